Background: an optimization exercise with open tools, aiming at small area and a short achievable clock period. Do not read the settings as production practice.
RTL that was checked went through simulation tests only; none was proved equivalent to the original.
The runs stand in the order in which they began. Some may have run side by side, so a run need not build on the results above it, and the first need not be the original design.
Not every run is shown, and edits may drop behaviour that the tests do not exercise.
The RTL of runs 4 to 8, 13 to 16 and 20 was laid out without a check of its function.
No activity file was given, so power comes from the tool's default toggle rates.

==> flow/design.v <==
`timescale 1ns/1ps
module ALU(X, B, R, y, valid_in, clk);
    input [15:0] X, B;
    input clk;
    input R;
	input valid_in;   
    output reg [38:0] y;
    wire [38:0] multiplier_out;
    wire [38:0] adder_out;
    multiplier multiplier (.A(X), .B(B), .Out(multiplier_out));
    addern adder (.X(multiplier_out), .Y(y), .S(adder_out), .valid_in(valid_in), .clk(clk));   
    always @(posedge clk) begin
        if (R) 
            y <= 39'b0;   
        else
            y <= adder_out;   
    end
endmodule
module multiplier(A,B,Out);
	input wire [15:0]A,B;
	output wire [38:0]Out;
	assign Out[31:0] = A * B;
	assign Out[38:32] = {7{Out[31]}};
endmodule
module addern(X, Y, S, valid_in, clk);
    parameter n = 38;  
    input wire [n:0] X, Y;
    input wire valid_in, clk;
    output wire [n:0] S;
	assign S = valid_in ? X + Y : Y;
endmodule
==> flow/run.sh <==
#!/bin/bash
# synth_recipe.tcl (not shown) runs the flow's synth.tcl, then flattens the netlist and writes it again
# the make line also repeats each setting of config.mk as NAME=value (left out here)
make -C /OpenROAD-flow-scripts/flow DESIGN_CONFIG=/design/flow/config.mk WORK_HOME=/design/flow/orfs CLKGATE_MAP_FILE= SYNTH_SCRIPT=/design/flow/synth_recipe.tcl finish
==> flow/config.mk <==
export PLATFORM = sky130hd
export DESIGN_NAME = ALU
export DESIGN_NICKNAME = ALU
export VERILOG_FILES = /design/flow/design.v
export SDC_FILE = /design/flow/constraint.sdc
export NUM_CORES = 4
export LEC_CHECK = 0
export CAP_MARGIN = 20
export CORE_MARGIN = 2
export CORE_UTILIZATION = 40
export SLEW_MARGIN = 20
==> flow/constraint.sdc <==
create_clock -name core_clock -period 10.0 [get_ports {clk}]
set_input_delay 2.0000 -clock core_clock [delete_from_list [all_inputs] [get_ports {clk}]]
set_output_delay 2.0000 -clock core_clock [all_outputs]
set_load 0.01 [all_outputs]
==> results of run 1 <==
routing by layer:
| layer | up-vias | global-route usage [%] | wire length, µm |
|---|---|---|---|
| met2 | 124 | 36.5 | 15600 |
| met1 | 5042 | 27.3 | 13800 |
| met5 | - | 0 | 0 |
| li1 | 4939 | - | - |
| met3 | 27 | 1.50 | 604 |
| met4 | 0 | 3.24 | 408 |
layout by cell type (no fill, tap or decap), types with 13 or more instances in the layout:
master and instances:
xnor2_1 35, a21oi_1 52, clkdlybuf4s50_1 50, ha_1 139
and2_1 117, inv_1 240, fa_1 188, buf_4 176
a21o_1 45, o21ai_0 28, dfxtp_1 39, mux2i_1 21
o21bai_1 13, nand2_1 181, nor2_1 67, xor2_1 21
what timing repair did:
action | 4_1_cts | 5_1_grt
endpoints found under the setup margin | 1 | 7
endpoints found under the hold margin | 0 | 0
pin swaps | 27 | 26
setup buffers | 4 | 1
hold buffers | 0 | 0
resized for setup | 37 | 50
stage by stage:
stage,area (µm²),instances,utilization (%)
after floorplan,12000,1414,-
after CTS,14600,2010,49.3
after global placement,14300,1998,48.3
final,14700,2011,49.7
after detailed placement,14300,1998,48.3
after global routing,14700,2011,49.7
worst max-delay path, delay by kind of cell:
family / cells / cell delay, ns
AO/OA/AOI/OAI: 13 / 2.55
AND/OR/NAND/NOR: 2 / 0.48
multiplexers: 2 / 0.66
buffers and inverters: 5 / 0.49
adder cells (fa/ha/maj): 8 / 3.54
XOR/XNOR: 1 / 0.13
Yosys cell counts, types with 29 or more instances:
cell	count	area share, %
dfxtp_1	39	6.5
clkbuf_1	47	1.5
nand2_1	185	5.8
ha_1	145	15
fa_1	195	33
xnor2_1	35	2.6
inv_1	242	7.6
a21oi_1	57	2.4
and2_1	119	6.2
o21ai_0	29	1.2
nor2_1	67	2.1
a21o_1	45	2.8
worst min-delay path by stage:
stage,start,to,depth (start not counted)
2_1_floorplan,y[34],y[34],2
3_3_place_gp,y[34],y[34],2
3_5_place_dp,y[36],y[36],2
5_1_grt,y[34],y[34],2
6_report,y[36],y[36],2
4_1_cts,y[36],y[36],2
area by class of cell:
cell class	count	area (µm²)	share of cell area, %
inverters	243	912	6.21
clock buffers	5	125	0.852
flip-flops and latches	39	781	5.31
well taps	390	488	3.32
multi-input cells	1076	10200	69.7
repair buffers	255	2080	14.2
clock inverters	3	67.6	0.460
cell families after synthesis:
group	after synthesis	synth area share [%]
adder cells (fa/ha/maj)	340	47.8
XOR/XNOR	56	4.10
flip-flops	39	6.53
buffers and inverters	299	9.52
AO/OA/AOI/OAI	226	12.8
multiplexers	23	1.95
AND/OR/NAND/NOR	431	17.3
==> impl_metrics.ini, run 1 <==
[outcome]
outcome = timing/DRC/antenna clean

[drt]
wire_per_inst_um = 15.1
vias = 10100
viasPerCell = 5.04
dr.pass1.iters = 5
drc = 0
drt_iter0_markers = 435
routed_wirelength_mm = 30.4
drtAntennaViolNets = 0

[sta]
fmax_mhz = 103
worst_hold_slack_ns = 0.499
rsz0062_at_grt = no
finalHoldViolations = 0
clock-skew-final_ns = 0.00627
slew_viol_final = 0
tightest_slew_ns = 1.03
post-route-min-period_ns = 9.69
relSlewSlack_pct = 31.2
fin_ws_ns = 0.314
setup_viol = 0
finalSetupTns_ns = 0
fin_crit_sh_pct = 96.9

[yosys]
synth_cells = 1414
yosys_warnings = 1
synthFlopType = dfxtp_1
avgSynthCellArea_um2 = 8.46
synth_seq_cells = 39
syn_area_um2 = 12000
synth.distinct_cells = 65
async_flop_share_pct = 0
synth-seq-area-share_pct = 6.53
synth_edf_count = 0

[worst_setup_path]
crit_top_cell = fa_1
cp_slowest_cell = fa_1
r2r_cells = 11
cp-start-kind = input port
cp-end-kind = flip-flop
crit_path_max_incr_delay_ns = 0.56
cp-endpoint = y[38]
r2r-start = y[0]
startpoint = B[3]
crit_required_ns = 10.18
cp.arrival_ns = 9.87
rr_endpoint = y[38]
reg2reg_slack_ns = 6.77
crit_type = input port to flip-flop
path_max_fanout = 5

[flow_run]
cap_viol_max_count = 0

[cells_and_area]
drive_above_1_share_pct = 15.5
largestRegisters = y: 39 flops
syn2layout_area_growth_pct = 22.9
fillerInstances = 2874
nets = 1995
top_register = y
largest_register_ff_count = 39
antenna_cells = 0

[clocking]
clk_latency_ns = 0.30
root_buffer = clkbuf_16
cts_buffers = 5
clk_pin_slew_worst_paths_ns = 0.06
cts_buffer_depth = 2
htree_levels = 2
cts_tree = yes
cts_sinks = 39

[global_route]
grt_usage_pct = 20.3
grt_max_degree = 43
grt_pass1_vias = 10700
overflow = 0
grt_pass1_wl_mm = 52.1
antenna_found_initial = 0

[floorplan]
start_util_pct = 40.4
io_pins = 74
die_h_um = 177
rows = 63
fp.dieW_um = 177
dieArea_um2 = 31300
coreArea_um2 = 29600

[placed_design]
gp_congestion = 0.914
pre_cts_ws_ns = -0.542
hpwl_mm = 26.4
numPortBuffers = 73

[hold_path]
hp-class = flip-flop to flip-flop
Power of run 1 is not shown: default switching activity piles up to over one toggle a cycle in this logic, so the estimate is an artifact.
==> run 2: changes to the inputs <==
==> flow/design.v (replaced) <==
`timescale 1ns/1ps
module ALU(X, B, R, y, valid_in, clk);
    input [15:0] X, B;
    input clk;
    input R;
    input valid_in;
    output reg [38:0] y;
    wire v = valid_in & ~R;
    wire [15:0] bg = B & {16{v}};
    wire [38:0] yg = y & {39{~R}};
    wire [255:0] pp;
    genvar gi, gj;
    generate
        for (gi = 0; gi < 16; gi = gi + 1) begin : g_row
            for (gj = 0; gj < 16; gj = gj + 1) begin : g_col
                assign pp[gi*16+gj] = X[gi] & bg[gj];
            end
        end
    endgenerate
  wire hs0, hc0;
  ha u_ha0 (.a(pp[13]), .b(pp[28]), .s(hs0), .co(hc0));
  wire fs0, fc0;
  fa u_fa0 (.a(pp[14]), .b(pp[29]), .c(pp[44]), .s(fs0), .co(fc0));
  wire hs1, hc1;
  ha u_ha1 (.a(pp[59]), .b(pp[74]), .s(hs1), .co(hc1));
  wire fs1, fc1;
  fa u_fa1 (.a(pp[15]), .b(pp[30]), .c(pp[45]), .s(fs1), .co(fc1));
  wire fs2, fc2;
  fa u_fa2 (.a(pp[60]), .b(pp[75]), .c(pp[90]), .s(fs2), .co(fc2));
  wire hs2, hc2;
  ha u_ha2 (.a(pp[105]), .b(pp[120]), .s(hs2), .co(hc2));
  wire fs3, fc3;
  fa u_fa3 (.a(pp[31]), .b(pp[46]), .c(pp[61]), .s(fs3), .co(fc3));
  wire fs4, fc4;
  fa u_fa4 (.a(pp[76]), .b(pp[91]), .c(pp[106]), .s(fs4), .co(fc4));
  wire hs3, hc3;
  ha u_ha3 (.a(pp[121]), .b(pp[136]), .s(hs3), .co(hc3));
  wire fs5, fc5;
  fa u_fa5 (.a(pp[47]), .b(pp[62]), .c(pp[77]), .s(fs5), .co(fc5));
  wire fs6, fc6;
  fa u_fa6 (.a(pp[92]), .b(pp[107]), .c(pp[122]), .s(fs6), .co(fc6));
  wire fs7, fc7;
  fa u_fa7 (.a(pp[63]), .b(pp[78]), .c(pp[93]), .s(fs7), .co(fc7));
  wire hs4, hc4;
  ha u_ha4 (.a(pp[9]), .b(pp[24]), .s(hs4), .co(hc4));
  wire fs8, fc8;
  fa u_fa8 (.a(pp[10]), .b(pp[25]), .c(pp[40]), .s(fs8), .co(fc8));
  wire hs5, hc5;
  ha u_ha5 (.a(pp[55]), .b(pp[70]), .s(hs5), .co(hc5));
  wire fs9, fc9;
  fa u_fa9 (.a(pp[11]), .b(pp[26]), .c(pp[41]), .s(fs9), .co(fc9));
  wire fs10, fc10;
  fa u_fa10 (.a(pp[56]), .b(pp[71]), .c(pp[86]), .s(fs10), .co(fc10));
  wire hs6, hc6;
  ha u_ha6 (.a(pp[101]), .b(pp[116]), .s(hs6), .co(hc6));
  wire fs11, fc11;
  fa u_fa11 (.a(pp[12]), .b(pp[27]), .c(pp[42]), .s(fs11), .co(fc11));
  wire fs12, fc12;
  fa u_fa12 (.a(pp[57]), .b(pp[72]), .c(pp[87]), .s(fs12), .co(fc12));
  wire fs13, fc13;
  fa u_fa13 (.a(pp[102]), .b(pp[117]), .c(pp[132]), .s(fs13), .co(fc13));
  wire hs7, hc7;
  ha u_ha7 (.a(pp[147]), .b(pp[162]), .s(hs7), .co(hc7));
  wire fs14, fc14;
  fa u_fa14 (.a(pp[43]), .b(pp[58]), .c(pp[73]), .s(fs14), .co(fc14));
  wire fs15, fc15;
  fa u_fa15 (.a(pp[88]), .b(pp[103]), .c(pp[118]), .s(fs15), .co(fc15));
  wire fs16, fc16;
  fa u_fa16 (.a(pp[133]), .b(pp[148]), .c(pp[163]), .s(fs16), .co(fc16));
  wire fs17, fc17;
  fa u_fa17 (.a(pp[178]), .b(pp[193]), .c(pp[208]), .s(fs17), .co(fc17));
  wire fs18, fc18;
  fa u_fa18 (.a(pp[89]), .b(pp[104]), .c(pp[119]), .s(fs18), .co(fc18));
  wire fs19, fc19;
  fa u_fa19 (.a(pp[134]), .b(pp[149]), .c(pp[164]), .s(fs19), .co(fc19));
  wire fs20, fc20;
  fa u_fa20 (.a(pp[179]), .b(pp[194]), .c(pp[209]), .s(fs20), .co(fc20));
  wire fs21, fc21;
  fa u_fa21 (.a(pp[224]), .b(hc0), .c(hs1), .s(fs21), .co(fc21));
  wire fs22, fc22;
  fa u_fa22 (.a(pp[135]), .b(pp[150]), .c(pp[165]), .s(fs22), .co(fc22));
  wire fs23, fc23;
  fa u_fa23 (.a(pp[180]), .b(pp[195]), .c(pp[210]), .s(fs23), .co(fc23));
  wire fs24, fc24;
  fa u_fa24 (.a(pp[225]), .b(pp[240]), .c(hc1), .s(fs24), .co(fc24));
  wire fs25, fc25;
  fa u_fa25 (.a(hs2), .b(fc0), .c(fs1), .s(fs25), .co(fc25));
  wire fs26, fc26;
  fa u_fa26 (.a(pp[151]), .b(pp[166]), .c(pp[181]), .s(fs26), .co(fc26));
  wire fs27, fc27;
  fa u_fa27 (.a(pp[196]), .b(pp[211]), .c(pp[226]), .s(fs27), .co(fc27));
  wire fs28, fc28;
  fa u_fa28 (.a(pp[241]), .b(hc2), .c(hs3), .s(fs28), .co(fc28));
  wire fs29, fc29;
  fa u_fa29 (.a(fc1), .b(fc2), .c(fs3), .s(fs29), .co(fc29));
  wire fs30, fc30;
  fa u_fa30 (.a(pp[137]), .b(pp[152]), .c(pp[167]), .s(fs30), .co(fc30));
  wire fs31, fc31;
  fa u_fa31 (.a(pp[182]), .b(pp[197]), .c(pp[212]), .s(fs31), .co(fc31));
  wire fs32, fc32;
  fa u_fa32 (.a(pp[227]), .b(pp[242]), .c(hc3), .s(fs32), .co(fc32));
  wire fs33, fc33;
  fa u_fa33 (.a(fc3), .b(fc4), .c(fs5), .s(fs33), .co(fc33));
  wire fs34, fc34;
  fa u_fa34 (.a(pp[108]), .b(pp[123]), .c(pp[138]), .s(fs34), .co(fc34));
  wire fs35, fc35;
  fa u_fa35 (.a(pp[153]), .b(pp[168]), .c(pp[183]), .s(fs35), .co(fc35));
  wire fs36, fc36;
  fa u_fa36 (.a(pp[198]), .b(pp[213]), .c(pp[228]), .s(fs36), .co(fc36));
  wire fs37, fc37;
  fa u_fa37 (.a(pp[243]), .b(fc5), .c(fc6), .s(fs37), .co(fc37));
  wire fs38, fc38;
  fa u_fa38 (.a(pp[79]), .b(pp[94]), .c(pp[109]), .s(fs38), .co(fc38));
  wire fs39, fc39;
  fa u_fa39 (.a(pp[124]), .b(pp[139]), .c(pp[154]), .s(fs39), .co(fc39));
  wire fs40, fc40;
  fa u_fa40 (.a(pp[169]), .b(pp[184]), .c(pp[199]), .s(fs40), .co(fc40));
  wire fs41, fc41;
  fa u_fa41 (.a(pp[214]), .b(pp[229]), .c(pp[244]), .s(fs41), .co(fc41));
  wire fs42, fc42;
  fa u_fa42 (.a(pp[95]), .b(pp[110]), .c(pp[125]), .s(fs42), .co(fc42));
  wire fs43, fc43;
  fa u_fa43 (.a(pp[140]), .b(pp[155]), .c(pp[170]), .s(fs43), .co(fc43));
  wire fs44, fc44;
  fa u_fa44 (.a(pp[185]), .b(pp[200]), .c(pp[215]), .s(fs44), .co(fc44));
  wire fs45, fc45;
  fa u_fa45 (.a(pp[111]), .b(pp[126]), .c(pp[141]), .s(fs45), .co(fc45));
  wire fs46, fc46;
  fa u_fa46 (.a(pp[156]), .b(pp[171]), .c(pp[186]), .s(fs46), .co(fc46));
  wire fs47, fc47;
  fa u_fa47 (.a(pp[127]), .b(pp[142]), .c(pp[157]), .s(fs47), .co(fc47));
  wire hs8, hc8;
  ha u_ha8 (.a(pp[6]), .b(pp[21]), .s(hs8), .co(hc8));
  wire fs48, fc48;
  fa u_fa48 (.a(pp[7]), .b(pp[22]), .c(pp[37]), .s(fs48), .co(fc48));
  wire hs9, hc9;
  ha u_ha9 (.a(pp[52]), .b(pp[67]), .s(hs9), .co(hc9));
  wire fs49, fc49;
  fa u_fa49 (.a(pp[8]), .b(pp[23]), .c(pp[38]), .s(fs49), .co(fc49));
  wire fs50, fc50;
  fa u_fa50 (.a(pp[53]), .b(pp[68]), .c(pp[83]), .s(fs50), .co(fc50));
  wire hs10, hc10;
  ha u_ha10 (.a(pp[98]), .b(pp[113]), .s(hs10), .co(hc10));
  wire fs51, fc51;
  fa u_fa51 (.a(pp[39]), .b(pp[54]), .c(pp[69]), .s(fs51), .co(fc51));
  wire fs52, fc52;
  fa u_fa52 (.a(pp[84]), .b(pp[99]), .c(pp[114]), .s(fs52), .co(fc52));
  wire fs53, fc53;
  fa u_fa53 (.a(pp[129]), .b(pp[144]), .c(hs4), .s(fs53), .co(fc53));
  wire fs54, fc54;
  fa u_fa54 (.a(pp[85]), .b(pp[100]), .c(pp[115]), .s(fs54), .co(fc54));
  wire fs55, fc55;
  fa u_fa55 (.a(pp[130]), .b(pp[145]), .c(pp[160]), .s(fs55), .co(fc55));
  wire fs56, fc56;
  fa u_fa56 (.a(hc4), .b(hs5), .c(fs8), .s(fs56), .co(fc56));
  wire fs57, fc57;
  fa u_fa57 (.a(pp[131]), .b(pp[146]), .c(pp[161]), .s(fs57), .co(fc57));
  wire fs58, fc58;
  fa u_fa58 (.a(pp[176]), .b(hc5), .c(hs6), .s(fs58), .co(fc58));
  wire fs59, fc59;
  fa u_fa59 (.a(fc8), .b(fs9), .c(fs10), .s(fs59), .co(fc59));
  wire fs60, fc60;
  fa u_fa60 (.a(pp[177]), .b(pp[192]), .c(hc6), .s(fs60), .co(fc60));
  wire fs61, fc61;
  fa u_fa61 (.a(hs7), .b(fc9), .c(fc10), .s(fs61), .co(fc61));
  wire fs62, fc62;
  fa u_fa62 (.a(fs11), .b(fs12), .c(fs13), .s(fs62), .co(fc62));
  wire fs63, fc63;
  fa u_fa63 (.a(hc7), .b(hs0), .c(fc11), .s(fs63), .co(fc63));
  wire fs64, fc64;
  fa u_fa64 (.a(fc12), .b(fc13), .c(fs14), .s(fs64), .co(fc64));
  wire fs65, fc65;
  fa u_fa65 (.a(fs15), .b(fs16), .c(fs17), .s(fs65), .co(fc65));
  wire fs66, fc66;
  fa u_fa66 (.a(fc14), .b(fc15), .c(fc16), .s(fs66), .co(fc66));
  wire fs67, fc67;
  fa u_fa67 (.a(fc17), .b(fs18), .c(fs19), .s(fs67), .co(fc67));
  wire fs68, fc68;
  fa u_fa68 (.a(fs20), .b(fs0), .c(fs21), .s(fs68), .co(fc68));
  wire fs69, fc69;
  fa u_fa69 (.a(fc18), .b(fc19), .c(fc20), .s(fs69), .co(fc69));
  wire fs70, fc70;
  fa u_fa70 (.a(fs22), .b(fs23), .c(fs2), .s(fs70), .co(fc70));
  wire fs71, fc71;
  fa u_fa71 (.a(fc21), .b(fs24), .c(fs25), .s(fs71), .co(fc71));
  wire fs72, fc72;
  fa u_fa72 (.a(fc22), .b(fc23), .c(fs26), .s(fs72), .co(fc72));
  wire fs73, fc73;
  fa u_fa73 (.a(fs27), .b(fs4), .c(fc24), .s(fs73), .co(fc73));
  wire fs74, fc74;
  fa u_fa74 (.a(fs28), .b(fc25), .c(fs29), .s(fs74), .co(fc74));
  wire fs75, fc75;
  fa u_fa75 (.a(fc26), .b(fc27), .c(fs30), .s(fs75), .co(fc75));
  wire fs76, fc76;
  fa u_fa76 (.a(fs31), .b(fs6), .c(fc28), .s(fs76), .co(fc76));
  wire fs77, fc77;
  fa u_fa77 (.a(fs32), .b(fc29), .c(fs33), .s(fs77), .co(fc77));
  wire fs78, fc78;
  fa u_fa78 (.a(fc30), .b(fc31), .c(fs34), .s(fs78), .co(fc78));
  wire fs79, fc79;
  fa u_fa79 (.a(fs35), .b(fs36), .c(fs7), .s(fs79), .co(fc79));
  wire fs80, fc80;
  fa u_fa80 (.a(fc32), .b(fc33), .c(fs37), .s(fs80), .co(fc80));
  wire fs81, fc81;
  fa u_fa81 (.a(fc34), .b(fc35), .c(fc36), .s(fs81), .co(fc81));
  wire fs82, fc82;
  fa u_fa82 (.a(fc7), .b(fs38), .c(fs39), .s(fs82), .co(fc82));
  wire fs83, fc83;
  fa u_fa83 (.a(fs40), .b(fs41), .c(fc37), .s(fs83), .co(fc83));
  wire fs84, fc84;
  fa u_fa84 (.a(pp[230]), .b(pp[245]), .c(fc38), .s(fs84), .co(fc84));
  wire fs85, fc85;
  fa u_fa85 (.a(fc39), .b(fc40), .c(fc41), .s(fs85), .co(fc85));
  wire fs86, fc86;
  fa u_fa86 (.a(fs42), .b(fs43), .c(fs44), .s(fs86), .co(fc86));
  wire fs87, fc87;
  fa u_fa87 (.a(pp[201]), .b(pp[216]), .c(pp[231]), .s(fs87), .co(fc87));
  wire fs88, fc88;
  fa u_fa88 (.a(pp[246]), .b(fc42), .c(fc43), .s(fs88), .co(fc88));
  wire fs89, fc89;
  fa u_fa89 (.a(fc44), .b(fs45), .c(fs46), .s(fs89), .co(fc89));
  wire fs90, fc90;
  fa u_fa90 (.a(pp[172]), .b(pp[187]), .c(pp[202]), .s(fs90), .co(fc90));
  wire fs91, fc91;
  fa u_fa91 (.a(pp[217]), .b(pp[232]), .c(pp[247]), .s(fs91), .co(fc91));
  wire fs92, fc92;
  fa u_fa92 (.a(fc45), .b(fc46), .c(fs47), .s(fs92), .co(fc92));
  wire fs93, fc93;
  fa u_fa93 (.a(pp[143]), .b(pp[158]), .c(pp[173]), .s(fs93), .co(fc93));
  wire fs94, fc94;
  fa u_fa94 (.a(pp[188]), .b(pp[203]), .c(pp[218]), .s(fs94), .co(fc94));
  wire fs95, fc95;
  fa u_fa95 (.a(pp[233]), .b(pp[248]), .c(fc47), .s(fs95), .co(fc95));
  wire fs96, fc96;
  fa u_fa96 (.a(pp[159]), .b(pp[174]), .c(pp[189]), .s(fs96), .co(fc96));
  wire fs97, fc97;
  fa u_fa97 (.a(pp[204]), .b(pp[219]), .c(pp[234]), .s(fs97), .co(fc97));
  wire fs98, fc98;
  fa u_fa98 (.a(pp[175]), .b(pp[190]), .c(pp[205]), .s(fs98), .co(fc98));
  wire hs11, hc11;
  ha u_ha11 (.a(pp[4]), .b(pp[19]), .s(hs11), .co(hc11));
  wire fs99, fc99;
  fa u_fa99 (.a(pp[5]), .b(pp[20]), .c(pp[35]), .s(fs99), .co(fc99));
  wire hs12, hc12;
  ha u_ha12 (.a(pp[50]), .b(pp[65]), .s(hs12), .co(hc12));
  wire fs100, fc100;
  fa u_fa100 (.a(pp[36]), .b(pp[51]), .c(pp[66]), .s(fs100), .co(fc100));
  wire fs101, fc101;
  fa u_fa101 (.a(pp[81]), .b(pp[96]), .c(hs8), .s(fs101), .co(fc101));
  wire fs102, fc102;
  fa u_fa102 (.a(pp[82]), .b(pp[97]), .c(pp[112]), .s(fs102), .co(fc102));
  wire fs103, fc103;
  fa u_fa103 (.a(hc8), .b(hs9), .c(fs48), .s(fs103), .co(fc103));
  wire fs104, fc104;
  fa u_fa104 (.a(pp[128]), .b(hc9), .c(hs10), .s(fs104), .co(fc104));
  wire fs105, fc105;
  fa u_fa105 (.a(fc48), .b(fs49), .c(fs50), .s(fs105), .co(fc105));
  wire fs106, fc106;
  fa u_fa106 (.a(hc10), .b(fc49), .c(fc50), .s(fs106), .co(fc106));
  wire fs107, fc107;
  fa u_fa107 (.a(fs51), .b(fs52), .c(fs53), .s(fs107), .co(fc107));
  wire fs108, fc108;
  fa u_fa108 (.a(fc51), .b(fc52), .c(fs54), .s(fs108), .co(fc108));
  wire fs109, fc109;
  fa u_fa109 (.a(fs55), .b(fc53), .c(fs56), .s(fs109), .co(fc109));
  wire fs110, fc110;
  fa u_fa110 (.a(fc54), .b(fc55), .c(fs57), .s(fs110), .co(fc110));
  wire fs111, fc111;
  fa u_fa111 (.a(fs58), .b(fc56), .c(fs59), .s(fs111), .co(fc111));
  wire fs112, fc112;
  fa u_fa112 (.a(fc57), .b(fc58), .c(fs60), .s(fs112), .co(fc112));
  wire fs113, fc113;
  fa u_fa113 (.a(fc59), .b(fs61), .c(fs62), .s(fs113), .co(fc113));
  wire fs114, fc114;
  fa u_fa114 (.a(fc60), .b(fc61), .c(fc62), .s(fs114), .co(fc114));
  wire fs115, fc115;
  fa u_fa115 (.a(fs63), .b(fs64), .c(fs65), .s(fs115), .co(fc115));
  wire fs116, fc116;
  fa u_fa116 (.a(fc63), .b(fc64), .c(fc65), .s(fs116), .co(fc116));
  wire fs117, fc117;
  fa u_fa117 (.a(fs66), .b(fs67), .c(fs68), .s(fs117), .co(fc117));
  wire fs118, fc118;
  fa u_fa118 (.a(fc66), .b(fc67), .c(fs69), .s(fs118), .co(fc118));
  wire fs119, fc119;
  fa u_fa119 (.a(fs70), .b(fc68), .c(fs71), .s(fs119), .co(fc119));
  wire fs120, fc120;
  fa u_fa120 (.a(fc69), .b(fc70), .c(fs72), .s(fs120), .co(fc120));
  wire fs121, fc121;
  fa u_fa121 (.a(fs73), .b(fc71), .c(fs74), .s(fs121), .co(fc121));
  wire fs122, fc122;
  fa u_fa122 (.a(fc72), .b(fc73), .c(fs75), .s(fs122), .co(fc122));
  wire fs123, fc123;
  fa u_fa123 (.a(fs76), .b(fc74), .c(fs77), .s(fs123), .co(fc123));
  wire fs124, fc124;
  fa u_fa124 (.a(fc75), .b(fs78), .c(fs79), .s(fs124), .co(fc124));
  wire fs125, fc125;
  fa u_fa125 (.a(fc76), .b(fc77), .c(fs80), .s(fs125), .co(fc125));
  wire fs126, fc126;
  fa u_fa126 (.a(fc78), .b(fc79), .c(fs81), .s(fs126), .co(fc126));
  wire fs127, fc127;
  fa u_fa127 (.a(fs82), .b(fc80), .c(fs83), .s(fs127), .co(fc127));
  wire fs128, fc128;
  fa u_fa128 (.a(fc81), .b(fc82), .c(fs84), .s(fs128), .co(fc128));
  wire fs129, fc129;
  fa u_fa129 (.a(fs85), .b(fs86), .c(fc83), .s(fs129), .co(fc129));
  wire fs130, fc130;
  fa u_fa130 (.a(fs87), .b(fc84), .c(fc85), .s(fs130), .co(fc130));
  wire fs131, fc131;
  fa u_fa131 (.a(fc86), .b(fs88), .c(fs89), .s(fs131), .co(fc131));
  wire fs132, fc132;
  fa u_fa132 (.a(fc87), .b(fs90), .c(fs91), .s(fs132), .co(fc132));
  wire fs133, fc133;
  fa u_fa133 (.a(fc88), .b(fc89), .c(fs92), .s(fs133), .co(fc133));
  wire fs134, fc134;
  fa u_fa134 (.a(fc90), .b(fc91), .c(fs93), .s(fs134), .co(fc134));
  wire fs135, fc135;
  fa u_fa135 (.a(fs94), .b(fc92), .c(fs95), .s(fs135), .co(fc135));
  wire fs136, fc136;
  fa u_fa136 (.a(pp[249]), .b(fc93), .c(fc94), .s(fs136), .co(fc136));
  wire fs137, fc137;
  fa u_fa137 (.a(fs96), .b(fs97), .c(fc95), .s(fs137), .co(fc137));
  wire fs138, fc138;
  fa u_fa138 (.a(pp[220]), .b(pp[235]), .c(pp[250]), .s(fs138), .co(fc138));
  wire fs139, fc139;
  fa u_fa139 (.a(fc96), .b(fc97), .c(fs98), .s(fs139), .co(fc139));
  wire fs140, fc140;
  fa u_fa140 (.a(pp[191]), .b(pp[206]), .c(pp[221]), .s(fs140), .co(fc140));
  wire fs141, fc141;
  fa u_fa141 (.a(pp[236]), .b(pp[251]), .c(fc98), .s(fs141), .co(fc141));
  wire fs142, fc142;
  fa u_fa142 (.a(pp[207]), .b(pp[222]), .c(pp[237]), .s(fs142), .co(fc142));
  wire hs13, hc13;
  ha u_ha13 (.a(pp[3]), .b(pp[18]), .s(hs13), .co(hc13));
  wire fs143, fc143;
  fa u_fa143 (.a(pp[34]), .b(pp[49]), .c(pp[64]), .s(fs143), .co(fc143));
  wire fs144, fc144;
  fa u_fa144 (.a(pp[80]), .b(hc11), .c(hs12), .s(fs144), .co(fc144));
  wire fs145, fc145;
  fa u_fa145 (.a(hc12), .b(fc99), .c(fs100), .s(fs145), .co(fc145));
  wire fs146, fc146;
  fa u_fa146 (.a(fc100), .b(fs102), .c(fc101), .s(fs146), .co(fc146));
  wire fs147, fc147;
  fa u_fa147 (.a(fc102), .b(fs104), .c(fc103), .s(fs147), .co(fc147));
  wire fs148, fc148;
  fa u_fa148 (.a(fc104), .b(fc105), .c(fs106), .s(fs148), .co(fc148));
  wire fs149, fc149;
  fa u_fa149 (.a(fc106), .b(fs108), .c(fc107), .s(fs149), .co(fc149));
  wire fs150, fc150;
  fa u_fa150 (.a(fc108), .b(fs110), .c(fc109), .s(fs150), .co(fc150));
  wire fs151, fc151;
  fa u_fa151 (.a(fc110), .b(fs112), .c(fc111), .s(fs151), .co(fc151));
  wire fs152, fc152;
  fa u_fa152 (.a(fc112), .b(fc113), .c(fs114), .s(fs152), .co(fc152));
  wire fs153, fc153;
  fa u_fa153 (.a(fc114), .b(fc115), .c(fs116), .s(fs153), .co(fc153));
  wire fs154, fc154;
  fa u_fa154 (.a(fc116), .b(fs118), .c(fc117), .s(fs154), .co(fc154));
  wire fs155, fc155;
  fa u_fa155 (.a(fc118), .b(fs120), .c(fc119), .s(fs155), .co(fc155));
  wire fs156, fc156;
  fa u_fa156 (.a(fc120), .b(fs122), .c(fc121), .s(fs156), .co(fc156));
  wire fs157, fc157;
  fa u_fa157 (.a(fc122), .b(fs124), .c(fc123), .s(fs157), .co(fc157));
  wire fs158, fc158;
  fa u_fa158 (.a(fc124), .b(fs126), .c(fc125), .s(fs158), .co(fc158));
  wire fs159, fc159;
  fa u_fa159 (.a(fc126), .b(fs128), .c(fc127), .s(fs159), .co(fc159));
  wire fs160, fc160;
  fa u_fa160 (.a(fc128), .b(fs130), .c(fs131), .s(fs160), .co(fc160));
  wire fs161, fc161;
  fa u_fa161 (.a(fs132), .b(fc130), .c(fc131), .s(fs161), .co(fc161));
  wire fs162, fc162;
  fa u_fa162 (.a(fc132), .b(fs134), .c(fc133), .s(fs162), .co(fc162));
  wire fs163, fc163;
  fa u_fa163 (.a(fc134), .b(fs136), .c(fc135), .s(fs163), .co(fc163));
  wire fs164, fc164;
  fa u_fa164 (.a(fs138), .b(fc136), .c(fs139), .s(fs164), .co(fc164));
  wire fs165, fc165;
  fa u_fa165 (.a(fc138), .b(fs140), .c(fc139), .s(fs165), .co(fc165));
  wire fs166, fc166;
  fa u_fa166 (.a(pp[252]), .b(fc140), .c(fs142), .s(fs166), .co(fc166));
  wire fs167, fc167;
  fa u_fa167 (.a(pp[223]), .b(pp[238]), .c(pp[253]), .s(fs167), .co(fc167));
  wire hs14, hc14;
  ha u_ha14 (.a(pp[2]), .b(pp[17]), .s(hs14), .co(hc14));
  wire fs168, fc168;
  fa u_fa168 (.a(pp[33]), .b(pp[48]), .c(hs13), .s(fs168), .co(fc168));
  wire fs169, fc169;
  fa u_fa169 (.a(hc13), .b(hs11), .c(fs143), .s(fs169), .co(fc169));
  wire fs170, fc170;
  fa u_fa170 (.a(fc143), .b(fs99), .c(fs144), .s(fs170), .co(fc170));
  wire fs171, fc171;
  fa u_fa171 (.a(fc144), .b(fs101), .c(fs145), .s(fs171), .co(fc171));
  wire fs172, fc172;
  fa u_fa172 (.a(fc145), .b(fs103), .c(fs146), .s(fs172), .co(fc172));
  wire fs173, fc173;
  fa u_fa173 (.a(fs105), .b(fc146), .c(fs147), .s(fs173), .co(fc173));
  wire fs174, fc174;
  fa u_fa174 (.a(fc147), .b(fs107), .c(fs148), .s(fs174), .co(fc174));
  wire fs175, fc175;
  fa u_fa175 (.a(fc148), .b(fs109), .c(fs149), .s(fs175), .co(fc175));
  wire fs176, fc176;
  fa u_fa176 (.a(fs111), .b(fc149), .c(fs150), .s(fs176), .co(fc176));
  wire fs177, fc177;
  fa u_fa177 (.a(fs113), .b(fc150), .c(fs151), .s(fs177), .co(fc177));
  wire fs178, fc178;
  fa u_fa178 (.a(fs115), .b(fc151), .c(fs152), .s(fs178), .co(fc178));
  wire fs179, fc179;
  fa u_fa179 (.a(fc152), .b(fs117), .c(fs153), .s(fs179), .co(fc179));
  wire fs180, fc180;
  fa u_fa180 (.a(fc153), .b(fs119), .c(fs154), .s(fs180), .co(fc180));
  wire fs181, fc181;
  fa u_fa181 (.a(fs121), .b(fc154), .c(fs155), .s(fs181), .co(fc181));
  wire fs182, fc182;
  fa u_fa182 (.a(fs123), .b(fc155), .c(fs156), .s(fs182), .co(fc182));
  wire fs183, fc183;
  fa u_fa183 (.a(fs125), .b(fc156), .c(fs157), .s(fs183), .co(fc183));
  wire fs184, fc184;
  fa u_fa184 (.a(fs127), .b(fc157), .c(fs158), .s(fs184), .co(fc184));
  wire fs185, fc185;
  fa u_fa185 (.a(fs129), .b(fc158), .c(fs159), .s(fs185), .co(fc185));
  wire fs186, fc186;
  fa u_fa186 (.a(fc129), .b(fs160), .c(fc159), .s(fs186), .co(fc186));
  wire fs187, fc187;
  fa u_fa187 (.a(fs133), .b(fc160), .c(fs161), .s(fs187), .co(fc187));
  wire fs188, fc188;
  fa u_fa188 (.a(fs135), .b(fc161), .c(fs162), .s(fs188), .co(fc188));
  wire fs189, fc189;
  fa u_fa189 (.a(fs137), .b(fc162), .c(fs163), .s(fs189), .co(fc189));
  wire fs190, fc190;
  fa u_fa190 (.a(fc137), .b(fs164), .c(fc163), .s(fs190), .co(fc190));
  wire fs191, fc191;
  fa u_fa191 (.a(fs141), .b(fc164), .c(fs165), .s(fs191), .co(fc191));
  wire fs192, fc192;
  fa u_fa192 (.a(fc141), .b(fs166), .c(fc165), .s(fs192), .co(fc192));
  wire fs193, fc193;
  fa u_fa193 (.a(fc142), .b(fs167), .c(fc166), .s(fs193), .co(fc193));
  wire fs194, fc194;
  fa u_fa194 (.a(pp[239]), .b(pp[254]), .c(fc167), .s(fs194), .co(fc194));
  wire [31:0] ps, pc;
  assign ps[0] = pp[0]; assign pc[0] = 1'b0;
  assign ps[1] = pp[1]; assign pc[1] = pp[16];
  assign ps[2] = pp[32]; assign pc[2] = hs14;
  assign ps[3] = hc14; assign pc[3] = fs168;
  assign ps[4] = fc168; assign pc[4] = fs169;
  assign ps[5] = fc169; assign pc[5] = fs170;
  assign ps[6] = fc170; assign pc[6] = fs171;
  assign ps[7] = fc171; assign pc[7] = fs172;
  assign ps[8] = fc172; assign pc[8] = fs173;
  assign ps[9] = fc173; assign pc[9] = fs174;
  assign ps[10] = fc174; assign pc[10] = fs175;
  assign ps[11] = fc175; assign pc[11] = fs176;
  assign ps[12] = fc176; assign pc[12] = fs177;
  assign ps[13] = fc177; assign pc[13] = fs178;
  assign ps[14] = fc178; assign pc[14] = fs179;
  assign ps[15] = fc179; assign pc[15] = fs180;
  assign ps[16] = fc180; assign pc[16] = fs181;
  assign ps[17] = fc181; assign pc[17] = fs182;
  assign ps[18] = fc182; assign pc[18] = fs183;
  assign ps[19] = fc183; assign pc[19] = fs184;
  assign ps[20] = fc184; assign pc[20] = fs185;
  assign ps[21] = fc185; assign pc[21] = fs186;
  assign ps[22] = fs187; assign pc[22] = fc186;
  assign ps[23] = fc187; assign pc[23] = fs188;
  assign ps[24] = fc188; assign pc[24] = fs189;
  assign ps[25] = fc189; assign pc[25] = fs190;
  assign ps[26] = fs191; assign pc[26] = fc190;
  assign ps[27] = fc191; assign pc[27] = fs192;
  assign ps[28] = fs193; assign pc[28] = fc192;
  assign ps[29] = fs194; assign pc[29] = fc193;
  assign ps[30] = pp[255]; assign pc[30] = fc194;
  assign ps[31] = 1'b0; assign pc[31] = 1'b0;
    wire [31:0] s3 = yg[31:0] ^ ps ^ pc;
    wire [32:0] c3 = {(yg[31:0] & ps) | (yg[31:0] & pc) | (ps & pc), 1'b0};
    wire [32:0] lo = {1'b0, s3} + c3;
    wire [31:0] pfull = ps + pc;
    wire p31 = pfull[31];
    wire [6:0] yh = yg[38:32];
    wire [6:0] yinc = yh + 7'd1;
    wire [6:0] ydec = yh - 7'd1;
    wire [6:0] hi = (lo[32] & ~p31) ? yinc : (~lo[32] & p31) ? ydec : yh;
    always @(posedge clk)
        y <= {hi, lo[31:0]};
endmodule
module fa(a, b, c, s, co);
    input a, b, c;
    output s, co;
    assign s = a ^ b ^ c;
    assign co = (a & b) | (c & (a ^ b));
endmodule
module ha(a, b, s, co);
    input a, b;
    output s, co;
    assign s = a ^ b;
    assign co = a & b;
endmodule
==> run 2 against run 1 <==
Effect of this change: global-route usage rose by 1.0 points; clock skew rose by 0.0047 ns; critical path depth decreased by 8; maximum frequency up 2.1%; wire length is 4.5% lower; hold slack improved by 0.047 ns; final area fell by 19%; flip-flop and latch count did not move; final cell count decreased by 20%; die area is 11% lower; setup slack gained 0.20 ns.
==> impl_metrics.ini, run 2 <==
[clocking]
cts_buffer_depth = 2
cts_setup_buffers = 0
cts_sinks = 39
htree_levels = 2
cts_buffers = 5
cts_tree = yes
clk_latency_ns = 0.29
hold_buffers = 0
clk_pin_slew_worst_paths_ns = 0.06
root_buffer = clkbuf_16
cts.repair.resized = 0

[floorplan]
rows = 59
fp.dieW_um = 167
io_pins = 74
coreArea_um2 = 26100
dieArea_um2 = 28000
die_h_um = 167
start_util_pct = 40.8

[cells_and_area]
fillerInstances = 2601
fin_area_um2 = 11900
layout_common_cells = inv_1, fa_1, nand2_1, and3_1, ha_1
syn2layout_area_growth_pct = 11.7
drive_above_1_share_pct = 2.68
largestRegisters = y: 39 flops
largest_register_ff_count = 39
seq_area_um2 = 781
antenna_cells = 0
top_register = y
nets = 1605
layout.cells.most_common = inv_1
multi_input_area_um2 = 8750

[placed_design]
numPortBuffers = 73
place_area_um2 = 11700
hpwl_mm = 23.5
gp_congestion = 0.875

[pwr]
peakVddDrop_v = 0.000108
p_leak_uw = 0.00614
p_total_uw = 1700
switching_share_pct = 47.4
clkPwrFrac_pct = 10.1
power_density_nw_per_um2 = 142
p_int_uw = 891
comb_power_share_pct = 74.6
seq_power_share_pct = 15.3
switchingPower_uw = 804

[yosys]
yosys-top-cells-count = inv_1, fa_1, nand2_1
synth_seq_cells = 39
synth_top_family_by_area = adder cells
synth-seq-area-share_pct = 7.33
yosys.area_share.simple_pct = 19.7
synth-compound-area-share_pct = 8.31
synth.largest_area_cell = fa_1
synth_cells = 1224
muxShareOfSynthArea_pct = 0
synthXorXnorAreaFrac_pct = 2.38
yosysMostFrequentCell = inv_1
synthFlopType = dfxtp_1
avgSynthCellArea_um2 = 8.71
synth_fa_ha_area_share_pct = 51.6
async_flop_share_pct = 0
synth_top_area_share_pct = 42.5
synthTopCellsByArea = fa_1, ha_1, inv_1, dfxtp_1, and3_1
synth.distinct_cells = 54
synth_edf_count = 0
yosys_warnings = 1
syn_area_um2 = 10700

[sta]
fin_crit_sh_pct = 94.9
relSlewSlack_pct = 42.8
finalSetupTns_ns = 0
finalHoldViolations = 0
slew_viol_final = 0
tightest_slew_ns = 0.856
post-route-min-period_ns = 9.49
clock-skew-final_ns = 0.0110
worst_hold_slack_ns = 0.546
setup_viol = 0
fmax_mhz = 105
rsz0062_at_grt = no

[hold_path]
min_from = y[37]
hp-class = flip-flop to flip-flop
min_to = y[37]
hold_depth = 1

[global_route]
grt_pass1_wl_mm = 46.7
grt_pass1_vias = 8912
grt_usage_pct = 21.4
overflow = 0
antenna_found_initial = 1
grt_max_degree = 102

[worst_setup_path]
r2r-start = y[1]
r2r_cells = 15
crit_type = input port to flip-flop
rr_endpoint = y[31]
cp.arrival_ns = 9.63
reg2reg_slack_ns = 6.05
cp-end-kind = flip-flop
crit_required_ns = 10.15
path_max_fanout = 101
cp-start-kind = input port

[outcome]
outcome = timing/DRC/antenna clean

[drt]
routed_wirelength_mm = 29.1
dr.pass1.iters = 16
drt_iter0_markers = 475
wire_per_inst_um = 18.1
viasPerCell = 5.30
drtAntennaViolNets = 0
drc = 0
vias = 8485

[flow_run]
cap_viol_max_count = 0
==> run 2: stage by stage <==
step,cells,utilization [%],setup slack [ns]
2_1_floorplan,1224,-,1.64
3_3_place_gp,1594,44.9,0.399
3_5_place_dp,1594,44.9,0.333
4_1_cts,1602,45.6,0.608
5_1_grt,1602,45.6,0.168
6_report,1602,45.6,0.514
==> run 2: kinds of logic after synthesis <==
family	after synthesis
xor gates and xnor gates	29
and+or+nand+nor	416
AOI/OAI and AO/OA	133
DFF	39
buffers and inverters	303
adders and majority gates	304
==> run 2: worst max path at each step <==
stage | cells past startpoint | from | endpoint
finish | 23 | valid_in | y[36]
global route | 23 | valid_in | y[36]
CTS | 23 | valid_in | y[36]
detailed placement | 23 | valid_in | y[36]
global placement | 26 | valid_in | y[26]
floorplan | 25 | valid_in | y[38]
==> run 2: final cells by class <==
cell class	instances	area share [%]
tap	335	3.52
clock inverter	1	0.0631
multi-input combinational	882	73.5
inverter	249	7.85
sequential	39	6.56
clock buffer	7	1.28
timing repair buffer	89	7.25
==> run 2: critical path, cell delays in order <==
cell and delay, ns:
clkdlybuf4s50_1 0.56, nor2b_4 0.57, buf_12 0.38, and2_1 0.49, nand2_1 0.15, fa_1 0.57
inv_1 0.05, fa_1 0.48, inv_1 0.05, fa_1 0.39, fa_1 0.53, inv_1 0.06
fa_1 0.42, fa_1 0.48, ha_1 0.39, a211oi_1 0.25, nor2_1 0.11, o41a_1 0.52
a41o_1 0.30, nor3_2 0.39, a32oi_1 0.17, a21boi_0 0.20, o21ai_0 0.10
==> run 2: power groups by stage <==
stage	clock [µW]	sequential [µW]	combinational [µW]
2_1_floorplan	0	283	853
3_3_place_gp	0	265	1250
3_5_place_dp	0	263	1260
4_1_cts	177	262	1270
5_1_grt	184	268	1420
6_report	171	260	1260
==> run 2: per-layer routing <==
layer	wire, µm	GRT usage [%]	part of all wire (%)	up-vias
li1	-	-	-	3902
met1	11800	27.6	41	4251
met2	14900	37.5	51	273
met3	1500	3.00	5.2	59
met4	811	6.47	2.8	0
met5	0	0	0	-
==> run 3: changes to the inputs <==
--- a/flow/config.mk
+++ b/flow/config.mk
@@ -8,4 +8,5 @@
 export CAP_MARGIN = 20
 export CORE_MARGIN = 2
 export CORE_UTILIZATION = 40
+export SETUP_SLACK_MARGIN = 3
 export SLEW_MARGIN = 20
==> run 3 against run 2 <==
Effect of this change: highest routed layer unchanged; flip-flop and latch count unchanged; clock power increased by 9%; clock-buffer cell count decreased by 2; global-route usage increased by 1.5 points; setup slack improved by 1.5 ns; critical path depth increased by 3; final cell count increased by 5.1%; critical path type unchanged; wire length increased by 9.4%; via count increased by 5.3%; die area unchanged; maximum frequency increased by 19%.
==> impl_metrics.ini, run 3 <==
[cells_and_area]
top_register = y
antenna_cells = 0
layout.cells.most_common = inv_1
largestRegisters = y: 39 flops
syn2layout_area_growth_pct = 26.3
layout_common_cells = inv_1, fa_1, nand2_1, and3_1, buf_4
fillerInstances = 2441
nets = 1687
seq_area_um2 = 781
multi_input_area_um2 = 9440
drive_above_1_share_pct = 19.9
largest_register_ff_count = 39

[clocking]
clk_latency_ns = 0.29
hold_buffers = 0
cts_tree = yes
cts_buffer_depth = 2
root_buffer = clkbuf_16
clk_pin_slew_worst_paths_ns = 0.06
cts_buffers = 5
cts_sinks = 39
htree_levels = 2

[yosys]
synth_seq_cells = 39
synth.distinct_cells = 54
yosys-top-cells-count = inv_1, fa_1, nand2_1
synthFlopType = dfxtp_1
synthTopCellsByArea = fa_1, ha_1, inv_1, dfxtp_1, and3_1
synth_cells = 1224
synth_top_area_share_pct = 42.5
synth.largest_area_cell = fa_1
avgSynthCellArea_um2 = 8.71
syn_area_um2 = 10700
async_flop_share_pct = 0
synth-seq-area-share_pct = 7.33
yosysMostFrequentCell = inv_1
yosys_warnings = 1
synth_edf_count = 0

[drt]
highest_layer = met4
drtAntennaViolNets = 0
viasPerCell = 5.31
drc = 0
routed_wirelength_mm = 31.8
dr_wl_met2_mm = 16.2
drt_iter0_markers = 508
dr_wl_met3_mm = 1.51
vias = 8931
met1_length_mm = 13.0
wire_per_inst_um = 18.9
dr.pass1.iters = 16

[sta]
fmax_mhz = 126
finalHoldViolations = 0
fin_crit_sh_pct = 79.7
worst_hold_slack_ns = 0.508
slew_viol_final = 0
post-route-min-period_ns = 7.97
relSlewSlack_pct = 45.8
clock-skew-final_ns = 0.00497
setup_viol = 0
finalSetupTns_ns = 0
rsz0062_at_grt = yes
tightest_slew_ns = 0.813

[global_route]
grt_max_degree = 45
grt_pass1_vias = 9225
grt_pass1_wl_mm = 49.7
grt_usage_pct = 22.9
overflow = 0
antenna_found_initial = 0

[floorplan]
die_h_um = 167
rows = 59
dieArea_um2 = 28000
coreArea_um2 = 26100
start_util_pct = 40.8
fp.dieW_um = 167
io_pins = 74

[worst_setup_path]
critPathBufInv = 6
path_max_fanout = 5
crit_type = input port to flip-flop
cp-end-kind = flip-flop
crit_top_cell = fa_2
cp_slowest_cell = fa_2
crit_path_max_incr_delay_ns = 0.61
crit_required_ns = 10.24
cpLargestDelayFamily = adder cells
cp-start-kind = input port
cp.arrival_ns = 8.20

[pwr]
peakVddDrop_v = 0.000169
p_leak_uw = 0.00671
power_density_nw_per_um2 = 173

[placed_design]
hpwl_mm = 23.5
gp_congestion = 0.881
numPortBuffers = 73

[flow_run]
cap_viol_max_count = 0

[hold_path]
hp-class = flip-flop to flip-flop

[outcome]
outcome = timing/DRC/antenna clean
## run 3: cell families (layout without fill, tap and decap cells)
| logic type | Yosys count | in the layout | synth area share (%) |
|---|---|---|---|
| xor+xnor | 29 | 29 | 2.38 |
| simple gates | 416 | 417 | 19.7 |
| flops | 39 | 39 | 7.33 |
| compound gates | 133 | 133 | 8.31 |
| buf+inv | 303 | 426 | 10.7 |
| fa+ha+maj | 304 | 304 | 51.6 |
## run 3: routing by layer
metal  global-route usage (%)  vias to the layer above
met5                        0                        -
met4                     8.32                        0
met3                     2.55                       60
met2                     39.4                      277
met1                     29.9                     4520
li1                         -                     4074
## run 3: worst paths after layout
kind	cells after the start	end	slack, ns	start
min reg2reg	1	y[37]	0.51	y[37]
min	1	y[37]	0.51	y[37]
max reg2reg	13	y[38]	6.34	y[2]
max	26	y[38]	2.03	valid_in
## run 3: power breakdown
group	total (µW)	switching, µW	leakage [µW]	internal (µW)
Clock	187	70.1	0.0000759	116
Sequential	260	33.9	0.000325	226
Combinational	1880	951	0.00631	927
Total	2320	1050	0.00671	1270
## run 3: final cells by class
cell class / instances / area share [%]
repair buffers: 170 / 12.8
well taps: 335 / 3.11
clock inverters: 2 / 0.279
flip-flops and latches: 39 / 5.80
inverters: 249 / 6.94
multi-input cells: 883 / 70.1
clock buffers: 5 / 0.929
## run 3: through the flow
step	instances	setup WS, ns	cell area, µm²	power [µW]	util [%]
5_1_grt	1683	1.91	13500	2510	51.5
3_5_place_dp	1589	0.458	11800	1600	45.3
6_report	1683	2.03	13500	2320	51.5
4_1_cts	1648	2.08	12800	2010	49.0
2_1_floorplan	1224	2.11	10900	1200	-
3_3_place_gp	1589	0.588	11800	1580	45.3
## run 3: timing repair
action / CTS / global route
gates cloned: 3 / 2
setup endpoints to repair: 31 / 26
resized for setup: 187 / 78
setup buffers: 49 / 33
pin swaps: 49 / 53
hold endpoints to repair: 0 / 0
--- run 4: outline of the changes from run 3 ---
flow/design.v: 496 -> 2104 lines; modules unchanged: 0
  ALU: edited, 483 -> 1991 lines, shown in part
  c_hipre: new, 12 lines
  c_f0: new, 5 lines
  c_f1: new, 5 lines
  c_f2: new, 5 lines
  c_f3: new, 5 lines
  c_f4: new, 5 lines
  c_f5: new, 5 lines
  c_f6: new, 5 lines
  c_f7: new, 5 lines
  c_f8: new, 5 lines
  c_f9: new, 5 lines
  c_f10: new, 5 lines
  c_f11: new, 5 lines
  c_f12: new, 5 lines
  c_f13: new, 5 lines
  c_f14: new, 5 lines
  c_f15: new, 5 lines
  c_f16: new, 5 lines
  c_f17: new, 5 lines
  c_f18: new, 5 lines
  c_f19: new, 5 lines
  removed: fa, ha
==> module ALU as of run 4, first 65 of 1991 lines <==
module ALU(X, B, R, y, valid_in, clk);
    input [15:0] X, B;
    input clk;
    input R;
    input valid_in;
    output reg [38:0] y;
  wire [6:0] yh = y[38:32] & {7{~R}};
  wire [6:0] hi;
  wire n1;
  c_f0 u_n1 (.i0(valid_in), .i1(R), .o0(n1));
  wire n2;
  c_f1 u_n2 (.i0(B[0]), .i1(n1), .o0(n2));
  wire n3;
  c_f1 u_n3 (.i0(B[1]), .i1(n1), .o0(n3));
  wire n4;
  c_f1 u_n4 (.i0(B[2]), .i1(n1), .o0(n4));
  wire n5;
  c_f1 u_n5 (.i0(B[3]), .i1(n1), .o0(n5));
  wire n6;
  c_f1 u_n6 (.i0(B[4]), .i1(n1), .o0(n6));
  wire n7;
  c_f1 u_n7 (.i0(B[5]), .i1(n1), .o0(n7));
  wire n8;
  c_f1 u_n8 (.i0(B[6]), .i1(n1), .o0(n8));
  wire n9;
  c_f1 u_n9 (.i0(B[7]), .i1(n1), .o0(n9));
  wire n10;
  c_f1 u_n10 (.i0(B[8]), .i1(n1), .o0(n10));
  wire n11;
  c_f1 u_n11 (.i0(B[9]), .i1(n1), .o0(n11));
  wire n12;
  c_f1 u_n12 (.i0(B[10]), .i1(n1), .o0(n12));
  wire n13;
  c_f1 u_n13 (.i0(B[11]), .i1(n1), .o0(n13));
  wire n14;
  c_f1 u_n14 (.i0(B[12]), .i1(n1), .o0(n14));
  wire n15;
  c_f1 u_n15 (.i0(B[13]), .i1(n1), .o0(n15));
  wire n16;
  c_f1 u_n16 (.i0(B[14]), .i1(n1), .o0(n16));
  wire n17;
  c_f1 u_n17 (.i0(B[15]), .i1(n1), .o0(n17));
  wire n18;
  c_f2 u_n18 (.i0(X[0]), .i1(n2), .o0(n18));
  wire n19;
  c_f2 u_n19 (.i0(X[0]), .i1(n3), .o0(n19));
  wire n20;
  c_f2 u_n20 (.i0(X[0]), .i1(n4), .o0(n20));
  wire n21;
  c_f2 u_n21 (.i0(X[0]), .i1(n5), .o0(n21));
  wire n22;
  c_f2 u_n22 (.i0(X[0]), .i1(n6), .o0(n22));
  wire n23;
  c_f2 u_n23 (.i0(X[0]), .i1(n7), .o0(n23));
  wire n24;
  c_f2 u_n24 (.i0(X[0]), .i1(n8), .o0(n24));
  wire n25;
  c_f2 u_n25 (.i0(X[0]), .i1(n9), .o0(n25));
  wire n26;
  c_f2 u_n26 (.i0(X[0]), .i1(n10), .o0(n26));
  wire n27;
  c_f2 u_n27 (.i0(X[0]), .i1(n11), .o0(n27));
  wire n28;
  c_f2 u_n28 (.i0(X[0]), .i1(n12), .o0(n28));
  wire n29;
==> module c_hipre as of run 4 <==
module c_hipre(yh, a1, b0, b1, h1, h0);
  input [6:0] yh;
  input a1, b0, b1;
  output [6:0] h1, h0;
  wire [6:0] yinc = yh + 7'd1;
  wire [6:0] ydec = yh - 7'd1;
  wire [1:0] b = b0 + b1;
  wire [1:0] a = {1'b0, a1};
  wire [1:0] ap = a + 2'd1;
  assign h1 = (ap > b) ? yinc : (ap < b) ? ydec : yh;
  assign h0 = (a > b) ? yinc : (a < b) ? ydec : yh;
endmodule
==> module c_f0 as of run 4 <==
module c_f0(i0, i1, o0);
  input i0, i1;
  output o0;
  assign o0 = i0 & ~i1;
endmodule
==> module c_f1 as of run 4 <==
module c_f1(i0, i1, o0);
  input i0, i1;
  output o0;
  assign o0 = i0 & i1;
endmodule
==> module c_f2 as of run 4 <==
module c_f2(i0, i1, o0);
  input i0, i1;
  output o0;
  assign o0 = ~(i0 & i1);
endmodule
==> module c_f3 as of run 4 <==
module c_f3(i0, i1, o0);
  input i0, i1;
  output o0;
  assign o0 = ~(i0 ^ i1);
endmodule
==> module c_f4 as of run 4 <==
module c_f4(i0, i1, o0);
  input i0, i1;
  output o0;
  assign o0 = i0 | i1;
endmodule
==> module c_f5 as of run 4 <==
module c_f5(i0, i1, i2, o0, o1);
  input i0, i1, i2;
  output o0, o1;
  assign o0 = i0 ^ i1 ^ i2; assign o1 = (i0 & i1) | (i2 & (i0 ^ i1));
endmodule
==> module c_f6 as of run 4 <==
module c_f6(i0, i1, o0);
  input i0, i1;
  output o0;
  assign o0 = ~i0 | i1;
endmodule
==> module c_f7 as of run 4 <==
module c_f7(i0, i1, o0);
  input i0, i1;
  output o0;
  assign o0 = ~(i0 | i1);
endmodule
==> module c_f8 as of run 4 <==
module c_f8(i0, i1, o0);
  input i0, i1;
  output o0;
  assign o0 = i0 ^ i1;
endmodule
==> module c_f9 as of run 4 <==
module c_f9(i0, i1, i2, o0);
  input i0, i1, i2;
  output o0;
  assign o0 = ~(i0 | (i1 & i2));
endmodule
==> module c_f10 as of run 4 <==
module c_f10(i0, i1, i2, o0);
  input i0, i1, i2;
  output o0;
  assign o0 = (~i0 | (~i1 & i2));
endmodule
==> module c_f11 as of run 4 <==
module c_f11(i0, i1, i2, o0);
  input i0, i1, i2;
  output o0;
  assign o0 = ~(i0 | (i1 & ~i2));
endmodule
==> module c_f12 as of run 4 <==
module c_f12(i0, i1, o0);
  input i0, i1;
  output o0;
  assign o0 = (i0 & ~i1);
endmodule
==> module c_f13 as of run 4 <==
module c_f13(i0, i1, i2, o0);
  input i0, i1, i2;
  output o0;
  assign o0 = (~i0 | (~i1 & ~i2));
endmodule
==> module c_f14 as of run 4 <==
module c_f14(i0, i1, o0);
  input i0, i1;
  output o0;
  assign o0 = (~i0 & ~i1);
endmodule
==> module c_f15 as of run 4 <==
module c_f15(i0, i1, i2, o0);
  input i0, i1, i2;
  output o0;
  assign o0 = ~(~i0 | (i1 & i2));
endmodule
==> module c_f16 as of run 4 <==
module c_f16(i0, i1, o0);
  input i0, i1;
  output o0;
  assign o0 = (~i0 & i1);
endmodule
==> module c_f17 as of run 4 <==
module c_f17(i0, i1, i2, o0);
  input i0, i1, i2;
  output o0;
  assign o0 = (~i0 | (i1 & ~i2));
endmodule
==> module c_f18 as of run 4 <==
module c_f18(i0, o0);
  input i0;
  output o0;
  assign o0 = ~i0;
endmodule
==> module c_f19 as of run 4 <==
module c_f19(i0, i1, i2, o0);
  input i0, i1, i2;
  output o0;
  assign o0 = i0 ? i1 : i2;
endmodule
--- a/flow/config.mk
+++ b/flow/config.mk
@@ -8,5 +8,6 @@
 export CAP_MARGIN = 20
 export CORE_MARGIN = 2
 export CORE_UTILIZATION = 40
-export SETUP_SLACK_MARGIN = 3
 export SLEW_MARGIN = 20
+export SYNTH_HIERARCHICAL = 1
+export SYNTH_MINIMUM_KEEP_SIZE = 0
==> run 4 against run 3 <==
Effect of this change: combinational power fell by 27%; setup slack got worse by 0.90 ns; total power fell by 20%; final area fell by 15%; global-route usage fell by 2.9 points; critical path type unchanged; critical endpoint unchanged; largest cell class unchanged; highest routed layer unchanged.
==> impl_metrics.ini, run 4 <==
[outcome]
outcome = timing/DRC/antenna clean

[sta]
rsz0062_at_grt = no
slew_viol_final = 0
tightest_slew_ns = 0.851
finalSetupTns_ns = 0
clock-skew-final_ns = 0.00676
setup_viol = 0
fin_crit_sh_pct = 88.7
finalHoldViolations = 0
relSlewSlack_pct = 43.1
post-route-min-period_ns = 8.87
fmax_mhz = 113

[worst_setup_path]
cp_slowest_cell = clkdlybuf4s50_1
r2r-start = y[17]
crit_type = input port to flip-flop
reg2reg_slack_ns = 6.93
r2r_cells = 10
crit_path_max_incr_delay_ns = 0.61
cp_cell_sequence = clkdlybuf4s50_1, nor2b_4, and2_1, nand2_1, fa_1, fa_1, fa_1, fa_1, fa_1, fa_1, fa_1, nor2_1, a21oi_2, o21ai_1, a21oi_2, o21ai_1, a21oi_2, inv_1, mux2_4
cp.arrival_ns = 9.07
crit_top_cell = fa_1
cp-start-kind = input port
rr_endpoint = y[38]
cp-end-kind = flip-flop
crit_required_ns = 10.20
path_max_fanout = 16

[floorplan]
fp.dieW_um = 162
coreArea_um2 = 24400
rows = 57
io_pins = 74
start_util_pct = 40.9
die_h_um = 162
dieArea_um2 = 26200

[placed_design]
hpwl_mm = 20.0
numPortBuffers = 73
dp_cells = 1516
gp_congestion = 0.809

[hold_path]
min_from = y[0]
hp-class = flip-flop to flip-flop
hold_depth = 3
min_to = y[0]

[global_route]
grt_usage_pct = 20.0
grt_max_degree = 40
antenna_found_initial = 0
grt_pass1_vias = 8112
overflow = 0
grt_pass1_wl_mm = 41.4

[clocking]
cts_tree = yes
cts.repair.resized = 0
cts_setup_buffers = 0
root_buffer = clkbuf_16
cts_buffers = 5
htree_levels = 2
cts_sinks = 39
cts_buffer_depth = 2
clk_latency_ns = 0.31
clk_pin_slew_worst_paths_ns = 0.08
hold_buffers = 0

[pwr]
clkPwrFrac_pct = 11.2
peakVddDrop_v = 0.000123
p_leak_uw = 0.00341
p_total_uw = 1860
power_density_nw_per_um2 = 164
switching_share_pct = 48.7
switchingPower_uw = 908
seq_power_share_pct = 14.8
comb_power_share_pct = 74.0
p_int_uw = 957

[yosys]
synth_cells = 1099
async_flop_share_pct = 0
synth-seq-area-share_pct = 7.84
yosysMostFrequentCell = nand2_1
yosys.area_share.simple_pct = 24.6
synth_top_family_by_area = adder cells
synth_seq_cells = 39
synth_top_area_share_pct = 45.6
synth-compound-area-share_pct = 9.66
synth.largest_area_cell = fa_1
yosys_warnings = 7
synthFlopType = dfxtp_1
yosys-top-cells-count = nand2_1, fa_1, nor2_1
muxShareOfSynthArea_pct = 1.27
synthTopCellsByArea = fa_1, nand2_1, dfxtp_1, xor2_1, a21oi_2
synthXorXnorAreaFrac_pct = 7.82
avgSynthCellArea_um2 = 9.07
syn_area_um2 = 9960
synth_edf_count = 0
synth.distinct_cells = 42
synth_fa_ha_area_share_pct = 46.2

[drt]
drtAntennaViolNets = 0
dr_wl_met2_mm = 13.0
drt_iter0_markers = 361
routed_wirelength_mm = 24.8
dr_wl_met3_um = 806
viasPerCell = 5.02
dr.pass1.iters = 7
met1_length_mm = 10.2
wire_per_inst_um = 16.3
highest_layer = met4
drc = 0
vias = 7650

[cells_and_area]
drive_above_1_share_pct = 11.8
nets = 1466
syn2layout_area_growth_pct = 14.4
final-instance-count-excl-fill = 1524
fillerInstances = 2382
antenna_cells = 0
layout_common_cells = nand2_1, fa_1, nor2_1, clkdlybuf4s50_1, xor2_1
largest_register_ff_count = 39
largestRegisters = y: 39 flops
top_register = y
layout.cells.most_common = nand2_1

[flow_run]
cap_viol_max_count = 0
==> run 4: cell types whose count changed in the layout (fill, tap and decap cells not counted), moves of 23 or more <==
cell             previous run  this run
a21o_1                     27         1
a21oi_1                    27         1
a21oi_2                     5        65
and3_1                    107         0
buf_4                      64        18
clkdlybuf4s50_1            42        73
fa_1                      204       227
ha_1                       61         5
inv_1                     232        58
nand2_1                   160       362
nor2_1                     27        85
xor2_1                     13        69
==> run 4: stage by stage <==
stage / hold slack (ns) / worst slack (ns) / instance area [µm²] / util (%)
after floorplan: 0.541 / 2.13 / 9990 / -
after global placement: 0.524 / 0.901 / 11200 / 46.0
after detailed placement: 0.521 / 0.746 / 11200 / 46.0
after CTS: 0.547 / 1.06 / 11400 / 46.7
after global routing: 0.607 / 0.670 / 11400 / 46.7
final: 0.540 / 1.13 / 11400 / 46.7
==> run 4: layer usage <==
metal | GRT usage (%) | vias to the layer above
li1 | - | 3608
met1 | 26.1 | 3860
met2 | 35.0 | 151
met3 | 1.79 | 31
met4 | 6.88 | 0
met5 | 0 | -
==> run 4: worst max-delay path: cells and delay by family <==
kind            cells  cell delay, ns
fa+ha+maj           7            3.42
compound gates      5            1.41
buf+inv             2            0.72
mux                 1            0.30
simple gates        4            1.21
==> run 4: worst max path at each step <==
stage	slack (ns)	start	endpoint
after floorplan	2.13	valid_in	y[32]
after global placement	0.90	R	y[38]
after detailed placement	0.75	R	y[37]
after CTS	1.06	R	y[37]
after global routing	0.67	R	y[33]
final	1.13	R	y[38]
==> run 4: power groups by stage <==
stage / registers (µW) / clock network [µW] / logic (µW)
after floorplan: 304 / 0 / 1000
after CTS: 278 / 216 / 1400
after global routing: 285 / 220 / 1550
after global placement: 280 / 0 / 1370
after detailed placement: 281 / 0 / 1390
final: 276 / 208 / 1380
==> run 4: cells by family after synthesis <==
family,Yosys count
simple gates,548
fa+ha+maj,232
compound gates,119
xor+xnor,89
buf+inv,62
flops,39
mux,9
other cells,1
==> run 4: final cells by class <==
class / instances / area (µm²) / share of cell area, %
clock buffer: 5 / 125 / 1.10
clock inverter: 3 / 46.3 / 0.406
inverter: 58 / 218 / 1.91
multi-input combinational: 1004 / 8960 / 78.6
sequential: 39 / 781 / 6.85
tap: 324 / 405 / 3.56
timing repair buffer: 91 / 866 / 7.60
==> run 4: per-module statistics from Yosys, one instance, submodules excluded, excerpt <==
module / copies in the design / area, µm² / flops+latches
c_f9: 51 / 8.76 / 0
c_f18: 27 / 3.75 / 0
c_f7: 61 / 3.75 / 0
c_f16: 3 / 13.8 / 0
c_f11: 14 / 12.5 / 0
c_hipre: 1 / 538 / 0
c_f17: 2 / 12.5 / 0
c_f12: 11 / 13.8 / 0
==> run 5: changes to the inputs <==
--- a/flow/design.v
+++ b/flow/design.v
@@ -1996,11 +1996,9 @@
   output [6:0] h1, h0;
   wire [6:0] yinc = yh + 7'd1;
   wire [6:0] ydec = yh - 7'd1;
-  wire [1:0] b = b0 + b1;
-  wire [1:0] a = {1'b0, a1};
-  wire [1:0] ap = a + 2'd1;
-  assign h1 = (ap > b) ? yinc : (ap < b) ? ydec : yh;
-  assign h0 = (a > b) ? yinc : (a < b) ? ydec : yh;
+  wire [6:0] m = b0 ? yh : yinc;
+  assign h1 = m;
+  assign h0 = a1 ? m : b0 ? ydec : yh;
 endmodule
 module c_f0(i0, i1, o0);
   input i0, i1;
--- a/flow/config.mk
+++ b/flow/config.mk
@@ -8,6 +8,7 @@
 export CAP_MARGIN = 20
 export CORE_MARGIN = 2
 export CORE_UTILIZATION = 40
+export SETUP_SLACK_MARGIN = 2
 export SLEW_MARGIN = 20
 export SYNTH_HIERARCHICAL = 1
 export SYNTH_MINIMUM_KEEP_SIZE = 0
==> run 5 against run 4 <==
Effect of this change: sequential share of layout area decreased by 0.054 points; still clean on timing, DRC and antenna; final area grew 0.79%; largest power group unchanged; core utilization is 0.79 points higher; sequential power decreased by 4%.
==> impl_metrics.ini, run 5 <==
[placed_design]
pre_cts_ws_ns = 0.864
place_area_um2 = 11000
hpwl_mm = 19.5
gp_congestion = 0.842
dp_cells = 1486
numPortBuffers = 73

[drt]
drtAntennaViolNets = 0
routed_wirelength_mm = 24.4
vias = 7663
drc = 0
drt_iter0_markers = 424
dr.pass1.iters = 4
wire_per_inst_um = 16.1
viasPerCell = 5.05

[worst_setup_path]
cp.arrival_ns = 7.97
cp-start-kind = input port
path_max_fanout = 9
cp-end-kind = flip-flop
crit_type = input port to flip-flop
crit_required_ns = 10.19

[sta]
fin_ws_ns = 2.23
slew_viol_final = 0
fmax_mhz = 129
fin_crit_sh_pct = 77.7
setup_viol = 0
clock-skew-final_ns = 0.00889
tightest_slew_ns = 0.855
finalHoldViolations = 0
post-route-min-period_ns = 7.77
rsz0062_at_grt = no
finalSetupTns_ns = 0
relSlewSlack_pct = 42.8

[cells_and_area]
syn2layout_area_growth_pct = 17.1
final_core_util_pct = 47.5
antenna_cells = 0
largestRegisters = y: 39 flops
layout_common_cells = nand2_1, fa_1, nor2_1, clkdlybuf4s50_1, xor2_1
layout.cells.most_common = nand2_1
fin_area_um2 = 11500
nets = 1453
drive_above_1_share_pct = 14.7
final-instance-count-excl-fill = 1516
largest_register_ff_count = 39
top_register = y

[global_route]
overflow = 0
grt_usage_pct = 19.8
antenna_found_initial = 0
grt_pass1_vias = 7909
grt_max_degree = 40
grt_pass1_wl_mm = 40.6

[floorplan]
rows = 57
start_util_pct = 40.6
dieArea_um2 = 25800
coreArea_um2 = 24200
die_h_um = 161
fp.dieW_um = 161
io_pins = 74

[yosys]
yosys_warnings = 7
synthFlopType = dfxtp_1
synth_cells = 1079
synth-seq-area-share_pct = 7.96
syn_area_um2 = 9810
yosys-top-cells-count = nand2_1, fa_1, nor2_1
async_flop_share_pct = 0
synth.distinct_cells = 35
avgSynthCellArea_um2 = 9.09
synth_seq_cells = 39
synth_edf_count = 0
yosysMostFrequentCell = nand2_1
synth.largest_area_cell = fa_1
synthTopCellsByArea = fa_1, nand2_1, dfxtp_1, xor2_1, a21oi_2
synth_top_area_share_pct = 45.9

[hold_path]
hp-class = flip-flop to flip-flop

[outcome]
outcome = timing/DRC/antenna clean

[clocking]
cts_buffers = 5
root_buffer = clkbuf_16
htree_levels = 2
clk_pin_slew_worst_paths_ns = 0.07
clk_latency_ns = 0.31
cts_sinks = 39
cts_buffer_depth = 2
cts_tree = yes
hold_buffers = 0

[flow_run]
cap_viol_max_count = 0

[pwr]
peakVddDrop_v = 0.000114
p_leak_uw = 0.00348
power_density_nw_per_um2 = 163
-- run 5: changes by cell type in the layout (fill, tap and decap cells not counted), moves of 4 or more --
cell,before,now
and2_1,16,4
and2_4,0,10
buf_4,18,34
clkdlybuf4s50_1,73,69
conb_1,7,1
inv_1,58,54
nor2_1,85,80
-- run 5: final timing paths --
check,startpoint,end,slack (ns),cells past startpoint
hold reg to reg,y[0],y[0],0.54,3
hold / removal,y[0],y[0],0.54,3
setup reg to reg,y[1],y[25],7.09,12
setup / recovery,valid_in,y[34],2.23,20
-- run 5: modules after synthesis, one instance, submodules excluded, excerpt --
module / times used / flops+latches / area (µm²)
c_f6: 32 / 0 / 6.26
c_f8: 61 / 0 / 8.76
c_f3: 16 / 0 / 8.76
c_f11: 14 / 0 / 12.5
c_f15: 8 / 0 / 11.3
c_f19: 7 / 0 / 15.0
c_f13: 24 / 0 / 5.00
c_f10: 9 / 0 / 12.5
c_f9: 51 / 0 / 8.76
ALU: 1 / 39 / 828
c_f12: 11 / 0 / 13.8
-- run 5: cells by family (layout without fill, tap and decap cells) --
logic type / Yosys count / after routing / synth area share [%]
other: 1 / 1 / 0.0382
multiplexers: 9 / 9 / 1.30
AO/OA/AOI/OAI: 115 / 115 / 9.53
XOR/XNOR: 89 / 89 / 7.95
adder cells (fa/ha/maj): 227 / 227 / 46.2
buffers and inverters: 59 / 171 / 2.53
flip-flops: 39 / 39 / 7.96
AND/OR/NAND/NOR: 540 / 541 / 24.5
-- run 5: report_power, final --
part | total (µW) | switching (µW) | internal, µW
Clock | 228 | 84.6 | 144
Combinational | 1380 | 785 | 599
Sequential | 266 | 37.0 | 229
Total | 1880 | 906 | 971
-- run 5: cell type report --
cell class                 instances  area [µm²]
fill                            2318       12700
multi-input combinational        982        8890
timing repair buffer             108        1010
sequential                        39         781
tap                              324         405
inverter                          55         206
clock buffer                       5         125
clock inverter                     3        67.6
-- run 5: per-layer routing --
| layer | vias to the layer above | global-route usage (%) | share of wire [%] |
|---|---|---|---|
| met5 | - | 0 | 0 |
| met4 | 0 | 5.94 | 2.8 |
| met3 | 41 | 2.53 | 4.6 |
| met2 | 194 | 34.8 | 52 |
| met1 | 3845 | 25.6 | 41 |
| li1 | 3583 | - | - |
-- run 5: repair_timing --
action	4_1_cts	5_1_grt
setup buffers	2	19
cloned	1	0
setup endpoints to repair	18	18
pin swaps	1	7
gates resized for setup	20	21
hold endpoints to repair	0	0
-- run 5: worst max-delay path, stage by stage --
cell and delay (ns):
clkdlybuf4s50_1 0.51, nor2b_4 0.25, and2_4 0.20, buf_4 0.11
nand2_1 0.06, fa_1 0.58, fa_1 0.44, fa_1 0.46
fa_1 0.44, fa_1 0.47, fa_1 0.55, fa_1 0.47
nand2_1 0.15, nand2_1 0.15, nor2_4 0.21, nand2_4 0.16
nor2_1 0.24, a21oi_4 0.12, inv_1 0.09, mux2_4 0.30
-- run 5: per-stage QoR --
| stage | hold WS [ns] | power (µW) |
|---|---|---|
| 6_report | 0.543 | 1880 |
| 5_1_grt | 0.584 | 2070 |
| 4_1_cts | 0.553 | 1850 |
| 3_5_place_dp | 0.535 | 1590 |
| 3_3_place_gp | 0.522 | 1570 |
| 2_1_floorplan | 0.541 | 1240 |
==> run 6: changes to the inputs <==
--- a/flow/config.mk
+++ b/flow/config.mk
@@ -8,7 +8,7 @@
 export CAP_MARGIN = 20
 export CORE_MARGIN = 2
 export CORE_UTILIZATION = 40
-export SETUP_SLACK_MARGIN = 2
+export SETUP_SLACK_MARGIN = 4
 export SLEW_MARGIN = 20
 export SYNTH_HIERARCHICAL = 1
 export SYNTH_MINIMUM_KEEP_SIZE = 0
==> run 6 against run 5 <==
Effect of this change: still clean on timing, DRC and antenna; clock power decreased by 2%; critical path depth is 1 higher; combinational power increased by 23%; final area up 8.9%; synthesized cell count unchanged; register-to-register slack better by 0.04 ns; die area is the same; setup slack gained 0.53 ns; final cell count rose by 4.4%; sequential power about the same; sequential share of layout area decreased by 0.56 points; highest routed layer unchanged.
==> impl_metrics.ini, run 6 <==
[drt]
routed_wirelength_mm = 26.2
dr_wl_met2_mm = 13.6
met1_length_mm = 10.8
drc = 0
drt_iter0_markers = 433
vias = 8004
dr.pass1.iters = 5
viasPerCell = 5.06
dr_wl_met3_mm = 1.15
drtAntennaViolNets = 0
highest_layer = met4
wire_per_inst_um = 16.5

[yosys]
async_flop_share_pct = 0
synth_seq_cells = 39
yosysMostFrequentCell = nand2_1
syn_area_um2 = 9810
synthTopCellsByArea = fa_1, nand2_1, dfxtp_1, xor2_1, a21oi_2
synthFlopType = dfxtp_1
avgSynthCellArea_um2 = 9.09
synth.distinct_cells = 35
yosys-top-cells-count = nand2_1, fa_1, nor2_1
synth_edf_count = 0
yosys_warnings = 7
synth_top_area_share_pct = 45.9
synth_cells = 1079
synth.largest_area_cell = fa_1
synth-seq-area-share_pct = 7.96

[worst_setup_path]
critPathBufInv = 4
r2r_cells = 13
crit_path_max_incr_delay_ns = 0.60
cpLargestDelayFamily = adder cells
cp_slowest_cell = fa_2
crit_required_ns = 10.19
path_max_fanout = 7
reg2reg_slack_ns = 7.13
cp.arrival_ns = 7.43
cp-end-kind = flip-flop
crit_top_cell = fa_2
crit_type = input port to flip-flop
rr_endpoint = y[37]
r2r-start = y[1]
cp_cell_sequence = buf_12, nor2b_4, and2_4, buf_4, nand2_1, fa_2, fa_1, fa_2, fa_2, fa_1, fa_1, fa_2, nor2_2, a21oi_2, o21ai_4, a21oi_4, o21ai_2, a21oi_4, buf_12, inv_2, mux2_4
cp-start-kind = input port

[cells_and_area]
drive_above_1_share_pct = 28.5
largest_register_ff_count = 39
nets = 1519
top_register = y
fillerInstances = 2204
syn2layout_area_growth_pct = 27.6
largestRegisters = y: 39 flops
final-instance-count-excl-fill = 1582
antenna_cells = 0
layout_common_cells = nand2_1, fa_1, buf_4, nor2_1, xor2_1
layout.cells.most_common = nand2_1

[sta]
clock-skew-final_ns = 0.00579
setup_viol = 0
slew_viol_final = 0
post-route-min-period_ns = 7.24
finalSetupTns_ns = 0
fin_crit_sh_pct = 72.4
relSlewSlack_pct = 47.9
fmax_mhz = 138
tightest_slew_ns = 0.782
rsz0062_at_grt = yes
finalHoldViolations = 0
worst_hold_slack_ns = 0.545

[flow_run]
cap_viol_max_count = 0

[floorplan]
fp.dieW_um = 161
dieArea_um2 = 25800
die_h_um = 161
start_util_pct = 40.6
coreArea_um2 = 24200
io_pins = 74
rows = 57

[global_route]
grt_pass1_wl_mm = 42.8
overflow = 0
grt_max_degree = 40
antenna_found_initial = 0
grt_pass1_vias = 8475
grt_usage_pct = 20.9

[outcome]
outcome = timing/DRC/antenna clean

[pwr]
p_leak_uw = 0.00395
power_density_nw_per_um2 = 175
peakVddDrop_v = 0.000129

[clocking]
cts_tree = yes
clk_pin_slew_worst_paths_ns = 0.07
root_buffer = clkbuf_16
htree_levels = 2
cts_buffer_depth = 2
cts_sinks = 39
clk_latency_ns = 0.30
cts_buffers = 5

[hold_path]
min_to = y[0]
hold_depth = 3
min_from = y[0]
hp-class = flip-flop to flip-flop

[placed_design]
hpwl_mm = 19.5
numPortBuffers = 73
gp_congestion = 0.807
dp_cells = 1477
run 6: cell counts after synthesis:
No cell type changed its count.
run 6: cell families after synthesis:
| family | Yosys count | synth area share [%] |
|---|---|---|
| simple gates | 540 | 24.5 |
| buf+inv | 59 | 2.53 |
| mux | 9 | 1.30 |
| fa+ha+maj | 227 | 46.2 |
| xor+xnor | 89 | 7.95 |
| compound gates | 115 | 9.53 |
| flops | 39 | 7.96 |
| other cells | 1 | 0.0382 |
run 6: per-layer routing:
metal  up-vias  GRT usage, %
li1       3708             -
met1      4052          26.7
met2       200          37.2
met3        44          2.76
met4         0          5.73
met5         -             0
run 6: worst register-to-register path: stages, from the launching register on:
cell and delay [ns]:
dfxtp_1 0.33, nand2b_1 0.08, fa_1 0.51, nor2_1 0.23, inv_1 0.08, o21ai_2 0.33
a21oi_2 0.10, buf_6 0.17, o21ai_4 0.23, buf_8 0.15, a21oi_4 0.05, buf_12 0.15
inv_2 0.06, mux2_4 0.28
run 6: per-stage QoR:
| step | util (%) | total power, µW | setup slack [ns] | area, µm² |
|---|---|---|---|---|
| 4_1_cts | 49.6 | 2050 | 2.70 | 12000 |
| 3_3_place_gp | 45.7 | 1610 | 1.42 | 11000 |
| 2_1_floorplan | - | 1290 | 2.72 | 9910 |
| 5_1_grt | 51.7 | 2380 | 2.64 | 12500 |
| 3_5_place_dp | 45.7 | 1630 | 1.36 | 11000 |
| 6_report | 51.7 | 2180 | 2.76 | 12500 |
run 6: how the worst max path moves through the flow:
stage	startpoint	to	slack (ns)	depth (start not counted)
2_1_floorplan	valid_in	y[32]	2.72	18
3_3_place_gp	R	y[37]	1.42	19
3_5_place_dp	R	y[32]	1.36	19
4_1_cts	R	y[37]	2.70	20
5_1_grt	R	y[37]	2.64	21
6_report	R	y[37]	2.76	21
run 6: layout make-up:
cell class,count,area [µm²],area share (%)
flip-flops and latches,39,781,6.24
inverters,55,221,1.77
multi-input cells,983,9240,73.9
clock inverters,3,67.6,0.540
repair buffers,173,1670,13.3
well taps,324,405,3.24
clock buffers,5,125,1.00
run 6: power breakdown:
group	leakage (µW)	internal (µW)	switching [µW]
sequential	0.000326	229	34.6
clock	0.0000900	143	80.8
combinational	0.00353	790	907
run 6: what timing repair did:
action / CTS / global route
buffers inserted: 66 / 28
cloned: 2 / 1
setup endpoints to repair: 32 / 31
hold buffers: 0 / 0
pin swaps: 37 / 47
gates resized for setup: 139 / 86
run 6: per-module statistics from Yosys (local to each module, per instance), excerpt:
module | times used | cell area, µm²
ALU | 1 | 828
c_f5 | 225 | 20.0
c_f19 | 7 | 15.0
c_f12 | 11 | 13.8
c_f10 | 9 | 12.5
c_f17 | 2 | 12.5
c_f15 | 8 | 11.3
c_f9 | 51 | 8.76
c_f13 | 24 | 5.00
c_f14 | 19 | 3.75
c_f18 | 27 | 3.75
c_f7 | 61 | 3.75
==> run 7: changes to the inputs <==
==> flow/flow/run.sh (new file) <==
#!/bin/bash
# The standard layout, with every input and output port buffered by a
# plain buffer (buf_2) instead of the default delay-cell buffer; the
# resizer may then size these buffers like any other.
set -euo pipefail
cd "$(dirname "$0")/.."
export BUFFER_PORTS_ARGS="-buffer_cell sky130_fd_sc_hd__buf_2"
bash standard.sh > flow_standard.log 2>&1
==> flow/standard.sh (new file) <==
#!/bin/bash
# synth_recipe.tcl (not shown) runs the flow's synth.tcl, then flattens the netlist and writes it again
# the make line also repeats each setting of config.mk as NAME=value (left out here)
make -C /OpenROAD-flow-scripts/flow DESIGN_CONFIG=/design/flow/config.mk WORK_HOME=/design/flow/orfs CLKGATE_MAP_FILE= SYNTH_SCRIPT=/design/flow/synth_recipe.tcl "${@:-finish}"
--- a/flow/config.mk
+++ b/flow/config.mk
@@ -8,7 +8,7 @@
 export CAP_MARGIN = 20
 export CORE_MARGIN = 2
 export CORE_UTILIZATION = 40
-export SETUP_SLACK_MARGIN = 4
+export SETUP_SLACK_MARGIN = 2.5
 export SLEW_MARGIN = 20
 export SYNTH_HIERARCHICAL = 1
 export SYNTH_MINIMUM_KEEP_SIZE = 0
removed: flow/run.sh
==> run 7 against run 6 <==
Effect of this change: critical path depth is 2 lower; non-clock buffer count is 63 lower; first-iteration DRC count is 8.8% higher; area after synthesis stayed put; still clean; global-route usage is 1.2 points lower; largest power group unchanged; highest routed layer unchanged; sequential power hardly changed; final area is 11% lower.
==> impl_metrics.ini, run 7 <==
[pwr]
p_leak_uw = 0.00350
power_density_nw_per_um2 = 159
peakVddDrop_v = 0.0000923

[worst_setup_path]
cp-start-kind = input port
cp.arrival_ns = 7.49
cp-end-kind = flip-flop
crit_top_cell = fa_1
cp_cell_sequence = buf_2, nor2b_4, and2_4, nand2_1, fa_1, fa_1, fa_1, fa_1, fa_1, fa_1, fa_1, nand2_1, nand2_2, o21ai_4, a21oi_4, o21ai_1, a21oi_4, inv_1, mux2_4
r2r_cells = 12
reg2reg_slack_ns = 6.97
crit_path_max_incr_delay_ns = 0.57
r2r-start = y[1]
rr_endpoint = y[34]
crit_type = input port to flip-flop
crit_required_ns = 10.18
path_max_fanout = 8
cp_slowest_cell = fa_1

[cells_and_area]
largest_register_ff_count = 39
top_register = y
final_core_util_pct = 46.2
syn2layout_area_growth_pct = 13.9
drive_above_1_share_pct = 22.7
fillerInstances = 2333
antenna_cells = 0
nets = 1455
layout.cells.most_common = nand2_1
final-instance-count-excl-fill = 1518
layout_common_cells = nand2_1, fa_1, nor2_1, buf_2, xor2_1
largestRegisters = y: 39 flops

[yosys]
avgSynthCellArea_um2 = 9.09
yosys_warnings = 7
synth_edf_count = 0
async_flop_share_pct = 0
yosys-top-cells-count = nand2_1, fa_1, nor2_1
synth.distinct_cells = 35
synth_seq_cells = 39
synthFlopType = dfxtp_1
syn_area_um2 = 9810
synth_cells = 1079
yosysMostFrequentCell = nand2_1
synthTopCellsByArea = fa_1, nand2_1, dfxtp_1, xor2_1, a21oi_2
synth_top_area_share_pct = 45.9
synth-seq-area-share_pct = 7.96
synth.largest_area_cell = fa_1

[global_route]
grt_max_degree = 40
grt_usage_pct = 19.7
grt_pass1_vias = 8061
overflow = 0
antenna_found_initial = 0
grt_pass1_wl_mm = 40.4

[outcome]
outcome = timing/DRC/antenna clean

[floorplan]
coreArea_um2 = 24200
die_h_um = 161
start_util_pct = 40.6
rows = 57
dieArea_um2 = 25800
fp.dieW_um = 161
io_pins = 74

[drt]
drt_iter0_markers = 471
routed_wirelength_mm = 24.4
wire_per_inst_um = 16.1
vias = 7650
viasPerCell = 5.04
drtAntennaViolNets = 0
dr.pass1.iters = 5
drc = 0

[sta]
tightest_slew_ns = 0.650
fin_crit_sh_pct = 73.1
fin_ws_ns = 2.69
worst_hold_slack_ns = 0.543
slew_viol_final = 0
finalSetupTns_ns = 0
clock-skew-final_ns = 0.0145
finalHoldViolations = 0
post-route-min-period_ns = 7.31
relSlewSlack_pct = 56.6
setup_viol = 0
fmax_mhz = 137
rsz0062_at_grt = no

[hold_path]
hp-class = flip-flop to flip-flop
min_to = y[0]
hold_depth = 3
min_from = y[0]

[placed_design]
hpwl_mm = 19.1
pre_cts_ws_ns = 1.52
numPortBuffers = 73
dp_cells = 1477
gp_congestion = 0.877

[clocking]
cts_tree = yes
clk_pin_slew_worst_paths_ns = 0.07
cts_sinks = 39
cts_buffer_depth = 2
root_buffer = clkbuf_16
cts_buffers = 5
clk_latency_ns = 0.30
hold_buffers = 0
htree_levels = 2

[flow_run]
cap_viol_max_count = 0
-- run 7: cell counts after synthesis --
No cell type changed its count.
-- run 7: cell families after synthesis --
logic type	Yosys count	synth area share, %
xor+xnor	89	7.95
fa+ha+maj	227	46.2
buf+inv	59	2.53
flops	39	7.96
simple gates	540	24.5
other cells	1	0.0382
compound gates	115	9.53
mux	9	1.30
-- run 7: per-stage QoR --
stage	instance area, µm²	total power, µW
after floorplan	9820	1250
after global routing	11200	1970
after CTS	10900	1740
after detailed placement	10600	1530
after global placement	10600	1510
final	11200	1780
-- run 7: modules after synthesis, one instance, submodules excluded, a selection --
module | area, µm² | copies in the design | flip-flops and latches | cells inside
c_f14 | 3.75 | 19 | 0 | 1
c_f5 | 20.0 | 225 | 0 | 1
c_f16 | 13.8 | 3 | 0 | 1
c_hipre | 380 | 1 | 0 | 48
c_f13 | 5.00 | 24 | 0 | 1
c_f12 | 13.8 | 11 | 0 | 1
-- run 7: repair_timing --
action                                  4_1_cts  5_1_grt
gates resized for setup                      20       34
pin swaps                                     5       13
cloned                                        0        1
endpoints found under the setup margin       16       22
setup buffers                                10       22
-- run 7: layer usage --
| layer | global-route usage (%) | wire length (µm) |
|---|---|---|
| met2 | 34.3 | 12300 |
| met5 | 0 | 0 |
| met1 | 25.5 | 10400 |
| met4 | 6.55 | 703 |
| met3 | 2.40 | 1010 |
-- run 7: final cells by class --
| type | count | area (µm²) | area share [%] |
|---|---|---|---|
| clock buffer | 5 | 125 | 1.12 |
| clock inverter | 3 | 15.0 | 0.134 |
| tap | 324 | 405 | 3.63 |
| sequential | 39 | 781 | 6.99 |
| timing repair buffer | 110 | 672 | 6.02 |
| inverter | 55 | 206 | 1.85 |
| multi-input combinational | 982 | 8960 | 80.3 |
-- run 7: worst max path at each step --
| stage | cells after the start | endpoint | start | slack (ns) |
|---|---|---|---|---|
| after floorplan | 18 | y[32] | valid_in | 2.51 |
| after global placement | 19 | y[36] | R | 1.65 |
| after detailed placement | 19 | y[35] | R | 1.52 |
| after CTS | 19 | y[35] | R | 2.50 |
| after global routing | 20 | y[34] | R | 2.49 |
| final | 19 | y[34] | R | 2.69 |
-- run 7: power by group --
| group | leakage, µW | switching [µW] | total [µW] | internal, µW |
|---|---|---|---|---|
| registers | 0.000326 | 31.7 | 261 | 229 |
| clock network | 0.0000733 | 75.8 | 167 | 91.4 |
| logic | 0.00310 | 807 | 1350 | 544 |
-- run 7: critical path, delay by kind of cell --
| kind | cells | cell delay, ns |
|---|---|---|
| adders and majority gates | 7 | 3.40 |
| and+or+nand+nor | 5 | 0.82 |
| AOI/OAI and AO/OA | 4 | 0.69 |
| muxes | 1 | 0.29 |
| buffers and inverters | 2 | 0.28 |
==> run 8: changes to the inputs <==
==> flow/design.v (replaced) <==
`timescale 1ns/1ps
module ALU(X, B, R, y, valid_in, clk);
    input [15:0] X, B;
    input clk;
    input R;
    input valid_in;
    output reg [38:0] y;
  wire [6:0] yh = y[38:32] & {7{~R}};
  wire [6:0] hi;
  wire n1;
  c_f0 u_n1 (.i0(valid_in), .i1(R), .o0(n1));
  wire n2;
  c_f1 u_n2 (.i0(B[0]), .i1(n1), .o0(n2));
  wire n3;
  c_f2 u_n3 (.i0(B[1]), .i1(B[0]), .i2(n1), .o0(n3));
  wire n4;
  c_f1 u_n4 (.i0(B[1]), .i1(n1), .o0(n4));
  wire n5;
  c_f3 u_n5 (.i0(X[0]), .i1(n2), .o0(n5));
  wire n6;
  c_f4 u_n6 (.i0(n5), .i1(n4), .o0(n6));
  wire n7;
  c_f5 u_n7 (.i0(X[1]), .i1(n2), .i2(X[0]), .i3(n3), .o0(n7));
  wire n8;
  c_f4 u_n8 (.i0(n7), .i1(n4), .o0(n8));
  wire n9;
  c_f5 u_n9 (.i0(X[2]), .i1(n2), .i2(X[1]), .i3(n3), .o0(n9));
  wire n10;
  c_f4 u_n10 (.i0(n9), .i1(n4), .o0(n10));
  wire n11;
  c_f5 u_n11 (.i0(X[3]), .i1(n2), .i2(X[2]), .i3(n3), .o0(n11));
  wire n12;
  c_f4 u_n12 (.i0(n11), .i1(n4), .o0(n12));
  wire n13;
  c_f5 u_n13 (.i0(X[4]), .i1(n2), .i2(X[3]), .i3(n3), .o0(n13));
  wire n14;
  c_f4 u_n14 (.i0(n13), .i1(n4), .o0(n14));
  wire n15;
  c_f5 u_n15 (.i0(X[5]), .i1(n2), .i2(X[4]), .i3(n3), .o0(n15));
  wire n16;
  c_f4 u_n16 (.i0(n15), .i1(n4), .o0(n16));
  wire n17;
  c_f5 u_n17 (.i0(X[6]), .i1(n2), .i2(X[5]), .i3(n3), .o0(n17));
  wire n18;
  c_f4 u_n18 (.i0(n17), .i1(n4), .o0(n18));
  wire n19;
  c_f5 u_n19 (.i0(X[7]), .i1(n2), .i2(X[6]), .i3(n3), .o0(n19));
  wire n20;
  c_f4 u_n20 (.i0(n19), .i1(n4), .o0(n20));
  wire n21;
  c_f5 u_n21 (.i0(X[8]), .i1(n2), .i2(X[7]), .i3(n3), .o0(n21));
  wire n22;
  c_f4 u_n22 (.i0(n21), .i1(n4), .o0(n22));
  wire n23;
  c_f5 u_n23 (.i0(X[9]), .i1(n2), .i2(X[8]), .i3(n3), .o0(n23));
  wire n24;
  c_f4 u_n24 (.i0(n23), .i1(n4), .o0(n24));
  wire n25;
  c_f5 u_n25 (.i0(X[10]), .i1(n2), .i2(X[9]), .i3(n3), .o0(n25));
  wire n26;
  c_f4 u_n26 (.i0(n25), .i1(n4), .o0(n26));
  wire n27;
  c_f5 u_n27 (.i0(X[11]), .i1(n2), .i2(X[10]), .i3(n3), .o0(n27));
  wire n28;
  c_f4 u_n28 (.i0(n27), .i1(n4), .o0(n28));
  wire n29;
  c_f5 u_n29 (.i0(X[12]), .i1(n2), .i2(X[11]), .i3(n3), .o0(n29));
  wire n30;
  c_f4 u_n30 (.i0(n29), .i1(n4), .o0(n30));
  wire n31;
  c_f5 u_n31 (.i0(X[13]), .i1(n2), .i2(X[12]), .i3(n3), .o0(n31));
  wire n32;
  c_f4 u_n32 (.i0(n31), .i1(n4), .o0(n32));
  wire n33;
  c_f5 u_n33 (.i0(X[14]), .i1(n2), .i2(X[13]), .i3(n3), .o0(n33));
  wire n34;
  c_f4 u_n34 (.i0(n33), .i1(n4), .o0(n34));
  wire n35;
  c_f5 u_n35 (.i0(X[15]), .i1(n2), .i2(X[14]), .i3(n3), .o0(n35));
  wire n36;
  c_f4 u_n36 (.i0(n35), .i1(n4), .o0(n36));
  wire n37;
  c_f3 u_n37 (.i0(X[15]), .i1(n3), .o0(n37));
  wire n38;
  c_f4 u_n38 (.i0(n37), .i1(n4), .o0(n38));
  wire n39;
  c_f3 u_n39 (.i0(B[1]), .i1(n1), .o0(n39));
  wire n40;
  c_f6 u_n40 (.i0(B[2]), .i1(B[1]), .i2(n1), .o0(n40));
  wire n41;
  c_f7 u_n41 (.i0(B[3]), .i1(B[2]), .i2(B[1]), .i3(n1), .o0(n41));
  wire n42;
  c_f1 u_n42 (.i0(B[3]), .i1(n1), .o0(n42));
  wire n43;
  c_f3 u_n43 (.i0(X[0]), .i1(n40), .o0(n43));
  wire n44;
  c_f4 u_n44 (.i0(n43), .i1(n42), .o0(n44));
  wire n45;
  c_f5 u_n45 (.i0(X[1]), .i1(n40), .i2(X[0]), .i3(n41), .o0(n45));
  wire n46;
  c_f4 u_n46 (.i0(n45), .i1(n42), .o0(n46));
  wire n47;
  c_f5 u_n47 (.i0(X[2]), .i1(n40), .i2(X[1]), .i3(n41), .o0(n47));
  wire n48;
  c_f4 u_n48 (.i0(n47), .i1(n42), .o0(n48));
  wire n49;
  c_f5 u_n49 (.i0(X[3]), .i1(n40), .i2(X[2]), .i3(n41), .o0(n49));
  wire n50;
  c_f4 u_n50 (.i0(n49), .i1(n42), .o0(n50));
  wire n51;
  c_f5 u_n51 (.i0(X[4]), .i1(n40), .i2(X[3]), .i3(n41), .o0(n51));
  wire n52;
  c_f4 u_n52 (.i0(n51), .i1(n42), .o0(n52));
  wire n53;
  c_f5 u_n53 (.i0(X[5]), .i1(n40), .i2(X[4]), .i3(n41), .o0(n53));
  wire n54;
  c_f4 u_n54 (.i0(n53), .i1(n42), .o0(n54));
  wire n55;
  c_f5 u_n55 (.i0(X[6]), .i1(n40), .i2(X[5]), .i3(n41), .o0(n55));
  wire n56;
  c_f4 u_n56 (.i0(n55), .i1(n42), .o0(n56));
  wire n57;
  c_f5 u_n57 (.i0(X[7]), .i1(n40), .i2(X[6]), .i3(n41), .o0(n57));
  wire n58;
  c_f4 u_n58 (.i0(n57), .i1(n42), .o0(n58));
  wire n59;
  c_f5 u_n59 (.i0(X[8]), .i1(n40), .i2(X[7]), .i3(n41), .o0(n59));
  wire n60;
  c_f4 u_n60 (.i0(n59), .i1(n42), .o0(n60));
  wire n61;
  c_f5 u_n61 (.i0(X[9]), .i1(n40), .i2(X[8]), .i3(n41), .o0(n61));
  wire n62;
  c_f4 u_n62 (.i0(n61), .i1(n42), .o0(n62));
  wire n63;
  c_f5 u_n63 (.i0(X[10]), .i1(n40), .i2(X[9]), .i3(n41), .o0(n63));
  wire n64;
  c_f4 u_n64 (.i0(n63), .i1(n42), .o0(n64));
  wire n65;
  c_f5 u_n65 (.i0(X[11]), .i1(n40), .i2(X[10]), .i3(n41), .o0(n65));
  wire n66;
  c_f4 u_n66 (.i0(n65), .i1(n42), .o0(n66));
  wire n67;
  c_f5 u_n67 (.i0(X[12]), .i1(n40), .i2(X[11]), .i3(n41), .o0(n67));
  wire n68;
  c_f4 u_n68 (.i0(n67), .i1(n42), .o0(n68));
  wire n69;
  c_f5 u_n69 (.i0(X[13]), .i1(n40), .i2(X[12]), .i3(n41), .o0(n69));
  wire n70;
  c_f4 u_n70 (.i0(n69), .i1(n42), .o0(n70));
  wire n71;
  c_f5 u_n71 (.i0(X[14]), .i1(n40), .i2(X[13]), .i3(n41), .o0(n71));
  wire n72;
  c_f4 u_n72 (.i0(n71), .i1(n42), .o0(n72));
  wire n73;
  c_f5 u_n73 (.i0(X[15]), .i1(n40), .i2(X[14]), .i3(n41), .o0(n73));
  wire n74;
  c_f4 u_n74 (.i0(n73), .i1(n42), .o0(n74));
  wire n75;
  c_f3 u_n75 (.i0(X[15]), .i1(n41), .o0(n75));
  wire n76;
  c_f4 u_n76 (.i0(n75), .i1(n42), .o0(n76));
  wire n77;
  c_f3 u_n77 (.i0(B[3]), .i1(n1), .o0(n77));
  wire n78;
  c_f6 u_n78 (.i0(B[4]), .i1(B[3]), .i2(n1), .o0(n78));
  wire n79;
  c_f7 u_n79 (.i0(B[5]), .i1(B[4]), .i2(B[3]), .i3(n1), .o0(n79));
  wire n80;
  c_f1 u_n80 (.i0(B[5]), .i1(n1), .o0(n80));
  wire n81;
  c_f3 u_n81 (.i0(X[0]), .i1(n78), .o0(n81));
  wire n82;
  c_f4 u_n82 (.i0(n81), .i1(n80), .o0(n82));
  wire n83;
  c_f5 u_n83 (.i0(X[1]), .i1(n78), .i2(X[0]), .i3(n79), .o0(n83));
  wire n84;
  c_f4 u_n84 (.i0(n83), .i1(n80), .o0(n84));
  wire n85;
  c_f5 u_n85 (.i0(X[2]), .i1(n78), .i2(X[1]), .i3(n79), .o0(n85));
  wire n86;
  c_f4 u_n86 (.i0(n85), .i1(n80), .o0(n86));
  wire n87;
  c_f5 u_n87 (.i0(X[3]), .i1(n78), .i2(X[2]), .i3(n79), .o0(n87));
  wire n88;
  c_f4 u_n88 (.i0(n87), .i1(n80), .o0(n88));
  wire n89;
  c_f5 u_n89 (.i0(X[4]), .i1(n78), .i2(X[3]), .i3(n79), .o0(n89));
  wire n90;
  c_f4 u_n90 (.i0(n89), .i1(n80), .o0(n90));
  wire n91;
  c_f5 u_n91 (.i0(X[5]), .i1(n78), .i2(X[4]), .i3(n79), .o0(n91));
  wire n92;
  c_f4 u_n92 (.i0(n91), .i1(n80), .o0(n92));
  wire n93;
  c_f5 u_n93 (.i0(X[6]), .i1(n78), .i2(X[5]), .i3(n79), .o0(n93));
  wire n94;
  c_f4 u_n94 (.i0(n93), .i1(n80), .o0(n94));
  wire n95;
  c_f5 u_n95 (.i0(X[7]), .i1(n78), .i2(X[6]), .i3(n79), .o0(n95));
  wire n96;
  c_f4 u_n96 (.i0(n95), .i1(n80), .o0(n96));
  wire n97;
  c_f5 u_n97 (.i0(X[8]), .i1(n78), .i2(X[7]), .i3(n79), .o0(n97));
  wire n98;
  c_f4 u_n98 (.i0(n97), .i1(n80), .o0(n98));
  wire n99;
  c_f5 u_n99 (.i0(X[9]), .i1(n78), .i2(X[8]), .i3(n79), .o0(n99));
  wire n100;
  c_f4 u_n100 (.i0(n99), .i1(n80), .o0(n100));
  wire n101;
  c_f5 u_n101 (.i0(X[10]), .i1(n78), .i2(X[9]), .i3(n79), .o0(n101));
  wire n102;
  c_f4 u_n102 (.i0(n101), .i1(n80), .o0(n102));
  wire n103;
  c_f5 u_n103 (.i0(X[11]), .i1(n78), .i2(X[10]), .i3(n79), .o0(n103));
  wire n104;
  c_f4 u_n104 (.i0(n103), .i1(n80), .o0(n104));
  wire n105;
  c_f5 u_n105 (.i0(X[12]), .i1(n78), .i2(X[11]), .i3(n79), .o0(n105));
  wire n106;
  c_f4 u_n106 (.i0(n105), .i1(n80), .o0(n106));
  wire n107;
  c_f5 u_n107 (.i0(X[13]), .i1(n78), .i2(X[12]), .i3(n79), .o0(n107));
  wire n108;
  c_f4 u_n108 (.i0(n107), .i1(n80), .o0(n108));
  wire n109;
  c_f5 u_n109 (.i0(X[14]), .i1(n78), .i2(X[13]), .i3(n79), .o0(n109));
  wire n110;
  c_f4 u_n110 (.i0(n109), .i1(n80), .o0(n110));
  wire n111;
  c_f5 u_n111 (.i0(X[15]), .i1(n78), .i2(X[14]), .i3(n79), .o0(n111));
  wire n112;
  c_f4 u_n112 (.i0(n111), .i1(n80), .o0(n112));
  wire n113;
  c_f3 u_n113 (.i0(X[15]), .i1(n79), .o0(n113));
  wire n114;
  c_f4 u_n114 (.i0(n113), .i1(n80), .o0(n114));
  wire n115;
  c_f3 u_n115 (.i0(B[5]), .i1(n1), .o0(n115));
  wire n116;
  c_f6 u_n116 (.i0(B[6]), .i1(B[5]), .i2(n1), .o0(n116));
  wire n117;
  c_f7 u_n117 (.i0(B[7]), .i1(B[6]), .i2(B[5]), .i3(n1), .o0(n117));
  wire n118;
  c_f1 u_n118 (.i0(B[7]), .i1(n1), .o0(n118));
  wire n119;
  c_f3 u_n119 (.i0(X[0]), .i1(n116), .o0(n119));
  wire n120;
  c_f4 u_n120 (.i0(n119), .i1(n118), .o0(n120));
  wire n121;
  c_f5 u_n121 (.i0(X[1]), .i1(n116), .i2(X[0]), .i3(n117), .o0(n121));
  wire n122;
  c_f4 u_n122 (.i0(n121), .i1(n118), .o0(n122));
  wire n123;
  c_f5 u_n123 (.i0(X[2]), .i1(n116), .i2(X[1]), .i3(n117), .o0(n123));
  wire n124;
  c_f4 u_n124 (.i0(n123), .i1(n118), .o0(n124));
  wire n125;
  c_f5 u_n125 (.i0(X[3]), .i1(n116), .i2(X[2]), .i3(n117), .o0(n125));
  wire n126;
  c_f4 u_n126 (.i0(n125), .i1(n118), .o0(n126));
  wire n127;
  c_f5 u_n127 (.i0(X[4]), .i1(n116), .i2(X[3]), .i3(n117), .o0(n127));
  wire n128;
  c_f4 u_n128 (.i0(n127), .i1(n118), .o0(n128));
  wire n129;
  c_f5 u_n129 (.i0(X[5]), .i1(n116), .i2(X[4]), .i3(n117), .o0(n129));
  wire n130;
  c_f4 u_n130 (.i0(n129), .i1(n118), .o0(n130));
  wire n131;
  c_f5 u_n131 (.i0(X[6]), .i1(n116), .i2(X[5]), .i3(n117), .o0(n131));
  wire n132;
  c_f4 u_n132 (.i0(n131), .i1(n118), .o0(n132));
  wire n133;
  c_f5 u_n133 (.i0(X[7]), .i1(n116), .i2(X[6]), .i3(n117), .o0(n133));
  wire n134;
  c_f4 u_n134 (.i0(n133), .i1(n118), .o0(n134));
  wire n135;
  c_f5 u_n135 (.i0(X[8]), .i1(n116), .i2(X[7]), .i3(n117), .o0(n135));
  wire n136;
  c_f4 u_n136 (.i0(n135), .i1(n118), .o0(n136));
  wire n137;
  c_f5 u_n137 (.i0(X[9]), .i1(n116), .i2(X[8]), .i3(n117), .o0(n137));
  wire n138;
  c_f4 u_n138 (.i0(n137), .i1(n118), .o0(n138));
  wire n139;
  c_f5 u_n139 (.i0(X[10]), .i1(n116), .i2(X[9]), .i3(n117), .o0(n139));
  wire n140;
  c_f4 u_n140 (.i0(n139), .i1(n118), .o0(n140));
  wire n141;
  c_f5 u_n141 (.i0(X[11]), .i1(n116), .i2(X[10]), .i3(n117), .o0(n141));
  wire n142;
  c_f4 u_n142 (.i0(n141), .i1(n118), .o0(n142));
  wire n143;
  c_f5 u_n143 (.i0(X[12]), .i1(n116), .i2(X[11]), .i3(n117), .o0(n143));
  wire n144;
  c_f4 u_n144 (.i0(n143), .i1(n118), .o0(n144));
  wire n145;
  c_f5 u_n145 (.i0(X[13]), .i1(n116), .i2(X[12]), .i3(n117), .o0(n145));
  wire n146;
  c_f4 u_n146 (.i0(n145), .i1(n118), .o0(n146));
  wire n147;
  c_f5 u_n147 (.i0(X[14]), .i1(n116), .i2(X[13]), .i3(n117), .o0(n147));
  wire n148;
  c_f4 u_n148 (.i0(n147), .i1(n118), .o0(n148));
  wire n149;
  c_f5 u_n149 (.i0(X[15]), .i1(n116), .i2(X[14]), .i3(n117), .o0(n149));
  wire n150;
  c_f4 u_n150 (.i0(n149), .i1(n118), .o0(n150));
  wire n151;
  c_f3 u_n151 (.i0(X[15]), .i1(n117), .o0(n151));
  wire n152;
  c_f4 u_n152 (.i0(n151), .i1(n118), .o0(n152));
  wire n153;
  c_f3 u_n153 (.i0(B[7]), .i1(n1), .o0(n153));
  wire n154;
  c_f6 u_n154 (.i0(B[8]), .i1(B[7]), .i2(n1), .o0(n154));
  wire n155;
  c_f7 u_n155 (.i0(B[9]), .i1(B[8]), .i2(B[7]), .i3(n1), .o0(n155));
  wire n156;
  c_f1 u_n156 (.i0(B[9]), .i1(n1), .o0(n156));
  wire n157;
  c_f3 u_n157 (.i0(X[0]), .i1(n154), .o0(n157));
  wire n158;
  c_f4 u_n158 (.i0(n157), .i1(n156), .o0(n158));
  wire n159;
  c_f5 u_n159 (.i0(X[1]), .i1(n154), .i2(X[0]), .i3(n155), .o0(n159));
  wire n160;
  c_f4 u_n160 (.i0(n159), .i1(n156), .o0(n160));
  wire n161;
  c_f5 u_n161 (.i0(X[2]), .i1(n154), .i2(X[1]), .i3(n155), .o0(n161));
  wire n162;
  c_f4 u_n162 (.i0(n161), .i1(n156), .o0(n162));
  wire n163;
  c_f5 u_n163 (.i0(X[3]), .i1(n154), .i2(X[2]), .i3(n155), .o0(n163));
  wire n164;
  c_f4 u_n164 (.i0(n163), .i1(n156), .o0(n164));
  wire n165;
  c_f5 u_n165 (.i0(X[4]), .i1(n154), .i2(X[3]), .i3(n155), .o0(n165));
  wire n166;
  c_f4 u_n166 (.i0(n165), .i1(n156), .o0(n166));
  wire n167;
  c_f5 u_n167 (.i0(X[5]), .i1(n154), .i2(X[4]), .i3(n155), .o0(n167));
  wire n168;
  c_f4 u_n168 (.i0(n167), .i1(n156), .o0(n168));
  wire n169;
  c_f5 u_n169 (.i0(X[6]), .i1(n154), .i2(X[5]), .i3(n155), .o0(n169));
  wire n170;
  c_f4 u_n170 (.i0(n169), .i1(n156), .o0(n170));
  wire n171;
  c_f5 u_n171 (.i0(X[7]), .i1(n154), .i2(X[6]), .i3(n155), .o0(n171));
  wire n172;
  c_f4 u_n172 (.i0(n171), .i1(n156), .o0(n172));
  wire n173;
  c_f5 u_n173 (.i0(X[8]), .i1(n154), .i2(X[7]), .i3(n155), .o0(n173));
  wire n174;
  c_f4 u_n174 (.i0(n173), .i1(n156), .o0(n174));
  wire n175;
  c_f5 u_n175 (.i0(X[9]), .i1(n154), .i2(X[8]), .i3(n155), .o0(n175));
  wire n176;
  c_f4 u_n176 (.i0(n175), .i1(n156), .o0(n176));
  wire n177;
  c_f5 u_n177 (.i0(X[10]), .i1(n154), .i2(X[9]), .i3(n155), .o0(n177));
  wire n178;
  c_f4 u_n178 (.i0(n177), .i1(n156), .o0(n178));
  wire n179;
  c_f5 u_n179 (.i0(X[11]), .i1(n154), .i2(X[10]), .i3(n155), .o0(n179));
  wire n180;
  c_f4 u_n180 (.i0(n179), .i1(n156), .o0(n180));
  wire n181;
  c_f5 u_n181 (.i0(X[12]), .i1(n154), .i2(X[11]), .i3(n155), .o0(n181));
  wire n182;
  c_f4 u_n182 (.i0(n181), .i1(n156), .o0(n182));
  wire n183;
  c_f5 u_n183 (.i0(X[13]), .i1(n154), .i2(X[12]), .i3(n155), .o0(n183));
  wire n184;
  c_f4 u_n184 (.i0(n183), .i1(n156), .o0(n184));
  wire n185;
  c_f5 u_n185 (.i0(X[14]), .i1(n154), .i2(X[13]), .i3(n155), .o0(n185));
  wire n186;
  c_f4 u_n186 (.i0(n185), .i1(n156), .o0(n186));
  wire n187;
  c_f5 u_n187 (.i0(X[15]), .i1(n154), .i2(X[14]), .i3(n155), .o0(n187));
  wire n188;
  c_f4 u_n188 (.i0(n187), .i1(n156), .o0(n188));
  wire n189;
  c_f3 u_n189 (.i0(X[15]), .i1(n155), .o0(n189));
  wire n190;
  c_f4 u_n190 (.i0(n189), .i1(n156), .o0(n190));
  wire n191;
  c_f3 u_n191 (.i0(B[9]), .i1(n1), .o0(n191));
  wire n192;
  c_f6 u_n192 (.i0(B[10]), .i1(B[9]), .i2(n1), .o0(n192));
  wire n193;
  c_f7 u_n193 (.i0(B[11]), .i1(B[10]), .i2(B[9]), .i3(n1), .o0(n193));
  wire n194;
  c_f1 u_n194 (.i0(B[11]), .i1(n1), .o0(n194));
  wire n195;
  c_f3 u_n195 (.i0(X[0]), .i1(n192), .o0(n195));
  wire n196;
  c_f4 u_n196 (.i0(n195), .i1(n194), .o0(n196));
  wire n197;
  c_f5 u_n197 (.i0(X[1]), .i1(n192), .i2(X[0]), .i3(n193), .o0(n197));
  wire n198;
  c_f4 u_n198 (.i0(n197), .i1(n194), .o0(n198));
  wire n199;
  c_f5 u_n199 (.i0(X[2]), .i1(n192), .i2(X[1]), .i3(n193), .o0(n199));
  wire n200;
  c_f4 u_n200 (.i0(n199), .i1(n194), .o0(n200));
  wire n201;
  c_f5 u_n201 (.i0(X[3]), .i1(n192), .i2(X[2]), .i3(n193), .o0(n201));
  wire n202;
  c_f4 u_n202 (.i0(n201), .i1(n194), .o0(n202));
  wire n203;
  c_f5 u_n203 (.i0(X[4]), .i1(n192), .i2(X[3]), .i3(n193), .o0(n203));
  wire n204;
  c_f4 u_n204 (.i0(n203), .i1(n194), .o0(n204));
  wire n205;
  c_f5 u_n205 (.i0(X[5]), .i1(n192), .i2(X[4]), .i3(n193), .o0(n205));
  wire n206;
  c_f4 u_n206 (.i0(n205), .i1(n194), .o0(n206));
  wire n207;
  c_f5 u_n207 (.i0(X[6]), .i1(n192), .i2(X[5]), .i3(n193), .o0(n207));
  wire n208;
  c_f4 u_n208 (.i0(n207), .i1(n194), .o0(n208));
  wire n209;
  c_f5 u_n209 (.i0(X[7]), .i1(n192), .i2(X[6]), .i3(n193), .o0(n209));
  wire n210;
  c_f4 u_n210 (.i0(n209), .i1(n194), .o0(n210));
  wire n211;
  c_f5 u_n211 (.i0(X[8]), .i1(n192), .i2(X[7]), .i3(n193), .o0(n211));
  wire n212;
  c_f4 u_n212 (.i0(n211), .i1(n194), .o0(n212));
  wire n213;
  c_f5 u_n213 (.i0(X[9]), .i1(n192), .i2(X[8]), .i3(n193), .o0(n213));
  wire n214;
  c_f4 u_n214 (.i0(n213), .i1(n194), .o0(n214));
  wire n215;
  c_f5 u_n215 (.i0(X[10]), .i1(n192), .i2(X[9]), .i3(n193), .o0(n215));
  wire n216;
  c_f4 u_n216 (.i0(n215), .i1(n194), .o0(n216));
  wire n217;
  c_f5 u_n217 (.i0(X[11]), .i1(n192), .i2(X[10]), .i3(n193), .o0(n217));
  wire n218;
  c_f4 u_n218 (.i0(n217), .i1(n194), .o0(n218));
  wire n219;
  c_f5 u_n219 (.i0(X[12]), .i1(n192), .i2(X[11]), .i3(n193), .o0(n219));
  wire n220;
  c_f4 u_n220 (.i0(n219), .i1(n194), .o0(n220));
  wire n221;
  c_f5 u_n221 (.i0(X[13]), .i1(n192), .i2(X[12]), .i3(n193), .o0(n221));
  wire n222;
  c_f4 u_n222 (.i0(n221), .i1(n194), .o0(n222));
  wire n223;
  c_f5 u_n223 (.i0(X[14]), .i1(n192), .i2(X[13]), .i3(n193), .o0(n223));
  wire n224;
  c_f4 u_n224 (.i0(n223), .i1(n194), .o0(n224));
  wire n225;
  c_f5 u_n225 (.i0(X[15]), .i1(n192), .i2(X[14]), .i3(n193), .o0(n225));
  wire n226;
  c_f4 u_n226 (.i0(n225), .i1(n194), .o0(n226));
  wire n227;
  c_f3 u_n227 (.i0(X[15]), .i1(n193), .o0(n227));
  wire n228;
  c_f4 u_n228 (.i0(n227), .i1(n194), .o0(n228));
  wire n229;
  c_f3 u_n229 (.i0(B[11]), .i1(n1), .o0(n229));
  wire n230;
  c_f6 u_n230 (.i0(B[12]), .i1(B[11]), .i2(n1), .o0(n230));
  wire n231;
  c_f7 u_n231 (.i0(B[13]), .i1(B[12]), .i2(B[11]), .i3(n1), .o0(n231));
  wire n232;
  c_f1 u_n232 (.i0(B[13]), .i1(n1), .o0(n232));
  wire n233;
  c_f3 u_n233 (.i0(X[0]), .i1(n230), .o0(n233));
  wire n234;
  c_f4 u_n234 (.i0(n233), .i1(n232), .o0(n234));
  wire n235;
  c_f5 u_n235 (.i0(X[1]), .i1(n230), .i2(X[0]), .i3(n231), .o0(n235));
  wire n236;
  c_f4 u_n236 (.i0(n235), .i1(n232), .o0(n236));
  wire n237;
  c_f5 u_n237 (.i0(X[2]), .i1(n230), .i2(X[1]), .i3(n231), .o0(n237));
  wire n238;
  c_f4 u_n238 (.i0(n237), .i1(n232), .o0(n238));
  wire n239;
  c_f5 u_n239 (.i0(X[3]), .i1(n230), .i2(X[2]), .i3(n231), .o0(n239));
  wire n240;
  c_f4 u_n240 (.i0(n239), .i1(n232), .o0(n240));
  wire n241;
  c_f5 u_n241 (.i0(X[4]), .i1(n230), .i2(X[3]), .i3(n231), .o0(n241));
  wire n242;
  c_f4 u_n242 (.i0(n241), .i1(n232), .o0(n242));
  wire n243;
  c_f5 u_n243 (.i0(X[5]), .i1(n230), .i2(X[4]), .i3(n231), .o0(n243));
  wire n244;
  c_f4 u_n244 (.i0(n243), .i1(n232), .o0(n244));
  wire n245;
  c_f5 u_n245 (.i0(X[6]), .i1(n230), .i2(X[5]), .i3(n231), .o0(n245));
  wire n246;
  c_f4 u_n246 (.i0(n245), .i1(n232), .o0(n246));
  wire n247;
  c_f5 u_n247 (.i0(X[7]), .i1(n230), .i2(X[6]), .i3(n231), .o0(n247));
  wire n248;
  c_f4 u_n248 (.i0(n247), .i1(n232), .o0(n248));
  wire n249;
  c_f5 u_n249 (.i0(X[8]), .i1(n230), .i2(X[7]), .i3(n231), .o0(n249));
  wire n250;
  c_f4 u_n250 (.i0(n249), .i1(n232), .o0(n250));
  wire n251;
  c_f5 u_n251 (.i0(X[9]), .i1(n230), .i2(X[8]), .i3(n231), .o0(n251));
  wire n252;
  c_f4 u_n252 (.i0(n251), .i1(n232), .o0(n252));
  wire n253;
  c_f5 u_n253 (.i0(X[10]), .i1(n230), .i2(X[9]), .i3(n231), .o0(n253));
  wire n254;
  c_f4 u_n254 (.i0(n253), .i1(n232), .o0(n254));
  wire n255;
  c_f5 u_n255 (.i0(X[11]), .i1(n230), .i2(X[10]), .i3(n231), .o0(n255));
  wire n256;
  c_f4 u_n256 (.i0(n255), .i1(n232), .o0(n256));
  wire n257;
  c_f5 u_n257 (.i0(X[12]), .i1(n230), .i2(X[11]), .i3(n231), .o0(n257));
  wire n258;
  c_f4 u_n258 (.i0(n257), .i1(n232), .o0(n258));
  wire n259;
  c_f5 u_n259 (.i0(X[13]), .i1(n230), .i2(X[12]), .i3(n231), .o0(n259));
  wire n260;
  c_f4 u_n260 (.i0(n259), .i1(n232), .o0(n260));
  wire n261;
  c_f5 u_n261 (.i0(X[14]), .i1(n230), .i2(X[13]), .i3(n231), .o0(n261));
  wire n262;
  c_f4 u_n262 (.i0(n261), .i1(n232), .o0(n262));
  wire n263;
  c_f5 u_n263 (.i0(X[15]), .i1(n230), .i2(X[14]), .i3(n231), .o0(n263));
  wire n264;
  c_f4 u_n264 (.i0(n263), .i1(n232), .o0(n264));
  wire n265;
  c_f3 u_n265 (.i0(X[15]), .i1(n231), .o0(n265));
  wire n266;
  c_f4 u_n266 (.i0(n265), .i1(n232), .o0(n266));
  wire n267;
  c_f3 u_n267 (.i0(B[13]), .i1(n1), .o0(n267));
  wire n268;
  c_f6 u_n268 (.i0(B[14]), .i1(B[13]), .i2(n1), .o0(n268));
  wire n269;
  c_f7 u_n269 (.i0(B[15]), .i1(B[14]), .i2(B[13]), .i3(n1), .o0(n269));
  wire n270;
  c_f1 u_n270 (.i0(B[15]), .i1(n1), .o0(n270));
  wire n271;
  c_f3 u_n271 (.i0(X[0]), .i1(n268), .o0(n271));
  wire n272;
  c_f4 u_n272 (.i0(n271), .i1(n270), .o0(n272));
  wire n273;
  c_f5 u_n273 (.i0(X[1]), .i1(n268), .i2(X[0]), .i3(n269), .o0(n273));
  wire n274;
  c_f4 u_n274 (.i0(n273), .i1(n270), .o0(n274));
  wire n275;
  c_f5 u_n275 (.i0(X[2]), .i1(n268), .i2(X[1]), .i3(n269), .o0(n275));
  wire n276;
  c_f4 u_n276 (.i0(n275), .i1(n270), .o0(n276));
  wire n277;
  c_f5 u_n277 (.i0(X[3]), .i1(n268), .i2(X[2]), .i3(n269), .o0(n277));
  wire n278;
  c_f4 u_n278 (.i0(n277), .i1(n270), .o0(n278));
  wire n279;
  c_f5 u_n279 (.i0(X[4]), .i1(n268), .i2(X[3]), .i3(n269), .o0(n279));
  wire n280;
  c_f4 u_n280 (.i0(n279), .i1(n270), .o0(n280));
  wire n281;
  c_f5 u_n281 (.i0(X[5]), .i1(n268), .i2(X[4]), .i3(n269), .o0(n281));
  wire n282;
  c_f4 u_n282 (.i0(n281), .i1(n270), .o0(n282));
  wire n283;
  c_f5 u_n283 (.i0(X[6]), .i1(n268), .i2(X[5]), .i3(n269), .o0(n283));
  wire n284;
  c_f4 u_n284 (.i0(n283), .i1(n270), .o0(n284));
  wire n285;
  c_f5 u_n285 (.i0(X[7]), .i1(n268), .i2(X[6]), .i3(n269), .o0(n285));
  wire n286;
  c_f4 u_n286 (.i0(n285), .i1(n270), .o0(n286));
  wire n287;
  c_f5 u_n287 (.i0(X[8]), .i1(n268), .i2(X[7]), .i3(n269), .o0(n287));
  wire n288;
  c_f4 u_n288 (.i0(n287), .i1(n270), .o0(n288));
  wire n289;
  c_f5 u_n289 (.i0(X[9]), .i1(n268), .i2(X[8]), .i3(n269), .o0(n289));
  wire n290;
  c_f4 u_n290 (.i0(n289), .i1(n270), .o0(n290));
  wire n291;
  c_f5 u_n291 (.i0(X[10]), .i1(n268), .i2(X[9]), .i3(n269), .o0(n291));
  wire n292;
  c_f4 u_n292 (.i0(n291), .i1(n270), .o0(n292));
  wire n293;
  c_f5 u_n293 (.i0(X[11]), .i1(n268), .i2(X[10]), .i3(n269), .o0(n293));
  wire n294;
  c_f4 u_n294 (.i0(n293), .i1(n270), .o0(n294));
  wire n295;
  c_f5 u_n295 (.i0(X[12]), .i1(n268), .i2(X[11]), .i3(n269), .o0(n295));
  wire n296;
  c_f4 u_n296 (.i0(n295), .i1(n270), .o0(n296));
  wire n297;
  c_f5 u_n297 (.i0(X[13]), .i1(n268), .i2(X[12]), .i3(n269), .o0(n297));
  wire n298;
  c_f4 u_n298 (.i0(n297), .i1(n270), .o0(n298));
  wire n299;
  c_f5 u_n299 (.i0(X[14]), .i1(n268), .i2(X[13]), .i3(n269), .o0(n299));
  wire n300;
  c_f4 u_n300 (.i0(n299), .i1(n270), .o0(n300));
  wire n301;
  c_f5 u_n301 (.i0(X[15]), .i1(n268), .i2(X[14]), .i3(n269), .o0(n301));
  wire n302;
  c_f4 u_n302 (.i0(n301), .i1(n270), .o0(n302));
  wire n303;
  c_f3 u_n303 (.i0(X[15]), .i1(n269), .o0(n303));
  wire n304;
  c_f4 u_n304 (.i0(n303), .i1(n270), .o0(n304));
  wire n305;
  c_f3 u_n305 (.i0(B[15]), .i1(n1), .o0(n305));
  wire n306;
  c_f1 u_n306 (.i0(B[15]), .i1(n1), .o0(n306));
  wire n307;
  c_f3 u_n307 (.i0(X[0]), .i1(n306), .o0(n307));
  wire n308;
  c_f3 u_n308 (.i0(X[1]), .i1(n306), .o0(n308));
  wire n309;
  c_f3 u_n309 (.i0(X[2]), .i1(n306), .o0(n309));
  wire n310;
  c_f3 u_n310 (.i0(X[3]), .i1(n306), .o0(n310));
  wire n311;
  c_f3 u_n311 (.i0(X[4]), .i1(n306), .o0(n311));
  wire n312;
  c_f3 u_n312 (.i0(X[5]), .i1(n306), .o0(n312));
  wire n313;
  c_f3 u_n313 (.i0(X[6]), .i1(n306), .o0(n313));
  wire n314;
  c_f3 u_n314 (.i0(X[7]), .i1(n306), .o0(n314));
  wire n315;
  c_f3 u_n315 (.i0(X[8]), .i1(n306), .o0(n315));
  wire n316;
  c_f3 u_n316 (.i0(X[9]), .i1(n306), .o0(n316));
  wire n317;
  c_f3 u_n317 (.i0(X[10]), .i1(n306), .o0(n317));
  wire n318;
  c_f3 u_n318 (.i0(X[11]), .i1(n306), .o0(n318));
  wire n319;
  c_f3 u_n319 (.i0(X[12]), .i1(n306), .o0(n319));
  wire n320;
  c_f3 u_n320 (.i0(X[13]), .i1(n306), .o0(n320));
  wire n321;
  c_f3 u_n321 (.i0(X[14]), .i1(n306), .o0(n321));
  wire n322;
  c_f3 u_n322 (.i0(X[15]), .i1(n306), .o0(n322));
  wire n323;
  c_f8 u_n323 (.i0(n229), .i1(n26), .o0(n323));
  wire n324;
  c_f9 u_n324 (.i0(n229), .i1(n26), .o0(n324));
  wire n325;
  c_f8 u_n325 (.i0(n28), .i1(n62), .o0(n325));
  wire n326;
  c_f9 u_n326 (.i0(n28), .i1(n62), .o0(n326));
  wire n327, n328;
  c_f10 u_n327 (.i0(n267), .i1(n30), .i2(n64), .o0(n327), .o1(n328));
  wire n329;
  c_f8 u_n329 (.i0(n98), .i1(n132), .o0(n329));
  wire n330;
  c_f9 u_n330 (.i0(n98), .i1(n132), .o0(n330));
  wire n331, n332;
  c_f10 u_n331 (.i0(n32), .i1(n66), .i2(n100), .o0(n331), .o1(n332));
  wire n333;
  c_f8 u_n333 (.i0(n134), .i1(n168), .o0(n333));
  wire n334;
  c_f9 u_n334 (.i0(n134), .i1(n168), .o0(n334));
  wire n335, n336;
  c_f10 u_n335 (.i0(n305), .i1(n34), .i2(n68), .o0(n335), .o1(n336));
  wire n337, n338;
  c_f10 u_n337 (.i0(n102), .i1(n136), .i2(n170), .o0(n337), .o1(n338));
  wire n339;
  c_f8 u_n339 (.i0(n204), .i1(n238), .o0(n339));
  wire n340;
  c_f9 u_n340 (.i0(n204), .i1(n238), .o0(n340));
  wire n341, n342;
  c_f10 u_n341 (.i0(n36), .i1(n70), .i2(n104), .o0(n341), .o1(n342));
  wire n343, n344;
  c_f10 u_n343 (.i0(n138), .i1(n172), .i2(n206), .o0(n343), .o1(n344));
  wire n345;
  c_f8 u_n345 (.i0(n240), .i1(n274), .o0(n345));
  wire n346;
  c_f9 u_n346 (.i0(n240), .i1(n274), .o0(n346));
  wire n347, n348;
  c_f10 u_n347 (.i0(n307), .i1(n38), .i2(n72), .o0(n347), .o1(n348));
  wire n349, n350;
  c_f10 u_n349 (.i0(n106), .i1(n140), .i2(n174), .o0(n349), .o1(n350));
  wire n351, n352;
  c_f10 u_n351 (.i0(n208), .i1(n242), .i2(n276), .o0(n351), .o1(n352));
  wire n353;
  c_f11 u_n353 (.i0(n308), .o0(n353));
  wire n354, n355;
  c_f10 u_n354 (.i0(n4), .i1(n353), .i2(n74), .o0(n354), .o1(n355));
  wire n356, n357;
  c_f10 u_n356 (.i0(n108), .i1(n142), .i2(n176), .o0(n356), .o1(n357));
  wire n358, n359;
  c_f10 u_n358 (.i0(n210), .i1(n244), .i2(n278), .o0(n358), .o1(n359));
  wire n360;
  c_f11 u_n360 (.i0(n308), .o0(n360));
  wire n361, n362;
  c_f10 u_n361 (.i0(n309), .i1(n360), .i2(n76), .o0(n361), .o1(n362));
  wire n363, n364;
  c_f10 u_n363 (.i0(n110), .i1(n144), .i2(n178), .o0(n363), .o1(n364));
  wire n365, n366;
  c_f10 u_n365 (.i0(n212), .i1(n246), .i2(n280), .o0(n365), .o1(n366));
  wire n367, n368;
  c_f10 u_n367 (.i0(n42), .i1(n310), .i2(n308), .o0(n367), .o1(n368));
  wire n369, n370;
  c_f10 u_n369 (.i0(n112), .i1(n146), .i2(n180), .o0(n369), .o1(n370));
  wire n371, n372;
  c_f10 u_n371 (.i0(n214), .i1(n248), .i2(n282), .o0(n371), .o1(n372));
  wire n373;
  c_f11 u_n373 (.i0(n311), .o0(n373));
  wire n374, n375;
  c_f10 u_n374 (.i0(n373), .i1(n114), .i2(n148), .o0(n374), .o1(n375));
  wire n376, n377;
  c_f10 u_n376 (.i0(n182), .i1(n216), .i2(n250), .o0(n376), .o1(n377));
  wire n378, n379;
  c_f10 u_n378 (.i0(n80), .i1(n312), .i2(n311), .o0(n378), .o1(n379));
  wire n380, n381;
  c_f10 u_n380 (.i0(n150), .i1(n184), .i2(n218), .o0(n380), .o1(n381));
  wire n382;
  c_f11 u_n382 (.i0(n313), .o0(n382));
  wire n383, n384;
  c_f10 u_n383 (.i0(n382), .i1(n152), .i2(n186), .o0(n383), .o1(n384));
  wire n385, n386;
  c_f10 u_n385 (.i0(n118), .i1(n314), .i2(n313), .o0(n385), .o1(n386));
  wire n387;
  c_f8 u_n387 (.i0(n153), .i1(n18), .o0(n387));
  wire n388;
  c_f9 u_n388 (.i0(n153), .i1(n18), .o0(n388));
  wire n389;
  c_f8 u_n389 (.i0(n20), .i1(n54), .o0(n389));
  wire n390;
  c_f9 u_n390 (.i0(n20), .i1(n54), .o0(n390));
  wire n391, n392;
  c_f10 u_n391 (.i0(n191), .i1(n22), .i2(n56), .o0(n391), .o1(n392));
  wire n393;
  c_f8 u_n393 (.i0(n90), .i1(n124), .o0(n393));
  wire n394;
  c_f9 u_n394 (.i0(n90), .i1(n124), .o0(n394));
  wire n395, n396;
  c_f10 u_n395 (.i0(n24), .i1(n58), .i2(n92), .o0(n395), .o1(n396));
  wire n397;
  c_f8 u_n397 (.i0(n126), .i1(n160), .o0(n397));
  wire n398;
  c_f9 u_n398 (.i0(n126), .i1(n160), .o0(n398));
  wire n399, n400;
  c_f10 u_n399 (.i0(n60), .i1(n94), .i2(n128), .o0(n399), .o1(n400));
  wire n401, n402;
  c_f10 u_n401 (.i0(n162), .i1(n196), .i2(n323), .o0(n401), .o1(n402));
  wire n403, n404;
  c_f10 u_n403 (.i0(n96), .i1(n130), .i2(n164), .o0(n403), .o1(n404));
  wire n405, n406;
  c_f10 u_n405 (.i0(n198), .i1(n325), .i2(n324), .o0(n405), .o1(n406));
  wire n407, n408;
  c_f10 u_n407 (.i0(n166), .i1(n200), .i2(n234), .o0(n407), .o1(n408));
  wire n409, n410;
  c_f10 u_n409 (.i0(n329), .i1(n326), .i2(n327), .o0(n409), .o1(n410));
  wire n411, n412;
  c_f10 u_n411 (.i0(n202), .i1(n236), .i2(n333), .o0(n411), .o1(n412));
  wire n413, n414;
  c_f10 u_n413 (.i0(n330), .i1(n328), .i2(n331), .o0(n413), .o1(n414));
  wire n415, n416;
  c_f10 u_n415 (.i0(n272), .i1(n339), .i2(n334), .o0(n415), .o1(n416));
  wire n417, n418;
  c_f10 u_n417 (.i0(n332), .i1(n335), .i2(n337), .o0(n417), .o1(n418));
  wire n419, n420;
  c_f10 u_n419 (.i0(n345), .i1(n340), .i2(n336), .o0(n419), .o1(n420));
  wire n421, n422;
  c_f10 u_n421 (.i0(n338), .i1(n341), .i2(n343), .o0(n421), .o1(n422));
  wire n423, n424;
  c_f10 u_n423 (.i0(n346), .i1(n342), .i2(n344), .o0(n423), .o1(n424));
  wire n425, n426;
  c_f10 u_n425 (.i0(n347), .i1(n349), .i2(n351), .o0(n425), .o1(n426));
  wire n427, n428;
  c_f10 u_n427 (.i0(n348), .i1(n350), .i2(n352), .o0(n427), .o1(n428));
  wire n429, n430;
  c_f10 u_n429 (.i0(n354), .i1(n356), .i2(n358), .o0(n429), .o1(n430));
  wire n431, n432;
  c_f10 u_n431 (.i0(n355), .i1(n357), .i2(n359), .o0(n431), .o1(n432));
  wire n433, n434;
  c_f10 u_n433 (.i0(n361), .i1(n363), .i2(n365), .o0(n433), .o1(n434));
  wire n435, n436;
  c_f10 u_n435 (.i0(n367), .i1(n362), .i2(n364), .o0(n435), .o1(n436));
  wire n437, n438;
  c_f10 u_n437 (.i0(n366), .i1(n369), .i2(n371), .o0(n437), .o1(n438));
  wire n439, n440;
  c_f10 u_n439 (.i0(n284), .i1(n368), .i2(n370), .o0(n439), .o1(n440));
  wire n441, n442;
  c_f10 u_n441 (.i0(n372), .i1(n374), .i2(n376), .o0(n441), .o1(n442));
  wire n443, n444;
  c_f10 u_n443 (.i0(n252), .i1(n286), .i2(n378), .o0(n443), .o1(n444));
  wire n445, n446;
  c_f10 u_n445 (.i0(n375), .i1(n377), .i2(n380), .o0(n445), .o1(n446));
  wire n447, n448;
  c_f10 u_n447 (.i0(n220), .i1(n254), .i2(n288), .o0(n447), .o1(n448));
  wire n449, n450;
  c_f10 u_n449 (.i0(n379), .i1(n381), .i2(n383), .o0(n449), .o1(n450));
  wire n451, n452;
  c_f10 u_n451 (.i0(n188), .i1(n222), .i2(n256), .o0(n451), .o1(n452));
  wire n453, n454;
  c_f10 u_n453 (.i0(n290), .i1(n385), .i2(n384), .o0(n453), .o1(n454));
  wire n455;
  c_f11 u_n455 (.i0(n315), .o0(n455));
  wire n456, n457;
  c_f10 u_n456 (.i0(n455), .i1(n190), .i2(n224), .o0(n456), .o1(n457));
  wire n458, n459;
  c_f10 u_n458 (.i0(n258), .i1(n292), .i2(n386), .o0(n458), .o1(n459));
  wire n460, n461;
  c_f10 u_n460 (.i0(n156), .i1(n316), .i2(n315), .o0(n460), .o1(n461));
  wire n462, n463;
  c_f10 u_n462 (.i0(n226), .i1(n260), .i2(n294), .o0(n462), .o1(n463));
  wire n464;
  c_f11 u_n464 (.i0(n317), .o0(n464));
  wire n465, n466;
  c_f10 u_n465 (.i0(n464), .i1(n228), .i2(n262), .o0(n465), .o1(n466));
  wire n467, n468;
  c_f10 u_n467 (.i0(n194), .i1(n318), .i2(n317), .o0(n467), .o1(n468));
  wire n469;
  c_f8 u_n469 (.i0(n115), .i1(n14), .o0(n469));
  wire n470;
  c_f9 u_n470 (.i0(n115), .i1(n14), .o0(n470));
  wire n471;
  c_f8 u_n471 (.i0(n16), .i1(n50), .o0(n471));
  wire n472;
  c_f9 u_n472 (.i0(n16), .i1(n50), .o0(n472));
  wire n473, n474;
  c_f10 u_n473 (.i0(n52), .i1(n86), .i2(n120), .o0(n473), .o1(n474));
  wire n475, n476;
  c_f10 u_n475 (.i0(n88), .i1(n122), .i2(n389), .o0(n475), .o1(n476));
  wire n477, n478;
  c_f10 u_n477 (.i0(n158), .i1(n393), .i2(n390), .o0(n477), .o1(n478));
  wire n479, n480;
  c_f10 u_n479 (.i0(n397), .i1(n394), .i2(n392), .o0(n479), .o1(n480));
  wire n481, n482;
  c_f10 u_n481 (.i0(n398), .i1(n396), .i2(n399), .o0(n481), .o1(n482));
  wire n483, n484;
  c_f10 u_n483 (.i0(n400), .i1(n403), .i2(n402), .o0(n483), .o1(n484));
  wire n485, n486;
  c_f10 u_n485 (.i0(n404), .i1(n407), .i2(n406), .o0(n485), .o1(n486));
  wire n487, n488;
  c_f10 u_n487 (.i0(n408), .i1(n411), .i2(n410), .o0(n487), .o1(n488));
  wire n489, n490;
  c_f10 u_n489 (.i0(n412), .i1(n415), .i2(n414), .o0(n489), .o1(n490));
  wire n491, n492;
  c_f10 u_n491 (.i0(n416), .i1(n418), .i2(n419), .o0(n491), .o1(n492));
  wire n493, n494;
  c_f10 u_n493 (.i0(n420), .i1(n422), .i2(n423), .o0(n493), .o1(n494));
  wire n495, n496;
  c_f10 u_n495 (.i0(n424), .i1(n426), .i2(n427), .o0(n495), .o1(n496));
  wire n497, n498;
  c_f10 u_n497 (.i0(n428), .i1(n430), .i2(n431), .o0(n497), .o1(n498));
  wire n499, n500;
  c_f10 u_n499 (.i0(n432), .i1(n434), .i2(n435), .o0(n499), .o1(n500));
  wire n501, n502;
  c_f10 u_n501 (.i0(n436), .i1(n438), .i2(n439), .o0(n501), .o1(n502));
  wire n503, n504;
  c_f10 u_n503 (.i0(n443), .i1(n440), .i2(n442), .o0(n503), .o1(n504));
  wire n505, n506;
  c_f10 u_n505 (.i0(n447), .i1(n444), .i2(n446), .o0(n505), .o1(n506));
  wire n507, n508;
  c_f10 u_n507 (.i0(n448), .i1(n451), .i2(n450), .o0(n507), .o1(n508));
  wire n509, n510;
  c_f10 u_n509 (.i0(n452), .i1(n456), .i2(n458), .o0(n509), .o1(n510));
  wire n511, n512;
  c_f10 u_n511 (.i0(n460), .i1(n457), .i2(n462), .o0(n511), .o1(n512));
  wire n513, n514;
  c_f10 u_n513 (.i0(n296), .i1(n461), .i2(n463), .o0(n513), .o1(n514));
  wire n515, n516;
  c_f10 u_n515 (.i0(n264), .i1(n298), .i2(n467), .o0(n515), .o1(n516));
  wire n517;
  c_f11 u_n517 (.i0(n319), .o0(n517));
  wire n518, n519;
  c_f10 u_n518 (.i0(n517), .i1(n266), .i2(n300), .o0(n518), .o1(n519));
  wire n520, n521;
  c_f10 u_n520 (.i0(n232), .i1(n320), .i2(n319), .o0(n520), .o1(n521));
  wire n522;
  c_f8 u_n522 (.i0(n77), .i1(n10), .o0(n522));
  wire n523;
  c_f9 u_n523 (.i0(n77), .i1(n10), .o0(n523));
  wire n524;
  c_f8 u_n524 (.i0(n12), .i1(n46), .o0(n524));
  wire n525;
  c_f9 u_n525 (.i0(n12), .i1(n46), .o0(n525));
  wire n526, n527;
  c_f10 u_n526 (.i0(n48), .i1(n82), .i2(n469), .o0(n526), .o1(n527));
  wire n528, n529;
  c_f10 u_n528 (.i0(n84), .i1(n471), .i2(n470), .o0(n528), .o1(n529));
  wire n530, n531;
  c_f10 u_n530 (.i0(n387), .i1(n472), .i2(n473), .o0(n530), .o1(n531));
  wire n532, n533;
  c_f10 u_n532 (.i0(n388), .i1(n474), .i2(n475), .o0(n532), .o1(n533));
  wire n534, n535;
  c_f10 u_n534 (.i0(n391), .i1(n476), .i2(n477), .o0(n534), .o1(n535));
  wire n536, n537;
  c_f10 u_n536 (.i0(n395), .i1(n478), .i2(n479), .o0(n536), .o1(n537));
  wire n538, n539;
  c_f10 u_n538 (.i0(n401), .i1(n480), .i2(n481), .o0(n538), .o1(n539));
  wire n540, n541;
  c_f10 u_n540 (.i0(n405), .i1(n482), .i2(n483), .o0(n540), .o1(n541));
  wire n542, n543;
  c_f10 u_n542 (.i0(n409), .i1(n484), .i2(n485), .o0(n542), .o1(n543));
  wire n544, n545;
  c_f10 u_n544 (.i0(n413), .i1(n486), .i2(n487), .o0(n544), .o1(n545));
  wire n546, n547;
  c_f10 u_n546 (.i0(n417), .i1(n488), .i2(n489), .o0(n546), .o1(n547));
  wire n548, n549;
  c_f10 u_n548 (.i0(n421), .i1(n490), .i2(n491), .o0(n548), .o1(n549));
  wire n550, n551;
  c_f10 u_n550 (.i0(n425), .i1(n492), .i2(n493), .o0(n550), .o1(n551));
  wire n552, n553;
  c_f10 u_n552 (.i0(n429), .i1(n494), .i2(n495), .o0(n552), .o1(n553));
  wire n554, n555;
  c_f10 u_n554 (.i0(n433), .i1(n496), .i2(n497), .o0(n554), .o1(n555));
  wire n556, n557;
  c_f10 u_n556 (.i0(n437), .i1(n498), .i2(n499), .o0(n556), .o1(n557));
  wire n558, n559;
  c_f10 u_n558 (.i0(n441), .i1(n500), .i2(n501), .o0(n558), .o1(n559));
  wire n560, n561;
  c_f10 u_n560 (.i0(n445), .i1(n502), .i2(n503), .o0(n560), .o1(n561));
  wire n562, n563;
  c_f10 u_n562 (.i0(n449), .i1(n504), .i2(n505), .o0(n562), .o1(n563));
  wire n564, n565;
  c_f10 u_n564 (.i0(n453), .i1(n506), .i2(n507), .o0(n564), .o1(n565));
  wire n566, n567;
  c_f10 u_n566 (.i0(n454), .i1(n509), .i2(n508), .o0(n566), .o1(n567));
  wire n568, n569;
  c_f10 u_n568 (.i0(n459), .i1(n511), .i2(n510), .o0(n568), .o1(n569));
  wire n570, n571;
  c_f10 u_n570 (.i0(n465), .i1(n512), .i2(n513), .o0(n570), .o1(n571));
  wire n572, n573;
  c_f10 u_n572 (.i0(n466), .i1(n515), .i2(n514), .o0(n572), .o1(n573));
  wire n574, n575;
  c_f10 u_n574 (.i0(n468), .i1(n518), .i2(n516), .o0(n574), .o1(n575));
  wire n576, n577;
  c_f10 u_n576 (.i0(n302), .i1(n520), .i2(n519), .o0(n576), .o1(n577));
  wire n578;
  c_f11 u_n578 (.i0(n321), .o0(n578));
  wire n579, n580;
  c_f10 u_n579 (.i0(n578), .i1(n304), .i2(n521), .o0(n579), .o1(n580));
  wire n581, n582;
  c_f10 u_n581 (.i0(n270), .i1(n322), .i2(n321), .o0(n581), .o1(n582));
  wire n583;
  c_f12 u_n583 (.i0(y[0]), .i1(R), .o0(n583));
  wire n584;
  c_f12 u_n584 (.i0(y[1]), .i1(R), .o0(n584));
  wire n585;
  c_f12 u_n585 (.i0(y[2]), .i1(R), .o0(n585));
  wire n586;
  c_f12 u_n586 (.i0(y[3]), .i1(R), .o0(n586));
  wire n587;
  c_f12 u_n587 (.i0(y[4]), .i1(R), .o0(n587));
  wire n588;
  c_f12 u_n588 (.i0(y[5]), .i1(R), .o0(n588));
  wire n589;
  c_f12 u_n589 (.i0(y[6]), .i1(R), .o0(n589));
  wire n590;
  c_f12 u_n590 (.i0(y[7]), .i1(R), .o0(n590));
  wire n591;
  c_f12 u_n591 (.i0(y[8]), .i1(R), .o0(n591));
  wire n592;
  c_f12 u_n592 (.i0(y[9]), .i1(R), .o0(n592));
  wire n593;
  c_f12 u_n593 (.i0(y[10]), .i1(R), .o0(n593));
  wire n594;
  c_f12 u_n594 (.i0(y[11]), .i1(R), .o0(n594));
  wire n595;
  c_f12 u_n595 (.i0(y[12]), .i1(R), .o0(n595));
  wire n596;
  c_f12 u_n596 (.i0(y[13]), .i1(R), .o0(n596));
  wire n597;
  c_f12 u_n597 (.i0(y[14]), .i1(R), .o0(n597));
  wire n598;
  c_f12 u_n598 (.i0(y[15]), .i1(R), .o0(n598));
  wire n599;
  c_f12 u_n599 (.i0(y[16]), .i1(R), .o0(n599));
  wire n600;
  c_f12 u_n600 (.i0(y[17]), .i1(R), .o0(n600));
  wire n601;
  c_f12 u_n601 (.i0(y[18]), .i1(R), .o0(n601));
  wire n602;
  c_f12 u_n602 (.i0(y[19]), .i1(R), .o0(n602));
  wire n603;
  c_f12 u_n603 (.i0(y[20]), .i1(R), .o0(n603));
  wire n604;
  c_f12 u_n604 (.i0(y[21]), .i1(R), .o0(n604));
  wire n605;
  c_f12 u_n605 (.i0(y[22]), .i1(R), .o0(n605));
  wire n606;
  c_f12 u_n606 (.i0(y[23]), .i1(R), .o0(n606));
  wire n607;
  c_f12 u_n607 (.i0(y[24]), .i1(R), .o0(n607));
  wire n608;
  c_f12 u_n608 (.i0(y[25]), .i1(R), .o0(n608));
  wire n609;
  c_f12 u_n609 (.i0(y[26]), .i1(R), .o0(n609));
  wire n610;
  c_f12 u_n610 (.i0(y[27]), .i1(R), .o0(n610));
  wire n611;
  c_f12 u_n611 (.i0(y[28]), .i1(R), .o0(n611));
  wire n612;
  c_f12 u_n612 (.i0(y[29]), .i1(R), .o0(n612));
  wire n613;
  c_f12 u_n613 (.i0(y[30]), .i1(R), .o0(n613));
  wire n614;
  c_f12 u_n614 (.i0(y[31]), .i1(R), .o0(n614));
  wire n615;
  c_f12 u_n615 (.i0(y[32]), .i1(R), .o0(n615));
  wire n616;
  c_f12 u_n616 (.i0(y[33]), .i1(R), .o0(n616));
  wire n617;
  c_f12 u_n617 (.i0(y[34]), .i1(R), .o0(n617));
  wire n618;
  c_f12 u_n618 (.i0(y[35]), .i1(R), .o0(n618));
  wire n619;
  c_f12 u_n619 (.i0(y[36]), .i1(R), .o0(n619));
  wire n620;
  c_f12 u_n620 (.i0(y[37]), .i1(R), .o0(n620));
  wire n621;
  c_f12 u_n621 (.i0(y[38]), .i1(R), .o0(n621));
  wire n622, n623;
  c_f10 u_n622 (.i0(n583), .i1(n39), .i2(n6), .o0(n622), .o1(n623));
  wire n624;
  c_f8 u_n624 (.i0(n584), .i1(n8), .o0(n624));
  wire n625;
  c_f9 u_n625 (.i0(n584), .i1(n8), .o0(n625));
  wire n626, n627;
  c_f10 u_n626 (.i0(n585), .i1(n44), .i2(n522), .o0(n626), .o1(n627));
  wire n628, n629;
  c_f10 u_n628 (.i0(n586), .i1(n524), .i2(n523), .o0(n628), .o1(n629));
  wire n630, n631;
  c_f10 u_n630 (.i0(n587), .i1(n525), .i2(n526), .o0(n630), .o1(n631));
  wire n632, n633;
  c_f10 u_n632 (.i0(n588), .i1(n527), .i2(n528), .o0(n632), .o1(n633));
  wire n634, n635;
  c_f10 u_n634 (.i0(n589), .i1(n529), .i2(n530), .o0(n634), .o1(n635));
  wire n636, n637;
  c_f10 u_n636 (.i0(n590), .i1(n531), .i2(n532), .o0(n636), .o1(n637));
  wire n638, n639;
  c_f10 u_n638 (.i0(n591), .i1(n533), .i2(n534), .o0(n638), .o1(n639));
  wire n640, n641;
  c_f10 u_n640 (.i0(n592), .i1(n535), .i2(n536), .o0(n640), .o1(n641));
  wire n642, n643;
  c_f10 u_n642 (.i0(n593), .i1(n537), .i2(n538), .o0(n642), .o1(n643));
  wire n644, n645;
  c_f10 u_n644 (.i0(n594), .i1(n539), .i2(n540), .o0(n644), .o1(n645));
  wire n646, n647;
  c_f10 u_n646 (.i0(n595), .i1(n541), .i2(n542), .o0(n646), .o1(n647));
  wire n648, n649;
  c_f10 u_n648 (.i0(n596), .i1(n543), .i2(n544), .o0(n648), .o1(n649));
  wire n650, n651;
  c_f10 u_n650 (.i0(n597), .i1(n545), .i2(n546), .o0(n650), .o1(n651));
  wire n652, n653;
  c_f10 u_n652 (.i0(n598), .i1(n547), .i2(n548), .o0(n652), .o1(n653));
  wire n654, n655;
  c_f10 u_n654 (.i0(n599), .i1(n549), .i2(n550), .o0(n654), .o1(n655));
  wire n656, n657;
  c_f10 u_n656 (.i0(n600), .i1(n551), .i2(n552), .o0(n656), .o1(n657));
  wire n658, n659;
  c_f10 u_n658 (.i0(n601), .i1(n553), .i2(n554), .o0(n658), .o1(n659));
  wire n660, n661;
  c_f10 u_n660 (.i0(n602), .i1(n555), .i2(n556), .o0(n660), .o1(n661));
  wire n662, n663;
  c_f10 u_n662 (.i0(n603), .i1(n557), .i2(n558), .o0(n662), .o1(n663));
  wire n664, n665;
  c_f10 u_n664 (.i0(n604), .i1(n559), .i2(n560), .o0(n664), .o1(n665));
  wire n666, n667;
  c_f10 u_n666 (.i0(n605), .i1(n561), .i2(n562), .o0(n666), .o1(n667));
  wire n668, n669;
  c_f10 u_n668 (.i0(n606), .i1(n563), .i2(n564), .o0(n668), .o1(n669));
  wire n670, n671;
  c_f10 u_n670 (.i0(n607), .i1(n565), .i2(n566), .o0(n670), .o1(n671));
  wire n672, n673;
  c_f10 u_n672 (.i0(n608), .i1(n568), .i2(n567), .o0(n672), .o1(n673));
  wire n674, n675;
  c_f10 u_n674 (.i0(n609), .i1(n570), .i2(n569), .o0(n674), .o1(n675));
  wire n676, n677;
  c_f10 u_n676 (.i0(n610), .i1(n571), .i2(n572), .o0(n676), .o1(n677));
  wire n678, n679;
  c_f10 u_n678 (.i0(n611), .i1(n574), .i2(n573), .o0(n678), .o1(n679));
  wire n680, n681;
  c_f10 u_n680 (.i0(n612), .i1(n576), .i2(n575), .o0(n680), .o1(n681));
  wire n682, n683;
  c_f10 u_n682 (.i0(n613), .i1(n579), .i2(n577), .o0(n682), .o1(n683));
  wire n684, n685;
  c_f10 u_n684 (.i0(n614), .i1(n581), .i2(n580), .o0(n684), .o1(n685));
  wire n686;
  c_f13 u_n686 (.i0(n624), .i1(n623), .o0(n686));
  wire n687;
  c_f3 u_n687 (.i0(n624), .i1(n623), .o0(n687));
  wire n688;
  c_f4 u_n688 (.i0(n624), .i1(n623), .o0(n688));
  wire n689;
  c_f13 u_n689 (.i0(n626), .i1(n625), .o0(n689));
  wire n690;
  c_f3 u_n690 (.i0(n626), .i1(n625), .o0(n690));
  wire n691;
  c_f4 u_n691 (.i0(n626), .i1(n625), .o0(n691));
  wire n692;
  c_f13 u_n692 (.i0(n628), .i1(n627), .o0(n692));
  wire n693;
  c_f3 u_n693 (.i0(n628), .i1(n627), .o0(n693));
  wire n694;
  c_f4 u_n694 (.i0(n628), .i1(n627), .o0(n694));
  wire n695;
  c_f13 u_n695 (.i0(n630), .i1(n629), .o0(n695));
  wire n696;
  c_f3 u_n696 (.i0(n630), .i1(n629), .o0(n696));
  wire n697;
  c_f4 u_n697 (.i0(n630), .i1(n629), .o0(n697));
  wire n698;
  c_f13 u_n698 (.i0(n632), .i1(n631), .o0(n698));
  wire n699;
  c_f3 u_n699 (.i0(n632), .i1(n631), .o0(n699));
  wire n700;
  c_f4 u_n700 (.i0(n632), .i1(n631), .o0(n700));
  wire n701;
  c_f13 u_n701 (.i0(n634), .i1(n633), .o0(n701));
  wire n702;
  c_f3 u_n702 (.i0(n634), .i1(n633), .o0(n702));
  wire n703;
  c_f4 u_n703 (.i0(n634), .i1(n633), .o0(n703));
  wire n704;
  c_f13 u_n704 (.i0(n636), .i1(n635), .o0(n704));
  wire n705;
  c_f3 u_n705 (.i0(n636), .i1(n635), .o0(n705));
  wire n706;
  c_f4 u_n706 (.i0(n636), .i1(n635), .o0(n706));
  wire n707;
  c_f13 u_n707 (.i0(n638), .i1(n637), .o0(n707));
  wire n708;
  c_f3 u_n708 (.i0(n638), .i1(n637), .o0(n708));
  wire n709;
  c_f4 u_n709 (.i0(n638), .i1(n637), .o0(n709));
  wire n710;
  c_f13 u_n710 (.i0(n640), .i1(n639), .o0(n710));
  wire n711;
  c_f3 u_n711 (.i0(n640), .i1(n639), .o0(n711));
  wire n712;
  c_f4 u_n712 (.i0(n640), .i1(n639), .o0(n712));
  wire n713;
  c_f13 u_n713 (.i0(n642), .i1(n641), .o0(n713));
  wire n714;
  c_f3 u_n714 (.i0(n642), .i1(n641), .o0(n714));
  wire n715;
  c_f4 u_n715 (.i0(n642), .i1(n641), .o0(n715));
  wire n716;
  c_f13 u_n716 (.i0(n644), .i1(n643), .o0(n716));
  wire n717;
  c_f3 u_n717 (.i0(n644), .i1(n643), .o0(n717));
  wire n718;
  c_f4 u_n718 (.i0(n644), .i1(n643), .o0(n718));
  wire n719;
  c_f13 u_n719 (.i0(n646), .i1(n645), .o0(n719));
  wire n720;
  c_f3 u_n720 (.i0(n646), .i1(n645), .o0(n720));
  wire n721;
  c_f4 u_n721 (.i0(n646), .i1(n645), .o0(n721));
  wire n722;
  c_f13 u_n722 (.i0(n648), .i1(n647), .o0(n722));
  wire n723;
  c_f3 u_n723 (.i0(n648), .i1(n647), .o0(n723));
  wire n724;
  c_f4 u_n724 (.i0(n648), .i1(n647), .o0(n724));
  wire n725;
  c_f13 u_n725 (.i0(n650), .i1(n649), .o0(n725));
  wire n726;
  c_f3 u_n726 (.i0(n650), .i1(n649), .o0(n726));
  wire n727;
  c_f4 u_n727 (.i0(n650), .i1(n649), .o0(n727));
  wire n728;
  c_f13 u_n728 (.i0(n652), .i1(n651), .o0(n728));
  wire n729;
  c_f3 u_n729 (.i0(n652), .i1(n651), .o0(n729));
  wire n730;
  c_f4 u_n730 (.i0(n652), .i1(n651), .o0(n730));
  wire n731;
  c_f13 u_n731 (.i0(n654), .i1(n653), .o0(n731));
  wire n732;
  c_f3 u_n732 (.i0(n654), .i1(n653), .o0(n732));
  wire n733;
  c_f4 u_n733 (.i0(n654), .i1(n653), .o0(n733));
  wire n734;
  c_f13 u_n734 (.i0(n656), .i1(n655), .o0(n734));
  wire n735;
  c_f3 u_n735 (.i0(n656), .i1(n655), .o0(n735));
  wire n736;
  c_f4 u_n736 (.i0(n656), .i1(n655), .o0(n736));
  wire n737;
  c_f13 u_n737 (.i0(n658), .i1(n657), .o0(n737));
  wire n738;
  c_f3 u_n738 (.i0(n658), .i1(n657), .o0(n738));
  wire n739;
  c_f4 u_n739 (.i0(n658), .i1(n657), .o0(n739));
  wire n740;
  c_f13 u_n740 (.i0(n660), .i1(n659), .o0(n740));
  wire n741;
  c_f3 u_n741 (.i0(n660), .i1(n659), .o0(n741));
  wire n742;
  c_f4 u_n742 (.i0(n660), .i1(n659), .o0(n742));
  wire n743;
  c_f13 u_n743 (.i0(n662), .i1(n661), .o0(n743));
  wire n744;
  c_f3 u_n744 (.i0(n662), .i1(n661), .o0(n744));
  wire n745;
  c_f4 u_n745 (.i0(n662), .i1(n661), .o0(n745));
  wire n746;
  c_f13 u_n746 (.i0(n664), .i1(n663), .o0(n746));
  wire n747;
  c_f3 u_n747 (.i0(n664), .i1(n663), .o0(n747));
  wire n748;
  c_f4 u_n748 (.i0(n664), .i1(n663), .o0(n748));
  wire n749;
  c_f13 u_n749 (.i0(n666), .i1(n665), .o0(n749));
  wire n750;
  c_f3 u_n750 (.i0(n666), .i1(n665), .o0(n750));
  wire n751;
  c_f4 u_n751 (.i0(n666), .i1(n665), .o0(n751));
  wire n752;
  c_f13 u_n752 (.i0(n668), .i1(n667), .o0(n752));
  wire n753;
  c_f3 u_n753 (.i0(n668), .i1(n667), .o0(n753));
  wire n754;
  c_f4 u_n754 (.i0(n668), .i1(n667), .o0(n754));
  wire n755;
  c_f13 u_n755 (.i0(n670), .i1(n669), .o0(n755));
  wire n756;
  c_f3 u_n756 (.i0(n670), .i1(n669), .o0(n756));
  wire n757;
  c_f4 u_n757 (.i0(n670), .i1(n669), .o0(n757));
  wire n758;
  c_f13 u_n758 (.i0(n672), .i1(n671), .o0(n758));
  wire n759;
  c_f3 u_n759 (.i0(n672), .i1(n671), .o0(n759));
  wire n760;
  c_f4 u_n760 (.i0(n672), .i1(n671), .o0(n760));
  wire n761;
  c_f13 u_n761 (.i0(n674), .i1(n673), .o0(n761));
  wire n762;
  c_f3 u_n762 (.i0(n674), .i1(n673), .o0(n762));
  wire n763;
  c_f4 u_n763 (.i0(n674), .i1(n673), .o0(n763));
  wire n764;
  c_f13 u_n764 (.i0(n676), .i1(n675), .o0(n764));
  wire n765;
  c_f3 u_n765 (.i0(n676), .i1(n675), .o0(n765));
  wire n766;
  c_f4 u_n766 (.i0(n676), .i1(n675), .o0(n766));
  wire n767;
  c_f13 u_n767 (.i0(n678), .i1(n677), .o0(n767));
  wire n768;
  c_f3 u_n768 (.i0(n678), .i1(n677), .o0(n768));
  wire n769;
  c_f4 u_n769 (.i0(n678), .i1(n677), .o0(n769));
  wire n770;
  c_f13 u_n770 (.i0(n680), .i1(n679), .o0(n770));
  wire n771;
  c_f3 u_n771 (.i0(n680), .i1(n679), .o0(n771));
  wire n772;
  c_f4 u_n772 (.i0(n680), .i1(n679), .o0(n772));
  wire n773;
  c_f13 u_n773 (.i0(n682), .i1(n681), .o0(n773));
  wire n774;
  c_f3 u_n774 (.i0(n682), .i1(n681), .o0(n774));
  wire n775;
  c_f4 u_n775 (.i0(n682), .i1(n681), .o0(n775));
  wire n776;
  c_f13 u_n776 (.i0(n684), .i1(n683), .o0(n776));
  wire n777;
  c_f3 u_n777 (.i0(n684), .i1(n683), .o0(n777));
  wire n778;
  c_f4 u_n778 (.i0(n684), .i1(n683), .o0(n778));
  wire n779;
  c_f14 u_n779 (.i0(n692), .i1(n693), .i2(n689), .o0(n779));
  wire n780;
  c_f3 u_n780 (.i0(n693), .i1(n690), .o0(n780));
  wire n781;
  c_f14 u_n781 (.i0(n698), .i1(n699), .i2(n695), .o0(n781));
  wire n782;
  c_f3 u_n782 (.i0(n699), .i1(n696), .o0(n782));
  wire n783;
  c_f14 u_n783 (.i0(n704), .i1(n705), .i2(n701), .o0(n783));
  wire n784;
  c_f3 u_n784 (.i0(n705), .i1(n702), .o0(n784));
  wire n785;
  c_f14 u_n785 (.i0(n710), .i1(n711), .i2(n707), .o0(n785));
  wire n786;
  c_f3 u_n786 (.i0(n711), .i1(n708), .o0(n786));
  wire n787;
  c_f14 u_n787 (.i0(n716), .i1(n717), .i2(n713), .o0(n787));
  wire n788;
  c_f3 u_n788 (.i0(n717), .i1(n714), .o0(n788));
  wire n789;
  c_f14 u_n789 (.i0(n722), .i1(n723), .i2(n719), .o0(n789));
  wire n790;
  c_f3 u_n790 (.i0(n723), .i1(n720), .o0(n790));
  wire n791;
  c_f14 u_n791 (.i0(n728), .i1(n729), .i2(n725), .o0(n791));
  wire n792;
  c_f3 u_n792 (.i0(n729), .i1(n726), .o0(n792));
  wire n793;
  c_f14 u_n793 (.i0(n734), .i1(n735), .i2(n731), .o0(n793));
  wire n794;
  c_f3 u_n794 (.i0(n735), .i1(n732), .o0(n794));
  wire n795;
  c_f14 u_n795 (.i0(n740), .i1(n741), .i2(n737), .o0(n795));
  wire n796;
  c_f3 u_n796 (.i0(n741), .i1(n738), .o0(n796));
  wire n797;
  c_f14 u_n797 (.i0(n746), .i1(n747), .i2(n743), .o0(n797));
  wire n798;
  c_f3 u_n798 (.i0(n747), .i1(n744), .o0(n798));
  wire n799;
  c_f14 u_n799 (.i0(n752), .i1(n753), .i2(n749), .o0(n799));
  wire n800;
  c_f3 u_n800 (.i0(n753), .i1(n750), .o0(n800));
  wire n801;
  c_f14 u_n801 (.i0(n758), .i1(n759), .i2(n755), .o0(n801));
  wire n802;
  c_f3 u_n802 (.i0(n759), .i1(n756), .o0(n802));
  wire n803;
  c_f14 u_n803 (.i0(n764), .i1(n765), .i2(n761), .o0(n803));
  wire n804;
  c_f3 u_n804 (.i0(n765), .i1(n762), .o0(n804));
  wire n805;
  c_f14 u_n805 (.i0(n770), .i1(n771), .i2(n767), .o0(n805));
  wire n806;
  c_f3 u_n806 (.i0(n771), .i1(n768), .o0(n806));
  wire n807;
  c_f14 u_n807 (.i0(n776), .i1(n777), .i2(n773), .o0(n807));
  wire n808;
  c_f3 u_n808 (.i0(n777), .i1(n774), .o0(n808));
  wire n809;
  c_f14 u_n809 (.i0(n689), .i1(n690), .i2(n686), .o0(n809));
  wire n810;
  c_f15 u_n810 (.i0(n779), .i1(n780), .i2(n686), .o0(n810));
  wire n811;
  c_f16 u_n811 (.i0(n701), .i1(n702), .i2(n781), .o0(n811));
  wire n812;
  c_f17 u_n812 (.i0(n702), .i1(n782), .o0(n812));
  wire n813;
  c_f18 u_n813 (.i0(n783), .i1(n784), .i2(n781), .o0(n813));
  wire n814;
  c_f19 u_n814 (.i0(n784), .i1(n782), .o0(n814));
  wire n815;
  c_f16 u_n815 (.i0(n713), .i1(n714), .i2(n785), .o0(n815));
  wire n816;
  c_f17 u_n816 (.i0(n714), .i1(n786), .o0(n816));
  wire n817;
  c_f18 u_n817 (.i0(n787), .i1(n788), .i2(n785), .o0(n817));
  wire n818;
  c_f19 u_n818 (.i0(n788), .i1(n786), .o0(n818));
  wire n819;
  c_f16 u_n819 (.i0(n725), .i1(n726), .i2(n789), .o0(n819));
  wire n820;
  c_f17 u_n820 (.i0(n726), .i1(n790), .o0(n820));
  wire n821;
  c_f18 u_n821 (.i0(n791), .i1(n792), .i2(n789), .o0(n821));
  wire n822;
  c_f19 u_n822 (.i0(n792), .i1(n790), .o0(n822));
  wire n823;
  c_f16 u_n823 (.i0(n737), .i1(n738), .i2(n793), .o0(n823));
  wire n824;
  c_f17 u_n824 (.i0(n738), .i1(n794), .o0(n824));
  wire n825;
  c_f18 u_n825 (.i0(n795), .i1(n796), .i2(n793), .o0(n825));
  wire n826;
  c_f19 u_n826 (.i0(n796), .i1(n794), .o0(n826));
  wire n827;
  c_f16 u_n827 (.i0(n749), .i1(n750), .i2(n797), .o0(n827));
  wire n828;
  c_f17 u_n828 (.i0(n750), .i1(n798), .o0(n828));
  wire n829;
  c_f18 u_n829 (.i0(n799), .i1(n800), .i2(n797), .o0(n829));
  wire n830;
  c_f19 u_n830 (.i0(n800), .i1(n798), .o0(n830));
  wire n831;
  c_f16 u_n831 (.i0(n761), .i1(n762), .i2(n801), .o0(n831));
  wire n832;
  c_f17 u_n832 (.i0(n762), .i1(n802), .o0(n832));
  wire n833;
  c_f18 u_n833 (.i0(n803), .i1(n804), .i2(n801), .o0(n833));
  wire n834;
  c_f19 u_n834 (.i0(n804), .i1(n802), .o0(n834));
  wire n835;
  c_f16 u_n835 (.i0(n773), .i1(n774), .i2(n805), .o0(n835));
  wire n836;
  c_f17 u_n836 (.i0(n774), .i1(n806), .o0(n836));
  wire n837;
  c_f18 u_n837 (.i0(n807), .i1(n808), .i2(n805), .o0(n837));
  wire n838;
  c_f19 u_n838 (.i0(n808), .i1(n806), .o0(n838));
  wire n839;
  c_f14 u_n839 (.i0(n695), .i1(n696), .i2(n810), .o0(n839));
  wire n840;
  c_f15 u_n840 (.i0(n781), .i1(n782), .i2(n810), .o0(n840));
  wire n841;
  c_f20 u_n841 (.i0(n811), .i1(n812), .i2(n810), .o0(n841));
  wire n842;
  c_f14 u_n842 (.i0(n813), .i1(n814), .i2(n810), .o0(n842));
  wire n843;
  c_f14 u_n843 (.i0(n719), .i1(n720), .i2(n817), .o0(n843));
  wire n844;
  c_f3 u_n844 (.i0(n720), .i1(n818), .o0(n844));
  wire n845;
  c_f15 u_n845 (.i0(n789), .i1(n790), .i2(n817), .o0(n845));
  wire n846;
  c_f21 u_n846 (.i0(n790), .i1(n818), .o0(n846));
  wire n847;
  c_f20 u_n847 (.i0(n819), .i1(n820), .i2(n817), .o0(n847));
  wire n848;
  c_f3 u_n848 (.i0(n820), .i1(n818), .o0(n848));
  wire n849;
  c_f14 u_n849 (.i0(n821), .i1(n822), .i2(n817), .o0(n849));
  wire n850;
  c_f3 u_n850 (.i0(n822), .i1(n818), .o0(n850));
  wire n851;
  c_f14 u_n851 (.i0(n743), .i1(n744), .i2(n825), .o0(n851));
  wire n852;
  c_f3 u_n852 (.i0(n744), .i1(n826), .o0(n852));
  wire n853;
  c_f15 u_n853 (.i0(n797), .i1(n798), .i2(n825), .o0(n853));
  wire n854;
  c_f21 u_n854 (.i0(n798), .i1(n826), .o0(n854));
  wire n855;
  c_f20 u_n855 (.i0(n827), .i1(n828), .i2(n825), .o0(n855));
  wire n856;
  c_f3 u_n856 (.i0(n828), .i1(n826), .o0(n856));
  wire n857;
  c_f14 u_n857 (.i0(n829), .i1(n830), .i2(n825), .o0(n857));
  wire n858;
  c_f3 u_n858 (.i0(n830), .i1(n826), .o0(n858));
  wire n859;
  c_f14 u_n859 (.i0(n767), .i1(n768), .i2(n833), .o0(n859));
  wire n860;
  c_f3 u_n860 (.i0(n768), .i1(n834), .o0(n860));
  wire n861;
  c_f15 u_n861 (.i0(n805), .i1(n806), .i2(n833), .o0(n861));
  wire n862;
  c_f21 u_n862 (.i0(n806), .i1(n834), .o0(n862));
  wire n863;
  c_f20 u_n863 (.i0(n835), .i1(n836), .i2(n833), .o0(n863));
  wire n864;
  c_f3 u_n864 (.i0(n836), .i1(n834), .o0(n864));
  wire n865;
  c_f14 u_n865 (.i0(n837), .i1(n838), .i2(n833), .o0(n865));
  wire n866;
  c_f3 u_n866 (.i0(n838), .i1(n834), .o0(n866));
  wire n867;
  c_f16 u_n867 (.i0(n707), .i1(n708), .i2(n842), .o0(n867));
  wire n868;
  c_f18 u_n868 (.i0(n785), .i1(n786), .i2(n842), .o0(n868));
  wire n869;
  c_f22 u_n869 (.i0(n815), .i1(n816), .i2(n842), .o0(n869));
  wire n870;
  c_f16 u_n870 (.i0(n817), .i1(n818), .i2(n842), .o0(n870));
  wire n871;
  c_f18 u_n871 (.i0(n843), .i1(n844), .i2(n842), .o0(n871));
  wire n872;
  c_f16 u_n872 (.i0(n845), .i1(n846), .i2(n842), .o0(n872));
  wire n873;
  c_f18 u_n873 (.i0(n847), .i1(n848), .i2(n842), .o0(n873));
  wire n874;
  c_f18 u_n874 (.i0(n849), .i1(n850), .i2(n842), .o0(n874));
  wire n875;
  c_f16 u_n875 (.i0(n755), .i1(n756), .i2(n857), .o0(n875));
  wire n876;
  c_f17 u_n876 (.i0(n756), .i1(n858), .o0(n876));
  wire n877;
  c_f18 u_n877 (.i0(n801), .i1(n802), .i2(n857), .o0(n877));
  wire n878;
  c_f19 u_n878 (.i0(n802), .i1(n858), .o0(n878));
  wire n879;
  c_f22 u_n879 (.i0(n831), .i1(n832), .i2(n857), .o0(n879));
  wire n880;
  c_f17 u_n880 (.i0(n832), .i1(n858), .o0(n880));
  wire n881;
  c_f16 u_n881 (.i0(n833), .i1(n834), .i2(n857), .o0(n881));
  wire n882;
  c_f17 u_n882 (.i0(n834), .i1(n858), .o0(n882));
  wire n883;
  c_f18 u_n883 (.i0(n859), .i1(n860), .i2(n857), .o0(n883));
  wire n884;
  c_f19 u_n884 (.i0(n860), .i1(n858), .o0(n884));
  wire n885;
  c_f16 u_n885 (.i0(n861), .i1(n862), .i2(n857), .o0(n885));
  wire n886;
  c_f17 u_n886 (.i0(n862), .i1(n858), .o0(n886));
  wire n887;
  c_f18 u_n887 (.i0(n863), .i1(n864), .i2(n857), .o0(n887));
  wire n888;
  c_f19 u_n888 (.i0(n864), .i1(n858), .o0(n888));
  wire n889;
  c_f18 u_n889 (.i0(n865), .i1(n866), .i2(n857), .o0(n889));
  wire n890;
  c_f19 u_n890 (.i0(n866), .i1(n858), .o0(n890));
  wire n891;
  c_f14 u_n891 (.i0(n731), .i1(n732), .i2(n874), .o0(n891));
  wire n892;
  c_f15 u_n892 (.i0(n793), .i1(n794), .i2(n874), .o0(n892));
  wire n893;
  c_f20 u_n893 (.i0(n823), .i1(n824), .i2(n874), .o0(n893));
  wire n894;
  c_f14 u_n894 (.i0(n825), .i1(n826), .i2(n874), .o0(n894));
  wire n895;
  c_f15 u_n895 (.i0(n851), .i1(n852), .i2(n874), .o0(n895));
  wire n896;
  c_f14 u_n896 (.i0(n853), .i1(n854), .i2(n874), .o0(n896));
  wire n897;
  c_f15 u_n897 (.i0(n855), .i1(n856), .i2(n874), .o0(n897));
  wire n898;
  c_f15 u_n898 (.i0(n857), .i1(n858), .i2(n874), .o0(n898));
  wire n899;
  c_f20 u_n899 (.i0(n875), .i1(n876), .i2(n874), .o0(n899));
  wire n900;
  c_f14 u_n900 (.i0(n877), .i1(n878), .i2(n874), .o0(n900));
  wire n901;
  c_f14 u_n901 (.i0(n879), .i1(n880), .i2(n874), .o0(n901));
  wire n902;
  c_f20 u_n902 (.i0(n881), .i1(n882), .i2(n874), .o0(n902));
  wire n903;
  c_f14 u_n903 (.i0(n883), .i1(n884), .i2(n874), .o0(n903));
  wire n904;
  c_f20 u_n904 (.i0(n885), .i1(n886), .i2(n874), .o0(n904));
  wire n905;
  c_f14 u_n905 (.i0(n887), .i1(n888), .i2(n874), .o0(n905));
  wire n906;
  c_f14 u_n906 (.i0(n889), .i1(n890), .i2(n874), .o0(n906));
  wire n907;
  c_f4 u_n907 (.i0(n691), .i1(n686), .o0(n907));
  wire n908;
  c_f8 u_n908 (.i0(n694), .i1(n809), .o0(n908));
  wire n909;
  c_f4 u_n909 (.i0(n697), .i1(n810), .o0(n909));
  wire n910;
  c_f8 u_n910 (.i0(n700), .i1(n839), .o0(n910));
  wire n911;
  c_f4 u_n911 (.i0(n703), .i1(n840), .o0(n911));
  wire n912;
  c_f8 u_n912 (.i0(n706), .i1(n841), .o0(n912));
  wire n913;
  c_f8 u_n913 (.i0(n709), .i1(n842), .o0(n913));
  wire n914;
  c_f8 u_n914 (.i0(n712), .i1(n867), .o0(n914));
  wire n915;
  c_f4 u_n915 (.i0(n715), .i1(n868), .o0(n915));
  wire n916;
  c_f4 u_n916 (.i0(n718), .i1(n869), .o0(n916));
  wire n917;
  c_f8 u_n917 (.i0(n721), .i1(n870), .o0(n917));
  wire n918;
  c_f4 u_n918 (.i0(n724), .i1(n871), .o0(n918));
  wire n919;
  c_f8 u_n919 (.i0(n727), .i1(n872), .o0(n919));
  wire n920;
  c_f4 u_n920 (.i0(n730), .i1(n873), .o0(n920));
  wire n921;
  c_f4 u_n921 (.i0(n733), .i1(n874), .o0(n921));
  wire n922;
  c_f8 u_n922 (.i0(n736), .i1(n891), .o0(n922));
  wire n923;
  c_f4 u_n923 (.i0(n739), .i1(n892), .o0(n923));
  wire n924;
  c_f8 u_n924 (.i0(n742), .i1(n893), .o0(n924));
  wire n925;
  c_f8 u_n925 (.i0(n745), .i1(n894), .o0(n925));
  wire n926;
  c_f4 u_n926 (.i0(n748), .i1(n895), .o0(n926));
  wire n927;
  c_f8 u_n927 (.i0(n751), .i1(n896), .o0(n927));
  wire n928;
  c_f4 u_n928 (.i0(n754), .i1(n897), .o0(n928));
  wire n929;
  c_f4 u_n929 (.i0(n757), .i1(n898), .o0(n929));
  wire n930;
  c_f8 u_n930 (.i0(n760), .i1(n899), .o0(n930));
  wire n931;
  c_f8 u_n931 (.i0(n763), .i1(n900), .o0(n931));
  wire n932;
  c_f8 u_n932 (.i0(n766), .i1(n901), .o0(n932));
  wire n933;
  c_f8 u_n933 (.i0(n769), .i1(n902), .o0(n933));
  wire n934;
  c_f8 u_n934 (.i0(n772), .i1(n903), .o0(n934));
  wire n935;
  c_f8 u_n935 (.i0(n775), .i1(n904), .o0(n935));
  wire n936;
  c_f8 u_n936 (.i0(n778), .i1(n905), .o0(n936));
  wire n937;
  c_f13 u_n937 (.i0(n39), .i1(n6), .o0(n937));
  wire n938;
  c_f3 u_n938 (.i0(n39), .i1(n6), .o0(n938));
  wire n939;
  c_f13 u_n939 (.i0(n44), .i1(n522), .o0(n939));
  wire n940;
  c_f3 u_n940 (.i0(n44), .i1(n522), .o0(n940));
  wire n941;
  c_f13 u_n941 (.i0(n524), .i1(n523), .o0(n941));
  wire n942;
  c_f3 u_n942 (.i0(n524), .i1(n523), .o0(n942));
  wire n943;
  c_f13 u_n943 (.i0(n525), .i1(n526), .o0(n943));
  wire n944;
  c_f3 u_n944 (.i0(n525), .i1(n526), .o0(n944));
  wire n945;
  c_f13 u_n945 (.i0(n527), .i1(n528), .o0(n945));
  wire n946;
  c_f3 u_n946 (.i0(n527), .i1(n528), .o0(n946));
  wire n947;
  c_f13 u_n947 (.i0(n529), .i1(n530), .o0(n947));
  wire n948;
  c_f3 u_n948 (.i0(n529), .i1(n530), .o0(n948));
  wire n949;
  c_f13 u_n949 (.i0(n531), .i1(n532), .o0(n949));
  wire n950;
  c_f3 u_n950 (.i0(n531), .i1(n532), .o0(n950));
  wire n951;
  c_f13 u_n951 (.i0(n533), .i1(n534), .o0(n951));
  wire n952;
  c_f3 u_n952 (.i0(n533), .i1(n534), .o0(n952));
  wire n953;
  c_f13 u_n953 (.i0(n535), .i1(n536), .o0(n953));
  wire n954;
  c_f3 u_n954 (.i0(n535), .i1(n536), .o0(n954));
  wire n955;
  c_f13 u_n955 (.i0(n537), .i1(n538), .o0(n955));
  wire n956;
  c_f3 u_n956 (.i0(n537), .i1(n538), .o0(n956));
  wire n957;
  c_f13 u_n957 (.i0(n539), .i1(n540), .o0(n957));
  wire n958;
  c_f3 u_n958 (.i0(n539), .i1(n540), .o0(n958));
  wire n959;
  c_f13 u_n959 (.i0(n541), .i1(n542), .o0(n959));
  wire n960;
  c_f3 u_n960 (.i0(n541), .i1(n542), .o0(n960));
  wire n961;
  c_f13 u_n961 (.i0(n543), .i1(n544), .o0(n961));
  wire n962;
  c_f3 u_n962 (.i0(n543), .i1(n544), .o0(n962));
  wire n963;
  c_f13 u_n963 (.i0(n545), .i1(n546), .o0(n963));
  wire n964;
  c_f3 u_n964 (.i0(n545), .i1(n546), .o0(n964));
  wire n965;
  c_f13 u_n965 (.i0(n547), .i1(n548), .o0(n965));
  wire n966;
  c_f3 u_n966 (.i0(n547), .i1(n548), .o0(n966));
  wire n967;
  c_f13 u_n967 (.i0(n549), .i1(n550), .o0(n967));
  wire n968;
  c_f3 u_n968 (.i0(n549), .i1(n550), .o0(n968));
  wire n969;
  c_f13 u_n969 (.i0(n551), .i1(n552), .o0(n969));
  wire n970;
  c_f3 u_n970 (.i0(n551), .i1(n552), .o0(n970));
  wire n971;
  c_f13 u_n971 (.i0(n553), .i1(n554), .o0(n971));
  wire n972;
  c_f3 u_n972 (.i0(n553), .i1(n554), .o0(n972));
  wire n973;
  c_f13 u_n973 (.i0(n555), .i1(n556), .o0(n973));
  wire n974;
  c_f3 u_n974 (.i0(n555), .i1(n556), .o0(n974));
  wire n975;
  c_f13 u_n975 (.i0(n557), .i1(n558), .o0(n975));
  wire n976;
  c_f3 u_n976 (.i0(n557), .i1(n558), .o0(n976));
  wire n977;
  c_f13 u_n977 (.i0(n559), .i1(n560), .o0(n977));
  wire n978;
  c_f3 u_n978 (.i0(n559), .i1(n560), .o0(n978));
  wire n979;
  c_f13 u_n979 (.i0(n561), .i1(n562), .o0(n979));
  wire n980;
  c_f3 u_n980 (.i0(n561), .i1(n562), .o0(n980));
  wire n981;
  c_f13 u_n981 (.i0(n563), .i1(n564), .o0(n981));
  wire n982;
  c_f3 u_n982 (.i0(n563), .i1(n564), .o0(n982));
  wire n983;
  c_f13 u_n983 (.i0(n565), .i1(n566), .o0(n983));
  wire n984;
  c_f3 u_n984 (.i0(n565), .i1(n566), .o0(n984));
  wire n985;
  c_f13 u_n985 (.i0(n568), .i1(n567), .o0(n985));
  wire n986;
  c_f3 u_n986 (.i0(n568), .i1(n567), .o0(n986));
  wire n987;
  c_f13 u_n987 (.i0(n570), .i1(n569), .o0(n987));
  wire n988;
  c_f3 u_n988 (.i0(n570), .i1(n569), .o0(n988));
  wire n989;
  c_f13 u_n989 (.i0(n571), .i1(n572), .o0(n989));
  wire n990;
  c_f3 u_n990 (.i0(n571), .i1(n572), .o0(n990));
  wire n991;
  c_f13 u_n991 (.i0(n574), .i1(n573), .o0(n991));
  wire n992;
  c_f3 u_n992 (.i0(n574), .i1(n573), .o0(n992));
  wire n993;
  c_f13 u_n993 (.i0(n576), .i1(n575), .o0(n993));
  wire n994;
  c_f3 u_n994 (.i0(n576), .i1(n575), .o0(n994));
  wire n995;
  c_f13 u_n995 (.i0(n579), .i1(n577), .o0(n995));
  wire n996;
  c_f3 u_n996 (.i0(n579), .i1(n577), .o0(n996));
  wire n997;
  c_f14 u_n997 (.i0(n995), .i1(n996), .i2(n993), .o0(n997));
  wire n998;
  c_f3 u_n998 (.i0(n996), .i1(n994), .o0(n998));
  wire n999;
  c_f14 u_n999 (.i0(n991), .i1(n992), .i2(n989), .o0(n999));
  wire n1000;
  c_f3 u_n1000 (.i0(n992), .i1(n990), .o0(n1000));
  wire n1001;
  c_f18 u_n1001 (.i0(n997), .i1(n998), .i2(n999), .o0(n1001));
  wire n1002;
  c_f19 u_n1002 (.i0(n998), .i1(n1000), .o0(n1002));
  wire n1003;
  c_f14 u_n1003 (.i0(n987), .i1(n988), .i2(n985), .o0(n1003));
  wire n1004;
  c_f3 u_n1004 (.i0(n988), .i1(n986), .o0(n1004));
  wire n1005;
  c_f14 u_n1005 (.i0(n983), .i1(n984), .i2(n981), .o0(n1005));
  wire n1006;
  c_f3 u_n1006 (.i0(n984), .i1(n982), .o0(n1006));
  wire n1007;
  c_f18 u_n1007 (.i0(n1003), .i1(n1004), .i2(n1005), .o0(n1007));
  wire n1008;
  c_f19 u_n1008 (.i0(n1004), .i1(n1006), .o0(n1008));
  wire n1009;
  c_f14 u_n1009 (.i0(n1001), .i1(n1002), .i2(n1007), .o0(n1009));
  wire n1010;
  c_f3 u_n1010 (.i0(n1002), .i1(n1008), .o0(n1010));
  wire n1011;
  c_f14 u_n1011 (.i0(n979), .i1(n980), .i2(n977), .o0(n1011));
  wire n1012;
  c_f3 u_n1012 (.i0(n980), .i1(n978), .o0(n1012));
  wire n1013;
  c_f14 u_n1013 (.i0(n975), .i1(n976), .i2(n973), .o0(n1013));
  wire n1014;
  c_f3 u_n1014 (.i0(n976), .i1(n974), .o0(n1014));
  wire n1015;
  c_f18 u_n1015 (.i0(n1011), .i1(n1012), .i2(n1013), .o0(n1015));
  wire n1016;
  c_f19 u_n1016 (.i0(n1012), .i1(n1014), .o0(n1016));
  wire n1017;
  c_f14 u_n1017 (.i0(n971), .i1(n972), .i2(n969), .o0(n1017));
  wire n1018;
  c_f3 u_n1018 (.i0(n972), .i1(n970), .o0(n1018));
  wire n1019;
  c_f14 u_n1019 (.i0(n967), .i1(n968), .i2(n965), .o0(n1019));
  wire n1020;
  c_f3 u_n1020 (.i0(n968), .i1(n966), .o0(n1020));
  wire n1021;
  c_f18 u_n1021 (.i0(n1017), .i1(n1018), .i2(n1019), .o0(n1021));
  wire n1022;
  c_f19 u_n1022 (.i0(n1018), .i1(n1020), .o0(n1022));
  wire n1023;
  c_f14 u_n1023 (.i0(n1015), .i1(n1016), .i2(n1021), .o0(n1023));
  wire n1024;
  c_f3 u_n1024 (.i0(n1016), .i1(n1022), .o0(n1024));
  wire n1025;
  c_f18 u_n1025 (.i0(n1009), .i1(n1010), .i2(n1023), .o0(n1025));
  wire n1026;
  c_f19 u_n1026 (.i0(n1010), .i1(n1024), .o0(n1026));
  wire n1027;
  c_f14 u_n1027 (.i0(n963), .i1(n964), .i2(n961), .o0(n1027));
  wire n1028;
  c_f3 u_n1028 (.i0(n964), .i1(n962), .o0(n1028));
  wire n1029;
  c_f14 u_n1029 (.i0(n959), .i1(n960), .i2(n957), .o0(n1029));
  wire n1030;
  c_f3 u_n1030 (.i0(n960), .i1(n958), .o0(n1030));
  wire n1031;
  c_f18 u_n1031 (.i0(n1027), .i1(n1028), .i2(n1029), .o0(n1031));
  wire n1032;
  c_f19 u_n1032 (.i0(n1028), .i1(n1030), .o0(n1032));
  wire n1033;
  c_f14 u_n1033 (.i0(n955), .i1(n956), .i2(n953), .o0(n1033));
  wire n1034;
  c_f3 u_n1034 (.i0(n956), .i1(n954), .o0(n1034));
  wire n1035;
  c_f14 u_n1035 (.i0(n951), .i1(n952), .i2(n949), .o0(n1035));
  wire n1036;
  c_f3 u_n1036 (.i0(n952), .i1(n950), .o0(n1036));
  wire n1037;
  c_f18 u_n1037 (.i0(n1033), .i1(n1034), .i2(n1035), .o0(n1037));
  wire n1038;
  c_f19 u_n1038 (.i0(n1034), .i1(n1036), .o0(n1038));
  wire n1039;
  c_f14 u_n1039 (.i0(n1031), .i1(n1032), .i2(n1037), .o0(n1039));
  wire n1040;
  c_f3 u_n1040 (.i0(n1032), .i1(n1038), .o0(n1040));
  wire n1041;
  c_f14 u_n1041 (.i0(n947), .i1(n948), .i2(n945), .o0(n1041));
  wire n1042;
  c_f3 u_n1042 (.i0(n948), .i1(n946), .o0(n1042));
  wire n1043;
  c_f14 u_n1043 (.i0(n943), .i1(n944), .i2(n941), .o0(n1043));
  wire n1044;
  c_f3 u_n1044 (.i0(n944), .i1(n942), .o0(n1044));
  wire n1045;
  c_f18 u_n1045 (.i0(n1041), .i1(n1042), .i2(n1043), .o0(n1045));
  wire n1046;
  c_f19 u_n1046 (.i0(n1042), .i1(n1044), .o0(n1046));
  wire n1047;
  c_f17 u_n1047 (.i0(n940), .i1(n8), .o0(n1047));
  wire n1048;
  c_f14 u_n1048 (.i0(n939), .i1(n1047), .i2(n937), .o0(n1048));
  wire n1049;
  c_f16 u_n1049 (.i0(n1045), .i1(n1046), .i2(n1048), .o0(n1049));
  wire n1050;
  c_f18 u_n1050 (.i0(n1039), .i1(n1040), .i2(n1049), .o0(n1050));
  wire n1051;
  c_f14 u_n1051 (.i0(n1025), .i1(n1026), .i2(n1050), .o0(n1051));
  wire n1052;
  c_f4 u_n1052 (.i0(n581), .i1(n580), .o0(n1052));
  wire n1053;
  c_f4 u_n1053 (.i0(n1052), .i1(n1051), .o0(n1053));
  wire n1054;
  c_f13 u_n1054 (.i0(n581), .i1(n580), .o0(n1054));
  wire n1055;
  c_f3 u_n1055 (.i0(n581), .i1(n580), .o0(n1055));
  wire n1056;
  c_f16 u_n1056 (.i0(n1054), .i1(n1055), .i2(n1051), .o0(n1056));
  wire n1057;
  c_f11 u_n1057 (.i0(n622), .o0(n1057));
  wire n1058;
  c_f11 u_n1058 (.i0(n1056), .o0(n1058));
  wire n1059;
  c_f11 u_n1059 (.i0(n685), .o0(n1059));
  wire n1060;
  c_f11 u_n1060 (.i0(n1053), .o0(n1060));
  wire n1061;
  c_f23 u_n1061 (.i0(n906), .i1(h0[0]), .i2(h1[0]), .o0(n1061));
  wire n1062;
  c_f23 u_n1062 (.i0(n906), .i1(h0[1]), .i2(h1[1]), .o0(n1062));
  wire n1063;
  c_f23 u_n1063 (.i0(n906), .i1(h0[2]), .i2(h1[2]), .o0(n1063));
  wire n1064;
  c_f23 u_n1064 (.i0(n906), .i1(h0[3]), .i2(h1[3]), .o0(n1064));
  wire n1065;
  c_f23 u_n1065 (.i0(n906), .i1(h0[4]), .i2(h1[4]), .o0(n1065));
  wire n1066;
  c_f23 u_n1066 (.i0(n906), .i1(h0[5]), .i2(h1[5]), .o0(n1066));
  wire n1067;
  c_f23 u_n1067 (.i0(n906), .i1(h0[6]), .i2(h1[6]), .o0(n1067));
  wire [31:0] lo;
  assign lo[0] = n1057;
  assign lo[1] = n688;
  assign lo[2] = n907;
  assign lo[3] = n908;
  assign lo[4] = n909;
  assign lo[5] = n910;
  assign lo[6] = n911;
  assign lo[7] = n912;
  assign lo[8] = n913;
  assign lo[9] = n914;
  assign lo[10] = n915;
  assign lo[11] = n916;
  assign lo[12] = n917;
  assign lo[13] = n918;
  assign lo[14] = n919;
  assign lo[15] = n920;
  assign lo[16] = n921;
  assign lo[17] = n922;
  assign lo[18] = n923;
  assign lo[19] = n924;
  assign lo[20] = n925;
  assign lo[21] = n926;
  assign lo[22] = n927;
  assign lo[23] = n928;
  assign lo[24] = n929;
  assign lo[25] = n930;
  assign lo[26] = n931;
  assign lo[27] = n932;
  assign lo[28] = n933;
  assign lo[29] = n934;
  assign lo[30] = n935;
  assign lo[31] = n936;
  wire [6:0] h1, h0;
  c_hipre u_hipre (.yh(yh), .a1(n1059), .b0(n1060), .b1(n1058), .h1(h1), .h0(h0));
  assign hi[0] = n1061;
  assign hi[1] = n1062;
  assign hi[2] = n1063;
  assign hi[3] = n1064;
  assign hi[4] = n1065;
  assign hi[5] = n1066;
  assign hi[6] = n1067;
  always @(posedge clk)
    y <= {hi, lo};
endmodule
module c_hipre(yh, a1, b0, b1, h1, h0);
  input [6:0] yh;
  input a1, b0, b1;
  output [6:0] h1, h0;
  wire [6:0] yinc = yh + 7'd1;
  wire [6:0] ydec = yh - 7'd1;
  wire [1:0] b = b0 + b1;
  wire [1:0] a = {1'b0, a1};
  wire [1:0] ap = a + 2'd1;
  assign h1 = (ap > b) ? yinc : (ap < b) ? ydec : yh;
  assign h0 = (a > b) ? yinc : (a < b) ? ydec : yh;
endmodule
module c_f0(i0, i1, o0);
  input i0, i1;
  output o0;
  assign o0 = i0 & ~i1;
endmodule
module c_f1(i0, i1, o0);
  input i0, i1;
  output o0;
  assign o0 = i0 & i1;
endmodule
module c_f2(i0, i1, i2, o0);
  input i0, i1, i2;
  output o0;
  assign o0 = i0 & ~i1 & i2;
endmodule
module c_f3(i0, i1, o0);
  input i0, i1;
  output o0;
  assign o0 = ~(i0 & i1);
endmodule
module c_f4(i0, i1, o0);
  input i0, i1;
  output o0;
  assign o0 = i0 ^ i1;
endmodule
module c_f5(i0, i1, i2, i3, o0);
  input i0, i1, i2, i3;
  output o0;
  assign o0 = ~((i0 & i1) | (i2 & i3));
endmodule
module c_f6(i0, i1, i2, o0);
  input i0, i1, i2;
  output o0;
  assign o0 = (i0 ^ i1) & i2;
endmodule
module c_f7(i0, i1, i2, i3, o0);
  input i0, i1, i2, i3;
  output o0;
  assign o0 = ((i0 & ~i1 & ~i2) | (~i0 & i1 & i2)) & i3;
endmodule
module c_f8(i0, i1, o0);
  input i0, i1;
  output o0;
  assign o0 = ~(i0 ^ i1);
endmodule
module c_f9(i0, i1, o0);
  input i0, i1;
  output o0;
  assign o0 = i0 | i1;
endmodule
module c_f10(i0, i1, i2, o0, o1);
  input i0, i1, i2;
  output o0, o1;
  assign o0 = i0 ^ i1 ^ i2; assign o1 = (i0 & i1) | (i2 & (i0 ^ i1));
endmodule
module c_f11(i0, o0);
  input i0;
  output o0;
  assign o0 = ~i0;
endmodule
module c_f12(i0, i1, o0);
  input i0, i1;
  output o0;
  assign o0 = ~i0 | i1;
endmodule
module c_f13(i0, i1, o0);
  input i0, i1;
  output o0;
  assign o0 = ~(i0 | i1);
endmodule
module c_f14(i0, i1, i2, o0);
  input i0, i1, i2;
  output o0;
  assign o0 = ~(i0 | (i1 & i2));
endmodule
module c_f15(i0, i1, i2, o0);
  input i0, i1, i2;
  output o0;
  assign o0 = (~i0 | (~i1 & i2));
endmodule
module c_f16(i0, i1, i2, o0);
  input i0, i1, i2;
  output o0;
  assign o0 = ~(i0 | (i1 & ~i2));
endmodule
module c_f17(i0, i1, o0);
  input i0, i1;
  output o0;
  assign o0 = (i0 & ~i1);
endmodule
module c_f18(i0, i1, i2, o0);
  input i0, i1, i2;
  output o0;
  assign o0 = (~i0 | (~i1 & ~i2));
endmodule
module c_f19(i0, i1, o0);
  input i0, i1;
  output o0;
  assign o0 = (~i0 & ~i1);
endmodule
module c_f20(i0, i1, i2, o0);
  input i0, i1, i2;
  output o0;
  assign o0 = ~(~i0 | (i1 & i2));
endmodule
module c_f21(i0, i1, o0);
  input i0, i1;
  output o0;
  assign o0 = (~i0 & i1);
endmodule
module c_f22(i0, i1, i2, o0);
  input i0, i1, i2;
  output o0;
  assign o0 = (~i0 | (i1 & ~i2));
endmodule
module c_f23(i0, i1, i2, o0);
  input i0, i1, i2;
  output o0;
  assign o0 = i0 ? i1 : i2;
endmodule
==> run 8 against run 7 <==
Effect of this change: flip-flop and latch count unchanged; final cell count up 3.2%; final area up 11%; wire length up 20%; first-iteration DRC count up 7.4%; critical path depth up 8; still clean; clock-buffer cell count up 1.
==> impl_metrics.ini, run 8 <==
[outcome]
outcome = timing/DRC/antenna clean

[sta]
clock-skew-final_ns = 0.0115
slew_viol_final = 0
rsz0062_at_grt = yes
finalHoldViolations = 0
relSlewSlack_pct = 40.4
tightest_slew_ns = 0.892
fin_crit_sh_pct = 74.2
fmax_mhz = 135
setup_viol = 0
finalSetupTns_ns = 0
fin_ws_ns = 2.58
post-route-min-period_ns = 7.42

[cells_and_area]
final-instance-count-excl-fill = 1567
layout.cells.most_common = xor2_1
fillerInstances = 2481
drive_above_1_share_pct = 37.5
layout_common_cells = xor2_1, nand2_1, fa_1, a22oi_2, nor2_1
syn2layout_area_growth_pct = 19.2
nets = 1415
largestRegisters = y: 39 flops
fin_area_um2 = 12400
largest_register_ff_count = 39
top_register = y

[floorplan]
io_pins = 74
start_util_pct = 40.3
die_h_um = 165
fp.dieW_um = 165
rows = 59
dieArea_um2 = 27300
coreArea_um2 = 25800

[drt]
drtAntennaViolNets = 0
wire_per_inst_um = 18.7
routed_wirelength_mm = 29.3
drt_iter0_markers = 506
vias = 8441
viasPerCell = 5.39
dr.pass1.iters = 5
drc = 0

[clocking]
root_buffer = clkbuf_16
cts_buffer_depth = 2
hold_buffers = 0
cts_tree = yes
clk_latency_ns = 0.30
cts_sinks = 39
clk_pin_slew_worst_paths_ns = 0.07
htree_levels = 2
cts_buffers = 5

[worst_setup_path]
critPathBufInv = 5
crit_type = input port to flip-flop
crit_top_cell = a21oi_2
cp-end-kind = flip-flop
cp.arrival_ns = 7.61
cp-start-kind = input port
cpLargestDelayFamily = adder cells
path_max_fanout = 5
crit_path_max_incr_delay_ns = 0.61
crit_required_ns = 10.20
cp_slowest_cell = fa_2

[hold_path]
hp-class = flip-flop to flip-flop

[yosys]
async_flop_share_pct = 0
synth_cells = 1081
yosys_warnings = 7
synthTopCellsByArea = fa_1, xor2_1, a22oi_2, dfxtp_1, nand2_1
synth.distinct_cells = 45
synth-seq-area-share_pct = 7.50
syn_area_um2 = 10400
synth_top_area_share_pct = 27.9
synth_edf_count = 0
synth.largest_area_cell = fa_1
synthFlopType = dfxtp_1
synth_seq_cells = 39
yosys-top-cells-count = xor2_1, nand2_1, fa_1
avgSynthCellArea_um2 = 9.63
yosysMostFrequentCell = xor2_1

[global_route]
grt_pass1_vias = 8443
grt_usage_pct = 21.2
grt_pass1_wl_mm = 44.8
grt_max_degree = 40
overflow = 0
antenna_found_initial = 0

[placed_design]
numPortBuffers = 73
gp_congestion = 0.821
place_area_um2 = 11300
hpwl_mm = 20.8
pre_cts_ws_ns = 1.47
dp_cells = 1486

[flow_run]
cap_viol_max_count = 0
[run 8: changes by cell type after synthesis, sizes merged, moves of 11 or more]
cell,delta
a22oi,+120
fa,-80
inv,-11
nand2,-203
xnor2,+15
xor2,+129
[run 8: timing repair]
action	in CTS	in global routing
resized for setup	18	56
setup buffers	28	39
gates cloned	3	2
endpoints found under the setup margin	18	7
pin swaps	8	39
[run 8: through the flow]
stage | util (%) | hold slack [ns]
floorplan | - | 0.652
global placement | 43.7 | 0.642
detailed placement | 43.7 | 0.671
CTS | 45.6 | 0.688
global route | 48.0 | 0.717
finish | 48.0 | 0.687
[run 8: per-layer routing]
| layer | share of wire [%] | vias up | wire, µm | track usage (%) |
|---|---|---|---|---|
| li1 | - | 3940 | - | - |
| met1 | 41 | 4203 | 12100 | 26.3 |
| met2 | 50 | 230 | 14500 | 36.9 |
| met3 | 4.8 | 68 | 1400 | 2.97 |
| met4 | 4.3 | 0 | 1260 | 9.01 |
| met5 | 0 | - | 0 | 0 |
[run 8: final timing paths]
kind              startpoint     to  slack, ns  cells past startpoint
setup reg to reg        y[0]  y[23]       6.89                     11
setup / recovery    valid_in  y[35]       2.58                     27
hold / removal          y[0]   y[0]       0.69                      3
hold reg to reg         y[0]   y[0]       0.69                      3
[run 8: per-module statistics from Yosys, one instance, submodules excluded, a selection]
| module | copies in the design | cell area [µm²] | flip-flops and latches |
|---|---|---|---|
| ALU | 1 | 825 | 39 |
| c_f0 | 1 | 13.8 | 0 |
| c_f16 | 15 | 12.5 | 0 |
| c_f19 | 19 | 3.75 | 0 |
| c_f9 | 15 | 6.26 | 0 |
| c_f17 | 12 | 13.8 | 0 |
| c_f8 | 33 | 8.76 | 0 |
| c_f4 | 181 | 8.76 | 0 |
| c_f21 | 3 | 13.8 | 0 |
| c_f3 | 141 | 3.75 | 0 |
| c_f10 | 143 | 20.0 | 0 |
| c_f6 | 7 | 15.0 | 0 |
| c_f23 | 7 | 15.0 | 0 |
| c_f2 | 1 | 8.76 | 0 |
| c_f20 | 8 | 11.3 | 0 |
[run 8: cell type report]
cell class / count / area, µm² / area share, %
Antenna cell: 1 / 2.50 / 0.0202
Clock buffer: 6 / 129 / 1.04
Clock inverter: 2 / 12.5 / 0.101
Inverter: 44 / 165 / 1.33
Multi-Input combinational cell: 997 / 9820 / 79.1
Sequential cell: 39 / 781 / 6.29
Tap cell: 335 / 419 / 3.38
Timing Repair Buffer: 143 / 1080 / 8.69
[run 8: worst reg2reg max path, cell delays in order, from the launching register on]
cell	delay, ns
dfxtp_1	0.36
nand2b_1	0.09
fa_1	0.46
nor2_1	0.26
inv_1	0.09
o21ai_2	0.31
a21oi_2	0.24
o21ai_2	0.45
buf_4	0.37
inv_1	0.10
o21ai_2	0.15
xor2_1	0.16
[run 8: logic make-up after synthesis]
logic type	Yosys count	synth area share, %
compound gates	241	23.8
xor+xnor	233	19.6
fa+ha+maj	150	28.5
buf+inv	49	1.87
flops	39	7.50
mux	7	1.01
simple gates	362	17.7
Power of run 8 is not shown: the default activity estimate is doubtful for this run.
==> run 9: too many edits to list; what changed since run 8 <==
flow/design.v: 2034 -> 2052 lines; modules unchanged: 2
  ALU: edited, 1901 -> 1941 lines, shown in part
  c_hipre: edited, 12 -> 10 lines
  c_f2: edited, 5 -> 5 lines
  c_f3: edited, 5 -> 5 lines
  c_f4: edited, 5 -> 5 lines
  c_f5: edited, 5 -> 5 lines
  c_f6: edited, 5 -> 5 lines
  c_f7: edited, 5 -> 5 lines
  c_f8: edited, 5 -> 5 lines
  c_f9: edited, 5 -> 5 lines
  c_f10: edited, 5 -> 5 lines
  c_f11: edited, 5 -> 5 lines
  c_f12: edited, 5 -> 5 lines
  c_f13: edited, 5 -> 5 lines
  c_f14: edited, 5 -> 5 lines
  c_f15: edited, 5 -> 5 lines
  c_f16: edited, 5 -> 5 lines
  c_f17: edited, 5 -> 5 lines
  c_f18: edited, 5 -> 5 lines
  c_f19: edited, 5 -> 5 lines
  removed: c_f20, c_f21, c_f22, c_f23
==> module ALU, changes in run 9, first 49 of 3141 lines <==
@@ -11,1891 +11,1931 @@
   wire n2;
   c_f1 u_n2 (.i0(B[0]), .i1(n1), .o0(n2));
   wire n3;
-  c_f2 u_n3 (.i0(B[1]), .i1(B[0]), .i2(n1), .o0(n3));
+  c_f1 u_n3 (.i0(B[1]), .i1(n1), .o0(n3));
   wire n4;
-  c_f1 u_n4 (.i0(B[1]), .i1(n1), .o0(n4));
+  c_f1 u_n4 (.i0(B[2]), .i1(n1), .o0(n4));
   wire n5;
-  c_f3 u_n5 (.i0(X[0]), .i1(n2), .o0(n5));
+  c_f1 u_n5 (.i0(B[3]), .i1(n1), .o0(n5));
   wire n6;
-  c_f4 u_n6 (.i0(n5), .i1(n4), .o0(n6));
+  c_f1 u_n6 (.i0(B[4]), .i1(n1), .o0(n6));
   wire n7;
-  c_f5 u_n7 (.i0(X[1]), .i1(n2), .i2(X[0]), .i3(n3), .o0(n7));
+  c_f1 u_n7 (.i0(B[5]), .i1(n1), .o0(n7));
   wire n8;
-  c_f4 u_n8 (.i0(n7), .i1(n4), .o0(n8));
+  c_f1 u_n8 (.i0(B[6]), .i1(n1), .o0(n8));
   wire n9;
-  c_f5 u_n9 (.i0(X[2]), .i1(n2), .i2(X[1]), .i3(n3), .o0(n9));
+  c_f1 u_n9 (.i0(B[7]), .i1(n1), .o0(n9));
   wire n10;
-  c_f4 u_n10 (.i0(n9), .i1(n4), .o0(n10));
+  c_f1 u_n10 (.i0(B[8]), .i1(n1), .o0(n10));
   wire n11;
-  c_f5 u_n11 (.i0(X[3]), .i1(n2), .i2(X[2]), .i3(n3), .o0(n11));
+  c_f1 u_n11 (.i0(B[9]), .i1(n1), .o0(n11));
   wire n12;
-  c_f4 u_n12 (.i0(n11), .i1(n4), .o0(n12));
+  c_f1 u_n12 (.i0(B[10]), .i1(n1), .o0(n12));
   wire n13;
-  c_f5 u_n13 (.i0(X[4]), .i1(n2), .i2(X[3]), .i3(n3), .o0(n13));
+  c_f1 u_n13 (.i0(B[11]), .i1(n1), .o0(n13));
   wire n14;
-  c_f4 u_n14 (.i0(n13), .i1(n4), .o0(n14));
+  c_f1 u_n14 (.i0(B[12]), .i1(n1), .o0(n14));
   wire n15;
-  c_f5 u_n15 (.i0(X[5]), .i1(n2), .i2(X[4]), .i3(n3), .o0(n15));
+  c_f1 u_n15 (.i0(B[13]), .i1(n1), .o0(n15));
   wire n16;
-  c_f4 u_n16 (.i0(n15), .i1(n4), .o0(n16));
+  c_f1 u_n16 (.i0(B[14]), .i1(n1), .o0(n16));
   wire n17;
-  c_f5 u_n17 (.i0(X[6]), .i1(n2), .i2(X[5]), .i3(n3), .o0(n17));
+  c_f1 u_n17 (.i0(B[15]), .i1(n1), .o0(n17));
   wire n18;
==> module c_hipre as of run 9 <==
module c_hipre(yh, a1, b0, b1, h1, h0);
  input [6:0] yh;
  input a1, b0, b1;
  output [6:0] h1, h0;
  wire [6:0] yinc = yh + 7'd1;
  wire [6:0] ydec = yh - 7'd1;
  wire [6:0] m = b0 ? yh : yinc;
  assign h1 = m;
  assign h0 = a1 ? m : b0 ? ydec : yh;
endmodule
==> module c_f2 as of run 9 <==
module c_f2(i0, i1, o0);
  input i0, i1;
  output o0;
  assign o0 = ~(i0 & i1);
endmodule
==> module c_f3 as of run 9 <==
module c_f3(i0, i1, o0);
  input i0, i1;
  output o0;
  assign o0 = ~(i0 ^ i1);
endmodule
==> module c_f4 as of run 9 <==
module c_f4(i0, i1, o0);
  input i0, i1;
  output o0;
  assign o0 = i0 | i1;
endmodule
==> module c_f5 as of run 9 <==
module c_f5(i0, i1, i2, o0, o1);
  input i0, i1, i2;
  output o0, o1;
  assign o0 = i0 ^ i1 ^ i2; assign o1 = (i0 & i1) | (i2 & (i0 ^ i1));
endmodule
==> module c_f6 as of run 9 <==
module c_f6(i0, i1, o0);
  input i0, i1;
  output o0;
  assign o0 = ~i0 | i1;
endmodule
==> module c_f7 as of run 9 <==
module c_f7(i0, i1, o0);
  input i0, i1;
  output o0;
  assign o0 = ~(i0 | i1);
endmodule
==> module c_f8 as of run 9 <==
module c_f8(i0, i1, o0);
  input i0, i1;
  output o0;
  assign o0 = i0 ^ i1;
endmodule
==> module c_f9 as of run 9 <==
module c_f9(i0, i1, i2, o0);
  input i0, i1, i2;
  output o0;
  assign o0 = ~(i0 | (i1 & i2));
endmodule
==> module c_f10 as of run 9 <==
module c_f10(i0, i1, i2, o0);
  input i0, i1, i2;
  output o0;
  assign o0 = (~i0 | (~i1 & i2));
endmodule
==> module c_f11 as of run 9 <==
module c_f11(i0, i1, i2, o0);
  input i0, i1, i2;
  output o0;
  assign o0 = ~(i0 | (i1 & ~i2));
endmodule
==> module c_f12 as of run 9 <==
module c_f12(i0, i1, o0);
  input i0, i1;
  output o0;
  assign o0 = (i0 & ~i1);
endmodule
==> module c_f13 as of run 9 <==
module c_f13(i0, i1, i2, o0);
  input i0, i1, i2;
  output o0;
  assign o0 = (~i0 | (~i1 & ~i2));
endmodule
==> module c_f14 as of run 9 <==
module c_f14(i0, i1, o0);
  input i0, i1;
  output o0;
  assign o0 = (~i0 & ~i1);
endmodule
==> module c_f15 as of run 9 <==
module c_f15(i0, i1, i2, o0);
  input i0, i1, i2;
  output o0;
  assign o0 = ~(~i0 | (i1 & i2));
endmodule
==> module c_f16 as of run 9 <==
module c_f16(i0, i1, o0);
  input i0, i1;
  output o0;
  assign o0 = (~i0 & i1);
endmodule
==> module c_f17 as of run 9 <==
module c_f17(i0, i1, i2, o0);
  input i0, i1, i2;
  output o0;
  assign o0 = (~i0 | (i1 & ~i2));
endmodule
==> module c_f18 as of run 9 <==
module c_f18(i0, o0);
  input i0;
  output o0;
  assign o0 = ~i0;
endmodule
==> module c_f19 as of run 9 <==
module c_f19(i0, i1, i2, o0);
  input i0, i1, i2;
  output o0;
  assign o0 = i0 ? i1 : i2;
endmodule
==> flow/flow/run.sh (replaced) <==
#!/bin/bash
# The standard layout, with every input and output port buffered by a
# plain buffer (buf_2) instead of the default delay-cell buffer, and
# power recovery (downsizing of gates off the critical paths) after
# global routing.
set -euo pipefail
cd "$(dirname "$0")/.."
bash standard.sh "BUFFER_PORTS_ARGS=-buffer_cell sky130_fd_sc_hd__buf_2" RECOVER_POWER=100 finish > flow_standard.log 2>&1
==> run 9 against run 8 <==
Effect of this change: still clean; global-route usage is 1.4 points lower; die area is 6.5% lower; clock-buffer cell count stayed put; core utilization is 3.2 points lower; hold slack worse by 0.14 ns; register-to-register slack worse by 0.37 ns; non-clock buffer count is 38 lower; via count is 10% lower; largest cell class unchanged; highest routed layer unchanged.
==> impl_metrics.ini, run 9 <==
[drt]
drc = 0
routed_wirelength_mm = 24.3
drtAntennaViolNets = 0
wire_per_inst_um = 16.3
vias = 7573
drt_iter0_markers = 372
viasPerCell = 5.09
dr.pass1.iters = 5

[sta]
post-route-min-period_ns = 8.36
relSlewSlack_pct = 29.0
fmax_mhz = 120
clock-skew-final_ns = 0.0113
finalHoldViolations = 0
slew_viol_final = 0
fin_crit_sh_pct = 83.6
finalSetupTns_ns = 0
fin_ws_ns = 1.64
tightest_slew_ns = 1.06
rsz0062_at_grt = no
setup_viol = 0

[clocking]
clk_latency_ns = 0.31
root_buffer = clkbuf_16
cts_buffer_depth = 2
clk_pin_slew_worst_paths_ns = 0.08
htree_levels = 2
cts_buffers = 5
cts_tree = yes
hold_buffers = 0
cts_sinks = 39

[placed_design]
place_area_um2 = 10500
hpwl_mm = 18.9
numPortBuffers = 73
pre_cts_ws_ns = 1.68
gp_congestion = 0.846
dp_cells = 1452

[global_route]
grt_usage_pct = 19.8
grt_pass1_wl_mm = 40.5
antenna_found_initial = 0
grt_max_degree = 40
grt_pass1_vias = 7940
overflow = 0

[yosys]
synth_seq_cells = 39
synth.largest_area_cell = fa_1
synth_edf_count = 0
avgSynthCellArea_um2 = 9.22
synth_top_area_share_pct = 46.4
synthFlopType = dfxtp_1
yosys-top-cells-count = nand2_1, fa_1, nor2_1
syn_area_um2 = 9710
synthTopCellsByArea = fa_1, nand2_1, dfxtp_1, a21oi_2, xor2_1
async_flop_share_pct = 0
yosysMostFrequentCell = nand2_1
synth.distinct_cells = 35
synth_cells = 1054
synth-seq-area-share_pct = 8.04
yosys_warnings = 7

[worst_setup_path]
cp-end-kind = flip-flop
r2r-start = y[5]
cp-start-kind = input port
crit_required_ns = 10.19
crit_type = input port to flip-flop
path_max_fanout = 16
cp.arrival_ns = 8.54
startpoint = R

[cells_and_area]
largest_register_ff_count = 39
syn2layout_area_growth_pct = 11.2
layout.cells.most_common = nand2_1
fin_area_um2 = 10800
largestRegisters = y: 39 flops
final-instance-count-excl-fill = 1487
nets = 1424
fillerInstances = 2460
antenna_cells = 0
top_register = y
drive_above_1_share_pct = 15.3
layout_common_cells = nand2_1, fa_1, nor2_1, a21oi_2, xor2_1

[floorplan]
io_pins = 74
dieArea_um2 = 25500
coreArea_um2 = 24100
start_util_pct = 40.3
fp.dieW_um = 160
die_h_um = 160
rows = 57

[outcome]
outcome = timing/DRC/antenna clean

[flow_run]
cap_viol_max_count = 0

[hold_path]
min_from = y[0]
hp-class = flip-flop to flip-flop

[pwr]
p_total_uw = 1760
peakVddDrop_v = 0.000112
p_leak_uw = 0.00310
power_density_nw_per_um2 = 163
-- run 9: per-layer routing --
| metal | GRT usage [%] | vias up | routed length [µm] |
|---|---|---|---|
| li1 | - | 3523 | - |
| met1 | 25.3 | 3875 | 10200 |
| met2 | 36.2 | 152 | 13000 |
| met3 | 1.97 | 23 | 727 |
| met4 | 4.79 | 0 | 418 |
| met5 | 0 | - | 0 |
-- run 9: logic make-up (layout without fill, tap and decap cells) --
family          count (synthesis)  count (layout)  synth area share, %
flops                          39              39                 8.04
fa+ha+maj                     227             227                 46.6
buf+inv                        34             143                 1.58
simple gates                  540             540                 24.7
mux                             9               9                 1.31
compound gates                115             115                 9.62
other cells                     1               1               0.0386
xor+xnor                       89              89                 8.03
-- run 9: final timing paths --
check                             end  slack (ns)  cells past startpoint
worst max register to register  y[37]        6.52                     12
worst max-delay path            y[37]        1.64                     20
worst min register to register   y[0]        0.55                      3
worst min-delay path             y[0]        0.55                      3
-- run 9: critical path: stages --
cell and delay [ns]:
clkbuf_1 0.21, nor2b_1 0.20, clkbuf_1 0.35, and2_0 0.89
nand2_1 0.19, fa_1 0.61, fa_1 0.45, fa_1 0.40
fa_1 0.51, fa_1 0.46, fa_1 0.55, nand2_1 0.10
a21oi_2 0.14, o21ai_1 0.07, a21oi_1 0.21, o21ai_4 0.13
clkbuf_1 0.16, a21oi_4 0.11, clkbuf_1 0.42, mux2_1 0.38
-- run 9: report_power, final --
group,leakage [µW],total (µW),switching (µW),internal (µW)
sequential,0.000326,262,33.6,229
clock,0.0000875,218,91.2,126
combinational,0.00269,1280,750,531
total,0.00310,1760,875,886
-- run 9: layout make-up --
cell class	count	area (µm²)	share of cell area [%]
Clock buffer	6	139	1.29
Timing Repair Buffer	105	537	4.97
Tap cell	324	405	3.75
Clock inverter	2	38.8	0.359
Sequential cell	39	781	7.23
Inverter	30	113	1.04
Multi-Input combinational cell	981	8790	81.4
-- run 9: metrics by stage --
stage          util (%)  hold slack, ns
2_1_floorplan         -           0.541
3_3_place_gp       43.6           0.517
3_5_place_dp       43.6           0.521
4_1_cts            45.0           0.546
5_1_grt            44.8           0.595
6_report           44.8           0.547
-- run 9: per-module statistics from Yosys (local to each module, per instance), excerpt --
module / flops+latches / cells inside / copies in the design / area (µm²)
c_f19: 0 / 1 / 7 / 15.0
c_f2: 0 / 1 / 356 / 3.75
c_f1: 0 / 1 / 16 / 6.26
c_f6: 0 / 1 / 32 / 6.26
c_f15: 0 / 1 / 8 / 11.3
c_f14: 0 / 1 / 19 / 3.75
c_f3: 0 / 1 / 34 / 8.76
-- run 9: repair_timing --
item,4_1_cts,5_1_grt
pin swaps,7,3
resized for setup,18,9
setup buffers,12,15
endpoints found under the setup margin,19,19
==> run 10: changes to the inputs <==
==> flow/flow/run.sh (replaced) <==
#!/bin/bash
# The standard layout, with every input and output port buffered by a
# plain buffer (buf_2) instead of the default delay-cell buffer; the
# resizer may then size these buffers like any other.
set -euo pipefail
cd "$(dirname "$0")/.."
export BUFFER_PORTS_ARGS="-buffer_cell sky130_fd_sc_hd__buf_2"
bash standard.sh > flow_standard.log 2>&1
--- a/flow/config.mk
+++ b/flow/config.mk
@@ -8,7 +8,7 @@
 export CAP_MARGIN = 20
 export CORE_MARGIN = 2
 export CORE_UTILIZATION = 40
-export SETUP_SLACK_MARGIN = 2.5
+export SETUP_SLACK_MARGIN = 3.5
 export SLEW_MARGIN = 20
 export SYNTH_HIERARCHICAL = 1
 export SYNTH_MINIMUM_KEEP_SIZE = 0
==> run 10 against run 9 <==
Effect of this change: synthesized cell count unchanged; register-to-register slack improved by 0.56 ns; clock skew about the same; non-clock buffer count increased by 66; clock-buffer cell count decreased by 1; flip-flop and latch count stayed put; wire length grew 3.8%; sequential share of layout area is 0.72 points lower; hold slack got worse by 0.0037 ns; clock power decreased by 2%; highest routed layer unchanged.
==> impl_metrics.ini, run 10 <==
[sta]
finalSetupTns_ns = 0
setup_viol = 0
relSlewSlack_pct = 55.1
post-route-min-period_ns = 7.07
fin_crit_sh_pct = 70.7
fmax_mhz = 142
worst_hold_slack_ns = 0.543
fin_ws_ns = 2.93
finalHoldViolations = 0
rsz0062_at_grt = yes
slew_viol_final = 0
tightest_slew_ns = 0.671
clock-skew-final_ns = 0.0112

[global_route]
grt_pass1_wl_mm = 41.1
grt_max_degree = 40
antenna_found_initial = 0
grt_pass1_vias = 8271
overflow = 0
grt_usage_pct = 20.2

[yosys]
synth_top_area_share_pct = 46.4
yosysMostFrequentCell = nand2_1
synth-seq-area-share_pct = 8.04
synth_seq_cells = 39
synth.distinct_cells = 35
synth_cells = 1054
synth_edf_count = 0
synthTopCellsByArea = fa_1, nand2_1, dfxtp_1, a21oi_2, xor2_1
synthFlopType = dfxtp_1
syn_area_um2 = 9710
synth.largest_area_cell = fa_1
yosys_warnings = 7
yosys-top-cells-count = nand2_1, fa_1, nor2_1
avgSynthCellArea_um2 = 9.22
async_flop_share_pct = 0

[worst_setup_path]
cp_cell_sequence = buf_12, nor2b_4, and2_4, buf_4, nand2_1, fa_1, fa_1, fa_1, fa_2, fa_1, fa_2, fa_2, nand2_4, a21oi_4, o21ai_4, a21oi_4, o21ai_2, a21oi_4, buf_12, mux2_4
path_max_fanout = 7
cp_slowest_cell = fa_2
crit_top_cell = fa_1
cp-end-kind = flip-flop
crit_type = input port to flip-flop
cp-start-kind = input port
crit_path_max_incr_delay_ns = 0.62
crit_required_ns = 10.19
reg2reg_slack_ns = 7.08
cp.arrival_ns = 7.26

[drt]
drt_iter0_markers = 394
routed_wirelength_mm = 25.2
vias = 7851
drc = 0
drtAntennaViolNets = 0
dr.pass1.iters = 5
viasPerCell = 5.05
wire_per_inst_um = 16.2

[placed_design]
gp_congestion = 0.844
hpwl_mm = 18.7
place_area_um2 = 10600
pre_cts_ws_ns = 1.92
numPortBuffers = 73

[clocking]
clk_latency_ns = 0.31
clk_pin_slew_worst_paths_ns = 0.08
root_buffer = clkbuf_16
cts_sinks = 39
htree_levels = 2
cts_tree = yes
hold_buffers = 0
cts_buffers = 5
cts_buffer_depth = 2

[cells_and_area]
largest_register_ff_count = 39
largestRegisters = y: 39 flops
nets = 1492
fin_area_um2 = 12000
fillerInstances = 2283
syn2layout_area_growth_pct = 23.5
top_register = y
layout_common_cells = nand2_1, fa_1, buf_4, buf_2, nor2_1
antenna_cells = 0
drive_above_1_share_pct = 32.7
layout.cells.most_common = nand2_1

[floorplan]
rows = 57
dieArea_um2 = 25500
start_util_pct = 40.3
fp.dieW_um = 160
coreArea_um2 = 24100
io_pins = 74
die_h_um = 160

[hold_path]
hp-class = flip-flop to flip-flop

[outcome]
outcome = timing/DRC/antenna clean

[flow_run]
cap_viol_max_count = 0

[pwr]
peakVddDrop_v = 0.000140
p_leak_uw = 0.00374
power_density_nw_per_um2 = 182
==> run 10: cell counts after synthesis <==
No cell type changed its count.
==> run 10: final cells by class <==
class | instances | area, µm² | area share (%)
sequential | 39 | 781 | 6.51
multi-input combinational | 983 | 9250 | 77.1
tap | 324 | 405 | 3.38
clock buffer | 5 | 125 | 1.04
inverter | 30 | 113 | 0.939
clock inverter | 3 | 46.3 | 0.386
timing repair buffer | 171 | 1280 | 10.7
==> run 10: cells by family (layout without fill, tap and decap cells) <==
family | count (synthesis) | count (layout) | share of synthesized area (%)
and+or+nand+nor | 540 | 542 | 24.7
adders and majority gates | 227 | 227 | 46.6
AOI/OAI and AO/OA | 115 | 115 | 9.62
xor gates and xnor gates | 89 | 89 | 8.03
DFF | 39 | 39 | 8.04
buffers and inverters | 34 | 209 | 1.58
muxes | 9 | 9 | 1.31
other | 1 | 1 | 0.0386
==> run 10: critical path: cells and delay by family <==
kind	cells	cell delay (ns)
adder cells (fa/ha/maj)	7	3.41
AO/OA/AOI/OAI	5	0.66
multiplexers	1	0.29
AND/OR/NAND/NOR	4	0.51
buffers and inverters	3	0.39
==> run 10: path summary, 6_finish.rpt <==
path | end | from | cells past startpoint
worst max-delay path | y[38] | R | 20
worst min-delay path | y[0] | y[0] | 3
worst max register to register | y[24] | y[1] | 14
worst min register to register | y[0] | y[0] | 3
==> run 10: what timing repair did <==
item,4_1_cts,5_1_grt
gates resized for setup,75,67
pin swaps,35,49
gates cloned,1,1
endpoints found under the setup margin,27,27
buffers inserted,62,34
==> run 10: per-module statistics from Yosys (local to each module, per instance), a selection <==
module / copies in the design / cells inside / cell area (µm²)
ALU: 1 / 47 / 828
c_f1: 16 / 1 / 6.26
c_f13: 24 / 1 / 5.00
c_f15: 8 / 1 / 11.3
c_f18: 2 / 1 / 3.75
c_f19: 7 / 1 / 15.0
c_f2: 356 / 1 / 3.75
c_f3: 34 / 1 / 8.76
c_f4: 16 / 1 / 6.26
c_f5: 225 / 1 / 20.0
c_f7: 61 / 1 / 3.75
c_f9: 51 / 1 / 8.76
==> run 10: routing by layer <==
layer  GRT usage [%]  share of wire [%]  vias to the layer above
met4            7.08                3.1                        0
met2            35.9                 52                      200
li1                -                  -                     3656
met1            25.3                 40                     3955
met5               0                  0                        -
met3            2.36                4.7                       40
==> run 10: stage by stage <==
step | util (%) | power (µW) | std cells
4_1_cts | 47.7 | 1970 | 1520
6_report | 49.8 | 2180 | 1555
2_1_floorplan | - | 1280 | 1054
3_5_place_dp | 43.8 | 1550 | 1449
5_1_grt | 49.8 | 2370 | 1555
3_3_place_gp | 43.8 | 1540 | 1449
==> run 10: power breakdown <==
group,switching [µW],total (µW),internal [µW],leakage [µW]
combinational,913,1700,789,0.00334
clock,93.7,213,120,0.0000804
sequential,34.1,263,229,0.000326
==> run 11: changes to the inputs <==
--- a/flow/config.mk
+++ b/flow/config.mk
@@ -8,7 +8,7 @@
 export CAP_MARGIN = 20
 export CORE_MARGIN = 2
 export CORE_UTILIZATION = 40
-export SETUP_SLACK_MARGIN = 3.5
+export SETUP_SLACK_MARGIN = 3
 export SLEW_MARGIN = 20
 export SYNTH_HIERARCHICAL = 1
 export SYNTH_MINIMUM_KEEP_SIZE = 0
==> run 11 against run 10 <==
Effect of this change: via count shrank 3.2%; total power shrank 9.4%; final area shrank 4.9%; hold slack lost 0.0051 ns; sequential share of layout area grew 0.34 points; critical endpoint is now y[36]; largest cell class unchanged; largest power group unchanged.
==> impl_metrics.ini, run 11 <==
[clocking]
cts_sinks = 39
clk_latency_ns = 0.30
cts_tree = yes
hold_buffers = 0
cts_buffer_depth = 2
cts_buffers = 5
root_buffer = clkbuf_16
htree_levels = 2
clk_pin_slew_worst_paths_ns = 0.07

[floorplan]
dieArea_um2 = 25500
start_util_pct = 40.3
io_pins = 74
die_h_um = 160
coreArea_um2 = 24100
fp.dieW_um = 160
rows = 57

[sta]
worst_hold_slack_ns = 0.538
slew_viol_final = 0
finalSetupTns_ns = 0
rsz0062_at_grt = yes
tightest_slew_ns = 0.642
setup_viol = 0
fmax_mhz = 140
post-route-min-period_ns = 7.15
relSlewSlack_pct = 57.1
fin_crit_sh_pct = 71.5
finalHoldViolations = 0
clock-skew-final_ns = 0.00896

[pwr]
peakVddDrop_v = 0.000136
power_density_nw_per_um2 = 173
p_total_uw = 1970
p_leak_uw = 0.00343

[worst_setup_path]
r2r_cells = 11
crit_required_ns = 10.18
cp.arrival_ns = 7.34
path_max_fanout = 7
cp-start-kind = input port
reg2reg_slack_ns = 7.13
crit_type = input port to flip-flop
cp-end-kind = flip-flop

[yosys]
yosysMostFrequentCell = nand2_1
synthTopCellsByArea = fa_1, nand2_1, dfxtp_1, a21oi_2, xor2_1
synth-seq-area-share_pct = 8.04
synth.distinct_cells = 35
synth.largest_area_cell = fa_1
async_flop_share_pct = 0
syn_area_um2 = 9710
synth_edf_count = 0
synth_top_area_share_pct = 46.4
avgSynthCellArea_um2 = 9.22
yosys_warnings = 7
synth_cells = 1054
yosys-top-cells-count = nand2_1, fa_1, nor2_1
synth_seq_cells = 39
synthFlopType = dfxtp_1

[flow_run]
cap_viol_max_count = 0

[hold_path]
hold_depth = 3
hp-class = flip-flop to flip-flop

[placed_design]
place_area_um2 = 10600
dp_cells = 1449
hpwl_mm = 19.2
gp_congestion = 0.859
numPortBuffers = 73

[drt]
vias = 7599
drc = 0
drt_iter0_markers = 367
drtAntennaViolNets = 0
routed_wirelength_mm = 24.5
viasPerCell = 5.07
dr.pass1.iters = 8
wire_per_inst_um = 16.4

[outcome]
outcome = timing/DRC/antenna clean

[global_route]
antenna_found_initial = 0
grt_pass1_wl_mm = 40.4
grt_usage_pct = 19.9
grt_pass1_vias = 8093
grt_max_degree = 40
overflow = 0

[cells_and_area]
layout_common_cells = nand2_1, fa_1, buf_2, nor2_1, a21oi_2
final-instance-count-excl-fill = 1499
largest_register_ff_count = 39
syn2layout_area_growth_pct = 17.4
layout.cells.most_common = nand2_1
top_register = y
nets = 1436
fin_area_um2 = 11400
drive_above_1_share_pct = 27.3
largestRegisters = y: 39 flops
antenna_cells = 0
## run 11: stage by stage
stage	util, %	setup slack [ns]
global placement	43.8	2.01
global route	47.3	2.71
floorplan	-	2.68
finish	47.3	2.85
CTS	46.0	2.90
detailed placement	43.8	1.94
## run 11: Yosys stat by module, one instance, submodules excluded, a selection
module,flip-flops and latches,copies in the design,cell area [µm²],cells
c_f6,0,32,6.26,1
c_f11,0,14,12.5,2
c_f10,0,9,12.5,2
c_f5,0,225,20.0,1
ALU,39,1,828,47
c_f2,0,356,3.75,1
c_f9,0,51,8.76,1
c_f17,0,2,12.5,2
c_f16,0,3,13.8,1
c_f8,0,43,8.76,1
c_f1,0,16,6.26,1
c_f18,0,2,3.75,1
c_f0,0,1,13.8,1
c_f14,0,19,3.75,1
c_f7,0,61,3.75,1
## run 11: path summary, 6_finish.rpt
check	end	start
setup / recovery	y[36]	R
hold / removal	y[0]	y[0]
setup reg to reg	y[36]	y[1]
hold reg to reg	y[0]	y[0]
## run 11: cell type report
class	instances	area, µm²
clock buffer	5	125
clock inverter	3	67.6
fill	2337	12700
inverter	30	113
multi-input combinational	981	9140
sequential	39	781
tap	324	405
timing repair buffer	117	776
## run 11: timing repair
item                       CTS  global route
setup endpoints to repair   23            23
buffers inserted            28            14
pin swaps                   22            32
gates resized for setup     41            59
## run 11: worst max-delay path, cell delays in order
cell,delay [ns]
buf_12,0.12
nor2b_4,0.17
buf_6,0.13
and2_4,0.19
nand2_1,0.08
fa_1,0.53
fa_1,0.44
fa_1,0.52
fa_2,0.37
fa_1,0.52
fa_1,0.47
fa_2,0.61
nand2_4,0.08
a21oi_4,0.20
o21ai_4,0.10
a21oi_4,0.15
o21ai_2,0.08
a21oi_4,0.13
buf_12,0.15
mux2_4,0.29
## run 11: metal layers
layer	GRT usage [%]	wire length, µm
met4	8.19	945
met5	0	0
met1	25.2	9810
met3	2.21	1040
met2	34.8	12700
## run 11: power by group
| group | internal, µW | total [µW] | leakage (µW) | switching [µW] |
|---|---|---|---|---|
| combinational | 640 | 1490 | 0.00301 | 847 |
| clock | 143 | 224 | 0.0000900 | 80.3 |
| sequential | 229 | 264 | 0.000326 | 34.7 |
## run 11: kinds of logic (layout without fill, tap and decap cells)
kind of cell	after synthesis	after routing	share of synthesized area, %
fa+ha+maj	227	227	46.6
buf+inv	34	155	1.58
compound gates	115	115	9.62
xor+xnor	89	89	8.03
other cells	1	1	0.0386
simple gates	540	540	24.7
flops	39	39	8.04
mux	9	9	1.31
==> run 12: changes to the inputs <==
--- a/flow/config.mk
+++ b/flow/config.mk
@@ -7,7 +7,7 @@
 export LEC_CHECK = 0
 export CAP_MARGIN = 20
 export CORE_MARGIN = 2
-export CORE_UTILIZATION = 40
+export CORE_UTILIZATION = 60
 export SETUP_SLACK_MARGIN = 3
 export SLEW_MARGIN = 20
 export SYNTH_HIERARCHICAL = 1
==> run 12 against run 11 <==
Effect of this change: still clean; maximum frequency shrank 1.4%; total power is 1.9% lower; combinational power hardly changed; setup slack worse by 0.098 ns; final cell count is 5.9% lower; clock-buffer cell count stayed put; sequential share of layout area is essentially flat; sequential power shrank 2%; hold slack improved by 0.027 ns; area after synthesis unchanged; critical path depth rose by 2; via count is 3.4% higher; critical path type unchanged; highest routed layer unchanged.
==> impl_metrics.ini, run 12 <==
[cells_and_area]
drive_above_1_share_pct = 28.1
layout.cells.most_common = nand2_1
nets = 1455
syn2layout_area_growth_pct = 17.2
layout_common_cells = nand2_1, fa_1, nor2_1, buf_2, a21oi_2
largestRegisters = y: 39 flops
final-instance-count-excl-fill = 1410
largest_register_ff_count = 39
top_register = y
antenna_cells = 0

[floorplan]
coreArea_um2 = 15800
dieArea_um2 = 17200
rows = 46
io_pins = 74
start_util_pct = 61.4
fp.dieW_um = 131
die_h_um = 131

[worst_setup_path]
crit_type = input port to flip-flop
cp.arrival_ns = 7.43
cp-start-kind = input port
reg2reg_slack_ns = 7.11
cp-end-kind = flip-flop
crit_required_ns = 10.17
cp_slowest_cell = fa_2
r2r-start = y[3]
crit_path_max_incr_delay_ns = 0.65
crit_top_cell = fa_2
startpoint = R
path_max_fanout = 8
cp_cell_sequence = buf_12, nor2b_4, buf_12, buf_8, and2_4, buf_6, nand2_2, or2_1, fa_1, fa_2, fa_2, fa_1, fa_2, fa_2, nor2_4, a21oi_4, o21ai_4, a21oi_4, o21ai_2, a21oi_4, buf_12, mux2_4

[drt]
viasPerCell = 5.58
drtAntennaViolNets = 0
drt_iter0_markers = 407
drc = 0
wire_per_inst_um = 18.3
dr.pass1.iters = 5
vias = 7861
routed_wirelength_mm = 25.8

[sta]
fmax_mhz = 138
slew_viol_final = 0
fin_crit_sh_pct = 72.5
clock-skew-final_ns = 0.00606
post-route-min-period_ns = 7.25
rsz0062_at_grt = yes
worst_hold_slack_ns = 0.565
tightest_slew_ns = 0.675
relSlewSlack_pct = 54.9
finalHoldViolations = 0
finalSetupTns_ns = 0
setup_viol = 0

[global_route]
grt_usage_pct = 30.8
grt_pass1_vias = 8270
grt_pass1_wl_mm = 41.9
overflow = 0
grt_max_degree = 40
global_route.usage.met2_pct = 54.4
top_usage_layer = met2
met3_usage_pct = 6.02
grtUsageMet1_pct = 39.1
antenna_found_initial = 0

[placed_design]
numPortBuffers = 73
hpwl_mm = 19.0
gp_congestion = 0.847
dp_cells = 1340

[yosys]
synth_seq_cells = 39
synth.largest_area_cell = fa_1
async_flop_share_pct = 0
synth.distinct_cells = 35
synth-seq-area-share_pct = 8.04
avgSynthCellArea_um2 = 9.22
synthTopCellsByArea = fa_1, nand2_1, dfxtp_1, a21oi_2, xor2_1
yosysMostFrequentCell = nand2_1
synthFlopType = dfxtp_1
yosys_warnings = 7
synth_top_area_share_pct = 46.4
synth_edf_count = 0
syn_area_um2 = 9710
synth_cells = 1054
yosys-top-cells-count = nand2_1, fa_1, nor2_1

[pwr]
switching_share_pct = 50.1
peakVddDrop_v = 0.000182
p_total_uw = 1940
clkPwrFrac_pct = 8.6
power_density_nw_per_um2 = 170
p_int_uw = 966
seq_power_share_pct = 13.4
comb_power_share_pct = 78.0
p_leak_uw = 0.00350
switchingPower_uw = 970

[hold_path]
hp-class = flip-flop to flip-flop
min_from = y[0]

[clocking]
root_buffer = clkbuf_16
cts_buffers = 5
clk_latency_ns = 0.29
clk_pin_slew_worst_paths_ns = 0.07
hold_buffers = 0
htree_levels = 2
cts_sinks = 39
cts_tree = yes
cts_buffer_depth = 2

[flow_run]
cap_viol_max_count = 0

[outcome]
outcome = timing/DRC/antenna clean
run 12: kinds of logic (layout without fill, tap and decap cells):
family / Yosys count / count (layout) / synth area share (%)
flip-flops: 39 / 39 / 8.04
buffers and inverters: 34 / 173 / 1.58
adder cells (fa/ha/maj): 227 / 227 / 46.6
other: 1 / 1 / 0.0386
AO/OA/AOI/OAI: 115 / 115 / 9.62
multiplexers: 9 / 9 / 1.31
XOR/XNOR: 89 / 89 / 8.03
AND/OR/NAND/NOR: 540 / 541 / 24.7
run 12: final cells by class:
cell class,count,area (µm²)
multi-input cells,982,9120
fillers,1230,4440
repair buffers,135,951
flip-flops and latches,39,781
well taps,216,270
clock buffers,5,125
inverters,30,113
clock inverters,3,23.8
run 12: worst max-delay path, delay by kind of cell:
kind | cells | cell delay, ns
AOI/OAI and AO/OA | 5 | 0.65
and+or+nand+nor | 5 | 0.71
muxes | 1 | 0.29
buffers and inverters | 5 | 0.63
adders and majority gates | 6 | 3.14
run 12: power groups by stage:
| stage | sequential (µW) | combinational [µW] | clock, µW |
|---|---|---|---|
| floorplan | 290 | 985 | 0 |
| global placement | 264 | 1270 | 0 |
| detailed placement | 263 | 1290 | 0 |
| CTS | 260 | 1400 | 171 |
| global route | 268 | 1660 | 179 |
| finish | 260 | 1510 | 167 |
run 12: timing repair:
action                                  4_1_cts  5_1_grt
gates resized for setup                      46       54
endpoints found under the setup margin       23       23
hold endpoints to repair                      0        0
buffers inserted                             37       24
gates cloned                                  0        1
pin swaps                                    25       37
run 12: per-layer routing:
metal	wire (µm)	up-vias
li1	-	3578
met1	9890	3900
met2	13400	305
met3	1790	78
met4	693	0
met5	0	-
run 12: metrics by stage:
step | instance area [µm²] | util [%] | setup slack (ns)
6_report | 11400 | 71.9 | 2.75
5_1_grt | 11400 | 71.9 | 2.65
4_1_cts | 11000 | 69.5 | 2.86
3_5_place_dp | 10400 | 65.8 | 1.86
3_3_place_gp | 10400 | 65.8 | 1.95
2_1_floorplan | 9810 | - | 2.68
run 12: path summary, 6_finish.rpt:
| kind | to | depth (start not counted) |
|---|---|---|
| max | y[32] | 22 |
| min | y[0] | 3 |
| max reg2reg | y[32] | 10 |
| min reg2reg | y[0] | 3 |
run 12: Yosys stat by module, one instance, submodules excluded, a selection:
module   copies in the design  cell area (µm²)  cells  flops+latches
c_f15                       8             11.3      1              0
c_f6                       32             6.26      1              0
c_f7                       61             3.75      1              0
c_f3                       34             8.76      1              0
c_f13                      24             5.00      1              0
c_f14                      19             3.75      1              0
c_f19                       7             15.0      1              0
c_f2                      356             3.75      1              0
c_hipre                     1              380     48              0
ALU                         1              828     47             39
c_f16                       3             13.8      1              0
c_f0                        1             13.8      1              0
==> run 13: too many edits to list; what changed since run 12 <==
flow/design.v: 2052 -> 2045 lines; modules unchanged: 1
  ALU: edited, 1941 -> 1939 lines, shown in part
  c_f0: edited, 5 -> 5 lines
  c_f1: edited, 5 -> 5 lines
  c_f2: edited, 5 -> 5 lines
  c_f3: edited, 5 -> 5 lines
  c_f4: edited, 5 -> 5 lines
  c_f5: edited, 5 -> 5 lines
  c_f6: edited, 5 -> 5 lines
  c_f7: edited, 5 -> 5 lines
  c_f8: edited, 5 -> 5 lines
  c_f9: edited, 5 -> 5 lines
  c_f10: edited, 5 -> 5 lines
  c_f11: edited, 5 -> 5 lines
  c_f12: edited, 5 -> 5 lines
  c_f13: edited, 5 -> 5 lines
  c_f14: edited, 5 -> 5 lines
  c_f15: edited, 5 -> 5 lines
  c_f16: edited, 5 -> 5 lines
  c_f17: edited, 5 -> 5 lines
  c_f18: edited, 5 -> 5 lines
  removed: c_f19
==> module ALU, changes in run 13, first 47 of 3160 lines <==
@@ -7,1935 +7,1933 @@
   wire [6:0] yh = y[38:32] & {7{~R}};
   wire [6:0] hi;
   wire n1;
-  c_f0 u_n1 (.i0(valid_in), .i1(R), .o0(n1));
+  c_f0 u_n1 (.i0(B[0]), .i1(valid_in), .i2(R), .o0(n1));
   wire n2;
-  c_f1 u_n2 (.i0(B[0]), .i1(n1), .o0(n2));
+  c_f0 u_n2 (.i0(B[1]), .i1(valid_in), .i2(R), .o0(n2));
   wire n3;
-  c_f1 u_n3 (.i0(B[1]), .i1(n1), .o0(n3));
+  c_f0 u_n3 (.i0(B[2]), .i1(valid_in), .i2(R), .o0(n3));
   wire n4;
-  c_f1 u_n4 (.i0(B[2]), .i1(n1), .o0(n4));
+  c_f0 u_n4 (.i0(B[3]), .i1(valid_in), .i2(R), .o0(n4));
   wire n5;
-  c_f1 u_n5 (.i0(B[3]), .i1(n1), .o0(n5));
+  c_f0 u_n5 (.i0(B[4]), .i1(valid_in), .i2(R), .o0(n5));
   wire n6;
-  c_f1 u_n6 (.i0(B[4]), .i1(n1), .o0(n6));
+  c_f0 u_n6 (.i0(B[5]), .i1(valid_in), .i2(R), .o0(n6));
   wire n7;
-  c_f1 u_n7 (.i0(B[5]), .i1(n1), .o0(n7));
+  c_f0 u_n7 (.i0(B[6]), .i1(valid_in), .i2(R), .o0(n7));
   wire n8;
-  c_f1 u_n8 (.i0(B[6]), .i1(n1), .o0(n8));
+  c_f0 u_n8 (.i0(B[7]), .i1(valid_in), .i2(R), .o0(n8));
   wire n9;
-  c_f1 u_n9 (.i0(B[7]), .i1(n1), .o0(n9));
+  c_f0 u_n9 (.i0(B[8]), .i1(valid_in), .i2(R), .o0(n9));
   wire n10;
-  c_f1 u_n10 (.i0(B[8]), .i1(n1), .o0(n10));
+  c_f0 u_n10 (.i0(B[9]), .i1(valid_in), .i2(R), .o0(n10));
   wire n11;
-  c_f1 u_n11 (.i0(B[9]), .i1(n1), .o0(n11));
+  c_f0 u_n11 (.i0(B[10]), .i1(valid_in), .i2(R), .o0(n11));
   wire n12;
-  c_f1 u_n12 (.i0(B[10]), .i1(n1), .o0(n12));
+  c_f0 u_n12 (.i0(B[11]), .i1(valid_in), .i2(R), .o0(n12));
   wire n13;
-  c_f1 u_n13 (.i0(B[11]), .i1(n1), .o0(n13));
+  c_f0 u_n13 (.i0(B[12]), .i1(valid_in), .i2(R), .o0(n13));
   wire n14;
-  c_f1 u_n14 (.i0(B[12]), .i1(n1), .o0(n14));
+  c_f0 u_n14 (.i0(B[13]), .i1(valid_in), .i2(R), .o0(n14));
   wire n15;
-  c_f1 u_n15 (.i0(B[13]), .i1(n1), .o0(n15));
==> module c_f0 as of run 13 <==
module c_f0(i0, i1, i2, o0);
  input i0, i1, i2;
  output o0;
  assign o0 = i0 & i1 & ~i2;
endmodule
==> module c_f1 as of run 13 <==
module c_f1(i0, i1, o0);
  input i0, i1;
  output o0;
  assign o0 = ~(i0 & i1);
endmodule
==> module c_f2 as of run 13 <==
module c_f2(i0, i1, o0);
  input i0, i1;
  output o0;
  assign o0 = ~(i0 ^ i1);
endmodule
==> module c_f3 as of run 13 <==
module c_f3(i0, i1, o0);
  input i0, i1;
  output o0;
  assign o0 = i0 | i1;
endmodule
==> module c_f4 as of run 13 <==
module c_f4(i0, i1, i2, o0, o1);
  input i0, i1, i2;
  output o0, o1;
  assign o0 = i0 ^ i1 ^ i2; assign o1 = (i0 & i1) | (i2 & (i0 ^ i1));
endmodule
==> module c_f5 as of run 13 <==
module c_f5(i0, i1, o0);
  input i0, i1;
  output o0;
  assign o0 = ~i0 | i1;
endmodule
==> module c_f6 as of run 13 <==
module c_f6(i0, i1, o0);
  input i0, i1;
  output o0;
  assign o0 = ~(i0 | i1);
endmodule
==> module c_f7 as of run 13 <==
module c_f7(i0, i1, o0);
  input i0, i1;
  output o0;
  assign o0 = i0 ^ i1;
endmodule
==> module c_f8 as of run 13 <==
module c_f8(i0, i1, i2, o0);
  input i0, i1, i2;
  output o0;
  assign o0 = ~(i0 | (i1 & i2));
endmodule
==> module c_f9 as of run 13 <==
module c_f9(i0, i1, i2, o0);
  input i0, i1, i2;
  output o0;
  assign o0 = (~i0 | (~i1 & i2));
endmodule
==> module c_f10 as of run 13 <==
module c_f10(i0, i1, i2, o0);
  input i0, i1, i2;
  output o0;
  assign o0 = ~(i0 | (i1 & ~i2));
endmodule
==> module c_f11 as of run 13 <==
module c_f11(i0, i1, o0);
  input i0, i1;
  output o0;
  assign o0 = (i0 & ~i1);
endmodule
==> module c_f12 as of run 13 <==
module c_f12(i0, i1, i2, o0);
  input i0, i1, i2;
  output o0;
  assign o0 = (~i0 | (~i1 & ~i2));
endmodule
==> module c_f13 as of run 13 <==
module c_f13(i0, i1, o0);
  input i0, i1;
  output o0;
  assign o0 = (~i0 & ~i1);
endmodule
==> module c_f14 as of run 13 <==
module c_f14(i0, i1, i2, o0);
  input i0, i1, i2;
  output o0;
  assign o0 = ~(~i0 | (i1 & i2));
endmodule
==> module c_f15 as of run 13 <==
module c_f15(i0, i1, o0);
  input i0, i1;
  output o0;
  assign o0 = (~i0 & i1);
endmodule
==> module c_f16 as of run 13 <==
module c_f16(i0, i1, i2, o0);
  input i0, i1, i2;
  output o0;
  assign o0 = (~i0 | (i1 & ~i2));
endmodule
==> module c_f17 as of run 13 <==
module c_f17(i0, o0);
  input i0;
  output o0;
  assign o0 = ~i0;
endmodule
==> module c_f18 as of run 13 <==
module c_f18(i0, i1, i2, o0);
  input i0, i1, i2;
  output o0;
  assign o0 = i0 ? i1 : i2;
endmodule
--- a/flow/config.mk
+++ b/flow/config.mk
@@ -7,7 +7,7 @@
 export LEC_CHECK = 0
 export CAP_MARGIN = 20
 export CORE_MARGIN = 2
-export CORE_UTILIZATION = 60
+export CORE_UTILIZATION = 40
 export SETUP_SLACK_MARGIN = 3
 export SLEW_MARGIN = 20
 export SYNTH_HIERARCHICAL = 1
==> run 13 against run 12 <==
Effect of this change: largest cell class unchanged; highest routed layer unchanged; synthesized cell count barely moved; clock power increased by 5%; total power shrank 0.17%; area after synthesis grew 0.27%; flip-flop and latch count unchanged; setup slack gained 0.23 ns; register-to-register slack worse by 0.08 ns; non-clock buffer count rose by 14.
==> impl_metrics.ini, run 13 <==
[yosys]
synthFlopType = dfxtp_1
yosys_warnings = 7
synth.largest_area_cell = fa_1
synth_top_area_share_pct = 46.2
async_flop_share_pct = 0
synth_cells = 1053
yosysMostFrequentCell = nand2_1
synth_edf_count = 0
yosys-top-cells-count = nand2_1, fa_1, nor2_1
synthTopCellsByArea = fa_1, nand2_1, dfxtp_1, a21oi_2, xor2_1
avgSynthCellArea_um2 = 9.25
synth-seq-area-share_pct = 8.02
synth_seq_cells = 39
synth.distinct_cells = 35
syn_area_um2 = 9740

[hold_path]
hp-class = flip-flop to flip-flop
hold_depth = 3
min_from = y[0]

[global_route]
grt_pass1_wl_mm = 43.3
grt_usage_pct = 21.4
grt_max_degree = 28
antenna_found_initial = 0
grt_pass1_vias = 8166
overflow = 0

[sta]
slew_viol_final = 0
worst_hold_slack_ns = 0.545
finalHoldViolations = 0
clock-skew-final_ns = 0.00356
finalSetupTns_ns = 0
rsz0062_at_grt = yes
setup_viol = 0
tightest_slew_ns = 0.724
fmax_mhz = 142
relSlewSlack_pct = 51.6
fin_crit_sh_pct = 70.2
post-route-min-period_ns = 7.02

[outcome]
outcome = timing/DRC/antenna clean

[clocking]
cts_buffer_depth = 2
cts_sinks = 39
clk_pin_slew_worst_paths_ns = 0.07
cts_tree = yes
clk_latency_ns = 0.30
hold_buffers = 0
root_buffer = clkbuf_16
htree_levels = 2
cts_buffers = 5

[worst_setup_path]
cp.arrival_ns = 7.21
r2r_cells = 11
cp-start-kind = input port
startpoint = R
reg2reg_slack_ns = 7.03
crit_type = input port to flip-flop
path_max_fanout = 7
cp-end-kind = flip-flop
crit_required_ns = 10.20
r2r-start = y[3]

[drt]
drt_iter0_markers = 509
wire_per_inst_um = 17.4
drtAntennaViolNets = 0
viasPerCell = 5.18
dr.pass1.iters = 5
vias = 7941
routed_wirelength_mm = 26.7
drc = 0

[floorplan]
coreArea_um2 = 24100
die_h_um = 160
fp.dieW_um = 160
dieArea_um2 = 25600
start_util_pct = 40.4
rows = 57
io_pins = 74

[cells_and_area]
final_core_util_pct = 48.7
final-instance-count-excl-fill = 1533
largestRegisters = y: 39 flops
largest_register_ff_count = 39
drive_above_1_share_pct = 28.9
antenna_cells = 0
layout_common_cells = nand2_1, fa_1, nor2_1, buf_2, buf_4
top_register = y
nets = 1470
syn2layout_area_growth_pct = 20.7
fin_area_um2 = 11800
layout.cells.most_common = nand2_1

[pwr]
p_leak_uw = 0.00361
peakVddDrop_v = 0.000146
power_density_nw_per_um2 = 164

[placed_design]
dp_cells = 1447
hpwl_mm = 19.2
numPortBuffers = 73
place_area_um2 = 10600
gp_congestion = 0.836

[flow_run]
cap_viol_max_count = 0
run 13: cell types whose count changed in the layout (fill, tap and decap cells not counted), moves of 4 or more:
| cell | before | now |
|---|---|---|
| buf_4 | 47 | 64 |
| and2_4 | 16 | 0 |
| and3b_4 | 0 | 15 |
| buf_6 | 10 | 3 |
| fa_1 | 205 | 198 |
| fa_2 | 20 | 27 |
| nand2_1 | 339 | 343 |
run 13: kinds of logic (layout without fill, tap and decap cells):
| group | Yosys count | in the layout | synth area share (%) |
|---|---|---|---|
| flops | 39 | 39 | 8.02 |
| fa+ha+maj | 227 | 227 | 46.5 |
| simple gates | 539 | 542 | 24.9 |
| other cells | 1 | 1 | 0.0385 |
| compound gates | 115 | 115 | 9.60 |
| xor+xnor | 89 | 89 | 8.00 |
| buf+inv | 34 | 187 | 1.58 |
| mux | 9 | 9 | 1.31 |
run 13: repair_timing:
item	CTS	global route
gates resized for setup	41	65
pin swaps	17	24
gates cloned	3	3
endpoints found under the setup margin	25	23
setup buffers	30	42
run 13: through the flow:
step           setup slack, ns  total power [µW]
2_1_floorplan             2.78              1270
3_3_place_gp              1.71              1540
3_5_place_dp              1.59              1550
4_1_cts                   2.81              1850
5_1_grt                   2.87              2110
6_report                  2.98              1930
run 13: layer usage:
layer / track usage, % / part of all wire, % / up-vias
li1: - / - / 3631
met1: 28.3 / 42 / 3995
met2: 36.5 / 50 / 266
met3: 3.48 / 5.8 / 49
met4: 5.86 / 2.4 / 0
met5: 0 / 0 / -
run 13: Yosys stat by module (local to each module, per instance), a selection:
module,cells,flip-flops and latches,area (µm²),times used
c_f0,1,0,8.76,16
c_f11,1,0,13.8,11
c_f12,1,0,5.00,24
c_f13,1,0,3.75,19
c_f15,1,0,13.8,3
c_f16,2,0,12.5,2
c_f2,1,0,8.76,34
c_f8,1,0,8.76,51
run 13: worst max-delay path, stage by stage:
cell and delay [ns]:
buf_16 0.12, and3b_4 0.33, buf_6 0.12, nand2_2 0.05
fa_2 0.53, fa_1 0.43, fa_1 0.46, fa_2 0.37
fa_1 0.50, fa_1 0.47, fa_2 0.59, nand2_2 0.09
a21oi_4 0.19, o21ai_4 0.11, a21oi_4 0.16, o21ai_2 0.09
a21oi_4 0.14, buf_12 0.15, mux2_4 0.29
run 13: power by group:
part           switching (µW)  leakage (µW)  internal [µW]
clock network            83.8     0.0000658           92.5
logic                     859       0.00322            638
registers                31.6      0.000326            229
run 13: final cells by class:
| type | count | area, µm² |
|---|---|---|
| Clock buffer | 5 | 125 |
| Clock inverter | 3 | 20.0 |
| Fill cell | 2351 | 12400 |
| Inverter | 30 | 113 |
| Multi-Input combinational cell | 983 | 9180 |
| Sequential cell | 39 | 781 |
| Tap cell | 324 | 405 |
| Timing Repair Buffer | 149 | 1120 |
run 13: final timing paths:
check             endpoint
setup / recovery     y[34]
hold / removal        y[0]
setup reg to reg     y[34]
hold reg to reg       y[0]
## Run 14: large edit since run 13, in outline
flow/design.v: 2045 -> 2081 lines; modules unchanged: 0
  ALU: edited, 1939 -> 1947 lines, shown in part
  c_hipre: edited, 10 -> 13 lines
  c_f0: edited, 5 -> 5 lines
  c_f1: edited, 5 -> 5 lines
  c_f2: edited, 5 -> 5 lines
  c_f3: edited, 5 -> 5 lines
  c_f4: edited, 5 -> 5 lines
  c_f5: edited, 5 -> 5 lines
  c_f6: edited, 5 -> 5 lines
  c_f7: edited, 5 -> 5 lines
  c_f8: edited, 5 -> 5 lines
  c_f9: edited, 5 -> 5 lines
  c_f10: edited, 5 -> 5 lines
  c_f11: edited, 5 -> 5 lines
  c_f12: edited, 5 -> 5 lines
  c_f13: edited, 5 -> 5 lines
  c_f14: edited, 5 -> 5 lines
  c_f15: edited, 5 -> 5 lines
  c_f16: edited, 5 -> 5 lines
  c_f17: edited, 5 -> 5 lines
  c_f18: edited, 5 -> 5 lines
  c_f19: new, 5 lines
  c_f20: new, 5 lines
  c_f21: new, 5 lines
  c_f22: new, 5 lines
  c_f23: new, 5 lines
==> module ALU, changes in run 14, first 43 of 3192 lines <==
@@ -7,1933 +7,1941 @@
   wire [6:0] yh = y[38:32] & {7{~R}};
   wire [6:0] hi;
   wire n1;
-  c_f0 u_n1 (.i0(B[0]), .i1(valid_in), .i2(R), .o0(n1));
+  c_f0 u_n1 (.i0(valid_in), .i1(R), .o0(n1));
   wire n2;
-  c_f0 u_n2 (.i0(B[1]), .i1(valid_in), .i2(R), .o0(n2));
+  c_f1 u_n2 (.i0(B[0]), .i1(valid_in), .i2(R), .o0(n2));
   wire n3;
-  c_f0 u_n3 (.i0(B[2]), .i1(valid_in), .i2(R), .o0(n3));
+  c_f1 u_n3 (.i0(B[1]), .i1(valid_in), .i2(R), .o0(n3));
   wire n4;
-  c_f0 u_n4 (.i0(B[3]), .i1(valid_in), .i2(R), .o0(n4));
+  c_f1 u_n4 (.i0(B[2]), .i1(valid_in), .i2(R), .o0(n4));
   wire n5;
-  c_f0 u_n5 (.i0(B[4]), .i1(valid_in), .i2(R), .o0(n5));
+  c_f1 u_n5 (.i0(B[3]), .i1(valid_in), .i2(R), .o0(n5));
   wire n6;
-  c_f0 u_n6 (.i0(B[5]), .i1(valid_in), .i2(R), .o0(n6));
+  c_f1 u_n6 (.i0(B[4]), .i1(valid_in), .i2(R), .o0(n6));
   wire n7;
-  c_f0 u_n7 (.i0(B[6]), .i1(valid_in), .i2(R), .o0(n7));
+  c_f1 u_n7 (.i0(B[5]), .i1(valid_in), .i2(R), .o0(n7));
   wire n8;
-  c_f0 u_n8 (.i0(B[7]), .i1(valid_in), .i2(R), .o0(n8));
+  c_f1 u_n8 (.i0(B[6]), .i1(valid_in), .i2(R), .o0(n8));
   wire n9;
-  c_f0 u_n9 (.i0(B[8]), .i1(valid_in), .i2(R), .o0(n9));
+  c_f1 u_n9 (.i0(B[7]), .i1(valid_in), .i2(R), .o0(n9));
   wire n10;
-  c_f0 u_n10 (.i0(B[9]), .i1(valid_in), .i2(R), .o0(n10));
+  c_f1 u_n10 (.i0(B[8]), .i1(valid_in), .i2(R), .o0(n10));
   wire n11;
-  c_f0 u_n11 (.i0(B[10]), .i1(valid_in), .i2(R), .o0(n11));
+  c_f1 u_n11 (.i0(B[9]), .i1(valid_in), .i2(R), .o0(n11));
   wire n12;
-  c_f0 u_n12 (.i0(B[11]), .i1(valid_in), .i2(R), .o0(n12));
+  c_f1 u_n12 (.i0(B[10]), .i1(valid_in), .i2(R), .o0(n12));
   wire n13;
-  c_f0 u_n13 (.i0(B[12]), .i1(valid_in), .i2(R), .o0(n13));
+  c_f1 u_n13 (.i0(B[11]), .i1(valid_in), .i2(R), .o0(n13));
   wire n14;
==> module c_hipre as of run 14 <==
module c_hipre(yh, a1, b0, b1, h1, h0);
  input [6:0] yh;
  input a1, b0, b1;
  output [6:0] h1, h0;
  wire [6:0] yinc = yh + 7'd1;
  wire [6:0] ydec = yh - 7'd1;
  wire inc1 = a1 ? ~(b0 & b1) : ~(b0 | b1);
  wire dec1 = ~a1 & b0 & b1;
  wire inc0 = a1 & ~b0 & ~b1;
  wire dec0 = a1 ? (b0 & b1) : (b0 | b1);
  assign h1 = ~(inc1 ? yinc : dec1 ? ydec : yh);
  assign h0 = ~(inc0 ? yinc : dec0 ? ydec : yh);
endmodule
==> module c_f0 as of run 14 <==
module c_f0(i0, i1, o0);
  input i0, i1;
  output o0;
  assign o0 = i0 & ~i1;
endmodule
==> module c_f1 as of run 14 <==
module c_f1(i0, i1, i2, o0);
  input i0, i1, i2;
  output o0;
  assign o0 = i0 & i1 & ~i2;
endmodule
==> module c_f2 as of run 14 <==
module c_f2(i0, o0);
  input i0;
  output o0;
  assign o0 = ~i0;
endmodule
==> module c_f3 as of run 14 <==
module c_f3(i0, i1, o0);
  input i0, i1;
  output o0;
  assign o0 = ~(i0 & ~i1);
endmodule
==> module c_f4 as of run 14 <==
module c_f4(i0, i1, o0);
  input i0, i1;
  output o0;
  assign o0 = ~(i0 | i1);
endmodule
==> module c_f5 as of run 14 <==
module c_f5(i0, i1, o0);
  input i0, i1;
  output o0;
  assign o0 = ~(i0 ^ i1);
endmodule
==> module c_f6 as of run 14 <==
module c_f6(i0, i1, i2, i3, o0);
  input i0, i1, i2, i3;
  output o0;
  assign o0 = ~((i0 | i1) & (i2 | i3));
endmodule
==> module c_f7 as of run 14 <==
module c_f7(i0, i1, i2, o0);
  input i0, i1, i2;
  output o0;
  assign o0 = ~(i0 & i1 & ~i2);
endmodule
==> module c_f8 as of run 14 <==
module c_f8(i0, i1, i2, o0);
  input i0, i1, i2;
  output o0;
  assign o0 = ~((i0 & ~i1 & ~i2) | (~i0 & i1 & i2));
endmodule
==> module c_f9 as of run 14 <==
module c_f9(i0, i1, o0);
  input i0, i1;
  output o0;
  assign o0 = ~(i0 & i1);
endmodule
==> module c_f10 as of run 14 <==
module c_f10(i0, i1, o0);
  input i0, i1;
  output o0;
  assign o0 = i0 | i1;
endmodule
==> module c_f11 as of run 14 <==
module c_f11(i0, i1, i2, o0, o1);
  input i0, i1, i2;
  output o0, o1;
  assign o0 = i0 ^ i1 ^ i2; assign o1 = (i0 & i1) | (i2 & (i0 ^ i1));
endmodule
==> module c_f12 as of run 14 <==
module c_f12(i0, i1, o0);
  input i0, i1;
  output o0;
  assign o0 = ~i0 | i1;
endmodule
==> module c_f13 as of run 14 <==
module c_f13(i0, i1, o0);
  input i0, i1;
  output o0;
  assign o0 = i0 ^ i1;
endmodule
==> module c_f14 as of run 14 <==
module c_f14(i0, i1, i2, o0);
  input i0, i1, i2;
  output o0;
  assign o0 = ~(i0 | (i1 & i2));
endmodule
==> module c_f15 as of run 14 <==
module c_f15(i0, i1, i2, o0);
  input i0, i1, i2;
  output o0;
  assign o0 = (~i0 | (~i1 & i2));
endmodule
==> module c_f16 as of run 14 <==
module c_f16(i0, i1, i2, o0);
  input i0, i1, i2;
  output o0;
  assign o0 = ~(i0 | (i1 & ~i2));
endmodule
==> module c_f17 as of run 14 <==
module c_f17(i0, i1, o0);
  input i0, i1;
  output o0;
  assign o0 = (i0 & ~i1);
endmodule
==> module c_f18 as of run 14 <==
module c_f18(i0, i1, i2, o0);
  input i0, i1, i2;
  output o0;
  assign o0 = (~i0 | (~i1 & ~i2));
endmodule
==> module c_f19 as of run 14 <==
module c_f19(i0, i1, o0);
  input i0, i1;
  output o0;
  assign o0 = (~i0 & ~i1);
endmodule
==> module c_f20 as of run 14 <==
module c_f20(i0, i1, i2, o0);
  input i0, i1, i2;
  output o0;
  assign o0 = ~(~i0 | (i1 & i2));
endmodule
==> module c_f21 as of run 14 <==
module c_f21(i0, i1, o0);
  input i0, i1;
  output o0;
  assign o0 = (~i0 & i1);
endmodule
==> module c_f22 as of run 14 <==
module c_f22(i0, i1, i2, o0);
  input i0, i1, i2;
  output o0;
  assign o0 = (~i0 | (i1 & ~i2));
endmodule
==> module c_f23 as of run 14 <==
module c_f23(i0, i1, i2, o0);
  input i0, i1, i2;
  output o0;
  assign o0 = ~(i0 ? i1 : i2);
endmodule
--- a/flow/config.mk
+++ b/flow/config.mk
@@ -8,7 +8,7 @@
 export CAP_MARGIN = 20
 export CORE_MARGIN = 2
 export CORE_UTILIZATION = 40
-export SETUP_SLACK_MARGIN = 3
+export SETUP_SLACK_MARGIN = 3.5
 export SLEW_MARGIN = 20
 export SYNTH_HIERARCHICAL = 1
 export SYNTH_MINIMUM_KEEP_SIZE = 0
==> run 14 against run 13 <==
Effect of this change: register-to-register slack better by 0.28 ns; flip-flop and latch count stayed put; first-iteration DRC count is 66% higher; global-route usage rose by 2.4 points; final area up 10%; sequential share of layout area is 0.62 points lower; die area decreased by 1.4%; critical endpoint is now y[36].
==> impl_metrics.ini, run 14 <==
[yosys]
yosys-top-cells-count = xnor2_1, fa_1, o22ai_1
synth_top_area_share_pct = 29.8
synth_cells = 1084
synth_edf_count = 0
synth.distinct_cells = 40
synth.largest_area_cell = fa_1
yosys_warnings = 7
async_flop_share_pct = 0
syn_area_um2 = 9600
synth-seq-area-share_pct = 8.13
yosysMostFrequentCell = xnor2_1
synthTopCellsByArea = fa_1, xnor2_1, dfxtp_1, o22ai_1, a21oi_2
avgSynthCellArea_um2 = 8.85
synthFlopType = dfxtp_1
synth_seq_cells = 39

[global_route]
grt_usage_pct = 23.7
grt_pass1_wl_mm = 48.4
overflow = 0
grt_pass1_vias = 9059
antenna_found_initial = 0
grt_max_degree = 27

[sta]
relSlewSlack_pct = 37.4
setup_viol = 0
finalSetupTns_ns = 0
tightest_slew_ns = 0.940
clock-skew-final_ns = 0.0104
finalHoldViolations = 0
slew_viol_final = 0
rsz0062_at_grt = yes
fmax_mhz = 138
fin_crit_sh_pct = 72.2
worst_hold_slack_ns = 0.655
post-route-min-period_ns = 7.22

[floorplan]
coreArea_um2 = 23500
dieArea_um2 = 25200
start_util_pct = 40.8
die_h_um = 159
fp.dieW_um = 159
io_pins = 74
rows = 56

[clocking]
clk_pin_slew_worst_paths_ns = 0.07
clk_latency_ns = 0.31
cts_buffers = 5
htree_levels = 2
cts_sinks = 39
root_buffer = clkbuf_16
cts_tree = yes
cts_buffer_depth = 2

[outcome]
outcome = timing/DRC/antenna clean

[drt]
drtAntennaViolNets = 0
routed_wirelength_mm = 31.0
dr.pass1.iters = 5
viasPerCell = 5.51
drt_iter0_markers = 845
drc = 0
vias = 8839
wire_per_inst_um = 19.3

[worst_setup_path]
crit_top_cell = a21oi_2
path_max_fanout = 13
cpLargestDelayFamily = adder cells
crit_path_max_incr_delay_ns = 0.57
cp.arrival_ns = 7.41
crit_required_ns = 10.19
cp-end-kind = flip-flop
critPathBufInv = 4
crit_type = input port to flip-flop
cp-start-kind = input port
cp_cell_sequence = bufbuf_16, and3b_1, clkinvlp_4, o22ai_1, xnor2_1, fa_2, fa_2, fa_1, fa_2, nand2_2, a21oi_2, o21ai_2, a21oi_2, o21ai_2, a21oi_2, inv_1, a21oi_2, inv_2, or3b_4, or2_1, o21ai_2, xnor2_1, mux2i_1
cp_slowest_cell = fa_2

[flow_run]
cap_viol_max_count = 0

[cells_and_area]
antenna_cells = 0
largestRegisters = y: 39 flops
layout.cells.most_common = xnor2_1
syn2layout_area_growth_pct = 35.1
fin_area_um2 = 13000
layout_common_cells = xnor2_1, fa_1, nand2_1, o22ai_1, nor2_1
largest_register_ff_count = 39
final-instance-count-excl-fill = 1604
drive_above_1_share_pct = 36.5
top_register = y
nets = 1464
fillerInstances = 2075

[placed_design]
gp_congestion = 0.867
place_area_um2 = 10700
numPortBuffers = 73
dp_cells = 1477
hpwl_mm = 19.5

[hold_path]
hp-class = flip-flop to flip-flop
-- run 14: Yosys stat by module (local to each module, per instance), excerpt --
module	cell area [µm²]	times used
c_f7	7.51	8
c_hipre	422	1
c_f17	13.8	12
c_f9	3.75	117
c_f2	3.75	29
c_f20	11.3	8
c_f10	6.26	15
c_f4	3.75	78
c_f18	5.00	24
c_f3	6.26	1
c_f6	6.26	120
c_f19	3.75	19
c_f13	8.76	45
c_f15	12.5	9
-- run 14: path summary, 6_finish.rpt --
check,from,endpoint,slack (ns),cells after the start
min reg2reg,y[0],y[0],0.65,3
max reg2reg,y[0],y[33],7.31,12
max,R,y[36],2.78,23
min,y[0],y[0],0.65,3
-- run 14: worst reg2reg max path: cells and delay by family (launching register included) --
kind	cells	cell delay, ns
flip-flops	1	0.33
buffers and inverters	4	0.62
multiplexers	1	0.11
adder cells (fa/ha/maj)	1	0.45
AO/OA/AOI/OAI	4	0.69
AND/OR/NAND/NOR	2	0.36
-- run 14: per-stage QoR --
step	setup slack [ns]	util [%]
floorplan	2.97	-
global placement	1.67	45.3
detailed placement	1.53	45.3
CTS	2.99	52.6
global route	2.65	55.1
finish	2.78	55.1
-- run 14: cells by family after synthesis --
logic type                 count (synthesis)  synth area share (%)
and+or+nand+nor                          347                  18.7
buffers and inverters                     61                  2.45
xor gates and xnor gates                 233                  21.3
DFF                                       39                  8.13
adders and majority gates                145                  30.1
AOI/OAI and AO/OA                        252                  18.7
muxes                                      7                 0.730
-- run 14: timing repair --
action                                  CTS  global route
pin swaps                                71            63
hold buffers                              0             0
gates cloned                             14             3
resized for setup                       121            71
setup buffers                            80            22
endpoints found under the setup margin   30            25
-- run 14: metal layers --
metal	global-route usage, %	wire (µm)	part of all wire (%)
met1	31.3	12800	41
met3	4.49	2200	7.1
met5	0	0	0
met4	7.48	1170	3.8
met2	39.6	14800	48
-- run 14: area by class of cell --
cell class / count / area (µm²) / area share, %
multi-input combinational: 993 / 9710 / 74.8
timing repair buffer: 188 / 1690 / 13.0
sequential: 39 / 781 / 6.02
tap: 319 / 399 / 3.08
inverter: 57 / 218 / 1.68
clock buffer: 6 / 139 / 1.07
clock inverter: 2 / 35.0 / 0.270
Power of run 14 is not shown: the default activity estimate is doubtful for this run.
==> run 15: changes to the inputs <==
--- a/flow/config.mk
+++ b/flow/config.mk
@@ -8,7 +8,7 @@
 export CAP_MARGIN = 20
 export CORE_MARGIN = 2
 export CORE_UTILIZATION = 40
-export SETUP_SLACK_MARGIN = 3.5
+export SETUP_SLACK_MARGIN = 3
 export SLEW_MARGIN = 20
 export SYNTH_HIERARCHICAL = 1
 export SYNTH_MINIMUM_KEEP_SIZE = 0
==> run 15 against run 14 <==
Effect of this change: global-route usage about the same; critical path type unchanged; clock-buffer cell count shrank 1; setup slack better by 0.086 ns; non-clock buffer count is 20 higher; die area unchanged; via count rose by 1.5%; still clean on timing, DRC and antenna; area after synthesis is the same.
==> impl_metrics.ini, run 15 <==
[drt]
dr.pass1.iters = 9
drtAntennaViolNets = 0
vias = 8973
drt_iter0_markers = 889
wire_per_inst_um = 18.9
routed_wirelength_mm = 30.7
viasPerCell = 5.53
drc = 0

[sta]
slew_viol_final = 0
tightest_slew_ns = 0.938
relSlewSlack_pct = 37.5
fin_crit_sh_pct = 71.4
clock-skew-final_ns = 0.00943
finalHoldViolations = 0
fmax_mhz = 140
setup_viol = 0
rsz0062_at_grt = yes
post-route-min-period_ns = 7.14
finalSetupTns_ns = 0
fin_ws_ns = 2.86

[global_route]
grt_max_degree = 33
grt_pass1_vias = 9136
overflow = 0
antenna_found_initial = 0
grt_usage_pct = 23.8
grt_pass1_wl_mm = 48.3

[yosys]
async_flop_share_pct = 0
avgSynthCellArea_um2 = 8.85
synth.distinct_cells = 40
synthFlopType = dfxtp_1
yosysMostFrequentCell = xnor2_1
synth_top_area_share_pct = 29.8
synthTopCellsByArea = fa_1, xnor2_1, dfxtp_1, o22ai_1, a21oi_2
synth_edf_count = 0
syn_area_um2 = 9600
synth-seq-area-share_pct = 8.13
synth.largest_area_cell = fa_1
synth_cells = 1084
yosys_warnings = 7
synth_seq_cells = 39
yosys-top-cells-count = xnor2_1, fa_1, o22ai_1

[placed_design]
numPortBuffers = 73
gp_congestion = 0.869
hpwl_mm = 19.2
pre_cts_ws_ns = 1.58

[floorplan]
dieArea_um2 = 25200
die_h_um = 159
fp.dieW_um = 159
start_util_pct = 40.8
rows = 56
coreArea_um2 = 23500
io_pins = 74

[clocking]
cts_sinks = 39
root_buffer = clkbuf_16
clk_pin_slew_worst_paths_ns = 0.07
cts_buffer_depth = 2
clk_latency_ns = 0.31
htree_levels = 2
cts_tree = yes
cts_buffers = 5
hold_buffers = 0

[cells_and_area]
nets = 1484
layout.cells.most_common = xnor2_1
antenna_cells = 0
final_core_util_pct = 55.1
syn2layout_area_growth_pct = 35.1
drive_above_1_share_pct = 36.9
top_register = y
layout_common_cells = xnor2_1, fa_1, nand2_1, buf_4, o22ai_1
largest_register_ff_count = 39
largestRegisters = y: 39 flops

[worst_setup_path]
crit_required_ns = 10.24
cp.arrival_ns = 7.38
cp-end-kind = flip-flop
reg2reg_slack_ns = 7.38
cp-start-kind = input port
crit_type = input port to flip-flop
path_max_fanout = 7

[outcome]
outcome = timing/DRC/antenna clean

[hold_path]
hp-class = flip-flop to flip-flop

[flow_run]
cap_viol_max_count = 0
[run 15: cell types whose count changed in the layout (fill, tap and decap cells not counted), moves of 3 or more]
cell | previous run | this run
a21oi_4 | 18 | 15
nor2_4 | 8 | 4
o22ai_4 | 2 | 6
clkbuf_16 | 8 | 5
o21ai_1 | 13 | 17
xnor2_1 | 166 | 161
buf_4 | 78 | 107
nand2_1 | 103 | 107
buf_12 | 18 | 14
buf_6 | 12 | 9
o22ai_1 | 99 | 95
xnor2_2 | 12 | 17
o21ai_2 | 22 | 16
[run 15: worst max-delay path, cell delays in order]
cell,delay (ns)
buf_16,0.12
and3b_4,0.36
nor3b_4,0.24
a21oi_4,0.08
buf_12,0.14
buf_16,0.13
o22ai_1,0.22
xnor2_1,0.20
fa_1,0.50
fa_2,0.38
fa_2,0.54
fa_1,0.45
buf_4,0.16
fa_1,0.54
nand2_2,0.12
a21oi_4,0.18
o21ai_1,0.14
a21oi_4,0.26
buf_4,0.18
inv_1,0.04
a21oi_2,0.10
a21boi_2,0.17
xnor2_1,0.12
[run 15: per-module statistics from Yosys (local to each module, per instance), a selection]
module | cell area (µm²) | flops+latches
c_f8 | 18.8 | 0
ALU | 825 | 39
c_f15 | 12.5 | 0
c_f2 | 3.75 | 0
c_f17 | 13.8 | 0
c_f5 | 8.76 | 0
c_hipre | 422 | 0
c_f6 | 6.26 | 0
c_f20 | 11.3 | 0
c_f14 | 8.76 | 0
[run 15: path summary, 6_finish.rpt]
path,to,cells past startpoint,startpoint
worst min-delay path,y[0],3,y[0]
worst max-delay path,y[25],23,R
worst max register to register,y[32],12,y[0]
worst min register to register,y[0],3,y[0]
[run 15: cell type report]
| class | count | area (µm²) |
|---|---|---|
| multi-input cells | 993 | 9660 |
| well taps | 319 | 399 |
| flip-flops and latches | 39 | 781 |
| inverters | 57 | 218 |
| clock inverters | 3 | 67.6 |
| repair buffers | 208 | 1720 |
| fillers | 2096 | 10600 |
| clock buffers | 5 | 125 |
[run 15: cells by family after synthesis]
logic type	after synthesis	share of synthesized area (%)
buf+inv	61	2.45
flops	39	8.13
simple gates	347	18.7
xor+xnor	233	21.3
compound gates	252	18.7
mux	7	0.730
fa+ha+maj	145	30.1
[run 15: per-stage QoR]
step	hold WS, ns	cells	instance area (µm²)
floorplan	0.652	1084	9890
global placement	0.643	1477	10700
detailed placement	0.636	1477	10700
CTS	0.662	1591	12400
global route	0.732	1624	13000
finish	0.662	1624	13000
[run 15: repair_timing]
action	in CTS	in global routing
gates cloned	13	0
setup endpoints to repair	25	23
pin swaps	91	63
buffers inserted	93	33
gates resized for setup	102	73
[run 15: routing by layer]
metal	vias to the layer above	share of wire, %	global-route usage [%]
met3	121	7.6	4.62
met4	0	4.4	9.67
met1	4307	40	30.8
met2	426	48	39.1
met5	-	0	0
li1	4119	-	-
Power of run 15 is not shown: the default activity estimate is doubtful for this run.
## Run 16: large edit since run 15, in outline
flow/design.v: 2081 -> 2067 lines; modules unchanged: 20
  ALU: edited, 1947 -> 1933 lines, shown in part
  c_f1: edited, 5 -> 5 lines
  c_f4: edited, 5 -> 5 lines
  c_f5: edited, 5 -> 5 lines
  c_f6: edited, 5 -> 5 lines
  c_f7: edited, 5 -> 5 lines
==> module ALU, changes in run 16, first 43 of 3075 lines <==
@@ -9,1939 +9,1925 @@
   wire n1;
   c_f0 u_n1 (.i0(valid_in), .i1(R), .o0(n1));
   wire n2;
-  c_f1 u_n2 (.i0(B[0]), .i1(valid_in), .i2(R), .o0(n2));
+  c_f1 u_n2 (.i0(X[0]), .i1(valid_in), .i2(R), .o0(n2));
   wire n3;
-  c_f1 u_n3 (.i0(B[1]), .i1(valid_in), .i2(R), .o0(n3));
+  c_f1 u_n3 (.i0(X[1]), .i1(valid_in), .i2(R), .o0(n3));
   wire n4;
-  c_f1 u_n4 (.i0(B[2]), .i1(valid_in), .i2(R), .o0(n4));
+  c_f1 u_n4 (.i0(X[2]), .i1(valid_in), .i2(R), .o0(n4));
   wire n5;
-  c_f1 u_n5 (.i0(B[3]), .i1(valid_in), .i2(R), .o0(n5));
+  c_f1 u_n5 (.i0(X[3]), .i1(valid_in), .i2(R), .o0(n5));
   wire n6;
-  c_f1 u_n6 (.i0(B[4]), .i1(valid_in), .i2(R), .o0(n6));
+  c_f1 u_n6 (.i0(X[4]), .i1(valid_in), .i2(R), .o0(n6));
   wire n7;
-  c_f1 u_n7 (.i0(B[5]), .i1(valid_in), .i2(R), .o0(n7));
+  c_f1 u_n7 (.i0(X[5]), .i1(valid_in), .i2(R), .o0(n7));
   wire n8;
-  c_f1 u_n8 (.i0(B[6]), .i1(valid_in), .i2(R), .o0(n8));
+  c_f1 u_n8 (.i0(X[6]), .i1(valid_in), .i2(R), .o0(n8));
   wire n9;
-  c_f1 u_n9 (.i0(B[7]), .i1(valid_in), .i2(R), .o0(n9));
+  c_f1 u_n9 (.i0(X[7]), .i1(valid_in), .i2(R), .o0(n9));
   wire n10;
-  c_f1 u_n10 (.i0(B[8]), .i1(valid_in), .i2(R), .o0(n10));
+  c_f1 u_n10 (.i0(X[8]), .i1(valid_in), .i2(R), .o0(n10));
   wire n11;
-  c_f1 u_n11 (.i0(B[9]), .i1(valid_in), .i2(R), .o0(n11));
+  c_f1 u_n11 (.i0(X[9]), .i1(valid_in), .i2(R), .o0(n11));
   wire n12;
-  c_f1 u_n12 (.i0(B[10]), .i1(valid_in), .i2(R), .o0(n12));
+  c_f1 u_n12 (.i0(X[10]), .i1(valid_in), .i2(R), .o0(n12));
   wire n13;
-  c_f1 u_n13 (.i0(B[11]), .i1(valid_in), .i2(R), .o0(n13));
+  c_f1 u_n13 (.i0(X[11]), .i1(valid_in), .i2(R), .o0(n13));
   wire n14;
-  c_f1 u_n14 (.i0(B[12]), .i1(valid_in), .i2(R), .o0(n14));
+  c_f1 u_n14 (.i0(X[12]), .i1(valid_in), .i2(R), .o0(n14));
   wire n15;
==> module c_f1 as of run 16 <==
module c_f1(i0, i1, i2, o0);
  input i0, i1, i2;
  output o0;
  assign o0 = ~(i0 & i1 & ~i2);
endmodule
==> module c_f4 as of run 16 <==
module c_f4(i0, i1, i2, o0);
  input i0, i1, i2;
  output o0;
  assign o0 = i0 & i1 & ~i2;
endmodule
==> module c_f5 as of run 16 <==
module c_f5(i0, i1, o0);
  input i0, i1;
  output o0;
  assign o0 = ~(i0 | i1);
endmodule
==> module c_f6 as of run 16 <==
module c_f6(i0, i1, o0);
  input i0, i1;
  output o0;
  assign o0 = ~(i0 ^ i1);
endmodule
==> module c_f7 as of run 16 <==
module c_f7(i0, i1, i2, i3, o0);
  input i0, i1, i2, i3;
  output o0;
  assign o0 = ~((i0 | i1) & (i2 | i3));
endmodule
==> run 16 against run 15 <==
Effect of this change: sequential share of layout area is 0.45 points higher; wire length shrank 11%; largest cell class unchanged; non-clock buffer count fell by 19.
==> impl_metrics.ini, run 16 <==
[hold_path]
min_from = y[1]
hp-class = flip-flop to flip-flop
hold_depth = 3
min_to = y[1]

[yosys]
yosys-top-cells-count = xnor2_1, fa_1, o22ai_1
synth.distinct_cells = 40
yosysMostFrequentCell = xnor2_1
synth-seq-area-share_pct = 8.14
synth_cells = 1077
syn_area_um2 = 9600
synth.largest_area_cell = fa_1
synth_edf_count = 0
async_flop_share_pct = 0
synth_top_area_share_pct = 29.8
synthFlopType = dfxtp_1
synthTopCellsByArea = fa_1, xnor2_1, dfxtp_1, o22ai_1, a21oi_2
yosys_warnings = 7
synth_seq_cells = 39
avgSynthCellArea_um2 = 8.91

[cells_and_area]
final_core_util_pct = 51.3
largest_register_ff_count = 39
top_register = y
layout_common_cells = xnor2_1, fa_1, nand2_1, o22ai_1, buf_4
nets = 1449
antenna_cells = 0
fillerInstances = 2185
drive_above_1_share_pct = 29.9
largestRegisters = y: 39 flops
layout.cells.most_common = xnor2_1
syn2layout_area_growth_pct = 25.7

[worst_setup_path]
cp-end-kind = flip-flop
cp.arrival_ns = 7.01
crit_required_ns = 10.19
path_max_fanout = 50
r2r-start = y[3]
cp_slowest_cell = fa_1
cp-start-kind = input port
crit_top_cell = fa_1
critPathBufInv = 5
crit_path_max_incr_delay_ns = 0.56
cpLargestDelayFamily = adder cells
reg2reg_slack_ns = 7.13
crit_type = input port to flip-flop
rr_endpoint = y[32]
cp_cell_sequence = buf_16, nand3b_1, buf_4, buf_4, o22ai_1, xnor2_1, fa_1, fa_1, fa_1, fa_1, fa_1, nand2_1, nand2_1, nor2_1, a21oi_2, buf_4, o21ai_1, a21oi_4, buf_12, mux2i_1
r2r_cells = 12

[global_route]
overflow = 0
antenna_found_initial = 0
grt_max_degree = 51
grt_usage_pct = 21.2
grt_pass1_wl_mm = 44.0
grt_pass1_vias = 8679

[placed_design]
numPortBuffers = 73
gp_congestion = 0.901
hpwl_mm = 20.1

[floorplan]
start_util_pct = 40.8
die_h_um = 159
dieArea_um2 = 25200
coreArea_um2 = 23500
rows = 56
io_pins = 74
fp.dieW_um = 159

[drt]
drt_iter0_markers = 672
vias = 8603
drtAntennaViolNets = 0
wire_per_inst_um = 17.2
routed_wirelength_mm = 27.4
viasPerCell = 5.41
drc = 0
dr.pass1.iters = 5

[sta]
finalSetupTns_ns = 0
slew_viol_final = 0
fin_crit_sh_pct = 68.2
clock-skew-final_ns = 0.00843
post-route-min-period_ns = 6.82
setup_viol = 0
tightest_slew_ns = 0.610
finalHoldViolations = 0
relSlewSlack_pct = 59.4
fmax_mhz = 147
rsz0062_at_grt = no

[clocking]
cts_buffers = 5
cts_tree = yes
clk_latency_ns = 0.31
root_buffer = clkbuf_16
cts_buffer_depth = 2
htree_levels = 2
cts_sinks = 39
hold_buffers = 0
clk_pin_slew_worst_paths_ns = 0.07

[outcome]
outcome = timing/DRC/antenna clean

[flow_run]
cap_viol_max_count = 0
-- run 16: cell count changes after synthesis, sizes merged --
cell    delta
inv       -16
nand3b    +16
and3b      -7
-- run 16: worst max path at each step --
stage,slack [ns],end,depth (start not counted),from
final,3.18,y[33],20,R
after global routing,2.93,y[36],23,R
after CTS,3.01,y[37],22,B[11]
after detailed placement,1.78,y[36],16,R
after global placement,1.83,y[33],16,R
after floorplan,3.01,y[32],14,R
-- run 16: per-layer routing --
layer  part of all wire (%)  vias up  routed length, µm  global-route usage, %
met5                      0        -                  0                      0
met4                    3.0        0                813                   6.16
met3                    5.7       59               1550                   2.35
met2                     49      319              13500                   36.6
met1                     42     4167              11500                   28.1
li1                       -     4058                  -                      -
-- run 16: what timing repair did --
| item | CTS | global route |
|---|---|---|
| pin swaps | 24 | 48 |
| gates resized for setup | 30 | 76 |
| setup buffers | 59 | 42 |
| endpoints found under the setup margin | 23 | 20 |
-- run 16: area by class of cell --
type	instances	area [µm²]	area share, %
Clock buffer	5	125	1.04
Clock inverter	3	43.8	0.363
Inverter	41	154	1.28
Multi-Input combinational cell	993	9150	75.8
Sequential cell	39	781	6.47
Tap cell	319	399	3.31
Timing Repair Buffer	189	1420	11.7
-- run 16: cells by family after synthesis --
logic type	share of synthesized area, %
AO/OA/AOI/OAI	18.7
multiplexers	0.730
adder cells (fa/ha/maj)	30.1
AND/OR/NAND/NOR	19.3
flip-flops	8.14
XOR/XNOR	21.3
buffers and inverters	1.83
-- run 16: Yosys stat by module, one instance, submodules excluded, a selection --
module,flip-flops and latches,times used
c_f23,0,7
c_f16,0,15
c_f8,0,7
c_f5,0,78
c_f10,0,15
c_f19,0,19
c_f18,0,24
c_f11,0,143
c_f2,0,13
c_f1,0,24
c_f17,0,12
c_f22,0,2
ALU,39,1
c_f13,0,45
c_f14,0,51
c_f20,0,8
-- run 16: stage by stage --
| stage | hold WS (ns) | worst slack (ns) | area, µm² | cells |
|---|---|---|---|---|
| detailed placement | 0.644 | 1.78 | 10500 | 1480 |
| global placement | 0.649 | 1.83 | 10500 | 1480 |
| floorplan | 0.652 | 3.01 | 9680 | 1077 |
| finish | 0.661 | 3.18 | 12100 | 1589 |
| global route | 0.710 | 2.93 | 12100 | 1589 |
| CTS | 0.662 | 3.01 | 11300 | 1547 |
-- run 16: worst min-delay path, stage by stage (launching register included) --
cell	delay (ns)
dfxtp_1	0.32
nand2b_1	0.09
xnor2_1	0.09
xor2_1	0.12
Power of run 16 is not shown: the default activity estimate is doubtful for this run.
--- run 17: outline of the changes from run 16 ---
flow/design.v: 2067 -> 2045 lines; modules unchanged: 0
  ALU: edited, 1933 -> 1939 lines, shown in part
  c_hipre: edited, 13 -> 10 lines
  c_f0: edited, 5 -> 5 lines
  c_f1: edited, 5 -> 5 lines
  c_f2: edited, 5 -> 5 lines
  c_f3: edited, 5 -> 5 lines
  c_f4: edited, 5 -> 5 lines
  c_f5: edited, 5 -> 5 lines
  c_f6: edited, 5 -> 5 lines
  c_f7: edited, 5 -> 5 lines
  c_f8: edited, 5 -> 5 lines
  c_f9: edited, 5 -> 5 lines
  c_f10: edited, 5 -> 5 lines
  c_f11: edited, 5 -> 5 lines
  c_f12: edited, 5 -> 5 lines
  c_f13: edited, 5 -> 5 lines
  c_f14: edited, 5 -> 5 lines
  c_f15: edited, 5 -> 5 lines
  c_f16: edited, 5 -> 5 lines
  c_f17: edited, 5 -> 5 lines
  c_f18: edited, 5 -> 5 lines
  removed: c_f19, c_f20, c_f21, c_f22, c_f23
==> module ALU, changes in run 17, first 43 of 3172 lines <==
@@ -7,1927 +7,1933 @@
   wire [6:0] yh = y[38:32] & {7{~R}};
   wire [6:0] hi;
   wire n1;
-  c_f0 u_n1 (.i0(valid_in), .i1(R), .o0(n1));
+  c_f0 u_n1 (.i0(B[0]), .i1(valid_in), .i2(R), .o0(n1));
   wire n2;
-  c_f1 u_n2 (.i0(X[0]), .i1(valid_in), .i2(R), .o0(n2));
+  c_f0 u_n2 (.i0(B[1]), .i1(valid_in), .i2(R), .o0(n2));
   wire n3;
-  c_f1 u_n3 (.i0(X[1]), .i1(valid_in), .i2(R), .o0(n3));
+  c_f0 u_n3 (.i0(B[2]), .i1(valid_in), .i2(R), .o0(n3));
   wire n4;
-  c_f1 u_n4 (.i0(X[2]), .i1(valid_in), .i2(R), .o0(n4));
+  c_f0 u_n4 (.i0(B[3]), .i1(valid_in), .i2(R), .o0(n4));
   wire n5;
-  c_f1 u_n5 (.i0(X[3]), .i1(valid_in), .i2(R), .o0(n5));
+  c_f0 u_n5 (.i0(B[4]), .i1(valid_in), .i2(R), .o0(n5));
   wire n6;
-  c_f1 u_n6 (.i0(X[4]), .i1(valid_in), .i2(R), .o0(n6));
+  c_f0 u_n6 (.i0(B[5]), .i1(valid_in), .i2(R), .o0(n6));
   wire n7;
-  c_f1 u_n7 (.i0(X[5]), .i1(valid_in), .i2(R), .o0(n7));
+  c_f0 u_n7 (.i0(B[6]), .i1(valid_in), .i2(R), .o0(n7));
   wire n8;
-  c_f1 u_n8 (.i0(X[6]), .i1(valid_in), .i2(R), .o0(n8));
+  c_f0 u_n8 (.i0(B[7]), .i1(valid_in), .i2(R), .o0(n8));
   wire n9;
-  c_f1 u_n9 (.i0(X[7]), .i1(valid_in), .i2(R), .o0(n9));
+  c_f0 u_n9 (.i0(B[8]), .i1(valid_in), .i2(R), .o0(n9));
   wire n10;
-  c_f1 u_n10 (.i0(X[8]), .i1(valid_in), .i2(R), .o0(n10));
+  c_f0 u_n10 (.i0(B[9]), .i1(valid_in), .i2(R), .o0(n10));
   wire n11;
-  c_f1 u_n11 (.i0(X[9]), .i1(valid_in), .i2(R), .o0(n11));
+  c_f0 u_n11 (.i0(B[10]), .i1(valid_in), .i2(R), .o0(n11));
   wire n12;
-  c_f1 u_n12 (.i0(X[10]), .i1(valid_in), .i2(R), .o0(n12));
+  c_f0 u_n12 (.i0(B[11]), .i1(valid_in), .i2(R), .o0(n12));
   wire n13;
-  c_f1 u_n13 (.i0(X[11]), .i1(valid_in), .i2(R), .o0(n13));
+  c_f0 u_n13 (.i0(B[12]), .i1(valid_in), .i2(R), .o0(n13));
   wire n14;
==> module c_hipre as of run 17 <==
module c_hipre(yh, a1, b0, b1, h1, h0);
  input [6:0] yh;
  input a1, b0, b1;
  output [6:0] h1, h0;
  wire [6:0] yinc = yh + 7'd1;
  wire [6:0] ydec = yh - 7'd1;
  wire [6:0] m = b0 ? yh : yinc;
  assign h1 = ~m;
  assign h0 = ~(a1 ? m : b0 ? ydec : yh);
endmodule
==> module c_f0 as of run 17 <==
module c_f0(i0, i1, i2, o0);
  input i0, i1, i2;
  output o0;
  assign o0 = i0 & i1 & ~i2;
endmodule
==> module c_f1 as of run 17 <==
module c_f1(i0, i1, o0);
  input i0, i1;
  output o0;
  assign o0 = ~(i0 & i1);
endmodule
==> module c_f2 as of run 17 <==
module c_f2(i0, i1, o0);
  input i0, i1;
  output o0;
  assign o0 = ~(i0 ^ i1);
endmodule
==> module c_f3 as of run 17 <==
module c_f3(i0, i1, o0);
  input i0, i1;
  output o0;
  assign o0 = i0 | i1;
endmodule
==> module c_f4 as of run 17 <==
module c_f4(i0, i1, i2, o0, o1);
  input i0, i1, i2;
  output o0, o1;
  assign o0 = i0 ^ i1 ^ i2; assign o1 = (i0 & i1) | (i2 & (i0 ^ i1));
endmodule
==> module c_f5 as of run 17 <==
module c_f5(i0, i1, o0);
  input i0, i1;
  output o0;
  assign o0 = ~i0 | i1;
endmodule
==> module c_f6 as of run 17 <==
module c_f6(i0, i1, o0);
  input i0, i1;
  output o0;
  assign o0 = ~(i0 | i1);
endmodule
==> module c_f7 as of run 17 <==
module c_f7(i0, i1, o0);
  input i0, i1;
  output o0;
  assign o0 = i0 ^ i1;
endmodule
==> module c_f8 as of run 17 <==
module c_f8(i0, i1, i2, o0);
  input i0, i1, i2;
  output o0;
  assign o0 = ~(i0 | (i1 & i2));
endmodule
==> module c_f9 as of run 17 <==
module c_f9(i0, i1, i2, o0);
  input i0, i1, i2;
  output o0;
  assign o0 = (~i0 | (~i1 & i2));
endmodule
==> module c_f10 as of run 17 <==
module c_f10(i0, i1, i2, o0);
  input i0, i1, i2;
  output o0;
  assign o0 = ~(i0 | (i1 & ~i2));
endmodule
==> module c_f11 as of run 17 <==
module c_f11(i0, i1, o0);
  input i0, i1;
  output o0;
  assign o0 = (i0 & ~i1);
endmodule
==> module c_f12 as of run 17 <==
module c_f12(i0, i1, i2, o0);
  input i0, i1, i2;
  output o0;
  assign o0 = (~i0 | (~i1 & ~i2));
endmodule
==> module c_f13 as of run 17 <==
module c_f13(i0, i1, o0);
  input i0, i1;
  output o0;
  assign o0 = (~i0 & ~i1);
endmodule
==> module c_f14 as of run 17 <==
module c_f14(i0, i1, i2, o0);
  input i0, i1, i2;
  output o0;
  assign o0 = ~(~i0 | (i1 & i2));
endmodule
==> module c_f15 as of run 17 <==
module c_f15(i0, i1, o0);
  input i0, i1;
  output o0;
  assign o0 = (~i0 & i1);
endmodule
==> module c_f16 as of run 17 <==
module c_f16(i0, i1, i2, o0);
  input i0, i1, i2;
  output o0;
  assign o0 = (~i0 | (i1 & ~i2));
endmodule
==> module c_f17 as of run 17 <==
module c_f17(i0, o0);
  input i0;
  output o0;
  assign o0 = ~i0;
endmodule
==> module c_f18 as of run 17 <==
module c_f18(i0, i1, i2, o0);
  input i0, i1, i2;
  output o0;
  assign o0 = ~(i0 ? i1 : i2);
endmodule
==> run 17 against run 16 <==
Effect of this change: global-route usage rose by 0.20 points; clock-buffer cell count stayed put; setup slack got worse by 0.18 ns; flip-flop and latch count unchanged; register-to-register slack improved by 0.18 ns; non-clock buffer count down 58; hold slack worse by 0.11 ns; area after synthesis increased by 1.0%; critical path depth did not move.
==> impl_metrics.ini, run 17 <==
[drt]
drtAntennaViolNets = 0
drc = 0
routed_wirelength_mm = 26.3
drt_iter0_markers = 336
viasPerCell = 5.10
vias = 7715
dr.pass1.iters = 7
wire_per_inst_um = 17.4

[floorplan]
start_util_pct = 41.1
coreArea_um2 = 23600
die_h_um = 160
fp.dieW_um = 160
dieArea_um2 = 25500
rows = 56
io_pins = 74

[yosys]
synthTopCellsByArea = fa_1, nand2_1, dfxtp_1, a21oi_2, xor2_1
syn_area_um2 = 9690
synth_cells = 1050
synth.distinct_cells = 32
synth_fa_ha_area_share_pct = 46.7
avgSynthCellArea_um2 = 9.23
yosys_warnings = 7
muxShareOfSynthArea_pct = 0.826
synth_seq_cells = 39
synth-compound-area-share_pct = 9.72
synthXorXnorAreaFrac_pct = 8.13
synthFlopType = dfxtp_1
yosys-top-cells-count = nand2_1, fa_1, nor2_1
yosys.area_share.simple_pct = 25.1
synth_edf_count = 0
async_flop_share_pct = 0
synth-seq-area-share_pct = 8.05
synth_top_area_share_pct = 46.5
synth.largest_area_cell = fa_1
yosysMostFrequentCell = nand2_1
synth_top_family_by_area = adder cells

[pwr]
power_density_nw_per_um2 = 168
p_total_uw = 1940
peakVddDrop_v = 0.0000993
p_leak_uw = 0.00348

[sta]
finalSetupTns_ns = 0
tightest_slew_ns = 0.750
finalHoldViolations = 0
clock-skew-final_ns = 0.00844
relSlewSlack_pct = 49.9
worst_hold_slack_ns = 0.549
slew_viol_final = 0
fin_crit_sh_pct = 70.0
rsz0062_at_grt = yes
fmax_mhz = 143
post-route-min-period_ns = 7.00
fin_ws_ns = 3.00
setup_viol = 0

[clocking]
clk_latency_ns = 0.30
cts_buffers = 5
cts_sinks = 39
cts_tree = yes
root_buffer = clkbuf_16
cts_buffer_depth = 2
htree_levels = 2
clk_pin_slew_worst_paths_ns = 0.07
hold_buffers = 0

[worst_setup_path]
reg2reg_slack_ns = 7.31
path_max_fanout = 6
cp-start-kind = input port
critPathBufInv = 4
cp-end-kind = flip-flop
cpLargestDelayFamily = adder cells
cp_slowest_cell = fa_1
crit_required_ns = 10.19
cp_cell_sequence = buf_16, and3b_4, buf_4, nand2_1, fa_2, fa_1, fa_1, fa_2, fa_1, fa_1, fa_1, nand2_2, a21oi_4, o21ai_4, a21oi_4, buf_4, buf_4, o21ai_2, a21oi_2, xnor2_1
crit_path_max_incr_delay_ns = 0.58
rr_endpoint = y[36]
crit_top_cell = fa_1
r2r-start = y[1]
cp.arrival_ns = 7.19
r2r_cells = 12
crit_type = input port to flip-flop

[placed_design]
pre_cts_ws_ns = 2.04
numPortBuffers = 73
gp_congestion = 0.847
hpwl_mm = 19.9

[cells_and_area]
largestRegisters = y: 39 flops
layout.cells.most_common = nand2_1
largest_register_ff_count = 39
fillerInstances = 2285
layout_common_cells = nand2_1, fa_1, nor2_1, buf_2, a21oi_2
nets = 1454
final_core_util_pct = 48.8
syn2layout_area_growth_pct = 18.8
top_register = y
drive_above_1_share_pct = 26.2

[hold_path]
hp-class = flip-flop to flip-flop
hold_depth = 3
min_to = y[0]
min_from = y[0]

[flow_run]
cap_viol_max_count = 0

[global_route]
grt_usage_pct = 21.4
antenna_found_initial = 0
overflow = 0
grt_pass1_wl_mm = 43.3
grt_max_degree = 30
grt_pass1_vias = 8250

[outcome]
outcome = timing/DRC/antenna clean
## run 17: report_power, final
group	internal [µW]	total (µW)	switching (µW)
clock	93.8	177	83.5
combinational	656	1500	843
sequential	229	263	34.4
total	979	1940	961
## run 17: repair_timing
action                                  in CTS  in global routing
gates cloned                                 3                  0
gates resized for setup                     49                 34
endpoints found under the setup margin      23                 23
setup buffers                               42                 11
pin swaps                                   25                 19
## run 17: final cells by class
cell class                      count  area, µm²  share of cell area [%]
Inverter                           30        113                   0.978
Timing Repair Buffer              131        977                    8.49
Clock inverter                      3       25.0                   0.217
Clock buffer                        5        125                    1.09
Sequential cell                    39        781                    6.78
Multi-Input combinational cell    985       9090                    79.0
Tap cell                          319        399                    3.47
Antenna cell                        1       2.50                  0.0217
## run 17: per-stage QoR
step / std cells / area [µm²]
2_1_floorplan: 1056 / 9800
3_3_place_gp: 1448 / 10600
3_5_place_dp: 1448 / 10600
4_1_cts: 1501 / 11300
5_1_grt: 1512 / 11500
6_report: 1513 / 11500
## run 17: worst max-delay path by stage
stage                     start  endpoint  slack, ns  depth (start not counted)
after floorplan               R     y[32]       2.97                         16
after global placement        R     y[34]       2.11                         17
final                         R     y[27]       3.00                         20
after CTS                     R     y[36]       2.95                         18
after detailed placement      R     y[38]       2.04                         20
after global routing          R     y[34]       2.78                         19
## run 17: worst register-to-register path, stage by stage, from the launching register on
cell and delay [ns]:
dfxtp_1 0.34, nand2b_1 0.08, fa_1 0.52, nor2_1 0.25, inv_1 0.09, o21ai_2 0.31, a21oi_2 0.12, buf_4 0.20
o21ai_4 0.16, buf_12 0.17, a21oi_4 0.09, buf_12 0.14, mux2i_1 0.11
## run 17: routing by layer
metal / track usage, % / vias up / wire length [µm]
met5: 0 / - / 0
met4: 5.17 / 0 / 522
met3: 3.17 / 36 / 1470
met2: 37.7 / 219 / 13500
met1: 27.9 / 3883 / 10800
li1: - / 3577 / -
## run 17: cells by family (layout without fill, tap and decap cells)
logic type,after synthesis,count (layout)
AOI/OAI and AO/OA,115,116
xor gates and xnor gates,90,90
adders and majority gates,227,227
buffers and inverters,33,169
DFF,39,39
muxes,8,8
other,1,8
and+or+nand+nor,537,537
## run 17: Yosys stat by module, one instance, submodules excluded, a selection
module,times used,cells
c_f9,9,2
c_f13,19,1
c_f1,356,1
c_f12,24,1
c_f10,14,2
c_f0,16,1
c_f18,7,1
c_f16,2,2
ALU,1,47
c_hipre,1,45
c_f17,2,1
c_f8,51,1
c_f2,34,1
c_f3,16,1
c_f14,8,1
c_f11,11,1
==> run 18: changes to the inputs <==
==> flow/flow/run.sh (replaced) <==
#!/bin/bash
# The standard layout, with every input and output port buffered by a
# plain buffer (buf_1) instead of the default delay-cell buffer; the
# resizer may then size these buffers like any other.
set -euo pipefail
cd "$(dirname "$0")/.."
export BUFFER_PORTS_ARGS="-buffer_cell sky130_fd_sc_hd__buf_1"
bash standard.sh > flow_standard.log 2>&1
==> run 18 against run 17 <==
Effect of this change: still clean; critical path type unchanged; synthesized cell count did not move; critical endpoint is now y[30]; sequential share of layout area rose by 0.068 points; flip-flop and latch count stayed put.
==> impl_metrics.ini, run 18 <==
[outcome]
outcome = timing/DRC/antenna clean

[placed_design]
gp_congestion = 0.841
numPortBuffers = 73
hpwl_mm = 19.6

[clocking]
clk_latency_ns = 0.31
clk_pin_slew_worst_paths_ns = 0.07
cts_buffer_depth = 2
cts_tree = yes
cts_buffers = 5
cts_sinks = 39
hold_buffers = 0
htree_levels = 2
root_buffer = clkbuf_16

[worst_setup_path]
cp_slowest_cell = fa_2
critPathBufInv = 4
crit_top_cell = fa_1
r2r_cells = 12
cp.depth = 20
crit_type = input port to flip-flop
cpLargestDelayFamily = adder cells
cp.arrival_ns = 7.21
cp-start-kind = input port
crit_path_max_incr_delay_ns = 0.59
cp-end-kind = flip-flop
cp_cell_sequence = clkbuf_16, and3b_4, buf_6, nand2_2, fa_2, fa_1, fa_1, fa_2, fa_1, fa_1, fa_2, nand2_4, a21oi_4, o21ai_4, a21oi_4, buf_12, inv_1, a21oi_2, a21boi_2, xnor2_1
path_max_fanout = 7
crit_required_ns = 10.23

[pwr]
p_int_uw = 995
power_density_nw_per_um2 = 171
peakVddDrop_v = 0.000105
switching_share_pct = 49.0
p_leak_uw = 0.00324
seq_power_share_pct = 13.6
comb_power_share_pct = 74.8
clkPwrFrac_pct = 11.6
switchingPower_uw = 957

[yosys]
synthFlopType = dfxtp_1
async_flop_share_pct = 0
syn_area_um2 = 9690
synth-seq-area-share_pct = 8.05
yosysMostFrequentCell = nand2_1
avgSynthCellArea_um2 = 9.23
yosys_warnings = 7
synthTopCellsByArea = fa_1, nand2_1, dfxtp_1, a21oi_2, xor2_1
synth_top_area_share_pct = 46.5
synth.distinct_cells = 32
yosys-top-cells-count = nand2_1, fa_1, nor2_1
synth_seq_cells = 39
synth_edf_count = 0
synth.largest_area_cell = fa_1
synth_cells = 1050

[cells_and_area]
largest_register_ff_count = 39
layout.cells.most_common = nand2_1
antenna_cells = 0
drive_above_1_share_pct = 20.4
syn2layout_area_growth_pct = 17.6
nets = 1445
largestRegisters = y: 39 flops
top_register = y
layout_common_cells = nand2_1, fa_1, nor2_1, a21oi_2, buf_1

[global_route]
grt_pass1_wl_mm = 43.8
met3_usage_pct = 3.53
grt_pass1_vias = 8349
overflow = 0
global_route.usage.met2_pct = 36.9
antenna_found_initial = 0
grtUsageMet1_pct = 28.2
grt_max_degree = 30
grt_usage_pct = 21.7
top_usage_layer = met2

[sta]
setup_viol = 0
finalSetupTns_ns = 0
relSlewSlack_pct = 35.7
rsz0062_at_grt = yes
slew_viol_final = 0
finalHoldViolations = 0
fmax_mhz = 143
worst_hold_slack_ns = 0.566
fin_crit_sh_pct = 69.8
post-route-min-period_ns = 6.98
clock-skew-final_ns = 0.00976
tightest_slew_ns = 0.965

[hold_path]
hp-class = flip-flop to flip-flop
hold_depth = 3

[floorplan]
fp.dieW_um = 160
dieArea_um2 = 25500
start_util_pct = 41.1
io_pins = 74
rows = 56
coreArea_um2 = 23600
die_h_um = 160

[flow_run]
cap_viol_max_count = 0

[drt]
routed_wirelength_mm = 26.4
dr.pass1.iters = 5
viasPerCell = 5.19
drtAntennaViolNets = 0
drt_iter0_markers = 370
wire_per_inst_um = 17.5
drc = 0
vias = 7795
## run 18: cell counts after synthesis
No cell type changed its count.
## run 18: final cells by class
type	instances	area (µm²)
clock buffer	5	125
clock inverter	3	67.6
fill	2275	12200
tap	319	399
timing repair buffer	123	842
inverter	30	113
sequential	39	781
multi-input combinational	984	9070
## run 18: what timing repair did
| action | CTS | global route |
|---|---|---|
| gates resized for setup | 72 | 33 |
| cloned | 2 | 0 |
| pin swaps | 27 | 20 |
| endpoints found under the setup margin | 25 | 19 |
| buffers inserted | 37 | 4 |
## run 18: path summary, 6_finish.rpt
check        startpoint    end  slack (ns)
min reg2reg        y[0]   y[0]        0.57
min                y[0]   y[0]        0.57
max reg2reg        y[1]  y[35]        7.32
max                   R  y[30]        3.02
## run 18: cell families after synthesis
group	synth area share (%)
simple gates	25.1
mux	0.826
other cells	0.0387
xor+xnor	8.13
buf+inv	1.43
fa+ha+maj	46.7
flops	8.05
compound gates	9.72
## run 18: power by group through the flow
| stage | sequential (µW) | clock [µW] | combinational [µW] |
|---|---|---|---|
| floorplan | 290 | 0 | 980 |
| global placement | 270 | 0 | 1250 |
| detailed placement | 269 | 0 | 1270 |
| CTS | 266 | 234 | 1420 |
| global route | 272 | 239 | 1620 |
| finish | 265 | 227 | 1460 |
## run 18: per-layer routing
metal	vias up	wire, µm
li1	3565	-
met1	3939	11000
met2	236	13000
met3	55	1500
met4	0	850
met5	-	0
## run 18: worst reg2reg max path, delay by kind of cell, from the launching register on
kind,cells,cell delay [ns]
AO/OA/AOI/OAI,4,0.65
flip-flops,1,0.33
AND/OR/NAND/NOR,2,0.34
buffers and inverters,4,0.61
multiplexers,1,0.12
adder cells (fa/ha/maj),1,0.52
## run 18: through the flow
stage	utilization [%]	instances	setup WS [ns]	instance area [µm²]	total power, µW
finish	48.3	1503	3.02	11400	1950
floorplan	-	1056	2.97	9800	1270
CTS	47.8	1499	2.89	11300	1920
global route	48.3	1503	2.87	11400	2130
detailed placement	44.5	1452	1.86	10500	1540
global placement	44.5	1452	1.96	10500	1520
## run 18: Yosys stat by module (local to each module, per instance), a selection
| module | times used | flops+latches |
|---|---|---|
| c_f3 | 16 | 0 |
| c_f12 | 24 | 0 |
| c_f14 | 8 | 0 |
| c_hipre | 1 | 0 |
| c_f8 | 51 | 0 |
| c_f15 | 3 | 0 |
| c_f13 | 19 | 0 |
| c_f16 | 2 | 0 |
| c_f18 | 7 | 0 |
| c_f6 | 61 | 0 |
| ALU | 1 | 39 |
| c_f10 | 14 | 0 |
| c_f5 | 32 | 0 |
| c_f17 | 2 | 0 |
| c_f4 | 225 | 0 |
| c_f9 | 9 | 0 |
==> run 19: changes to the inputs <==
==> flow/flow/run.sh (replaced) <==
#!/bin/bash
# The standard layout, with every input and output port buffered by a
# plain buffer (buf_2) instead of the default delay-cell buffer; the
# resizer may then size these buffers like any other.
set -euo pipefail
cd "$(dirname "$0")/.."
export BUFFER_PORTS_ARGS="-buffer_cell sky130_fd_sc_hd__buf_2"
bash standard.sh > flow_standard.log 2>&1
--- a/flow/config.mk
+++ b/flow/config.mk
@@ -8,6 +8,7 @@
 export CAP_MARGIN = 20
 export CORE_MARGIN = 2
 export CORE_UTILIZATION = 40
+export PLACE_DENSITY = 0.8
 export SETUP_SLACK_MARGIN = 3
 export SLEW_MARGIN = 20
 export SYNTH_HIERARCHICAL = 1
==> run 19 against run 18 <==
Effect of this change: non-clock buffer count is 6 lower; hold slack lost 0.022 ns; clock-buffer cell count unchanged; register-to-register slack about the same; area after synthesis unchanged; setup slack worse by 0.090 ns; total power shrank 3.0%; still clean; core utilization is 0.25 points lower.
==> impl_metrics.ini, run 19 <==
[sta]
fmax_mhz = 141
finalHoldViolations = 0
post-route-min-period_ns = 7.07
setup_viol = 0
clock-skew-final_ns = 0.00829
worst_hold_slack_ns = 0.544
fin_crit_sh_pct = 70.7
slew_viol_final = 0
finalSetupTns_ns = 0
tightest_slew_ns = 0.756
rsz0062_at_grt = yes
relSlewSlack_pct = 49.5

[placed_design]
gp_congestion = 0.894
hpwl_mm = 18.9
numPortBuffers = 73

[worst_setup_path]
crit_required_ns = 10.23
r2r-start = y[1]
reg2reg_slack_ns = 7.31
rr_endpoint = y[34]
cp-end-kind = flip-flop
r2r_cells = 12
startpoint = R
path_max_fanout = 7
cp.arrival_ns = 7.30
cp-start-kind = input port
crit_type = input port to flip-flop

[yosys]
synth.largest_area_cell = fa_1
yosysMostFrequentCell = nand2_1
synth-seq-area-share_pct = 8.05
synth_cells = 1050
avgSynthCellArea_um2 = 9.23
yosys-top-cells-count = nand2_1, fa_1, nor2_1
synth_top_area_share_pct = 46.5
async_flop_share_pct = 0
yosys_warnings = 7
synth_edf_count = 0
syn_area_um2 = 9690
synthTopCellsByArea = fa_1, nand2_1, dfxtp_1, a21oi_2, xor2_1
synth_seq_cells = 39
synthFlopType = dfxtp_1
synth.distinct_cells = 32

[drt]
vias = 7969
wire_per_inst_um = 17.1
dr.pass1.iters = 5
drtAntennaViolNets = 0
routed_wirelength_mm = 25.6
viasPerCell = 5.32
drt_iter0_markers = 542
drc = 0

[cells_and_area]
nets = 1440
fillerInstances = 2146
largest_register_ff_count = 39
multi_input_area_um2 = 9040
top_register = y
layout_common_cells = nand2_1, fa_1, nor2_1, buf_2, a21oi_2
layout.cells.most_common = nand2_1
final_core_util_pct = 48.0
syn2layout_area_growth_pct = 17.0
seq_area_um2 = 781
drive_above_1_share_pct = 23.7
largestRegisters = y: 39 flops
antenna_cells = 0

[flow_run]
cap_viol_max_count = 0

[floorplan]
die_h_um = 160
start_util_pct = 41.1
fp.dieW_um = 160
io_pins = 74
rows = 56
coreArea_um2 = 23600
dieArea_um2 = 25500

[global_route]
grt_usage_pct = 20.4
grt_pass1_wl_mm = 41.7
grt_max_degree = 28
antenna_found_initial = 0
grt_pass1_vias = 8569
overflow = 0

[hold_path]
min_to = y[0]
hold_depth = 3
hp-class = flip-flop to flip-flop
min_from = y[0]

[clocking]
clk_latency_ns = 0.30
cts_tree = yes
hold_buffers = 0
cts_buffers = 5
htree_levels = 2
root_buffer = clkbuf_16
cts_buffer_depth = 2
cts_sinks = 39
clk_pin_slew_worst_paths_ns = 0.07

[pwr]
peakVddDrop_v = 0.000120
power_density_nw_per_um2 = 167
p_leak_uw = 0.00340

[outcome]
outcome = timing/DRC/antenna clean
[run 19: worst max path at each step]
stage | to | depth (start not counted)
after detailed placement | y[33] | 17
after global placement | y[37] | 17
final | y[38] | 19
after global routing | y[32] | 19
after CTS | y[38] | 19
after floorplan | y[32] | 16
[run 19: final cells by class]
class,instances,area share [%]
repair buffers,117,7.58
inverters,30,0.993
multi-input cells,985,79.7
clock inverters,3,0.221
well taps,319,3.52
clock buffers,5,1.10
flip-flops and latches,39,6.88
[run 19: routing by layer]
layer  track usage, %  vias up  share of wire (%)
met3             3.58       95                7.0
met2             35.1      337                 50
met4             10.2        0                4.7
met5                0        -                  0
met1             24.7     3973                 38
li1                 -     3564                  -
[run 19: cell families (layout without fill, tap and decap cells)]
family	after synthesis	after routing	synth area share, %
and+or+nand+nor	537	538	25.1
buffers and inverters	33	155	1.43
other	1	7	0.0387
adders and majority gates	227	227	46.7
DFF	39	39	8.05
xor gates and xnor gates	90	90	8.13
muxes	8	8	0.826
AOI/OAI and AO/OA	115	115	9.72
[run 19: modules after synthesis (local to each module, per instance), excerpt]
module  cells  area (µm²)
c_f6        1        3.75
c_f4        1        20.0
c_f11       1        13.8
c_f8        1        8.76
c_f18       1        10.0
c_f1        1        3.75
c_f5        1        6.26
c_f9        2        12.5
[run 19: power by group]
| part | internal, µW | switching (µW) | total, µW |
|---|---|---|---|
| clock network | 93.6 | 79.4 | 173 |
| logic | 626 | 827 | 1450 |
| registers | 229 | 36.7 | 266 |
[run 19: worst max-delay path, stage by stage]
cell     delay, ns
buf_16        0.12
and3b_4       0.32
buf_12        0.12
nand2_4       0.04
fa_2          0.57
fa_1          0.44
fa_1          0.51
fa_2          0.36
fa_1          0.50
fa_1          0.46
fa_2          0.58
nand2_2       0.09
a21oi_4       0.20
o21ai_4       0.09
a21oi_4       0.28
o21ai_2       0.12
a21oi_4       0.14
buf_12        0.14
mux2i_1       0.19
[run 19: what timing repair did]
item                       4_1_cts  5_1_grt
setup endpoints to repair       25       23
pin swaps                       21       14
setup buffers                   27       13
gates cloned                     3        1
gates resized for setup         42       27
[run 19: per-stage QoR]
stage / instance area [µm²] / power [µW] / std cells / worst slack [ns]
detailed placement: 10500 / 1540 / 1446 / 1.82
global placement: 10500 / 1500 / 1446 / 1.96
CTS: 11100 / 1840 / 1484 / 2.90
finish: 11300 / 1890 / 1498 / 2.93
global route: 11300 / 2060 / 1498 / 2.81
floorplan: 9800 / 1270 / 1056 / 2.97
==> run 20: changes to the inputs <==
==> flow/design.v: back to that of run 16 <==
==> flow/flow/run.sh (replaced) <==
#!/bin/bash
# The standard layout, with every input and output port buffered by a
# plain buffer (buf_1) instead of the default delay-cell buffer; the
# resizer may then size these buffers like any other.
set -euo pipefail
cd "$(dirname "$0")/.."
export BUFFER_PORTS_ARGS="-buffer_cell sky130_fd_sc_hd__buf_1"
bash standard.sh > flow_standard.log 2>&1
==> run 20 against run 19 <==
Effect of this change: setup slack better by 0.0047 ns; area after synthesis decreased by 1.0%; via count up 17%; critical endpoint is now y[36]; register-to-register slack got worse by 0.11 ns; wire length up 22%; final area grew 8.4%; final cell count increased by 6.8%; flip-flop and latch count unchanged; critical path type unchanged; core utilization grew 4.2 points; still clean on timing, DRC and antenna.
==> impl_metrics.ini, run 20 <==
[outcome]
outcome = timing/DRC/antenna clean

[clocking]
hold_buffers = 0
cts_sinks = 39
clk_pin_slew_worst_paths_ns = 0.07
cts_buffers = 5
clk_latency_ns = 0.31
cts_buffer_depth = 2
htree_levels = 2
cts_tree = yes
root_buffer = clkbuf_16

[sta]
finalHoldViolations = 0
relSlewSlack_pct = 58.4
clock-skew-final_ns = 0.0110
slew_viol_final = 0
setup_viol = 0
rsz0062_at_grt = yes
fin_ws_ns = 2.93
finalSetupTns_ns = 0
post-route-min-period_ns = 7.07
fmax_mhz = 141
fin_crit_sh_pct = 70.7
tightest_slew_ns = 0.620

[cells_and_area]
syn2layout_area_growth_pct = 28.1
layout.cells.most_common = xnor2_1
drive_above_1_share_pct = 27.5
antenna_cells = 0
nets = 1460
top_register = y
layout_common_cells = xnor2_1, nand2_1, fa_1, o22ai_1, buf_4
largest_register_ff_count = 39
largestRegisters = y: 39 flops

[global_route]
grt_usage_pct = 21.8
grt_max_degree = 55
antenna_found_initial = 0
grt_pass1_wl_mm = 45.0
overflow = 0
grt_pass1_vias = 9072

[drt]
routed_wirelength_mm = 31.3
vias = 9299
drt_iter0_markers = 1058
dr.pass1.iters = 8
drc = 0
drtAntennaViolNets = 0
wire_per_inst_um = 19.5
viasPerCell = 5.81

[worst_setup_path]
cp.arrival_ns = 7.27
r2r_cells = 11
crit_required_ns = 10.20
cp-end-kind = flip-flop
crit_type = input port to flip-flop
cp-start-kind = input port
path_max_fanout = 5

[yosys]
synth_top_family_by_area = adder cells
synth.largest_area_cell = fa_1
synthTopCellsByArea = fa_1, xnor2_1, dfxtp_1, o22ai_1, a21oi_2
avgSynthCellArea_um2 = 8.91
synth_top_area_share_pct = 29.8
synth_cells = 1077
muxShareOfSynthArea_pct = 0.730
synth-compound-area-share_pct = 18.7
synth_edf_count = 0
yosys-top-cells-count = xnor2_1, fa_1, o22ai_1
yosys_warnings = 7
async_flop_share_pct = 0
synth-seq-area-share_pct = 8.14
yosysMostFrequentCell = xnor2_1
synth_fa_ha_area_share_pct = 30.1
synthXorXnorAreaFrac_pct = 21.3
yosys.area_share.simple_pct = 19.3
synth.distinct_cells = 40
synthFlopType = dfxtp_1
synth_seq_cells = 39
syn_area_um2 = 9600

[placed_design]
pre_cts_ws_ns = 1.43
gp_congestion = 0.911
numPortBuffers = 73
hpwl_mm = 20.0

[hold_path]
hp-class = flip-flop to flip-flop
hold_depth = 3

[floorplan]
io_pins = 74
fp.dieW_um = 159
rows = 56
die_h_um = 159
coreArea_um2 = 23500
start_util_pct = 40.8
dieArea_um2 = 25200

[flow_run]
cap_viol_max_count = 0
==> run 20: routing by layer <==
layer	vias to the layer above	GRT usage [%]	routed length, µm
li1	4085	-	-
met1	4472	27.1	11400
met2	549	37.7	15200
met3	193	3.19	2600
met4	0	9.63	2070
met5	-	0	0
==> run 20: path summary, 6_finish.rpt <==
path	start	end	slack, ns
setup / recovery	B[4]	y[36]	2.93
hold / removal	y[0]	y[0]	0.66
hold reg to reg	y[0]	y[0]	0.66
setup reg to reg	y[3]	y[38]	7.20
==> run 20: cell type report <==
cell class	instances	area, µm²
well taps	319	399
fillers	2009	11200
clock buffers	5	125
clock inverters	3	15.0
repair buffers	199	1550
flip-flops and latches	39	781
multi-input cells	994	9280
inverters	41	154
==> run 20: kinds of logic (layout without fill, tap and decap cells) <==
kind of cell | after synthesis | after routing
muxes | 7 | 7
buffers and inverters | 45 | 248
DFF | 39 | 39
AOI/OAI and AO/OA | 252 | 253
and+or+nand+nor | 356 | 356
adders and majority gates | 145 | 145
xor gates and xnor gates | 233 | 233
==> run 20: critical path, cell delays in order <==
cell	delay, ns
clkbuf_4	0.20
nor3b_4	0.50
a21oi_4	0.11
buf_4	0.18
o22ai_4	0.16
xnor2_2	0.16
fa_1	0.47
fa_2	0.36
fa_1	0.50
fa_2	0.57
nand2_1	0.08
a21oi_2	0.13
o21ai_1	0.08
a21oi_2	0.14
o21ai_2	0.09
a21oi_2	0.27
xor2_1	0.18
inv_1	0.10
or3b_4	0.45
or2_1	0.25
o21ai_2	0.07
xnor2_1	0.12
mux2i_1	0.08
==> run 20: timing repair <==
| item | CTS | global route |
|---|---|---|
| setup buffers | 69 | 45 |
| gates resized for setup | 52 | 117 |
| cloned | 0 | 3 |
| endpoints found under the hold margin | 0 | 0 |
| pin swaps | 4 | 71 |
| setup endpoints to repair | 24 | 23 |
==> run 20: metrics by stage <==
step                      hold WS (ns)  area (µm²)  utilization (%)  std cells
after CTS                        0.662       11400             48.2       1552
after global placement           0.646       10400             44.2       1475
after global routing             0.706       12300             52.2       1600
final                            0.655       12300             52.2       1600
after floorplan                  0.652        9680                -       1077
after detailed placement         0.637       10400             44.2       1475
==> run 20: Yosys stat by module, one instance, submodules excluded, excerpt <==
module / cell area, µm² / times used
ALU: 825 / 1
c_f11: 20.0 / 143
c_f14: 8.76 / 51
c_f15: 12.5 / 9
c_f21: 13.8 / 3
c_f23: 10.0 / 7
c_f8: 18.8 / 7
Power of run 20 is not shown: the default activity estimate is doubtful for this run.
==> run 21: changes to the inputs <==
==> flow/design.v: back to that of run 17 <==
==> run 21 against run 20 <==
Effect of this change: hold slack worse by 0.099 ns; setup slack better by 0.074 ns; clock skew down 0.0014 ns; via count down 14%; final area down 8.0%; clock-buffer cell count unchanged; flip-flop and latch count unchanged; first-iteration DRC count down 47%; core utilization down 4.3 points; critical path type unchanged; highest routed layer unchanged.
==> impl_metrics.ini, run 21 <==
[yosys]
synth_cells = 1050
synth.distinct_cells = 32
async_flop_share_pct = 0
synth_top_area_share_pct = 46.5
synthTopCellsByArea = fa_1, nand2_1, dfxtp_1, a21oi_2, xor2_1
avgSynthCellArea_um2 = 9.23
yosys_warnings = 7
synthFlopType = dfxtp_1
synth.largest_area_cell = fa_1
syn_area_um2 = 9690
synth_edf_count = 0
synth_seq_cells = 39
synth-seq-area-share_pct = 8.05
yosys-top-cells-count = nand2_1, fa_1, nor2_1
yosysMostFrequentCell = nand2_1

[worst_setup_path]
cp.arrival_ns = 7.18
crit_type = input port to flip-flop
reg2reg_slack_ns = 7.14
cp_slowest_cell = fa_2
cpLargestDelayFamily = adder cells
r2r-start = y[3]
startpoint = R
cp-end-kind = flip-flop
cp-start-kind = input port
cp_cell_sequence = clkbuf_16, and3b_4, nand2_1, fa_2, fa_1, fa_1, fa_2, fa_1, fa_2, nand2_1, a21oi_2, o21ai_2, a21oi_2, o21ai_1, a21oi_2, inv_2, buf_4, nand4b_1, nor2_2, xnor2_1, mux2i_1
critPathBufInv = 3
crit_required_ns = 10.18
crit_path_max_incr_delay_ns = 0.59
path_max_fanout = 7

[drt]
viasPerCell = 5.35
routed_wirelength_mm = 25.8
wire_per_inst_um = 17.3
drc = 0
drtAntennaViolNets = 0
vias = 8003
drt_iter0_markers = 563
dr.pass1.iters = 6

[pwr]
seq_power_share_pct = 13.8
peakVddDrop_v = 0.000123
switchingPower_uw = 975
switching_share_pct = 50.1
power_density_nw_per_um2 = 172
clkPwrFrac_pct = 10.2
p_total_uw = 1950
p_leak_uw = 0.00321
comb_power_share_pct = 76.0
p_int_uw = 970

[sta]
rsz0062_at_grt = yes
fmax_mhz = 143
relSlewSlack_pct = 42.2
slew_viol_final = 0
tightest_slew_ns = 0.867
setup_viol = 0
clock-skew-final_ns = 0.00960
fin_crit_sh_pct = 69.9
finalHoldViolations = 0
finalSetupTns_ns = 0
post-route-min-period_ns = 6.99

[hold_path]
hp-class = flip-flop to flip-flop
min_from = y[0]

[floorplan]
fp.dieW_um = 160
io_pins = 74
die_h_um = 160
coreArea_um2 = 23600
dieArea_um2 = 25500
start_util_pct = 41.1
rows = 56

[flow_run]
cap_viol_max_count = 0

[placed_design]
hpwl_mm = 18.8
numPortBuffers = 73
gp_congestion = 0.915

[cells_and_area]
drive_above_1_share_pct = 20.9
layout_common_cells = nand2_1, fa_1, nor2_1, a21oi_2, buf_1
final_core_util_pct = 47.9
layout.cells.most_common = nand2_1
top_register = y
nets = 1438
largestRegisters = y: 39 flops
syn2layout_area_growth_pct = 16.7
largest_register_ff_count = 39

[global_route]
antenna_found_initial = 0
grt_pass1_vias = 8630
grt_pass1_wl_mm = 41.8
grt_usage_pct = 20.3
overflow = 0
grt_max_degree = 28

[clocking]
clk_pin_slew_worst_paths_ns = 0.07
root_buffer = clkbuf_16
clk_latency_ns = 0.30
cts_buffer_depth = 2
cts_tree = yes
hold_buffers = 0
cts_buffers = 5
htree_levels = 2
cts_sinks = 39

[outcome]
outcome = timing/DRC/antenna clean
run 21: cell count changes after synthesis, sizes merged, moves of 6 or more:
cell	previous run	this run
inv	41	30
and3b	9	16
nand3b	24	0
o22ai	122	0
xnor2	184	41
nor2b	29	23
nand2	120	362
nor3b	9	1
fa	143	225
a21oi	76	66
nor2	104	82
run 21: kinds of logic after synthesis:
family,Yosys count,share of synthesized area (%)
mux,8,0.826
flops,39,8.05
xor+xnor,90,8.13
compound gates,115,9.72
other cells,1,0.0387
fa+ha+maj,227,46.7
simple gates,537,25.1
buf+inv,33,1.43
run 21: metal layers:
metal	global-route usage [%]	share of wire [%]
met5	0	0
met4	8.51	4.2
met3	3.45	6.7
met2	36.3	52
met1	24.1	37
run 21: Yosys stat by module (local to each module, per instance), excerpt:
module  cells inside  copies in the design  flops+latches
c_f3               1                    16              0
c_f4               1                   225              0
c_f6               1                    61              0
c_f0               1                    16              0
c_f11              1                    11              0
c_f12              1                    24              0
c_f1               1                   356              0
c_f13              1                    19              0
c_f9               2                     9              0
c_f16              2                     2              0
c_f14              1                     8              0
ALU               47                     1             39
c_f18              1                     7              0
c_f5               1                    32              0
c_f10              2                    14              0
c_f8               1                    51              0
run 21: final timing paths:
kind	endpoint	depth (start not counted)
max	y[37]	21
min	y[0]	3
max reg2reg	y[36]	11
min reg2reg	y[0]	3
run 21: layout make-up:
type / instances / area [µm²]
Antenna cell: 1 / 2.50
Clock buffer: 5 / 125
Clock inverter: 3 / 43.8
Fill cell: 2179 / 12300
Inverter: 30 / 113
Multi-Input combinational cell: 984 / 9110
Sequential cell: 39 / 781
Tap cell: 319 / 399
Timing Repair Buffer: 116 / 742
run 21: power by group through the flow:
stage	Clock (µW)	Combinational [µW]	Sequential [µW]
after floorplan	0	980	290
after global placement	0	1210	272
after detailed placement	0	1250	272
final	199	1480	269
after CTS	201	1360	269
after global routing	210	1620	276
run 21: repair_timing:
item,in CTS,in global routing
resized for setup,49,68
cloned,3,0
endpoints found under the setup margin,27,23
pin swaps,16,24
setup buffers,34,5
run 21: worst reg2reg max path, cell delays in order, from the launching register on:
cell      delay (ns)
dfxtp_1         0.34
nand2b_1        0.08
fa_1            0.62
nand2_1         0.11
a21oi_2         0.15
o21ai_2         0.13
a21oi_2         0.59
o21ai_4         0.10
buf_12          0.18
a21oi_4         0.16
buf_12          0.14
mux2i_1         0.19
run 21: stage by stage:
stage	setup WS, ns	cell area [µm²]	hold slack, ns	std cells
finish	3.01	11300	0.556	1497
global route	2.86	11300	0.588	1496
CTS	2.96	11100	0.556	1491
detailed placement	1.64	10500	0.535	1446
global placement	1.77	10500	0.524	1446
floorplan	2.97	9800	0.541	1056
==> run 22: changes to the inputs <==
--- a/flow/config.mk
+++ b/flow/config.mk
@@ -5,11 +5,11 @@
 export SDC_FILE = /design/flow/constraint.sdc
 export NUM_CORES = 4
 export LEC_CHECK = 0
-export CAP_MARGIN = 20
+export CAP_MARGIN = 5
 export CORE_MARGIN = 2
 export CORE_UTILIZATION = 40
 export PLACE_DENSITY = 0.8
 export SETUP_SLACK_MARGIN = 3
-export SLEW_MARGIN = 20
+export SLEW_MARGIN = 5
 export SYNTH_HIERARCHICAL = 1
 export SYNTH_MINIMUM_KEEP_SIZE = 0
==> run 22 against run 21 <==
Effect of this change: still clean on timing, DRC and antenna; combinational power hardly changed; sequential share of layout area unchanged; flip-flop and latch count stayed put.
==> impl_metrics.ini, run 22 <==
[floorplan]
coreArea_um2 = 23600
fp.dieW_um = 160
dieArea_um2 = 25500
die_h_um = 160
rows = 56
start_util_pct = 41.1
io_pins = 74

[worst_setup_path]
cpLargestDelayFamily = adder cells
cp_cell_sequence = clkbuf_16, and3b_4, nand2_1, fa_2, fa_1, fa_1, fa_2, fa_1, fa_2, nand2_1, a21oi_2, o21ai_2, a21oi_2, o21ai_1, a21oi_2, inv_2, buf_4, nand4b_1, nor2_2, xnor2_1, mux2i_1
cp-end-kind = flip-flop
r2r-start = y[3]
crit_required_ns = 10.18
cp.arrival_ns = 7.18
crit_type = input port to flip-flop
cp.depth = 21
cp-start-kind = input port
reg2reg_slack_ns = 7.14
cp_slowest_cell = fa_2
path_max_fanout = 7
crit_path_max_incr_delay_ns = 0.59
critPathBufInv = 3
rr_endpoint = y[36]
r2r_cells = 11

[yosys]
syn_area_um2 = 9690
avgSynthCellArea_um2 = 9.23
async_flop_share_pct = 0
yosysMostFrequentCell = nand2_1
yosys_warnings = 7
synth_top_area_share_pct = 46.5
synth-seq-area-share_pct = 8.05
synth.distinct_cells = 32
synthFlopType = dfxtp_1
yosys-top-cells-count = nand2_1, fa_1, nor2_1
synth_edf_count = 0
synth_cells = 1050
synthTopCellsByArea = fa_1, nand2_1, dfxtp_1, a21oi_2, xor2_1
synth_seq_cells = 39
synth.largest_area_cell = fa_1

[global_route]
grt_max_degree = 28
antenna_found_initial = 0
overflow = 0
grt_usage_pct = 20.3
grt_pass1_wl_mm = 41.8
grt_pass1_vias = 8630

[drt]
dr.pass1.iters = 6
drtAntennaViolNets = 0
viasPerCell = 5.35
routed_wirelength_mm = 25.8
wire_per_inst_um = 17.3
drc = 0
drt_iter0_markers = 563
vias = 8003

[cells_and_area]
syn2layout_area_growth_pct = 16.7
nets = 1438
layout.cells.most_common = nand2_1
largest_register_ff_count = 39
fillerInstances = 2179
final_core_util_pct = 47.9
top_register = y
largestRegisters = y: 39 flops
layout_common_cells = nand2_1, fa_1, nor2_1, a21oi_2, buf_1
drive_above_1_share_pct = 20.9

[hold_path]
min_from = y[0]
hp-class = flip-flop to flip-flop
min_to = y[0]
hold_depth = 3

[sta]
post-route-min-period_ns = 6.99
finalHoldViolations = 0
fmax_mhz = 143
fin_crit_sh_pct = 69.9
relSlewSlack_pct = 42.2
finalSetupTns_ns = 0
setup_viol = 0
rsz0062_at_grt = yes
clock-skew-final_ns = 0.00960
tightest_slew_ns = 0.867
worst_hold_slack_ns = 0.556
slew_viol_final = 0

[pwr]
p_int_uw = 970
comb_power_share_pct = 76.0
switchingPower_uw = 975
peakVddDrop_v = 0.000123
seq_power_share_pct = 13.8
switching_share_pct = 50.1
p_leak_uw = 0.00321
power_density_nw_per_um2 = 172
clkPwrFrac_pct = 10.2

[clocking]
root_buffer = clkbuf_16
cts_tree = yes
hold_buffers = 0
htree_levels = 2
cts_sinks = 39
clk_pin_slew_worst_paths_ns = 0.07
cts_buffer_depth = 2
cts_buffers = 5
clk_latency_ns = 0.30

[outcome]
outcome = timing/DRC/antenna clean

[placed_design]
gp_congestion = 0.915
hpwl_mm = 18.8
numPortBuffers = 73

[flow_run]
cap_viol_max_count = 0
run 22: cell counts in the layout (fill, tap and decap cells not counted):
Identical to the previous run, type by type.
run 22: how the worst max path moves through the flow:
stage                     startpoint  endpoint  slack [ns]
final                              R     y[37]        3.01
after global routing               R     y[38]        2.86
after detailed placement           R     y[36]        1.64
after CTS                          R     y[37]        2.96
after global placement             R     y[37]        1.77
after floorplan                    R     y[32]        2.97
run 22: per-layer routing:
| layer | routed length, µm | vias up | global-route usage [%] |
|---|---|---|---|
| li1 | - | 3553 | - |
| met1 | 9630 | 4011 | 24.1 |
| met2 | 13400 | 344 | 36.3 |
| met3 | 1730 | 95 | 3.45 |
| met4 | 1070 | 0 | 8.51 |
| met5 | 0 | - | 0 |
run 22: stage by stage:
stage | area (µm²) | total power [µW] | worst slack (ns) | std cells
2_1_floorplan | 9800 | 1270 | 2.97 | 1056
3_3_place_gp | 10500 | 1480 | 1.77 | 1446
3_5_place_dp | 10500 | 1520 | 1.64 | 1446
4_1_cts | 11100 | 1830 | 2.96 | 1491
5_1_grt | 11300 | 2110 | 2.86 | 1496
6_report | 11300 | 1950 | 3.01 | 1497
run 22: timing repair:
action,CTS,global route
endpoints found under the setup margin,27,23
cloned,3,0
pin swaps,16,24
gates resized for setup,49,68
setup buffers,34,5
run 22: Yosys stat by module, one instance, submodules excluded, a selection:
| module | times used | area [µm²] |
|---|---|---|
| c_f3 | 16 | 6.26 |
| c_f2 | 34 | 8.76 |
| c_f1 | 356 | 3.75 |
| c_f17 | 2 | 3.75 |
| c_f8 | 51 | 8.76 |
| c_f18 | 7 | 10.0 |
| c_f11 | 11 | 13.8 |
| ALU | 1 | 828 |
| c_f13 | 19 | 3.75 |
| c_f9 | 9 | 12.5 |
run 22: area by class of cell:
cell class                      instances  area, µm²  share of cell area, %
Multi-Input combinational cell        984       9110                   80.5
Sequential cell                        39        781                   6.90
Timing Repair Buffer                  116        742                   6.56
Tap cell                              319        399                   3.53
Clock buffer                            5        125                   1.11
Inverter                               30        113                  0.995
Clock inverter                          3       43.8                  0.387
Antenna cell                            1       2.50                 0.0221
run 22: power by group through the flow:
stage,Combinational [µW],Sequential [µW],Clock [µW]
6_report,1480,269,199
5_1_grt,1620,276,210
4_1_cts,1360,269,201
3_5_place_dp,1250,272,0
3_3_place_gp,1210,272,0
2_1_floorplan,980,290,0
run 22: cell families (layout without fill, tap and decap cells):
family | after synthesis | count (layout) | synth area share [%]
buf+inv | 33 | 154 | 1.43
mux | 8 | 8 | 0.826
fa+ha+maj | 227 | 227 | 46.7
xor+xnor | 90 | 90 | 8.13
compound gates | 115 | 115 | 9.72
flops | 39 | 39 | 8.05
other cells | 1 | 8 | 0.0387
simple gates | 537 | 537 | 25.1
run 22: worst reg2reg max path: stages, from the launching register on:
cell and delay [ns]:
dfxtp_1 0.34, nand2b_1 0.08, fa_1 0.62, nand2_1 0.11, a21oi_2 0.15, o21ai_2 0.13
a21oi_2 0.59, o21ai_4 0.10, buf_12 0.18, a21oi_4 0.16, buf_12 0.14, mux2i_1 0.19
==> run 23: changes to the inputs <==
--- a/flow/design.v
+++ b/flow/design.v
@@ -5,7 +5,7 @@
     input R;
     input valid_in;
     output reg [38:0] y;
-  wire [6:0] yh = y[38:32] & {7{~R}};
+  wire [6:0] yh;
   wire [6:0] hi;
   wire n1;
   c_f0 u_n1 (.i0(B[0]), .i1(valid_in), .i2(R), .o0(n1));
@@ -1002,939 +1002,942 @@
   wire n691, n692;
   c_f4 u_n691 (.i0(n256), .i1(n271), .i2(n636), .o0(n691), .o1(n692));
   wire n693;
-  c_f5 u_n693 (.i0(y[0]), .i1(R), .o0(n693));
+  c_f5 u_n693 (.i0(R), .o0(n693));
   wire n694;
-  c_f5 u_n694 (.i0(y[1]), .i1(R), .o0(n694));
+  c_f1 u_n694 (.i0(y[0]), .i1(n693), .o0(n694));
   wire n695;
-  c_f5 u_n695 (.i0(y[2]), .i1(R), .o0(n695));
+  c_f1 u_n695 (.i0(y[1]), .i1(n693), .o0(n695));
   wire n696;
-  c_f5 u_n696 (.i0(y[3]), .i1(R), .o0(n696));
+  c_f1 u_n696 (.i0(y[2]), .i1(n693), .o0(n696));
   wire n697;
-  c_f5 u_n697 (.i0(y[4]), .i1(R), .o0(n697));
+  c_f1 u_n697 (.i0(y[3]), .i1(n693), .o0(n697));
   wire n698;
-  c_f5 u_n698 (.i0(y[5]), .i1(R), .o0(n698));
+  c_f1 u_n698 (.i0(y[4]), .i1(n693), .o0(n698));
   wire n699;
-  c_f5 u_n699 (.i0(y[6]), .i1(R), .o0(n699));
+  c_f1 u_n699 (.i0(y[5]), .i1(n693), .o0(n699));
   wire n700;
-  c_f5 u_n700 (.i0(y[7]), .i1(R), .o0(n700));
+  c_f1 u_n700 (.i0(y[6]), .i1(n693), .o0(n700));
   wire n701;
-  c_f5 u_n701 (.i0(y[8]), .i1(R), .o0(n701));
+  c_f1 u_n701 (.i0(y[7]), .i1(n693), .o0(n701));
   wire n702;
-  c_f5 u_n702 (.i0(y[9]), .i1(R), .o0(n702));
+  c_f1 u_n702 (.i0(y[8]), .i1(n693), .o0(n702));
   wire n703;
-  c_f5 u_n703 (.i0(y[10]), .i1(R), .o0(n703));
+  c_f1 u_n703 (.i0(y[9]), .i1(n693), .o0(n703));
   wire n704;
-  c_f5 u_n704 (.i0(y[11]), .i1(R), .o0(n704));
+  c_f1 u_n704 (.i0(y[10]), .i1(n693), .o0(n704));
   wire n705;
-  c_f5 u_n705 (.i0(y[12]), .i1(R), .o0(n705));
+  c_f1 u_n705 (.i0(y[11]), .i1(n693), .o0(n705));
   wire n706;
-  c_f5 u_n706 (.i0(y[13]), .i1(R), .o0(n706));
+  c_f1 u_n706 (.i0(y[12]), .i1(n693), .o0(n706));
   wire n707;
-  c_f5 u_n707 (.i0(y[14]), .i1(R), .o0(n707));
+  c_f1 u_n707 (.i0(y[13]), .i1(n693), .o0(n707));
   wire n708;
-  c_f5 u_n708 (.i0(y[15]), .i1(R), .o0(n708));
+  c_f1 u_n708 (.i0(y[14]), .i1(n693), .o0(n708));
   wire n709;
-  c_f5 u_n709 (.i0(y[16]), .i1(R), .o0(n709));
+  c_f1 u_n709 (.i0(y[15]), .i1(n693), .o0(n709));
   wire n710;
-  c_f5 u_n710 (.i0(y[17]), .i1(R), .o0(n710));
+  c_f1 u_n710 (.i0(y[16]), .i1(n693), .o0(n710));
   wire n711;
-  c_f5 u_n711 (.i0(y[18]), .i1(R), .o0(n711));
+  c_f1 u_n711 (.i0(y[17]), .i1(n693), .o0(n711));
   wire n712;
-  c_f5 u_n712 (.i0(y[19]), .i1(R), .o0(n712));
+  c_f1 u_n712 (.i0(y[18]), .i1(n693), .o0(n712));
   wire n713;
-  c_f5 u_n713 (.i0(y[20]), .i1(R), .o0(n713));
+  c_f1 u_n713 (.i0(y[19]), .i1(n693), .o0(n713));
   wire n714;
-  c_f5 u_n714 (.i0(y[21]), .i1(R), .o0(n714));
+  c_f1 u_n714 (.i0(y[20]), .i1(n693), .o0(n714));
   wire n715;
-  c_f5 u_n715 (.i0(y[22]), .i1(R), .o0(n715));
+  c_f1 u_n715 (.i0(y[21]), .i1(n693), .o0(n715));
   wire n716;
-  c_f5 u_n716 (.i0(y[23]), .i1(R), .o0(n716));
+  c_f1 u_n716 (.i0(y[22]), .i1(n693), .o0(n716));
   wire n717;
-  c_f5 u_n717 (.i0(y[24]), .i1(R), .o0(n717));
+  c_f1 u_n717 (.i0(y[23]), .i1(n693), .o0(n717));
   wire n718;
-  c_f5 u_n718 (.i0(y[25]), .i1(R), .o0(n718));
+  c_f1 u_n718 (.i0(y[24]), .i1(n693), .o0(n718));
   wire n719;
-  c_f5 u_n719 (.i0(y[26]), .i1(R), .o0(n719));
+  c_f1 u_n719 (.i0(y[25]), .i1(n693), .o0(n719));
   wire n720;
-  c_f5 u_n720 (.i0(y[27]), .i1(R), .o0(n720));
+  c_f1 u_n720 (.i0(y[26]), .i1(n693), .o0(n720));
   wire n721;
-  c_f5 u_n721 (.i0(y[28]), .i1(R), .o0(n721));
+  c_f1 u_n721 (.i0(y[27]), .i1(n693), .o0(n721));
   wire n722;
-  c_f5 u_n722 (.i0(y[29]), .i1(R), .o0(n722));
+  c_f1 u_n722 (.i0(y[28]), .i1(n693), .o0(n722));
   wire n723;
-  c_f5 u_n723 (.i0(y[30]), .i1(R), .o0(n723));
+  c_f1 u_n723 (.i0(y[29]), .i1(n693), .o0(n723));
   wire n724;
-  c_f5 u_n724 (.i0(y[31]), .i1(R), .o0(n724));
+  c_f1 u_n724 (.i0(y[30]), .i1(n693), .o0(n724));
   wire n725;
-  c_f5 u_n725 (.i0(y[32]), .i1(R), .o0(n725));
+  c_f1 u_n725 (.i0(y[31]), .i1(n693), .o0(n725));
   wire n726;
-  c_f5 u_n726 (.i0(y[33]), .i1(R), .o0(n726));
+  c_f1 u_n726 (.i0(y[32]), .i1(n693), .o0(n726));
   wire n727;
-  c_f5 u_n727 (.i0(y[34]), .i1(R), .o0(n727));
+  c_f1 u_n727 (.i0(y[33]), .i1(n693), .o0(n727));
   wire n728;
-  c_f5 u_n728 (.i0(y[35]), .i1(R), .o0(n728));
+  c_f1 u_n728 (.i0(y[34]), .i1(n693), .o0(n728));
   wire n729;
-  c_f5 u_n729 (.i0(y[36]), .i1(R), .o0(n729));
+  c_f1 u_n729 (.i0(y[35]), .i1(n693), .o0(n729));
   wire n730;
-  c_f5 u_n730 (.i0(y[37]), .i1(R), .o0(n730));
+  c_f1 u_n730 (.i0(y[36]), .i1(n693), .o0(n730));
   wire n731;
-  c_f5 u_n731 (.i0(y[38]), .i1(R), .o0(n731));
+  c_f1 u_n731 (.i0(y[37]), .i1(n693), .o0(n731));
   wire n732;
-  c_f2 u_n732 (.i0(n693), .i1(n17), .o0(n732));
+  c_f1 u_n732 (.i0(y[38]), .i1(n693), .o0(n732));
   wire n733;
-  c_f3 u_n733 (.i0(n693), .i1(n17), .o0(n733));
-  wire n734, n735;
-  c_f4 u_n734 (.i0(n694), .i1(n18), .i2(n33), .o0(n734), .o1(n735));
-  wire n736, n737;
-  c_f4 u_n736 (.i0(n695), .i1(n49), .i2(n637), .o0(n736), .o1(n737));
-  wire n738, n739;
-  c_f4 u_n738 (.i0(n696), .i1(n638), .i2(n639), .o0(n738), .o1(n739));
-  wire n740, n741;
-  c_f4 u_n740 (.i0(n697), .i1(n640), .i2(n641), .o0(n740), .o1(n741));
-  wire n742, n743;
-  c_f4 u_n742 (.i0(n698), .i1(n642), .i2(n643), .o0(n742), .o1(n743));
-  wire n744, n745;
-  c_f4 u_n744 (.i0(n699), .i1(n644), .i2(n645), .o0(n744), .o1(n745));
-  wire n746, n747;
-  c_f4 u_n746 (.i0(n700), .i1(n646), .i2(n647), .o0(n746), .o1(n747));
-  wire n748, n749;
-  c_f4 u_n748 (.i0(n701), .i1(n648), .i2(n649), .o0(n748), .o1(n749));
-  wire n750, n751;
-  c_f4 u_n750 (.i0(n702), .i1(n650), .i2(n651), .o0(n750), .o1(n751));
-  wire n752, n753;
-  c_f4 u_n752 (.i0(n703), .i1(n652), .i2(n653), .o0(n752), .o1(n753));
-  wire n754, n755;
-  c_f4 u_n754 (.i0(n704), .i1(n654), .i2(n655), .o0(n754), .o1(n755));
-  wire n756, n757;
-  c_f4 u_n756 (.i0(n705), .i1(n656), .i2(n657), .o0(n756), .o1(n757));
-  wire n758, n759;
-  c_f4 u_n758 (.i0(n706), .i1(n658), .i2(n659), .o0(n758), .o1(n759));
-  wire n760, n761;
-  c_f4 u_n760 (.i0(n707), .i1(n660), .i2(n661), .o0(n760), .o1(n761));
-  wire n762, n763;
-  c_f4 u_n762 (.i0(n708), .i1(n662), .i2(n663), .o0(n762), .o1(n763));
-  wire n764, n765;
-  c_f4 u_n764 (.i0(n709), .i1(n664), .i2(n665), .o0(n764), .o1(n765));
-  wire n766, n767;
-  c_f4 u_n766 (.i0(n710), .i1(n666), .i2(n667), .o0(n766), .o1(n767));
-  wire n768, n769;
-  c_f4 u_n768 (.i0(n711), .i1(n668), .i2(n669), .o0(n768), .o1(n769));
-  wire n770, n771;
-  c_f4 u_n770 (.i0(n712), .i1(n670), .i2(n671), .o0(n770), .o1(n771));
-  wire n772, n773;
-  c_f4 u_n772 (.i0(n713), .i1(n672), .i2(n673), .o0(n772), .o1(n773));
-  wire n774, n775;
-  c_f4 u_n774 (.i0(n714), .i1(n674), .i2(n675), .o0(n774), .o1(n775));
-  wire n776, n777;
-  c_f4 u_n776 (.i0(n715), .i1(n677), .i2(n676), .o0(n776), .o1(n777));
-  wire n778, n779;
-  c_f4 u_n778 (.i0(n716), .i1(n678), .i2(n679), .o0(n778), .o1(n779));
-  wire n780, n781;
-  c_f4 u_n780 (.i0(n717), .i1(n680), .i2(n681), .o0(n780), .o1(n781));
-  wire n782, n783;
-  c_f4 u_n782 (.i0(n718), .i1(n682), .i2(n683), .o0(n782), .o1(n783));
-  wire n784, n785;
-  c_f4 u_n784 (.i0(n719), .i1(n685), .i2(n684), .o0(n784), .o1(n785));
-  wire n786, n787;
-  c_f4 u_n786 (.i0(n720), .i1(n686), .i2(n687), .o0(n786), .o1(n787));
-  wire n788, n789;
-  c_f4 u_n788 (.i0(n721), .i1(n689), .i2(n688), .o0(n788), .o1(n789));
-  wire n790, n791;
-  c_f4 u_n790 (.i0(n722), .i1(n691), .i2(n690), .o0(n790), .o1(n791));
-  wire n792, n793;
-  c_f4 u_n792 (.i0(n723), .i1(n272), .i2(n692), .o0(n792), .o1(n793));
-  wire n794;
-  c_f6 u_n794 (.i0(n734), .i1(n733), .o0(n794));
+  c_f2 u_n733 (.i0(n694), .i1(n17), .o0(n733));
+  wire n734;
+  c_f3 u_n734 (.i0(n694), .i1(n17), .o0(n734));
+  wire n735, n736;
+  c_f4 u_n735 (.i0(n695), .i1(n18), .i2(n33), .o0(n735), .o1(n736));
+  wire n737, n738;
+  c_f4 u_n737 (.i0(n696), .i1(n49), .i2(n637), .o0(n737), .o1(n738));
+  wire n739, n740;
+  c_f4 u_n739 (.i0(n697), .i1(n638), .i2(n639), .o0(n739), .o1(n740));
+  wire n741, n742;
+  c_f4 u_n741 (.i0(n698), .i1(n640), .i2(n641), .o0(n741), .o1(n742));
+  wire n743, n744;
+  c_f4 u_n743 (.i0(n699), .i1(n642), .i2(n643), .o0(n743), .o1(n744));
+  wire n745, n746;
+  c_f4 u_n745 (.i0(n700), .i1(n644), .i2(n645), .o0(n745), .o1(n746));
+  wire n747, n748;
+  c_f4 u_n747 (.i0(n701), .i1(n646), .i2(n647), .o0(n747), .o1(n748));
+  wire n749, n750;
+  c_f4 u_n749 (.i0(n702), .i1(n648), .i2(n649), .o0(n749), .o1(n750));
+  wire n751, n752;
+  c_f4 u_n751 (.i0(n703), .i1(n650), .i2(n651), .o0(n751), .o1(n752));
+  wire n753, n754;
+  c_f4 u_n753 (.i0(n704), .i1(n652), .i2(n653), .o0(n753), .o1(n754));
+  wire n755, n756;
+  c_f4 u_n755 (.i0(n705), .i1(n654), .i2(n655), .o0(n755), .o1(n756));
+  wire n757, n758;
+  c_f4 u_n757 (.i0(n706), .i1(n656), .i2(n657), .o0(n757), .o1(n758));
+  wire n759, n760;
+  c_f4 u_n759 (.i0(n707), .i1(n658), .i2(n659), .o0(n759), .o1(n760));
+  wire n761, n762;
+  c_f4 u_n761 (.i0(n708), .i1(n660), .i2(n661), .o0(n761), .o1(n762));
+  wire n763, n764;
+  c_f4 u_n763 (.i0(n709), .i1(n662), .i2(n663), .o0(n763), .o1(n764));
+  wire n765, n766;
+  c_f4 u_n765 (.i0(n710), .i1(n664), .i2(n665), .o0(n765), .o1(n766));
+  wire n767, n768;
+  c_f4 u_n767 (.i0(n711), .i1(n666), .i2(n667), .o0(n767), .o1(n768));
+  wire n769, n770;
+  c_f4 u_n769 (.i0(n712), .i1(n668), .i2(n669), .o0(n769), .o1(n770));
+  wire n771, n772;
+  c_f4 u_n771 (.i0(n713), .i1(n670), .i2(n671), .o0(n771), .o1(n772));
+  wire n773, n774;
+  c_f4 u_n773 (.i0(n714), .i1(n672), .i2(n673), .o0(n773), .o1(n774));
+  wire n775, n776;
+  c_f4 u_n775 (.i0(n715), .i1(n674), .i2(n675), .o0(n775), .o1(n776));
+  wire n777, n778;
+  c_f4 u_n777 (.i0(n716), .i1(n677), .i2(n676), .o0(n777), .o1(n778));
+  wire n779, n780;
+  c_f4 u_n779 (.i0(n717), .i1(n678), .i2(n679), .o0(n779), .o1(n780));
+  wire n781, n782;
+  c_f4 u_n781 (.i0(n718), .i1(n680), .i2(n681), .o0(n781), .o1(n782));
+  wire n783, n784;
+  c_f4 u_n783 (.i0(n719), .i1(n682), .i2(n683), .o0(n783), .o1(n784));
+  wire n785, n786;
+  c_f4 u_n785 (.i0(n720), .i1(n685), .i2(n684), .o0(n785), .o1(n786));
+  wire n787, n788;
+  c_f4 u_n787 (.i0(n721), .i1(n686), .i2(n687), .o0(n787), .o1(n788));
+  wire n789, n790;
+  c_f4 u_n789 (.i0(n722), .i1(n689), .i2(n688), .o0(n789), .o1(n790));
+  wire n791, n792;
+  c_f4 u_n791 (.i0(n723), .i1(n691), .i2(n690), .o0(n791), .o1(n792));
+  wire n793, n794;
+  c_f4 u_n793 (.i0(n724), .i1(n272), .i2(n692), .o0(n793), .o1(n794));
   wire n795;
-  c_f1 u_n795 (.i0(n734), .i1(n733), .o0(n795));
+  c_f6 u_n795 (.i0(n735), .i1(n734), .o0(n795));
   wire n796;
-  c_f7 u_n796 (.i0(n734), .i1(n733), .o0(n796));
+  c_f1 u_n796 (.i0(n735), .i1(n734), .o0(n796));
   wire n797;
-  c_f6 u_n797 (.i0(n736), .i1(n735), .o0(n797));
+  c_f7 u_n797 (.i0(n735), .i1(n734), .o0(n797));
   wire n798;
-  c_f1 u_n798 (.i0(n736), .i1(n735), .o0(n798));
+  c_f6 u_n798 (.i0(n737), .i1(n736), .o0(n798));
   wire n799;
-  c_f7 u_n799 (.i0(n736), .i1(n735), .o0(n799));
+  c_f1 u_n799 (.i0(n737), .i1(n736), .o0(n799));
   wire n800;
-  c_f6 u_n800 (.i0(n738), .i1(n737), .o0(n800));
+  c_f7 u_n800 (.i0(n737), .i1(n736), .o0(n800));
   wire n801;
-  c_f1 u_n801 (.i0(n738), .i1(n737), .o0(n801));
+  c_f6 u_n801 (.i0(n739), .i1(n738), .o0(n801));
   wire n802;
-  c_f7 u_n802 (.i0(n738), .i1(n737), .o0(n802));
+  c_f1 u_n802 (.i0(n739), .i1(n738), .o0(n802));
   wire n803;
-  c_f6 u_n803 (.i0(n740), .i1(n739), .o0(n803));
+  c_f7 u_n803 (.i0(n739), .i1(n738), .o0(n803));
   wire n804;
-  c_f1 u_n804 (.i0(n740), .i1(n739), .o0(n804));
+  c_f6 u_n804 (.i0(n741), .i1(n740), .o0(n804));
   wire n805;
-  c_f7 u_n805 (.i0(n740), .i1(n739), .o0(n805));
+  c_f1 u_n805 (.i0(n741), .i1(n740), .o0(n805));
   wire n806;
-  c_f6 u_n806 (.i0(n742), .i1(n741), .o0(n806));
+  c_f7 u_n806 (.i0(n741), .i1(n740), .o0(n806));
   wire n807;
-  c_f1 u_n807 (.i0(n742), .i1(n741), .o0(n807));
+  c_f6 u_n807 (.i0(n743), .i1(n742), .o0(n807));
   wire n808;
-  c_f7 u_n808 (.i0(n742), .i1(n741), .o0(n808));
+  c_f1 u_n808 (.i0(n743), .i1(n742), .o0(n808));
   wire n809;
-  c_f6 u_n809 (.i0(n744), .i1(n743), .o0(n809));
+  c_f7 u_n809 (.i0(n743), .i1(n742), .o0(n809));
   wire n810;
-  c_f1 u_n810 (.i0(n744), .i1(n743), .o0(n810));
+  c_f6 u_n810 (.i0(n745), .i1(n744), .o0(n810));
   wire n811;
-  c_f7 u_n811 (.i0(n744), .i1(n743), .o0(n811));
+  c_f1 u_n811 (.i0(n745), .i1(n744), .o0(n811));
   wire n812;
-  c_f6 u_n812 (.i0(n746), .i1(n745), .o0(n812));
+  c_f7 u_n812 (.i0(n745), .i1(n744), .o0(n812));
   wire n813;
-  c_f1 u_n813 (.i0(n746), .i1(n745), .o0(n813));
+  c_f6 u_n813 (.i0(n747), .i1(n746), .o0(n813));
   wire n814;
-  c_f7 u_n814 (.i0(n746), .i1(n745), .o0(n814));
+  c_f1 u_n814 (.i0(n747), .i1(n746), .o0(n814));
   wire n815;
-  c_f6 u_n815 (.i0(n748), .i1(n747), .o0(n815));
+  c_f7 u_n815 (.i0(n747), .i1(n746), .o0(n815));
   wire n816;
-  c_f1 u_n816 (.i0(n748), .i1(n747), .o0(n816));
+  c_f6 u_n816 (.i0(n749), .i1(n748), .o0(n816));
   wire n817;
-  c_f7 u_n817 (.i0(n748), .i1(n747), .o0(n817));
+  c_f1 u_n817 (.i0(n749), .i1(n748), .o0(n817));
   wire n818;
-  c_f6 u_n818 (.i0(n750), .i1(n749), .o0(n818));
+  c_f7 u_n818 (.i0(n749), .i1(n748), .o0(n818));
   wire n819;
-  c_f1 u_n819 (.i0(n750), .i1(n749), .o0(n819));
+  c_f6 u_n819 (.i0(n751), .i1(n750), .o0(n819));
   wire n820;
-  c_f7 u_n820 (.i0(n750), .i1(n749), .o0(n820));
+  c_f1 u_n820 (.i0(n751), .i1(n750), .o0(n820));
   wire n821;
-  c_f6 u_n821 (.i0(n752), .i1(n751), .o0(n821));
+  c_f7 u_n821 (.i0(n751), .i1(n750), .o0(n821));
   wire n822;
-  c_f1 u_n822 (.i0(n752), .i1(n751), .o0(n822));
+  c_f6 u_n822 (.i0(n753), .i1(n752), .o0(n822));
   wire n823;
-  c_f7 u_n823 (.i0(n752), .i1(n751), .o0(n823));
+  c_f1 u_n823 (.i0(n753), .i1(n752), .o0(n823));
   wire n824;
-  c_f6 u_n824 (.i0(n754), .i1(n753), .o0(n824));
+  c_f7 u_n824 (.i0(n753), .i1(n752), .o0(n824));
   wire n825;
-  c_f1 u_n825 (.i0(n754), .i1(n753), .o0(n825));
+  c_f6 u_n825 (.i0(n755), .i1(n754), .o0(n825));
   wire n826;
-  c_f7 u_n826 (.i0(n754), .i1(n753), .o0(n826));
+  c_f1 u_n826 (.i0(n755), .i1(n754), .o0(n826));
   wire n827;
-  c_f6 u_n827 (.i0(n756), .i1(n755), .o0(n827));
+  c_f7 u_n827 (.i0(n755), .i1(n754), .o0(n827));
   wire n828;
-  c_f1 u_n828 (.i0(n756), .i1(n755), .o0(n828));
+  c_f6 u_n828 (.i0(n757), .i1(n756), .o0(n828));
   wire n829;
-  c_f7 u_n829 (.i0(n756), .i1(n755), .o0(n829));
+  c_f1 u_n829 (.i0(n757), .i1(n756), .o0(n829));
   wire n830;
-  c_f6 u_n830 (.i0(n758), .i1(n757), .o0(n830));
+  c_f7 u_n830 (.i0(n757), .i1(n756), .o0(n830));
   wire n831;
-  c_f1 u_n831 (.i0(n758), .i1(n757), .o0(n831));
+  c_f6 u_n831 (.i0(n759), .i1(n758), .o0(n831));
   wire n832;
-  c_f7 u_n832 (.i0(n758), .i1(n757), .o0(n832));
+  c_f1 u_n832 (.i0(n759), .i1(n758), .o0(n832));
   wire n833;
-  c_f6 u_n833 (.i0(n760), .i1(n759), .o0(n833));
+  c_f7 u_n833 (.i0(n759), .i1(n758), .o0(n833));
   wire n834;
-  c_f1 u_n834 (.i0(n760), .i1(n759), .o0(n834));
+  c_f6 u_n834 (.i0(n761), .i1(n760), .o0(n834));
   wire n835;
-  c_f7 u_n835 (.i0(n760), .i1(n759), .o0(n835));
+  c_f1 u_n835 (.i0(n761), .i1(n760), .o0(n835));
   wire n836;
-  c_f6 u_n836 (.i0(n762), .i1(n761), .o0(n836));
+  c_f7 u_n836 (.i0(n761), .i1(n760), .o0(n836));
   wire n837;
-  c_f1 u_n837 (.i0(n762), .i1(n761), .o0(n837));
+  c_f6 u_n837 (.i0(n763), .i1(n762), .o0(n837));
   wire n838;
-  c_f7 u_n838 (.i0(n762), .i1(n761), .o0(n838));
+  c_f1 u_n838 (.i0(n763), .i1(n762), .o0(n838));
   wire n839;
-  c_f6 u_n839 (.i0(n764), .i1(n763), .o0(n839));
+  c_f7 u_n839 (.i0(n763), .i1(n762), .o0(n839));
   wire n840;
-  c_f1 u_n840 (.i0(n764), .i1(n763), .o0(n840));
+  c_f6 u_n840 (.i0(n765), .i1(n764), .o0(n840));
   wire n841;
-  c_f7 u_n841 (.i0(n764), .i1(n763), .o0(n841));
+  c_f1 u_n841 (.i0(n765), .i1(n764), .o0(n841));
   wire n842;
-  c_f6 u_n842 (.i0(n766), .i1(n765), .o0(n842));
+  c_f7 u_n842 (.i0(n765), .i1(n764), .o0(n842));
   wire n843;
-  c_f1 u_n843 (.i0(n766), .i1(n765), .o0(n843));
+  c_f6 u_n843 (.i0(n767), .i1(n766), .o0(n843));
   wire n844;
-  c_f7 u_n844 (.i0(n766), .i1(n765), .o0(n844));
+  c_f1 u_n844 (.i0(n767), .i1(n766), .o0(n844));
   wire n845;
-  c_f6 u_n845 (.i0(n768), .i1(n767), .o0(n845));
+  c_f7 u_n845 (.i0(n767), .i1(n766), .o0(n845));
   wire n846;
-  c_f1 u_n846 (.i0(n768), .i1(n767), .o0(n846));
+  c_f6 u_n846 (.i0(n769), .i1(n768), .o0(n846));
   wire n847;
-  c_f7 u_n847 (.i0(n768), .i1(n767), .o0(n847));
+  c_f1 u_n847 (.i0(n769), .i1(n768), .o0(n847));
   wire n848;
-  c_f6 u_n848 (.i0(n770), .i1(n769), .o0(n848));
+  c_f7 u_n848 (.i0(n769), .i1(n768), .o0(n848));
   wire n849;
-  c_f1 u_n849 (.i0(n770), .i1(n769), .o0(n849));
+  c_f6 u_n849 (.i0(n771), .i1(n770), .o0(n849));
   wire n850;
-  c_f7 u_n850 (.i0(n770), .i1(n769), .o0(n850));
+  c_f1 u_n850 (.i0(n771), .i1(n770), .o0(n850));
   wire n851;
-  c_f6 u_n851 (.i0(n772), .i1(n771), .o0(n851));
+  c_f7 u_n851 (.i0(n771), .i1(n770), .o0(n851));
   wire n852;
-  c_f1 u_n852 (.i0(n772), .i1(n771), .o0(n852));
+  c_f6 u_n852 (.i0(n773), .i1(n772), .o0(n852));
   wire n853;
-  c_f7 u_n853 (.i0(n772), .i1(n771), .o0(n853));
+  c_f1 u_n853 (.i0(n773), .i1(n772), .o0(n853));
   wire n854;
-  c_f6 u_n854 (.i0(n774), .i1(n773), .o0(n854));
+  c_f7 u_n854 (.i0(n773), .i1(n772), .o0(n854));
   wire n855;
-  c_f1 u_n855 (.i0(n774), .i1(n773), .o0(n855));
+  c_f6 u_n855 (.i0(n775), .i1(n774), .o0(n855));
   wire n856;
-  c_f7 u_n856 (.i0(n774), .i1(n773), .o0(n856));
+  c_f1 u_n856 (.i0(n775), .i1(n774), .o0(n856));
   wire n857;
-  c_f6 u_n857 (.i0(n776), .i1(n775), .o0(n857));
+  c_f7 u_n857 (.i0(n775), .i1(n774), .o0(n857));
   wire n858;
-  c_f1 u_n858 (.i0(n776), .i1(n775), .o0(n858));
+  c_f6 u_n858 (.i0(n777), .i1(n776), .o0(n858));
   wire n859;
-  c_f7 u_n859 (.i0(n776), .i1(n775), .o0(n859));
+  c_f1 u_n859 (.i0(n777), .i1(n776), .o0(n859));
   wire n860;
-  c_f6 u_n860 (.i0(n778), .i1(n777), .o0(n860));
+  c_f7 u_n860 (.i0(n777), .i1(n776), .o0(n860));
   wire n861;
-  c_f1 u_n861 (.i0(n778), .i1(n777), .o0(n861));
+  c_f6 u_n861 (.i0(n779), .i1(n778), .o0(n861));
   wire n862;
-  c_f7 u_n862 (.i0(n778), .i1(n777), .o0(n862));
+  c_f1 u_n862 (.i0(n779), .i1(n778), .o0(n862));
   wire n863;
-  c_f6 u_n863 (.i0(n780), .i1(n779), .o0(n863));
+  c_f7 u_n863 (.i0(n779), .i1(n778), .o0(n863));
   wire n864;
-  c_f1 u_n864 (.i0(n780), .i1(n779), .o0(n864));
+  c_f6 u_n864 (.i0(n781), .i1(n780), .o0(n864));
   wire n865;
-  c_f7 u_n865 (.i0(n780), .i1(n779), .o0(n865));
+  c_f1 u_n865 (.i0(n781), .i1(n780), .o0(n865));
   wire n866;
-  c_f6 u_n866 (.i0(n782), .i1(n781), .o0(n866));
+  c_f7 u_n866 (.i0(n781), .i1(n780), .o0(n866));
   wire n867;
-  c_f1 u_n867 (.i0(n782), .i1(n781), .o0(n867));
+  c_f6 u_n867 (.i0(n783), .i1(n782), .o0(n867));
   wire n868;
-  c_f7 u_n868 (.i0(n782), .i1(n781), .o0(n868));
+  c_f1 u_n868 (.i0(n783), .i1(n782), .o0(n868));
   wire n869;
-  c_f6 u_n869 (.i0(n784), .i1(n783), .o0(n869));
+  c_f7 u_n869 (.i0(n783), .i1(n782), .o0(n869));
   wire n870;
-  c_f1 u_n870 (.i0(n784), .i1(n783), .o0(n870));
+  c_f6 u_n870 (.i0(n785), .i1(n784), .o0(n870));
   wire n871;
-  c_f7 u_n871 (.i0(n784), .i1(n783), .o0(n871));
+  c_f1 u_n871 (.i0(n785), .i1(n784), .o0(n871));
   wire n872;
-  c_f6 u_n872 (.i0(n786), .i1(n785), .o0(n872));
+  c_f7 u_n872 (.i0(n785), .i1(n784), .o0(n872));
   wire n873;
-  c_f1 u_n873 (.i0(n786), .i1(n785), .o0(n873));
+  c_f6 u_n873 (.i0(n787), .i1(n786), .o0(n873));
   wire n874;
-  c_f7 u_n874 (.i0(n786), .i1(n785), .o0(n874));
+  c_f1 u_n874 (.i0(n787), .i1(n786), .o0(n874));
   wire n875;
-  c_f6 u_n875 (.i0(n788), .i1(n787), .o0(n875));
+  c_f7 u_n875 (.i0(n787), .i1(n786), .o0(n875));
   wire n876;
-  c_f1 u_n876 (.i0(n788), .i1(n787), .o0(n876));
+  c_f6 u_n876 (.i0(n789), .i1(n788), .o0(n876));
   wire n877;
-  c_f7 u_n877 (.i0(n788), .i1(n787), .o0(n877));
+  c_f1 u_n877 (.i0(n789), .i1(n788), .o0(n877));
   wire n878;
-  c_f6 u_n878 (.i0(n790), .i1(n789), .o0(n878));
+  c_f7 u_n878 (.i0(n789), .i1(n788), .o0(n878));
   wire n879;
-  c_f1 u_n879 (.i0(n790), .i1(n789), .o0(n879));
+  c_f6 u_n879 (.i0(n791), .i1(n790), .o0(n879));
   wire n880;
-  c_f7 u_n880 (.i0(n790), .i1(n789), .o0(n880));
+  c_f1 u_n880 (.i0(n791), .i1(n790), .o0(n880));
   wire n881;
-  c_f6 u_n881 (.i0(n792), .i1(n791), .o0(n881));
+  c_f7 u_n881 (.i0(n791), .i1(n790), .o0(n881));
   wire n882;
-  c_f1 u_n882 (.i0(n792), .i1(n791), .o0(n882));
+  c_f6 u_n882 (.i0(n793), .i1(n792), .o0(n882));
   wire n883;
-  c_f7 u_n883 (.i0(n792), .i1(n791), .o0(n883));
+  c_f1 u_n883 (.i0(n793), .i1(n792), .o0(n883));
   wire n884;
-  c_f6 u_n884 (.i0(n724), .i1(n793), .o0(n884));
+  c_f7 u_n884 (.i0(n793), .i1(n792), .o0(n884));
   wire n885;
-  c_f1 u_n885 (.i0(n724), .i1(n793), .o0(n885));
+  c_f6 u_n885 (.i0(n725), .i1(n794), .o0(n885));
   wire n886;
-  c_f7 u_n886 (.i0(n724), .i1(n793), .o0(n886));
+  c_f1 u_n886 (.i0(n725), .i1(n794), .o0(n886));
   wire n887;
-  c_f8 u_n887 (.i0(n800), .i1(n801), .i2(n797), .o0(n887));
+  c_f7 u_n887 (.i0(n725), .i1(n794), .o0(n887));
   wire n888;
-  c_f1 u_n888 (.i0(n801), .i1(n798), .o0(n888));
+  c_f8 u_n888 (.i0(n801), .i1(n802), .i2(n798), .o0(n888));
   wire n889;
-  c_f8 u_n889 (.i0(n806), .i1(n807), .i2(n803), .o0(n889));
+  c_f1 u_n889 (.i0(n802), .i1(n799), .o0(n889));
   wire n890;
-  c_f1 u_n890 (.i0(n807), .i1(n804), .o0(n890));
+  c_f8 u_n890 (.i0(n807), .i1(n808), .i2(n804), .o0(n890));
   wire n891;
-  c_f8 u_n891 (.i0(n812), .i1(n813), .i2(n809), .o0(n891));
+  c_f1 u_n891 (.i0(n808), .i1(n805), .o0(n891));
   wire n892;
-  c_f1 u_n892 (.i0(n813), .i1(n810), .o0(n892));
+  c_f8 u_n892 (.i0(n813), .i1(n814), .i2(n810), .o0(n892));
   wire n893;
-  c_f8 u_n893 (.i0(n818), .i1(n819), .i2(n815), .o0(n893));
+  c_f1 u_n893 (.i0(n814), .i1(n811), .o0(n893));
   wire n894;
-  c_f1 u_n894 (.i0(n819), .i1(n816), .o0(n894));
+  c_f8 u_n894 (.i0(n819), .i1(n820), .i2(n816), .o0(n894));
   wire n895;
-  c_f8 u_n895 (.i0(n824), .i1(n825), .i2(n821), .o0(n895));
+  c_f1 u_n895 (.i0(n820), .i1(n817), .o0(n895));
   wire n896;
-  c_f1 u_n896 (.i0(n825), .i1(n822), .o0(n896));
+  c_f8 u_n896 (.i0(n825), .i1(n826), .i2(n822), .o0(n896));
   wire n897;
-  c_f8 u_n897 (.i0(n830), .i1(n831), .i2(n827), .o0(n897));
+  c_f1 u_n897 (.i0(n826), .i1(n823), .o0(n897));
   wire n898;
-  c_f1 u_n898 (.i0(n831), .i1(n828), .o0(n898));
+  c_f8 u_n898 (.i0(n831), .i1(n832), .i2(n828), .o0(n898));
   wire n899;
-  c_f8 u_n899 (.i0(n836), .i1(n837), .i2(n833), .o0(n899));
+  c_f1 u_n899 (.i0(n832), .i1(n829), .o0(n899));
   wire n900;
-  c_f1 u_n900 (.i0(n837), .i1(n834), .o0(n900));
+  c_f8 u_n900 (.i0(n837), .i1(n838), .i2(n834), .o0(n900));
   wire n901;
-  c_f8 u_n901 (.i0(n842), .i1(n843), .i2(n839), .o0(n901));
+  c_f1 u_n901 (.i0(n838), .i1(n835), .o0(n901));
   wire n902;
-  c_f1 u_n902 (.i0(n843), .i1(n840), .o0(n902));
+  c_f8 u_n902 (.i0(n843), .i1(n844), .i2(n840), .o0(n902));
   wire n903;
-  c_f8 u_n903 (.i0(n848), .i1(n849), .i2(n845), .o0(n903));
+  c_f1 u_n903 (.i0(n844), .i1(n841), .o0(n903));
   wire n904;
-  c_f1 u_n904 (.i0(n849), .i1(n846), .o0(n904));
+  c_f8 u_n904 (.i0(n849), .i1(n850), .i2(n846), .o0(n904));
   wire n905;
-  c_f8 u_n905 (.i0(n854), .i1(n855), .i2(n851), .o0(n905));
+  c_f1 u_n905 (.i0(n850), .i1(n847), .o0(n905));
   wire n906;
-  c_f1 u_n906 (.i0(n855), .i1(n852), .o0(n906));
+  c_f8 u_n906 (.i0(n855), .i1(n856), .i2(n852), .o0(n906));
   wire n907;
-  c_f8 u_n907 (.i0(n860), .i1(n861), .i2(n857), .o0(n907));
+  c_f1 u_n907 (.i0(n856), .i1(n853), .o0(n907));
   wire n908;
-  c_f1 u_n908 (.i0(n861), .i1(n858), .o0(n908));
+  c_f8 u_n908 (.i0(n861), .i1(n862), .i2(n858), .o0(n908));
   wire n909;
-  c_f8 u_n909 (.i0(n866), .i1(n867), .i2(n863), .o0(n909));
+  c_f1 u_n909 (.i0(n862), .i1(n859), .o0(n909));
   wire n910;
-  c_f1 u_n910 (.i0(n867), .i1(n864), .o0(n910));
+  c_f8 u_n910 (.i0(n867), .i1(n868), .i2(n864), .o0(n910));
   wire n911;
-  c_f8 u_n911 (.i0(n872), .i1(n873), .i2(n869), .o0(n911));
+  c_f1 u_n911 (.i0(n868), .i1(n865), .o0(n911));
   wire n912;
-  c_f1 u_n912 (.i0(n873), .i1(n870), .o0(n912));
+  c_f8 u_n912 (.i0(n873), .i1(n874), .i2(n870), .o0(n912));
   wire n913;
-  c_f8 u_n913 (.i0(n878), .i1(n879), .i2(n875), .o0(n913));
+  c_f1 u_n913 (.i0(n874), .i1(n871), .o0(n913));
   wire n914;
-  c_f1 u_n914 (.i0(n879), .i1(n876), .o0(n914));
+  c_f8 u_n914 (.i0(n879), .i1(n880), .i2(n876), .o0(n914));
   wire n915;
-  c_f8 u_n915 (.i0(n884), .i1(n885), .i2(n881), .o0(n915));
+  c_f1 u_n915 (.i0(n880), .i1(n877), .o0(n915));
   wire n916;
-  c_f1 u_n916 (.i0(n885), .i1(n882), .o0(n916));
+  c_f8 u_n916 (.i0(n885), .i1(n886), .i2(n882), .o0(n916));
   wire n917;
-  c_f8 u_n917 (.i0(n797), .i1(n798), .i2(n794), .o0(n917));
+  c_f1 u_n917 (.i0(n886), .i1(n883), .o0(n917));
   wire n918;
-  c_f9 u_n918 (.i0(n887), .i1(n888), .i2(n794), .o0(n918));
+  c_f8 u_n918 (.i0(n798), .i1(n799), .i2(n795), .o0(n918));
   wire n919;
-  c_f10 u_n919 (.i0(n809), .i1(n810), .i2(n889), .o0(n919));
+  c_f9 u_n919 (.i0(n888), .i1(n889), .i2(n795), .o0(n919));
   wire n920;
-  c_f11 u_n920 (.i0(n810), .i1(n890), .o0(n920));
+  c_f10 u_n920 (.i0(n810), .i1(n811), .i2(n890), .o0(n920));
   wire n921;
-  c_f12 u_n921 (.i0(n891), .i1(n892), .i2(n889), .o0(n921));
+  c_f11 u_n921 (.i0(n811), .i1(n891), .o0(n921));
   wire n922;
-  c_f13 u_n922 (.i0(n892), .i1(n890), .o0(n922));
+  c_f12 u_n922 (.i0(n892), .i1(n893), .i2(n890), .o0(n922));
   wire n923;
-  c_f10 u_n923 (.i0(n821), .i1(n822), .i2(n893), .o0(n923));
+  c_f13 u_n923 (.i0(n893), .i1(n891), .o0(n923));
   wire n924;
-  c_f11 u_n924 (.i0(n822), .i1(n894), .o0(n924));
+  c_f10 u_n924 (.i0(n822), .i1(n823), .i2(n894), .o0(n924));
   wire n925;
-  c_f12 u_n925 (.i0(n895), .i1(n896), .i2(n893), .o0(n925));
+  c_f11 u_n925 (.i0(n823), .i1(n895), .o0(n925));
   wire n926;
-  c_f13 u_n926 (.i0(n896), .i1(n894), .o0(n926));
+  c_f12 u_n926 (.i0(n896), .i1(n897), .i2(n894), .o0(n926));
   wire n927;
-  c_f10 u_n927 (.i0(n833), .i1(n834), .i2(n897), .o0(n927));
+  c_f13 u_n927 (.i0(n897), .i1(n895), .o0(n927));
   wire n928;
-  c_f11 u_n928 (.i0(n834), .i1(n898), .o0(n928));
+  c_f10 u_n928 (.i0(n834), .i1(n835), .i2(n898), .o0(n928));
   wire n929;
-  c_f12 u_n929 (.i0(n899), .i1(n900), .i2(n897), .o0(n929));
+  c_f11 u_n929 (.i0(n835), .i1(n899), .o0(n929));
   wire n930;
-  c_f13 u_n930 (.i0(n900), .i1(n898), .o0(n930));
+  c_f12 u_n930 (.i0(n900), .i1(n901), .i2(n898), .o0(n930));
   wire n931;
-  c_f10 u_n931 (.i0(n845), .i1(n846), .i2(n901), .o0(n931));
+  c_f13 u_n931 (.i0(n901), .i1(n899), .o0(n931));
   wire n932;
-  c_f11 u_n932 (.i0(n846), .i1(n902), .o0(n932));
+  c_f10 u_n932 (.i0(n846), .i1(n847), .i2(n902), .o0(n932));
   wire n933;
-  c_f12 u_n933 (.i0(n903), .i1(n904), .i2(n901), .o0(n933));
+  c_f11 u_n933 (.i0(n847), .i1(n903), .o0(n933));
   wire n934;
-  c_f13 u_n934 (.i0(n904), .i1(n902), .o0(n934));
+  c_f12 u_n934 (.i0(n904), .i1(n905), .i2(n902), .o0(n934));
   wire n935;
-  c_f10 u_n935 (.i0(n857), .i1(n858), .i2(n905), .o0(n935));
+  c_f13 u_n935 (.i0(n905), .i1(n903), .o0(n935));
   wire n936;
-  c_f11 u_n936 (.i0(n858), .i1(n906), .o0(n936));
+  c_f10 u_n936 (.i0(n858), .i1(n859), .i2(n906), .o0(n936));
   wire n937;
-  c_f12 u_n937 (.i0(n907), .i1(n908), .i2(n905), .o0(n937));
+  c_f11 u_n937 (.i0(n859), .i1(n907), .o0(n937));
   wire n938;
-  c_f13 u_n938 (.i0(n908), .i1(n906), .o0(n938));
+  c_f12 u_n938 (.i0(n908), .i1(n909), .i2(n906), .o0(n938));
   wire n939;
-  c_f10 u_n939 (.i0(n869), .i1(n870), .i2(n909), .o0(n939));
+  c_f13 u_n939 (.i0(n909), .i1(n907), .o0(n939));
   wire n940;
-  c_f11 u_n940 (.i0(n870), .i1(n910), .o0(n940));
+  c_f10 u_n940 (.i0(n870), .i1(n871), .i2(n910), .o0(n940));
   wire n941;
-  c_f12 u_n941 (.i0(n911), .i1(n912), .i2(n909), .o0(n941));
+  c_f11 u_n941 (.i0(n871), .i1(n911), .o0(n941));
   wire n942;
-  c_f13 u_n942 (.i0(n912), .i1(n910), .o0(n942));
+  c_f12 u_n942 (.i0(n912), .i1(n913), .i2(n910), .o0(n942));
   wire n943;
-  c_f10 u_n943 (.i0(n881), .i1(n882), .i2(n913), .o0(n943));
+  c_f13 u_n943 (.i0(n913), .i1(n911), .o0(n943));
   wire n944;
-  c_f11 u_n944 (.i0(n882), .i1(n914), .o0(n944));
+  c_f10 u_n944 (.i0(n882), .i1(n883), .i2(n914), .o0(n944));
   wire n945;
-  c_f12 u_n945 (.i0(n915), .i1(n916), .i2(n913), .o0(n945));
+  c_f11 u_n945 (.i0(n883), .i1(n915), .o0(n945));
   wire n946;
-  c_f13 u_n946 (.i0(n916), .i1(n914), .o0(n946));
+  c_f12 u_n946 (.i0(n916), .i1(n917), .i2(n914), .o0(n946));
   wire n947;
-  c_f8 u_n947 (.i0(n803), .i1(n804), .i2(n918), .o0(n947));
+  c_f13 u_n947 (.i0(n917), .i1(n915), .o0(n947));
   wire n948;
-  c_f9 u_n948 (.i0(n889), .i1(n890), .i2(n918), .o0(n948));
+  c_f8 u_n948 (.i0(n804), .i1(n805), .i2(n919), .o0(n948));
   wire n949;
-  c_f14 u_n949 (.i0(n919), .i1(n920), .i2(n918), .o0(n949));
+  c_f9 u_n949 (.i0(n890), .i1(n891), .i2(n919), .o0(n949));
   wire n950;
-  c_f8 u_n950 (.i0(n921), .i1(n922), .i2(n918), .o0(n950));
+  c_f14 u_n950 (.i0(n920), .i1(n921), .i2(n919), .o0(n950));
   wire n951;
-  c_f8 u_n951 (.i0(n827), .i1(n828), .i2(n925), .o0(n951));
+  c_f8 u_n951 (.i0(n922), .i1(n923), .i2(n919), .o0(n951));
   wire n952;
-  c_f1 u_n952 (.i0(n828), .i1(n926), .o0(n952));
+  c_f8 u_n952 (.i0(n828), .i1(n829), .i2(n926), .o0(n952));
   wire n953;
-  c_f9 u_n953 (.i0(n897), .i1(n898), .i2(n925), .o0(n953));
+  c_f1 u_n953 (.i0(n829), .i1(n927), .o0(n953));
   wire n954;
-  c_f15 u_n954 (.i0(n898), .i1(n926), .o0(n954));
+  c_f9 u_n954 (.i0(n898), .i1(n899), .i2(n926), .o0(n954));
   wire n955;
-  c_f14 u_n955 (.i0(n927), .i1(n928), .i2(n925), .o0(n955));
+  c_f15 u_n955 (.i0(n899), .i1(n927), .o0(n955));
   wire n956;
-  c_f1 u_n956 (.i0(n928), .i1(n926), .o0(n956));
+  c_f14 u_n956 (.i0(n928), .i1(n929), .i2(n926), .o0(n956));
   wire n957;
-  c_f8 u_n957 (.i0(n929), .i1(n930), .i2(n925), .o0(n957));
+  c_f1 u_n957 (.i0(n929), .i1(n927), .o0(n957));
   wire n958;
-  c_f1 u_n958 (.i0(n930), .i1(n926), .o0(n958));
+  c_f8 u_n958 (.i0(n930), .i1(n931), .i2(n926), .o0(n958));
   wire n959;
-  c_f8 u_n959 (.i0(n851), .i1(n852), .i2(n933), .o0(n959));
+  c_f1 u_n959 (.i0(n931), .i1(n927), .o0(n959));
   wire n960;
-  c_f1 u_n960 (.i0(n852), .i1(n934), .o0(n960));
+  c_f8 u_n960 (.i0(n852), .i1(n853), .i2(n934), .o0(n960));
   wire n961;
-  c_f9 u_n961 (.i0(n905), .i1(n906), .i2(n933), .o0(n961));
+  c_f1 u_n961 (.i0(n853), .i1(n935), .o0(n961));
   wire n962;
-  c_f15 u_n962 (.i0(n906), .i1(n934), .o0(n962));
+  c_f9 u_n962 (.i0(n906), .i1(n907), .i2(n934), .o0(n962));
   wire n963;
-  c_f14 u_n963 (.i0(n935), .i1(n936), .i2(n933), .o0(n963));
+  c_f15 u_n963 (.i0(n907), .i1(n935), .o0(n963));
   wire n964;
-  c_f1 u_n964 (.i0(n936), .i1(n934), .o0(n964));
+  c_f14 u_n964 (.i0(n936), .i1(n937), .i2(n934), .o0(n964));
   wire n965;
-  c_f8 u_n965 (.i0(n937), .i1(n938), .i2(n933), .o0(n965));
+  c_f1 u_n965 (.i0(n937), .i1(n935), .o0(n965));
   wire n966;
-  c_f1 u_n966 (.i0(n938), .i1(n934), .o0(n966));
+  c_f8 u_n966 (.i0(n938), .i1(n939), .i2(n934), .o0(n966));
   wire n967;
-  c_f8 u_n967 (.i0(n875), .i1(n876), .i2(n941), .o0(n967));
+  c_f1 u_n967 (.i0(n939), .i1(n935), .o0(n967));
   wire n968;
-  c_f1 u_n968 (.i0(n876), .i1(n942), .o0(n968));
+  c_f8 u_n968 (.i0(n876), .i1(n877), .i2(n942), .o0(n968));
   wire n969;
-  c_f9 u_n969 (.i0(n913), .i1(n914), .i2(n941), .o0(n969));
+  c_f1 u_n969 (.i0(n877), .i1(n943), .o0(n969));
   wire n970;
-  c_f15 u_n970 (.i0(n914), .i1(n942), .o0(n970));
+  c_f9 u_n970 (.i0(n914), .i1(n915), .i2(n942), .o0(n970));
   wire n971;
-  c_f14 u_n971 (.i0(n943), .i1(n944), .i2(n941), .o0(n971));
+  c_f15 u_n971 (.i0(n915), .i1(n943), .o0(n971));
   wire n972;
-  c_f1 u_n972 (.i0(n944), .i1(n942), .o0(n972));
+  c_f14 u_n972 (.i0(n944), .i1(n945), .i2(n942), .o0(n972));
   wire n973;
-  c_f8 u_n973 (.i0(n945), .i1(n946), .i2(n941), .o0(n973));
+  c_f1 u_n973 (.i0(n945), .i1(n943), .o0(n973));
   wire n974;
-  c_f1 u_n974 (.i0(n946), .i1(n942), .o0(n974));
+  c_f8 u_n974 (.i0(n946), .i1(n947), .i2(n942), .o0(n974));
   wire n975;
-  c_f10 u_n975 (.i0(n815), .i1(n816), .i2(n950), .o0(n975));
+  c_f1 u_n975 (.i0(n947), .i1(n943), .o0(n975));
   wire n976;
-  c_f12 u_n976 (.i0(n893), .i1(n894), .i2(n950), .o0(n976));
+  c_f10 u_n976 (.i0(n816), .i1(n817), .i2(n951), .o0(n976));
   wire n977;
-  c_f16 u_n977 (.i0(n923), .i1(n924), .i2(n950), .o0(n977));
+  c_f12 u_n977 (.i0(n894), .i1(n895), .i2(n951), .o0(n977));
   wire n978;
-  c_f10 u_n978 (.i0(n925), .i1(n926), .i2(n950), .o0(n978));
+  c_f16 u_n978 (.i0(n924), .i1(n925), .i2(n951), .o0(n978));
   wire n979;
-  c_f12 u_n979 (.i0(n951), .i1(n952), .i2(n950), .o0(n979));
+  c_f10 u_n979 (.i0(n926), .i1(n927), .i2(n951), .o0(n979));
   wire n980;
-  c_f10 u_n980 (.i0(n953), .i1(n954), .i2(n950), .o0(n980));
+  c_f12 u_n980 (.i0(n952), .i1(n953), .i2(n951), .o0(n980));
   wire n981;
-  c_f12 u_n981 (.i0(n955), .i1(n956), .i2(n950), .o0(n981));
+  c_f10 u_n981 (.i0(n954), .i1(n955), .i2(n951), .o0(n981));
   wire n982;
-  c_f12 u_n982 (.i0(n957), .i1(n958), .i2(n950), .o0(n982));
+  c_f12 u_n982 (.i0(n956), .i1(n957), .i2(n951), .o0(n982));
   wire n983;
-  c_f10 u_n983 (.i0(n863), .i1(n864), .i2(n965), .o0(n983));
+  c_f12 u_n983 (.i0(n958), .i1(n959), .i2(n951), .o0(n983));
   wire n984;
-  c_f11 u_n984 (.i0(n864), .i1(n966), .o0(n984));
+  c_f10 u_n984 (.i0(n864), .i1(n865), .i2(n966), .o0(n984));
   wire n985;
-  c_f12 u_n985 (.i0(n909), .i1(n910), .i2(n965), .o0(n985));
+  c_f11 u_n985 (.i0(n865), .i1(n967), .o0(n985));
   wire n986;
-  c_f13 u_n986 (.i0(n910), .i1(n966), .o0(n986));
+  c_f12 u_n986 (.i0(n910), .i1(n911), .i2(n966), .o0(n986));
   wire n987;
-  c_f16 u_n987 (.i0(n939), .i1(n940), .i2(n965), .o0(n987));
+  c_f13 u_n987 (.i0(n911), .i1(n967), .o0(n987));
   wire n988;
-  c_f11 u_n988 (.i0(n940), .i1(n966), .o0(n988));
+  c_f16 u_n988 (.i0(n940), .i1(n941), .i2(n966), .o0(n988));
   wire n989;
-  c_f10 u_n989 (.i0(n941), .i1(n942), .i2(n965), .o0(n989));
+  c_f11 u_n989 (.i0(n941), .i1(n967), .o0(n989));
   wire n990;
-  c_f11 u_n990 (.i0(n942), .i1(n966), .o0(n990));
+  c_f10 u_n990 (.i0(n942), .i1(n943), .i2(n966), .o0(n990));
   wire n991;
-  c_f12 u_n991 (.i0(n967), .i1(n968), .i2(n965), .o0(n991));
+  c_f11 u_n991 (.i0(n943), .i1(n967), .o0(n991));
   wire n992;
-  c_f13 u_n992 (.i0(n968), .i1(n966), .o0(n992));
+  c_f12 u_n992 (.i0(n968), .i1(n969), .i2(n966), .o0(n992));
   wire n993;
-  c_f10 u_n993 (.i0(n969), .i1(n970), .i2(n965), .o0(n993));
+  c_f13 u_n993 (.i0(n969), .i1(n967), .o0(n993));
   wire n994;
-  c_f11 u_n994 (.i0(n970), .i1(n966), .o0(n994));
+  c_f10 u_n994 (.i0(n970), .i1(n971), .i2(n966), .o0(n994));
   wire n995;
-  c_f12 u_n995 (.i0(n971), .i1(n972), .i2(n965), .o0(n995));
+  c_f11 u_n995 (.i0(n971), .i1(n967), .o0(n995));
   wire n996;
-  c_f13 u_n996 (.i0(n972), .i1(n966), .o0(n996));
+  c_f12 u_n996 (.i0(n972), .i1(n973), .i2(n966), .o0(n996));
   wire n997;
-  c_f12 u_n997 (.i0(n973), .i1(n974), .i2(n965), .o0(n997));
+  c_f13 u_n997 (.i0(n973), .i1(n967), .o0(n997));
   wire n998;
-  c_f13 u_n998 (.i0(n974), .i1(n966), .o0(n998));
+  c_f12 u_n998 (.i0(n974), .i1(n975), .i2(n966), .o0(n998));
   wire n999;
-  c_f8 u_n999 (.i0(n839), .i1(n840), .i2(n982), .o0(n999));
+  c_f13 u_n999 (.i0(n975), .i1(n967), .o0(n999));
   wire n1000;
-  c_f9 u_n1000 (.i0(n901), .i1(n902), .i2(n982), .o0(n1000));
+  c_f8 u_n1000 (.i0(n840), .i1(n841), .i2(n983), .o0(n1000));
   wire n1001;
-  c_f14 u_n1001 (.i0(n931), .i1(n932), .i2(n982), .o0(n1001));
+  c_f9 u_n1001 (.i0(n902), .i1(n903), .i2(n983), .o0(n1001));
   wire n1002;
-  c_f8 u_n1002 (.i0(n933), .i1(n934), .i2(n982), .o0(n1002));
+  c_f14 u_n1002 (.i0(n932), .i1(n933), .i2(n983), .o0(n1002));
   wire n1003;
-  c_f9 u_n1003 (.i0(n959), .i1(n960), .i2(n982), .o0(n1003));
+  c_f8 u_n1003 (.i0(n934), .i1(n935), .i2(n983), .o0(n1003));
   wire n1004;
-  c_f8 u_n1004 (.i0(n961), .i1(n962), .i2(n982), .o0(n1004));
+  c_f9 u_n1004 (.i0(n960), .i1(n961), .i2(n983), .o0(n1004));
   wire n1005;
-  c_f9 u_n1005 (.i0(n963), .i1(n964), .i2(n982), .o0(n1005));
+  c_f8 u_n1005 (.i0(n962), .i1(n963), .i2(n983), .o0(n1005));
   wire n1006;
-  c_f9 u_n1006 (.i0(n965), .i1(n966), .i2(n982), .o0(n1006));
+  c_f9 u_n1006 (.i0(n964), .i1(n965), .i2(n983), .o0(n1006));
   wire n1007;
-  c_f14 u_n1007 (.i0(n983), .i1(n984), .i2(n982), .o0(n1007));
+  c_f9 u_n1007 (.i0(n966), .i1(n967), .i2(n983), .o0(n1007));
   wire n1008;
-  c_f8 u_n1008 (.i0(n985), .i1(n986), .i2(n982), .o0(n1008));
+  c_f14 u_n1008 (.i0(n984), .i1(n985), .i2(n983), .o0(n1008));
   wire n1009;
-  c_f8 u_n1009 (.i0(n987), .i1(n988), .i2(n982), .o0(n1009));
+  c_f8 u_n1009 (.i0(n986), .i1(n987), .i2(n983), .o0(n1009));
   wire n1010;
-  c_f14 u_n1010 (.i0(n989), .i1(n990), .i2(n982), .o0(n1010));
+  c_f8 u_n1010 (.i0(n988), .i1(n989), .i2(n983), .o0(n1010));
   wire n1011;
-  c_f8 u_n1011 (.i0(n991), .i1(n992), .i2(n982), .o0(n1011));
+  c_f14 u_n1011 (.i0(n990), .i1(n991), .i2(n983), .o0(n1011));
   wire n1012;
-  c_f14 u_n1012 (.i0(n993), .i1(n994), .i2(n982), .o0(n1012));
+  c_f8 u_n1012 (.i0(n992), .i1(n993), .i2(n983), .o0(n1012));
   wire n1013;
-  c_f8 u_n1013 (.i0(n995), .i1(n996), .i2(n982), .o0(n1013));
+  c_f14 u_n1013 (.i0(n994), .i1(n995), .i2(n983), .o0(n1013));
   wire n1014;
-  c_f8 u_n1014 (.i0(n997), .i1(n998), .i2(n982), .o0(n1014));
+  c_f8 u_n1014 (.i0(n996), .i1(n997), .i2(n983), .o0(n1014));
   wire n1015;
-  c_f7 u_n1015 (.i0(n799), .i1(n794), .o0(n1015));
+  c_f8 u_n1015 (.i0(n998), .i1(n999), .i2(n983), .o0(n1015));
   wire n1016;
-  c_f2 u_n1016 (.i0(n802), .i1(n917), .o0(n1016));
+  c_f7 u_n1016 (.i0(n800), .i1(n795), .o0(n1016));
   wire n1017;
-  c_f7 u_n1017 (.i0(n805), .i1(n918), .o0(n1017));
+  c_f2 u_n1017 (.i0(n803), .i1(n918), .o0(n1017));
   wire n1018;
-  c_f2 u_n1018 (.i0(n808), .i1(n947), .o0(n1018));
+  c_f7 u_n1018 (.i0(n806), .i1(n919), .o0(n1018));
   wire n1019;
-  c_f7 u_n1019 (.i0(n811), .i1(n948), .o0(n1019));
+  c_f2 u_n1019 (.i0(n809), .i1(n948), .o0(n1019));
   wire n1020;
-  c_f2 u_n1020 (.i0(n814), .i1(n949), .o0(n1020));
+  c_f7 u_n1020 (.i0(n812), .i1(n949), .o0(n1020));
   wire n1021;
-  c_f2 u_n1021 (.i0(n817), .i1(n950), .o0(n1021));
+  c_f2 u_n1021 (.i0(n815), .i1(n950), .o0(n1021));
   wire n1022;
-  c_f2 u_n1022 (.i0(n820), .i1(n975), .o0(n1022));
+  c_f2 u_n1022 (.i0(n818), .i1(n951), .o0(n1022));
   wire n1023;
-  c_f7 u_n1023 (.i0(n823), .i1(n976), .o0(n1023));
+  c_f2 u_n1023 (.i0(n821), .i1(n976), .o0(n1023));
   wire n1024;
-  c_f7 u_n1024 (.i0(n826), .i1(n977), .o0(n1024));
+  c_f7 u_n1024 (.i0(n824), .i1(n977), .o0(n1024));
   wire n1025;
-  c_f2 u_n1025 (.i0(n829), .i1(n978), .o0(n1025));
+  c_f7 u_n1025 (.i0(n827), .i1(n978), .o0(n1025));
   wire n1026;
-  c_f7 u_n1026 (.i0(n832), .i1(n979), .o0(n1026));
+  c_f2 u_n1026 (.i0(n830), .i1(n979), .o0(n1026));
   wire n1027;
-  c_f2 u_n1027 (.i0(n835), .i1(n980), .o0(n1027));
+  c_f7 u_n1027 (.i0(n833), .i1(n980), .o0(n1027));
   wire n1028;
-  c_f7 u_n1028 (.i0(n838), .i1(n981), .o0(n1028));
+  c_f2 u_n1028 (.i0(n836), .i1(n981), .o0(n1028));
   wire n1029;
-  c_f7 u_n1029 (.i0(n841), .i1(n982), .o0(n1029));
+  c_f7 u_n1029 (.i0(n839), .i1(n982), .o0(n1029));
   wire n1030;
-  c_f2 u_n1030 (.i0(n844), .i1(n999), .o0(n1030));
+  c_f7 u_n1030 (.i0(n842), .i1(n983), .o0(n1030));
   wire n1031;
-  c_f7 u_n1031 (.i0(n847), .i1(n1000), .o0(n1031));
+  c_f2 u_n1031 (.i0(n845), .i1(n1000), .o0(n1031));
   wire n1032;
-  c_f2 u_n1032 (.i0(n850), .i1(n1001), .o0(n1032));
+  c_f7 u_n1032 (.i0(n848), .i1(n1001), .o0(n1032));
   wire n1033;
-  c_f2 u_n1033 (.i0(n853), .i1(n1002), .o0(n1033));
+  c_f2 u_n1033 (.i0(n851), .i1(n1002), .o0(n1033));
   wire n1034;
-  c_f7 u_n1034 (.i0(n856), .i1(n1003), .o0(n1034));
+  c_f2 u_n1034 (.i0(n854), .i1(n1003), .o0(n1034));
   wire n1035;
-  c_f2 u_n1035 (.i0(n859), .i1(n1004), .o0(n1035));
+  c_f7 u_n1035 (.i0(n857), .i1(n1004), .o0(n1035));
   wire n1036;
-  c_f7 u_n1036 (.i0(n862), .i1(n1005), .o0(n1036));
+  c_f2 u_n1036 (.i0(n860), .i1(n1005), .o0(n1036));
   wire n1037;
-  c_f7 u_n1037 (.i0(n865), .i1(n1006), .o0(n1037));
+  c_f7 u_n1037 (.i0(n863), .i1(n1006), .o0(n1037));
   wire n1038;
-  c_f2 u_n1038 (.i0(n868), .i1(n1007), .o0(n1038));
+  c_f7 u_n1038 (.i0(n866), .i1(n1007), .o0(n1038));
   wire n1039;
-  c_f2 u_n1039 (.i0(n871), .i1(n1008), .o0(n1039));
+  c_f2 u_n1039 (.i0(n869), .i1(n1008), .o0(n1039));
   wire n1040;
-  c_f2 u_n1040 (.i0(n874), .i1(n1009), .o0(n1040));
+  c_f2 u_n1040 (.i0(n872), .i1(n1009), .o0(n1040));
   wire n1041;
-  c_f2 u_n1041 (.i0(n877), .i1(n1010), .o0(n1041));
+  c_f2 u_n1041 (.i0(n875), .i1(n1010), .o0(n1041));
   wire n1042;
-  c_f2 u_n1042 (.i0(n880), .i1(n1011), .o0(n1042));
+  c_f2 u_n1042 (.i0(n878), .i1(n1011), .o0(n1042));
   wire n1043;
-  c_f2 u_n1043 (.i0(n883), .i1(n1012), .o0(n1043));
+  c_f2 u_n1043 (.i0(n881), .i1(n1012), .o0(n1043));
   wire n1044;
-  c_f2 u_n1044 (.i0(n886), .i1(n1013), .o0(n1044));
+  c_f2 u_n1044 (.i0(n884), .i1(n1013), .o0(n1044));
   wire n1045;
-  c_f6 u_n1045 (.i0(n18), .i1(n33), .o0(n1045));
+  c_f2 u_n1045 (.i0(n887), .i1(n1014), .o0(n1045));
   wire n1046;
-  c_f1 u_n1046 (.i0(n18), .i1(n33), .o0(n1046));
+  c_f6 u_n1046 (.i0(n18), .i1(n33), .o0(n1046));
   wire n1047;
-  c_f6 u_n1047 (.i0(n49), .i1(n637), .o0(n1047));
+  c_f1 u_n1047 (.i0(n18), .i1(n33), .o0(n1047));
   wire n1048;
-  c_f1 u_n1048 (.i0(n49), .i1(n637), .o0(n1048));
+  c_f6 u_n1048 (.i0(n49), .i1(n637), .o0(n1048));
   wire n1049;
-  c_f6 u_n1049 (.i0(n638), .i1(n639), .o0(n1049));
+  c_f1 u_n1049 (.i0(n49), .i1(n637), .o0(n1049));
   wire n1050;
-  c_f1 u_n1050 (.i0(n638), .i1(n639), .o0(n1050));
+  c_f6 u_n1050 (.i0(n638), .i1(n639), .o0(n1050));
   wire n1051;
-  c_f6 u_n1051 (.i0(n640), .i1(n641), .o0(n1051));
+  c_f1 u_n1051 (.i0(n638), .i1(n639), .o0(n1051));
   wire n1052;
-  c_f1 u_n1052 (.i0(n640), .i1(n641), .o0(n1052));
+  c_f6 u_n1052 (.i0(n640), .i1(n641), .o0(n1052));
   wire n1053;
-  c_f6 u_n1053 (.i0(n642), .i1(n643), .o0(n1053));
+  c_f1 u_n1053 (.i0(n640), .i1(n641), .o0(n1053));
   wire n1054;
-  c_f1 u_n1054 (.i0(n642), .i1(n643), .o0(n1054));
+  c_f6 u_n1054 (.i0(n642), .i1(n643), .o0(n1054));
   wire n1055;
-  c_f6 u_n1055 (.i0(n644), .i1(n645), .o0(n1055));
+  c_f1 u_n1055 (.i0(n642), .i1(n643), .o0(n1055));
   wire n1056;
-  c_f1 u_n1056 (.i0(n644), .i1(n645), .o0(n1056));
+  c_f6 u_n1056 (.i0(n644), .i1(n645), .o0(n1056));
   wire n1057;
-  c_f6 u_n1057 (.i0(n646), .i1(n647), .o0(n1057));
+  c_f1 u_n1057 (.i0(n644), .i1(n645), .o0(n1057));
   wire n1058;
-  c_f1 u_n1058 (.i0(n646), .i1(n647), .o0(n1058));
+  c_f6 u_n1058 (.i0(n646), .i1(n647), .o0(n1058));
   wire n1059;
-  c_f6 u_n1059 (.i0(n648), .i1(n649), .o0(n1059));
+  c_f1 u_n1059 (.i0(n646), .i1(n647), .o0(n1059));
   wire n1060;
-  c_f1 u_n1060 (.i0(n648), .i1(n649), .o0(n1060));
+  c_f6 u_n1060 (.i0(n648), .i1(n649), .o0(n1060));
   wire n1061;
-  c_f6 u_n1061 (.i0(n650), .i1(n651), .o0(n1061));
+  c_f1 u_n1061 (.i0(n648), .i1(n649), .o0(n1061));
   wire n1062;
-  c_f1 u_n1062 (.i0(n650), .i1(n651), .o0(n1062));
+  c_f6 u_n1062 (.i0(n650), .i1(n651), .o0(n1062));
   wire n1063;
-  c_f6 u_n1063 (.i0(n652), .i1(n653), .o0(n1063));
+  c_f1 u_n1063 (.i0(n650), .i1(n651), .o0(n1063));
   wire n1064;
-  c_f1 u_n1064 (.i0(n652), .i1(n653), .o0(n1064));
+  c_f6 u_n1064 (.i0(n652), .i1(n653), .o0(n1064));
   wire n1065;
-  c_f6 u_n1065 (.i0(n654), .i1(n655), .o0(n1065));
+  c_f1 u_n1065 (.i0(n652), .i1(n653), .o0(n1065));
   wire n1066;
-  c_f1 u_n1066 (.i0(n654), .i1(n655), .o0(n1066));
+  c_f6 u_n1066 (.i0(n654), .i1(n655), .o0(n1066));
   wire n1067;
-  c_f6 u_n1067 (.i0(n656), .i1(n657), .o0(n1067));
+  c_f1 u_n1067 (.i0(n654), .i1(n655), .o0(n1067));
   wire n1068;
-  c_f1 u_n1068 (.i0(n656), .i1(n657), .o0(n1068));
+  c_f6 u_n1068 (.i0(n656), .i1(n657), .o0(n1068));
   wire n1069;
-  c_f6 u_n1069 (.i0(n658), .i1(n659), .o0(n1069));
+  c_f1 u_n1069 (.i0(n656), .i1(n657), .o0(n1069));
   wire n1070;
-  c_f1 u_n1070 (.i0(n658), .i1(n659), .o0(n1070));
+  c_f6 u_n1070 (.i0(n658), .i1(n659), .o0(n1070));
   wire n1071;
-  c_f6 u_n1071 (.i0(n660), .i1(n661), .o0(n1071));
+  c_f1 u_n1071 (.i0(n658), .i1(n659), .o0(n1071));
   wire n1072;
-  c_f1 u_n1072 (.i0(n660), .i1(n661), .o0(n1072));
+  c_f6 u_n1072 (.i0(n660), .i1(n661), .o0(n1072));
   wire n1073;
-  c_f6 u_n1073 (.i0(n662), .i1(n663), .o0(n1073));
+  c_f1 u_n1073 (.i0(n660), .i1(n661), .o0(n1073));
   wire n1074;
-  c_f1 u_n1074 (.i0(n662), .i1(n663), .o0(n1074));
+  c_f6 u_n1074 (.i0(n662), .i1(n663), .o0(n1074));
   wire n1075;
-  c_f6 u_n1075 (.i0(n664), .i1(n665), .o0(n1075));
+  c_f1 u_n1075 (.i0(n662), .i1(n663), .o0(n1075));
   wire n1076;
-  c_f1 u_n1076 (.i0(n664), .i1(n665), .o0(n1076));
+  c_f6 u_n1076 (.i0(n664), .i1(n665), .o0(n1076));
   wire n1077;
-  c_f6 u_n1077 (.i0(n666), .i1(n667), .o0(n1077));
+  c_f1 u_n1077 (.i0(n664), .i1(n665), .o0(n1077));
   wire n1078;
-  c_f1 u_n1078 (.i0(n666), .i1(n667), .o0(n1078));
+  c_f6 u_n1078 (.i0(n666), .i1(n667), .o0(n1078));
   wire n1079;
-  c_f6 u_n1079 (.i0(n668), .i1(n669), .o0(n1079));
+  c_f1 u_n1079 (.i0(n666), .i1(n667), .o0(n1079));
   wire n1080;
-  c_f1 u_n1080 (.i0(n668), .i1(n669), .o0(n1080));
+  c_f6 u_n1080 (.i0(n668), .i1(n669), .o0(n1080));
   wire n1081;
-  c_f6 u_n1081 (.i0(n670), .i1(n671), .o0(n1081));
+  c_f1 u_n1081 (.i0(n668), .i1(n669), .o0(n1081));
   wire n1082;
-  c_f1 u_n1082 (.i0(n670), .i1(n671), .o0(n1082));
+  c_f6 u_n1082 (.i0(n670), .i1(n671), .o0(n1082));
   wire n1083;
-  c_f6 u_n1083 (.i0(n672), .i1(n673), .o0(n1083));
+  c_f1 u_n1083 (.i0(n670), .i1(n671), .o0(n1083));
   wire n1084;
-  c_f1 u_n1084 (.i0(n672), .i1(n673), .o0(n1084));
+  c_f6 u_n1084 (.i0(n672), .i1(n673), .o0(n1084));
   wire n1085;
-  c_f6 u_n1085 (.i0(n674), .i1(n675), .o0(n1085));
+  c_f1 u_n1085 (.i0(n672), .i1(n673), .o0(n1085));
   wire n1086;
-  c_f1 u_n1086 (.i0(n674), .i1(n675), .o0(n1086));
+  c_f6 u_n1086 (.i0(n674), .i1(n675), .o0(n1086));
   wire n1087;
-  c_f6 u_n1087 (.i0(n677), .i1(n676), .o0(n1087));
+  c_f1 u_n1087 (.i0(n674), .i1(n675), .o0(n1087));
   wire n1088;
-  c_f1 u_n1088 (.i0(n677), .i1(n676), .o0(n1088));
+  c_f6 u_n1088 (.i0(n677), .i1(n676), .o0(n1088));
   wire n1089;
-  c_f6 u_n1089 (.i0(n678), .i1(n679), .o0(n1089));
+  c_f1 u_n1089 (.i0(n677), .i1(n676), .o0(n1089));
   wire n1090;
-  c_f1 u_n1090 (.i0(n678), .i1(n679), .o0(n1090));
+  c_f6 u_n1090 (.i0(n678), .i1(n679), .o0(n1090));
   wire n1091;
-  c_f6 u_n1091 (.i0(n680), .i1(n681), .o0(n1091));
+  c_f1 u_n1091 (.i0(n678), .i1(n679), .o0(n1091));
   wire n1092;
-  c_f1 u_n1092 (.i0(n680), .i1(n681), .o0(n1092));
+  c_f6 u_n1092 (.i0(n680), .i1(n681), .o0(n1092));
   wire n1093;
-  c_f6 u_n1093 (.i0(n682), .i1(n683), .o0(n1093));
+  c_f1 u_n1093 (.i0(n680), .i1(n681), .o0(n1093));
   wire n1094;
-  c_f1 u_n1094 (.i0(n682), .i1(n683), .o0(n1094));
+  c_f6 u_n1094 (.i0(n682), .i1(n683), .o0(n1094));
   wire n1095;
-  c_f6 u_n1095 (.i0(n685), .i1(n684), .o0(n1095));
+  c_f1 u_n1095 (.i0(n682), .i1(n683), .o0(n1095));
   wire n1096;
-  c_f1 u_n1096 (.i0(n685), .i1(n684), .o0(n1096));
+  c_f6 u_n1096 (.i0(n685), .i1(n684), .o0(n1096));
   wire n1097;
-  c_f6 u_n1097 (.i0(n686), .i1(n687), .o0(n1097));
+  c_f1 u_n1097 (.i0(n685), .i1(n684), .o0(n1097));
   wire n1098;
-  c_f1 u_n1098 (.i0(n686), .i1(n687), .o0(n1098));
+  c_f6 u_n1098 (.i0(n686), .i1(n687), .o0(n1098));
   wire n1099;
-  c_f6 u_n1099 (.i0(n689), .i1(n688), .o0(n1099));
+  c_f1 u_n1099 (.i0(n686), .i1(n687), .o0(n1099));
   wire n1100;
-  c_f1 u_n1100 (.i0(n689), .i1(n688), .o0(n1100));
+  c_f6 u_n1100 (.i0(n689), .i1(n688), .o0(n1100));
   wire n1101;
-  c_f6 u_n1101 (.i0(n691), .i1(n690), .o0(n1101));
+  c_f1 u_n1101 (.i0(n689), .i1(n688), .o0(n1101));
   wire n1102;
-  c_f1 u_n1102 (.i0(n691), .i1(n690), .o0(n1102));
+  c_f6 u_n1102 (.i0(n691), .i1(n690), .o0(n1102));
   wire n1103;
-  c_f6 u_n1103 (.i0(n272), .i1(n692), .o0(n1103));
+  c_f1 u_n1103 (.i0(n691), .i1(n690), .o0(n1103));
   wire n1104;
-  c_f1 u_n1104 (.i0(n272), .i1(n692), .o0(n1104));
+  c_f6 u_n1104 (.i0(n272), .i1(n692), .o0(n1104));
   wire n1105;
-  c_f8 u_n1105 (.i0(n1103), .i1(n1104), .i2(n1101), .o0(n1105));
+  c_f1 u_n1105 (.i0(n272), .i1(n692), .o0(n1105));
   wire n1106;
-  c_f1 u_n1106 (.i0(n1104), .i1(n1102), .o0(n1106));
+  c_f8 u_n1106 (.i0(n1104), .i1(n1105), .i2(n1102), .o0(n1106));
   wire n1107;
-  c_f8 u_n1107 (.i0(n1099), .i1(n1100), .i2(n1097), .o0(n1107));
+  c_f1 u_n1107 (.i0(n1105), .i1(n1103), .o0(n1107));
   wire n1108;
-  c_f1 u_n1108 (.i0(n1100), .i1(n1098), .o0(n1108));
+  c_f8 u_n1108 (.i0(n1100), .i1(n1101), .i2(n1098), .o0(n1108));
   wire n1109;
-  c_f12 u_n1109 (.i0(n1105), .i1(n1106), .i2(n1107), .o0(n1109));
+  c_f1 u_n1109 (.i0(n1101), .i1(n1099), .o0(n1109));
   wire n1110;
-  c_f13 u_n1110 (.i0(n1106), .i1(n1108), .o0(n1110));
+  c_f12 u_n1110 (.i0(n1106), .i1(n1107), .i2(n1108), .o0(n1110));
   wire n1111;
-  c_f8 u_n1111 (.i0(n1095), .i1(n1096), .i2(n1093), .o0(n1111));
+  c_f13 u_n1111 (.i0(n1107), .i1(n1109), .o0(n1111));
   wire n1112;
-  c_f1 u_n1112 (.i0(n1096), .i1(n1094), .o0(n1112));
+  c_f8 u_n1112 (.i0(n1096), .i1(n1097), .i2(n1094), .o0(n1112));
   wire n1113;
-  c_f8 u_n1113 (.i0(n1091), .i1(n1092), .i2(n1089), .o0(n1113));
+  c_f1 u_n1113 (.i0(n1097), .i1(n1095), .o0(n1113));
   wire n1114;
-  c_f1 u_n1114 (.i0(n1092), .i1(n1090), .o0(n1114));
+  c_f8 u_n1114 (.i0(n1092), .i1(n1093), .i2(n1090), .o0(n1114));
   wire n1115;
-  c_f12 u_n1115 (.i0(n1111), .i1(n1112), .i2(n1113), .o0(n1115));
+  c_f1 u_n1115 (.i0(n1093), .i1(n1091), .o0(n1115));
   wire n1116;
-  c_f13 u_n1116 (.i0(n1112), .i1(n1114), .o0(n1116));
+  c_f12 u_n1116 (.i0(n1112), .i1(n1113), .i2(n1114), .o0(n1116));
   wire n1117;
-  c_f8 u_n1117 (.i0(n1109), .i1(n1110), .i2(n1115), .o0(n1117));
+  c_f13 u_n1117 (.i0(n1113), .i1(n1115), .o0(n1117));
   wire n1118;
-  c_f1 u_n1118 (.i0(n1110), .i1(n1116), .o0(n1118));
+  c_f8 u_n1118 (.i0(n1110), .i1(n1111), .i2(n1116), .o0(n1118));
   wire n1119;
-  c_f8 u_n1119 (.i0(n1087), .i1(n1088), .i2(n1085), .o0(n1119));
+  c_f1 u_n1119 (.i0(n1111), .i1(n1117), .o0(n1119));
   wire n1120;
-  c_f1 u_n1120 (.i0(n1088), .i1(n1086), .o0(n1120));
+  c_f8 u_n1120 (.i0(n1088), .i1(n1089), .i2(n1086), .o0(n1120));
   wire n1121;
-  c_f8 u_n1121 (.i0(n1083), .i1(n1084), .i2(n1081), .o0(n1121));
+  c_f1 u_n1121 (.i0(n1089), .i1(n1087), .o0(n1121));
   wire n1122;
-  c_f1 u_n1122 (.i0(n1084), .i1(n1082), .o0(n1122));
+  c_f8 u_n1122 (.i0(n1084), .i1(n1085), .i2(n1082), .o0(n1122));
   wire n1123;
-  c_f12 u_n1123 (.i0(n1119), .i1(n1120), .i2(n1121), .o0(n1123));
+  c_f1 u_n1123 (.i0(n1085), .i1(n1083), .o0(n1123));
   wire n1124;
-  c_f13 u_n1124 (.i0(n1120), .i1(n1122), .o0(n1124));
+  c_f12 u_n1124 (.i0(n1120), .i1(n1121), .i2(n1122), .o0(n1124));
   wire n1125;
-  c_f8 u_n1125 (.i0(n1079), .i1(n1080), .i2(n1077), .o0(n1125));
+  c_f13 u_n1125 (.i0(n1121), .i1(n1123), .o0(n1125));
   wire n1126;
-  c_f1 u_n1126 (.i0(n1080), .i1(n1078), .o0(n1126));
+  c_f8 u_n1126 (.i0(n1080), .i1(n1081), .i2(n1078), .o0(n1126));
   wire n1127;
-  c_f8 u_n1127 (.i0(n1075), .i1(n1076), .i2(n1073), .o0(n1127));
+  c_f1 u_n1127 (.i0(n1081), .i1(n1079), .o0(n1127));
   wire n1128;
-  c_f1 u_n1128 (.i0(n1076), .i1(n1074), .o0(n1128));
+  c_f8 u_n1128 (.i0(n1076), .i1(n1077), .i2(n1074), .o0(n1128));
   wire n1129;
-  c_f12 u_n1129 (.i0(n1125), .i1(n1126), .i2(n1127), .o0(n1129));
+  c_f1 u_n1129 (.i0(n1077), .i1(n1075), .o0(n1129));
   wire n1130;
-  c_f13 u_n1130 (.i0(n1126), .i1(n1128), .o0(n1130));
+  c_f12 u_n1130 (.i0(n1126), .i1(n1127), .i2(n1128), .o0(n1130));
   wire n1131;
-  c_f8 u_n1131 (.i0(n1123), .i1(n1124), .i2(n1129), .o0(n1131));
+  c_f13 u_n1131 (.i0(n1127), .i1(n1129), .o0(n1131));
   wire n1132;
-  c_f1 u_n1132 (.i0(n1124), .i1(n1130), .o0(n1132));
+  c_f8 u_n1132 (.i0(n1124), .i1(n1125), .i2(n1130), .o0(n1132));
   wire n1133;
-  c_f12 u_n1133 (.i0(n1117), .i1(n1118), .i2(n1131), .o0(n1133));
+  c_f1 u_n1133 (.i0(n1125), .i1(n1131), .o0(n1133));
   wire n1134;
-  c_f13 u_n1134 (.i0(n1118), .i1(n1132), .o0(n1134));
+  c_f12 u_n1134 (.i0(n1118), .i1(n1119), .i2(n1132), .o0(n1134));
   wire n1135;
-  c_f8 u_n1135 (.i0(n1071), .i1(n1072), .i2(n1069), .o0(n1135));
+  c_f13 u_n1135 (.i0(n1119), .i1(n1133), .o0(n1135));
   wire n1136;
-  c_f1 u_n1136 (.i0(n1072), .i1(n1070), .o0(n1136));
+  c_f8 u_n1136 (.i0(n1072), .i1(n1073), .i2(n1070), .o0(n1136));
   wire n1137;
-  c_f8 u_n1137 (.i0(n1067), .i1(n1068), .i2(n1065), .o0(n1137));
+  c_f1 u_n1137 (.i0(n1073), .i1(n1071), .o0(n1137));
   wire n1138;
-  c_f1 u_n1138 (.i0(n1068), .i1(n1066), .o0(n1138));
+  c_f8 u_n1138 (.i0(n1068), .i1(n1069), .i2(n1066), .o0(n1138));
   wire n1139;
-  c_f12 u_n1139 (.i0(n1135), .i1(n1136), .i2(n1137), .o0(n1139));
+  c_f1 u_n1139 (.i0(n1069), .i1(n1067), .o0(n1139));
   wire n1140;
-  c_f13 u_n1140 (.i0(n1136), .i1(n1138), .o0(n1140));
+  c_f12 u_n1140 (.i0(n1136), .i1(n1137), .i2(n1138), .o0(n1140));
   wire n1141;
-  c_f8 u_n1141 (.i0(n1063), .i1(n1064), .i2(n1061), .o0(n1141));
+  c_f13 u_n1141 (.i0(n1137), .i1(n1139), .o0(n1141));
   wire n1142;
-  c_f1 u_n1142 (.i0(n1064), .i1(n1062), .o0(n1142));
+  c_f8 u_n1142 (.i0(n1064), .i1(n1065), .i2(n1062), .o0(n1142));
   wire n1143;
-  c_f8 u_n1143 (.i0(n1059), .i1(n1060), .i2(n1057), .o0(n1143));
+  c_f1 u_n1143 (.i0(n1065), .i1(n1063), .o0(n1143));
   wire n1144;
-  c_f1 u_n1144 (.i0(n1060), .i1(n1058), .o0(n1144));
+  c_f8 u_n1144 (.i0(n1060), .i1(n1061), .i2(n1058), .o0(n1144));
   wire n1145;
-  c_f12 u_n1145 (.i0(n1141), .i1(n1142), .i2(n1143), .o0(n1145));
+  c_f1 u_n1145 (.i0(n1061), .i1(n1059), .o0(n1145));
   wire n1146;
-  c_f13 u_n1146 (.i0(n1142), .i1(n1144), .o0(n1146));
+  c_f12 u_n1146 (.i0(n1142), .i1(n1143), .i2(n1144), .o0(n1146));
   wire n1147;
-  c_f8 u_n1147 (.i0(n1139), .i1(n1140), .i2(n1145), .o0(n1147));
+  c_f13 u_n1147 (.i0(n1143), .i1(n1145), .o0(n1147));
   wire n1148;
-  c_f1 u_n1148 (.i0(n1140), .i1(n1146), .o0(n1148));
+  c_f8 u_n1148 (.i0(n1140), .i1(n1141), .i2(n1146), .o0(n1148));
   wire n1149;
-  c_f8 u_n1149 (.i0(n1055), .i1(n1056), .i2(n1053), .o0(n1149));
+  c_f1 u_n1149 (.i0(n1141), .i1(n1147), .o0(n1149));
   wire n1150;
-  c_f1 u_n1150 (.i0(n1056), .i1(n1054), .o0(n1150));
+  c_f8 u_n1150 (.i0(n1056), .i1(n1057), .i2(n1054), .o0(n1150));
   wire n1151;
-  c_f8 u_n1151 (.i0(n1051), .i1(n1052), .i2(n1049), .o0(n1151));
+  c_f1 u_n1151 (.i0(n1057), .i1(n1055), .o0(n1151));
   wire n1152;
-  c_f1 u_n1152 (.i0(n1052), .i1(n1050), .o0(n1152));
+  c_f8 u_n1152 (.i0(n1052), .i1(n1053), .i2(n1050), .o0(n1152));
   wire n1153;
-  c_f12 u_n1153 (.i0(n1149), .i1(n1150), .i2(n1151), .o0(n1153));
+  c_f1 u_n1153 (.i0(n1053), .i1(n1051), .o0(n1153));
   wire n1154;
-  c_f13 u_n1154 (.i0(n1150), .i1(n1152), .o0(n1154));
+  c_f12 u_n1154 (.i0(n1150), .i1(n1151), .i2(n1152), .o0(n1154));
   wire n1155;
-  c_f8 u_n1155 (.i0(n1047), .i1(n1048), .i2(n1045), .o0(n1155));
+  c_f13 u_n1155 (.i0(n1151), .i1(n1153), .o0(n1155));
   wire n1156;
-  c_f1 u_n1156 (.i0(n1048), .i1(n1046), .o0(n1156));
+  c_f8 u_n1156 (.i0(n1048), .i1(n1049), .i2(n1046), .o0(n1156));
   wire n1157;
-  c_f10 u_n1157 (.i0(n1153), .i1(n1154), .i2(n1155), .o0(n1157));
+  c_f1 u_n1157 (.i0(n1049), .i1(n1047), .o0(n1157));
   wire n1158;
-  c_f12 u_n1158 (.i0(n1147), .i1(n1148), .i2(n1157), .o0(n1158));
+  c_f10 u_n1158 (.i0(n1154), .i1(n1155), .i2(n1156), .o0(n1158));
   wire n1159;
-  c_f8 u_n1159 (.i0(n1133), .i1(n1134), .i2(n1158), .o0(n1159));
+  c_f12 u_n1159 (.i0(n1148), .i1(n1149), .i2(n1158), .o0(n1159));
   wire n1160;
-  c_f17 u_n1160 (.i0(n732), .o0(n1160));
+  c_f8 u_n1160 (.i0(n1134), .i1(n1135), .i2(n1159), .o0(n1160));
   wire n1161;
-  c_f17 u_n1161 (.i0(n1159), .o0(n1161));
+  c_f5 u_n1161 (.i0(n733), .o0(n1161));
   wire n1162;
-  c_f18 u_n1162 (.i0(n1014), .i1(h0[0]), .i2(h1[0]), .o0(n1162));
+  c_f5 u_n1162 (.i0(n1160), .o0(n1162));
   wire n1163;
-  c_f18 u_n1163 (.i0(n1014), .i1(h0[1]), .i2(h1[1]), .o0(n1163));
+  c_f17 u_n1163 (.i0(n1015), .i1(h0[0]), .i2(h1[0]), .o0(n1163));
   wire n1164;
-  c_f18 u_n1164 (.i0(n1014), .i1(h0[2]), .i2(h1[2]), .o0(n1164));
+  c_f17 u_n1164 (.i0(n1015), .i1(h0[1]), .i2(h1[1]), .o0(n1164));
   wire n1165;
-  c_f18 u_n1165 (.i0(n1014), .i1(h0[3]), .i2(h1[3]), .o0(n1165));
+  c_f17 u_n1165 (.i0(n1015), .i1(h0[2]), .i2(h1[2]), .o0(n1165));
   wire n1166;
-  c_f18 u_n1166 (.i0(n1014), .i1(h0[4]), .i2(h1[4]), .o0(n1166));
+  c_f17 u_n1166 (.i0(n1015), .i1(h0[3]), .i2(h1[3]), .o0(n1166));
   wire n1167;
-  c_f18 u_n1167 (.i0(n1014), .i1(h0[5]), .i2(h1[5]), .o0(n1167));
+  c_f17 u_n1167 (.i0(n1015), .i1(h0[4]), .i2(h1[4]), .o0(n1167));
   wire n1168;
-  c_f18 u_n1168 (.i0(n1014), .i1(h0[6]), .i2(h1[6]), .o0(n1168));
+  c_f17 u_n1168 (.i0(n1015), .i1(h0[5]), .i2(h1[5]), .o0(n1168));
+  wire n1169;
+  c_f17 u_n1169 (.i0(n1015), .i1(h0[6]), .i2(h1[6]), .o0(n1169));
+  assign yh = y[38:32] & {7{n693}};
   wire [31:0] lo;
-  assign lo[0] = n1160;
-  assign lo[1] = n796;
-  assign lo[2] = n1015;
-  assign lo[3] = n1016;
-  assign lo[4] = n1017;
-  assign lo[5] = n1018;
-  assign lo[6] = n1019;
-  assign lo[7] = n1020;
-  assign lo[8] = n1021;
-  assign lo[9] = n1022;
-  assign lo[10] = n1023;
-  assign lo[11] = n1024;
-  assign lo[12] = n1025;
-  assign lo[13] = n1026;
-  assign lo[14] = n1027;
-  assign lo[15] = n1028;
-  assign lo[16] = n1029;
-  assign lo[17] = n1030;
-  assign lo[18] = n1031;
-  assign lo[19] = n1032;
-  assign lo[20] = n1033;
-  assign lo[21] = n1034;
-  assign lo[22] = n1035;
-  assign lo[23] = n1036;
-  assign lo[24] = n1037;
-  assign lo[25] = n1038;
-  assign lo[26] = n1039;
-  assign lo[27] = n1040;
-  assign lo[28] = n1041;
-  assign lo[29] = n1042;
-  assign lo[30] = n1043;
-  assign lo[31] = n1044;
+  assign lo[0] = n1161;
+  assign lo[1] = n797;
+  assign lo[2] = n1016;
+  assign lo[3] = n1017;
+  assign lo[4] = n1018;
+  assign lo[5] = n1019;
+  assign lo[6] = n1020;
+  assign lo[7] = n1021;
+  assign lo[8] = n1022;
+  assign lo[9] = n1023;
+  assign lo[10] = n1024;
+  assign lo[11] = n1025;
+  assign lo[12] = n1026;
+  assign lo[13] = n1027;
+  assign lo[14] = n1028;
+  assign lo[15] = n1029;
+  assign lo[16] = n1030;
+  assign lo[17] = n1031;
+  assign lo[18] = n1032;
+  assign lo[19] = n1033;
+  assign lo[20] = n1034;
+  assign lo[21] = n1035;
+  assign lo[22] = n1036;
+  assign lo[23] = n1037;
+  assign lo[24] = n1038;
+  assign lo[25] = n1039;
+  assign lo[26] = n1040;
+  assign lo[27] = n1041;
+  assign lo[28] = n1042;
+  assign lo[29] = n1043;
+  assign lo[30] = n1044;
+  assign lo[31] = n1045;
   wire [6:0] h1, h0;
-  c_hipre u_hipre (.yh(yh), .a1(1'b0), .b0(n1161), .b1(1'b0), .h1(h1), .h0(h0));
-  assign hi[0] = n1162;
-  assign hi[1] = n1163;
-  assign hi[2] = n1164;
-  assign hi[3] = n1165;
-  assign hi[4] = n1166;
-  assign hi[5] = n1167;
-  assign hi[6] = n1168;
+  c_hipre u_hipre (.yh(yh), .a1(1'b0), .b0(n1162), .b1(1'b0), .h1(h1), .h0(h0));
+  assign hi[0] = n1163;
+  assign hi[1] = n1164;
+  assign hi[2] = n1165;
+  assign hi[3] = n1166;
+  assign hi[4] = n1167;
+  assign hi[5] = n1168;
+  assign hi[6] = n1169;
   always @(posedge clk)
     y <= {hi, lo};
 endmodule
@@ -1973,10 +1976,10 @@
   output o0, o1;
   assign o0 = i0 ^ i1 ^ i2; assign o1 = (i0 & i1) | (i2 & (i0 ^ i1));
 endmodule
-module c_f5(i0, i1, o0);
-  input i0, i1;
+module c_f5(i0, o0);
+  input i0;
   output o0;
-  assign o0 = ~i0 | i1;
+  assign o0 = ~i0;
 endmodule
 module c_f6(i0, i1, o0);
   input i0, i1;
@@ -2033,12 +2036,7 @@
   output o0;
   assign o0 = (~i0 | (i1 & ~i2));
 endmodule
-module c_f17(i0, o0);
-  input i0;
-  output o0;
-  assign o0 = ~i0;
-endmodule
-module c_f18(i0, i1, i2, o0);
+module c_f17(i0, i1, i2, o0);
   input i0, i1, i2;
   output o0;
   assign o0 = ~(i0 ? i1 : i2);
--- a/flow/config.mk
+++ b/flow/config.mk
@@ -5,11 +5,11 @@
 export SDC_FILE = /design/flow/constraint.sdc
 export NUM_CORES = 4
 export LEC_CHECK = 0
-export CAP_MARGIN = 5
+export CAP_MARGIN = 20
 export CORE_MARGIN = 2
 export CORE_UTILIZATION = 40
 export PLACE_DENSITY = 0.8
 export SETUP_SLACK_MARGIN = 3
-export SLEW_MARGIN = 5
+export SLEW_MARGIN = 20
 export SYNTH_HIERARCHICAL = 1
 export SYNTH_MINIMUM_KEEP_SIZE = 0
==> run 23 against run 22 <==
Effect of this change: setup slack improved by 0.012 ns; non-clock buffer count rose by 12; clock power rose by 12%; combinational power barely moved; via count rose by 1.1%; register-to-register slack improved by 0.24 ns; clock skew barely moved; critical endpoint is now y[25]; wire length fell by 3.6%; die area fell by 0.77%; sequential power barely moved; clock-buffer cell count did not move.
==> impl_metrics.ini, run 23 <==
[pwr]
power_density_nw_per_um2 = 175
switching_share_pct = 48.9
peakVddDrop_v = 0.000115
p_int_uw = 1020
switchingPower_uw = 973
comb_power_share_pct = 75.5
clkPwrFrac_pct = 11.1
p_leak_uw = 0.00326
seq_power_share_pct = 13.3
p_total_uw = 1990

[drt]
wire_per_inst_um = 16.5
routed_wirelength_mm = 24.9
viasPerCell = 5.36
drt_iter0_markers = 487
drc = 0
vias = 8093
drtAntennaViolNets = 0
dr.pass1.iters = 5

[yosys]
synth_edf_count = 0
syn_area_um2 = 9620
synth_top_area_share_pct = 46.8
synthTopCellsByArea = fa_1, nand2_1, dfxtp_1, a21oi_2, xor2_1
synthXorXnorAreaFrac_pct = 8.20
yosys.area_share.simple_pct = 24.4
synth_seq_cells = 39
synth-seq-area-share_pct = 8.12
yosys_warnings = 7
synth.largest_area_cell = fa_1
async_flop_share_pct = 0
synth-compound-area-share_pct = 9.80
muxShareOfSynthArea_pct = 0.833
synth_fa_ha_area_share_pct = 47.1
synth_cells = 1051
synthFlopType = dfxtp_1
synth.distinct_cells = 32
yosysMostFrequentCell = nand2_1
synth_top_family_by_area = adder cells
yosys-top-cells-count = nand2_1, fa_1, nor2_1
avgSynthCellArea_um2 = 9.15

[floorplan]
rows = 56
die_h_um = 159
fp.dieW_um = 159
dieArea_um2 = 25300
coreArea_um2 = 23500
io_pins = 74
start_util_pct = 40.9

[worst_setup_path]
startpoint = R
crit_path_max_incr_delay_ns = 0.63
cp.depth = 20
cpLargestDelayFamily = adder cells
crit_type = input port to flip-flop
cp.arrival_ns = 7.22
crit_required_ns = 10.24
crit_top_cell = fa_2
path_max_fanout = 7
r2r_cells = 12
critPathBufInv = 4
cp-endpoint = y[25]
cp_slowest_cell = fa_2
cp_cell_sequence = buf_12, and3b_4, buf_6, nand2_1, fa_2, fa_1, fa_2, fa_2, fa_1, fa_2, fa_2, nor2_4, a21oi_4, o21ai_4, a21oi_4, buf_12, inv_1, a21oi_2, a21boi_2, xnor2_1
cp-start-kind = input port
r2r-start = y[1]
cp-end-kind = flip-flop
rr_endpoint = y[38]
reg2reg_slack_ns = 7.38

[clocking]
hold_buffers = 0
root_buffer = clkbuf_16
clk_pin_slew_worst_paths_ns = 0.07
cts_tree = yes
htree_levels = 2
cts_sinks = 39
clk_latency_ns = 0.30
cts_buffer_depth = 2
cts_buffers = 5

[cells_and_area]
drive_above_1_share_pct = 21.6
layout_common_cells = nand2_1, fa_1, nor2_1, a21oi_2, buf_1
fillerInstances = 2186
layout.cells.most_common = nand2_1
seq_area_um2 = 781
largest_register_ff_count = 39
largestRegisters = y: 39 flops
antenna_cells = 0
multi_input_area_um2 = 9020
top_register = y
syn2layout_area_growth_pct = 18.0
nets = 1451

[sta]
finalHoldViolations = 0
relSlewSlack_pct = 41.7
fmax_mhz = 143
fin_crit_sh_pct = 69.8
setup_viol = 0
clock-skew-final_ns = 0.00922
tightest_slew_ns = 0.874
rsz0062_at_grt = yes
worst_hold_slack_ns = 0.538
post-route-min-period_ns = 6.98
finalSetupTns_ns = 0
slew_viol_final = 0

[global_route]
grt_usage_pct = 20.2
grtUsageMet1_pct = 24.2
met3_usage_pct = 3.96
antenna_found_initial = 0
grt_pass1_wl_mm = 41.8
grt_max_degree = 40
overflow = 0
global_route.usage.met2_pct = 35.7
top_usage_layer = met2
grt_pass1_vias = 8786

[outcome]
outcome = timing/DRC/antenna clean

[placed_design]
numPortBuffers = 73
gp_congestion = 0.848
hpwl_mm = 19.1

[flow_run]
cap_viol_max_count = 0

[hold_path]
hp-class = flip-flop to flip-flop
==> run 23: cell count changes in the layout (fill, tap and decap cells not counted), sizes merged, moves of 6 or more <==
cell / before / now
and2: 0 / 7
buf: 103 / 121
clkbuf: 14 / 8
nand2: 362 / 394
nand2b: 32 / 0
nor2b: 23 / 16
==> run 23: worst min-delay path by stage <==
stage,startpoint,end,depth (start not counted)
6_report,y[0],y[0],3
5_1_grt,y[0],y[0],3
4_1_cts,y[0],y[0],3
3_5_place_dp,y[0],y[0],3
3_3_place_gp,y[0],y[0],3
2_1_floorplan,y[0],y[0],3
==> run 23: layer usage <==
layer | wire [µm] | share of wire, %
met2 | 12800 | 51
met5 | 0 | 0
met4 | 995 | 4.0
met3 | 1970 | 7.9
met1 | 9140 | 37
==> run 23: cells by family (layout without fill, tap and decap cells) <==
group | Yosys count | after routing
adder cells (fa/ha/maj) | 227 | 227
AO/OA/AOI/OAI | 115 | 115
multiplexers | 8 | 8
XOR/XNOR | 90 | 90
buffers and inverters | 34 | 167
flip-flops | 39 | 39
AND/OR/NAND/NOR | 537 | 537
other | 1 | 7
==> run 23: worst min-delay path, delay by kind of cell (launching register included) <==
family        cells  cell delay, ns
simple gates      1            0.10
flops             1            0.31
buf+inv           1            0.04
xor+xnor          1            0.07
==> run 23: per-stage QoR <==
stage | area, µm² | setup slack (ns) | util (%) | instances
2_1_floorplan | 9730 | 3.00 | - | 1057
3_3_place_gp | 10400 | 2.16 | 44.2 | 1449
3_5_place_dp | 10400 | 1.94 | 44.2 | 1449
6_report | 11400 | 3.02 | 48.2 | 1509
5_1_grt | 11400 | 2.84 | 48.2 | 1509
4_1_cts | 11100 | 2.99 | 47.2 | 1498
==> run 23: cell type report <==
cell class / instances / share of cell area (%)
clock buffers: 5 / 1.10
well taps: 319 / 3.52
repair buffers: 128 / 7.44
multi-input cells: 984 / 79.4
inverters: 31 / 1.05
flip-flops and latches: 39 / 6.88
clock inverters: 3 / 0.595
==> run 23: power groups by stage <==
stage / sequential, µW / clock [µW] / combinational, µW
2_1_floorplan: 290 / 0 / 988
3_3_place_gp: 267 / 0 / 1220
3_5_place_dp: 268 / 0 / 1270
4_1_cts: 265 / 225 / 1410
5_1_grt: 273 / 230 / 1650
6_report: 266 / 222 / 1500
==> run 23: Yosys stat by module, one instance, submodules excluded, excerpt <==
module,area (µm²),flip-flops and latches,copies in the design
ALU,828,39,1
c_hipre,370,0,1
c_f15,13.8,0,3
c_f11,13.8,0,11
c_f10,12.5,0,14
c_f16,12.5,0,2
c_f14,11.3,0,8
c_f7,8.76,0,43
c_f5,3.75,0,3
c_f1,3.75,0,388
==> run 23: timing repair <==
item,CTS,global route
setup endpoints to repair,23,23
gates cloned,2,0
resized for setup,49,57
pin swaps,18,17
endpoints found under the hold margin,0,0
buffers inserted,39,11
==> run 24: changes to the inputs <==
--- a/flow/config.mk
+++ b/flow/config.mk
@@ -9,7 +9,7 @@
 export CORE_MARGIN = 2
 export CORE_UTILIZATION = 40
 export PLACE_DENSITY = 0.8
-export SETUP_SLACK_MARGIN = 3
+export SETUP_SLACK_MARGIN = 3.25
 export SLEW_MARGIN = 20
 export SYNTH_HIERARCHICAL = 1
 export SYNTH_MINIMUM_KEEP_SIZE = 0
==> run 24 against run 23 <==
Effect of this change: still clean; final cell count increased by 1.3%; non-clock buffer count is 17 higher; maximum frequency rose by 1.0%; wire length up 4.6%; setup slack improved by 0.071 ns; global-route usage rose by 0.59 points; critical path type unchanged; critical endpoint is now y[28]; largest power group unchanged.
==> impl_metrics.ini, run 24 <==
[outcome]
outcome = timing/DRC/antenna clean

[floorplan]
coreArea_um2 = 23500
fp.dieW_um = 159
dieArea_um2 = 25300
die_h_um = 159
rows = 56
start_util_pct = 40.9
io_pins = 74

[clocking]
clk_latency_ns = 0.31
cts_sinks = 39
hold_buffers = 0
cts_buffers = 5
cts_tree = yes
cts_buffer_depth = 2
htree_levels = 2
root_buffer = clkbuf_16
clk_pin_slew_worst_paths_ns = 0.07

[hold_path]
min_from = y[0]
hold_depth = 3
min_to = y[0]
hp-class = flip-flop to flip-flop

[sta]
relSlewSlack_pct = 43.1
fin_crit_sh_pct = 69.1
worst_hold_slack_ns = 0.524
slew_viol_final = 0
finalSetupTns_ns = 0
rsz0062_at_grt = yes
post-route-min-period_ns = 6.91
finalHoldViolations = 0
tightest_slew_ns = 0.854
clock-skew-final_ns = 0.00884
fmax_mhz = 145
setup_viol = 0

[placed_design]
gp_congestion = 0.842
numPortBuffers = 73
dp_cells = 1448
hpwl_mm = 19.4
place_area_um2 = 10400

[drt]
drtAntennaViolNets = 0
vias = 8139
routed_wirelength_mm = 26.0
drc = 0
wire_per_inst_um = 17.0
viasPerCell = 5.33
drt_iter0_markers = 455
dr.pass1.iters = 6

[worst_setup_path]
reg2reg_slack_ns = 7.30
r2r-start = y[1]
rr_endpoint = y[33]
r2r_cells = 12
cp-end-kind = flip-flop
cp-start-kind = input port
path_max_fanout = 12
cp.arrival_ns = 7.14
crit_type = input port to flip-flop
crit_required_ns = 10.23

[yosys]
avgSynthCellArea_um2 = 9.15
synth-seq-area-share_pct = 8.12
synth_seq_cells = 39
synth_cells = 1051
synth.largest_area_cell = fa_1
synthTopCellsByArea = fa_1, nand2_1, dfxtp_1, a21oi_2, xor2_1
async_flop_share_pct = 0
yosys-top-cells-count = nand2_1, fa_1, nor2_1
synth_top_area_share_pct = 46.8
yosys_warnings = 7
synth.distinct_cells = 32
yosysMostFrequentCell = nand2_1
synthFlopType = dfxtp_1
synth_edf_count = 0
syn_area_um2 = 9620

[cells_and_area]
drive_above_1_share_pct = 22.7
largest_register_ff_count = 39
final_core_util_pct = 49.3
fin_area_um2 = 11600
final-instance-count-excl-fill = 1528
nets = 1470
layout.cells.most_common = nand2_1
layout_common_cells = nand2_1, fa_1, nor2_1, a21oi_2, buf_1
syn2layout_area_growth_pct = 20.6
largestRegisters = y: 39 flops
top_register = y
antenna_cells = 0

[pwr]
peakVddDrop_v = 0.000141
p_leak_uw = 0.00337
power_density_nw_per_um2 = 177

[global_route]
grt_usage_pct = 20.8
grt_max_degree = 35
grt_pass1_vias = 8784
overflow = 0
grt_pass1_wl_mm = 42.7
antenna_found_initial = 0

[flow_run]
cap_viol_max_count = 0
run 24: cell counts after synthesis:
No cell type changed its count.
run 24: cell type report:
| type | count | area [µm²] |
|---|---|---|
| multi-input cells | 986 | 9050 |
| fillers | 2152 | 11900 |
| well taps | 319 | 399 |
| repair buffers | 145 | 1060 |
| clock inverters | 3 | 67.6 |
| inverters | 31 | 116 |
| clock buffers | 5 | 125 |
| flip-flops and latches | 39 | 781 |
run 24: worst max-delay path by stage:
stage                         from     to  slack, ns  cells past startpoint
after floorplan                  R  y[32]       3.00                     16
after global placement    valid_in  y[36]       2.23                     17
after detailed placement  valid_in  y[33]       1.99                     17
after CTS                        R  y[36]       3.13                     18
after global routing             R  y[37]       2.91                     18
final                            R  y[28]       3.09                     19
run 24: per-layer routing:
layer	routed length (µm)	vias to the layer above	GRT usage (%)
met5	0	-	0
li1	-	3608	-
met2	13200	372	36.8
met4	981	0	7.52
met1	9930	4074	25.7
met3	1920	85	3.41
run 24: timing repair:
item / in CTS / in global routing
endpoints found under the setup margin: 25 / 23
gates resized for setup: 84 / 34
cloned: 3 / 1
setup buffers: 47 / 21
pin swaps: 24 / 16
run 24: logic make-up (layout without fill, tap and decap cells):
family	after synthesis	count (layout)	synth area share, %
xor+xnor	90	90	8.20
buf+inv	34	184	1.48
simple gates	537	538	24.4
other cells	1	7	0.0390
mux	8	8	0.833
fa+ha+maj	227	227	47.1
flops	39	39	8.12
compound gates	115	116	9.80
run 24: through the flow:
stage,setup slack (ns),power (µW)
floorplan,3.00,1290
global placement,2.23,1500
detailed placement,1.99,1550
CTS,3.13,1980
global route,2.91,2220
finish,3.09,2050
run 24: power breakdown:
part,internal [µW],switching (µW),leakage [µW]
Combinational,682,886,0.00295
Clock,143,78.1,0.0000900
Sequential,229,37.1,0.000326
Total,1050,1000,0.00337
run 24: critical path, cell delays in order:
cell	delay, ns
buf_12	0.10
and3b_4	0.34
buf_6	0.19
nand2_1	0.10
fa_1	0.52
fa_1	0.54
fa_1	0.45
fa_1	0.57
fa_1	0.48
fa_1	0.55
nand2_1	0.14
a21oi_2	0.26
o21ai_4	0.12
a21oi_4	0.18
buf_6	0.13
inv_1	0.04
a21oi_2	0.09
a21boi_2	0.18
xnor2_1	0.14
run 24: modules after synthesis, one instance, submodules excluded, a selection:
module	flops+latches	area (µm²)	cells inside	copies in the design
c_f5	0	3.75	1	3
c_f9	0	12.5	2	9
c_f7	0	8.76	1	43
c_f2	0	8.76	1	34
c_hipre	0	370	45	1
c_f11	0	13.8	1	11
c_f17	0	10.0	1	7
c_f0	0	8.76	1	16
c_f1	0	3.75	1	388
c_f15	0	13.8	1	3
==> run 25: changes to the inputs <==
--- a/flow/config.mk
+++ b/flow/config.mk
@@ -9,7 +9,7 @@
 export CORE_MARGIN = 2
 export CORE_UTILIZATION = 40
 export PLACE_DENSITY = 0.8
-export SETUP_SLACK_MARGIN = 3.25
+export SETUP_SLACK_MARGIN = 2.25
 export SLEW_MARGIN = 20
 export SYNTH_HIERARCHICAL = 1
 export SYNTH_MINIMUM_KEEP_SIZE = 0
==> run 25 against run 24 <==
Effect of this change: still clean on timing, DRC and antenna; maximum frequency shrank 8.4%; die area is the same; critical endpoint unchanged; total power shrank 16%; highest routed layer unchanged; sequential power is essentially flat; final area shrank 7.6%; synthesized cell count is the same.
==> impl_metrics.ini, run 25 <==
[sta]
finalSetupTns_ns = 0
rsz0062_at_grt = yes
finalHoldViolations = 0
relSlewSlack_pct = 28.8
fmax_mhz = 133
clock-skew-final_ns = 0.00876
setup_viol = 0
slew_viol_final = 0
tightest_slew_ns = 1.07
fin_crit_sh_pct = 75.4
post-route-min-period_ns = 7.54

[clocking]
cts_buffers = 5
cts_tree = yes
clk_latency_ns = 0.31
cts_sinks = 39
cts_buffer_depth = 2
htree_levels = 2
clk_pin_slew_worst_paths_ns = 0.07
root_buffer = clkbuf_16

[hold_path]
min_from = y[0]
hold_depth = 3
hp-class = flip-flop to flip-flop
min_to = y[0]

[worst_setup_path]
r2r-start = y[1]
cp_slowest_cell = buf_1
crit_top_cell = fa_1
critPathBufInv = 3
cp-end-kind = flip-flop
cp-start-kind = input port
path_max_fanout = 16
cpLargestDelayFamily = adder cells
crit_path_max_incr_delay_ns = 0.62
crit_required_ns = 10.23
cp_cell_sequence = buf_1, nand2_1, fa_1, fa_1, fa_1, fa_1, fa_1, fa_1, fa_1, nand2_1, nand2_1, o21ai_1, a21oi_4, buf_4, inv_1, a21oi_2, a21boi_2, xnor2_1
r2r_cells = 12
cp.arrival_ns = 7.77
reg2reg_slack_ns = 6.97
crit_type = input port to flip-flop
rr_endpoint = y[24]

[yosys]
synthFlopType = dfxtp_1
yosys-top-cells-count = nand2_1, fa_1, nor2_1
synth-seq-area-share_pct = 8.12
synth_edf_count = 0
synthTopCellsByArea = fa_1, nand2_1, dfxtp_1, a21oi_2, xor2_1
avgSynthCellArea_um2 = 9.15
synth_top_area_share_pct = 46.8
synth_seq_cells = 39
synth.distinct_cells = 32
synth.largest_area_cell = fa_1
synth_cells = 1051
yosys_warnings = 7
yosysMostFrequentCell = nand2_1
async_flop_share_pct = 0
syn_area_um2 = 9620

[cells_and_area]
fin_area_um2 = 10700
fillerInstances = 2275
syn2layout_area_growth_pct = 11.4
largestRegisters = y: 39 flops
drive_above_1_share_pct = 13.7
largest_register_ff_count = 39
top_register = y
layout.cells.most_common = nand2_1
nets = 1418
layout_common_cells = nand2_1, fa_1, nor2_1, buf_1, a21oi_2
antenna_cells = 0

[floorplan]
dieArea_um2 = 25300
fp.dieW_um = 159
coreArea_um2 = 23500
die_h_um = 159
start_util_pct = 40.9
rows = 56
io_pins = 74

[global_route]
met3_usage_pct = 3.52
antenna_found_initial = 0
grt_pass1_wl_mm = 40.8
global_route.usage.met2_pct = 34.6
overflow = 0
top_usage_layer = met2
grtUsageMet1_pct = 25.0
grt_max_degree = 26
grt_pass1_vias = 8325
grt_usage_pct = 19.8

[flow_run]
cap_viol_max_count = 0

[pwr]
comb_power_share_pct = 73.3
switching_share_pct = 50.7
clkPwrFrac_pct = 11.4
peakVddDrop_v = 0.000118
p_leak_uw = 0.00299
power_density_nw_per_um2 = 160
switchingPower_uw = 871
p_int_uw = 847
seq_power_share_pct = 15.3

[drt]
viasPerCell = 5.29
drtAntennaViolNets = 0
drt_iter0_markers = 540
drc = 0
wire_per_inst_um = 16.3
dr.pass1.iters = 5
vias = 7810
routed_wirelength_mm = 24.0

[placed_design]
numPortBuffers = 73
hpwl_mm = 18.8
place_area_um2 = 10300
gp_congestion = 0.834

[outcome]
outcome = timing/DRC/antenna clean
-- run 25: changes by cell type in the layout (fill, tap and decap cells not counted), sizes merged --
cell	before	now
clkinv	0	2
and3b	17	16
clkdlybuf4s15	6	1
buf	138	89
clkbuf	6	10
a21oi	67	66
clkinvlp	1	0
bufinv	2	1
-- run 25: cell families (layout without fill, tap and decap cells) --
kind of cell / count (synthesis) / after routing / share of synthesized area [%]
AND/OR/NAND/NOR: 537 / 537 / 24.4
adder cells (fa/ha/maj): 227 / 227 / 47.1
AO/OA/AOI/OAI: 115 / 115 / 9.80
XOR/XNOR: 90 / 90 / 8.20
flip-flops: 39 / 39 / 8.12
buffers and inverters: 34 / 134 / 1.48
multiplexers: 8 / 8 / 0.833
other: 1 / 7 / 0.0390
-- run 25: cell type report --
cell class	instances	area [µm²]	share of cell area, %
Clock buffer	5	125	1.17
Clock inverter	3	43.8	0.409
Inverter	31	116	1.09
Multi-Input combinational cell	984	8790	82.0
Sequential cell	39	781	7.28
Tap cell	319	399	3.72
Timing Repair Buffer	95	465	4.34
-- run 25: per-stage QoR --
step                utilization [%]  instances  hold slack, ns  worst slack [ns]  power (µW)
floorplan                         -       1057           0.533              2.41        1230
detailed placement             43.9       1451           0.522              1.39        1500
CTS                            44.8       1459           0.539              2.29        1710
global placement               43.9       1451           0.500              1.60        1450
global route                   45.5       1476           0.565              2.18        1880
finish                         45.5       1476           0.539              2.46        1720
-- run 25: power by group through the flow --
stage / clock (µW) / combinational [µW] / sequential, µW
floorplan: 0 / 944 / 290
global placement: 0 / 1190 / 265
detailed placement: 0 / 1230 / 266
CTS: 200 / 1250 / 263
global route: 206 / 1400 / 270
finish: 196 / 1260 / 263
-- run 25: how the worst max path moves through the flow --
stage	from	end	depth (start not counted)
after floorplan	R	y[32]	15
after global placement	valid_in	y[34]	17
after detailed placement	valid_in	y[32]	17
after CTS	R	y[33]	17
after global routing	X[7]	y[32]	16
final	X[4]	y[28]	18
-- run 25: timing repair --
| action | 4_1_cts | 5_1_grt |
|---|---|---|
| setup buffers | 0 | 17 |
| pin swaps | 0 | 1 |
| hold buffers | 0 | 0 |
| endpoints found under the setup margin | 15 | 19 |
| gates resized for setup | 19 | 20 |
| cloned | 0 | 0 |
-- run 25: modules after synthesis (local to each module, per instance), a selection --
module | times used | cells | flops+latches | cell area (µm²)
c_f12 | 24 | 1 | 0 | 5.00
c_f9 | 9 | 2 | 0 | 12.5
c_f14 | 8 | 1 | 0 | 11.3
c_f15 | 3 | 1 | 0 | 13.8
c_f2 | 34 | 1 | 0 | 8.76
c_f16 | 2 | 2 | 0 | 12.5
c_f7 | 43 | 1 | 0 | 8.76
-- run 25: metal layers --
| layer | part of all wire (%) | routed length [µm] |
|---|---|---|
| met4 | 2.3 | 554 |
| met1 | 40 | 9530 |
| met5 | 0 | 0 |
| met3 | 6.9 | 1650 |
| met2 | 51 | 12300 |
-- run 25: worst reg2reg max path, cell delays in order (launching register included) --
cell,delay [ns]
dfxtp_1,0.33
nand2_1,0.08
fa_1,0.55
nor2_1,0.25
inv_1,0.09
o21ai_2,0.31
a21oi_2,0.09
buf_4,0.20
o21ai_4,0.48
buf_4,0.27
inv_1,0.06
o21ai_2,0.12
xor2_1,0.14
==> run 26: changes to the inputs <==
--- a/flow/config.mk
+++ b/flow/config.mk
@@ -9,7 +9,7 @@
 export CORE_MARGIN = 2
 export CORE_UTILIZATION = 40
 export PLACE_DENSITY = 0.8
-export SETUP_SLACK_MARGIN = 2.25
+export SETUP_SLACK_MARGIN = 2.75
 export SLEW_MARGIN = 20
 export SYNTH_HIERARCHICAL = 1
 export SYNTH_MINIMUM_KEEP_SIZE = 0
==> run 26 against run 25 <==
Effect of this change: flip-flop and latch count is the same; sequential share of layout area fell by 0.16 points; final area up 2.2%; combinational power up 9.5%; final cell count grew 0.47%; via count rose by 0.36%; register-to-register slack improved by 0.33 ns; wire length increased by 2.1%; maximum frequency grew 5.2%; die area is the same; critical path type unchanged; critical endpoint is now y[26]; largest cell class unchanged; largest power group unchanged; highest routed layer unchanged.
==> impl_metrics.ini, run 26 <==
[outcome]
outcome = timing/DRC/antenna clean

[yosys]
synth_seq_cells = 39
synth_top_area_share_pct = 46.8
async_flop_share_pct = 0
synth_cells = 1051
synthFlopType = dfxtp_1
yosys-top-cells-count = nand2_1, fa_1, nor2_1
synth.largest_area_cell = fa_1
synth-seq-area-share_pct = 8.12
yosys_warnings = 7
synth_edf_count = 0
avgSynthCellArea_um2 = 9.15
yosysMostFrequentCell = nand2_1
synthTopCellsByArea = fa_1, nand2_1, dfxtp_1, a21oi_2, xor2_1
synth.distinct_cells = 32
syn_area_um2 = 9620

[global_route]
grt_pass1_vias = 8422
grt_pass1_wl_mm = 41.1
overflow = 0
grt_usage_pct = 20.0
antenna_found_initial = 0
grt_max_degree = 40

[cells_and_area]
largestRegisters = y: 39 flops
top_register = y
nets = 1425
syn2layout_area_growth_pct = 13.9
layout_common_cells = nand2_1, fa_1, nor2_1, a21oi_2, buf_1
largest_register_ff_count = 39
fin_area_um2 = 11000
final-instance-count-excl-fill = 1483
drive_above_1_share_pct = 16.9
antenna_cells = 0
layout.cells.most_common = nand2_1

[placed_design]
pre_cts_ws_ns = 1.76
dp_cells = 1448
place_area_um2 = 10300
gp_congestion = 0.893
numPortBuffers = 73
hpwl_mm = 19.2

[drt]
vias = 7838
wire_per_inst_um = 16.5
met1_length_mm = 9.47
drtAntennaViolNets = 0
drt_iter0_markers = 465
routed_wirelength_mm = 24.5
highest_layer = met4
dr.pass1.iters = 6
dr_wl_met2_mm = 12.4
viasPerCell = 5.29
dr_wl_met3_mm = 1.79
drc = 0

[worst_setup_path]
cp_cell_sequence = buf_1, nand2_1, fa_1, fa_1, fa_1, fa_1, fa_1, fa_2, nor2_1, a21oi_4, o21ai_4, a21oi_4, buf_4, buf_4, o21ai_1, a21oi_2, xnor2_1
critPathBufInv = 3
cpLargestDelayFamily = adder cells
crit_type = input port to flip-flop
path_max_fanout = 16
cp-end-kind = flip-flop
crit_required_ns = 10.23
rr_endpoint = y[38]
crit_path_max_incr_delay_ns = 0.67
cp.arrival_ns = 7.40
cp-start-kind = input port
cp_slowest_cell = buf_1
crit_top_cell = fa_1
r2r_cells = 11
r2r-start = y[8]
reg2reg_slack_ns = 7.30

[sta]
clock-skew-final_ns = 0.00856
fin_crit_sh_pct = 71.7
fin_ws_ns = 2.83
tightest_slew_ns = 0.920
finalSetupTns_ns = 0
finalHoldViolations = 0
setup_viol = 0
post-route-min-period_ns = 7.17
slew_viol_final = 0
worst_hold_slack_ns = 0.553
relSlewSlack_pct = 38.7
fmax_mhz = 140
rsz0062_at_grt = no

[flow_run]
cap_viol_max_count = 0

[hold_path]
hp-class = flip-flop to flip-flop
min_from = y[0]
hold_depth = 3
min_to = y[0]

[floorplan]
dieArea_um2 = 25300
rows = 56
start_util_pct = 40.9
die_h_um = 159
io_pins = 74
coreArea_um2 = 23500
fp.dieW_um = 159

[clocking]
htree_levels = 2
cts_sinks = 39
clk_latency_ns = 0.30
root_buffer = clkbuf_16
cts_buffers = 5
clk_pin_slew_worst_paths_ns = 0.07
cts_buffer_depth = 2
cts_tree = yes

[pwr]
power_density_nw_per_um2 = 168
peakVddDrop_v = 0.000134
p_leak_uw = 0.00308
## run 26: cell counts after synthesis
Identical to the previous run, type by type.
## run 26: cell families (layout without fill, tap and decap cells)
family,after synthesis,in the layout,share of synthesized area (%)
other,1,7,0.0390
XOR/XNOR,90,90,8.20
buffers and inverters,34,141,1.48
multiplexers,8,8,0.833
adder cells (fa/ha/maj),227,227,47.1
AO/OA/AOI/OAI,115,115,9.80
flip-flops,39,39,8.12
AND/OR/NAND/NOR,537,537,24.4
## run 26: layer usage
metal / global-route usage [%] / up-vias
li1: - / 3520
met1: 25.4 / 3918
met2: 35.0 / 340
met3: 2.87 / 60
met4: 6.69 / 0
met5: 0 / -
## run 26: worst max-delay path by stage
stage / to / start / depth (start not counted)
detailed placement: y[34] / valid_in / 16
global route: y[26] / valid_in / 19
global placement: y[35] / valid_in / 16
finish: y[26] / X[10] / 17
floorplan: y[32] / R / 16
CTS: y[38] / R / 18
## run 26: report_power, final
group / internal (µW) / switching (µW)
combinational: 577 / 803
clock: 118 / 77.9
sequential: 229 / 36.1
## run 26: Yosys stat by module (local to each module, per instance), a selection
module,flip-flops and latches,cells inside,copies in the design
c_hipre,0,45,1
c_f5,0,1,3
c_f13,0,1,19
c_f3,0,1,16
c_f4,0,1,225
c_f0,0,1,16
c_f1,0,1,388
c_f2,0,1,34
c_f17,0,1,7
c_f7,0,1,43
## run 26: worst reg2reg max path: cells and delay by family, from the launching register on
kind,cells,cell delay [ns]
adder cells (fa/ha/maj),1,0.56
multiplexers,1,0.15
flip-flops,1,0.33
AO/OA/AOI/OAI,5,0.92
buffers and inverters,2,0.32
AND/OR/NAND/NOR,2,0.32
## run 26: layout make-up
class                           count  area (µm²)
Fill cell                        2219       12600
Multi-Input combinational cell    984        8900
Sequential cell                    39         781
Timing Repair Buffer              102         591
Tap cell                          319         399
Clock buffer                        5         125
Inverter                           31         116
Clock inverter                      3        43.8
## run 26: stage by stage
stage / utilization [%] / power (µW)
floorplan: - / 1240
global placement: 43.9 / 1450
detailed placement: 43.9 / 1490
CTS: 45.7 / 1770
global route: 46.5 / 2010
finish: 46.5 / 1840
## run 26: what timing repair did
action                                  4_1_cts  5_1_grt
endpoints found under the setup margin       23       23
hold buffers                                  0        0
resized for setup                            35       46
pin swaps                                     2        8
buffers inserted                             18        9
cloned                                        0        0
==> run 27: changes to the inputs <==
--- a/flow/config.mk
+++ b/flow/config.mk
@@ -8,6 +8,7 @@
 export CAP_MARGIN = 20
 export CORE_MARGIN = 2
 export CORE_UTILIZATION = 40
+export GPL_ROUTABILITY_DRIVEN = 0
 export PLACE_DENSITY = 0.8
 export SETUP_SLACK_MARGIN = 2.75
 export SLEW_MARGIN = 20
==> run 27 against run 26 <==
Effect of this change: still clean; final area unchanged; hold slack unchanged; first-iteration DRC count unchanged; combinational power about the same; maximum frequency unchanged; final cell count unchanged; total power unchanged; highest routed layer unchanged.
==> impl_metrics.ini, run 27 <==
[sta]
slew_viol_final = 0
relSlewSlack_pct = 38.7
rsz0062_at_grt = no
fin_crit_sh_pct = 71.7
clock-skew-final_ns = 0.00856
finalHoldViolations = 0
worst_hold_slack_ns = 0.553
post-route-min-period_ns = 7.17
fin_ws_ns = 2.83
setup_viol = 0
finalSetupTns_ns = 0
tightest_slew_ns = 0.920
fmax_mhz = 140

[clocking]
hold_buffers = 0
clk_pin_slew_worst_paths_ns = 0.07
cts_buffers = 5
clk_latency_ns = 0.30
cts_buffer_depth = 2
cts_tree = yes
cts_sinks = 39
htree_levels = 2
root_buffer = clkbuf_16

[yosys]
synth_top_family_by_area = adder cells
synthTopCellsByArea = fa_1, nand2_1, dfxtp_1, a21oi_2, xor2_1
yosys_warnings = 7
synthXorXnorAreaFrac_pct = 8.20
yosysMostFrequentCell = nand2_1
yosys.area_share.simple_pct = 24.4
synth_cells = 1051
synth_seq_cells = 39
synth_top_area_share_pct = 46.8
avgSynthCellArea_um2 = 9.15
synth.largest_area_cell = fa_1
synth.distinct_cells = 32
synthFlopType = dfxtp_1
yosys-top-cells-count = nand2_1, fa_1, nor2_1
synth-compound-area-share_pct = 9.80
async_flop_share_pct = 0
synth-seq-area-share_pct = 8.12
synth_edf_count = 0
synth_fa_ha_area_share_pct = 47.1
muxShareOfSynthArea_pct = 0.833
syn_area_um2 = 9620

[global_route]
grt_pass1_wl_mm = 41.1
grt_pass1_vias = 8422
grt_max_degree = 40
antenna_found_initial = 0
grt_usage_pct = 20.0
overflow = 0

[pwr]
power_density_nw_per_um2 = 168
seq_power_share_pct = 14.4
peakVddDrop_v = 0.000134
comb_power_share_pct = 75.0
p_leak_uw = 0.00308
switching_share_pct = 49.8
clkPwrFrac_pct = 10.6
p_int_uw = 924
switchingPower_uw = 918
p_total_uw = 1840

[worst_setup_path]
r2r_cells = 11
path_max_fanout = 16
crit_required_ns = 10.23
crit_type = input port to flip-flop
cp.arrival_ns = 7.40
reg2reg_slack_ns = 7.30
r2r-start = y[8]
cp-start-kind = input port
rr_endpoint = y[38]
cp-end-kind = flip-flop

[cells_and_area]
largestRegisters = y: 39 flops
layout_common_cells = nand2_1, fa_1, nor2_1, a21oi_2, buf_1
nets = 1425
layout.cells.most_common = nand2_1
drive_above_1_share_pct = 16.9
final_core_util_pct = 46.5
top_register = y
syn2layout_area_growth_pct = 13.9
largest_register_ff_count = 39
antenna_cells = 0

[hold_path]
min_to = y[0]
hold_depth = 3
hp-class = flip-flop to flip-flop
min_from = y[0]

[drt]
routed_wirelength_mm = 24.5
viasPerCell = 5.29
dr_wl_met3_mm = 1.79
wire_per_inst_um = 16.5
dr.pass1.iters = 6
drc = 0
met1_length_mm = 9.47
vias = 7838
dr_wl_met2_mm = 12.4
drtAntennaViolNets = 0
highest_layer = met4
drt_iter0_markers = 465

[outcome]
outcome = timing/DRC/antenna clean

[floorplan]
coreArea_um2 = 23500
io_pins = 74
start_util_pct = 40.9
dieArea_um2 = 25300
die_h_um = 159
fp.dieW_um = 159
rows = 56

[placed_design]
hpwl_mm = 19.2
numPortBuffers = 73
pre_cts_ws_ns = 1.76

[flow_run]
cap_viol_max_count = 0
[run 27: how the worst max path moves through the flow]
stage                  start  slack, ns    end
floorplan                  R       2.81  y[32]
global route        valid_in       2.66  y[26]
global placement    valid_in       1.90  y[35]
finish                 X[10]       2.83  y[26]
CTS                        R       2.76  y[38]
detailed placement  valid_in       1.76  y[34]
[run 27: kinds of logic after synthesis]
| logic type | Yosys count |
|---|---|
| and+or+nand+nor | 537 |
| adders and majority gates | 227 |
| AOI/OAI and AO/OA | 115 |
| xor gates and xnor gates | 90 |
| DFF | 39 |
| buffers and inverters | 34 |
| muxes | 8 |
| other | 1 |
[run 27: per-module statistics from Yosys (local to each module, per instance), a selection]
module / area (µm²) / copies in the design
c_f4: 20.0 / 225
c_f5: 3.75 / 3
c_f8: 8.76 / 51
c_f16: 12.5 / 2
c_f7: 8.76 / 43
c_f14: 11.3 / 8
c_f6: 3.75 / 61
c_f17: 10.0 / 7
[run 27: worst max-delay path, stage by stage]
cell,delay [ns]
buf_1,0.67
nand2_1,0.18
fa_1,0.52
fa_1,0.64
fa_1,0.46
fa_1,0.53
fa_1,0.46
fa_2,0.59
nor2_1,0.10
a21oi_4,0.19
o21ai_4,0.11
a21oi_4,0.26
buf_4,0.15
buf_4,0.10
o21ai_1,0.09
a21oi_2,0.18
xnor2_1,0.15
[run 27: power groups by stage]
stage	Clock [µW]	Sequential (µW)	Combinational (µW)
4_1_cts	202	265	1300
3_5_place_dp	0	268	1230
5_1_grt	208	272	1530
6_report	196	265	1380
3_3_place_gp	0	268	1180
2_1_floorplan	0	290	951
[run 27: what timing repair did]
action                     CTS  global route
resized for setup           35            46
setup endpoints to repair   23            23
setup buffers               18             9
pin swaps                    2             8
[run 27: layout make-up]
class,instances,area [µm²]
Timing Repair Buffer,102,591
Clock buffer,5,125
Inverter,31,116
Clock inverter,3,43.8
Sequential cell,39,781
Tap cell,319,399
Fill cell,2219,12600
Multi-Input combinational cell,984,8900
[run 27: through the flow]
step / cell area (µm²) / cells
global route: 11000 / 1483
floorplan: 9670 / 1057
detailed placement: 10300 / 1448
CTS: 10800 / 1474
finish: 11000 / 1483
global placement: 10300 / 1448
[run 27: routing by layer]
metal	vias up	global-route usage, %
met4	0	6.69
met3	60	2.87
met5	-	0
met1	3918	25.4
li1	3520	-
met2	340	35.0

port drivers added, routing unchanged:
In the flow no input, the clock included, has a driving cell. The finished layouts below were timed again as built, in two steps.
Step 1: set_driving_cell puts a clkbuf_16 on clk and a buf_2 on each other input, an assumption about the parent block.
Step 2 adds t to the input delays and takes it off the output delays; t is the mean of the earliest and latest rising clock arrival at the registers after step 1. Input paths then give back, and output paths get back, about the clock's delay inside the block.
Slacks: no drivers / after step 1 / after step 2; pairs: no drivers / after step 1.
run	t (ns)	setup WS [ns]	worst setup path at the end	latest minus earliest clock arrival (ns)
run 1	0.328	0.314 / 0.323 / -0.005	input to register	0.006 / 0.006
run 2	0.324	0.514 / 0.522 / 0.198	input to register	0.011 / 0.011
run 3	0.333	2.032 / 2.023 / 1.691	input to register	0.005 / 0.005
run 4	0.352	1.131 / 1.158 / 0.805	input to register	0.006 / 0.007
run 5	0.346	2.227 / 2.246 / 1.900	input to register	0.009 / 0.009
run 6	0.343	2.761 / 2.759 / 2.416	input to register	0.005 / 0.006
run 7	0.340	2.688 / 2.714 / 2.374	input to register	0.015 / 0.014
run 8	0.341	2.583 / 2.574 / 2.233	input to register	0.011 / 0.012
run 9	0.353	1.644 / 1.670 / 1.317	input to register	0.011 / 0.011
run 10	0.349	2.933 / 2.932 / 2.584	input to register	0.011 / 0.011
run 11	0.343	2.846 / 2.843 / 2.500	input to register	0.009 / 0.009
run 12	0.320	2.748 / 2.718 / 2.398	input to register	0.007 / 0.006
run 13	0.345	2.982 / 2.857 / 2.513	input to register	0.004 / 0.003
run 14	0.351	2.779 / 2.661 / 2.310	input to register	0.010 / 0.010
run 15	0.354	2.865 / 2.639 / 2.285	input to register	0.010 / 0.010
run 16	0.351	3.176 / 3.162 / 2.811	input to register	0.008 / 0.009
run 17	0.343	3.000 / 2.892 / 2.549	input to register	0.009 / 0.008
run 18	0.350	3.017 / 2.960 / 2.610	input to register	0.010 / 0.010
run 19	0.346	2.927 / 2.799 / 2.453	input to register	0.008 / 0.008
run 20	0.357	2.932 / 2.956 / 2.598	input to register	0.011 / 0.011
run 21	0.344	3.006 / 2.879 / 2.536	input to register	0.010 / 0.009
run 22	0.344	3.006 / 2.879 / 2.536	input to register	0.010 / 0.009
run 23	0.341	3.019 / 2.984 / 2.644	input to register	0.009 / 0.009
run 24	0.347	3.090 / 3.002 / 2.656	input to register	0.009 / 0.009
run 25	0.348	2.458 / 2.479 / 2.130	input to register	0.009 / 0.009
run 26	0.346	2.832 / 2.846 / 2.501	input to register	0.009 / 0.009
run 27	0.346	2.832 / 2.846 / 2.501	input to register	0.009 / 0.009
Met with ideal ports but missed after step 2: setup timing in run 1. The setup slack of run 15, which loses most, moves by -0.226 ns with the drivers and by -0.580 ns with both steps.
